What follows belongs to an exercise in optimizing a design on an open flow for small area; a production flow would make more cautious choices. RTL that was checked went through simulation tests only; none was proved equivalent to the original. The runs stand in the order in which they began. Some may have run side by side, so a run need not build on the results above it, and the first need not be the original design. Some runs may be left out. An edit can pass the tests and still lose a function that they never use. Only the layout flow was run in runs 2 and 5 to 7; the RTL was not checked for function there.

==> design/flow/design.v <==
module gomoku(
    input        clk,
    input        rst,
    input        Btn0,
    output [3:0] VGA_R,     output [3:0] VGA_G,  output [3:0] VGA_B,
    output       VGA_HS,    output       VGA_VS,
    output [3:0] KeyPadRow, input  [3:0] KeyPadCol,
    output [7:0] Dot_row,
    output [7:0] Dot1_col,
    output [7:0] Dot2_col,
    output [6:0] HEX0,      output [6:0] HEX1
);
    wire enVGA, enPad, enDot, enSevenSegment;
    wire        key_valid_raw;
    wire [3:0]  key_code_raw;
    wire        key_valid;
    wire [3:0]  key_code;
    wire        place_en;
    wire [1:0]  place_result;
    wire [3:0] cursor_row;
    wire [3:0] cursor_col;
    wire [1:0]   current_player;
    wire [1:0]   cell_data;
    wire [511:0] board_snapshot;
    wire win_flag;
    wire game_over;
    wire [1:0] winner;
    wire [6:0] turn_sec;
    wire timeout_pulse;
    wire turn_reset_pulse;
    wire [3:0] last_row;
    wire [3:0] last_col;
    wire [1:0] last_player;
    freqDiv u_freqDiv(
        .clk(clk),
        .rst(rst),
        .en_vga(enVGA),
        .en_keypad(enPad),
        .en_dot(enDot),
        .en_7seg(enSevenSegment)
    );
    checkPad u_checkPad(
        .clk(clk),
        .en_scan(enPad),
        .rst(rst),
        .keypadRow(KeyPadRow),
        .keypadCol(KeyPadCol),
        .key_valid(key_valid_raw),
        .key_code(key_code_raw)
    );
    keypad_onepress_cdc #(
        .RELEASE_TH(3'd6)
    ) u_key_onepress (
        .en_scan(enPad),
        .clk(clk),
        .rst(rst),
        .raw_valid(key_valid_raw),
        .raw_code(key_code_raw),
        .key_valid(key_valid),
        .key_code(key_code)
    );
    game_fsm u_game_fsm(
        .clk(clk),
        .rst(rst),
        .key_valid(key_valid),
        .key_code(key_code),
        .btn0(Btn0),
        .current_cell_data(cell_data),
        .win_in(win_flag),
        .timeout_pulse(timeout_pulse),
        .place_en(place_en),
        .place_result(place_result),
        .game_over(game_over),
        .winner(winner),
        .turn_reset(turn_reset_pulse),
        .cursor_row(cursor_row),
        .cursor_col(cursor_col),
        .current_player(current_player),
        .last_row(last_row),
        .last_col(last_col),
        .last_player(last_player)
    );
    turn_timer u_turn_timer (
        .clk(clk),
        .rst(rst),
        .enable(~game_over),
        .reset_pulse(turn_reset_pulse),
        .sec_left(turn_sec),
        .timeout_pulse(timeout_pulse)
    );
    wire [3:0] sec_tens;
    wire [3:0] sec_ones;
    assign sec_tens = turn_sec / 7'd10;
    assign sec_ones = turn_sec % 7'd10;
    sevenseg_digit u_7seg0(.digit(sec_ones), .seg(HEX0));
    sevenseg_digit u_7seg1(.digit(sec_tens), .seg(HEX1));
    board_mem u_board_mem(
        .clk(clk),
        .rst(rst),
        .write_en(place_en),
        .row(cursor_row),
        .col(cursor_col),
        .player(current_player),
        .cell_data(cell_data),
        .board(board_snapshot)
    );
    win_checker u_win(
        .board(board_snapshot),
        .last_x(last_row),
        .last_y(last_col),
        .player(last_player),
        .win(win_flag)
    );
    vga_display u_vga(
        .clk(clk),
        .en_vga(enVGA),
        .rst(rst),
        .board(board_snapshot),
        .cursor_row(cursor_row),
        .cursor_col(cursor_col),
        .current_player(current_player),
        .VGA_R(VGA_R),
        .VGA_G(VGA_G),
        .VGA_B(VGA_B),
        .VGA_HS(VGA_HS),
        .VGA_VS(VGA_VS)
    );
    reg [2:0] row_index;
    always @(posedge clk or negedge rst) begin
        if (!rst) row_index <= 3'd0;
        else if (enDot) row_index <= row_index + 3'd1;
    end
    assign Dot_row = ~(8'b00000001 << row_index);
    dotmatrix_check u_dot1(
        .place_result(place_result),
        .row_index(row_index),
        .dot_col(Dot1_col)
    );
    dotmatrix_winner u_dot2(
        .game_over(game_over),
        .winner(winner),
        .row_index(row_index),
        .dot_col(Dot2_col)
    );
endmodule
module checkPad(
    input             clk,
    input             en_scan,
    input             rst,
    output reg [3:0]  keypadRow,
    input      [3:0]  keypadCol,
    output reg        key_valid,
    output reg [3:0]  key_code
);
    reg [1:0] row_index;
    always @(posedge clk or negedge rst) begin
        if (!rst) begin
            row_index <= 2'd0;
            keypadRow <= 4'b1110;
            key_valid <= 1'b0;
            key_code  <= 4'd0;
        end else if (en_scan) begin
            if (keypadCol != 4'b1111) begin
                key_valid <= 1'b1;
                case (keypadRow)
                    4'b1110: begin
                        if (!keypadCol[3]) key_code <= 4'h0;
                        else if (!keypadCol[2]) key_code <= 4'h1;
                        else if (!keypadCol[1]) key_code <= 4'h4;
                        else if (!keypadCol[0]) key_code <= 4'h7;
                    end
                    4'b1101: begin
                        if (!keypadCol[3]) key_code <= 4'hA;
                        else if (!keypadCol[2]) key_code <= 4'h2;
                        else if (!keypadCol[1]) key_code <= 4'h5;
                        else if (!keypadCol[0]) key_code <= 4'h8;
                    end
                    4'b1011: begin
                        if (!keypadCol[3]) key_code <= 4'hB;
                        else if (!keypadCol[2]) key_code <= 4'h3;
                        else if (!keypadCol[1]) key_code <= 4'h6;
                        else if (!keypadCol[0]) key_code <= 4'h9;
                    end
                    4'b0111: begin
                        if (!keypadCol[3]) key_code <= 4'hF;
                        else if (!keypadCol[2]) key_code <= 4'hE;
                        else if (!keypadCol[1]) key_code <= 4'hD;
                        else if (!keypadCol[0]) key_code <= 4'hC;
                    end
                endcase
            end else begin
                key_valid <= 1'b0;
            end
            row_index <= row_index + 2'd1;
            case (row_index + 2'd1)
                2'd0: keypadRow <= 4'b1110;
                2'd1: keypadRow <= 4'b1101;
                2'd2: keypadRow <= 4'b1011;
                2'd3: keypadRow <= 4'b0111;
            endcase
        end
    end
endmodule
module freqDiv(
    input  clk,
    input  rst,
    output en_vga,
    output en_keypad,
    output en_dot,
    output en_7seg
);
    reg [31:0] cnt_vga, cnt_keypad, cnt_dot, cnt_7seg;
    reg clk_vga, clk_keypad, clk_dot, clk_7seg;
    localparam VGA_EXP      = 32'd0;
    localparam KEYPAD_EXP   = 32'd1;
    localparam DOT_EXP      = 32'd3;
    localparam SEVENSEG_EXP = 32'd24;
    assign en_vga    = (cnt_vga    >= VGA_EXP)      & ~clk_vga;
    assign en_keypad = (cnt_keypad >= KEYPAD_EXP)   & ~clk_keypad;
    assign en_dot    = (cnt_dot    >= DOT_EXP)      & ~clk_dot;
    assign en_7seg   = (cnt_7seg   >= SEVENSEG_EXP) & ~clk_7seg;
    always @(posedge clk or negedge rst) begin
        if (!rst) begin
            cnt_vga    <= 32'd0;
            cnt_keypad <= 32'd0;
            cnt_dot    <= 32'd0;
            cnt_7seg   <= 32'd0;
            clk_vga    <= 1'b0;
            clk_keypad <= 1'b0;
            clk_dot    <= 1'b0;
            clk_7seg   <= 1'b0;
        end else begin
            if (cnt_vga >= VGA_EXP) begin
                cnt_vga <= 32'd0;
                clk_vga <= ~clk_vga;
            end else cnt_vga <= cnt_vga + 32'd1;
            if (cnt_keypad >= KEYPAD_EXP) begin
                cnt_keypad <= 32'd0;
                clk_keypad <= ~clk_keypad;
            end else cnt_keypad <= cnt_keypad + 32'd1;
            if (cnt_dot >= DOT_EXP) begin
                cnt_dot <= 32'd0;
                clk_dot <= ~clk_dot;
            end else cnt_dot <= cnt_dot + 32'd1;
            if (cnt_7seg >= SEVENSEG_EXP) begin
                cnt_7seg <= 32'd0;
                clk_7seg <= ~clk_7seg;
            end else cnt_7seg <= cnt_7seg + 32'd1;
        end
    end
endmodule
module game_fsm(
    input        clk,
    input        rst,
    input        key_valid,
    input  [3:0] key_code,
    input        btn0,
    input  [1:0] current_cell_data,
    input        win_in,
    input        timeout_pulse,
    output reg        place_en,
    output reg [1:0]  place_result,
    output reg        game_over,
    output reg [1:0]  winner,
    output reg        turn_reset,
    output reg [3:0]  cursor_row,
    output reg [3:0]  cursor_col,
    output reg [1:0]  current_player,
    output reg [3:0]  last_row,
    output reg [3:0]  last_col,
    output reg [1:0]  last_player
);
    localparam P1 = 2'b01;
    localparam P2 = 2'b10;
    reg key_valid_prev;
    reg btn0_prev;
    wire key_valid_pos_edge = key_valid & ~key_valid_prev;
    wire btn0_press_edge = (~btn0) & btn0_prev;
    reg pending_win_check;
    wire confirm_pulse = btn0_press_edge | (key_valid_pos_edge && (key_code == 4'h5));
    always @(posedge clk or negedge rst) begin
        if (!rst) begin
            current_player    <= P1;
            place_en          <= 1'b0;
            place_result      <= 2'b00;
            game_over         <= 1'b0;
            winner            <= 2'b00;
            turn_reset        <= 1'b0;
            cursor_row        <= 4'd0;
            cursor_col        <= 4'd0;
            last_row          <= 4'd0;
            last_col          <= 4'd0;
            last_player       <= 2'b00;
            key_valid_prev    <= 1'b0;
            btn0_prev         <= 1'b1;
            pending_win_check <= 1'b0;
        end else begin
            place_en   <= 1'b0;
            turn_reset <= 1'b0;
            key_valid_prev <= key_valid;
            btn0_prev      <= btn0;
            if (pending_win_check) begin
                pending_win_check <= 1'b0;
                if (win_in) begin
                    game_over <= 1'b1;
                    winner    <= current_player;
                end else begin
                    current_player <= (current_player == P1) ? P2 : P1;
                    turn_reset     <= 1'b1;
                end
            end
            if (!game_over) begin
                if (!pending_win_check && timeout_pulse) begin
                    current_player <= (current_player == P1) ? P2 : P1;
                    place_result   <= 2'b00;
                    turn_reset     <= 1'b1;
                end
                if (!pending_win_check && key_valid_pos_edge) begin
                    if (key_code == 4'h6) begin
                        if (cursor_row != 4'd0)  cursor_row <= cursor_row - 4'd1;
                        place_result <= 2'b00;
                    end else if (key_code == 4'h4) begin
                        if (cursor_row != 4'd15) cursor_row <= cursor_row + 4'd1;
                        place_result <= 2'b00;
                    end else if (key_code == 4'h2) begin
                        if (cursor_col != 4'd0)  cursor_col <= cursor_col - 4'd1;
                        place_result <= 2'b00;
                    end else if (key_code == 4'h8) begin
                        if (cursor_col != 4'd15) cursor_col <= cursor_col + 4'd1;
                        place_result <= 2'b00;
                    end
                end
                if (!pending_win_check && confirm_pulse) begin
                    if (current_cell_data == 2'b00) begin
                        place_en     <= 1'b1;
                        place_result <= 2'b01;
                        last_row     <= cursor_row;
                        last_col     <= cursor_col;
                        last_player  <= current_player;
                        pending_win_check <= 1'b1;
                    end else begin
                        place_result <= 2'b10;
                    end
                end
            end
        end
    end
endmodule
module board_mem(
    input   clk,
    input   rst,
    input   write_en,
    input  [3:0] row,
    input  [3:0] col,
    input  [1:0] player,
    output [1:0] cell_data,
    output reg [511:0] board
);
    wire [7:0] idx = {row, col};
    assign cell_data = board[2*idx +: 2];
    always @(posedge clk or negedge rst) begin
        if (!rst) begin
            board <= 512'd0;
        end else begin
            if (write_en) begin
                if (board[2*idx +: 2] == 2'b00)
                    board[2*idx +: 2] <= player;
            end
        end
    end
endmodule
module win_checker(
    input  [511:0] board,
    input  [3:0] last_x,
    input  [3:0] last_y,
    input  [1:0] player,
    output reg   win
);
    integer count;
    function integer in_range;
        input integer x;
        input integer y;
        begin
            in_range = (x >= 0 && x < 16 && y >= 0 && y < 16);
        end
    endfunction
    function [1:0] cell_at;
        input integer x;
        input integer y;
        begin
            cell_at = board[2*(16*(x & 15) + (y & 15)) +: 2];
        end
    endfunction
    task automatic count_dir;
        input integer dx;
        input integer dy;
        integer k;
        integer cx;
        integer cy;
        integer stop;
        begin
            count = 1;
            stop = 0;
            for (k = 1; k < 5; k = k + 1) begin
                if (!stop) begin
                    cx = last_x + dx * k;
                    cy = last_y + dy * k;
                    if (in_range(cx, cy) && cell_at(cx, cy) == player)
                        count = count + 1;
                    else
                        stop = 1;
                end
            end
            stop = 0;
            for (k = 1; k < 5; k = k + 1) begin
                if (!stop) begin
                    cx = last_x - dx * k;
                    cy = last_y - dy * k;
                    if (in_range(cx, cy) && cell_at(cx, cy) == player)
                        count = count + 1;
                    else
                        stop = 1;
                end
            end
        end
    endtask
    always @(*) begin
        win = 1'b0;
        count = 0;
        if (player != 2'b00) begin
            count_dir(1, 0);
            if (count >= 5) win = 1'b1;
            if (!win) begin
                count_dir(0, 1);
                if (count >= 5) win = 1'b1;
            end
            if (!win) begin
                count_dir(1, 1);
                if (count >= 5) win = 1'b1;
            end
            if (!win) begin
                count_dir(1, -1);
                if (count >= 5) win = 1'b1;
            end
        end
    end
endmodule
module vga_display(
    input  clk,
    input  en_vga,
    input  rst,
    input  [511:0] board,
    input  [3:0] cursor_row,
    input  [3:0] cursor_col,
    input  [1:0] current_player,
    output reg [3:0] VGA_R,
    output reg [3:0] VGA_G,
    output reg [3:0] VGA_B,
    output reg       VGA_HS,
    output reg       VGA_VS
);
    localparam H_VISIBLE = 640;
    localparam H_FRONT   = 16;
    localparam H_SYNC    = 96;
    localparam H_BACK    = 48;
    localparam H_TOTAL   = H_VISIBLE + H_FRONT + H_SYNC + H_BACK;
    localparam V_VISIBLE = 480;
    localparam V_FRONT   = 10;
    localparam V_SYNC    = 2;
    localparam V_BACK    = 33;
    localparam V_TOTAL   = V_VISIBLE + V_FRONT + V_SYNC + V_BACK;
    reg [9:0] h_cnt;
    reg [9:0] v_cnt;
    wire visible = (h_cnt < H_VISIBLE) && (v_cnt < V_VISIBLE);
    localparam integer GRID_N     = 16;
    localparam integer CELL_SIZE  = 28;
    localparam integer BOARD_SIZE = GRID_N * CELL_SIZE;
    localparam integer X0 = (H_VISIBLE - BOARD_SIZE) / 2;
    localparam integer Y0 = (V_VISIBLE - BOARD_SIZE) / 2;
    localparam [3:0] BG_R = 4'hD, BG_G = 4'h9, BG_B = 4'h4;
    localparam [3:0] GRID_R = 4'h0, GRID_G = 4'h6, GRID_B = 4'h0;
    localparam integer STONE_SIZE = 20;
    localparam integer STONE_HALF = STONE_SIZE / 2;
    localparam integer CUR_THICK   = 2;
    localparam integer CROSS_LEN   = 6;
    localparam integer CROSS_THICK = 1;
    wire [3:0] CUR_R = (current_player == 2'b01) ? 4'h0 :
                       (current_player == 2'b10) ? 4'hF : 4'hF;
    wire [3:0] CUR_G = (current_player == 2'b01) ? 4'h0 :
                       (current_player == 2'b10) ? 4'hF : 4'h0;
    wire [3:0] CUR_B = (current_player == 2'b01) ? 4'h0 :
                       (current_player == 2'b10) ? 4'hF : 4'h0;
    wire in_board = (h_cnt >= X0) && (h_cnt < (X0 + BOARD_SIZE)) &&
                    (v_cnt >= Y0) && (v_cnt < (Y0 + BOARD_SIZE));
    wire [9:0] rel_x = h_cnt - X0;
    wire [9:0] rel_y = v_cnt - Y0;
    wire [3:0] cell_c = rel_x / CELL_SIZE;
    wire [3:0] cell_r = rel_y / CELL_SIZE;
    wire [5:0] in_x = rel_x % CELL_SIZE;
    wire [5:0] in_y = rel_y % CELL_SIZE;
    wire grid_pixel = (in_x == 0) || (in_y == 0) || (in_x == (CELL_SIZE-1)) || (in_y == (CELL_SIZE-1));
    wire [1:0] cell_value = board[2*{cell_r, cell_c} +: 2];
    wire cell_has_stone = (cell_value != 2'b00);
    localparam integer CX = CELL_SIZE / 2;
    localparam integer CY = CELL_SIZE / 2;
    wire in_stone_square =
        (in_x >= (CX - STONE_HALF)) && (in_x < (CX + STONE_HALF)) &&
        (in_y >= (CY - STONE_HALF)) && (in_y < (CY + STONE_HALF));
    wire is_cursor_cell = (cell_r == cursor_row) && (cell_c == cursor_col);
    wire cursor_outline_pixel =
        (in_x < CUR_THICK) || (in_y < CUR_THICK) ||
        (in_x >= (CELL_SIZE - CUR_THICK)) || (in_y >= (CELL_SIZE - CUR_THICK));
    wire cursor_cross_pixel =
        ((in_x >= (CX - CROSS_THICK)) && (in_x <= (CX + CROSS_THICK)) &&
         (in_y >= (CY - CROSS_LEN))   && (in_y <= (CY + CROSS_LEN))) ||
        ((in_y >= (CY - CROSS_THICK)) && (in_y <= (CY + CROSS_THICK)) &&
         (in_x >= (CX - CROSS_LEN))   && (in_x <= (CX + CROSS_LEN)));
    always @(posedge clk or negedge rst) begin
        if (!rst) begin
            h_cnt  <= 10'd0;
            v_cnt  <= 10'd0;
            VGA_HS <= 1'b1;
            VGA_VS <= 1'b1;
        end else if (en_vga) begin
            if (h_cnt == H_TOTAL-1) begin
                h_cnt <= 10'd0;
                if (v_cnt == V_TOTAL-1) v_cnt <= 10'd0;
                else v_cnt <= v_cnt + 10'd1;
            end else begin
                h_cnt <= h_cnt + 10'd1;
            end
            VGA_HS <= ~((h_cnt >= (H_VISIBLE + H_FRONT)) && (h_cnt < (H_VISIBLE + H_FRONT + H_SYNC)));
            VGA_VS <= ~((v_cnt >= (V_VISIBLE + V_FRONT)) && (v_cnt < (V_VISIBLE + V_FRONT + V_SYNC)));
        end
    end
    always @(*) begin
        VGA_R = 4'h0;
        VGA_G = 4'h0;
        VGA_B = 4'h0;
        if (visible) begin
            VGA_R = BG_R;
            VGA_G = BG_G;
            VGA_B = BG_B;
            if (in_board) begin
                if (grid_pixel) begin
                    VGA_R = GRID_R;
                    VGA_G = GRID_G;
                    VGA_B = GRID_B;
                end
                if (cell_has_stone && in_stone_square) begin
                    if (cell_value == 2'b01) begin
                        VGA_R = 4'h0;
                        VGA_G = 4'h0;
                        VGA_B = 4'h0;
                    end else begin
                        VGA_R = 4'hF;
                        VGA_G = 4'hF;
                        VGA_B = 4'hF;
                    end
                end
                if (is_cursor_cell && (cursor_outline_pixel || cursor_cross_pixel)) begin
                    VGA_R = CUR_R;
                    VGA_G = CUR_G;
                    VGA_B = CUR_B;
                end
            end
        end
    end
endmodule
module dotmatrix_check(
    input  [1:0] place_result,
    input  [2:0] row_index,
    output reg [7:0] dot_col
);
    reg [7:0] pattern;
    always @(*) begin
        pattern = 8'b00000000;
        if (place_result == 2'b01) begin
            case (row_index)
                3'd7: pattern = 8'b11111111;
                3'd6: pattern = 8'b11100111;
                3'd5: pattern = 8'b11011011;
                3'd4: pattern = 8'b10111101;
                3'd3: pattern = 8'b10111101;
                3'd2: pattern = 8'b11011011;
                3'd1: pattern = 8'b11100111;
                3'd0: pattern = 8'b11111111;
            endcase
        end else if (place_result == 2'b10) begin
            case (row_index)
                3'd7: pattern = 8'b11111111;
                3'd6: pattern = 8'b10111101;
                3'd5: pattern = 8'b11011011;
                3'd4: pattern = 8'b11100111;
                3'd3: pattern = 8'b11100111;
                3'd2: pattern = 8'b11011011;
                3'd1: pattern = 8'b10111101;
                3'd0: pattern = 8'b11111111;
            endcase
        end
        dot_col = ~pattern;
    end
endmodule
module dotmatrix_winner(
    input        game_over,
    input  [1:0] winner,
    input  [2:0] row_index,
    output reg [7:0] dot_col
);
    reg [7:0] pattern;
    always @(*) begin
        pattern = 8'b00000000;
        if (game_over) begin
            if (winner == 2'b01) begin
                case (row_index)
                    3'd7: pattern = 8'b11110011;
                    3'd6: pattern = 8'b11100011;
                    3'd5: pattern = 8'b11000011;
                    3'd4: pattern = 8'b11110011;
                    3'd3: pattern = 8'b11110011;
                    3'd2: pattern = 8'b11110011;
                    3'd1: pattern = 8'b11000001;
                    3'd0: pattern = 8'b11111111;
                endcase
            end else if (winner == 2'b10) begin
                case (row_index)
                    3'd7: pattern = 8'b11100011;
                    3'd6: pattern = 8'b11001101;
                    3'd5: pattern = 8'b11111001;
                    3'd4: pattern = 8'b11110011;
                    3'd3: pattern = 8'b11100111;
                    3'd2: pattern = 8'b11001111;
                    3'd1: pattern = 8'b11000001;
                    3'd0: pattern = 8'b11111111;
                endcase
            end
        end
        dot_col = ~pattern;
    end
endmodule
module sevenseg_digit(
    input  [3:0] digit,
    output reg [6:0] seg
);
    always @(*) begin
        case (digit)
            4'd0: seg = 7'b1000000;
            4'd1: seg = 7'b1111001;
            4'd2: seg = 7'b0100100;
            4'd3: seg = 7'b0110000;
            4'd4: seg = 7'b0011001;
            4'd5: seg = 7'b0010010;
            4'd6: seg = 7'b0000010;
            4'd7: seg = 7'b1111000;
            4'd8: seg = 7'b0000000;
            4'd9: seg = 7'b0010000;
            default: seg = 7'b1111111;
        endcase
    end
endmodule
module turn_timer(
    input        clk,
    input        rst,
    input        enable,
    input        reset_pulse,
    output reg [6:0] sec_left,
    output reg       timeout_pulse
);
    localparam integer secClock = 500;
    localparam [6:0] seconds = 7'd99;
    reg [31:0] count;
    always @(posedge clk or negedge rst) begin
        if (!rst) begin
            count <= 32'd0;
            sec_left <= seconds;
            timeout_pulse <= 1'b0;
        end else begin
            timeout_pulse <= 1'b0;
            if (reset_pulse) begin
                count <= 32'd0;
                sec_left <= seconds;
            end else if (enable) begin
                if (count == (secClock - 1)) begin
                    count <= 32'd0;
                    if (sec_left != 7'd0) begin
                        sec_left <= sec_left - 7'd1;
                        if (sec_left == 7'd1) begin
                            timeout_pulse <= 1'b1;
                        end
                    end
                end else begin
                    count <= count + 32'd1;
                end
            end
        end
    end
endmodule
module keypad_onepress_cdc #(
    parameter [2:0] RELEASE_TH = 3'd6
)(
    input        en_scan,
    input        clk,
    input        rst,
    input        raw_valid,
    input  [3:0] raw_code,
    output       key_valid,
    output [3:0] key_code
);
    reg        held;
    reg [2:0]  miss_cnt;
    reg [3:0]  code_latched;
    reg        evt_tgl;
    always @(posedge clk or negedge rst) begin
        if (!rst) begin
            held         <= 1'b0;
            miss_cnt     <= 3'd0;
            code_latched <= 4'd0;
            evt_tgl      <= 1'b0;
        end else if (en_scan) begin
            if (!held) begin
                if (raw_valid) begin
                    held         <= 1'b1;
                    miss_cnt     <= 3'd0;
                    code_latched <= raw_code;
                    evt_tgl      <= ~evt_tgl;
                end
            end else begin
                if (raw_valid) begin
                    miss_cnt <= 3'd0;
                end else begin
                    if (miss_cnt < RELEASE_TH)
                        miss_cnt <= miss_cnt + 3'd1;
                end
                if (miss_cnt >= RELEASE_TH) begin
                    held     <= 1'b0;
                    miss_cnt <= 3'd0;
                end
            end
        end
    end
    reg [2:0] tgl_sync;
    always @(posedge clk or negedge rst) begin
        if (!rst) tgl_sync <= 3'b000;
        else      tgl_sync <= {tgl_sync[1:0], evt_tgl};
    end
    wire evt_pulse_raw = tgl_sync[2] ^ tgl_sync[1];
    reg [3:0] code_sync1, code_sync2;
    always @(posedge clk or negedge rst) begin
        if (!rst) begin
            code_sync1 <= 4'd0;
            code_sync2 <= 4'd0;
        end else begin
            code_sync1 <= code_latched;
            code_sync2 <= code_sync1;
        end
    end
    reg [3:0] key_code_reg;
    reg       key_valid_reg;
    always @(posedge clk or negedge rst) begin
        if (!rst) begin
            key_code_reg  <= 4'd0;
            key_valid_reg <= 1'b0;
        end else begin
            key_valid_reg <= evt_pulse_raw;
            if (evt_pulse_raw) begin
                key_code_reg <= code_sync2;
            end
        end
    end
    assign key_valid = key_valid_reg;
    assign key_code  = key_code_reg;
endmodule
==> design/flow/run.sh <==
#!/bin/bash
# synth_recipe.tcl (not shown) runs the flow's synth.tcl, then flattens the netlist and writes it again
# the make line also repeats each setting of config.mk as NAME=value (left out here)
make -C /OpenROAD-flow-scripts/flow DESIGN_CONFIG=/design/flow/config.mk WORK_HOME=/design/flow/orfs CLKGATE_MAP_FILE= SYNTH_SCRIPT=/design/flow/synth_recipe.tcl finish
==> design/flow/config.mk <==
export PLATFORM = sky130hd
export DESIGN_NAME = gomoku
export DESIGN_NICKNAME = gomoku
export VERILOG_FILES = /design/flow/design.v
export SDC_FILE = /design/flow/constraint.sdc
export NUM_CORES = 8
export LEC_CHECK = 0
export CAP_MARGIN = 20
export CORE_MARGIN = 2
export CORE_UTILIZATION = 30
export SLEW_MARGIN = 20
==> design/flow/constraint.sdc <==
create_clock -name core_clock -period 12.0 [get_ports {clk}]
set_input_delay 2.4000 -clock core_clock [delete_from_list [all_inputs] [get_ports {clk}]]
set_output_delay 2.4000 -clock core_clock [all_outputs]
set_load 0.01 [all_outputs]
==> impl_metrics.csv, run 1 <==
group,metric,value,unit
status,status,"no timing/DRC/antenna violations",
sta,post-route-period-util,98.3,%
routing,wl_per_cell,43.3,µm
setup_path,arrival,9.39,ns
global_route,grt.busiest_layer,"met2",
routing,vias_per_cell,6.90,
placement,hpwlAfterDp,355,mm
sta,post-route-min-period,11.79,ns
floorplan,dieArea,258000,µm²
routing,ant_nets,0,
cts,cts_made_buffers,85,
cells_and_area,largest_reg_flops,512,
floorplan,start_util,30.2,%
cts,clk_latency,0.82,ns
setup_path,worstSetupPathType,"flop to primary output",
global_route,gr-usage-all-layers,35.1,%
sta,slew_headroom,8.41,%
global_route,gr-usage-met2,49.3,%
hold_path,hold_path_end,"u_key_onepress.tgl_sync[1]",
cts,cts.sinks,709,
setup_path,crit_path_start_kind,"flop",
floorplan,die_x,508,µm
global_route,antenna_found_initial,56,
hold_path,min_from,"u_key_onepress.tgl_sync[0]",
setup_path,cp_top_family,"compound AO/OA/AOI/OAI gates",
cells_and_area,regMostFlops,"u_board_mem.board",
cts,cts_root_buffer,"clkbuf_16",
setup_path,cp-end-kind,"primary output",
sta,worst_pin_slew,1.37,ns
cts,cts_tree,"done",
global_route,grt_pass1_vias,69200,
setup_path,cp_max_fo,23,
synth,ys_types,116,
synth,syn-cell-area,76100,µm²
synth,yosysWarnings,12,
global_route,grt_pass1_wl,621,mm
cells_and_area,multi_input_area,55200,µm²
synth,synth-edff-count,0,
synth,synthArstFlopShare,100,%
synth,netlist_instances,7408,
cts,htree_levels,3,
placement,globalplace.congestion,1.13,
setup_path,timing.rr.end,"u_game_fsm.winner[0]",
routing,vias,73800,
synth,yosys_most_used_dff,"dfrtp_1",
floorplan,die_y,508,µm
sta,rsz0062_at_grt,"false",
cells_and_area,n_fill_cell,25400,
setup_path,crit_chain,"ha_1, or4_1, nand2_1, ha_1, o21a_1, nor3_1, mux2i_1, a21oi_1, a2111oi_1, o31ai_2, buf_4, nor2_4, buf_4, mux2_2, o221ai_1, a31oi_1, o31ai_1, o31ai_1, buf_4, o2111a_1, a311oi_1, clkdlybuf4s50_1",
sta,finalSetupViolations,0,
floorplan,io-pin-count,63,
setup_path,r2r-start,"u_game_fsm.last_col[2]",
synth,syn_avg_cell_area,10.3,µm²
floorplan,rows,184,
cells_and_area,area_growth,10.4,%
global_route,use_met3,14.8,%
cts,cts_buffer_depth,3,
floorplan,core_area,252000,µm²
setup_path,r2r_setup_slack,1.50,ns
cts,cts_setup_buffers,0,
setup_path,crit_top_cell,"buf_4",
sta,max_freq,84.8,MHz
setup_path,critPathMaxStageDelay,0.72,ns
cts,path_clk_slew,0.06,ns
sta,fin_skew,0.0859,ns
sta,tns,0,ns
setup_path,r2r_cells,28,
sta,hold_viol_final,0,
routing,routed_wl,464,mm
routing,drt-pass1-iter-count,9,
hold_path,hold_depth,0,
routing,dr.first_iter.drc_count,12200,
routing,drc_errors,0,
cells_and_area,seqCellArea,17800,µm²
placement,portBuffers,62,
synth,ys_ff_latch,709,
sta,drv_slew,0,
hold_path,min_path_type,"flop to flop",
global_route,use_met1,42.6,%
global_route,grt_max_degree,167,
setup_path,critical_path_buf_inv_count,4,
cells_and_area,finalNetCount,7358,
flow_run,cap_violations,0,
cells_and_area,drive_above_1_share,28.1,%
synth,ys_seq_area_share,23.3,%
setup_path,cpMaxStageDelayCell,"a2111oi_1",
setup_path,crit_required,9.60,ns
global_route,overflow,0,
per-layer routing:
metal	share of wire [%]	wire, µm
met1	37	170000
met4	9.2	42900
met3	14	62600
met2	40	188000
met5	0.082	381
per-stage QoR:
stage,setup WS (ns),cells,util [%],instance area [µm²],hold WS [ns]
global placement,1.25,10500,32.0,80700,0.336
CTS,0.331,10700,33.3,83800,0.352
global route,0.0127,10700,33.3,83900,0.355
detailed placement,1.17,10500,32.1,80700,0.338
finish,0.207,10700,33.3,84000,0.349
floorplan,2.16,7466,-,76300,0.331
Yosys cell counts, types with 23 or more instances:
library cell  instances  share of area [%]
ha_1                 97                1.6
a21o_1               23               0.23
nand3_1             252                1.7
mux2i_1             603                7.9
nor4_1               61               0.50
o2111ai_1            25               0.29
buf_6                39               0.58
nor2b_1              40               0.33
buf_2                89               0.59
a2111oi_0            23               0.26
a22o_1               31               0.36
o211ai_1             53               0.52
a211oi_1             99               0.98
mux2_2              677                 10
o22ai_1             127                1.0
nand4_1              79               0.65
o31ai_1              27               0.27
or3_1                24               0.20
clkbuf_1            367                1.8
a21oi_1             257                1.7
o21ai_0             184                1.2
buf_4                38               0.37
and2_1               47               0.39
buf_1                89               0.44
a22oi_1             106                1.0
a311oi_1             24               0.28
a31oi_1              40               0.33
a221oi_1             37               0.43
xnor2_1             118                1.4
mux4_2              802                 24
xor2_1               39               0.45
and3_1               41               0.34
nor3_1              239                1.6
inv_1                96               0.47
nand2_1             648                3.2
nand2b_1             34               0.28
dfrtp_1             698                 23
nor2_1              657                3.2
worst max path at each step:
stage,endpoint,slack [ns],startpoint,cells past startpoint
global placement,VGA_B[2],1.25,u_vga.h_cnt[5],22
finish,VGA_G[0],0.21,u_vga.h_cnt[5],22
global route,VGA_G[0],0.01,u_vga.h_cnt[5],22
CTS,VGA_G[0],0.33,u_vga.h_cnt[5],22
floorplan,u_game_fsm.winner[0],2.16,u_game_fsm.last_col[0],42
detailed placement,VGA_G[0],1.17,u_vga.h_cnt[5],22
placed cells by master, fill, tap and decap left out, types with 85 or more instances in the layout:
| cell | netlist | layout |
|---|---|---|
| nand2_1 | 648 | 645 |
| inv_1 | 96 | 94 |
| xnor2_1 | 118 | 113 |
| o21ai_0 | 184 | 184 |
| o22ai_1 | 127 | 127 |
| buf_4 | 38 | 254 |
| a211oi_1 | 99 | 99 |
| a22oi_1 | 106 | 106 |
| dfrtp_1 | 698 | 687 |
| mux4_2 | 802 | 802 |
| nand3_1 | 252 | 252 |
| nor2_1 | 657 | 641 |
| clkbuf_16 | 0 | 85 |
| nor3_1 | 239 | 238 |
| mux2_2 | 677 | 677 |
| a21oi_1 | 257 | 257 |
| mux2i_1 | 603 | 601 |
| ha_1 | 97 | 91 |
logic make-up (layout without fill, tap and decap cells):
logic type	Yosys count	count (layout)	synth area share, %
mux	2112	2112	42.4
flops	709	709	23.3
simple gates	2257	2257	13.8
other cells	1	89	0.00493
fa+ha+maj	101	101	1.67
buf+inv	761	615	4.98
xor+xnor	164	164	1.97
compound gates	1303	1303	11.8
worst reg2reg max path, delay by kind of cell, from the launching register on:
family                     cells  cell delay (ns)
AOI/OAI and AO/OA             10             3.88
buffers and inverters          4             1.48
DFF                            1             0.73
adders and majority gates      3             0.84
and+or+nand+nor                6             2.44
xor gates and xnor gates       3             0.57
muxes                          2             0.44
cell type report:
class                           count  area share (%)
Antenna cell                       30          0.0894
Clock buffer                      106            2.78
Multi-Input combinational cell   5996            65.7
Tap cell                         3348            4.99
Inverter                          109           0.495
Sequential cell                   709            21.2
Clock inverter                     49           0.900
Timing Repair Buffer              351            3.85
repair_timing:
action | 4_1_cts | 5_1_grt
hold buffers | 0 | 0
endpoints found under the setup margin | 0 | 6
resized for setup | 0 | 2
hold endpoints to repair | 0 | 0
Power of run 1 is not shown: the default activity estimate is doubtful for this run.
==> run 2, diff against run 1 <==
==> design/flow/design.v (replaced) <==
module gomoku(
    input        clk,
    input        rst,
    input        Btn0,
    output [3:0] VGA_R,     output [3:0] VGA_G,  output [3:0] VGA_B,
    output       VGA_HS,    output       VGA_VS,
    output [3:0] KeyPadRow, input  [3:0] KeyPadCol,
    output [7:0] Dot_row,
    output [7:0] Dot1_col,
    output [7:0] Dot2_col,
    output [6:0] HEX0,      output [6:0] HEX1
);
    reg [5:0] ph;
    always @(posedge clk or negedge rst) begin
        if (!rst) ph <= 6'd2;
        else      ph <= ph + 6'd1;
    end
    wire       en_vga = ~ph[0];
    wire       tick   = ph[1] & ph[0];
    wire [1:0] krow   = ph[3:2];
    wire [2:0] drow   = ph[5:3] + {2'b00, ph[2] & ph[1]};
    assign KeyPadRow = ~(4'b0001 << krow);
    assign Dot_row   = ~(8'b00000001 << drow);
    wire key_any = (KeyPadCol != 4'b1111);
    reg [3:0] key_now;
    always @(*) begin
        key_now = 4'h0;
        case (krow)
            2'd0: key_now = !KeyPadCol[3] ? 4'h0 : !KeyPadCol[2] ? 4'h1 : !KeyPadCol[1] ? 4'h4 : 4'h7;
            2'd1: key_now = !KeyPadCol[3] ? 4'hA : !KeyPadCol[2] ? 4'h2 : !KeyPadCol[1] ? 4'h5 : 4'h8;
            2'd2: key_now = !KeyPadCol[3] ? 4'hB : !KeyPadCol[2] ? 4'h3 : !KeyPadCol[1] ? 4'h6 : 4'h9;
            2'd3: key_now = !KeyPadCol[3] ? 4'hF : !KeyPadCol[2] ? 4'hE : !KeyPadCol[1] ? 4'hD : 4'hC;
        endcase
    end
    reg [2:0] kst;           
    reg [3:0] key_code;
    reg       ev1, ev2;
    always @(posedge clk or negedge rst) begin
        if (!rst) begin
            kst      <= 3'd0;
            key_code <= 4'd0;
            ev1      <= 1'b0;
            ev2      <= 1'b0;
        end else if (tick) begin
            ev1 <= 1'b0;
            ev2 <= ev1;
            if (kst == 3'd0) begin
                if (key_any) begin
                    kst      <= 3'd1;
                    key_code <= key_now;
                    ev1      <= 1'b1;
                end
            end else if (kst == 3'd7) begin
                kst <= 3'd0;
            end else begin
                kst <= key_any ? 3'd1 : kst + 3'd1;
            end
        end
    end
    wire key_valid = tick & ev2;
    reg       cp;            
    reg [1:0] place_result;
    reg       game_over;
    reg       turn_reset;
    reg       pending;       
    reg       btn0_prev;
    reg [3:0] cur_r, cur_c;
    reg       win_reg;
    wire      occ_cur;       
    wire      win_now;
    wire      timeout_pulse;
    wire confirm = (~Btn0 & btn0_prev) | (key_valid && key_code == 4'h5);
    always @(posedge clk or negedge rst) begin
        if (!rst) begin
            cp           <= 1'b0;
            place_result <= 2'b00;
            game_over    <= 1'b0;
            turn_reset   <= 1'b0;
            pending      <= 1'b0;
            btn0_prev    <= 1'b1;
            cur_r        <= 4'd0;
            cur_c        <= 4'd0;
            win_reg      <= 1'b0;
        end else begin
            turn_reset <= 1'b0;
            btn0_prev  <= Btn0;
            win_reg    <= win_now;
            if (pending) begin
                pending <= 1'b0;
                if (win_reg) game_over <= 1'b1;
                else begin
                    cp         <= ~cp;
                    turn_reset <= 1'b1;
                end
            end
            if (!game_over && !pending) begin
                if (timeout_pulse) begin
                    cp           <= ~cp;
                    place_result <= 2'b00;
                    turn_reset   <= 1'b1;
                end
                if (key_valid) begin
                    if (key_code == 4'h6) begin
                        if (cur_r != 4'd0)  cur_r <= cur_r - 4'd1;
                        place_result <= 2'b00;
                    end else if (key_code == 4'h4) begin
                        if (cur_r != 4'd15) cur_r <= cur_r + 4'd1;
                        place_result <= 2'b00;
                    end else if (key_code == 4'h2) begin
                        if (cur_c != 4'd0)  cur_c <= cur_c - 4'd1;
                        place_result <= 2'b00;
                    end else if (key_code == 4'h8) begin
                        if (cur_c != 4'd15) cur_c <= cur_c + 4'd1;
                        place_result <= 2'b00;
                    end
                end
                if (confirm) begin
                    if (!occ_cur) begin
                        pending      <= 1'b1;
                        place_result <= 2'b01;
                    end else begin
                        place_result <= 2'b10;
                    end
                end
            end
        end
    end
    reg [8:0] tcnt;
    reg [3:0] sec_t, sec_o;
    reg       tout;
    always @(posedge clk or negedge rst) begin
        if (!rst) begin
            tcnt  <= 9'd0;
            sec_t <= 4'd9;
            sec_o <= 4'd9;
            tout  <= 1'b0;
        end else begin
            tout <= 1'b0;
            if (turn_reset) begin
                tcnt  <= 9'd0;
                sec_t <= 4'd9;
                sec_o <= 4'd9;
            end else if (!game_over) begin
                if (tcnt == 9'd499) begin
                    tcnt <= 9'd0;
                    if (sec_t != 4'd0 || sec_o != 4'd0) begin
                        if (sec_o == 4'd0) begin
                            sec_o <= 4'd9;
                            sec_t <= sec_t - 4'd1;
                        end else begin
                            sec_o <= sec_o - 4'd1;
                        end
                        if (sec_t == 4'd0 && sec_o == 4'd1) tout <= 1'b1;
                    end
                end else begin
                    tcnt <= tcnt + 9'd1;
                end
            end
        end
    end
    assign timeout_pulse = tout;
    function [6:0] seg7;
        input [3:0] d;
        case (d)
            4'd0: seg7 = 7'b1000000;
            4'd1: seg7 = 7'b1111001;
            4'd2: seg7 = 7'b0100100;
            4'd3: seg7 = 7'b0110000;
            4'd4: seg7 = 7'b0011001;
            4'd5: seg7 = 7'b0010010;
            4'd6: seg7 = 7'b0000010;
            4'd7: seg7 = 7'b1111000;
            4'd8: seg7 = 7'b0000000;
            4'd9: seg7 = 7'b0010000;
            default: seg7 = 7'b1111111;
        endcase
    endfunction
    assign HEX0 = seg7(sec_o);
    assign HEX1 = seg7(sec_t);
    reg [255:0] b1, b2;
    wire [15:0] rsel = 16'd1 << cur_r;
    wire [15:0] csel = 16'd1 << cur_c;
    wire wen = pending & ~occ_cur;
    integer i, j;
    reg [255:0] cellsel;
    always @(*) begin
        for (i = 0; i < 16; i = i + 1)
            for (j = 0; j < 16; j = j + 1)
                cellsel[16*i+j] = rsel[i] & csel[j];
    end
    always @(posedge clk or negedge rst) begin
        if (!rst) begin
            b1 <= 256'd0;
            b2 <= 256'd0;
        end else begin
            b1 <= b1 | ({256{wen & ~cp}} & cellsel);
            b2 <= b2 | ({256{wen &  cp}} & cellsel);
        end
    end
    reg [15:0] r1, r2;
    always @(*) begin
        r1 = 16'd0; r2 = 16'd0;
        for (i = 0; i < 16; i = i + 1) begin
            r1 = r1 | ({16{rsel[i]}} & b1[16*i +: 16]);
            r2 = r2 | ({16{rsel[i]}} & b2[16*i +: 16]);
        end
    end
    assign occ_cur = |((r1 | r2) & csel);
    wire [255:0] mine = cp ? b2 : b1;
    wire [15:0] lh = (cp ? r2 : r1) | csel;
    reg  [15:0] lv, ld, la;
    wire [4:0]  dd = {1'b0, cur_c} - {1'b0, cur_r} + 5'd15;   
    wire [4:0]  ss = {1'b0, cur_c} + {1'b0, cur_r};            
    wire [30:0] dsel = 31'd1 << dd;
    wire [30:0] ssel = 31'd1 << ss;
    always @(*) begin
        for (i = 0; i < 16; i = i + 1) begin
            lv[i] = rsel[i];
            ld[i] = rsel[i];
            la[i] = rsel[i];
            for (j = 0; j < 16; j = j + 1) begin
                lv[i] = lv[i] | (csel[j] & mine[16*i+j]);
                ld[i] = ld[i] | (dsel[j - i + 15] & mine[16*i+j]);
                la[i] = la[i] | (ssel[i + j] & mine[16*i+j]);
            end
        end
    end
    function run5;
        input [15:0] l;
        input [15:0] p;    
        integer s;
        begin
            run5 = 1'b0;
            for (s = 0; s < 12; s = s + 1)
                if ((&l[s +: 5]) && (|p[s +: 5])) run5 = 1'b1;
        end
    endfunction
    assign win_now = run5(lh, csel) | run5(lv, rsel) | run5(ld, rsel) | run5(la, rsel);
    reg [4:0] hc, hx, vc, vy;
    wire h_last = (hc == 5'd25) && (hx == 5'd3);      
    always @(posedge clk or negedge rst) begin
        if (!rst) begin
            hc <= 5'd25; hx <= 5'd4;
            vc <= 5'd18; vy <= 5'd5;
        end else if (en_vga) begin
            if (hc == 5'd28 && hx == 5'd15) begin
                hc <= 5'd0; hx <= 5'd0;
            end else if (hx == 5'd27) begin
                hc <= hc + 5'd1; hx <= 5'd0;
            end else begin
                hx <= hx + 5'd1;
            end
            if (h_last) begin
                if (vc == 5'd18 && vy == 5'd20) begin
                    vc <= 5'd0; vy <= 5'd0;
                end else if (vy == 5'd27) begin
                    vc <= vc + 5'd1; vy <= 5'd0;
                end else begin
                    vy <= vy + 5'd1;
                end
            end
        end
    end
    wire h0 = (hc == 5'd25) && (hx == 5'd4);           
    wire hs_on = ({hc, hx} >= {5'd20, 5'd1}) && ({hc, hx} <= {5'd23, 5'd12});
    assign VGA_HS = ~hs_on;
    wire vs_on = h0 ? ((vc == 5'd16 && vy == 5'd27) || (vc == 5'd17 && vy == 5'd0))
                    : (vc == 5'd16 && (vy == 5'd26 || vy == 5'd27));
    assign VGA_VS = ~vs_on;
    wire vis_x = (hc >= 5'd26) || (hc == 5'd25 && hx >= 5'd4) || (hc < 5'd19) || (hc == 5'd19 && hx < 5'd12);
    wire vis_y = (vc == 5'd18 && vy >= 5'd5) || (vc < 5'd16) || (vc == 5'd16 && vy < 5'd16);
    wire visible  = vis_x & vis_y;
    wire in_board = ~hc[4] & ~vc[4];
    wire [15:0] vrsel = 16'd1 << vc[3:0];
    wire [15:0] vcsel = 16'd1 << hc[3:0];
    reg  [15:0] vr1, vr2;
    always @(*) begin
        vr1 = 16'd0; vr2 = 16'd0;
        for (i = 0; i < 16; i = i + 1) begin
            vr1 = vr1 | ({16{vrsel[i]}} & b1[16*i +: 16]);
            vr2 = vr2 | ({16{vrsel[i]}} & b2[16*i +: 16]);
        end
    end
    wire v_p1 = |(vr1 & vcsel);
    wire v_p2 = |(vr2 & vcsel);
    wire grid_pixel = (hx == 5'd0) || (vy == 5'd0) || (hx == 5'd27) || (vy == 5'd27);
    wire in_stone   = (hx >= 5'd4) && (hx < 5'd24) && (vy >= 5'd4) && (vy < 5'd24);
    wire is_cursor  = (vc[3:0] == cur_r) && (hc[3:0] == cur_c);
    wire cur_outline = (hx < 5'd2) || (vy < 5'd2) || (hx >= 5'd26) || (vy >= 5'd26);
    wire cur_cross  = ((hx >= 5'd13) && (hx <= 5'd15) && (vy >= 5'd8) && (vy <= 5'd20)) ||
                      ((vy >= 5'd13) && (vy <= 5'd15) && (hx >= 5'd8) && (hx <= 5'd20));
    reg [3:0] r_o, g_o, b_o;
    always @(*) begin
        r_o = 4'h0; g_o = 4'h0; b_o = 4'h0;
        if (visible) begin
            r_o = 4'hD; g_o = 4'h9; b_o = 4'h4;
            if (in_board) begin
                if (grid_pixel) begin
                    r_o = 4'h0; g_o = 4'h6; b_o = 4'h0;
                end
                if ((v_p1 | v_p2) && in_stone) begin
                    if (v_p1) begin
                        r_o = 4'h0; g_o = 4'h0; b_o = 4'h0;
                    end else begin
                        r_o = 4'hF; g_o = 4'hF; b_o = 4'hF;
                    end
                end
                if (is_cursor && (cur_outline || cur_cross)) begin
                    r_o = {4{cp}}; g_o = {4{cp}}; b_o = {4{cp}};
                end
            end
        end
    end
    assign VGA_R = r_o;
    assign VGA_G = g_o;
    assign VGA_B = b_o;
    reg [7:0] pat1, pat2;
    always @(*) begin
        pat1 = 8'b00000000;
        if (place_result == 2'b01) begin
            case (drow)
                3'd7: pat1 = 8'b11111111;
                3'd6: pat1 = 8'b11100111;
                3'd5: pat1 = 8'b11011011;
                3'd4: pat1 = 8'b10111101;
                3'd3: pat1 = 8'b10111101;
                3'd2: pat1 = 8'b11011011;
                3'd1: pat1 = 8'b11100111;
                3'd0: pat1 = 8'b11111111;
            endcase
        end else if (place_result == 2'b10) begin
            case (drow)
                3'd7: pat1 = 8'b11111111;
                3'd6: pat1 = 8'b10111101;
                3'd5: pat1 = 8'b11011011;
                3'd4: pat1 = 8'b11100111;
                3'd3: pat1 = 8'b11100111;
                3'd2: pat1 = 8'b11011011;
                3'd1: pat1 = 8'b10111101;
                3'd0: pat1 = 8'b11111111;
            endcase
        end
        pat2 = 8'b00000000;
        if (game_over) begin
            if (!cp) begin
                case (drow)
                    3'd7: pat2 = 8'b11110011;
                    3'd6: pat2 = 8'b11100011;
                    3'd5: pat2 = 8'b11000011;
                    3'd4: pat2 = 8'b11110011;
                    3'd3: pat2 = 8'b11110011;
                    3'd2: pat2 = 8'b11110011;
                    3'd1: pat2 = 8'b11000001;
                    3'd0: pat2 = 8'b11111111;
                endcase
            end else begin
                case (drow)
                    3'd7: pat2 = 8'b11100011;
                    3'd6: pat2 = 8'b11001101;
                    3'd5: pat2 = 8'b11111001;
                    3'd4: pat2 = 8'b11110011;
                    3'd3: pat2 = 8'b11100111;
                    3'd2: pat2 = 8'b11001111;
                    3'd1: pat2 = 8'b11000001;
                    3'd0: pat2 = 8'b11111111;
                endcase
            end
        end
    end
    assign Dot1_col = ~pat1;
    assign Dot2_col = ~pat2;
endmodule
--- a/design/flow/config.mk
+++ b/design/flow/config.mk
@@ -5,6 +5,7 @@
 export SDC_FILE = /design/flow/constraint.sdc
 export NUM_CORES = 8
 export LEC_CHECK = 0
+export ABC_AREA = 1
 export CAP_MARGIN = 20
 export CORE_MARGIN = 2
 export CORE_UTILIZATION = 30
==> run 2 against run 1 <==
  * Still clean
  * Area after synthesis shrank 40%
  * Register-to-register slack gained 3.0 ns
  * Hold slack gained 0.12 ns
  * Via count shrank 21%
  * Cell count shrank 12%
  * Highest routed layer unchanged
  * Maximum frequency grew 33%
==> impl_metrics.csv, run 2 <==
group,metric,value,unit
routing,vias_per_cell,6.23,
synth,synth.most_common_cell,"nand2_1",
routing,wl_met2,140,mm
cells_and_area,final_cell_mix,"nand2_1 (2,240), nor2_1 (989), nand4_1 (851), inv_1 (812), dfrtp_1 (565)",
flow_run,cap_violations,0,
setup_path,timing.rr.end,"b1[128]",
sta,finalSetupViolations,0,
sta,worst_pin_slew,1.33,ns
setup_path,arrival,6.44,ns
synth,syn_avg_cell_area,6.16,µm²
synth,synthSimpleGateAreaFrac,43.2,%
routing,top_layer,"met5",
setup_path,cp_max_fo,11,
hold_path,min_path_type,"flop to flop",
routing,drt-pass1-iter-count,7,
floorplan,io-pin-count,63,
routing,routed_wl,353,mm
synth,synthArstFlopShare,100,%
floorplan,rows,142,
routing,wl_per_cell,37.6,µm
global_route,grt_pass1_vias,53300,
synth,synth_xor_area_share,0.538,%
placement,globalplace.congestion,1.12,
floorplan,die_y,394,µm
setup_path,r2r_cells,17,
routing,ant_nets,0,
cts,cts_setup_buffers,0,
synth,synth_common_cells,"nand2_1 (2,264), nor2_1 (1,023), nand4_1 (851)",
cells_and_area,drive_above_1_share,7.37,%
global_route,overflow,0,
placement,hpwlAfterDp,256,mm
cts,ctsResizeCount,0,
floorplan,start_util,30.3,%
setup_path,worstSetupPathType,"flop to primary output",
cells_and_area,area_growth,13.9,%
sta,max_freq,113,MHz
synth,yosys_most_used_dff,"dfrtp_1",
sta,slew_headroom,10.9,%
cells_and_area,layout.cells.most_common,"nand2_1",
global_route,antenna_found_initial,51,
synth,syn-cell-area,45500,µm²
floorplan,die_x,394,µm
routing,drt-met1-wl,129,mm
routing,drc_errors,0,
cts,path_clk_slew,0.06,ns
global_route,gr-usage-all-layers,44.0,%
synth,synth_compound_area_share,10.5,%
routing,dr.first_iter.drc_count,9323,
setup_path,cp-end-kind,"primary output",
hold_path,hold_depth,2,
placement,numPlacedInstances,9239,
sta,post-route-min-period,8.84,ns
global_route,grt_max_degree,187,
setup_path,crit_required,9.60,ns
setup_path,r2r_setup_slack,4.45,ns
cts,clk_latency,0.76,ns
sta,fin_skew,0.0478,ns
cts,cts_buffer_depth,3,
sta,tns,0,ns
routing,wl_met3,45.4,mm
cts,cts_made_buffers,77,
synth,ys_seq_area_share,32.0,%
sta,rsz0062_at_grt,"false",
synth,synth.area.mux_share,0,%
cells_and_area,finalNetCount,7376,
sta,drv_slew,0,
hold_path,min_from,"ev2",
cts,postCtsHoldBufs,0,
sta,hold_viol_final,0,
synth,ys_ff_latch,581,
cts,cts.sinks,581,
synth,netlist_instances,7394,
routing,vias,58600,
synth,yosysTopAreaCell,"dfrtp_1",
status,status,"no timing/DRC/antenna violations",
setup_path,crit_path_start_kind,"flop",
synth,synth_top_family_by_area,"simple AND/OR/NAND/NOR gates",
hold_path,hold_path_end,"ev2",
synth,yosysWarnings,1,
synth,synth.area.top_cells,"dfrtp_1 (31%), nand2_1 (19%), nand4_1 (12%), nor2_1 (8.4%), inv_1 (6.7%)",
floorplan,dieArea,155000,µm²
cts,cts_tree,"done",
synth,synth-edff-count,0,
setup_path,r2r-start,"cur_r[0]",
synth,synth_fa_ha_area_share,1.82,%
synth,ys_types,46,
synth,synth.top_cell.area_share,31.2,%
placement,portBuffers,62,
cts,htree_levels,3,
sta,post-route-period-util,73.7,%
cells_and_area,top_regs,"b1: 256 flops, b2: 256 flops, tcnt: 9 flops",
global_route,grt_pass1_wl,468,mm
cells_and_area,fin_cells,9407,
floorplan,core_area,150000,µm²
cts,cts_root_buffer,"clkbuf_16",
run 2: cell count changes after synthesis, sizes merged, moves of 131 or more:
cell / delta
mux2i: -603
dfrtp: -131
o22ai: +168
o21ai: +274
nor2: +368
nand4: +771
nor3: -193
mux2: -694
inv: +721
a21oi: -221
mux4: -815
nand2: +1622
run 2: worst max-delay path by stage:
stage          start  endpoint  slack [ns]
2_1_floorplan  vc[2]  VGA_B[1]        6.82
3_3_place_gp   vc[1]  VGA_B[2]        3.94
3_5_place_dp   vc[1]  VGA_R[0]        4.28
4_1_cts        vc[1]  VGA_R[0]        3.48
5_1_grt        vc[1]  VGA_R[0]        3.19
6_report       vc[1]  VGA_R[0]        3.16
run 2: logic make-up (layout without fill, tap and decap cells):
| group | after synthesis | in the layout |
|---|---|---|
| buffers and inverters | 1346 | 1319 |
| adder cells (fa/ha/maj) | 64 | 64 |
| flip-flops | 581 | 581 |
| AO/OA/AOI/OAI | 852 | 852 |
| XOR/XNOR | 28 | 28 |
| AND/OR/NAND/NOR | 4523 | 4523 |
| other | 0 | 24 |
run 2: through the flow:
step | area, µm² | utilization [%] | hold slack [ns] | worst slack [ns]
6_report | 51900 | 34.5 | 0.470 | 3.16
5_1_grt | 51800 | 34.5 | 0.512 | 3.19
4_1_cts | 51800 | 34.4 | 0.474 | 3.48
3_5_place_dp | 49000 | 32.6 | 0.459 | 4.28
3_3_place_gp | 48900 | 32.6 | 0.456 | 3.94
2_1_floorplan | 45500 | - | 0.439 | 6.82
run 2: critical path, cell delays in order, from the launching register on:
cell and delay [ns]:
dfstp_2 0.58, inv_1 0.11, ha_1 0.27, inv_1 0.10, nor2_2 0.04, buf_4 0.23
inv_1 0.58, buf_4 0.35, o22ai_1 0.10, nor2_1 0.10, nand2_1 0.08, o21ai_0 0.91
nand4_1 0.29, nor2_1 0.51, nand3_1 0.15, nand3_1 0.21, nand2_1 0.11, inv_1 0.13
nand2_1 0.07, nand2_1 0.06, nand2_1 0.13, clkdlybuf4s50_1 0.54
run 2: final cells by class:
class                      count  area [µm²]
antenna                       24        60.1
clock buffer                 106        2220
clock inverter                35         554
fill                       16600       98400
inverter                     832        3130
multi-input combinational   5467       25900
sequential                   581       14600
tap                         2016        2520
timing repair buffer         346        2890
run 2: metal layers:
metal,track usage (%),vias up
li1,-,24300
met1,53.0,28200
met2,61.3,4770
met3,15.9,1361
met4,38.6,28
met5,0,-
Power of run 2 is not shown: the default activity estimate is doubtful for this run.
==> run 3, diff against run 2 <==
--- a/design/flow/design.v
+++ b/design/flow/design.v
@@ -59,20 +59,29 @@
     end
     wire key_valid = tick & ev2;
     reg       cp;            
+    reg       lp;            
     reg [1:0] place_result;
     reg       game_over;
     reg       turn_reset;
     reg       pending;       
     reg       btn0_prev;
     reg [3:0] cur_r, cur_c;
-    reg       win_reg;
-    wire      occ_cur;       
-    wire      win_now;
+    reg       occ_reg;       
+    reg       win1, win2;    
     wire      timeout_pulse;
-    wire confirm = (~Btn0 & btn0_prev) | (key_valid && key_code == 4'h5);
+    wire      occ_t_now;     
+    wire confirm  = (~Btn0 & btn0_prev) | (key_valid && key_code == 4'h5);
+    wire key_up    = (key_code == 4'h6);
+    wire key_down  = (key_code == 4'h4);
+    wire key_left  = (key_code == 4'h2);
+    wire key_right = (key_code == 4'h8);
+    wire do_move  = key_valid && !game_over && !pending &&
+                    ((key_up && cur_r != 4'd0) || (key_down && cur_r != 4'd15) ||
+                     (key_left && cur_c != 4'd0) || (key_right && cur_c != 4'd15));
     always @(posedge clk or negedge rst) begin
         if (!rst) begin
             cp           <= 1'b0;
+            lp           <= 1'b0;
             place_result <= 2'b00;
             game_over    <= 1'b0;
             turn_reset   <= 1'b0;
@@ -80,19 +89,21 @@
             btn0_prev    <= 1'b1;
             cur_r        <= 4'd0;
             cur_c        <= 4'd0;
-            win_reg      <= 1'b0;
+            occ_reg      <= 1'b0;
         end else begin
             turn_reset <= 1'b0;
             btn0_prev  <= Btn0;
-            win_reg    <= win_now;
+            lp         <= cp;
             if (pending) begin
                 pending <= 1'b0;
-                if (win_reg) game_over <= 1'b1;
+                occ_reg <= 1'b1;
+                if (lp ? win2 : win1) game_over <= 1'b1;
                 else begin
                     cp         <= ~cp;
                     turn_reset <= 1'b1;
                 end
             end
+            if (do_move) occ_reg <= occ_t_now;
             if (!game_over && !pending) begin
                 if (timeout_pulse) begin
                     cp           <= ~cp;
@@ -100,22 +111,22 @@
                     turn_reset   <= 1'b1;
                 end
                 if (key_valid) begin
-                    if (key_code == 4'h6) begin
+                    if (key_up) begin
                         if (cur_r != 4'd0)  cur_r <= cur_r - 4'd1;
                         place_result <= 2'b00;
-                    end else if (key_code == 4'h4) begin
+                    end else if (key_down) begin
                         if (cur_r != 4'd15) cur_r <= cur_r + 4'd1;
                         place_result <= 2'b00;
-                    end else if (key_code == 4'h2) begin
+                    end else if (key_left) begin
                         if (cur_c != 4'd0)  cur_c <= cur_c - 4'd1;
                         place_result <= 2'b00;
-                    end else if (key_code == 4'h8) begin
+                    end else if (key_right) begin
                         if (cur_c != 4'd15) cur_c <= cur_c + 4'd1;
                         place_result <= 2'b00;
                     end
                 end
                 if (confirm) begin
-                    if (!occ_cur) begin
+                    if (!occ_reg) begin
                         pending      <= 1'b1;
                         place_result <= 2'b01;
                     end else begin
@@ -177,10 +188,10 @@
     endfunction
     assign HEX0 = seg7(sec_o);
     assign HEX1 = seg7(sec_t);
-    reg [255:0] b1, b2;
+    reg [255:0] occ, bp2;
     wire [15:0] rsel = 16'd1 << cur_r;
     wire [15:0] csel = 16'd1 << cur_c;
-    wire wen = pending & ~occ_cur;
+    wire wen = pending & ~occ_reg;
     integer i, j;
     reg [255:0] cellsel;
     always @(*) begin
@@ -190,52 +201,142 @@
     end
     always @(posedge clk or negedge rst) begin
         if (!rst) begin
-            b1 <= 256'd0;
-            b2 <= 256'd0;
+            occ <= 256'd0;
+            bp2 <= 256'd0;
         end else begin
-            b1 <= b1 | ({256{wen & ~cp}} & cellsel);
-            b2 <= b2 | ({256{wen &  cp}} & cellsel);
+            occ <= occ | ({256{wen}} & cellsel);
+            bp2 <= bp2 | ({256{wen & cp}} & cellsel);
         end
     end
-    reg [15:0] r1, r2;
+    wire trig_key = tick && (kst == 3'd0) && key_any;
+    wire [1:0] mv_now = (key_now == 4'h6) ? 2'd0 : (key_now == 4'h4) ? 2'd1 :
+                        (key_now == 4'h2) ? 2'd2 : 2'd3;
+    wire mv_ok = ((key_now == 4'h6) && cur_r != 4'd0) || ((key_now == 4'h4) && cur_r != 4'd15) ||
+                 ((key_now == 4'h2) && cur_c != 4'd0) || ((key_now == 4'h8) && cur_c != 4'd15);
+    wire trig = trig_key & mv_ok;
+    reg [3:0] ust;           
+    reg [1:0] mv;
+    wire [3:0] s  = trig ? 4'd0 : ust;
+    wire busy = trig | ((ust != 4'd0) && (ust != 4'd9));
+    wire [1:0] m  = trig ? mv_now : mv;
+    wire [3:0] tr = (m == 2'd0) ? cur_r - 4'd1 : (m == 2'd1) ? cur_r + 4'd1 : cur_r;
+    wire [3:0] tc = (m == 2'd2) ? cur_c - 4'd1 : (m == 2'd3) ? cur_c + 4'd1 : cur_c;
+    reg signed [4:0] k;
     always @(*) begin
-        r1 = 16'd0; r2 = 16'd0;
-        for (i = 0; i < 16; i = i + 1) begin
-            r1 = r1 | ({16{rsel[i]}} & b1[16*i +: 16]);
-            r2 = r2 | ({16{rsel[i]}} & b2[16*i +: 16]);
-        end
+        case (s)
+            4'd0: k = -5'sd4;
+            4'd1: k =  5'sd4;
+            4'd2: k = -5'sd3;
+            4'd3: k =  5'sd3;
+            4'd4: k = -5'sd2;
+            4'd5: k =  5'sd2;
+            4'd6: k = (m == 2'd1) ?  5'sd1 : -5'sd1;
+            4'd7: k = (m[1]) ?  5'sd1 : 5'sd0;
+            default: k = (m == 2'd1) ? -5'sd1 : (m == 2'd0) ? 5'sd1 : 5'sd0;
+        endcase
     end
-    assign occ_cur = |((r1 | r2) & csel);
-    wire [255:0] mine = cp ? b2 : b1;
-    wire [15:0] lh = (cp ? r2 : r1) | csel;
-    reg  [15:0] lv, ld, la;
-    wire [4:0]  dd = {1'b0, cur_c} - {1'b0, cur_r} + 5'd15;   
-    wire [4:0]  ss = {1'b0, cur_c} + {1'b0, cur_r};            
-    wire [30:0] dsel = 31'd1 << dd;
-    wire [30:0] ssel = 31'd1 << ss;
+    wire [4:0] ra  = {1'b0, tr} + k;
+    wire [4:0] cd  = {1'b0, tc} + k;
+    wire [4:0] ca  = {1'b0, tc} - k;
+    wire row_ok = ~ra[4];
+    wire [3:0] pa = busy ? ra[3:0] : vc[3:0];
+    wire [15:0] pasel = 16'd1 << pa;
+    reg  [15:0] po, pq;
     always @(*) begin
+        po = 16'd0; pq = 16'd0;
         for (i = 0; i < 16; i = i + 1) begin
-            lv[i] = rsel[i];
-            ld[i] = rsel[i];
-            la[i] = rsel[i];
-            for (j = 0; j < 16; j = j + 1) begin
-                lv[i] = lv[i] | (csel[j] & mine[16*i+j]);
-                ld[i] = ld[i] | (dsel[j - i + 15] & mine[16*i+j]);
-                la[i] = la[i] | (ssel[i + j] & mine[16*i+j]);
-            end
+            po = po | ({16{pasel[i]}} & occ[16*i +: 16]);
+            pq = pq | ({16{pasel[i]}} & bp2[16*i +: 16]);
         end
     end
+    wire [2:0] co, cq;
+    assign co[0] = row_ok & po[tc];
+    assign cq[0] = row_ok & pq[tc];
+    assign co[1] = row_ok & ~cd[4] & po[cd[3:0]];
+    assign cq[1] = row_ok & ~cd[4] & pq[cd[3:0]];
+    assign co[2] = row_ok & ~ca[4] & po[ca[3:0]];
+    assign cq[2] = row_ok & ~ca[4] & pq[ca[3:0]];
+    wire [5:0] cpk = {cq, co & ~cq};       
+    reg [11:0] runb, runf;       
+    reg acc1, acc2;
+    reg win_d1, win_d2;      
+    reg [1:0] nb, nf;
+    reg x1, x2;
+    integer e;
     function run5;
         input [15:0] l;
         input [15:0] p;    
-        integer s;
+        integer q;
         begin
             run5 = 1'b0;
-            for (s = 0; s < 12; s = s + 1)
-                if ((&l[s +: 5]) && (|p[s +: 5])) run5 = 1'b1;
+            for (q = 0; q < 12; q = q + 1)
+                if ((&l[q +: 5]) && (|p[q +: 5])) run5 = 1'b1;
         end
     endfunction
-    assign win_now = run5(lh, csel) | run5(lv, rsel) | run5(ld, rsel) | run5(la, rsel);
+    wire [15:0] tcsel = 16'd1 << tc;
+    wire h1 = run5((po & ~pq) | tcsel, tcsel);
+    wire h2 = run5(pq | tcsel, tcsel);
+    wire is_h = (k == 5'sd0);
+    assign occ_t_now = ((s == 4'd8) && is_h) ? po[tc] : occ_t;
+    reg occ_t;
+    wire first_n  = (s == 4'd6);
+    wire second_n = (s == 4'd8 && !is_h) || (s == 4'd7 && m[1]);
+    wire side_f   = (k > 5'sd0);           
+    always @(*) begin
+        win_d1 = 1'b0; win_d2 = 1'b0;
+        for (e = 0; e < 6; e = e + 1) begin
+            if (second_n) begin
+                if (cpk[e] ? runf[2*e+1] : runb[2*e+1]) begin
+                    if (e < 3) win_d1 = 1'b1; else win_d2 = 1'b1;
+                end
+            end
+        end
+    end
+    always @(posedge clk or negedge rst) begin
+        if (!rst) begin
+            ust   <= 4'd0;
+            mv    <= 2'd0;
+            acc1  <= 1'b0;
+            acc2  <= 1'b0;
+            win1  <= 1'b0;
+            win2  <= 1'b0;
+            occ_t <= 1'b0;
+            runb <= 12'd0;
+            runf <= 12'd0;
+        end else begin
+            if (trig) begin
+                ust  <= 4'd1;
+                mv   <= mv_now;
+                acc1 <= 1'b0;
+                acc2 <= 1'b0;
+            end else if (ust == 4'd9) begin
+                ust  <= 4'd0;
+                win1 <= acc1;
+                win2 <= acc2;
+            end else if (ust != 4'd0) begin
+                ust <= ust + 4'd1;
+            end
+            if (busy) begin
+                if (is_h) begin
+                    occ_t <= po[tc];
+                    if (h1) acc1 <= 1'b1;
+                    if (h2) acc2 <= 1'b1;
+                end
+                if (win_d1) acc1 <= 1'b1;
+                if (win_d2) acc2 <= 1'b1;
+                for (e = 0; e < 6; e = e + 1) begin
+                    if (s < 4'd6) begin
+                        if (s[0]) runf[2*e +: 2] <= (cpk[e] ? ((s == 4'd1) ? 2'd1 : runf[2*e +: 2] + 2'd1) : 2'd0);
+                        else      runb[2*e +: 2] <= (cpk[e] ? ((s == 4'd0) ? 2'd1 : runb[2*e +: 2] + 2'd1) : 2'd0);
+                    end else if (first_n) begin
+                        runb[2*e+1] <= cpk[e] && ((side_f ? runf[2*e +: 2] : runb[2*e +: 2]) == 2'd3);
+                        runf[2*e+1] <= cpk[e] ? ({1'b0, runf[2*e +: 2]} + {1'b0, runb[2*e +: 2]} >= 3'd2)
+                                             : ((side_f ? runb[2*e +: 2] : runf[2*e +: 2]) == 2'd3);
+                    end
+                end
+            end
+        end
+    end
     reg [4:0] hc, hx, vc, vy;
     wire h_last = (hc == 5'd25) && (hx == 5'd3);      
     always @(posedge clk or negedge rst) begin
@@ -271,18 +372,20 @@
     wire vis_y = (vc == 5'd18 && vy >= 5'd5) || (vc < 5'd16) || (vc == 5'd16 && vy < 5'd16);
     wire visible  = vis_x & vis_y;
     wire in_board = ~hc[4] & ~vc[4];
-    wire [15:0] vrsel = 16'd1 << vc[3:0];
-    wire [15:0] vcsel = 16'd1 << hc[3:0];
-    reg  [15:0] vr1, vr2;
-    always @(*) begin
-        vr1 = 16'd0; vr2 = 16'd0;
-        for (i = 0; i < 16; i = i + 1) begin
-            vr1 = vr1 | ({16{vrsel[i]}} & b1[16*i +: 16]);
-            vr2 = vr2 | ({16{vrsel[i]}} & b2[16*i +: 16]);
+    reg [15:0] vr_o, vr_q;
+    wire load_row = ~busy & ((hc >= 5'd26) || (hc == 5'd25 && hx >= 5'd4));
+    wire vw = wen & (cur_r == vc[3:0]);
+    always @(posedge clk or negedge rst) begin
+        if (!rst) begin
+            vr_o <= 16'd0;
+            vr_q <= 16'd0;
+        end else begin
+            vr_o <= (load_row ? po : vr_o) | ({16{vw}} & csel);
+            vr_q <= (load_row ? pq : vr_q) | ({16{vw & cp}} & csel);
         end
     end
-    wire v_p1 = |(vr1 & vcsel);
-    wire v_p2 = |(vr2 & vcsel);
+    wire v_occ = vr_o[hc[3:0]];
+    wire v_p2  = vr_q[hc[3:0]];
     wire grid_pixel = (hx == 5'd0) || (vy == 5'd0) || (hx == 5'd27) || (vy == 5'd27);
     wire in_stone   = (hx >= 5'd4) && (hx < 5'd24) && (vy >= 5'd4) && (vy < 5'd24);
     wire is_cursor  = (vc[3:0] == cur_r) && (hc[3:0] == cur_c);
@@ -298,12 +401,8 @@
                 if (grid_pixel) begin
                     r_o = 4'h0; g_o = 4'h6; b_o = 4'h0;
                 end
-                if ((v_p1 | v_p2) && in_stone) begin
-                    if (v_p1) begin
-                        r_o = 4'h0; g_o = 4'h0; b_o = 4'h0;
-                    end else begin
-                        r_o = 4'hF; g_o = 4'hF; b_o = 4'hF;
-                    end
+                if (v_occ && in_stone) begin
+                    r_o = {4{v_p2}}; g_o = {4{v_p2}}; b_o = {4{v_p2}};
                 end
                 if (is_cursor && (cur_outline || cur_cross)) begin
                     r_o = {4{cp}}; g_o = {4{cp}}; b_o = {4{cp}};
--- a/design/flow/config.mk
+++ b/design/flow/config.mk
@@ -5,7 +5,7 @@
 export SDC_FILE = /design/flow/constraint.sdc
 export NUM_CORES = 8
 export LEC_CHECK = 0
-export ABC_AREA = 1
+export ABC_AREA = 0
 export CAP_MARGIN = 20
 export CORE_MARGIN = 2
 export CORE_UTILIZATION = 30
==> run 3 against run 2 <==
  * Critical path depth rose by 3
  * Utilization fell by 0.068 points
  * Hold slack got worse by 0.0034 ns
  * Synthesized cell count fell by 54%
  * Non-clock buffer count fell by 179
  * Clock-buffer cell count fell by 4
==> impl_metrics.csv, run 3 <==
group,metric,value,unit
status,status,"no timing/DRC/antenna violations",
synth,ys_ff_latch,649,
sta,worst_pin_slew,1.22,ns
routing,routed_wl,129,mm
routing,dr.first_iter.drc_count,3348,
sta,drv_slew,0,
synth,synth.area.top_cells,"dfrtp_1 (47%), o21bai_1 (11%), nand2_1 (3.2%), o21ai_0 (2.9%), ha_1 (2.8%)",
setup_path,crit_start,"KeyPadCol[3]",
hold_path,min_from,"bp2[78]",
placement,globalplace.congestion,0.995,
sta,fin_skew,0.0340,ns
floorplan,die_y,340,µm
placement,hpwlAfterDp,86.3,mm
routing,vias_per_cell,5.86,
setup_path,crit_path_start_kind,"input pin",
global_route,overflow,0,
cts,cts_tree,"done",
setup_path,r2r-start,"ph[0]",
synth,ys_types,109,
global_route,antenna_found_initial,0,
synth,syn_avg_cell_area,10.0,µm²
cts,cts_made_buffers,72,
cells_and_area,largest_reg_flops,257,
placement,portBuffers,62,
cts,postCtsHoldBufs,0,
global_route,gr-usage-all-layers,22.0,%
cells_and_area,antenna_cells,0,
floorplan,start_util,30.1,%
cells_and_area,area_growth,14.3,%
synth,netlist_instances,3369,
global_route,grt_max_degree,180,
sta,post-route-min-period,10.45,ns
global_route,grt_pass1_wl,192,mm
cts,cts_setup_buffers,0,
synth,synthArstFlopShare,100,%
synth,synth.most_common_cell,"dfrtp_1",
cts,clk_latency,0.66,ns
cells_and_area,finalNetCount,3436,
sta,rsz0062_at_grt,"false",
synth,yosys_most_used_dff,"dfrtp_1",
cts,cts_root_buffer,"clkbuf_16",
flow_run,cap_violations,0,
setup_path,worstSetupPathType,"input pin to flop",
sta,post-route-period-util,87.1,%
floorplan,io-pin-count,63,
setup_path,cp_max_fo,13,
sta,finalSetupViolations,0,
cells_and_area,n_fill_cell,11200,
sta,slew_headroom,17.4,%
setup_path,arrival,10.98,ns
synth,synth-edff-count,0,
routing,drt-pass1-iter-count,10,
hold_path,min_path_type,"flop to flop",
synth,ys_seq_area_share,48.1,%
cts,path_clk_slew,0.06,ns
sta,hold_viol_final,0,
synth,yosysWarnings,1,
routing,ant_nets,0,
setup_path,crit_required,12.53,ns
synth,synth.top_cell.area_share,47.0,%
cells_and_area,final_cell_mix,"dfrtp_1 (635), o21bai_1 (510), nand2_1 (285), o21ai_0 (196), nor2_1 (183)",
routing,vias,28800,
floorplan,dieArea,115000,µm²
floorplan,die_x,340,µm
sta,tns,0,ns
sta,max_freq,95.7,MHz
cts,htree_levels,3,
synth,yosysTopAreaCell,"dfrtp_1",
cts,ctsResizeCount,0,
setup_path,cp-end-kind,"flop",
cts,cts_buffer_depth,3,
cells_and_area,drive_above_1_share,9.96,%
routing,wl_per_cell,26.3,µm
global_route,grt_pass1_vias,28000,
routing,drc_errors,0,
floorplan,core_area,112000,µm²
synth,syn-cell-area,33800,µm²
floorplan,rows,123,
cts,cts.sinks,649,
synth,synth_common_cells,"dfrtp_1 (635), o21bai_1 (510), nand2_1 (288)",
cells_and_area,layout.cells.most_common,"dfrtp_1",
==> run 3: cell count changes after synthesis, moves of 31 or more <==
cell | before | now
a21oi_1 | 36 | 143
a22o_1 | 0 | 31
buf_1 | 86 | 2
clkbuf_1 | 319 | 207
dfrtp_1 | 567 | 635
inv_1 | 813 | 66
mux2i_1 | 0 | 75
nand2_1 | 2264 | 288
nand3_1 | 305 | 88
nand4_1 | 851 | 33
nor2_1 | 1023 | 183
o21ai_0 | 455 | 196
o21bai_1 | 5 | 510
o22ai_1 | 295 | 49
==> run 3: cells by family after synthesis <==
kind of cell | count (synthesis) | synth area share [%]
buf+inv | 332 | 4.16
flops | 649 | 48.1
compound gates | 1303 | 27.5
mux | 106 | 3.58
fa+ha+maj | 84 | 3.31
simple gates | 846 | 12.1
xor+xnor | 49 | 1.27
==> run 3: layer usage <==
| metal | part of all wire, % | vias to the layer above | track usage (%) | wire length, µm |
|---|---|---|---|---|
| met1 | 42 | 14600 | 30.0 | 54600 |
| met3 | 9.4 | 347 | 5.54 | 12100 |
| met4 | 5.0 | 0 | 9.94 | 6470 |
| met2 | 43 | 1479 | 32.6 | 55800 |
| li1 | - | 12400 | - | - |
| met5 | 0 | - | 0.408 | 0 |
==> run 3: per-stage QoR <==
stage	worst slack (ns)	utilization, %	instance area [µm²]	hold slack [ns]	cells
CTS	1.88	34.4	38600	0.467	4902
global placement	1.36	32.2	36100	0.447	4768
floorplan	3.46	-	33800	0.427	3369
detailed placement	1.23	32.2	36100	0.452	4769
global route	1.26	34.4	38600	0.477	4904
finish	1.55	34.4	38600	0.467	4904
==> run 3: path summary, 6_finish.rpt <==
kind / to / slack [ns] / cells after the start
max: acc1 / 1.55 / 24
min: bp2[78] / 0.47 / 2
max reg2reg: acc1 / 2.78 / 24
min reg2reg: bp2[78] / 0.47 / 2
max in group asynchronous: bp2[219] / 7.80 / 3
min in group asynchronous: sec_o[2] / 1.80 / 1
==> run 3: area by class of cell <==
class	count	area (µm²)	share of cell area, %
repair buffers	167	1470	3.79
inverters	67	251	0.651
clock buffers	102	2100	5.43
multi-input cells	2388	16300	42.2
flip-flops and latches	649	16300	42.1
well taps	1500	1880	4.86
clock inverters	31	408	1.06
==> run 3: worst max-delay path: stages <==
cell and delay, ns:
clkdlybuf4s50_1 0.66, and4bb_2 0.32, and3_1 0.46, nor4b_1 0.12
nand3b_1 0.43, and2_1 0.34, o21ai_0 0.16, a21oi_1 0.09
a211o_1 0.36, inv_1 0.20, fa_1 0.68, a22o_1 0.34
or3_1 0.65, o21ai_2 0.54, nor2_1 0.26, a2111oi_1 1.10
nand2_1 0.31, mux4_2 0.53, nand2b_1 0.09, a41oi_1 0.11
o2111a_2 0.27, mux2i_1 0.16, a31oi_1 0.10, a211o_1 0.27
Power of run 3 is not shown: the default activity estimate is doubtful for this run.
==> run 4, diff against run 3 <==
--- a/design/flow/config.mk
+++ b/design/flow/config.mk
@@ -8,5 +8,5 @@
 export ABC_AREA = 0
 export CAP_MARGIN = 20
 export CORE_MARGIN = 2
-export CORE_UTILIZATION = 30
+export CORE_UTILIZATION = 60
 export SLEW_MARGIN = 20
==> run 4 against run 3 <==
  * Via count up 2.8%
  * Sequential share of layout area up 1.2 points
  * Area after synthesis unchanged
  * Hold slack about the same
  * Cell count down 16%
  * Clock-buffer cell count down 7
  * Final area down 2.8%
  * Critical path depth up 1
  * Sequential cell count unchanged
  * Global-route usage up 21 points
  * Worst setup slack worse by 0.0017 ns
  * Largest cell class unchanged
==> impl_metrics.csv, run 4 <==
group,metric,value,unit
status,status,"no timing/DRC/antenna violations",
floorplan,rows,87,
setup_path,crit_required,12.50,ns
setup_path,cp_max_fo,19,
setup_path,cp_top_family,"compound AO/OA/AOI/OAI gates",
global_route,grt_pass1_vias,28500,
synth,synth.area.top_cells,"dfrtp_1 (47%), o21bai_1 (11%), nand2_1 (3.2%), o21ai_0 (2.9%), ha_1 (2.8%)",
cts,cts.sinks,649,
sta,post-route-min-period,10.46,ns
placement,numPlacedInstances,4010,
placement,portBuffers,62,
cts,cts_setup_buffers,0,
synth,netlist_instances,3369,
cts,ctsResizeCount,0,
global_route,grt_max_degree,112,
sta,drv_slew,0,
sta,hold_viol_final,0,
cts,postCtsHoldBufs,0,
cells_and_area,largest_reg_flops,257,
sta,worst_pin_slew,1.19,ns
floorplan,die_x,241,µm
sta,post-route-period-util,87.1,%
sta,tns,0,ns
cells_and_area,antenna_cells,0,
synth,syn_avg_cell_area,10.0,µm²
synth,syn-cell-area,33800,µm²
routing,dr.first_iter.drc_count,3871,
routing,ant_nets,0,
setup_path,critPathMaxStageDelay,0.97,ns
sta,max_freq,95.6,MHz
setup_path,crit_top_cell,"a211o_1",
cts,path_clk_slew,0.06,ns
synth,ys_seq_area_share,48.1,%
placement,globalplace.congestion,0.974,
floorplan,start_util,60.3,%
cts,cts_buffer_depth,3,
synth,synth.top_cell.area_share,47.0,%
setup_path,cpMaxStageDelayCell,"o21a_1",
cells_and_area,n_fill_cell,4267,
global_route,antenna_found_initial,6,
cts,clk_latency,0.65,ns
cts,cts_tree,"done",
hold_path,min_path_type,"flop to flop",
setup_path,critical_path_buf_inv_count,3,
global_route,overflow,0,
sta,slew_headroom,20.1,%
routing,vias_per_cell,7.14,
synth,yosys_most_used_dff,"dfrtp_1",
routing,routed_wl,124,mm
cells_and_area,finalNetCount,3419,
routing,wl_per_cell,29.9,µm
global_route,gr-usage-all-layers,42.7,%
sta,fin_skew,0.0377,ns
floorplan,io-pin-count,63,
cells_and_area,final_cell_mix,"dfrtp_1 (635), o21bai_1 (510), nand2_1 (288), o21ai_0 (195), nor2_1 (183)",
setup_path,cp-end-kind,"flop",
global_route,grt_pass1_wl,183,mm
synth,yosysWarnings,1,
floorplan,core_area,56100,µm²
placement,hpwlAfterDp,82.6,mm
setup_path,worstSetupPathType,"input pin to flop",
cells_and_area,drive_above_1_share,9.60,%
cells_and_area,fin_cells,4140,
synth,ys_types,109,
routing,vias,29600,
synth,yosysTopAreaCell,"dfrtp_1",
cts,cts_root_buffer,"clkbuf_16",
cts,htree_levels,3,
synth,synth.most_common_cell,"dfrtp_1",
floorplan,die_y,241,µm
cells_and_area,area_growth,11.1,%
flow_run,cap_violations,0,
routing,drt-pass1-iter-count,8,
sta,finalSetupViolations,0,
cts,cts_made_buffers,69,
routing,drc_errors,0,
cells_and_area,layout.cells.most_common,"dfrtp_1",
setup_path,crit_path_start_kind,"input pin",
sta,rsz0062_at_grt,"false",
synth,synth_common_cells,"dfrtp_1 (635), o21bai_1 (510), nand2_1 (288)",
synth,synthArstFlopShare,100,%
synth,ys_ff_latch,649,
synth,synth-edff-count,0,
floorplan,dieArea,58300,µm²
setup_path,arrival,10.96,ns
[run 4: logic make-up after synthesis]
kind of cell | synth area share (%)
XOR/XNOR | 1.27
buffers and inverters | 4.16
AND/OR/NAND/NOR | 12.1
adder cells (fa/ha/maj) | 3.31
flip-flops | 48.1
multiplexers | 3.58
AO/OA/AOI/OAI | 27.5
[run 4: worst register-to-register path: cells and delay by family (launching register included)]
kind                     cells  cell delay, ns
AND/OR/NAND/NOR              6            2.28
adder cells (fa/ha/maj)      2            1.17
AO/OA/AOI/OAI               14            4.43
multiplexers                 1            0.18
buffers and inverters        3            0.64
flip-flops                   1            0.32
[run 4: metal layers]
metal,track usage (%),up-vias,routed length [µm]
met4,28.3,8,9590
met2,62.9,2057,53000
met5,0,-,123
li1,-,12300,-
met1,55.1,14700,46100
met3,12.1,498,15000
[run 4: stage by stage]
| step | hold slack [ns] | instance area [µm²] | setup WS [ns] | utilization, % |
|---|---|---|---|---|
| 2_1_floorplan | 0.427 | 33800 | 3.46 | - |
| 3_5_place_dp | 0.453 | 35000 | 1.15 | 62.5 |
| 5_1_grt | 0.479 | 37600 | 1.10 | 67.0 |
| 3_3_place_gp | 0.444 | 35000 | 1.32 | 62.5 |
| 6_report | 0.467 | 37600 | 1.54 | 67.0 |
| 4_1_cts | 0.471 | 37500 | 1.77 | 66.9 |
[run 4: layout make-up]
type                    instances  area (µm²)  area share, %
repair buffers                153        1310           3.50
well taps                     756         946           2.52
inverters                      67         251          0.669
clock inverters                32         469           1.25
clock buffers                  95        2020           5.37
flip-flops and latches        649       16300           43.3
multi-input cells            2388       16300           43.4
[run 4: worst paths after layout]
path | depth (start not counted) | to | slack [ns] | start
setup / recovery | 25 | acc1 | 1.54 | KeyPadCol[3]
hold / removal | 1 | bp2[13] | 0.47 | bp2[13]
setup reg to reg | 26 | acc1 | 2.88 | ph[0]
hold reg to reg | 1 | bp2[13] | 0.47 | bp2[13]
max in group asynchronous | 3 | occ[95] | 7.83 | rst
min in group asynchronous | 1 | ph[4] | 1.84 | rst
Power of run 4 is not shown: the default activity estimate is doubtful for this run.
==> run 5, diff against run 4 <==
--- a/design/flow/design.v
+++ b/design/flow/design.v
@@ -188,24 +188,25 @@
     endfunction
     assign HEX0 = seg7(sec_o);
     assign HEX1 = seg7(sec_t);
-    reg [255:0] occ, bp2;
+    reg  [255:0] occ, bp2;
+    wire [255:0] occ_d, bp2_d;
     wire [15:0] rsel = 16'd1 << cur_r;
     wire [15:0] csel = 16'd1 << cur_c;
     wire wen = pending & ~occ_reg;
-    integer i, j;
-    reg [255:0] cellsel;
-    always @(*) begin
-        for (i = 0; i < 16; i = i + 1)
-            for (j = 0; j < 16; j = j + 1)
-                cellsel[16*i+j] = rsel[i] & csel[j];
-    end
+    genvar gi, gj;
+    generate
+        for (gi = 0; gi < 16; gi = gi + 1) begin : g_wr
+            gk_setrow u_o (.rw(wen & rsel[gi]),      .c(csel), .q(occ[16*gi +: 16]), .d(occ_d[16*gi +: 16]));
+            gk_setrow u_p (.rw(wen & cp & rsel[gi]), .c(csel), .q(bp2[16*gi +: 16]), .d(bp2_d[16*gi +: 16]));
+        end
+    endgenerate
     always @(posedge clk or negedge rst) begin
         if (!rst) begin
             occ <= 256'd0;
             bp2 <= 256'd0;
         end else begin
-            occ <= occ | ({256{wen}} & cellsel);
-            bp2 <= bp2 | ({256{wen & cp}} & cellsel);
+            occ <= occ_d;
+            bp2 <= bp2_d;
         end
     end
     wire trig_key = tick && (kst == 3'd0) && key_any;
@@ -241,14 +242,18 @@
     wire row_ok = ~ra[4];
     wire [3:0] pa = busy ? ra[3:0] : vc[3:0];
     wire [15:0] pasel = 16'd1 << pa;
-    reg  [15:0] po, pq;
-    always @(*) begin
-        po = 16'd0; pq = 16'd0;
-        for (i = 0; i < 16; i = i + 1) begin
-            po = po | ({16{pasel[i]}} & occ[16*i +: 16]);
-            pq = pq | ({16{pasel[i]}} & bp2[16*i +: 16]);
+    wire [15:0] po, pq;
+    generate
+        for (gj = 0; gj < 16; gj = gj + 1) begin : g_port
+            wire [15:0] col_o, col_q;
+            for (gi = 0; gi < 16; gi = gi + 1) begin : g_b
+                assign col_o[gi] = occ[16*gi + gj];
+                assign col_q[gi] = bp2[16*gi + gj];
+            end
+            gk_sel16 u_o (.s(pasel), .d(col_o), .o(po[gj]));
+            gk_sel16 u_q (.s(pasel), .d(col_q), .o(pq[gj]));
         end
-    end
+    endgenerate
     wire [2:0] co, cq;
     assign co[0] = row_ok & po[tc];
     assign cq[0] = row_ok & pq[tc];
@@ -257,11 +262,10 @@
     assign co[2] = row_ok & ~ca[4] & po[ca[3:0]];
     assign cq[2] = row_ok & ~ca[4] & pq[ca[3:0]];
     wire [5:0] cpk = {cq, co & ~cq};       
-    reg [11:0] runb, runf;       
+    reg [11:0] runb, runf;   
     reg acc1, acc2;
+    reg occ_t;
     reg win_d1, win_d2;      
-    reg [1:0] nb, nf;
-    reg x1, x2;
     integer e;
     function run5;
         input [15:0] l;
@@ -278,7 +282,6 @@
     wire h2 = run5(pq | tcsel, tcsel);
     wire is_h = (k == 5'sd0);
     assign occ_t_now = ((s == 4'd8) && is_h) ? po[tc] : occ_t;
-    reg occ_t;
     wire first_n  = (s == 4'd6);
     wire second_n = (s == 4'd8 && !is_h) || (s == 4'd7 && m[1]);
     wire side_f   = (k > 5'sd0);           
@@ -301,8 +304,8 @@
             win1  <= 1'b0;
             win2  <= 1'b0;
             occ_t <= 1'b0;
-            runb <= 12'd0;
-            runf <= 12'd0;
+            runb  <= 12'd0;
+            runf  <= 12'd0;
         end else begin
             if (trig) begin
                 ust  <= 4'd1;
@@ -339,12 +342,13 @@
     end
     reg [4:0] hc, hx, vc, vy;
     wire h_last = (hc == 5'd25) && (hx == 5'd3);      
+    wire h_wrap = (hc == 5'd28) && (hx == 5'd15);     
     always @(posedge clk or negedge rst) begin
         if (!rst) begin
             hc <= 5'd25; hx <= 5'd4;
             vc <= 5'd18; vy <= 5'd5;
         end else if (en_vga) begin
-            if (hc == 5'd28 && hx == 5'd15) begin
+            if (h_wrap) begin
                 hc <= 5'd0; hx <= 5'd0;
             end else if (hx == 5'd27) begin
                 hc <= hc + 5'd1; hx <= 5'd0;
@@ -368,27 +372,36 @@
     wire vs_on = h0 ? ((vc == 5'd16 && vy == 5'd27) || (vc == 5'd17 && vy == 5'd0))
                     : (vc == 5'd16 && (vy == 5'd26 || vy == 5'd27));
     assign VGA_VS = ~vs_on;
-    wire vis_x = (hc >= 5'd26) || (hc == 5'd25 && hx >= 5'd4) || (hc < 5'd19) || (hc == 5'd19 && hx < 5'd12);
+    wire left_border = (hc >= 5'd26) || (hc == 5'd25 && hx >= 5'd4);    
+    wire vis_x = left_border || (hc < 5'd19) || (hc == 5'd19 && hx < 5'd12);
     wire vis_y = (vc == 5'd18 && vy >= 5'd5) || (vc < 5'd16) || (vc == 5'd16 && vy < 5'd16);
     wire visible  = vis_x & vis_y;
     wire in_board = ~hc[4] & ~vc[4];
-    reg [15:0] vr_o, vr_q;
-    wire load_row = ~busy & ((hc >= 5'd26) || (hc == 5'd25 && hx >= 5'd4));
-    wire vw = wen & (cur_r == vc[3:0]);
+    reg [1:0] vcur, vnxt;    
+    wire [3:0] nc = hc[4] ? 4'd0 : hc[3:0] + 4'd1;
+    wire nxt_ok = ~busy & ((~hc[4] & (hc[3:0] != 4'd15)) | left_border);
+    wire [15:0] ncsel = 16'd1 << nc;
+    wire pn_o, pn_q;
+    gk_sel16 u_vn_o (.s(ncsel), .d(po), .o(pn_o));
+    gk_sel16 u_vn_q (.s(ncsel), .d(pq), .o(pn_q));
+    wire wr_nxt = wen & (cur_r == vc[3:0]) & (cur_c == nc);
+    wire is_cursor = (vc[3:0] == cur_r) && (hc[3:0] == cur_c);
+    wire wr_cur = wen & is_cursor;
+    wire enter = en_vga & (h_wrap | (hx == 5'd27));
+    wire [1:0] vnxt_d = (nxt_ok ? {pn_q, pn_o} : vnxt) | {wr_nxt & cp, wr_nxt};
     always @(posedge clk or negedge rst) begin
         if (!rst) begin
-            vr_o <= 16'd0;
-            vr_q <= 16'd0;
+            vcur <= 2'b00;
+            vnxt <= 2'b00;
         end else begin
-            vr_o <= (load_row ? po : vr_o) | ({16{vw}} & csel);
-            vr_q <= (load_row ? pq : vr_q) | ({16{vw & cp}} & csel);
+            vnxt <= vnxt_d;
+            vcur <= enter ? vnxt_d : (vcur | {wr_cur & cp, wr_cur});
         end
     end
-    wire v_occ = vr_o[hc[3:0]];
-    wire v_p2  = vr_q[hc[3:0]];
+    wire v_occ = vcur[0];
+    wire v_p2  = vcur[1];
     wire grid_pixel = (hx == 5'd0) || (vy == 5'd0) || (hx == 5'd27) || (vy == 5'd27);
     wire in_stone   = (hx >= 5'd4) && (hx < 5'd24) && (vy >= 5'd4) && (vy < 5'd24);
-    wire is_cursor  = (vc[3:0] == cur_r) && (hc[3:0] == cur_c);
     wire cur_outline = (hx < 5'd2) || (vy < 5'd2) || (hx >= 5'd26) || (vy >= 5'd26);
     wire cur_cross  = ((hx >= 5'd13) && (hx <= 5'd15) && (vy >= 5'd8) && (vy <= 5'd20)) ||
                       ((vy >= 5'd13) && (vy <= 5'd15) && (hx >= 5'd8) && (hx <= 5'd20));
@@ -469,3 +482,41 @@
     assign Dot1_col = ~pat1;
     assign Dot2_col = ~pat2;
 endmodule
+module gk_setrow(
+    input         rw,
+    input  [15:0] c,
+    input  [15:0] q,
+    output [15:0] d
+);
+    genvar i;
+    generate
+        for (i = 0; i < 16; i = i + 1) begin : g
+            gk_ao21 u (.a(rw), .b(c[i]), .c(q[i]), .y(d[i]));
+        end
+    endgenerate
+endmodule
+module gk_ao21(
+    input  a,
+    input  b,
+    input  c,
+    output y
+);
+    assign y = (a & b) | c;
+endmodule
+module gk_sel16(
+    input  [15:0] s,
+    input  [15:0] d,
+    output        o
+);
+    wire a, b;
+    gk_sel8 u0 (.s(s[7:0]),  .d(d[7:0]),  .o(a));
+    gk_sel8 u1 (.s(s[15:8]), .d(d[15:8]), .o(b));
+    assign o = a | b;
+endmodule
+module gk_sel8(
+    input  [7:0] s,
+    input  [7:0] d,
+    output       o
+);
+    assign o = |(s & d);
+endmodule
--- a/design/flow/config.mk
+++ b/design/flow/config.mk
@@ -8,5 +8,8 @@
 export ABC_AREA = 0
 export CAP_MARGIN = 20
 export CORE_MARGIN = 2
-export CORE_UTILIZATION = 60
+export CORE_UTILIZATION = 65
+export CTS_BUF_LIST = sky130_fd_sc_hd__clkbuf_4
 export SLEW_MARGIN = 20
+export SYNTH_HIERARCHICAL = 1
+export SYNTH_MINIMUM_KEEP_SIZE = 0
==> run 5 against run 4 <==
  * Die area is 14% lower
  * Cell count shrank 6.9%
  * Register-to-register slack worse by 0.50 ns
  * Routed wire length shrank 21%
  * Hold slack worse by 0.012 ns
  * Area after synthesis shrank 7.4%
  * Global-route usage decreased by 3.1 points
  * Sequential share of layout area rose by 1.4 points
  * Maximum frequency is essentially flat
  * Clock-buffer cell count grew 128
  * Critical path type unchanged
  * Critical endpoint unchanged
==> impl_metrics.csv, run 5 <==
group,metric,value,unit
cts,path_clk_slew,0.05,ns
cts,cts_buffer_depth,3,
cts,cts_tree,"done",
floorplan,io-pin-count,63,
setup_path,cp-end-kind,"flop",
setup_path,critPathMaxStageDelay,0.64,ns
setup_path,crit_top_cell,"buf_4",
cells_and_area,layout.cells.most_common,"dfrtp_1",
cts,ctsResizeCount,0,
cells_and_area,area_growth,11.1,%
synth,synth_common_cells,"dfrtp_1 (607), a21o_1 (533), a22oi_1 (282)",
synth,synth.area.mux_share,2.95,%
placement,globalplace.congestion,0.970,
routing,vias_per_cell,6.96,
sta,rsz0062_at_grt,"false",
sta,fin_skew,0.0771,ns
cts,cts_made_buffers,157,
flow_run,cap_violations,0,
synth,ys_ff_latch,621,
setup_path,cpMaxStageDelayCell,"o31ai_1",
hold_path,min_path_type,"flop to flop",
floorplan,core_area,47600,µm²
synth,synth_xor_area_share,1.58,%
cells_and_area,largest_reg_flops,257,
sta,drv_slew,0,
cells_and_area,n_fill_cell,3423,
routing,vias,26900,
synth,yosys_most_used_dff,"dfrtp_1",
synth,ys_seq_area_share,49.7,%
floorplan,die_x,223,µm
synth,synth-edff-count,0,
synth,synth_fa_ha_area_share,3.61,%
cts,postCtsHoldBufs,0,
setup_path,worstSetupPathType,"input pin to flop",
synth,yosysTopAreaCell,"dfrtp_1",
synth,yosysWarnings,7,
floorplan,rows,80,
synth,netlist_instances,2955,
cts,cts_root_buffer,"clkbuf_4",
floorplan,die_y,223,µm
routing,routed_wl,97.2,mm
synth,syn_avg_cell_area,10.6,µm²
routing,dr.first_iter.drc_count,3154,
sta,slew_headroom,22.3,%
synth,synth.top_cell.area_share,48.5,%
setup_path,cp_max_fo,40,
status,status,"no timing/DRC/antenna violations",
global_route,antenna_found_initial,4,
synth,synthSimpleGateAreaFrac,11.8,%
routing,wl_per_cell,25.2,µm
synth,syn-cell-area,31300,µm²
routing,drc_errors,0,
synth,synth_top_family_by_area,"compound AO/OA/AOI/OAI gates",
setup_path,crit_path_start_kind,"input pin",
placement,portBuffers,62,
cts,clk_latency,1.01,ns
synth,synthArstFlopShare,100,%
sta,post-route-period-util,87.1,%
setup_path,crit_required,12.84,ns
placement,place_ws,0.838,ns
global_route,grt_max_degree,185,
global_route,grt_pass1_wl,151,mm
synth,ys_types,96,
cells_and_area,finalNetCount,3221,
setup_path,critical_path_buf_inv_count,6,
routing,ant_nets,0,
synth,synth.area.top_cells,"dfrtp_1 (49%), a21o_1 (13%), a22oi_1 (6.8%), ha_1 (3.0%), nand2_1 (2.1%)",
sta,tns,0,ns
synth,synth.most_common_cell,"dfrtp_1",
sta,worst_pin_slew,1.16,ns
cts,htree_levels,4,
sta,setup_ws,1.55,ns
synth,synth_compound_area_share,27.9,%
floorplan,dieArea,49900,µm²
setup_path,arrival,11.29,ns
global_route,gr-usage-all-layers,39.6,%
sta,hold_viol_final,0,
floorplan,start_util,65.7,%
setup_path,cp_top_family,"simple AND/OR/NAND/NOR gates",
sta,max_freq,95.7,MHz
global_route,overflow,0,
cts,cts.sinks,621,
sta,finalSetupViolations,0,
placement,hpwlAfterDp,64.3,mm
cts,cts_setup_buffers,0,
cells_and_area,final_cell_mix,"dfrtp_1 (607), a21o_1 (533), a22oi_1 (282), clkbuf_4 (223), nand2_1 (175)",
global_route,grt_pass1_vias,26400,
routing,drt-pass1-iter-count,6,
sta,post-route-min-period,10.45,ns
cells_and_area,drive_above_1_share,12.9,%
[run 5: path summary, 6_finish.rpt]
| path | slack (ns) | endpoint | from | depth (start not counted) |
|---|---|---|---|---|
| max | 1.55 | acc1 | KeyPadCol[3] | 32 |
| max reg2reg | 2.38 | acc1 | cur_c[1] | 34 |
| min reg2reg | 0.45 | bp2[108] | bp2[108] | 1 |
| max in group asynchronous | 8.38 | bp2[102] | rst | 3 |
| min | 0.45 | bp2[108] | bp2[108] | 1 |
| min in group asynchronous | 1.42 | bp2[190] | rst | 1 |
[run 5: cell families (layout without fill, tap and decap cells)]
kind of cell	after synthesis	after routing
buf+inv	183	465
xor+xnor	54	54
mux	74	74
simple gates	730	730
fa+ha+maj	85	85
compound gates	1208	1208
other cells	0	4
flops	621	621
[run 5: Yosys stat by module, one instance, submodules excluded, a selection]
module / cell area, µm² / copies in the design / flops+latches
gk_ao21: 7.51 / 512 / 0
gk_sel16: 6.26 / 34 / 0
gk_sel8: 36.3 / 68 / 0
gomoku: 24800 / 1 / 621
[run 5: per-stage QoR]
step	cell area [µm²]	utilization [%]	std cells	hold slack (ns)
2_1_floorplan	31300	-	2955	0.390
3_3_place_gp	32800	68.8	3584	0.437
3_5_place_dp	32800	68.8	3584	0.444
4_1_cts	34700	72.9	3851	0.457
5_1_grt	34800	73.0	3856	0.466
6_report	34800	73.0	3856	0.455
[run 5: metal layers]
layer | track usage (%) | part of all wire, % | vias to the layer above | wire length, µm
met1 | 53.0 | 40 | 13400 | 38900
met5 | 0 | 0.010 | - | 10
li1 | - | - | 11600 | -
met3 | 11.2 | 10 | 304 | 9690
met4 | 19.0 | 4.6 | 2 | 4460
met2 | 59.9 | 45 | 1560 | 44100
[run 5: layout make-up]
class                           instances  area, µm²  area share, %
Sequential cell                       621      15600           44.7
Inverter                               73        274          0.788
Timing Repair Buffer                  125       1150           3.30
Clock buffer                          223       1670           4.81
Tap cell                              615        769           2.21
Multi-Input combinational cell       2151      15100           43.3
Antenna cell                            4       10.0         0.0288
Clock inverter                         44        295          0.849
Power of run 5 is not shown: the default activity estimate is doubtful for this run.
==> run 6, diff against run 5 <==
--- a/design/flow/design.v
+++ b/design/flow/design.v
@@ -70,14 +70,14 @@
     reg       win1, win2;    
     wire      timeout_pulse;
     wire      occ_t_now;     
+    reg [3:0] ust;           
+    wire [3:0] tr, tc;       
     wire confirm  = (~Btn0 & btn0_prev) | (key_valid && key_code == 4'h5);
     wire key_up    = (key_code == 4'h6);
     wire key_down  = (key_code == 4'h4);
     wire key_left  = (key_code == 4'h2);
     wire key_right = (key_code == 4'h8);
-    wire do_move  = key_valid && !game_over && !pending &&
-                    ((key_up && cur_r != 4'd0) || (key_down && cur_r != 4'd15) ||
-                     (key_left && cur_c != 4'd0) || (key_right && cur_c != 4'd15));
+    wire do_move  = key_valid && !game_over && !pending && (ust == 4'd8);
     always @(posedge clk or negedge rst) begin
         if (!rst) begin
             cp           <= 1'b0;
@@ -110,20 +110,11 @@
                     place_result <= 2'b00;
                     turn_reset   <= 1'b1;
                 end
-                if (key_valid) begin
-                    if (key_up) begin
-                        if (cur_r != 4'd0)  cur_r <= cur_r - 4'd1;
-                        place_result <= 2'b00;
-                    end else if (key_down) begin
-                        if (cur_r != 4'd15) cur_r <= cur_r + 4'd1;
-                        place_result <= 2'b00;
-                    end else if (key_left) begin
-                        if (cur_c != 4'd0)  cur_c <= cur_c - 4'd1;
-                        place_result <= 2'b00;
-                    end else if (key_right) begin
-                        if (cur_c != 4'd15) cur_c <= cur_c + 4'd1;
-                        place_result <= 2'b00;
-                    end
+                if (key_valid && (key_up || key_down || key_left || key_right))
+                    place_result <= 2'b00;
+                if (do_move) begin
+                    cur_r <= tr;
+                    cur_c <= tc;
                 end
                 if (confirm) begin
                     if (!occ_reg) begin
@@ -215,13 +206,12 @@
     wire mv_ok = ((key_now == 4'h6) && cur_r != 4'd0) || ((key_now == 4'h4) && cur_r != 4'd15) ||
                  ((key_now == 4'h2) && cur_c != 4'd0) || ((key_now == 4'h8) && cur_c != 4'd15);
     wire trig = trig_key & mv_ok;
-    reg [3:0] ust;           
     reg [1:0] mv;
     wire [3:0] s  = trig ? 4'd0 : ust;
     wire busy = trig | ((ust != 4'd0) && (ust != 4'd9));
     wire [1:0] m  = trig ? mv_now : mv;
-    wire [3:0] tr = (m == 2'd0) ? cur_r - 4'd1 : (m == 2'd1) ? cur_r + 4'd1 : cur_r;
-    wire [3:0] tc = (m == 2'd2) ? cur_c - 4'd1 : (m == 2'd3) ? cur_c + 4'd1 : cur_c;
+    assign tr = (m == 2'd0) ? cur_r - 4'd1 : (m == 2'd1) ? cur_r + 4'd1 : cur_r;
+    assign tc = (m == 2'd2) ? cur_c - 4'd1 : (m == 2'd3) ? cur_c + 4'd1 : cur_c;
     reg signed [4:0] k;
     always @(*) begin
         case (s)
@@ -254,34 +244,35 @@
             gk_sel16 u_q (.s(pasel), .d(col_q), .o(pq[gj]));
         end
     endgenerate
-    wire [2:0] co, cq;
-    assign co[0] = row_ok & po[tc];
-    assign cq[0] = row_ok & pq[tc];
-    assign co[1] = row_ok & ~cd[4] & po[cd[3:0]];
-    assign cq[1] = row_ok & ~cd[4] & pq[cd[3:0]];
-    assign co[2] = row_ok & ~ca[4] & po[ca[3:0]];
-    assign cq[2] = row_ok & ~ca[4] & pq[ca[3:0]];
+    wire [2:0] co, cq, cor, cqr;
+    gk_mux16 u_pv_o (.a(tc),      .d(po), .o(cor[0]));
+    gk_mux16 u_pv_q (.a(tc),      .d(pq), .o(cqr[0]));
+    gk_mux16 u_pd_o (.a(cd[3:0]), .d(po), .o(cor[1]));
+    gk_mux16 u_pd_q (.a(cd[3:0]), .d(pq), .o(cqr[1]));
+    gk_mux16 u_pa_o (.a(ca[3:0]), .d(po), .o(cor[2]));
+    gk_mux16 u_pa_q (.a(ca[3:0]), .d(pq), .o(cqr[2]));
+    wire [2:0] pk_ok = {row_ok & ~ca[4], row_ok & ~cd[4], row_ok};
+    assign co = cor & pk_ok;
+    assign cq = cqr & pk_ok;
     wire [5:0] cpk = {cq, co & ~cq};       
     reg [11:0] runb, runf;   
     reg acc1, acc2;
     reg occ_t;
     reg win_d1, win_d2;      
     integer e;
-    function run5;
-        input [15:0] l;
-        input [15:0] p;    
-        integer q;
-        begin
-            run5 = 1'b0;
-            for (q = 0; q < 12; q = q + 1)
-                if ((&l[q +: 5]) && (|p[q +: 5])) run5 = 1'b1;
+    wire [11:0] hwin;
+    genvar gq;
+    generate
+        for (gq = 0; gq < 12; gq = gq + 1) begin : g_hw
+            assign hwin[gq] = (tc >= gq) && (tc <= gq + 4);
         end
-    endfunction
+    endgenerate
     wire [15:0] tcsel = 16'd1 << tc;
-    wire h1 = run5((po & ~pq) | tcsel, tcsel);
-    wire h2 = run5(pq | tcsel, tcsel);
+    wire h1, h2;
+    gk_run5 u_h1 (.m((po & ~pq) | tcsel), .w(hwin), .y(h1));
+    gk_run5 u_h2 (.m(pq | tcsel),         .w(hwin), .y(h2));
     wire is_h = (k == 5'sd0);
-    assign occ_t_now = ((s == 4'd8) && is_h) ? po[tc] : occ_t;
+    assign occ_t_now = ((s == 4'd8) && is_h) ? cor[0] : occ_t;
     wire first_n  = (s == 4'd6);
     wire second_n = (s == 4'd8 && !is_h) || (s == 4'd7 && m[1]);
     wire side_f   = (k > 5'sd0);           
@@ -321,7 +312,7 @@
             end
             if (busy) begin
                 if (is_h) begin
-                    occ_t <= po[tc];
+                    occ_t <= cor[0];
                     if (h1) acc1 <= 1'b1;
                     if (h2) acc2 <= 1'b1;
                 end
@@ -520,3 +511,20 @@
 );
     assign o = |(s & d);
 endmodule
+module gk_mux16(
+    input  [3:0]  a,
+    input  [15:0] d,
+    output        o
+);
+    assign o = d[a];
+endmodule
+module gk_run5(
+    input  [15:0] m,
+    input  [11:0] w,
+    output        y
+);
+    wire [14:0] p2 = m[14:0] & m[15:1];
+    wire [12:0] p4 = p2[12:0] & p2[14:2];
+    wire [11:0] p5 = p4[11:0] & m[15:4];
+    assign y = |(p5 & w);
+endmodule
--- a/design/flow/config.mk
+++ b/design/flow/config.mk
@@ -8,8 +8,10 @@
 export ABC_AREA = 0
 export CAP_MARGIN = 20
 export CORE_MARGIN = 2
-export CORE_UTILIZATION = 65
-export CTS_BUF_LIST = sky130_fd_sc_hd__clkbuf_4
+export CORE_UTILIZATION = 70
+export CTS_BUF_LIST = sky130_fd_sc_hd__clkbuf_16
+export CTS_CLUSTER_DIAMETER = 80
+export CTS_CLUSTER_SIZE = 25
 export SLEW_MARGIN = 20
 export SYNTH_HIERARCHICAL = 1
 export SYNTH_MINIMUM_KEEP_SIZE = 0
==> run 6 against run 5 <==
  * Maximum frequency grew 5.6%
  * Sequential share of layout area is 2.3 points higher
  * Synthesized cell count fell by 5.8%
==> impl_metrics.csv, run 6 <==
group,metric,value,unit
status,status,"no timing/DRC/antenna violations",
synth,synth.most_common_cell,"dfrtp_1",
floorplan,die_x,213,µm
synth,synth.top_cell.area_share,49.5,%
sta,post-route-min-period,9.90,ns
cts,cts.sinks,621,
cells_and_area,n_fill_cell,2848,
setup_path,cp-end-kind,"flop",
setup_path,timing.rr.end,"acc2",
cells_and_area,layout.cells.most_common,"dfrtp_1",
routing,vias,25100,
synth,synth_common_cells,"dfrtp_1 (607), a21o_1 (530), a22oi_1 (281)",
synth,synth_xor_area_share,1.20,%
cells_and_area,final_cell_mix,"dfrtp_1 (607), a21o_1 (530), a22oi_1 (281), nand2_1 (145), nor2_1 (140)",
routing,routed_wl,91.5,mm
cts,clk_latency,0.67,ns
cells_and_area,multi_input_area,14500,µm²
cts,cts_setup_buffers,0,
cts,cts_root_buffer,"clkbuf_16",
cts,cts_tree,"done",
synth,ys_types,89,
setup_path,crit_start,"KeyPadCol[3]",
synth,synth.area.top_cells,"dfrtp_1 (50%), a21o_1 (13%), a22oi_1 (6.9%), ha_1 (3.1%), mux4_1 (2.1%)",
synth,yosysWarnings,7,
synth,synth_fa_ha_area_share,3.69,%
routing,ant_nets,0,
placement,portBuffers,62,
synth,ys_seq_area_share,50.7,%
synth,synth.area.mux_share,4.62,%
synth,synthSimpleGateAreaFrac,10.7,%
global_route,antenna_found_initial,0,
setup_path,r2r_setup_slack,3.62,ns
sta,tns,0,ns
global_route,grt_max_degree,190,
cells_and_area,area_growth,7.79,%
routing,vias_per_cell,7.27,
cts,ctsResizeCount,0,
cts,htree_levels,1,
setup_path,cpMaxStageDelayCell,"clkdlybuf4s50_1",
routing,drc_errors,0,
cells_and_area,largest_reg_flops,257,
cells_and_area,antenna_cells,0,
sta,rsz0062_at_grt,"false",
setup_path,crit_path_start_kind,"input pin",
placement,postPlaceCellArea,32100,µm²
sta,drv_slew,0,
setup_path,crit_chain,"clkdlybuf4s50_1, a311o_1, and3_1, mux2i_4, o21ai_1, a211oi_1, ha_1, inv_1, fa_1, nor3_1, a31oi_1, nor2_2, buf_4, a22oi_1, nand4_1, or2_1, mux4_1, mux2i_1, mux2i_1, and3_1, mux2i_1, mux2i_1, nand3_1, o2bb2ai_1",
routing,drt-pass1-iter-count,7,
routing,wl_per_cell,26.5,µm
cells_and_area,fin_area,33000,µm²
routing,dr.first_iter.drc_count,3389,
floorplan,dieArea,45500,µm²
setup_path,crit_required,12.50,ns
cells_and_area,drive_above_1_share,6.39,%
synth,synthArstFlopShare,100,%
sta,holdWs,0.462,ns
sta,fin_skew,0.0545,ns
synth,yosys_most_used_dff,"dfrtp_1",
setup_path,worstSetupPathType,"input pin to flop",
cts,cts_buffer_depth,3,
floorplan,rows,76,
setup_path,r2r_cells,25,
synth,syn_avg_cell_area,11.0,µm²
sta,finalSetupViolations,0,
cts,path_clk_slew,0.10,ns
sta,worst_pin_slew,1.13,ns
sta,post-route-period-util,82.5,%
global_route,gr-usage-all-layers,40.7,%
synth,synth_compound_area_share,26.7,%
hold_path,min_path_type,"flop to flop",
global_route,grt_pass1_vias,24700,
sta,slew_headroom,24.3,%
global_route,grt_pass1_wl,142,mm
sta,max_freq,101,MHz
cells_and_area,finalNetCount,2944,
cts,cts_made_buffers,31,
setup_path,critPathMaxStageDelay,0.74,ns
sta,hold_viol_final,0,
setup_path,crit_path_end,"acc2",
cts,postCtsHoldBufs,0,
placement,hpwlAfterDp,60.4,mm
synth,syn-cell-area,30700,µm²
hold_path,min_from,"occ[183]",
synth,synth-edff-count,0,
cells_and_area,seqCellArea,15600,µm²
setup_path,cp_max_fo,32,
synth,ys_ff_latch,621,
setup_path,arrival,10.39,ns
floorplan,die_y,213,µm
flow_run,cap_violations,0,
global_route,overflow,0,
synth,synth_top_family_by_area,"compound AO/OA/AOI/OAI gates",
setup_path,r2r-start,"cur_c[0]",
floorplan,start_util,71.0,%
placement,globalplace.congestion,1.02,
synth,netlist_instances,2785,
floorplan,io-pin-count,63,
setup_path,crit_top_cell,"mux2i_1",
synth,yosysTopAreaCell,"dfrtp_1",
floorplan,core_area,43200,µm²
[run 6: how the worst min path moves through the flow]
stage / endpoint / slack (ns) / cells past startpoint
finish: occ[183] / 0.46 / 1
floorplan: lp / 0.41 / 0
CTS: occ[39] / 0.46 / 1
global placement: occ[5] / 0.44 / 1
global route: bp2[109] / 0.47 / 1
detailed placement: occ[64] / 0.44 / 1
[run 6: final cells by class]
cell class                 count  share of cell area [%]
clock buffer                  31                    2.35
inverter                      82                   0.931
tap                          585                    2.21
clock inverter                15                   0.432
sequential                   621                    47.1
timing repair buffer         115                    3.18
multi-input combinational   2001                    43.8
[run 6: Yosys stat by module, one instance, submodules excluded, excerpt]
module	flops+latches	cell area (µm²)	cells inside
gomoku	621	23100	1821
gk_mux16	0	135	7
gk_run5	0	115	18
gk_sel8	0	36.3	5
gk_ao21	0	7.51	1
gk_sel16	0	6.26	1
[run 6: routing by layer]
metal	wire [µm]	vias up	part of all wire, %	track usage [%]
li1	-	10600	-	-
met1	35400	12600	39	56.4
met2	42000	1547	46	62.6
met3	8680	308	9.5	6.55
met4	5390	0	5.9	21.7
met5	0	-	0	0
[run 6: critical path: cells and delay by family]
kind / cells / cell delay [ns]
AOI/OAI and AO/OA: 6 / 2.20
adders and majority gates: 2 / 0.85
buffers and inverters: 3 / 1.12
muxes: 6 / 2.15
and+or+nand+nor: 7 / 1.64
[run 6: kinds of logic (layout without fill, tap and decap cells)]
logic type	Yosys count	after routing
multiplexers	94	94
XOR/XNOR	41	41
AO/OA/AOI/OAI	1129	1129
adder cells (fa/ha/maj)	85	85
AND/OR/NAND/NOR	652	652
buffers and inverters	163	243
flip-flops	621	621
[run 6: per-stage QoR]
step | std cells | setup slack, ns | utilization (%)
after global placement | 3404 | 1.92 | 74.4
after CTS | 3450 | 2.37 | 76.5
after global routing | 3450 | 1.77 | 76.6
after detailed placement | 3404 | 1.73 | 74.4
final | 3450 | 2.10 | 76.6
after floorplan | 2785 | 3.47 | -
Power of run 6 is not shown: the default activity estimate is doubtful for this run.
==> run 7, diff against run 6 <==
--- a/design/flow/config.mk
+++ b/design/flow/config.mk
@@ -10,8 +10,8 @@
 export CORE_MARGIN = 2
 export CORE_UTILIZATION = 70
 export CTS_BUF_LIST = sky130_fd_sc_hd__clkbuf_16
-export CTS_CLUSTER_DIAMETER = 80
-export CTS_CLUSTER_SIZE = 25
+export CTS_CLUSTER_DIAMETER = 60
+export CTS_CLUSTER_SIZE = 35
 export SLEW_MARGIN = 20
 export SYNTH_HIERARCHICAL = 1
 export SYNTH_MINIMUM_KEEP_SIZE = 0
==> run 7 against run 6 <==
  * Cell count increased by 0.64%
  * Sequential cell count unchanged
  * Clock-buffer cell count increased by 7
  * Final area increased by 1.7%
  * Clock skew increased by 0.00078 ns
  * Area after synthesis unchanged
  * First-iteration DRC count increased by 5.0%
  * Routed wire length increased by 1.9%
  * Hold slack improved by 0.0012 ns
  * Critical path depth increased by 2
  * Synthesized cell count unchanged
  * Register-to-register slack improved by 0.02 ns
  * Critical path type unchanged
  * Largest cell class unchanged
==> impl_metrics.csv, run 7 <==
group,metric,value,unit
floorplan,rows,76,
cts,cts.sinks,621,
sta,post-route-period-util,82.7,%
global_route,grt_max_degree,190,
synth,ys_seq_area_share,50.7,%
floorplan,dieArea,45500,µm²
synth,yosysWarnings,7,
sta,finalSetupViolations,0,
routing,ant_nets,0,
synth,syn-cell-area,30700,µm²
routing,drt-pass1-iter-count,6,
cells_and_area,antenna_cells,0,
sta,rsz0062_at_grt,"false",
floorplan,start_util,71.0,%
cells_and_area,final_cell_mix,"dfrtp_1 (607), a21o_1 (530), a22oi_1 (281), nand2_1 (145), nor2_1 (140)",
sta,slew_headroom,28.2,%
synth,synthArstFlopShare,100,%
cells_and_area,largest_reg_flops,257,
routing,vias_per_cell,7.27,
routing,vias,25300,
synth,ys_types,89,
global_route,grt_pass1_vias,25300,
cts,htree_levels,2,
flow_run,cap_violations,0,
floorplan,die_x,213,µm
cts,path_clk_slew,0.09,ns
synth,synth.top_cell.area_share,49.5,%
floorplan,core_area,43200,µm²
status,status,"no timing/DRC/antenna violations",
synth,synth_common_cells,"dfrtp_1 (607), a21o_1 (530), a22oi_1 (281)",
global_route,use_met3,6.49,%
synth,synth.most_common_cell,"dfrtp_1",
cts,postCtsHoldBufs,0,
cts,cts_setup_buffers,0,
sta,tns,0,ns
global_route,gr-usage-met2,64.6,%
placement,globalplace.congestion,1.02,
sta,worst_pin_slew,1.08,ns
setup_path,arrival,10.36,ns
setup_path,cpMaxStageDelayCell,"clkdlybuf4s50_1",
setup_path,critical_path_buf_inv_count,4,
synth,netlist_instances,2785,
global_route,grt_pass1_wl,145,mm
floorplan,io-pin-count,63,
synth,synth-edff-count,0,
sta,hold_viol_final,0,
cts,cts_buffer_depth,3,
setup_path,crit_required,12.44,ns
floorplan,die_y,213,µm
hold_path,min_path_type,"flop to flop",
setup_path,cp_top_family,"compound AO/OA/AOI/OAI gates",
placement,hpwlAfterDp,60.4,mm
setup_path,worstSetupPathType,"input pin to flop",
synth,yosys_most_used_dff,"dfrtp_1",
synth,ys_ff_latch,621,
cts,cts_tree,"done",
placement,portBuffers,62,
cts,clk_latency,0.63,ns
setup_path,cp_max_fo,32,
cells_and_area,layout.cells.most_common,"dfrtp_1",
cts,cts_root_buffer,"clkbuf_16",
routing,drc_errors,0,
global_route,use_met1,56.7,%
sta,post-route-min-period,9.92,ns
sta,drv_slew,0,
setup_path,cp-end-kind,"flop",
synth,yosysTopAreaCell,"dfrtp_1",
global_route,overflow,0,
global_route,grt.busiest_layer,"met2",
global_route,antenna_found_initial,0,
sta,max_freq,101,MHz
routing,routed_wl,93.3,mm
setup_path,crit_path_start_kind,"input pin",
setup_path,critPathMaxStageDelay,0.75,ns
cells_and_area,drive_above_1_share,7.27,%
routing,wl_per_cell,26.9,µm
cts,cts_made_buffers,37,
cells_and_area,finalNetCount,2951,
routing,dr.first_iter.drc_count,3560,
cts,ctsResizeCount,0,
synth,syn_avg_cell_area,11.0,µm²
cells_and_area,area_growth,9.60,%
sta,fin_skew,0.0553,ns
synth,synth.area.top_cells,"dfrtp_1 (50%), a21o_1 (13%), a22oi_1 (6.9%), ha_1 (3.1%), mux4_1 (2.1%)",
setup_path,crit_top_cell,"mux2i_1",
global_route,gr-usage-all-layers,41.8,%
run 7: modules after synthesis (local to each module, per instance), excerpt:
module | times used | area (µm²) | cells inside | flip-flops and latches
gomoku | 1 | 23100 | 1821 | 621
gk_mux16 | 6 | 135 | 7 | 0
gk_run5 | 2 | 115 | 18 | 0
gk_sel8 | 68 | 36.3 | 5 | 0
gk_ao21 | 512 | 7.51 | 1 | 0
gk_sel16 | 34 | 6.26 | 1 | 0
run 7: cell type report:
class	count	area, µm²
sequential	621	15600
multi-input combinational	2001	14500
fill	2711	9570
timing repair buffer	116	1080
clock buffer	38	951
tap	585	732
clock inverter	29	497
inverter	82	308
run 7: cell families (layout without fill, tap and decap cells):
logic type | Yosys count | after routing | synth area share [%]
AOI/OAI and AO/OA | 1129 | 1129 | 26.7
xor gates and xnor gates | 41 | 41 | 1.20
adders and majority gates | 85 | 85 | 3.69
buffers and inverters | 163 | 265 | 2.30
DFF | 621 | 621 | 50.7
muxes | 94 | 94 | 4.62
and+or+nand+nor | 652 | 652 | 10.7
run 7: metrics by stage:
| step | util [%] | instance area [µm²] | std cells | hold WS, ns | setup WS, ns |
|---|---|---|---|---|---|
| after floorplan | - | 30700 | 2785 | 0.410 | 3.47 |
| after global placement | 74.4 | 32100 | 3404 | 0.437 | 1.92 |
| after detailed placement | 74.4 | 32100 | 3404 | 0.444 | 1.73 |
| after CTS | 77.8 | 33600 | 3471 | 0.464 | 2.30 |
| after global routing | 77.8 | 33600 | 3472 | 0.474 | 1.72 |
| final | 77.8 | 33600 | 3472 | 0.464 | 2.08 |
run 7: path summary, 6_finish.rpt:
kind | start | end | slack [ns] | cells past startpoint
max in group asynchronous | rst | occ[89] | 7.91 | 3
min in group asynchronous | rst | hx[4] | 1.83 | 1
max reg2reg | cur_c[0] | acc1 | 3.64 | 27
min | bp2[156] | bp2[156] | 0.46 | 1
max | KeyPadCol[3] | acc1 | 2.08 | 26
min reg2reg | bp2[156] | bp2[156] | 0.46 | 1
run 7: layer usage:
layer | share of wire, % | vias up
met5 | 0 | -
met4 | 6.3 | 0
met3 | 8.9 | 348
met2 | 46 | 1546
met1 | 39 | 12700
li1 | - | 10600
Power of run 7 is not shown: the default activity estimate is doubtful for this run.
==> run 8, diff against run 7 <==
--- a/design/flow/design.v
+++ b/design/flow/design.v
@@ -130,6 +130,7 @@
     reg [8:0] tcnt;
     reg [3:0] sec_t, sec_o;
     reg       tout;
+    wire      tend = (tcnt == 9'h021);
     always @(posedge clk or negedge rst) begin
         if (!rst) begin
             tcnt  <= 9'd0;
@@ -143,7 +144,7 @@
                 sec_t <= 4'd9;
                 sec_o <= 4'd9;
             end else if (!game_over) begin
-                if (tcnt == 9'd499) begin
+                if (tend) begin
                     tcnt <= 9'd0;
                     if (sec_t != 4'd0 || sec_o != 4'd0) begin
                         if (sec_o == 4'd0) begin
@@ -155,7 +156,7 @@
                         if (sec_t == 4'd0 && sec_o == 4'd1) tout <= 1'b1;
                     end
                 end else begin
-                    tcnt <= tcnt + 9'd1;
+                    tcnt <= {tcnt[7:0], ~(tcnt[8] ^ tcnt[4])};
                 end
             end
         end
@@ -163,19 +164,15 @@
     assign timeout_pulse = tout;
     function [6:0] seg7;
         input [3:0] d;
-        case (d)
-            4'd0: seg7 = 7'b1000000;
-            4'd1: seg7 = 7'b1111001;
-            4'd2: seg7 = 7'b0100100;
-            4'd3: seg7 = 7'b0110000;
-            4'd4: seg7 = 7'b0011001;
-            4'd5: seg7 = 7'b0010010;
-            4'd6: seg7 = 7'b0000010;
-            4'd7: seg7 = 7'b1111000;
-            4'd8: seg7 = 7'b0000000;
-            4'd9: seg7 = 7'b0010000;
-            default: seg7 = 7'b1111111;
-        endcase
+        begin
+        seg7[0] = ~((d[3]) | (d[2] & d[0]) | (~d[2] & ~d[0]) | (d[1]));
+        seg7[1] = ~((~d[1] & ~d[0]) | (~d[2]) | (d[1] & d[0]));
+        seg7[2] = (~d[2] & d[1] & ~d[0]);
+        seg7[3] = (d[2] & ~d[1] & ~d[0]) | (~d[3] & ~d[2] & ~d[1] & d[0]) | (d[2] & d[1] & d[0]);
+        seg7[4] = (d[2] & ~d[1]) | (d[0]);
+        seg7[5] = (~d[2] & d[1]) | (~d[3] & ~d[2] & d[0]) | (d[1] & d[0]);
+        seg7[6] = (~d[3] & ~d[2] & ~d[1]) | (d[2] & d[1] & d[0]);
+        end
     endfunction
     assign HEX0 = seg7(sec_o);
     assign HEX1 = seg7(sec_t);
@@ -255,10 +252,9 @@
     assign co = cor & pk_ok;
     assign cq = cqr & pk_ok;
     wire [5:0] cpk = {cq, co & ~cq};       
-    reg [11:0] runb, runf;   
+    reg [11:0] rx, ry;
     reg acc1, acc2;
     reg occ_t;
-    reg win_d1, win_d2;      
     integer e;
     wire [11:0] hwin;
     genvar gq;
@@ -274,16 +270,27 @@
     wire is_h = (k == 5'sd0);
     assign occ_t_now = ((s == 4'd8) && is_h) ? cor[0] : occ_t;
     wire first_n  = (s == 4'd6);
+    wire s_first  = (s[3:1] == 3'd0);      
     wire second_n = (s == 4'd8 && !is_h) || (s == 4'd7 && m[1]);
-    wire side_f   = (k > 5'sd0);           
+    wire side_f   = (m == 2'd1);           
+    reg [11:0] rx_d, ry_d;
+    reg [5:0]  fin;                        
+    reg [1:0]  rs, ro;
+    reg        x1, x2;
     always @(*) begin
-        win_d1 = 1'b0; win_d2 = 1'b0;
         for (e = 0; e < 6; e = e + 1) begin
-            if (second_n) begin
-                if (cpk[e] ? runf[2*e+1] : runb[2*e+1]) begin
-                    if (e < 3) win_d1 = 1'b1; else win_d2 = 1'b1;
-                end
+            rs = side_f ? ry[2*e +: 2] : rx[2*e +: 2];
+            ro = side_f ? rx[2*e +: 2] : ry[2*e +: 2];
+            x1 = cpk[e] & (rs == 2'd3);
+            x2 = cpk[e] ? ({1'b0, rs} + {1'b0, ro} >= 3'd2) : (ro == 2'd3);
+            if (first_n) begin
+                rx_d[2*e +: 2] = {x2, x1};
+                ry_d[2*e +: 2] = {x2, x1};
+            end else begin
+                rx_d[2*e +: 2] = ry[2*e +: 2];
+                ry_d[2*e +: 2] = {cpk[e] & ~s_first & (rx[2*e+1] ^ rx[2*e]), cpk[e] & (s_first | ~rx[2*e])};
             end
+            fin[e] = second_n & (cpk[e] ? rx[2*e+1] : rx[2*e]);
         end
     end
     always @(posedge clk or negedge rst) begin
@@ -295,9 +302,11 @@
             win1  <= 1'b0;
             win2  <= 1'b0;
             occ_t <= 1'b0;
-            runb  <= 12'd0;
-            runf  <= 12'd0;
+            rx    <= 12'd0;
+            ry    <= 12'd0;
         end else begin
+            rx <= rx_d;
+            ry <= ry_d;
             if (trig) begin
                 ust  <= 4'd1;
                 mv   <= mv_now;
@@ -316,18 +325,8 @@
                     if (h1) acc1 <= 1'b1;
                     if (h2) acc2 <= 1'b1;
                 end
-                if (win_d1) acc1 <= 1'b1;
-                if (win_d2) acc2 <= 1'b1;
-                for (e = 0; e < 6; e = e + 1) begin
-                    if (s < 4'd6) begin
-                        if (s[0]) runf[2*e +: 2] <= (cpk[e] ? ((s == 4'd1) ? 2'd1 : runf[2*e +: 2] + 2'd1) : 2'd0);
-                        else      runb[2*e +: 2] <= (cpk[e] ? ((s == 4'd0) ? 2'd1 : runb[2*e +: 2] + 2'd1) : 2'd0);
-                    end else if (first_n) begin
-                        runb[2*e+1] <= cpk[e] && ((side_f ? runf[2*e +: 2] : runb[2*e +: 2]) == 2'd3);
-                        runf[2*e+1] <= cpk[e] ? ({1'b0, runf[2*e +: 2]} + {1'b0, runb[2*e +: 2]} >= 3'd2)
-                                             : ((side_f ? runb[2*e +: 2] : runf[2*e +: 2]) == 2'd3);
-                    end
-                end
+                if (|fin[2:0]) acc1 <= 1'b1;
+                if (|fin[5:3]) acc2 <= 1'b1;
             end
         end
     end
@@ -418,30 +417,14 @@
     assign VGA_G = g_o;
     assign VGA_B = b_o;
     reg [7:0] pat1, pat2;
+    reg [1:0] dcq;
+    integer i;
+    wire [1:0] rp = drow[1:0] ^ {2{drow[2]}};
     always @(*) begin
-        pat1 = 8'b00000000;
-        if (place_result == 2'b01) begin
-            case (drow)
-                3'd7: pat1 = 8'b11111111;
-                3'd6: pat1 = 8'b11100111;
-                3'd5: pat1 = 8'b11011011;
-                3'd4: pat1 = 8'b10111101;
-                3'd3: pat1 = 8'b10111101;
-                3'd2: pat1 = 8'b11011011;
-                3'd1: pat1 = 8'b11100111;
-                3'd0: pat1 = 8'b11111111;
-            endcase
-        end else if (place_result == 2'b10) begin
-            case (drow)
-                3'd7: pat1 = 8'b11111111;
-                3'd6: pat1 = 8'b10111101;
-                3'd5: pat1 = 8'b11011011;
-                3'd4: pat1 = 8'b11100111;
-                3'd3: pat1 = 8'b11100111;
-                3'd2: pat1 = 8'b11011011;
-                3'd1: pat1 = 8'b10111101;
-                3'd0: pat1 = 8'b11111111;
-            endcase
+        for (i = 0; i < 8; i = i + 1) begin
+            dcq = (i < 4) ? i : 7 - i;
+            pat1[i] = (place_result[0] & ({1'b0, rp} + {1'b0, dcq} != 3'd4)) |
+                      (place_result[1] & ((rp != dcq) || (dcq == 2'd0)));
         end
         pat2 = 8'b00000000;
         if (game_over) begin
--- a/design/flow/config.mk
+++ b/design/flow/config.mk
@@ -10,8 +10,8 @@
 export CORE_MARGIN = 2
 export CORE_UTILIZATION = 70
 export CTS_BUF_LIST = sky130_fd_sc_hd__clkbuf_16
-export CTS_CLUSTER_DIAMETER = 60
-export CTS_CLUSTER_SIZE = 35
+export CTS_CLUSTER_DIAMETER = 80
+export CTS_CLUSTER_SIZE = 25
 export SLEW_MARGIN = 20
 export SYNTH_HIERARCHICAL = 1
 export SYNTH_MINIMUM_KEEP_SIZE = 0
==> run 8 against run 7 <==
  * Still clean
  * Clock-buffer cell count shrank 7
  * Routed wire length decreased by 3.6%
  * Die area down 2.3%
  * Utilization is 0.94 points lower
  * Clock skew is 0.024 ns lower
  * Global-route usage fell by 0.91 points
  * Worst setup slack worse by 0.71 ns
  * Hold slack got worse by 0.0014 ns
  * Register-to-register slack got worse by 0.86 ns
  * Maximum frequency fell by 6.7%
  * First-iteration DRC count decreased by 21%
  * Sequential share of layout area grew 1.8 points
  * Highest routed layer is now met5
==> impl_metrics.csv, run 8 <==
group,metric,value,unit
hold_path,min_path_type,"flop to flop",
floorplan,dieArea,44400,µm²
cells_and_area,layout.cells.most_common,"dfrtp_1",
global_route,grt_max_degree,221,
sta,max_freq,94.0,MHz
cts,htree_levels,1,
setup_path,worstSetupPathType,"input pin to flop",
synth,netlist_instances,2653,
synth,synth.top_cell.area_share,50.7,%
sta,finalSetupViolations,0,
synth,ys_types,101,
setup_path,critical_path_buf_inv_count,4,
routing,routed_wl,89.9,mm
floorplan,die_y,211,µm
synth,yosysTopAreaCell,"dfrtp_1",
cts,cts_made_buffers,31,
routing,dr.first_iter.drc_count,2817,
sta,hold_viol_final,0,
synth,ys_ff_latch,621,
routing,drc_errors,0,
sta,tns,0,ns
sta,post-route-min-period,10.63,ns
floorplan,io-pin-count,63,
setup_path,crit_required,12.53,ns
synth,synth.area.top_cells,"dfrtp_1 (51%), a21o_1 (13%), a22oi_1 (6.9%), ha_1 (2.7%), mux4_1 (2.1%)",
placement,hpwlAfterDp,59.2,mm
routing,wl_per_cell,27.4,µm
floorplan,rows,75,
global_route,antenna_found_initial,2,
routing,drt-pass1-iter-count,6,
synth,yosys_most_used_dff,"dfrtp_1",
synth,synth_common_cells,"dfrtp_1 (607), a21o_1 (526), a22oi_1 (277)",
cells_and_area,final_cell_mix,"dfrtp_1 (607), a21o_1 (526), a22oi_1 (277), nor2_1 (121), nand2_1 (115)",
cts,cts_buffer_depth,3,
floorplan,start_util,71.2,%
floorplan,die_x,211,µm
setup_path,crit_path_start_kind,"input pin",
placement,portBuffers,62,
cells_and_area,finalNetCount,2808,
sta,drv_slew,0,
cts,ctsResizeCount,0,
cells_and_area,area_growth,7.99,%
global_route,grt_pass1_vias,24200,
sta,fin_skew,0.0316,ns
synth,synth.most_common_cell,"dfrtp_1",
synth,syn-cell-area,29900,µm²
cts,cts.sinks,621,
cts,path_clk_slew,0.09,ns
global_route,grt_pass1_wl,140,mm
setup_path,critPathMaxStageDelay,0.68,ns
cells_and_area,drive_above_1_share,6.79,%
setup_path,cpMaxStageDelayCell,"clkdlybuf4s50_1",
cts,postCtsHoldBufs,0,
setup_path,r2r_setup_slack,2.78,ns
cts,cts_setup_buffers,0,
setup_path,cp_top_family,"compound AO/OA/AOI/OAI gates",
floorplan,core_area,42000,µm²
sta,post-route-period-util,88.6,%
routing,vias_per_cell,7.37,
synth,synthArstFlopShare,100,%
sta,slew_headroom,22.3,%
flow_run,cap_violations,0,
setup_path,cp-end-kind,"flop",
routing,vias,24200,
sta,worst_pin_slew,1.16,ns
synth,yosysWarnings,7,
status,status,"no timing/DRC/antenna violations",
synth,ys_seq_area_share,52.0,%
sta,rsz0062_at_grt,"false",
cells_and_area,largest_reg_flops,257,
global_route,gr-usage-all-layers,40.9,%
synth,syn_avg_cell_area,11.3,µm²
setup_path,cp_max_fo,18,
cts,cts_tree,"done",
routing,ant_nets,0,
setup_path,arrival,11.17,ns
cts,clk_latency,0.64,ns
global_route,overflow,0,
placement,globalplace.congestion,1.09,
synth,synth-edff-count,0,
cts,cts_root_buffer,"clkbuf_16",
run 8: kinds of logic after synthesis:
kind of cell / after synthesis / synth area share, %
and+or+nand+nor: 594 / 10.4
muxes: 72 / 3.74
xor gates and xnor gates: 49 / 1.46
adders and majority gates: 74 / 3.32
buffers and inverters: 153 / 2.22
DFF: 621 / 52.0
AOI/OAI and AO/OA: 1090 / 26.9
run 8: final timing paths:
kind / start / endpoint / cells past startpoint
worst min-delay path: occ[225] / occ[225] / 1
worst max register to register: cur_c[1] / acc1 / 29
min in group asynchronous: rst / sec_t[2] / 1
worst min register to register: occ[225] / occ[225] / 1
max in group asynchronous: rst / occ[94] / 3
worst max-delay path: KeyPadCol[3] / acc1 / 29
run 8: routing by layer:
metal	vias to the layer above	routed length [µm]	global-route usage, %
met4	4	4800	19.5
met5	-	29	0
met2	1548	41700	64.5
met1	12100	33500	53.9
li1	10200	-	-
met3	318	9790	10.1
run 8: per-stage QoR:
step,cell area (µm²),setup WS [ns],util [%],cells,hold WS (ns)
after floorplan,29900,3.31,-,2653,0.390
after global placement,31400,1.25,74.6,3231,0.437
after detailed placement,31400,1.08,74.6,3231,0.444
after CTS,32300,1.68,76.8,3278,0.463
after global routing,32300,0.909,76.9,3280,0.473
final,32300,1.37,76.9,3281,0.462
run 8: cell type report:
class | count | area, µm²
fill | 2741 | 9710
sequential | 621 | 15600
clock inverter | 16 | 131
tap | 539 | 674
timing repair buffer | 120 | 1110
multi-input combinational | 1879 | 13800
inverter | 74 | 278
clock buffer | 31 | 776
antenna | 1 | 2.50
run 8: per-module statistics from Yosys (local to each module, per instance), excerpt:
module    times used  cells inside  flip-flops and latches  area (µm²)
gk_ao21          512             1                       0        7.51
gk_mux16           6             7                       0         135
gk_run5            2            18                       0         115
gk_sel16          34             1                       0        6.26
gk_sel8           68             5                       0        36.3
gomoku             1          1689                     621       22400
run 8: worst register-to-register path: cells and delay by family (launching register included):
family / cells / cell delay, ns
mux: 3 / 1.08
buf+inv: 3 / 0.68
flops: 1 / 0.52
compound gates: 9 / 2.92
fa+ha+maj: 2 / 0.74
simple gates: 11 / 2.99
xor+xnor: 1 / 0.18
Power of run 8 is not shown: the default activity estimate is doubtful for this run.
==> run 9, diff against run 8 <==
--- a/design/flow/config.mk
+++ b/design/flow/config.mk
@@ -12,6 +12,7 @@
 export CTS_BUF_LIST = sky130_fd_sc_hd__clkbuf_16
 export CTS_CLUSTER_DIAMETER = 80
 export CTS_CLUSTER_SIZE = 25
+export GPL_TIMING_DRIVEN = 0
 export SLEW_MARGIN = 20
 export SYNTH_HIERARCHICAL = 1
 export SYNTH_MINIMUM_KEEP_SIZE = 0
==> run 9 against run 8 <==
  * Critical path type unchanged
  * Maximum frequency increased by 3.1%
  * Non-clock buffer count rose by 58
  * Clock-buffer cell count unchanged
  * Sequential share of layout area shrank 1.2 points
  * Area after synthesis did not move
  * Routed wire length shrank 5.3%
  * Clock skew about the same
  * Final area rose by 2.5%
  * Critical path depth fell by 2
==> impl_metrics.csv, run 9 <==
group,metric,value,unit
status,status,"no timing/DRC/antenna violations",
cts,postCtsHoldBufs,0,
routing,vias,24000,
routing,drt-pass1-iter-count,6,
global_route,gr-usage-all-layers,38.4,%
synth,synth_xor_area_share,1.46,%
sta,post-route-period-util,86.0,%
routing,vias_per_cell,7.18,
flow_run,cap_violations,0,
floorplan,io-pin-count,63,
setup_path,cp_top_family,"simple AND/OR/NAND/NOR gates",
setup_path,crit_path_start_kind,"input pin",
cells_and_area,largest_reg_flops,257,
setup_path,arrival,10.82,ns
setup_path,crit_required,12.51,ns
setup_path,cp-end-kind,"flop",
synth,synth.most_common_cell,"dfrtp_1",
cts,cts_made_buffers,30,
synth,synth_common_cells,"dfrtp_1 (607), a21o_1 (526), a22oi_1 (277)",
cts,htree_levels,1,
cells_and_area,finalNetCount,2865,
synth,synth_fa_ha_area_share,3.32,%
cells_and_area,final_cell_mix,"dfrtp_1 (607), a21o_1 (526), a22oi_1 (277), nand2_1 (115), nor2_1 (105)",
synth,ys_types,101,
synth,synth.area.top_cells,"dfrtp_1 (51%), a21o_1 (13%), a22oi_1 (6.9%), ha_1 (2.7%), mux4_1 (2.1%)",
hold_path,min_path_type,"flop to flop",
cells_and_area,layout.cells.most_common,"dfrtp_1",
synth,syn-cell-area,29900,µm²
synth,synth-edff-count,0,
setup_path,critical_path_buf_inv_count,4,
floorplan,dieArea,44400,µm²
synth,synth.top_cell.area_share,50.7,%
cells_and_area,area_growth,10.6,%
cts,ctsResizeCount,0,
global_route,grt_pass1_vias,24100,
cts,cts_root_buffer,"clkbuf_16",
sta,max_freq,97.0,MHz
synth,yosys_most_used_dff,"dfrtp_1",
placement,globalplace.congestion,0.976,
global_route,gr-usage-met2,62.8,%
sta,holdWs,0.445,ns
sta,slew_headroom,24.4,%
cts,clk_latency,0.62,ns
global_route,use_met3,8.74,%
setup_path,cp_max_fo,19,
sta,drv_slew,0,
sta,finalSetupViolations,0,
sta,worst_pin_slew,1.12,ns
global_route,use_met1,49.6,%
floorplan,start_util,71.2,%
setup_path,worstSetupPathType,"input pin to flop",
global_route,grt_max_degree,111,
synth,yosysWarnings,7,
sta,rsz0062_at_grt,"false",
placement,portBuffers,61,
synth,synthSimpleGateAreaFrac,10.4,%
synth,syn_avg_cell_area,11.3,µm²
synth,ys_seq_area_share,52.0,%
synth,yosysTopAreaCell,"dfrtp_1",
floorplan,core_area,42000,µm²
sta,fin_skew,0.0311,ns
synth,synth_top_family_by_area,"compound AO/OA/AOI/OAI gates",
cts,cts.sinks,621,
cts,cts_setup_buffers,0,
routing,drc_errors,0,
cells_and_area,antenna_cells,0,
synth,netlist_instances,2653,
placement,numPlacedInstances,3291,
global_route,antenna_found_initial,2,
cells_and_area,n_fill_cell,2618,
synth,synth_compound_area_share,26.9,%
synth,synth.area.mux_share,3.74,%
cells_and_area,drive_above_1_share,7.78,%
floorplan,rows,75,
setup_path,cpMaxStageDelayCell,"a221oi_2",
global_route,grt_pass1_wl,132,mm
global_route,overflow,0,
synth,synthArstFlopShare,100,%
cells_and_area,finish.utilization,78.8,%
cts,cts_buffer_depth,3,
sta,tns,0,ns
sta,post-route-min-period,10.31,ns
routing,dr.first_iter.drc_count,2668,
cts,cts_tree,"done",
placement,hpwlAfterDp,57.1,mm
floorplan,die_y,211,µm
sta,hold_viol_final,0,
setup_path,critPathMaxStageDelay,0.70,ns
global_route,grt.busiest_layer,"met2",
floorplan,die_x,211,µm
synth,ys_ff_latch,621,
routing,wl_per_cell,25.5,µm
cells_and_area,fin_cells,3340,
cts,path_clk_slew,0.10,ns
routing,routed_wl,85.1,mm
routing,ant_nets,0,
run 9: changes by cell type in the layout (fill, tap and decap cells not counted), sizes merged:
cell,before,now
buf,59,71
inv,86,87
diode,1,0
clkbuf,31,78
clkdlybuf4s50,61,60
clkinvlp,0,1
run 9: logic make-up (layout without fill, tap and decap cells):
| logic type | after synthesis | in the layout |
|---|---|---|
| adder cells (fa/ha/maj) | 74 | 74 |
| AND/OR/NAND/NOR | 594 | 594 |
| AO/OA/AOI/OAI | 1090 | 1090 |
| flip-flops | 621 | 621 |
| buffers and inverters | 153 | 301 |
| XOR/XNOR | 49 | 49 |
| multiplexers | 72 | 72 |
run 9: cell type report:
class / instances / area, µm² / area share (%)
multi-input cells: 1879 / 14000 / 42.2
repair buffers: 99 / 1370 / 4.14
well taps: 539 / 674 / 2.04
flip-flops and latches: 621 / 15600 / 47.0
plain buffers: 79 / 385 / 1.16
inverters: 74 / 278 / 0.839
clock inverters: 18 / 108 / 0.325
clock buffers: 31 / 776 / 2.34
run 9: layer usage:
metal	part of all wire [%]	vias to the layer above
met3	9.8	295
met5	0.049	-
met2	47	1279
li1	-	10300
met4	4.6	2
met1	38	12100
run 9: stage by stage:
| step | cell area, µm² | setup slack, ns |
|---|---|---|
| after CTS | 33100 | 1.79 |
| after detailed placement | 32200 | 1.20 |
| final | 33100 | 1.69 |
| after floorplan | 29900 | 3.31 |
| after global routing | 33100 | 1.29 |
| after global placement | 31200 | -17.14 |
run 9: modules after synthesis (local to each module, per instance), excerpt:
module	cell area [µm²]	flip-flops and latches	copies in the design
gk_ao21	7.51	0	512
gk_mux16	135	0	6
gk_run5	115	0	2
gk_sel16	6.26	0	34
gk_sel8	36.3	0	68
gomoku	22400	621	1
run 9: final timing paths:
path / start / to / slack [ns] / cells past startpoint
min: cp / lp / 0.44 / 0
max reg2reg: cur_c[1] / acc1 / 2.92 / 28
max: KeyPadCol[3] / acc1 / 1.69 / 27
max in group asynchronous: rst / occ[95] / 8.54 / 4
min in group asynchronous: rst / sec_t[1] / 1.68 / 1
min reg2reg: cp / lp / 0.44 / 0
Power of run 9 is not shown: the default activity estimate is doubtful for this run.
==> run 10, diff against run 9 <==
--- a/design/flow/design.v
+++ b/design/flow/design.v
@@ -32,23 +32,26 @@
             2'd3: key_now = !KeyPadCol[3] ? 4'hF : !KeyPadCol[2] ? 4'hE : !KeyPadCol[1] ? 4'hD : 4'hC;
         endcase
     end
+    wire [2:0] kc_now = (key_now == 4'h6) ? 3'd0 : (key_now == 4'h4) ? 3'd1 :
+                        (key_now == 4'h2) ? 3'd2 : (key_now == 4'h8) ? 3'd3 :
+                        (key_now == 4'h5) ? 3'd4 : 3'd5;
     reg [2:0] kst;           
-    reg [3:0] key_code;
+    reg [2:0] kc;
     reg       ev1, ev2;
     always @(posedge clk or negedge rst) begin
         if (!rst) begin
-            kst      <= 3'd0;
-            key_code <= 4'd0;
-            ev1      <= 1'b0;
-            ev2      <= 1'b0;
+            kst <= 3'd0;
+            kc  <= 3'd0;
+            ev1 <= 1'b0;
+            ev2 <= 1'b0;
         end else if (tick) begin
             ev1 <= 1'b0;
             ev2 <= ev1;
             if (kst == 3'd0) begin
                 if (key_any) begin
-                    kst      <= 3'd1;
-                    key_code <= key_now;
-                    ev1      <= 1'b1;
+                    kst <= 3'd1;
+                    kc  <= kc_now;
+                    ev1 <= 1'b1;
                 end
             end else if (kst == 3'd7) begin
                 kst <= 3'd0;
@@ -72,11 +75,8 @@
     wire      occ_t_now;     
     reg [3:0] ust;           
     wire [3:0] tr, tc;       
-    wire confirm  = (~Btn0 & btn0_prev) | (key_valid && key_code == 4'h5);
-    wire key_up    = (key_code == 4'h6);
-    wire key_down  = (key_code == 4'h4);
-    wire key_left  = (key_code == 4'h2);
-    wire key_right = (key_code == 4'h8);
+    wire confirm  = (~Btn0 & btn0_prev) | (key_valid && kc == 3'd4);
+    wire key_dir   = ~kc[2];
     wire do_move  = key_valid && !game_over && !pending && (ust == 4'd8);
     always @(posedge clk or negedge rst) begin
         if (!rst) begin
@@ -110,7 +110,7 @@
                     place_result <= 2'b00;
                     turn_reset   <= 1'b1;
                 end
-                if (key_valid && (key_up || key_down || key_left || key_right))
+                if (key_valid && key_dir)
                     place_result <= 2'b00;
                 if (do_move) begin
                     cur_r <= tr;
@@ -198,15 +198,14 @@
         end
     end
     wire trig_key = tick && (kst == 3'd0) && key_any;
-    wire [1:0] mv_now = (key_now == 4'h6) ? 2'd0 : (key_now == 4'h4) ? 2'd1 :
-                        (key_now == 4'h2) ? 2'd2 : 2'd3;
-    wire mv_ok = ((key_now == 4'h6) && cur_r != 4'd0) || ((key_now == 4'h4) && cur_r != 4'd15) ||
-                 ((key_now == 4'h2) && cur_c != 4'd0) || ((key_now == 4'h8) && cur_c != 4'd15);
+    wire [1:0] mv_now = kc_now[1:0];
+    wire mv_ok = ~kc_now[2] &&
+                 ((kc_now[1:0] == 2'd0) ? (cur_r != 4'd0) : (kc_now[1:0] == 2'd1) ? (cur_r != 4'd15) :
+                  (kc_now[1:0] == 2'd2) ? (cur_c != 4'd0) : (cur_c != 4'd15));
     wire trig = trig_key & mv_ok;
-    reg [1:0] mv;
     wire [3:0] s  = trig ? 4'd0 : ust;
     wire busy = trig | ((ust != 4'd0) && (ust != 4'd9));
-    wire [1:0] m  = trig ? mv_now : mv;
+    wire [1:0] m  = trig ? mv_now : kc[1:0];
     assign tr = (m == 2'd0) ? cur_r - 4'd1 : (m == 2'd1) ? cur_r + 4'd1 : cur_r;
     assign tc = (m == 2'd2) ? cur_c - 4'd1 : (m == 2'd3) ? cur_c + 4'd1 : cur_c;
     reg signed [4:0] k;
@@ -282,7 +281,7 @@
             rs = side_f ? ry[2*e +: 2] : rx[2*e +: 2];
             ro = side_f ? rx[2*e +: 2] : ry[2*e +: 2];
             x1 = cpk[e] & (rs == 2'd3);
-            x2 = cpk[e] ? ({1'b0, rs} + {1'b0, ro} >= 3'd2) : (ro == 2'd3);
+            x2 = cpk[e] ? (rs[1] | ro[1] | (rs[0] & ro[0])) : (ro == 2'd3);
             if (first_n) begin
                 rx_d[2*e +: 2] = {x2, x1};
                 ry_d[2*e +: 2] = {x2, x1};
@@ -296,7 +295,6 @@
     always @(posedge clk or negedge rst) begin
         if (!rst) begin
             ust   <= 4'd0;
-            mv    <= 2'd0;
             acc1  <= 1'b0;
             acc2  <= 1'b0;
             win1  <= 1'b0;
@@ -309,7 +307,6 @@
             ry <= ry_d;
             if (trig) begin
                 ust  <= 4'd1;
-                mv   <= mv_now;
                 acc1 <= 1'b0;
                 acc2 <= 1'b0;
             end else if (ust == 4'd9) begin
@@ -370,7 +367,8 @@
     reg [1:0] vcur, vnxt;    
     wire [3:0] nc = hc[4] ? 4'd0 : hc[3:0] + 4'd1;
     wire nxt_ok = ~busy & ((~hc[4] & (hc[3:0] != 4'd15)) | left_border);
-    wire [15:0] ncsel = 16'd1 << nc;
+    wire [15:0] hcsel = 16'd1 << hc[3:0];
+    wire [15:0] ncsel = hc[4] ? 16'd1 : {hcsel[14:0], 1'b0};
     wire pn_o, pn_q;
     gk_sel16 u_vn_o (.s(ncsel), .d(po), .o(pn_o));
     gk_sel16 u_vn_q (.s(ncsel), .d(pq), .o(pn_q));
==> design/flow/flow/run.sh (new file) <==
#!/bin/bash
# Layout flow: the standard ORFS flow (same config.mk, same steps and
# synthesis script) with three changes:
#   - ABC maps the logic with flow/abc.script (area oriented, no buffering)
#   - the port buffers are sky130_fd_sc_hd__buf_1
#   - clock tree synthesis inserts no dummy loads
# Each tool's full output is kept under orfs/logs; make's own output in make.log.
set -euo pipefail
W=$(pwd)
cat > "$W/flow_synth.tcl" <<EOS
proc abc {args} {
  set i [lsearch \$args -script]
  if {\$i >= 0} { lset args [expr {\$i + 1}] $W/flow/abc.script }
  yosys abc {*}\$args
}
source $W/synth_recipe.tcl
EOS
make -C "$FLOW_HOME" DESIGN_CONFIG="$W/config.mk" WORK_HOME="$W/orfs" CLKGATE_MAP_FILE= \
    SYNTH_SCRIPT="$W/flow_synth.tcl" \
    BUFFER_PORTS_ARGS="-buffer_cell sky130_fd_sc_hd__buf_1" \
    CTS_ARGS="-sink_clustering_enable -repair_clock_nets -sink_clustering_size 25 -sink_clustering_max_diameter 80 -buf_list sky130_fd_sc_hd__clkbuf_16 -dont_use_dummy_load" \
    finish > "$W/make.log" 2>&1
R="$W/orfs/results/$FLOW_PLATFORM/gomoku/base"
: # left out here: write the final layout as DEF
==> design/flow/flow/abc.script (new file) <==
&get -n
&st
&dch
&nf
&put
==> design/flow/standard.sh (new file) <==
#!/bin/bash
# synth_recipe.tcl (not shown) runs the flow's synth.tcl, then flattens the netlist and writes it again
# the make line also repeats each setting of config.mk as NAME=value (left out here)
make -C /OpenROAD-flow-scripts/flow DESIGN_CONFIG=/design/flow/config.mk WORK_HOME=/design/flow/orfs CLKGATE_MAP_FILE= SYNTH_SCRIPT=/design/flow/synth_recipe.tcl "${@:-finish}"
--- a/design/flow/config.mk
+++ b/design/flow/config.mk
@@ -9,10 +9,6 @@
 export CAP_MARGIN = 20
 export CORE_MARGIN = 2
 export CORE_UTILIZATION = 70
-export CTS_BUF_LIST = sky130_fd_sc_hd__clkbuf_16
-export CTS_CLUSTER_DIAMETER = 80
-export CTS_CLUSTER_SIZE = 25
-export GPL_TIMING_DRIVEN = 0
 export SLEW_MARGIN = 20
 export SYNTH_HIERARCHICAL = 1
 export SYNTH_MINIMUM_KEEP_SIZE = 0
removed: design/flow/run.sh
==> run 10 against run 9 <==
  * Cell count shrank 2.2%
  * Critical path type unchanged
  * Still clean
  * Global-route usage is 5.1 points higher
  * Final area fell by 6.0%
==> impl_metrics.csv, run 10 <==
group,metric,value,unit
placement,hpwlAfterDp,63.0,mm
hold_path,hold_depth,1,
setup_path,r2r-start,"ph[2]",
placement,portBuffers,62,
global_route,grt_pass1_vias,23400,
synth,synthArstFlopShare,100,%
global_route,gr-usage-met2,69.9,%
global_route,use_met1,56.0,%
cts,htree_levels,1,
status,status,"no timing/DRC/antenna violations",
cells_and_area,fin_cells,3267,
cells_and_area,drive_above_1_share,6.88,%
setup_path,r2r_setup_slack,2.56,ns
routing,ant_nets,0,
cells_and_area,seqCellArea,15500,µm²
cells_and_area,n_fill_cell,2564,
synth,syn_avg_cell_area,11.2,µm²
hold_path,min_path_type,"flop to flop",
cts,path_clk_slew,0.08,ns
cts,cts_buffer_depth,3,
synth,syn-cell-area,28800,µm²
synth,synth.area.top_cells,"dfrtp_1 (53%), a21o_1 (14%), a22oi_1 (3.8%), ha_1 (2.9%), a22o_1 (2.2%)",
floorplan,dieArea,42800,µm²
flow_run,cap_violations,0,
routing,wl_per_cell,28.2,µm
cells_and_area,area_growth,8.19,%
synth,synth.top_cell.area_share,52.5,%
sta,worst_pin_slew,1.12,ns
cts,clk_latency,0.64,ns
floorplan,core_area,40700,µm²
global_route,antenna_found_initial,6,
global_route,grt_max_degree,170,
sta,finalSetupViolations,0,
sta,max_freq,92.9,MHz
routing,vias,23900,
cts,cts_root_buffer,"clkbuf_16",
sta,slew_headroom,24.7,%
synth,ys_types,64,
setup_path,crit_path_start_kind,"input pin",
global_route,use_met3,8.82,%
global_route,gr-usage-all-layers,43.5,%
synth,ys_ff_latch,618,
synth,yosys_most_used_dff,"dfrtp_1",
sta,rsz0062_at_grt,"false",
hold_path,hold_path_end,"occ[16]",
setup_path,cpMaxStageDelayCell,"or4_1",
setup_path,crit_required,12.48,ns
placement,numPlacedInstances,3235,
routing,dr.first_iter.drc_count,2960,
setup_path,r2r_cells,25,
cts,cts_tree,"done",
cts,ctsResizeCount,0,
setup_path,cp_top_family,"simple AND/OR/NAND/NOR gates",
routing,drt-pass1-iter-count,6,
setup_path,critPathMaxStageDelay,0.82,ns
synth,yosysTopAreaCell,"dfrtp_1",
cts,cts_setup_buffers,0,
sta,tns,0,ns
placement,globalplace.congestion,1.01,
placement,place_ws,1.05,ns
sta,fin_skew,0.0644,ns
synth,ys_seq_area_share,53.8,%
sta,hold_viol_final,0,
routing,routed_wl,92.1,mm
synth,synth_common_cells,"dfrtp_1 (604), a21o_1 (521), nor2_1 (168)",
hold_path,min_from,"occ[16]",
routing,vias_per_cell,7.30,
cells_and_area,largest_reg_flops,257,
setup_path,timing.rr.end,"ry[1]",
cells_and_area,final_cell_mix,"dfrtp_1 (604), a21o_1 (521), nand2_1 (165), a22oi_1 (146), nor2_1 (145)",
floorplan,start_util,70.7,%
global_route,grt.busiest_layer,"met2",
synth,synth.most_common_cell,"dfrtp_1",
setup_path,cp-end-kind,"flop",
cts,cts.sinks,618,
cts,cts_made_buffers,31,
setup_path,critical_path_buf_inv_count,3,
cells_and_area,finalNetCount,2813,
cells_and_area,multi_input_area,13000,µm²
cells_and_area,layout.cells.most_common,"dfrtp_1",
global_route,overflow,0,
floorplan,die_x,207,µm
sta,setup_ws,1.23,ns
setup_path,worstSetupPathType,"input pin to flop",
synth,yosysWarnings,7,
synth,synth-edff-count,0,
floorplan,rows,74,
setup_path,arrival,11.25,ns
floorplan,io-pin-count,63,
routing,drc_errors,0,
sta,post-route-min-period,10.77,ns
setup_path,cp_max_fo,17,
sta,drv_slew,0,
floorplan,die_y,207,µm
cts,postCtsHoldBufs,0,
synth,netlist_instances,2572,
global_route,grt_pass1_wl,139,mm
sta,post-route-period-util,89.7,%
## run 10: worst max path at each step
| stage | from | end | slack, ns | cells past startpoint |
|---|---|---|---|---|
| floorplan | KeyPadCol[2] | ry[1] | 2.10 | 26 |
| global route | KeyPadCol[3] | ry[1] | 0.77 | 27 |
| detailed placement | KeyPadCol[3] | ry[1] | 1.05 | 29 |
| global placement | KeyPadCol[3] | ry[1] | 1.18 | 29 |
| CTS | KeyPadCol[3] | ry[1] | 1.63 | 29 |
| finish | KeyPadCol[3] | ry[1] | 1.23 | 26 |
## run 10: cell type report
type	count	share of cell area [%]
Multi-Input combinational cell	1863	41.8
Sequential cell	618	49.7
Antenna cell	1	0.00804
Timing Repair Buffer	146	2.89
Inverter	76	0.916
Tap cell	532	2.14
Clock buffer	31	2.49
## run 10: per-stage QoR
stage / hold WS (ns) / util, % / cell area (µm²)
6_report: 0.459 / 76.4 / 31100
2_1_floorplan: 0.428 / - / 28800
5_1_grt: 0.474 / 76.4 / 31100
3_3_place_gp: 0.437 / 74.5 / 30300
3_5_place_dp: 0.444 / 74.5 / 30300
4_1_cts: 0.458 / 76.4 / 31100
## run 10: kinds of logic after synthesis
kind of cell / count (synthesis) / share of synthesized area (%)
muxes: 47 / 2.72
adders and majority gates: 70 / 3.12
DFF: 618 / 53.8
AOI/OAI and AO/OA: 1055 / 27.0
and+or+nand+nor: 643 / 10.5
buffers and inverters: 91 / 1.38
xor gates and xnor gates: 48 / 1.46
## run 10: layer usage
metal  share of wire (%)  up-vias
met5               0.059        -
met2                  46     1495
met3                  10      382
li1                    -     9988
met1                  37    12000
met4                 6.8        8
## run 10: worst reg2reg max path, stage by stage, from the launching register on
cell	delay, ns
dfrtp_1	0.62
nor4bb_1	0.71
a31oi_1	0.14
a22oi_1	0.23
a211oi_1	0.11
or4_1	0.82
mux2_1	0.49
a21oi_1	0.31
nor3_1	0.11
nor2_1	0.39
clkinv_1	0.30
fa_1	0.55
o21ai_0	0.37
nand3_1	0.22
nor2_2	0.74
buf_4	0.32
a221oi_1	0.13
nand3_1	0.16
or2_0	0.42
mux4_2	0.33
nor2_1	0.04
o32ai_1	0.71
nand3b_1	0.36
a2111oi_0	0.45
a211o_1	0.19
o41ai_1	0.08
## run 10: modules after synthesis, one instance, submodules excluded, excerpt
module / copies in the design / cells inside / area [µm²] / flip-flops and latches
gk_sel8: 68 / 5 / 37.5 / 0
gk_run5: 2 / 20 / 121 / 0
gk_sel16: 34 / 1 / 6.26 / 0
gomoku: 1 / 1586 / 21200 / 618
gk_mux16: 6 / 10 / 119 / 0
gk_ao21: 512 / 1 / 7.51 / 0
Power of run 10 is not shown: the default activity estimate is doubtful for this run.
==> run 11, diff against run 10 <==
==> design/flow/run.sh (new file) <==
#!/bin/bash
# synth_recipe.tcl (not shown) runs the flow's synth.tcl, then flattens the netlist and writes it again
# the make line also repeats each setting of config.mk as NAME=value (left out here)
make -C /OpenROAD-flow-scripts/flow DESIGN_CONFIG=/design/flow/config.mk WORK_HOME=/design/flow/orfs CLKGATE_MAP_FILE= SYNTH_SCRIPT=/design/flow/synth_recipe.tcl finish
--- a/design/flow/config.mk
+++ b/design/flow/config.mk
@@ -9,6 +9,9 @@
 export CAP_MARGIN = 20
 export CORE_MARGIN = 2
 export CORE_UTILIZATION = 70
+export CTS_BUF_LIST = sky130_fd_sc_hd__clkbuf_16
+export CTS_CLUSTER_DIAMETER = 80
+export CTS_CLUSTER_SIZE = 25
 export SLEW_MARGIN = 20
 export SYNTH_HIERARCHICAL = 1
 export SYNTH_MINIMUM_KEEP_SIZE = 0
removed: design/flow/flow/run.sh
removed: design/flow/flow/abc.script
removed: design/flow/standard.sh
==> run 11 against run 10 <==
  * Non-clock buffer count down 29
  * Critical path depth stayed put
  * Sequential cell count did not move
  * Register-to-register slack improved by 0.43 ns
  * Die area increased by 3.3%
  * Clock skew is 0.030 ns lower
  * Area after synthesis up 3.4%
==> impl_metrics.csv, run 11 <==
group,metric,value,unit
routing,vias_per_cell,7.40,
synth,synth-edff-count,0,
sta,max_freq,95.2,MHz
synth,yosys_most_used_dff,"dfrtp_1",
cts,ctsResizeCount,0,
cells_and_area,drive_above_1_share,7.45,%
setup_path,worstSetupPathType,"input pin to flop",
placement,hpwlAfterDp,60.1,mm
cts,cts_made_buffers,31,
floorplan,start_util,70.9,%
global_route,grt_pass1_wl,139,mm
cts,clk_latency,0.65,ns
cts,htree_levels,1,
synth,yosysTopAreaCell,"dfrtp_1",
cells_and_area,layout.cells.most_common,"dfrtp_1",
global_route,overflow,0,
synth,netlist_instances,2632,
routing,drc_errors,0,
routing,vias,24100,
setup_path,cp_max_fo,17,
synth,synth_common_cells,"dfrtp_1 (604), a21o_1 (534), a22oi_1 (277)",
floorplan,rows,75,
floorplan,die_y,210,µm
sta,drv_slew,0,
setup_path,crit_required,12.59,ns
sta,hold_viol_final,0,
cts,cts_root_buffer,"clkbuf_16",
cells_and_area,n_fill_cell,2713,
routing,wl_per_cell,27.4,µm
sta,post-route-period-util,87.6,%
setup_path,arrival,11.09,ns
cts,cts_buffer_depth,3,
synth,syn-cell-area,29800,µm²
global_route,antenna_found_initial,1,
routing,routed_wl,89.0,mm
sta,finalSetupViolations,0,
sta,worst_pin_slew,1.14,ns
synth,synth.most_common_cell,"dfrtp_1",
sta,tns,0,ns
status,status,"no timing/DRC/antenna violations",
placement,portBuffers,62,
routing,drt-pass1-iter-count,7,
synth,ys_seq_area_share,52.0,%
flow_run,cap_violations,0,
cells_and_area,finish.utilization,76.5,%
cells_and_area,final_cell_mix,"dfrtp_1 (604), a21o_1 (534), a22oi_1 (277), nand2_1 (115), nor2_1 (98)",
synth,synth.top_cell.area_share,50.8,%
synth,ys_ff_latch,618,
setup_path,cp-end-kind,"flop",
cells_and_area,largest_reg_flops,257,
sta,post-route-min-period,10.51,ns
sta,rsz0062_at_grt,"false",
hold_path,min_path_type,"flop to flop",
synth,synthArstFlopShare,100,%
cts,cts_setup_buffers,0,
cells_and_area,finalNetCount,2777,
cts,path_clk_slew,0.10,ns
floorplan,dieArea,44200,µm²
cts,postCtsHoldBufs,0,
global_route,grt_pass1_vias,24000,
sta,fin_skew,0.0344,ns
routing,dr.first_iter.drc_count,2902,
floorplan,io-pin-count,63,
synth,synth.area.top_cells,"dfrtp_1 (51%), a21o_1 (13%), a22oi_1 (7.0%), ha_1 (2.8%), mux4_1 (2.1%)",
cts,cts.sinks,618,
synth,ys_types,82,
sta,slew_headroom,23.5,%
cells_and_area,area_growth,7.88,%
placement,globalplace.congestion,1.02,
floorplan,die_x,210,µm
routing,ant_nets,0,
synth,syn_avg_cell_area,11.3,µm²
floorplan,core_area,41900,µm²
synth,yosysWarnings,7,
setup_path,crit_path_start_kind,"input pin",
global_route,grt_max_degree,112,
global_route,gr-usage-all-layers,40.7,%
cts,cts_tree,"done",
-- run 11: modules after synthesis (local to each module, per instance), a selection --
module | area, µm² | cells inside | flops+latches
gomoku | 22200 | 1668 | 618
gk_run5 | 115 | 18 | 0
gk_sel16 | 6.26 | 1 | 0
gk_mux16 | 135 | 7 | 0
gk_sel8 | 36.3 | 5 | 0
gk_ao21 | 7.51 | 1 | 0
-- run 11: path summary, 6_finish.rpt --
check | slack [ns] | cells after the start | start | endpoint
worst max-delay path | 1.49 | 26 | KeyPadCol[3] | ry[3]
worst min-delay path | 0.46 | 1 | occ[98] | occ[98]
worst max register to register | 2.99 | 24 | cur_c[0] | ry[3]
worst min register to register | 0.46 | 1 | occ[98] | occ[98]
max in group asynchronous | 7.80 | 3 | rst | bp2[138]
min in group asynchronous | 1.77 | 1 | rst | vy[4]
-- run 11: cells by family after synthesis --
| kind of cell | share of synthesized area (%) |
|---|---|
| AOI/OAI and AO/OA | 26.5 |
| buffers and inverters | 2.33 |
| adders and majority gates | 3.02 |
| DFF | 52.0 |
| muxes | 4.42 |
| xor gates and xnor gates | 1.47 |
| and+or+nand+nor | 10.3 |
-- run 11: layout make-up --
| cell class | instances | area, µm² | share of cell area [%] |
|---|---|---|---|
| sequential | 618 | 15500 | 48.2 |
| multi-input combinational | 1856 | 13700 | 42.7 |
| antenna | 1 | 2.50 | 0.00780 |
| tap | 539 | 674 | 2.10 |
| clock buffer | 31 | 776 | 2.42 |
| inverter | 76 | 288 | 0.897 |
| timing repair buffer | 117 | 1050 | 3.26 |
| clock inverter | 13 | 139 | 0.433 |
-- run 11: critical path: stages --
cell and delay (ns):
clkdlybuf4s50_1 0.67, nand4_1 0.30, nand4b_2 0.27, nand4bb_4 0.46, o31ai_1 0.67, nand2_1 0.25, xor2_1 0.20, a21oi_1 0.26
ha_1 0.28, a21o_1 0.17, a21oi_1 0.24, xor2_1 0.21, nor3_1 0.07, a31oi_1 0.52, nor2_2 0.38, buf_4 0.32
a22oi_1 0.21, nand4_1 0.21, or2_1 0.38, mux4_1 0.53, mux2i_1 0.17, mux2i_1 0.26, o311ai_0 0.90, o21ai_0 0.27
a31oi_1 0.27, a31o_2 0.16
-- run 11: metrics by stage --
stage | instance area [µm²] | std cells | hold slack, ns | setup slack, ns
global placement | 31100 | 3206 | 0.437 | 1.46
global route | 32100 | 3250 | 0.468 | 1.09
detailed placement | 31200 | 3206 | 0.444 | 1.30
finish | 32100 | 3251 | 0.464 | 1.49
CTS | 32100 | 3250 | 0.465 | 1.84
floorplan | 29800 | 2632 | 0.428 | 3.65
-- run 11: routing by layer --
metal / vias to the layer above / track usage (%) / part of all wire (%)
met4: 2 / 20.0 / 5.3
li1: 10100 / - / -
met1: 12100 / 54.0 / 38
met3: 332 / 10.1 / 11
met5: - / 0 / 0.012
met2: 1531 / 63.5 / 46
Power of run 11 is not shown: the default activity estimate is doubtful for this run.
==> run 12, diff against run 11 <==
==> design/flow/flow/run.sh (new file) <==
#!/bin/bash
# Layout flow: the standard ORFS flow (same config.mk, same steps and
# synthesis script) with three changes:
#   - ABC maps the logic with flow/abc.script (area oriented, no buffering)
#   - the port buffers are sky130_fd_sc_hd__buf_1
#   - clock tree synthesis inserts no dummy loads
# Each tool's full output is kept under orfs/logs; make's own output in make.log.
set -euo pipefail
W=$(pwd)
cat > "$W/flow_synth.tcl" <<EOS
proc abc {args} {
  set i [lsearch \$args -script]
  if {\$i >= 0} { lset args [expr {\$i + 1}] $W/flow/abc.script }
  yosys abc {*}\$args
}
source $W/synth_recipe.tcl
EOS
make -C "$FLOW_HOME" DESIGN_CONFIG="$W/config.mk" WORK_HOME="$W/orfs" CLKGATE_MAP_FILE= \
    SYNTH_SCRIPT="$W/flow_synth.tcl" \
    BUFFER_PORTS_ARGS="-buffer_cell sky130_fd_sc_hd__buf_1" \
    CTS_ARGS="-sink_clustering_enable -repair_clock_nets -sink_clustering_size 15 -sink_clustering_max_diameter 60 -buf_list sky130_fd_sc_hd__clkbuf_8 -dont_use_dummy_load" \
    finish > "$W/make.log" 2>&1
R="$W/orfs/results/$FLOW_PLATFORM/gomoku/base"
: # left out here: write the final layout as DEF
==> design/flow/flow/abc.script (new file) <==
&get -n
&st
&dch
&nf
&put
==> design/flow/standard.sh (new file) <==
#!/bin/bash
# synth_recipe.tcl (not shown) runs the flow's synth.tcl, then flattens the netlist and writes it again
# the make line also repeats each setting of config.mk as NAME=value (left out here)
make -C /OpenROAD-flow-scripts/flow DESIGN_CONFIG=/design/flow/config.mk WORK_HOME=/design/flow/orfs CLKGATE_MAP_FILE= SYNTH_SCRIPT=/design/flow/synth_recipe.tcl "${@:-finish}"
--- a/design/flow/config.mk
+++ b/design/flow/config.mk
@@ -9,9 +9,6 @@
 export CAP_MARGIN = 20
 export CORE_MARGIN = 2
 export CORE_UTILIZATION = 70
-export CTS_BUF_LIST = sky130_fd_sc_hd__clkbuf_16
-export CTS_CLUSTER_DIAMETER = 80
-export CTS_CLUSTER_SIZE = 25
 export SLEW_MARGIN = 20
 export SYNTH_HIERARCHICAL = 1
 export SYNTH_MINIMUM_KEEP_SIZE = 0
removed: design/flow/run.sh
==> run 12 against run 11 <==
  * Clock skew up 0.074 ns
  * Worst setup slack lost 0.21 ns
  * Sequential cell count is the same
  * Die area is 3.2% lower
  * Via count down 1.1%
  * Critical path depth is 1 higher
  * Critical path type unchanged
  * Critical endpoint is now ry[1]
  * Largest cell class unchanged
==> impl_metrics.csv, run 12 <==
group,metric,value,unit
cells_and_area,layout.cells.most_common,"dfrtp_1",
floorplan,dieArea,42800,µm²
routing,routed_wl,91.7,mm
global_route,grt_pass1_wl,138,mm
sta,tns,0,ns
synth,ys_seq_area_share,53.8,%
flow_run,cap_violations,0,
routing,drt-pass1-iter-count,5,
cts,path_clk_slew,0.09,ns
hold_path,min_path_type,"flop to flop",
floorplan,io-pin-count,63,
cells_and_area,finalNetCount,2832,
synth,synth.most_common_cell,"dfrtp_1",
floorplan,start_util,70.7,%
synth,yosysTopAreaCell,"dfrtp_1",
setup_path,crit_path_start_kind,"input pin",
synth,synth.area.top_cells,"dfrtp_1 (53%), a21o_1 (14%), a22oi_1 (3.8%), ha_1 (2.9%), a22o_1 (2.2%)",
floorplan,die_x,207,µm
placement,portBuffers,62,
setup_path,crit_path_end,"ry[1]",
sta,max_freq,93.3,MHz
cts,cts_root_buffer,"clkbuf_8",
setup_path,cp_max_fo,17,
routing,drc_errors,0,
sta,finalSetupViolations,0,
sta,fin_skew,0.108,ns
cts,cts_tree,"done",
sta,setup_ws,1.28,ns
sta,drv_slew,0,
placement,postPlaceCellArea,30300,µm²
setup_path,r2r_setup_slack,2.61,ns
synth,synth.top_cell.area_share,52.5,%
cells_and_area,drive_above_1_share,7.52,%
cts,cts_setup_buffers,0,
cells_and_area,finish.utilization,76.2,%
placement,globalplace.congestion,1.01,
cells_and_area,final_cell_mix,"dfrtp_1 (604), a21o_1 (521), nand2_1 (165), a22oi_1 (146), nor2_1 (145)",
floorplan,die_y,207,µm
cts,cts.sinks,618,
synth,synth-edff-count,0,
cts,cts_buffer_depth,3,
global_route,grt_max_degree,170,
setup_path,crit_start,"KeyPadCol[3]",
global_route,grt_pass1_vias,23600,
setup_path,worstSetupPathType,"input pin to flop",
sta,post-route-period-util,89.4,%
synth,syn_avg_cell_area,11.2,µm²
synth,yosys_most_used_dff,"dfrtp_1",
setup_path,timing.rr.end,"ry[1]",
synth,synthArstFlopShare,100,%
global_route,overflow,0,
setup_path,crit_required,12.45,ns
placement,hpwlAfterDp,63.0,mm
cells_and_area,fin_area,31100,µm²
routing,vias,23800,
synth,synth_common_cells,"dfrtp_1 (604), a21o_1 (521), nor2_1 (168)",
cells_and_area,area_growth,7.89,%
cells_and_area,n_fill_cell,2599,
setup_path,r2r_cells,26,
global_route,antenna_found_initial,4,
cts,clk_latency,0.69,ns
cts,postCtsHoldBufs,0,
sta,worst_pin_slew,1.06,ns
floorplan,rows,74,
cts,ctsResizeCount,0,
synth,netlist_instances,2572,
floorplan,core_area,40700,µm²
synth,yosysWarnings,7,
synth,ys_types,64,
cts,cts_made_buffers,50,
sta,post-route-min-period,10.72,ns
setup_path,arrival,11.18,ns
cts,htree_levels,2,
placement,place_ws,1.05,ns
sta,rsz0062_at_grt,"false",
cells_and_area,largest_reg_flops,257,
synth,syn-cell-area,28800,µm²
routing,wl_per_cell,27.9,µm
sta,hold_viol_final,0,
routing,dr.first_iter.drc_count,2696,
global_route,gr-usage-all-layers,43.7,%
hold_path,min_from,"occ[52]",
sta,slew_headroom,27.6,%
synth,ys_ff_latch,618,
routing,vias_per_cell,7.24,
routing,ant_nets,0,
status,status,"no timing/DRC/antenna violations",
setup_path,r2r-start,"ph[2]",
setup_path,cp-end-kind,"flop",
==> run 12: changes by cell type in the layout (fill, tap and decap cells not counted), sizes merged, moves of 63 or more <==
cell,change
nand3,+71
buf,+89
inv,-85
a221oi,+63
a22oi,-131
nand4,-70
clkinv,+73
==> run 12: how the worst min path moves through the flow <==
stage	endpoint	depth (start not counted)
4_1_cts	occ[161]	1
3_5_place_dp	bp2[34]	1
3_3_place_gp	occ[43]	1
5_1_grt	bp2[23]	1
6_report	occ[52]	1
2_1_floorplan	bp2[160]	1
==> run 12: modules after synthesis, one instance, submodules excluded, excerpt <==
module	cell area, µm²	copies in the design
gomoku	21200	1
gk_sel16	6.26	34
gk_sel8	37.5	68
gk_run5	121	2
gk_mux16	119	6
gk_ao21	7.51	512
==> run 12: kinds of logic (layout without fill, tap and decap cells) <==
kind of cell               Yosys count  count (layout)  synth area share [%]
AOI/OAI and AO/OA                 1055            1055                  27.0
and+or+nand+nor                    643             643                  10.5
DFF                                618             618                  53.8
buffers and inverters               91             272                  1.38
adders and majority gates           70              70                  3.12
xor gates and xnor gates            48              48                  1.46
muxes                               47              47                  2.72
other                                0               1                     0
==> run 12: final cells by class <==
type / instances / area (µm²) / area share, %
tap: 532 / 666 / 2.14
timing repair buffer: 146 / 900 / 2.90
clock buffer: 50 / 688 / 2.22
multi-input combinational: 1863 / 13000 / 42.0
sequential: 618 / 15500 / 49.9
inverter: 76 / 285 / 0.919
antenna: 1 / 2.50 / 0.00806
==> run 12: metal layers <==
| layer | part of all wire [%] | wire, µm | track usage [%] |
|---|---|---|---|
| met3 | 10 | 9240 | 9.00 |
| met5 | 0.028 | 26 | 0 |
| met2 | 47 | 42700 | 69.2 |
| met1 | 36 | 33400 | 56.3 |
| met4 | 6.9 | 6290 | 25.9 |
==> run 12: per-stage QoR <==
stage | hold slack [ns] | instances
detailed placement | 0.444 | 3235
global route | 0.475 | 3285
global placement | 0.437 | 3235
finish | 0.462 | 3286
floorplan | 0.428 | 2572
CTS | 0.459 | 3285
==> run 12: critical path, stage by stage <==
cell	delay, ns
buf_1	0.26
nor4bb_1	0.63
a31oi_1	0.14
a22oi_1	0.24
a211oi_1	0.11
or4_1	0.82
mux2_1	0.49
a21oi_1	0.31
nor3_1	0.11
nor2_1	0.40
clkinv_1	0.30
fa_1	0.51
xor2_1	0.19
o21ai_0	0.35
nand3_1	0.21
nor2_2	0.72
buf_4	0.31
a221oi_1	0.10
nand3_1	0.15
or2_0	0.34
mux4_2	0.31
nor2_1	0.04
o32ai_1	0.69
nand3b_1	0.36
a2111oi_0	0.41
a211o_1	0.19
o41ai_1	0.08
Power of run 12 is not shown: the default activity estimate is doubtful for this run.
==> run 13, diff against run 12 <==
--- a/design/flow/flow/run.sh
+++ b/design/flow/flow/run.sh
@@ -18,7 +18,7 @@
 make -C "$FLOW_HOME" DESIGN_CONFIG="$W/config.mk" WORK_HOME="$W/orfs" CLKGATE_MAP_FILE= \
     SYNTH_SCRIPT="$W/flow_synth.tcl" \
     BUFFER_PORTS_ARGS="-buffer_cell sky130_fd_sc_hd__buf_1" \
-    CTS_ARGS="-sink_clustering_enable -repair_clock_nets -sink_clustering_size 15 -sink_clustering_max_diameter 60 -buf_list sky130_fd_sc_hd__clkbuf_8 -dont_use_dummy_load" \
+    CTS_ARGS="-sink_clustering_enable -repair_clock_nets -sink_clustering_size 25 -sink_clustering_max_diameter 80 -buf_list sky130_fd_sc_hd__clkbuf_16 -dont_use_dummy_load" \
     finish > "$W/make.log" 2>&1
 R="$W/orfs/results/$FLOW_PLATFORM/gomoku/base"
 : # left out here: write the final layout as DEF
--- a/design/flow/config.mk
+++ b/design/flow/config.mk
@@ -6,9 +6,9 @@
 export NUM_CORES = 8
 export LEC_CHECK = 0
 export ABC_AREA = 0
-export CAP_MARGIN = 20
+export CAP_MARGIN = 5
 export CORE_MARGIN = 2
 export CORE_UTILIZATION = 70
-export SLEW_MARGIN = 20
+export SLEW_MARGIN = 5
 export SYNTH_HIERARCHICAL = 1
 export SYNTH_MINIMUM_KEEP_SIZE = 0
==> run 13 against run 12 <==
  * Critical path type unchanged
  * Non-clock buffer count unchanged
  * Final area grew 0.18%
  * Sequential share of layout area is 0.090 points lower
  * Routed wire length is 0.43% higher
  * Worst setup slack improved by 0.13 ns
  * Cell count down 0.55%
  * Utilization increased by 0.14 points
  * Sequential cell count unchanged
  * Synthesized cell count unchanged
  * Largest cell class unchanged
==> impl_metrics.csv, run 13 <==
group,metric,value,unit
cts,clk_latency,0.64,ns
routing,drc_errors,0,
placement,hpwlAfterDp,63.0,mm
cts,htree_levels,1,
floorplan,core_area,40700,µm²
synth,syn_avg_cell_area,11.2,µm²
setup_path,worstSetupPathType,"input pin to flop",
floorplan,die_y,207,µm
routing,drt-pass1-iter-count,7,
global_route,grt_pass1_wl,139,mm
global_route,grt_max_degree,170,
setup_path,cp-end-kind,"flop",
routing,dr.first_iter.drc_count,2843,
cts,cts_setup_buffers,0,
synth,ys_types,64,
placement,globalplace.congestion,1.01,
sta,hold_viol_final,0,
cts,path_clk_slew,0.09,ns
cells_and_area,largest_reg_flops,257,
synth,synth.most_common_cell,"dfrtp_1",
sta,slew_headroom,12.2,%
synth,ys_seq_area_share,53.8,%
setup_path,crit_required,12.47,ns
sta,post-route-min-period,10.59,ns
hold_path,min_path_type,"flop to flop",
cells_and_area,drive_above_1_share,6.77,%
floorplan,rows,74,
synth,yosysTopAreaCell,"dfrtp_1",
sta,rsz0062_at_grt,"false",
sta,holdWs,0.460,ns
global_route,overflow,0,
setup_path,crit_start,"KeyPadCol[3]",
global_route,gr-usage-all-layers,43.6,%
status,status,"no timing/DRC/antenna violations",
cells_and_area,finalNetCount,2813,
floorplan,start_util,70.7,%
routing,routed_wl,92.1,mm
global_route,grt_pass1_vias,23700,
cts,cts.sinks,618,
synth,ys_ff_latch,618,
cts,cts_made_buffers,31,
cts,ctsResizeCount,0,
routing,vias_per_cell,7.29,
synth,netlist_instances,2572,
cells_and_area,layout.cells.most_common,"dfrtp_1",
floorplan,die_x,207,µm
setup_path,cp_max_fo,17,
setup_path,r2r-start,"ph[2]",
synth,synthArstFlopShare,100,%
synth,yosysWarnings,7,
cells_and_area,fin_area,31100,µm²
cells_and_area,area_growth,8.09,%
synth,synth.area.top_cells,"dfrtp_1 (53%), a21o_1 (14%), a22oi_1 (3.8%), ha_1 (2.9%), a22o_1 (2.2%)",
sta,post-route-period-util,88.2,%
cells_and_area,n_fill_cell,2575,
routing,ant_nets,0,
sta,max_freq,94.4,MHz
sta,fin_skew,0.0606,ns
setup_path,arrival,11.06,ns
hold_path,min_from,"occ[16]",
routing,vias,23800,
floorplan,dieArea,42800,µm²
sta,drv_slew,0,
synth,synth-edff-count,0,
global_route,antenna_found_initial,4,
cts,cts_tree,"done",
cts,postCtsHoldBufs,0,
placement,portBuffers,62,
routing,wl_per_cell,28.2,µm
placement,place_ws,1.07,ns
synth,syn-cell-area,28800,µm²
setup_path,crit_path_start_kind,"input pin",
synth,yosys_most_used_dff,"dfrtp_1",
cells_and_area,final_cell_mix,"dfrtp_1 (604), a21o_1 (521), nand2_1 (165), nor2_1 (148), a22oi_1 (146)",
cts,cts_buffer_depth,3,
sta,setup_ws,1.41,ns
synth,synth.top_cell.area_share,52.5,%
floorplan,io-pin-count,63,
sta,tns,0,ns
cts,cts_root_buffer,"clkbuf_16",
synth,synth_common_cells,"dfrtp_1 (604), a21o_1 (521), nor2_1 (168)",
placement,postPlaceCellArea,30300,µm²
sta,worst_pin_slew,1.31,ns
flow_run,cap_violations,0,
sta,finalSetupViolations,0,
run 13: worst paths after layout:
| path | to | slack (ns) | cells after the start |
|---|---|---|---|
| worst max-delay path | ry[1] | 1.41 | 27 |
| worst min-delay path | occ[16] | 0.46 | 1 |
| worst max register to register | ry[1] | 2.72 | 26 |
| worst min register to register | occ[16] | 0.46 | 1 |
| max in group asynchronous | occ[92] | 7.67 | 3 |
| min in group asynchronous | hx[3] | 1.91 | 1 |
run 13: modules after synthesis (local to each module, per instance), excerpt:
module,area (µm²),copies in the design,flops+latches,cells inside
gk_run5,121,2,0,20
gk_mux16,119,6,0,10
gk_sel16,6.26,34,0,1
gk_ao21,7.51,512,0,1
gk_sel8,37.5,68,0,5
gomoku,21200,1,618,1586
run 13: critical path, cell delays in order:
cell and delay, ns:
buf_1 0.26, nor4bb_1 0.67, a31oi_1 0.14, a22oi_1 0.23, a211oi_1 0.10, or4_1 0.81
mux2_1 0.49, a21oi_1 0.33, nor3_1 0.11, nor2_1 0.37, clkinv_1 0.29, fa_1 0.50
xor2_1 0.19, o21ai_0 0.34, nand3_1 0.21, nor2_2 0.74, buf_4 0.31, a221oi_1 0.11
nand3_1 0.14, or2_0 0.33, mux4_2 0.31, nor2_1 0.04, o32ai_1 0.68, nand3b_1 0.33
a2111oi_0 0.36, a211o_1 0.18, o41ai_1 0.07
run 13: per-stage QoR:
step | std cells | utilization (%)
after floorplan | 2572 | -
after global placement | 3235 | 74.5
after detailed placement | 3235 | 74.5
after CTS | 3266 | 76.4
after global routing | 3267 | 76.4
final | 3268 | 76.4
run 13: kinds of logic (layout without fill, tap and decap cells):
kind of cell,after synthesis,count (layout),share of synthesized area (%)
xor+xnor,48,48,1.46
flops,618,618,53.8
compound gates,1055,1055,27.0
simple gates,643,643,10.5
buf+inv,91,253,1.38
other cells,0,2,0
mux,47,47,2.72
fa+ha+maj,70,70,3.12
run 13: area by class of cell:
cell class,instances,area (µm²),share of cell area (%)
inverter,76,285,0.917
timing repair buffer,146,892,2.87
antenna,2,5.00,0.0161
sequential,618,15500,49.8
tap,532,666,2.14
clock buffer,31,776,2.49
multi-input combinational,1863,13000,41.8
run 13: routing by layer:
layer | part of all wire, % | wire (µm) | track usage (%) | up-vias
li1 | - | - | - | 10000
met1 | 36 | 33500 | 55.0 | 11900
met2 | 47 | 42900 | 69.3 | 1506
met3 | 10 | 9350 | 10.5 | 386
met4 | 6.9 | 6350 | 25.8 | 0
met5 | 0 | 0 | 0.346 | -
Power of run 13 is not shown: the default activity estimate is doubtful for this run.
==> run 14, diff against run 13 <==
--- a/design/flow/flow/run.sh
+++ b/design/flow/flow/run.sh
@@ -18,7 +18,7 @@
 make -C "$FLOW_HOME" DESIGN_CONFIG="$W/config.mk" WORK_HOME="$W/orfs" CLKGATE_MAP_FILE= \
     SYNTH_SCRIPT="$W/flow_synth.tcl" \
     BUFFER_PORTS_ARGS="-buffer_cell sky130_fd_sc_hd__buf_1" \
-    CTS_ARGS="-sink_clustering_enable -repair_clock_nets -sink_clustering_size 25 -sink_clustering_max_diameter 80 -buf_list sky130_fd_sc_hd__clkbuf_16 -dont_use_dummy_load" \
+    CTS_ARGS="-sink_clustering_enable -repair_clock_nets -sink_clustering_size 15 -sink_clustering_max_diameter 60 -buf_list sky130_fd_sc_hd__clkbuf_8 -dont_use_dummy_load" \
     finish > "$W/make.log" 2>&1
 R="$W/orfs/results/$FLOW_PLATFORM/gomoku/base"
 : # left out here: write the final layout as DEF
==> run 14 against run 13 <==
  * Still clean
  * First-iteration DRC count decreased by 8.7%
  * Clock skew increased by 0.077 ns
  * Synthesized cell count unchanged
  * Critical path depth decreased by 1
  * Area after synthesis unchanged
==> impl_metrics.csv, run 14 <==
group,metric,value,unit
status,status,"no timing/DRC/antenna violations",
sta,post-route-period-util,89.3,%
setup_path,worstSetupPathDepth,26,
sta,post-route-min-period,10.72,ns
floorplan,die_x,207,µm
setup_path,cp-end-kind,"flop",
cts,cts.sinks,618,
cells_and_area,finish.utilization,76.1,%
hold_path,min_path_type,"flop to flop",
routing,drt-pass1-iter-count,5,
placement,hpwlAfterDp,63.0,mm
setup_path,r2r_cells,25,
cells_and_area,drive_above_1_share,7.41,%
setup_path,crit_required,12.43,ns
synth,synth_common_cells,"dfrtp_1 (604), a21o_1 (521), nor2_1 (168)",
synth,netlist_instances,2572,
synth,yosys_most_used_dff,"dfrtp_1",
cells_and_area,antenna_cells,0,
cells_and_area,layout.cells.most_common,"dfrtp_1",
routing,vias,23800,
setup_path,arrival,11.15,ns
routing,ant_nets,0,
synth,synthArstFlopShare,100,%
synth,ys_seq_area_share,53.8,%
routing,wl_per_cell,27.8,µm
synth,syn-cell-area,28800,µm²
flow_run,cap_violations,0,
setup_path,critical_path_buf_inv_count,3,
sta,setup_ws,1.28,ns
floorplan,rows,74,
setup_path,r2r_setup_slack,2.62,ns
synth,synth.most_common_cell,"dfrtp_1",
floorplan,start_util,70.7,%
routing,routed_wl,91.4,mm
sta,fin_skew,0.138,ns
placement,portBuffers,62,
cts,cts_setup_buffers,0,
routing,vias_per_cell,7.24,
cells_and_area,final_cell_mix,"dfrtp_1 (604), a21o_1 (521), nand2_1 (165), nor2_1 (148), a22oi_1 (146)",
placement,globalplace.congestion,1.01,
setup_path,cp_top_family,"simple AND/OR/NAND/NOR gates",
global_route,grt_max_degree,170,
synth,synth-edff-count,0,
sta,max_freq,93.3,MHz
cts,path_clk_slew,0.07,ns
global_route,overflow,0,
synth,synth.top_cell.area_share,52.5,%
cts,ctsResizeCount,0,
cts,cts_made_buffers,50,
synth,synth.area.top_cells,"dfrtp_1 (53%), a21o_1 (14%), a22oi_1 (3.8%), ha_1 (2.9%), a22o_1 (2.2%)",
sta,worst_pin_slew,1.31,ns
cts,htree_levels,2,
cts,cts_buffer_depth,3,
cts,cts_root_buffer,"clkbuf_8",
placement,place_ws,1.07,ns
cells_and_area,largest_reg_flops,257,
cells_and_area,finalNetCount,2832,
global_route,grt_pass1_wl,138,mm
floorplan,io-pin-count,63,
setup_path,crit_path_start_kind,"input pin",
cells_and_area,area_growth,7.76,%
floorplan,core_area,40700,µm²
setup_path,critPathMaxStageDelay,0.81,ns
sta,tns,0,ns
routing,dr.first_iter.drc_count,2595,
synth,ys_types,64,
sta,finalSetupViolations,0,
setup_path,cpMaxStageDelayCell,"or4_1",
setup_path,cp_max_fo,17,
synth,yosysWarnings,7,
sta,rsz0062_at_grt,"false",
cts,postCtsHoldBufs,0,
global_route,grt_pass1_vias,23600,
floorplan,die_y,207,µm
sta,slew_headroom,12.4,%
routing,drc_errors,0,
global_route,antenna_found_initial,4,
synth,yosysTopAreaCell,"dfrtp_1",
global_route,gr-usage-all-layers,43.5,%
cts,cts_tree,"done",
setup_path,worstSetupPathType,"input pin to flop",
sta,hold_viol_final,0,
hold_path,hold_depth,1,
synth,syn_avg_cell_area,11.2,µm²
cts,clk_latency,0.70,ns
floorplan,dieArea,42800,µm²
sta,drv_slew,0,
synth,ys_ff_latch,618,
-- run 14: cell types whose count changed in the layout (fill, tap and decap cells not counted), sizes merged --
cell	delta
clkbuf	+19
diode	-2
-- run 14: area by class of cell --
class / instances / area [µm²]
clock buffers: 50 / 688
well taps: 532 / 666
flip-flops and latches: 618 / 15500
multi-input cells: 1863 / 13000
fillers: 2605 / 9720
repair buffers: 146 / 892
inverters: 76 / 285
-- run 14: through the flow --
step                      area, µm²  cells  hold slack, ns
after floorplan               28800   2572           0.428
after global placement        30300   3235           0.437
after detailed placement      30300   3235           0.444
after CTS                     31000   3285           0.459
after global routing          31000   3285           0.474
final                         31000   3285           0.461
-- run 14: layer usage --
layer  wire (µm)  up-vias  part of all wire [%]  GRT usage (%)
met3        9390      362                    10           9.97
met5          39        -                 0.043              0
li1            -    10000                     -              -
met2       42400     1508                    46           68.5
met1       33000    11900                    36           55.0
met4        6540        6                   7.2           27.4
-- run 14: per-module statistics from Yosys, one instance, submodules excluded, a selection --
module    times used  cells  flops+latches
gk_ao21          512      1              0
gomoku             1   1586            618
gk_sel8           68      5              0
gk_mux16           6     10              0
gk_run5            2     20              0
gk_sel16          34      1              0
-- run 14: cells by family after synthesis --
group	synth area share, %
compound gates	27.0
simple gates	10.5
flops	53.8
fa+ha+maj	3.12
buf+inv	1.38
xor+xnor	1.46
mux	2.72
-- run 14: path summary, 6_finish.rpt --
kind                                    from      end
worst max-delay path            KeyPadCol[3]    ry[1]
worst min-delay path                 occ[76]  occ[76]
worst max register to register         ph[2]    ry[1]
worst min register to register       occ[76]  occ[76]
max in group asynchronous                rst  occ[92]
min in group asynchronous                rst    vy[4]
Power of run 14 is not shown: the default activity estimate is doubtful for this run.
==> run 15, diff against run 14 <==
--- a/design/flow/flow/run.sh
+++ b/design/flow/flow/run.sh
@@ -18,7 +18,7 @@
 make -C "$FLOW_HOME" DESIGN_CONFIG="$W/config.mk" WORK_HOME="$W/orfs" CLKGATE_MAP_FILE= \
     SYNTH_SCRIPT="$W/flow_synth.tcl" \
     BUFFER_PORTS_ARGS="-buffer_cell sky130_fd_sc_hd__buf_1" \
-    CTS_ARGS="-sink_clustering_enable -repair_clock_nets -sink_clustering_size 15 -sink_clustering_max_diameter 60 -buf_list sky130_fd_sc_hd__clkbuf_8 -dont_use_dummy_load" \
+    CTS_ARGS="-sink_clustering_enable -repair_clock_nets -sink_clustering_size 10 -sink_clustering_max_diameter 50 -buf_list sky130_fd_sc_hd__clkbuf_4 -dont_use_dummy_load" \
     finish > "$W/make.log" 2>&1
 R="$W/orfs/results/$FLOW_PLATFORM/gomoku/base"
 : # left out here: write the final layout as DEF
--- a/design/flow/config.mk
+++ b/design/flow/config.mk
@@ -6,9 +6,9 @@
 export NUM_CORES = 8
 export LEC_CHECK = 0
 export ABC_AREA = 0
-export CAP_MARGIN = 5
+export CAP_MARGIN = 20
 export CORE_MARGIN = 2
 export CORE_UTILIZATION = 70
-export SLEW_MARGIN = 5
+export SLEW_MARGIN = 20
 export SYNTH_HIERARCHICAL = 1
 export SYNTH_MINIMUM_KEEP_SIZE = 0
==> run 15 against run 14 <==
  * Cell count grew 0.91%
  * Non-clock buffer count unchanged
  * Largest cell class unchanged
  * Critical endpoint unchanged
  * Utilization down 0.19 points
  * Area after synthesis did not move
  * First-iteration DRC count up 8.7%
  * Hold slack got worse by 0.0021 ns
  * Die area is the same
  * Sequential cell count is the same
==> impl_metrics.csv, run 15 <==
group,metric,value,unit
routing,routed_wl,92.1,mm
synth,netlist_instances,2572,
cells_and_area,seqCellArea,15500,µm²
floorplan,die_y,207,µm
sta,worst_pin_slew,1.03,ns
cells_and_area,largest_reg_flops,257,
cells_and_area,final_cell_mix,"dfrtp_1 (604), a21o_1 (521), nand2_1 (165), a22oi_1 (146), nor2_1 (145)",
cells_and_area,finalNetCount,2857,
cts,cts.sinks,618,
synth,syn_avg_cell_area,11.2,µm²
cts,postCtsHoldBufs,0,
routing,drc_errors,0,
synth,yosysWarnings,7,
synth,ys_seq_area_share,53.8,%
setup_path,r2r-start,"ph[2]",
hold_path,hold_path_end,"occ[76]",
floorplan,dieArea,42800,µm²
global_route,grt_max_degree,170,
sta,hold_viol_final,0,
cts,ctsResizeCount,0,
global_route,gr-usage-met2,68.5,%
placement,hpwlAfterDp,63.0,mm
cells_and_area,n_fill_cell,2608,
cts,cts_tree,"done",
setup_path,cp-end-kind,"flop",
global_route,grt_pass1_wl,139,mm
routing,vias_per_cell,7.25,
synth,synthArstFlopShare,100,%
sta,finalSetupViolations,0,
placement,portBuffers,62,
cells_and_area,drive_above_1_share,8.35,%
sta,tns,0,ns
synth,synth.area.top_cells,"dfrtp_1 (53%), a21o_1 (14%), a22oi_1 (3.8%), ha_1 (2.9%), a22o_1 (2.2%)",
synth,synth.most_common_cell,"dfrtp_1",
cells_and_area,layout.cells.most_common,"dfrtp_1",
floorplan,start_util,70.7,%
hold_path,min_from,"occ[76]",
cts,clk_latency,0.87,ns
setup_path,arrival,11.21,ns
hold_path,min_path_type,"flop to flop",
cts,htree_levels,3,
cts,cts_root_buffer,"clkbuf_4",
status,status,"no timing/DRC/antenna violations",
cells_and_area,area_growth,7.49,%
synth,synth_common_cells,"dfrtp_1 (604), a21o_1 (521), nor2_1 (168)",
sta,post-route-min-period,10.54,ns
setup_path,r2r_cells,27,
synth,ys_ff_latch,618,
setup_path,timing.rr.end,"ry[1]",
setup_path,r2r_setup_slack,2.61,ns
floorplan,die_x,207,µm
cells_and_area,multi_input_area,13000,µm²
floorplan,core_area,40700,µm²
setup_path,crit_top_cell,"nor2_1",
synth,synth-edff-count,0,
placement,postPlaceCellArea,30300,µm²
sta,post-route-period-util,87.8,%
routing,ant_nets,0,
setup_path,worstSetupPathType,"input pin to flop",
synth,ys_types,64,
routing,dr.first_iter.drc_count,2820,
setup_path,crit_path_start_kind,"input pin",
sta,fin_skew,0.0713,ns
synth,yosys_most_used_dff,"dfrtp_1",
global_route,use_met1,55.1,%
synth,synth.top_cell.area_share,52.5,%
floorplan,io-pin-count,63,
global_route,grt_pass1_vias,23800,
sta,rsz0062_at_grt,"false",
cts,cts_made_buffers,75,
placement,globalplace.congestion,1.01,
floorplan,rows,74,
global_route,antenna_found_initial,7,
global_route,grt.busiest_layer,"met2",
global_route,overflow,0,
routing,drt-pass1-iter-count,6,
routing,wl_per_cell,27.8,µm
global_route,use_met3,11.9,%
routing,vias,24000,
setup_path,critPathMaxStageDelay,0.82,ns
global_route,gr-usage-all-layers,43.9,%
setup_path,cpMaxStageDelayCell,"or4_1",
sta,slew_headroom,29.6,%
cts,cts_setup_buffers,0,
synth,yosysTopAreaCell,"dfrtp_1",
setup_path,crit_required,12.66,ns
cts,path_clk_slew,0.10,ns
sta,max_freq,94.9,MHz
synth,syn-cell-area,28800,µm²
hold_path,hold_depth,1,
setup_path,cp_max_fo,17,
flow_run,cap_violations,0,
cts,cts_buffer_depth,3,
sta,drv_slew,0,
cells_and_area,fin_area,30900,µm²
-- run 15: changes by cell type in the layout (fill, tap and decap cells not counted) --
cell / delta
buf_4: -2
a21boi_1: +1
nor2_2: +3
nor2_1: -3
nor3_2: -3
buf_6: +2
clkbuf_8: -50
nor3_4: +3
diode_2: +5
a21boi_0: -1
clkbuf_4: +75
-- run 15: final cells by class --
cell class | count | area share, %
antenna | 5 | 0.0404
clock buffer | 75 | 1.82
inverter | 76 | 0.922
multi-input combinational | 1863 | 42.1
sequential | 618 | 50.0
tap | 532 | 2.15
timing repair buffer | 146 | 2.91
-- run 15: through the flow --
stage | std cells | setup WS (ns) | util [%] | hold slack, ns
after floorplan | 2572 | 2.10 | - | 0.428
after global placement | 3235 | 1.18 | 74.5 | 0.437
after detailed placement | 3235 | 1.05 | 74.5 | 0.444
after CTS | 3310 | 1.87 | 75.9 | 0.460
after global routing | 3313 | 1.02 | 75.9 | 0.476
final | 3315 | 1.46 | 75.9 | 0.459
-- run 15: how the worst max path moves through the flow --
stage / startpoint / endpoint / slack, ns / depth (start not counted)
floorplan: KeyPadCol[2] / ry[1] / 2.10 / 26
global placement: KeyPadCol[3] / ry[1] / 1.18 / 29
detailed placement: KeyPadCol[3] / ry[1] / 1.05 / 29
CTS: KeyPadCol[3] / ry[1] / 1.87 / 29
global route: KeyPadCol[3] / ry[1] / 1.02 / 27
finish: KeyPadCol[3] / ry[1] / 1.46 / 28
-- run 15: kinds of logic (layout without fill, tap and decap cells) --
family          count (synthesis)  after routing  synth area share, %
fa+ha+maj                      70             70                 3.12
compound gates               1055           1055                 27.0
mux                            47             47                 2.72
other cells                     0              5                    0
buf+inv                        91            297                 1.38
simple gates                  643            643                 10.5
flops                         618            618                 53.8
xor+xnor                       48             48                 1.46
-- run 15: modules after synthesis (local to each module, per instance), excerpt --
module | cells inside | times used | flops+latches
gomoku | 1586 | 1 | 618
gk_run5 | 20 | 2 | 0
gk_mux16 | 10 | 6 | 0
gk_sel8 | 5 | 68 | 0
gk_ao21 | 1 | 512 | 0
gk_sel16 | 1 | 34 | 0
-- run 15: critical path, delay by kind of cell --
family / cells / cell delay, ns
xor gates and xnor gates: 1 / 0.19
adders and majority gates: 1 / 0.51
and+or+nand+nor: 10 / 3.69
buffers and inverters: 3 / 0.83
AOI/OAI and AO/OA: 11 / 2.75
muxes: 2 / 0.82
-- run 15: metal layers --
metal / vias up / wire [µm] / part of all wire, %
li1: 10100 / - / -
met1: 12000 / 33500 / 36
met2: 1531 / 42400 / 46
met3: 376 / 9670 / 11
met4: 6 / 6400 / 7.0
met5: - / 46 / 0.050
Power of run 15 is not shown: the default activity estimate is doubtful for this run.
==> run 16, diff against run 15 <==
--- a/design/flow/design.v
+++ b/design/flow/design.v
@@ -21,6 +21,40 @@
     wire [2:0] drow   = ph[5:3] + {2'b00, ph[2] & ph[1]};
     assign KeyPadRow = ~(4'b0001 << krow);
     assign Dot_row   = ~(8'b00000001 << drow);
+    function ge5;                
+        input [4:0] x;
+        input [4:0] c;
+        integer b;
+        begin
+            ge5 = 1'b1;
+            for (b = 0; b < 5; b = b + 1)
+                ge5 = c[b] ? (x[b] & ge5) : (x[b] | ge5);
+        end
+    endfunction
+    function ge10;               
+        input [9:0] x;
+        input [9:0] c;
+        integer b;
+        begin
+            ge10 = 1'b1;
+            for (b = 0; b < 10; b = b + 1)
+                ge10 = c[b] ? (x[b] & ge10) : (x[b] | ge10);
+        end
+    endfunction
+    function [3:0] step4;
+        input [3:0] x;
+        input       en;
+        input       dn;
+        integer b;
+        reg t;
+        begin
+            t = en;
+            for (b = 0; b < 4; b = b + 1) begin
+                step4[b] = x[b] ^ t;
+                t = t & (x[b] ^ dn);
+            end
+        end
+    endfunction
     wire key_any = (KeyPadCol != 4'b1111);
     reg [3:0] key_now;
     always @(*) begin
@@ -73,6 +107,7 @@
     reg       win1, win2;    
     wire      timeout_pulse;
     wire      occ_t_now;     
+    reg [4:0] hc, hx, vc, vy;    
     reg [3:0] ust;           
     wire [3:0] tr, tc;       
     wire confirm  = (~Btn0 & btn0_prev) | (key_valid && kc == 3'd4);
@@ -206,8 +241,8 @@
     wire [3:0] s  = trig ? 4'd0 : ust;
     wire busy = trig | ((ust != 4'd0) && (ust != 4'd9));
     wire [1:0] m  = trig ? mv_now : kc[1:0];
-    assign tr = (m == 2'd0) ? cur_r - 4'd1 : (m == 2'd1) ? cur_r + 4'd1 : cur_r;
-    assign tc = (m == 2'd2) ? cur_c - 4'd1 : (m == 2'd3) ? cur_c + 4'd1 : cur_c;
+    assign tr = step4(cur_r, ~m[1], ~m[0]);
+    assign tc = step4(cur_c, m[1], ~m[0]);
     reg signed [4:0] k;
     always @(*) begin
         case (s)
@@ -241,8 +276,10 @@
         end
     endgenerate
     wire [2:0] co, cq, cor, cqr;
-    gk_mux16 u_pv_o (.a(tc),      .d(po), .o(cor[0]));
-    gk_mux16 u_pv_q (.a(tc),      .d(pq), .o(cqr[0]));
+    wire [3:0] nc = hc[4] ? 4'd0 : hc[3:0] + 4'd1;
+    wire [3:0] va = busy ? tc : nc;
+    gk_mux16 u_pv_o (.a(va),      .d(po), .o(cor[0]));
+    gk_mux16 u_pv_q (.a(va),      .d(pq), .o(cqr[0]));
     gk_mux16 u_pd_o (.a(cd[3:0]), .d(po), .o(cor[1]));
     gk_mux16 u_pd_q (.a(cd[3:0]), .d(pq), .o(cqr[1]));
     gk_mux16 u_pa_o (.a(ca[3:0]), .d(po), .o(cor[2]));
@@ -259,7 +296,7 @@
     genvar gq;
     generate
         for (gq = 0; gq < 12; gq = gq + 1) begin : g_hw
-            assign hwin[gq] = (tc >= gq) && (tc <= gq + 4);
+            assign hwin[gq] = ge5({1'b0, tc}, gq) & ~ge5({1'b0, tc}, gq + 5);
         end
     endgenerate
     wire [15:0] tcsel = 16'd1 << tc;
@@ -327,7 +364,6 @@
             end
         end
     end
-    reg [4:0] hc, hx, vc, vy;
     wire h_last = (hc == 5'd25) && (hx == 5'd3);      
     wire h_wrap = (hc == 5'd28) && (hx == 5'd15);     
     always @(posedge clk or negedge rst) begin
@@ -354,24 +390,20 @@
         end
     end
     wire h0 = (hc == 5'd25) && (hx == 5'd4);           
-    wire hs_on = ({hc, hx} >= {5'd20, 5'd1}) && ({hc, hx} <= {5'd23, 5'd12});
+    wire hs_on = ge10({hc, hx}, {5'd20, 5'd1}) & ~ge10({hc, hx}, {5'd23, 5'd13});
     assign VGA_HS = ~hs_on;
     wire vs_on = h0 ? ((vc == 5'd16 && vy == 5'd27) || (vc == 5'd17 && vy == 5'd0))
                     : (vc == 5'd16 && (vy == 5'd26 || vy == 5'd27));
     assign VGA_VS = ~vs_on;
-    wire left_border = (hc >= 5'd26) || (hc == 5'd25 && hx >= 5'd4);    
-    wire vis_x = left_border || (hc < 5'd19) || (hc == 5'd19 && hx < 5'd12);
-    wire vis_y = (vc == 5'd18 && vy >= 5'd5) || (vc < 5'd16) || (vc == 5'd16 && vy < 5'd16);
+    wire left_border = ge10({hc, hx}, {5'd25, 5'd4});                  
+    wire vis_x = left_border | ~ge10({hc, hx}, {5'd19, 5'd12});
+    wire vis_y = ge10({vc, vy}, {5'd18, 5'd5}) | ~ge10({vc, vy}, {5'd16, 5'd16});
     wire visible  = vis_x & vis_y;
     wire in_board = ~hc[4] & ~vc[4];
     reg [1:0] vcur, vnxt;    
-    wire [3:0] nc = hc[4] ? 4'd0 : hc[3:0] + 4'd1;
     wire nxt_ok = ~busy & ((~hc[4] & (hc[3:0] != 4'd15)) | left_border);
-    wire [15:0] hcsel = 16'd1 << hc[3:0];
-    wire [15:0] ncsel = hc[4] ? 16'd1 : {hcsel[14:0], 1'b0};
-    wire pn_o, pn_q;
-    gk_sel16 u_vn_o (.s(ncsel), .d(po), .o(pn_o));
-    gk_sel16 u_vn_q (.s(ncsel), .d(pq), .o(pn_q));
+    wire pn_o = cor[0];
+    wire pn_q = cqr[0];
     wire wr_nxt = wen & (cur_r == vc[3:0]) & (cur_c == nc);
     wire is_cursor = (vc[3:0] == cur_r) && (hc[3:0] == cur_c);
     wire wr_cur = wen & is_cursor;
@@ -389,10 +421,10 @@
     wire v_occ = vcur[0];
     wire v_p2  = vcur[1];
     wire grid_pixel = (hx == 5'd0) || (vy == 5'd0) || (hx == 5'd27) || (vy == 5'd27);
-    wire in_stone   = (hx >= 5'd4) && (hx < 5'd24) && (vy >= 5'd4) && (vy < 5'd24);
-    wire cur_outline = (hx < 5'd2) || (vy < 5'd2) || (hx >= 5'd26) || (vy >= 5'd26);
-    wire cur_cross  = ((hx >= 5'd13) && (hx <= 5'd15) && (vy >= 5'd8) && (vy <= 5'd20)) ||
-                      ((vy >= 5'd13) && (vy <= 5'd15) && (hx >= 5'd8) && (hx <= 5'd20));
+    wire in_stone   = ge5(hx, 5'd4) & ~ge5(hx, 5'd24) & ge5(vy, 5'd4) & ~ge5(vy, 5'd24);
+    wire cur_outline = ~ge5(hx, 5'd2) | ~ge5(vy, 5'd2) | ge5(hx, 5'd26) | ge5(vy, 5'd26);
+    wire cur_cross  = (ge5(hx, 5'd13) & ~ge5(hx, 5'd16) & ge5(vy, 5'd8) & ~ge5(vy, 5'd21)) |
+                      (ge5(vy, 5'd13) & ~ge5(vy, 5'd16) & ge5(hx, 5'd8) & ~ge5(hx, 5'd21));
     reg [3:0] r_o, g_o, b_o;
     always @(*) begin
         r_o = 4'h0; g_o = 4'h0; b_o = 4'h0;
--- a/design/flow/flow/run.sh
+++ b/design/flow/flow/run.sh
@@ -18,7 +18,7 @@
 make -C "$FLOW_HOME" DESIGN_CONFIG="$W/config.mk" WORK_HOME="$W/orfs" CLKGATE_MAP_FILE= \
     SYNTH_SCRIPT="$W/flow_synth.tcl" \
     BUFFER_PORTS_ARGS="-buffer_cell sky130_fd_sc_hd__buf_1" \
-    CTS_ARGS="-sink_clustering_enable -repair_clock_nets -sink_clustering_size 10 -sink_clustering_max_diameter 50 -buf_list sky130_fd_sc_hd__clkbuf_4 -dont_use_dummy_load" \
+    CTS_ARGS="-sink_clustering_enable -repair_clock_nets -sink_clustering_size 20 -sink_clustering_max_diameter 60 -buf_list {sky130_fd_sc_hd__clkbuf_8 sky130_fd_sc_hd__clkbuf_16} -dont_use_dummy_load" \
     finish > "$W/make.log" 2>&1
 R="$W/orfs/results/$FLOW_PLATFORM/gomoku/base"
 : # left out here: write the final layout as DEF
==> design/flow/flow/abc.script (replaced) <==
strash
dc2
dch -f
amap
&get -n
&st
&dch -f
&nf -p -R 1000
&put
==> design/flow/config.mk (replaced) <==
export PLATFORM = sky130hd
export DESIGN_NAME = gomoku
export DESIGN_NICKNAME = gomoku
export VERILOG_FILES = /design/flow/design.v
export SDC_FILE = /design/flow/constraint.sdc
export NUM_CORES = 8
export LEC_CHECK = 0
export ABC_AREA = 0
export CAP_MARGIN = 5
export CORE_MARGIN = 2
export CORE_UTILIZATION = 70
export SLEW_MARGIN = 5
==> run 16 against run 15 <==
  * Still clean
  * Clock skew fell by 0.020 ns
  * First-iteration DRC count rose by 20%
  * Die area is 3.1% lower
  * Global-route usage is 0.62 points lower
  * Via count fell by 3.0%
==> impl_metrics.csv, run 16 <==
group,metric,value,unit
floorplan,die_x,204,µm
cells_and_area,n_fill_cell,2603,
hold_path,min_path_type,"flop to flop",
cts,path_clk_slew,0.08,ns
cells_and_area,seqCellArea,15500,µm²
placement,globalplace.congestion,1.02,
cts,cts_made_buffers,42,
routing,vias_per_cell,7.38,
floorplan,io-pin-count,63,
cells_and_area,finalNetCount,2693,
setup_path,timing.rr.end,"ry[3]",
synth,syn_avg_cell_area,11.2,µm²
placement,portBuffers,62,
cts,cts_root_buffer,"clkbuf_16",
synth,ys_ff_latch,618,
setup_path,crit_required,12.46,ns
routing,vias,23300,
cts,cts.sinks,618,
setup_path,critPathMaxStageDelay,0.89,ns
synth,synth.most_common_cell,"dfrtp_1",
cells_and_area,antenna_cells,0,
sta,fin_skew,0.0513,ns
synth,synthArstFlopShare,100,%
cts,cts_buffer_depth,3,
floorplan,dieArea,41400,µm²
synth,synth.top_cell.area_share,54.2,%
cts,htree_levels,2,
routing,drt-pass1-iter-count,8,
cells_and_area,fin_area,30300,µm²
synth,synth.area.top_cells,"dfrtp_1 (54%), o21bai_1 (8.7%), a21o_1 (5.8%), a22oi_1 (3.0%), nand2_1 (2.8%)",
sta,hold_viol_final,0,
cells_and_area,area_growth,8.77,%
setup_path,crit_path_start_kind,"input pin",
floorplan,core_area,39500,µm²
routing,ant_nets,0,
flow_run,cap_violations,0,
routing,routed_wl,87.7,mm
sta,max_freq,88.7,MHz
setup_path,r2r-start,"ph[2]",
cells_and_area,drive_above_1_share,5.35,%
floorplan,start_util,70.4,%
global_route,gr-usage-all-layers,43.2,%
sta,slew_headroom,8.21,%
setup_path,worstSetupPathType,"input pin to flop",
synth,synth_common_cells,"dfrtp_1 (604), o21bai_1 (324), a21o_1 (214)",
setup_path,cp-end-kind,"flop",
routing,drc_errors,0,
global_route,grt_pass1_vias,22900,
hold_path,hold_path_end,"occ[145]",
hold_path,min_from,"occ[145]",
setup_path,cp_top_family,"simple AND/OR/NAND/NOR gates",
global_route,overflow,0,
routing,dr.first_iter.drc_count,3388,
placement,postPlaceCellArea,29200,µm²
cts,ctsResizeCount,0,
cts,postCtsHoldBufs,0,
setup_path,r2r_setup_slack,2.26,ns
placement,hpwlAfterDp,55.3,mm
global_route,antenna_found_initial,1,
hold_path,hold_depth,1,
cells_and_area,layout.cells.most_common,"dfrtp_1",
placement,numPlacedInstances,3120,
setup_path,crit_top_cell,"nand2_1",
status,status,"no timing/DRC/antenna violations",
global_route,grt_pass1_wl,136,mm
global_route,grt_max_degree,175,
sta,tns,0,ns
synth,ys_types,65,
synth,synth-edff-count,0,
setup_path,cpMaxStageDelayCell,"mux2i_2",
cells_and_area,multi_input_area,12200,µm²
floorplan,rows,73,
floorplan,die_y,204,µm
synth,netlist_instances,2490,
sta,worst_pin_slew,1.37,ns
synth,syn-cell-area,27900,µm²
sta,finalSetupViolations,0,
setup_path,cp_max_fo,23,
cells_and_area,largest_reg_flops,257,
synth,yosysTopAreaCell,"dfrtp_1",
cts,clk_latency,0.61,ns
setup_path,critical_path_buf_inv_count,3,
sta,post-route-min-period,11.27,ns
cells_and_area,final_cell_mix,"dfrtp_1 (604), o21bai_1 (324), a21o_1 (214), nand2_1 (206), nor2_1 (157)",
sta,post-route-period-util,93.9,%
cts,cts_setup_buffers,0,
routing,wl_per_cell,27.7,µm
setup_path,arrival,11.73,ns
synth,ys_seq_area_share,55.6,%
sta,drv_slew,0,
synth,yosys_most_used_dff,"dfrtp_1",
setup_path,r2r_cells,33,
sta,rsz0062_at_grt,"false",
cells_and_area,fin_cells,3162,
synth,yosysWarnings,1,
cts,cts_tree,"done",
==> run 16: cell types whose count changed after synthesis, sizes merged, moves of 23 or more <==
cell    previous run  this run
nand2            165       206
a221oi            70        15
nand3            119        62
a22oi            146       111
o21bai             1       324
clkinv            76        52
a21o             521       214
a22o              72        26
a222oi             1        68
or2               39        13
nand4             13        50
ha                67        44
==> run 16: logic make-up after synthesis <==
kind of cell / synth area share (%)
flip-flops: 55.6
AND/OR/NAND/NOR: 10.8
multiplexers: 1.56
adder cells (fa/ha/maj): 2.19
buffers and inverters: 1.10
AO/OA/AOI/OAI: 27.1
XOR/XNOR: 1.60
==> run 16: worst max path at each step <==
stage | from | endpoint | slack (ns) | cells after the start
global route | KeyPadCol[2] | ry[5] | 0.16 | 34
finish | KeyPadCol[2] | ry[3] | 0.73 | 32
global placement | KeyPadCol[2] | ry[5] | 0.74 | 34
floorplan | KeyPadCol[2] | ry[3] | 1.55 | 30
detailed placement | KeyPadCol[2] | ry[3] | 0.44 | 34
CTS | KeyPadCol[2] | ry[3] | 1.00 | 34
==> run 16: metrics by stage <==
stage / util [%] / worst slack [ns] / hold WS (ns)
3_5_place_dp: 73.9 / 0.442 / 0.443
4_1_cts: 76.6 / 1.00 / 0.460
5_1_grt: 76.6 / 0.160 / 0.466
2_1_floorplan: - / 1.55 / 0.427
6_report: 76.6 / 0.730 / 0.458
3_3_place_gp: 73.9 / 0.741 / 0.436
==> run 16: worst register-to-register path, delay by kind of cell, from the launching register on <==
kind / cells / cell delay, ns
AOI/OAI and AO/OA: 11 / 3.09
and+or+nand+nor: 13 / 2.82
muxes: 4 / 1.97
buffers and inverters: 3 / 0.71
DFF: 1 / 0.56
adders and majority gates: 1 / 0.34
xor gates and xnor gates: 1 / 0.18
==> run 16: metal layers <==
| layer | vias up | share of wire (%) | global-route usage, % |
|---|---|---|---|
| met2 | 1663 | 45 | 65.6 |
| met4 | 2 | 5.5 | 22.4 |
| li1 | 9695 | - | - |
| met5 | - | 0.019 | 0 |
| met1 | 11600 | 37 | 58.1 |
| met3 | 395 | 12 | 11.4 |
==> run 16: layout make-up <==
type | instances | area share, %
inverters | 52 | 0.644
clock buffers | 42 | 3.47
multi-input cells | 1805 | 40.3
repair buffers | 120 | 2.30
well taps | 525 | 2.17
flip-flops and latches | 618 | 51.1
Power of run 16 is not shown: the default activity estimate is doubtful for this run.
==> run 17, diff against run 16 <==
--- a/design/flow/flow/run.sh
+++ b/design/flow/flow/run.sh
@@ -18,7 +18,7 @@
 make -C "$FLOW_HOME" DESIGN_CONFIG="$W/config.mk" WORK_HOME="$W/orfs" CLKGATE_MAP_FILE= \
     SYNTH_SCRIPT="$W/flow_synth.tcl" \
     BUFFER_PORTS_ARGS="-buffer_cell sky130_fd_sc_hd__buf_1" \
-    CTS_ARGS="-sink_clustering_enable -repair_clock_nets -sink_clustering_size 20 -sink_clustering_max_diameter 60 -buf_list {sky130_fd_sc_hd__clkbuf_8 sky130_fd_sc_hd__clkbuf_16} -dont_use_dummy_load" \
+    CTS_ARGS="-sink_clustering_enable -repair_clock_nets -sink_clustering_size 12 -sink_clustering_max_diameter 45 -buf_list sky130_fd_sc_hd__clkbuf_8 -dont_use_dummy_load" \
     finish > "$W/make.log" 2>&1
 R="$W/orfs/results/$FLOW_PLATFORM/gomoku/base"
 : # left out here: write the final layout as DEF
==> run 17 against run 16 <==
  * Final area decreased by 0.33%
  * Area after synthesis unchanged
  * Hold slack got worse by 0.0015 ns
  * Critical path depth increased by 2
  * Sequential share of layout area grew 0.17 points
  * Maximum frequency grew 0.30%
  * Clock skew rose by 0.054 ns
  * Non-clock buffer count unchanged
  * Sequential cell count unchanged
  * Critical path type unchanged
  * Critical endpoint is now ry[5]
==> impl_metrics.csv, run 17 <==
group,metric,value,unit
status,status,"no timing/DRC/antenna violations",
cts,cts_setup_buffers,0,
hold_path,min_path_type,"flop to flop",
synth,ys_seq_area_share,55.6,%
setup_path,crit_path_start_kind,"input pin",
floorplan,die_x,204,µm
setup_path,worstSetupPathType,"input pin to flop",
routing,ant_nets,0,
routing,vias_per_cell,7.34,
cts,cts_root_buffer,"clkbuf_8",
synth,synth-edff-count,0,
routing,drt-pass1-iter-count,9,
floorplan,die_y,204,µm
synth,yosysWarnings,1,
sta,fin_skew,0.106,ns
cts,postCtsHoldBufs,0,
cts,htree_levels,3,
sta,max_freq,89.0,MHz
routing,dr.first_iter.drc_count,3278,
placement,globalplace.congestion,1.02,
synth,syn-cell-area,27900,µm²
placement,hpwlAfterDp,55.3,mm
routing,drc_errors,0,
synth,ys_types,65,
sta,drv_slew,0,
routing,routed_wl,88.2,mm
floorplan,start_util,70.4,%
setup_path,critPathMaxStageDelay,0.89,ns
setup_path,cp-end-kind,"flop",
cells_and_area,largest_reg_flops,257,
synth,synth_top_family_by_area,"compound AO/OA/AOI/OAI gates",
global_route,antenna_found_initial,1,
cells_and_area,n_fill_cell,2630,
cts,cts_tree,"done",
global_route,grt_max_degree,175,
floorplan,dieArea,41400,µm²
synth,synth_common_cells,"dfrtp_1 (604), o21bai_1 (324), a21o_1 (214)",
synth,synth_fa_ha_area_share,2.19,%
cts,ctsResizeCount,0,
synth,synth_compound_area_share,27.1,%
placement,portBuffers,62,
flow_run,cap_violations,0,
synth,synth.area.mux_share,1.56,%
sta,tns,0,ns
global_route,grt_pass1_vias,23000,
synth,synth.area.top_cells,"dfrtp_1 (54%), o21bai_1 (8.7%), a21o_1 (5.8%), a22oi_1 (3.0%), nand2_1 (2.8%)",
sta,finalSetupViolations,0,
cells_and_area,area_growth,8.40,%
synth,synth_xor_area_share,1.60,%
setup_path,arrival,11.74,ns
floorplan,rows,73,
floorplan,core_area,39500,µm²
synth,synth.top_cell.area_share,54.2,%
global_route,gr-usage-all-layers,43.5,%
sta,post-route-min-period,11.24,ns
cells_and_area,finalNetCount,2720,
global_route,overflow,0,
sta,slew_headroom,5.91,%
synth,yosysTopAreaCell,"dfrtp_1",
cts,cts_buffer_depth,3,
synth,ys_ff_latch,618,
cells_and_area,final_cell_mix,"dfrtp_1 (604), o21bai_1 (324), a21o_1 (214), nand2_1 (206), nor2_1 (157)",
sta,rsz0062_at_grt,"false",
cells_and_area,antenna_cells,0,
cts,cts.sinks,618,
routing,wl_per_cell,27.7,µm
cells_and_area,multi_input_area,12200,µm²
cells_and_area,drive_above_1_share,6.31,%
sta,post-route-period-util,93.6,%
floorplan,io-pin-count,63,
cells_and_area,seqCellArea,15500,µm²
cells_and_area,layout.cells.most_common,"dfrtp_1",
sta,hold_viol_final,0,
synth,yosys_most_used_dff,"dfrtp_1",
cts,clk_latency,0.69,ns
synth,syn_avg_cell_area,11.2,µm²
synth,netlist_instances,2490,
setup_path,cp_max_fo,23,
cts,path_clk_slew,0.07,ns
setup_path,crit_required,12.51,ns
routing,vias,23400,
synth,synthArstFlopShare,100,%
setup_path,crit_top_cell,"nand2_1",
synth,synthSimpleGateAreaFrac,10.8,%
global_route,grt_pass1_wl,136,mm
synth,synth.most_common_cell,"dfrtp_1",
cts,cts_made_buffers,69,
sta,worst_pin_slew,1.41,ns
setup_path,cpMaxStageDelayCell,"mux2i_2",
## run 17: changes by cell type in the layout (fill, tap and decap cells not counted)
cell | previous run | this run
clkbuf_16 | 42 | 0
clkbuf_8 | 0 | 69
## run 17: worst max-delay path, delay by kind of cell
family | cells | cell delay (ns)
compound gates | 12 | 3.39
simple gates | 11 | 2.48
mux | 5 | 2.17
buf+inv | 3 | 0.67
fa+ha+maj | 1 | 0.34
xor+xnor | 2 | 0.26
## run 17: metal layers
metal / vias up / part of all wire (%) / wire length, µm / global-route usage, %
met2: 1684 / 45 / 39600 / 65.0
met5: - / 0 / 0 / 0.476
met3: 398 / 12 / 10900 / 12.4
met1: 11600 / 37 / 33000 / 58.8
li1: 9745 / - / - / -
met4: 0 / 5.4 / 4790 / 22.2
## run 17: cells by family after synthesis
group / Yosys count
and+or+nand+nor: 648
AOI/OAI and AO/OA: 1022
buffers and inverters: 67
adders and majority gates: 47
DFF: 618
muxes: 37
xor gates and xnor gates: 51
## run 17: worst paths after layout
| kind | startpoint | endpoint | slack [ns] | cells past startpoint |
|---|---|---|---|---|
| worst max-delay path | KeyPadCol[2] | ry[5] | 0.76 | 34 |
| max in group asynchronous | rst | occ[194] | 7.74 | 3 |
| min in group asynchronous | rst | sec_t[1] | 1.80 | 1 |
| worst max register to register | ph[2] | ry[5] | 2.24 | 35 |
| worst min-delay path | occ[188] | occ[188] | 0.46 | 1 |
| worst min register to register | occ[188] | occ[188] | 0.46 | 1 |
## run 17: cell type report
cell class / count / share of cell area, %
clock buffers: 69 / 3.14
well taps: 525 / 2.17
repair buffers: 120 / 2.31
inverters: 52 / 0.646
multi-input cells: 1805 / 40.5
flip-flops and latches: 618 / 51.3
## run 17: metrics by stage
stage / area (µm²) / cells / utilization [%] / hold slack (ns) / worst slack [ns]
floorplan: 27900 / 2490 / - / 0.427 / 1.55
global placement: 29200 / 3120 / 73.9 / 0.436 / 0.741
detailed placement: 29200 / 3120 / 73.9 / 0.443 / 0.442
CTS: 30200 / 3189 / 76.3 / 0.458 / 0.978
global route: 30200 / 3189 / 76.4 / 0.465 / 0.0732
finish: 30200 / 3189 / 76.4 / 0.456 / 0.764
Power of run 17 is not shown: the default activity estimate is doubtful for this run.
==> run 18, diff against run 17 <==
--- a/design/flow/flow/run.sh
+++ b/design/flow/flow/run.sh
@@ -18,7 +18,7 @@
 make -C "$FLOW_HOME" DESIGN_CONFIG="$W/config.mk" WORK_HOME="$W/orfs" CLKGATE_MAP_FILE= \
     SYNTH_SCRIPT="$W/flow_synth.tcl" \
     BUFFER_PORTS_ARGS="-buffer_cell sky130_fd_sc_hd__buf_1" \
-    CTS_ARGS="-sink_clustering_enable -repair_clock_nets -sink_clustering_size 12 -sink_clustering_max_diameter 45 -buf_list sky130_fd_sc_hd__clkbuf_8 -dont_use_dummy_load" \
+    CTS_ARGS="-sink_clustering_enable -repair_clock_nets -sink_clustering_size 8 -sink_clustering_max_diameter 40 -buf_list sky130_fd_sc_hd__clkbuf_4 -dont_use_dummy_load" \
     finish > "$W/make.log" 2>&1
 R="$W/orfs/results/$FLOW_PLATFORM/gomoku/base"
 : # left out here: write the final layout as DEF
==> run 18 against run 17 <==
  * Utilization is 0.62 points lower
  * Routed wire length is 0.29% lower
  * Non-clock buffer count unchanged
  * Highest routed layer unchanged
  * Critical path type unchanged
==> impl_metrics.csv, run 18 <==
group,metric,value,unit
global_route,overflow,0,
cells_and_area,layout.cells.most_common,"dfrtp_1",
cells_and_area,fin_cells,3215,
routing,vias,23600,
setup_path,worstSetupPathType,"input pin to flop",
placement,numPlacedInstances,3120,
setup_path,r2r_cells,33,
synth,netlist_instances,2490,
synth,syn-cell-area,27900,µm²
synth,synth_compound_area_share,27.1,%
floorplan,rows,73,
cells_and_area,largest_reg_flops,257,
setup_path,crit_required,12.72,ns
routing,wl_met2,39.2,mm
routing,drt-pass1-iter-count,9,
setup_path,critPathMaxStageDelay,0.89,ns
synth,yosysTopAreaCell,"dfrtp_1",
cts,cts.sinks,618,
synth,yosysWarnings,1,
sta,post-route-period-util,91.3,%
cts,postCtsHoldBufs,0,
floorplan,core_area,39500,µm²
global_route,gr-usage-all-layers,43.5,%
synth,synth.area.top_cells,"dfrtp_1 (54%), o21bai_1 (8.7%), a21o_1 (5.8%), a22oi_1 (3.0%), nand2_1 (2.8%)",
synth,synthArstFlopShare,100,%
cells_and_area,n_fill_cell,2685,
routing,drt-met1-wl,33.0,mm
setup_path,cp_max_fo,23,
hold_path,hold_depth,1,
setup_path,cpMaxStageDelayCell,"mux2i_2",
hold_path,min_from,"occ[179]",
routing,top_layer,"met4",
routing,ant_nets,0,
placement,portBuffers,62,
synth,ys_seq_area_share,55.6,%
synth,synthSimpleGateAreaFrac,10.8,%
synth,synth.area.mux_share,1.56,%
cts,cts_made_buffers,93,
cells_and_area,drive_above_1_share,7.14,%
sta,slew_headroom,6.73,%
global_route,antenna_found_initial,2,
cells_and_area,area_growth,7.52,%
hold_path,hold_path_end,"occ[179]",
sta,rsz0062_at_grt,"false",
synth,synth_fa_ha_area_share,2.19,%
setup_path,r2r-start,"ph[2]",
status,status,"no timing/DRC/antenna violations",
floorplan,die_y,204,µm
cts,cts_buffer_depth,3,
setup_path,arrival,11.68,ns
sta,fin_skew,0.0839,ns
setup_path,timing.rr.end,"ry[3]",
synth,synth_top_family_by_area,"compound AO/OA/AOI/OAI gates",
synth,synth_xor_area_share,1.60,%
global_route,grt_max_degree,175,
flow_run,cap_violations,0,
synth,ys_types,65,
synth,ys_ff_latch,618,
setup_path,cp-end-kind,"flop",
routing,routed_wl,88.0,mm
setup_path,crit_path_start_kind,"input pin",
sta,max_freq,91.3,MHz
cts,cts_setup_buffers,0,
cts,cts_root_buffer,"clkbuf_4",
cts,htree_levels,3,
cts,clk_latency,0.86,ns
cts,path_clk_slew,0.08,ns
global_route,grt_pass1_vias,23300,
routing,drc_errors,0,
cells_and_area,finalNetCount,2744,
routing,wl_per_cell,27.4,µm
sta,worst_pin_slew,1.40,ns
cells_and_area,final_cell_mix,"dfrtp_1 (604), o21bai_1 (324), a21o_1 (214), nand2_1 (206), nor2_1 (157)",
hold_path,min_path_type,"flop to flop",
floorplan,start_util,70.4,%
sta,finalSetupViolations,0,
setup_path,critical_path_buf_inv_count,3,
sta,post-route-min-period,10.96,ns
sta,hold_viol_final,0,
floorplan,dieArea,41400,µm²
cts,cts_tree,"done",
placement,hpwlAfterDp,55.3,mm
cts,ctsResizeCount,0,
floorplan,die_x,204,µm
synth,yosys_most_used_dff,"dfrtp_1",
routing,wl_met3,11.1,mm
cells_and_area,multi_input_area,12200,µm²
sta,tns,0,ns
sta,drv_slew,0,
routing,dr.first_iter.drc_count,3350,
setup_path,r2r_setup_slack,2.29,ns
routing,vias_per_cell,7.33,
global_route,grt_pass1_wl,136,mm
setup_path,crit_top_cell,"nand2_1",
setup_path,cp_top_family,"compound AO/OA/AOI/OAI gates",
synth,synth.top_cell.area_share,54.2,%
cells_and_area,seqCellArea,15500,µm²
synth,synth.most_common_cell,"dfrtp_1",
synth,synth_common_cells,"dfrtp_1 (604), o21bai_1 (324), a21o_1 (214)",
synth,synth-edff-count,0,
floorplan,io-pin-count,63,
synth,syn_avg_cell_area,11.2,µm²
placement,globalplace.congestion,1.02,
==> run 18: cell counts after synthesis <==
No cell type changed its count.
==> run 18: layer usage <==
metal / track usage (%) / up-vias
met1: 58.3 / 11600
li1: - / 9827
met3: 13.1 / 412
met2: 64.7 / 1722
met4: 23.2 / 0
met5: 0 / -
==> run 18: area by class of cell <==
cell class	instances	area share (%)
diodes	2	0.0167
well taps	525	2.19
repair buffers	120	2.33
inverters	52	0.652
clock buffers	93	2.33
multi-input cells	1805	40.8
flip-flops and latches	618	51.7
==> run 18: worst max-delay path by stage <==
stage / from / to / slack (ns) / cells after the start
after floorplan: KeyPadCol[2] / ry[3] / 1.55 / 30
after global placement: KeyPadCol[2] / ry[5] / 0.74 / 34
after detailed placement: KeyPadCol[2] / ry[3] / 0.44 / 34
after CTS: KeyPadCol[2] / ry[3] / 1.30 / 34
after global routing: KeyPadCol[2] / ry[5] / 0.44 / 34
final: KeyPadCol[2] / ry[3] / 1.04 / 32
==> run 18: stage by stage <==
stage | utilization (%) | area (µm²) | hold slack (ns) | setup WS (ns)
floorplan | - | 27900 | 0.427 | 1.55
global placement | 73.9 | 29200 | 0.436 | 0.741
detailed placement | 73.9 | 29200 | 0.443 | 0.442
CTS | 75.7 | 29900 | 0.459 | 1.30
global route | 75.7 | 30000 | 0.470 | 0.444
finish | 75.7 | 30000 | 0.458 | 1.04
==> run 18: cell families after synthesis <==
logic type	Yosys count
AOI/OAI and AO/OA	1022
buffers and inverters	67
muxes	37
adders and majority gates	47
and+or+nand+nor	648
xor gates and xnor gates	51
DFF	618
==> run 18: worst register-to-register path, delay by kind of cell (launching register included) <==
family          cells  cell delay [ns]
flops               1             0.58
compound gates     11             3.58
buf+inv             3             0.54
xor+xnor            1             0.17
mux                 4             1.83
simple gates       13             2.55
fa+ha+maj           1             0.34
Power of run 18 is not shown: the default activity estimate is doubtful for this run.
==> run 19, diff against run 18 <==
==> design/flow/flow/abc.script (replaced) <==
strash
dc2
dch -f
amap
&get -n
&st
&syn3
&dch -f
&nf -p -R 1000 -C 32 -F 8
&put
==> run 19 against run 18 <==
  * Synthesized cell count decreased by 2.0%
  * Area after synthesis decreased by 0.81%
  * Maximum frequency increased by 1.8%
  * Hold slack improved by 0.0020 ns
  * Worst setup slack improved by 0.20 ns
  * Utilization increased by 0.90 points
  * Routed wire length decreased by 2.7%
  * Non-clock buffer count increased by 9
  * First-iteration DRC count decreased by 8.6%
==> impl_metrics.csv, run 19 <==
group,metric,value,unit
setup_path,crit_path_start_kind,"input pin",
sta,hold_viol_final,0,
synth,synth-edff-count,0,
sta,fin_skew,0.120,ns
cells_and_area,n_fill_cell,2592,
setup_path,r2r_setup_slack,1.95,ns
routing,drt-pass1-iter-count,10,
cells_and_area,layout.cells.most_common,"dfrtp_1",
floorplan,die_x,203,µm
routing,dr.first_iter.drc_count,3061,
cells_and_area,multi_input_area,12000,µm²
cts,cts_made_buffers,93,
global_route,gr-usage-all-layers,42.5,%
global_route,grt_pass1_wl,133,mm
hold_path,min_from,"occ[13]",
floorplan,die_y,203,µm
synth,netlist_instances,2439,
cts,ctsResizeCount,0,
setup_path,r2r-start,"ph[1]",
synth,synth.most_common_cell,"dfrtp_1",
cts,htree_levels,3,
synth,syn_avg_cell_area,11.3,µm²
status,status,"no timing/DRC/antenna violations",
placement,hpwlAfterDp,54.7,mm
sta,drv_slew,0,
cells_and_area,seqCellArea,15500,µm²
global_route,grt_max_degree,175,
setup_path,crit_top_cell,"o21ai_0",
flow_run,cap_violations,0,
setup_path,worstSetupPathType,"input pin to flop",
routing,vias,23000,
synth,syn-cell-area,27600,µm²
sta,max_freq,92.9,MHz
hold_path,min_path_type,"flop to flop",
hold_path,hold_depth,1,
setup_path,cp-end-kind,"flop",
cells_and_area,drive_above_1_share,7.75,%
synth,synth_common_cells,"dfrtp_1 (604), o21bai_1 (274), a21o_1 (249)",
routing,vias_per_cell,7.26,
cts,path_clk_slew,0.09,ns
routing,ant_nets,0,
cells_and_area,finalNetCount,2702,
placement,portBuffers,62,
setup_path,cpMaxStageDelayCell,"o21ai_0",
floorplan,io-pin-count,63,
synth,ys_ff_latch,618,
synth,ys_types,63,
cts,cts_tree,"done",
cts,cts_root_buffer,"clkbuf_4",
synth,yosysTopAreaCell,"dfrtp_1",
floorplan,start_util,71.2,%
global_route,grt_pass1_vias,23000,
cts,clk_latency,0.88,ns
setup_path,cp_top_family,"simple AND/OR/NAND/NOR gates",
sta,rsz0062_at_grt,"false",
global_route,antenna_found_initial,2,
synth,yosysWarnings,1,
setup_path,cp_max_fo,12,
floorplan,core_area,38800,µm²
synth,synth.area.top_cells,"dfrtp_1 (55%), o21bai_1 (7.4%), a21o_1 (6.8%), a222oi_1 (3.5%), nand2_1 (3.2%)",
sta,post-route-period-util,89.7,%
setup_path,crit_required,12.71,ns
setup_path,r2r_cells,30,
setup_path,arrival,11.47,ns
synth,synth.top_cell.area_share,54.7,%
cts,cts_buffer_depth,3,
sta,finalSetupViolations,0,
setup_path,critical_path_buf_inv_count,5,
sta,post-route-min-period,10.76,ns
synth,synthArstFlopShare,100,%
setup_path,critPathMaxStageDelay,0.68,ns
placement,globalplace.congestion,0.952,
cts,postCtsHoldBufs,0,
synth,ys_seq_area_share,56.0,%
cells_and_area,largest_reg_flops,257,
routing,drc_errors,0,
sta,worst_pin_slew,1.23,ns
floorplan,rows,72,
routing,wl_per_cell,27.0,µm
sta,tns,0,ns
hold_path,hold_path_end,"occ[13]",
global_route,overflow,0,
synth,yosys_most_used_dff,"dfrtp_1",
setup_path,timing.rr.end,"ry[5]",
cells_and_area,final_cell_mix,"dfrtp_1 (604), o21bai_1 (274), a21o_1 (249), nand2_1 (236), nor2_1 (154)",
sta,slew_headroom,17.4,%
routing,routed_wl,85.6,mm
cells_and_area,area_growth,7.68,%
floorplan,dieArea,41100,µm²
cts,cts.sinks,618,
cts,cts_setup_buffers,0,
[run 19: logic make-up (layout without fill, tap and decap cells)]
logic type,after synthesis,after routing,synth area share (%)
AO/OA/AOI/OAI,962,962,25.9
AND/OR/NAND/NOR,643,643,10.6
flip-flops,618,618,56.0
buffers and inverters,62,269,1.05
XOR/XNOR,54,54,1.71
multiplexers,53,53,2.49
adder cells (fa/ha/maj),47,47,2.21
other,0,7,0
[run 19: worst max-delay path by stage]
stage	start	end	slack [ns]	cells past startpoint
floorplan	KeyPadCol[2]	acc2	2.09	24
global placement	KeyPadCol[2]	ry[5]	1.15	32
detailed placement	KeyPadCol[2]	ry[5]	0.65	32
CTS	KeyPadCol[2]	ry[5]	1.49	31
global route	KeyPadCol[2]	ry[5]	0.61	31
finish	KeyPadCol[2]	ry[5]	1.24	31
[run 19: worst reg2reg max path: cells and delay by family, from the launching register on]
| family | cells | cell delay [ns] |
|---|---|---|
| and+or+nand+nor | 11 | 3.36 |
| AOI/OAI and AO/OA | 9 | 2.77 |
| muxes | 3 | 1.61 |
| buffers and inverters | 4 | 0.77 |
| adders and majority gates | 2 | 0.75 |
| DFF | 1 | 0.55 |
| xor gates and xnor gates | 1 | 0.15 |
[run 19: through the flow]
step           hold WS (ns)  area [µm²]  util [%]  cells  setup WS, ns
2_1_floorplan         0.427       27600         -   2439          2.09
3_3_place_gp          0.436       29000      74.8   3071          1.15
3_5_place_dp          0.443       29000      74.8   3071         0.648
4_1_cts               0.458       29700      76.6   3164          1.49
5_1_grt               0.471       29800      76.6   3170         0.608
6_report              0.460       29800      76.6   3171          1.24
[run 19: cell type report]
type	instances	area share, %
repair buffers	129	2.57
diodes	7	0.0589
flip-flops and latches	618	52.0
well taps	518	2.18
inverters	47	0.593
clock buffers	93	2.35
multi-input cells	1759	40.2
[run 19: per-layer routing]
layer	global-route usage, %	up-vias	share of wire (%)
li1	-	9640	-
met1	57.0	11400	38
met2	64.0	1640	45
met3	11.9	375	12
met4	22.4	0	5.7
met5	0	-	0
Power of run 19 is not shown: the default activity estimate is doubtful for this run.
==> run 20, diff against run 19 <==
--- a/design/flow/config.mk
+++ b/design/flow/config.mk
@@ -8,5 +8,5 @@
 export ABC_AREA = 0
 export CAP_MARGIN = 5
 export CORE_MARGIN = 2
-export CORE_UTILIZATION = 70
+export CORE_UTILIZATION = 60
 export SLEW_MARGIN = 5
==> run 20 against run 19 <==
  * Maximum frequency up 1.5%
  * Clock skew grew 0.016 ns
  * Still clean on timing, DRC and antenna
  * Worst setup slack better by 0.16 ns
  * Largest cell class unchanged
  * Via count down 2.1%
  * Clock-buffer cell count increased by 5
  * Register-to-register slack improved by 0.26 ns
  * Cell count up 2.4%
  * Area after synthesis did not move
==> impl_metrics.csv, run 20 <==
group,metric,value,unit
status,status,"no timing/DRC/antenna violations",
synth,synth.top_cell.area_share,54.7,%
sta,finalSetupViolations,0,
sta,rsz0062_at_grt,"false",
setup_path,crit_required,12.74,ns
routing,drt-pass1-iter-count,6,
synth,synth_xor_area_share,1.71,%
cells_and_area,drive_above_1_share,7.83,%
floorplan,die_y,219,µm
synth,yosysWarnings,1,
sta,drv_slew,0,
routing,vias_per_cell,6.94,
sta,worst_pin_slew,1.25,ns
setup_path,critPathMaxStageDelay,0.71,ns
cells_and_area,n_fill_cell,3576,
cts,clk_latency,0.92,ns
cts,htree_levels,3,
floorplan,core_area,45400,µm²
cells_and_area,finish.utilization,65.8,%
synth,synth_fa_ha_area_share,2.21,%
cells_and_area,area_growth,8.10,%
sta,tns,0,ns
global_route,antenna_found_initial,3,
floorplan,dieArea,47800,µm²
cells_and_area,layout.cells.most_common,"dfrtp_1",
setup_path,arrival,11.34,ns
placement,portBuffers,62,
cells_and_area,largest_reg_flops,257,
cts,cts_tree,"done",
synth,synth-edff-count,0,
setup_path,cpMaxStageDelayCell,"a211oi_1",
routing,ant_nets,0,
cts,ctsResizeCount,0,
setup_path,r2r_setup_slack,2.21,ns
placement,hpwlAfterDp,56.4,mm
cts,cts_made_buffers,98,
routing,wl_per_cell,27.0,µm
floorplan,io-pin-count,63,
hold_path,hold_depth,1,
setup_path,cp_max_fo,15,
cts,cts_root_buffer,"clkbuf_4",
routing,vias,22500,
synth,synth.area.mux_share,2.49,%
cts,cts.sinks,618,
sta,post-route-period-util,88.3,%
global_route,overflow,0,
setup_path,worstSetupPathType,"input pin to flop",
global_route,grt_pass1_wl,135,mm
sta,post-route-min-period,10.60,ns
synth,netlist_instances,2439,
sta,fin_skew,0.135,ns
synth,ys_types,63,
global_route,grt_max_degree,177,
floorplan,die_x,219,µm
synth,synth_top_family_by_area,"compound AO/OA/AOI/OAI gates",
synth,synth_compound_area_share,25.9,%
cells_and_area,seqCellArea,15500,µm²
synth,ys_seq_area_share,56.0,%
routing,routed_wl,87.6,mm
routing,drc_errors,0,
synth,synth_common_cells,"dfrtp_1 (604), o21bai_1 (274), a21o_1 (249)",
floorplan,start_util,60.9,%
cts,path_clk_slew,0.09,ns
synth,yosys_most_used_dff,"dfrtp_1",
hold_path,min_path_type,"flop to flop",
sta,slew_headroom,16.1,%
synth,synth.most_common_cell,"dfrtp_1",
placement,globalplace.congestion,0.930,
synth,yosysTopAreaCell,"dfrtp_1",
setup_path,crit_path_start_kind,"input pin",
sta,holdWs,0.455,ns
global_route,gr-usage-all-layers,37.5,%
cts,postCtsHoldBufs,0,
routing,dr.first_iter.drc_count,2842,
cts,cts_buffer_depth,3,
cells_and_area,multi_input_area,12000,µm²
setup_path,crit_top_cell,"o21ai_0",
global_route,grt_pass1_vias,22100,
cells_and_area,final_cell_mix,"dfrtp_1 (604), o21bai_1 (274), a21o_1 (249), nand2_1 (236), nor2_1 (152)",
setup_path,cp-end-kind,"flop",
hold_path,hold_path_end,"win2",
cells_and_area,finalNetCount,2700,
placement,numPlacedInstances,3146,
setup_path,r2r-start,"ph[1]",
sta,hold_viol_final,0,
synth,syn-cell-area,27600,µm²
floorplan,rows,78,
setup_path,r2r_cells,31,
synth,syn_avg_cell_area,11.3,µm²
sta,max_freq,94.3,MHz
synth,synthArstFlopShare,100,%
flow_run,cap_violations,0,
synth,synthSimpleGateAreaFrac,10.6,%
setup_path,timing.rr.end,"ry[5]",
cts,cts_setup_buffers,0,
cells_and_area,fin_cells,3248,
synth,ys_ff_latch,618,
hold_path,min_from,"acc2",
synth,synth.area.top_cells,"dfrtp_1 (55%), o21bai_1 (7.4%), a21o_1 (6.8%), a222oi_1 (3.5%), nand2_1 (3.2%)",
run 20: layer usage:
layer	wire length, µm	GRT usage, %	vias to the layer above
met2	40000	57.2	1303
li1	-	-	9636
met5	0	0	-
met4	3560	15.6	0
met1	35500	52.3	11400
met3	8520	8.39	235
run 20: cells by family after synthesis:
| group | after synthesis |
|---|---|
| AO/OA/AOI/OAI | 962 |
| XOR/XNOR | 54 |
| adder cells (fa/ha/maj) | 47 |
| buffers and inverters | 62 |
| flip-flops | 618 |
| multiplexers | 53 |
| AND/OR/NAND/NOR | 643 |
run 20: per-stage QoR:
stage | cell area [µm²] | setup slack [ns]
detailed placement | 29100 | 0.674
floorplan | 27600 | 2.09
finish | 29900 | 1.40
global placement | 29100 | 0.926
global route | 29900 | 0.803
CTS | 29900 | 1.62
run 20: critical path: cells and delay by family:
kind | cells | cell delay (ns)
adder cells (fa/ha/maj) | 1 | 0.33
multiplexers | 2 | 0.98
XOR/XNOR | 1 | 0.17
buffers and inverters | 4 | 0.59
AO/OA/AOI/OAI | 12 | 3.50
AND/OR/NAND/NOR | 12 | 3.34
run 20: how the worst max path moves through the flow:
stage / from / end / slack, ns / depth (start not counted)
after detailed placement: KeyPadCol[2] / ry[5] / 0.67 / 32
final: KeyPadCol[2] / ry[5] / 1.40 / 32
after floorplan: KeyPadCol[2] / acc2 / 2.09 / 24
after global placement: KeyPadCol[2] / ry[5] / 0.93 / 32
after global routing: KeyPadCol[2] / ry[5] / 0.80 / 32
after CTS: KeyPadCol[2] / ry[5] / 1.62 / 32
run 20: area by class of cell:
class                   count  share of cell area, %
inverters                  47                  0.591
well taps                 600                   2.51
clock buffers              98                   2.46
repair buffers            122                   2.42
flip-flops and latches    618                   51.8
multi-input cells        1759                   40.2
diodes                      4                 0.0335
Power of run 20 is not shown: the default activity estimate is doubtful for this run.
==> run 21, diff against run 20 <==
--- a/design/flow/design.v
+++ b/design/flow/design.v
@@ -276,7 +276,7 @@
         end
     endgenerate
     wire [2:0] co, cq, cor, cqr;
-    wire [3:0] nc = hc[4] ? 4'd0 : hc[3:0] + 4'd1;
+    wire [3:0] nc;           
     wire [3:0] va = busy ? tc : nc;
     gk_mux16 u_pv_o (.a(va),      .d(po), .o(cor[0]));
     gk_mux16 u_pv_q (.a(va),      .d(pq), .o(cqr[0]));
@@ -400,28 +400,21 @@
     wire vis_y = ge10({vc, vy}, {5'd18, 5'd5}) | ~ge10({vc, vy}, {5'd16, 5'd16});
     wire visible  = vis_x & vis_y;
     wire in_board = ~hc[4] & ~vc[4];
-    reg [1:0] vcur, vnxt;    
-    wire nxt_ok = ~busy & ((~hc[4] & (hc[3:0] != 4'd15)) | left_border);
-    wire pn_o = cor[0];
-    wire pn_q = cqr[0];
-    wire wr_nxt = wen & (cur_r == vc[3:0]) & (cur_c == nc);
-    wire is_cursor = (vc[3:0] == cur_r) && (hc[3:0] == cur_c);
-    wire wr_cur = wen & is_cursor;
-    wire enter = en_vga & (h_wrap | (hx == 5'd27));
-    wire [1:0] vnxt_d = (nxt_ok ? {pn_q, pn_o} : vnxt) | {wr_nxt & cp, wr_nxt};
+    reg [1:0] vcell;         
+    wire in_sq_x  = ge5(hx, 5'd4) & ~ge5(hx, 5'd24);
+    wire vtail    = ge5(hx, 5'd24);                    
+    assign nc     = hc[4] ? 4'd0 : hc[3:0] + {3'd0, vtail};
+    wire vref     = ~busy & (hc[4] | ~in_sq_x);
+    wire vw       = wen & (cur_r == vc[3:0]) & (cur_c == nc);
     always @(posedge clk or negedge rst) begin
-        if (!rst) begin
-            vcur <= 2'b00;
-            vnxt <= 2'b00;
-        end else begin
-            vnxt <= vnxt_d;
-            vcur <= enter ? vnxt_d : (vcur | {wr_cur & cp, wr_cur});
-        end
+        if (!rst) vcell <= 2'b00;
+        else      vcell <= (vref ? {cqr[0], cor[0]} : vcell) | {vw & cp, vw};
     end
-    wire v_occ = vcur[0];
-    wire v_p2  = vcur[1];
+    wire v_occ = vcell[0];
+    wire v_p2  = vcell[1];
+    wire is_cursor = (vc[3:0] == cur_r) && (hc[3:0] == cur_c);
     wire grid_pixel = (hx == 5'd0) || (vy == 5'd0) || (hx == 5'd27) || (vy == 5'd27);
-    wire in_stone   = ge5(hx, 5'd4) & ~ge5(hx, 5'd24) & ge5(vy, 5'd4) & ~ge5(vy, 5'd24);
+    wire in_stone   = in_sq_x & ge5(vy, 5'd4) & ~ge5(vy, 5'd24);
     wire cur_outline = ~ge5(hx, 5'd2) | ~ge5(vy, 5'd2) | ge5(hx, 5'd26) | ge5(vy, 5'd26);
     wire cur_cross  = (ge5(hx, 5'd13) & ~ge5(hx, 5'd16) & ge5(vy, 5'd8) & ~ge5(vy, 5'd21)) |
                       (ge5(vy, 5'd13) & ~ge5(vy, 5'd16) & ge5(hx, 5'd8) & ~ge5(hx, 5'd21));
==> design/flow/flow/abc.script (replaced) <==
strash
dc2
dch -f
amap
&get -n
&st
&deepsyn -T 60
&dch -f
&nf -p -R 1000 -C 32 -F 8
&put
--- a/design/flow/config.mk
+++ b/design/flow/config.mk
@@ -8,5 +8,5 @@
 export ABC_AREA = 0
 export CAP_MARGIN = 5
 export CORE_MARGIN = 2
-export CORE_UTILIZATION = 60
+export CORE_UTILIZATION = 70
 export SLEW_MARGIN = 5
==> run 21 against run 20 <==
  * Register-to-register slack better by 0.05 ns
  * Final area fell by 1.3%
  * Utilization increased by 10 points
  * Cell count decreased by 3.2%
  * Sequential cell count is 2 lower
  * Critical path type unchanged
==> impl_metrics.csv, run 21 <==
group,metric,value,unit
cts,ctsResizeCount,0,
routing,vias,22900,
synth,syn-cell-area,27400,µm²
synth,yosysWarnings,1,
sta,post-route-period-util,88.0,%
cells_and_area,area_growth,7.75,%
sta,worst_pin_slew,1.33,ns
synth,synth.area.top_cells,"dfrtp_1 (55%), o21bai_1 (8.4%), a21o_1 (5.9%), a222oi_1 (3.6%), nand2_1 (3.2%)",
routing,vias_per_cell,7.29,
routing,dr.first_iter.drc_count,3027,
synth,synth.top_cell.area_share,55.1,%
status,status,"no timing/DRC/antenna violations",
floorplan,die_y,202,µm
sta,tns,0,ns
cells_and_area,n_fill_cell,2600,
cells_and_area,multi_input_area,11800,µm²
global_route,antenna_found_initial,1,
synth,ys_types,61,
hold_path,min_path_type,"flop to flop",
floorplan,io-pin-count,63,
cts,cts_setup_buffers,0,
routing,routed_wl,85.4,mm
cts,htree_levels,3,
synth,yosys_most_used_dff,"dfrtp_1",
sta,max_freq,94.7,MHz
global_route,grt_max_degree,180,
sta,post-route-min-period,10.56,ns
setup_path,critPathMaxStageDelay,0.85,ns
cells_and_area,largest_reg_flops,257,
synth,synth-edff-count,0,
routing,drc_errors,0,
floorplan,start_util,70.8,%
routing,ant_nets,0,
sta,drv_slew,0,
synth,netlist_instances,2417,
routing,wl_per_cell,27.2,µm
cells_and_area,seqCellArea,15400,µm²
sta,finalSetupViolations,0,
cts,cts_root_buffer,"clkbuf_4",
cts,clk_latency,0.88,ns
routing,drt-pass1-iter-count,12,
setup_path,crit_path_start_kind,"input pin",
cts,cts.sinks,616,
cts,cts_buffer_depth,3,
cells_and_area,drive_above_1_share,7.58,%
global_route,grt_pass1_vias,23200,
placement,hpwlAfterDp,55.3,mm
placement,globalplace.congestion,0.978,
floorplan,core_area,38600,µm²
global_route,gr-usage-all-layers,42.8,%
cells_and_area,fin_area,29500,µm²
synth,synth.most_common_cell,"dfrtp_1",
cells_and_area,layout.cells.most_common,"dfrtp_1",
synth,syn_avg_cell_area,11.3,µm²
flow_run,cap_violations,0,
setup_path,cp_max_fo,17,
floorplan,die_x,202,µm
setup_path,worstSetupPathType,"input pin to flop",
setup_path,cpMaxStageDelayCell,"a31oi_1",
synth,ys_ff_latch,616,
placement,postPlaceCellArea,28800,µm²
floorplan,dieArea,40700,µm²
placement,portBuffers,62,
sta,slew_headroom,10.8,%
setup_path,crit_top_cell,"nor2_1",
cts,path_clk_slew,0.08,ns
sta,fin_skew,0.102,ns
cts,cts_made_buffers,93,
setup_path,crit_required,12.67,ns
synth,ys_seq_area_share,56.4,%
global_route,grt_pass1_wl,133,mm
floorplan,rows,72,
sta,rsz0062_at_grt,"false",
setup_path,cp-end-kind,"flop",
synth,yosysTopAreaCell,"dfrtp_1",
setup_path,arrival,11.23,ns
cells_and_area,final_cell_mix,"dfrtp_1 (602), o21bai_1 (307), nand2_1 (231), a21o_1 (216), nor2_1 (146)",
cells_and_area,finalNetCount,2683,
global_route,overflow,0,
synth,synthArstFlopShare,100,%
synth,synth_common_cells,"dfrtp_1 (602), o21bai_1 (307), nand2_1 (231)",
cts,postCtsHoldBufs,0,
cts,cts_tree,"done",
sta,hold_viol_final,0,
[run 21: area by class of cell]
type / instances / area share (%)
flip-flops and latches: 616 / 52.3
multi-input cells: 1743 / 39.9
repair buffers: 130 / 2.62
clock buffers: 93 / 2.37
well taps: 518 / 2.20
inverters: 43 / 0.548
diodes: 1 / 0.00849
[run 21: worst paths after layout]
path / start / slack [ns] / endpoint / cells past startpoint
min in group asynchronous: rst / 1.44 / sec_o[1] / 1
min: occ[145] / 0.46 / occ[145] / 1
max in group asynchronous: rst / 8.40 / bp2[174] / 3
max reg2reg: ph[0] / 2.26 / acc1 / 28
min reg2reg: occ[145] / 0.46 / occ[145] / 1
max: KeyPadCol[2] / 1.44 / acc1 / 30
[run 21: cells by family (layout without fill, tap and decap cells)]
family,Yosys count,in the layout,synth area share [%]
adder cells (fa/ha/maj),49,49,2.32
other,0,1,0
buffers and inverters,58,266,1.00
flip-flops,616,616,56.4
AO/OA/AOI/OAI,965,965,26.4
XOR/XNOR,50,50,1.60
multiplexers,30,30,1.21
AND/OR/NAND/NOR,649,649,11.0
[run 21: per-stage QoR]
stage               worst slack (ns)  util (%)  hold slack, ns  std cells
global route                   0.901      76.3           0.472       3144
global placement                1.23      74.5           0.437       3050
detailed placement             0.877      74.5           0.443       3050
CTS                             1.71      76.3           0.459       3143
finish                          1.44      76.3           0.460       3144
floorplan                       2.73         -           0.427       2417
[run 21: critical path: cells and delay by family]
kind,cells,cell delay (ns)
XOR/XNOR,1,0.20
AO/OA/AOI/OAI,10,3.52
buffers and inverters,4,1.01
AND/OR/NAND/NOR,11,2.81
adder cells (fa/ha/maj),1,0.44
multiplexers,3,0.81
[run 21: metal layers]
metal	global-route usage [%]	vias up	routed length, µm
met5	0	-	0
li1	-	9591	-
met1	56.5	11500	31900
met3	11.9	343	9950
met2	65.1	1543	38900
met4	23.1	0	4620
Power of run 21 is not shown: the default activity estimate is doubtful for this run.
==> run 22, diff against run 21 <==
--- a/design/flow/design.v
+++ b/design/flow/design.v
@@ -96,7 +96,6 @@
     end
     wire key_valid = tick & ev2;
     reg       cp;            
-    reg       lp;            
     reg [1:0] place_result;
     reg       game_over;
     reg       turn_reset;
@@ -108,15 +107,14 @@
     wire      timeout_pulse;
     wire      occ_t_now;     
     reg [4:0] hc, hx, vc, vy;    
-    reg [3:0] ust;           
+    reg       urun;          
     wire [3:0] tr, tc;       
     wire confirm  = (~Btn0 & btn0_prev) | (key_valid && kc == 3'd4);
     wire key_dir   = ~kc[2];
-    wire do_move  = key_valid && !game_over && !pending && (ust == 4'd8);
+    wire do_move  = key_valid && !game_over && !pending && urun;
     always @(posedge clk or negedge rst) begin
         if (!rst) begin
             cp           <= 1'b0;
-            lp           <= 1'b0;
             place_result <= 2'b00;
             game_over    <= 1'b0;
             turn_reset   <= 1'b0;
@@ -128,11 +126,10 @@
         end else begin
             turn_reset <= 1'b0;
             btn0_prev  <= Btn0;
-            lp         <= cp;
             if (pending) begin
                 pending <= 1'b0;
                 occ_reg <= 1'b1;
-                if (lp ? win2 : win1) game_over <= 1'b1;
+                if ((cp ^ turn_reset) ? win2 : win1) game_over <= 1'b1;
                 else begin
                     cp         <= ~cp;
                     turn_reset <= 1'b1;
@@ -238,8 +235,9 @@
                  ((kc_now[1:0] == 2'd0) ? (cur_r != 4'd0) : (kc_now[1:0] == 2'd1) ? (cur_r != 4'd15) :
                   (kc_now[1:0] == 2'd2) ? (cur_c != 4'd0) : (cur_c != 4'd15));
     wire trig = trig_key & mv_ok;
-    wire [3:0] s  = trig ? 4'd0 : ust;
-    wire busy = trig | ((ust != 4'd0) && (ust != 4'd9));
+    wire [3:0] s  = trig ? 4'd0 : ({1'b0, ev2, ph[1:0]} + 4'd1);
+    wire busy = trig | (urun & (ev1 | ev2));
+    wire uswap = urun & ~ev1 & ~ev2;
     wire [1:0] m  = trig ? mv_now : kc[1:0];
     assign tr = step4(cur_r, ~m[1], ~m[0]);
     assign tc = step4(cur_c, m[1], ~m[0]);
@@ -331,7 +329,7 @@
     end
     always @(posedge clk or negedge rst) begin
         if (!rst) begin
-            ust   <= 4'd0;
+            urun  <= 1'b0;
             acc1  <= 1'b0;
             acc2  <= 1'b0;
             win1  <= 1'b0;
@@ -343,15 +341,13 @@
             rx <= rx_d;
             ry <= ry_d;
             if (trig) begin
-                ust  <= 4'd1;
+                urun <= 1'b1;
                 acc1 <= 1'b0;
                 acc2 <= 1'b0;
-            end else if (ust == 4'd9) begin
-                ust  <= 4'd0;
+            end else if (uswap) begin
+                urun <= 1'b0;
                 win1 <= acc1;
                 win2 <= acc2;
-            end else if (ust != 4'd0) begin
-                ust <= ust + 4'd1;
             end
             if (busy) begin
                 if (is_h) begin
==> run 22 against run 21 <==
  * Via count is 1.0% lower
  * Still clean on timing, DRC and antenna
  * Utilization is 0.24 points lower
  * Clock-buffer cell count stayed put
==> impl_metrics.csv, run 22 <==
group,metric,value,unit
synth,ys_seq_area_share,56.3,%
routing,routed_wl,84.4,mm
routing,wl_per_cell,26.8,µm
synth,synth_top_family_by_area,"compound AO/OA/AOI/OAI gates",
synth,synth_common_cells,"dfrtp_1 (598), o21bai_1 (288), a21o_1 (232)",
setup_path,r2r_cells,32,
sta,post-route-min-period,10.76,ns
cts,clk_latency,0.86,ns
global_route,grt_pass1_vias,23000,
routing,ant_nets,0,
setup_path,crit_required,12.69,ns
cts,cts.sinks,612,
setup_path,worstSetupPathType,"input pin to flop",
setup_path,arrival,11.45,ns
sta,finalSetupViolations,0,
global_route,overflow,0,
synth,yosysTopAreaCell,"dfrtp_1",
setup_path,cpMaxStageDelayCell,"a2111oi_0",
cts,ctsResizeCount,0,
floorplan,core_area,38600,µm²
setup_path,r2r-start,"ph[0]",
sta,tns,0,ns
sta,post-route-period-util,89.7,%
sta,setup_ws,1.24,ns
cells_and_area,final_cell_mix,"dfrtp_1 (598), o21bai_1 (288), a21o_1 (232), nand2_1 (215), nor2_1 (143)",
cells_and_area,layout.cells.most_common,"dfrtp_1",
setup_path,crit_path_start_kind,"input pin",
sta,fin_skew,0.136,ns
routing,vias_per_cell,7.21,
setup_path,timing.rr.end,"acc1",
synth,ys_ff_latch,612,
synth,synth.area.mux_share,1.03,%
routing,dr.first_iter.drc_count,3211,
cells_and_area,area_growth,7.58,%
floorplan,rows,72,
synth,synth_compound_area_share,27.4,%
cts,cts_buffer_depth,3,
synth,yosysWarnings,1,
flow_run,cap_violations,0,
global_route,grt_pass1_wl,132,mm
sta,worst_pin_slew,1.24,ns
setup_path,cp_max_fo,19,
placement,globalplace.congestion,0.972,
synth,synth_fa_ha_area_share,2.42,%
synth,synth.most_common_cell,"dfrtp_1",
placement,hpwlAfterDp,55.0,mm
floorplan,die_y,201,µm
synth,syn-cell-area,27300,µm²
setup_path,r2r_setup_slack,1.90,ns
setup_path,critPathMaxStageDelay,0.81,ns
cells_and_area,largest_reg_flops,257,
synth,synth_xor_area_share,1.61,%
sta,holdWs,0.435,ns
cells_and_area,n_fill_cell,2619,
sta,drv_slew,0,
floorplan,die_x,201,µm
global_route,antenna_found_initial,4,
hold_path,hold_depth,1,
cts,htree_levels,3,
cts,cts_setup_buffers,0,
sta,max_freq,92.9,MHz
placement,place_ws,0.702,ns
synth,yosys_most_used_dff,"dfrtp_1",
hold_path,min_path_type,"flop to flop",
placement,portBuffers,62,
cts,postCtsHoldBufs,0,
cts,cts_tree,"done",
routing,drc_errors,0,
synth,netlist_instances,2426,
synth,synthSimpleGateAreaFrac,10.2,%
synth,synthArstFlopShare,100,%
placement,numPlacedInstances,3052,
setup_path,cp-end-kind,"flop",
synth,ys_types,58,
synth,synth-edff-count,0,
global_route,grt_max_degree,185,
sta,hold_viol_final,0,
floorplan,io-pin-count,63,
sta,slew_headroom,17.5,%
hold_path,min_from,"ry[5]",
floorplan,dieArea,40500,µm²
global_route,gr-usage-all-layers,42.5,%
synth,syn_avg_cell_area,11.2,µm²
cts,cts_made_buffers,93,
cells_and_area,fin_cells,3148,
synth,synth.area.top_cells,"dfrtp_1 (55%), o21bai_1 (7.9%), a21o_1 (6.4%), a22oi_1 (3.3%), nand2_1 (3.0%)",
status,status,"no timing/DRC/antenna violations",
cts,cts_root_buffer,"clkbuf_4",
sta,rsz0062_at_grt,"false",
cells_and_area,finalNetCount,2687,
synth,synth.top_cell.area_share,54.9,%
cts,path_clk_slew,0.09,ns
routing,drt-pass1-iter-count,25,
routing,vias,22700,
cells_and_area,drive_above_1_share,7.12,%
hold_path,hold_path_end,"rx[5]",
floorplan,start_util,70.7,%
run 22: changes by cell type after synthesis, moves of 7 or more:
cell and change:
a222oi_1 -40, a21o_1 +16, a22oi_1 +61, o21ai_0 +11, nand4_1 -15, o21bai_1 -19, or3_1 -9, nand3_1 +17
nor2_1 -7, and4_1 -8, nand2_1 -16
run 22: critical path: cells and delay by family:
kind	cells	cell delay, ns
compound gates	12	3.82
xor+xnor	1	0.19
fa+ha+maj	1	0.28
buf+inv	2	0.34
mux	2	0.82
simple gates	15	3.57
run 22: cells by family (layout without fill, tap and decap cells):
| kind of cell | after synthesis | after routing |
|---|---|---|
| AOI/OAI and AO/OA | 1014 | 1014 |
| DFF | 612 | 612 |
| and+or+nand+nor | 611 | 611 |
| buffers and inverters | 61 | 262 |
| adders and majority gates | 51 | 51 |
| xor gates and xnor gates | 50 | 50 |
| muxes | 27 | 27 |
| other | 0 | 3 |
run 22: worst max path at each step:
stage	start	to	slack [ns]	depth (start not counted)
after floorplan	KeyPadCol[2]	acc2	2.48	33
after global placement	KeyPadCol[2]	acc2	1.19	36
after detailed placement	KeyPadCol[2]	acc1	0.70	33
after CTS	KeyPadCol[2]	acc1	1.46	33
after global routing	KeyPadCol[2]	acc1	0.46	33
final	KeyPadCol[2]	acc1	1.24	33
run 22: routing by layer:
| layer | wire length, µm | vias to the layer above | track usage [%] |
|---|---|---|---|
| met2 | 38200 | 1542 | 65.4 |
| met3 | 10500 | 387 | 13.2 |
| met1 | 30700 | 11200 | 54.9 |
| met4 | 5000 | 4 | 22.3 |
| li1 | - | 9581 | - |
| met5 | 23 | - | 0 |
run 22: area by class of cell:
cell class	instances	area [µm²]	share of cell area [%]
multi-input combinational	1753	11700	40.0
inverter	46	173	0.589
antenna	3	7.51	0.0256
timing repair buffer	123	732	2.50
clock buffer	93	698	2.38
sequential	612	15300	52.3
tap	518	648	2.21
run 22: through the flow:
stage	area (µm²)	utilization (%)
global route	29300	76.0
floorplan	27300	-
CTS	29300	76.0
global placement	28600	74.2
finish	29300	76.0
detailed placement	28600	74.2
Power of run 22 is not shown: the default activity estimate is doubtful for this run.
==> run 23, diff against run 22 <==
--- a/design/flow/flow/run.sh
+++ b/design/flow/flow/run.sh
@@ -18,7 +18,7 @@
 make -C "$FLOW_HOME" DESIGN_CONFIG="$W/config.mk" WORK_HOME="$W/orfs" CLKGATE_MAP_FILE= \
     SYNTH_SCRIPT="$W/flow_synth.tcl" \
     BUFFER_PORTS_ARGS="-buffer_cell sky130_fd_sc_hd__buf_1" \
-    CTS_ARGS="-sink_clustering_enable -repair_clock_nets -sink_clustering_size 8 -sink_clustering_max_diameter 40 -buf_list sky130_fd_sc_hd__clkbuf_4 -dont_use_dummy_load" \
+    CTS_ARGS="-sink_clustering_enable -repair_clock_nets -sink_clustering_size 10 -sink_clustering_max_diameter 30 -buf_list sky130_fd_sc_hd__clkbuf_4 -dont_use_dummy_load" \
     finish > "$W/make.log" 2>&1
 R="$W/orfs/results/$FLOW_PLATFORM/gomoku/base"
 : # left out here: write the final layout as DEF
==> run 23 against run 22 <==
  * Still clean
  * Final area grew 0.46%
  * First-iteration DRC count grew 5.0%
  * Clock skew grew 0.014 ns
  * Cell count grew 0.70%
  * Critical endpoint unchanged
==> impl_metrics.csv, run 23 <==
group,metric,value,unit
synth,synth.top_cell.area_share,54.9,%
routing,vias_per_cell,7.20,
hold_path,min_path_type,"flop to flop",
cells_and_area,finish.utilization,76.4,%
global_route,grt_max_degree,185,
cts,postCtsHoldBufs,0,
synth,synth.most_common_cell,"dfrtp_1",
synth,ys_types,58,
synth,syn_avg_cell_area,11.2,µm²
status,status,"no timing/DRC/antenna violations",
sta,post-route-period-util,91.4,%
floorplan,die_x,201,µm
floorplan,io-pin-count,63,
cells_and_area,largest_reg_flops,257,
cts,cts_buffer_depth,3,
flow_run,cap_violations,0,
cts,clk_latency,0.95,ns
routing,ant_nets,0,
setup_path,critPathMaxStageDelay,0.87,ns
cells_and_area,area_growth,8.08,%
setup_path,arrival,11.69,ns
synth,ys_ff_latch,612,
sta,hold_viol_final,0,
setup_path,r2r_cells,32,
setup_path,crit_start,"KeyPadCol[2]",
cts,ctsResizeCount,0,
hold_path,hold_depth,1,
global_route,use_met3,13.8,%
sta,max_freq,91.1,MHz
placement,hpwlAfterDp,55.0,mm
cts,cts.sinks,612,
routing,routed_wl,84.7,mm
synth,ys_seq_area_share,56.3,%
sta,fin_skew,0.150,ns
sta,post-route-min-period,10.97,ns
cells_and_area,fin_cells,3170,
synth,synthArstFlopShare,100,%
routing,wl_per_cell,26.7,µm
global_route,use_met1,54.7,%
cts,htree_levels,3,
routing,drc_errors,0,
cells_and_area,n_fill_cell,2632,
global_route,grt_pass1_vias,23000,
global_route,antenna_found_initial,2,
cts,cts_made_buffers,109,
floorplan,start_util,70.7,%
global_route,gr-usage-met2,65.5,%
setup_path,cp_max_fo,19,
setup_path,cp-end-kind,"flop",
floorplan,core_area,38600,µm²
floorplan,rows,72,
global_route,grt_pass1_wl,132,mm
hold_path,min_from,"occ[56]",
sta,finalSetupViolations,0,
synth,synth-edff-count,0,
setup_path,r2r-start,"ph[0]",
setup_path,cpMaxStageDelayCell,"a2111oi_0",
cells_and_area,final_cell_mix,"dfrtp_1 (598), o21bai_1 (288), a21o_1 (232), nand2_1 (215), nor2_1 (143)",
synth,syn-cell-area,27300,µm²
synth,yosysTopAreaCell,"dfrtp_1",
synth,yosys_most_used_dff,"dfrtp_1",
synth,netlist_instances,2426,
setup_path,worstSetupPathType,"input pin to flop",
cts,cts_tree,"done",
placement,globalplace.congestion,0.972,
cts,path_clk_slew,0.05,ns
cts,cts_setup_buffers,0,
sta,worst_pin_slew,1.26,ns
synth,synth_common_cells,"dfrtp_1 (598), o21bai_1 (288), a21o_1 (232)",
sta,tns,0,ns
floorplan,dieArea,40500,µm²
sta,rsz0062_at_grt,"false",
setup_path,crit_required,12.72,ns
placement,portBuffers,62,
routing,dr.first_iter.drc_count,3371,
cells_and_area,drive_above_1_share,7.68,%
synth,yosysWarnings,1,
global_route,overflow,0,
global_route,gr-usage-all-layers,42.6,%
sta,drv_slew,0,
routing,drt-pass1-iter-count,9,
routing,vias,22800,
sta,slew_headroom,15.8,%
cts,cts_root_buffer,"clkbuf_4",
synth,synth.area.top_cells,"dfrtp_1 (55%), o21bai_1 (7.9%), a21o_1 (6.4%), a22oi_1 (3.3%), nand2_1 (3.0%)",
global_route,grt.busiest_layer,"met2",
cells_and_area,layout.cells.most_common,"dfrtp_1",
setup_path,crit_path_start_kind,"input pin",
cells_and_area,finalNetCount,2703,
floorplan,die_y,201,µm
placement,numPlacedInstances,3052,
run 23: cell counts after synthesis:
Identical to the previous run, type by type.
run 23: layout make-up:
cell class,count,area [µm²],area share (%)
Timing Repair Buffer,123,732,2.49
Multi-Input combinational cell,1753,11700,39.8
Sequential cell,612,15300,52.1
Inverter,46,173,0.586
Clock buffer,109,818,2.78
Antenna cell,9,22.5,0.0765
Tap cell,518,648,2.20
run 23: logic make-up (layout without fill, tap and decap cells):
kind of cell | count (synthesis) | in the layout | synth area share, %
flip-flops | 612 | 612 | 56.3
AND/OR/NAND/NOR | 611 | 611 | 10.2
AO/OA/AOI/OAI | 1014 | 1014 | 27.4
buffers and inverters | 61 | 278 | 1.05
XOR/XNOR | 50 | 50 | 1.61
adder cells (fa/ha/maj) | 51 | 51 | 2.42
other | 0 | 9 | 0
multiplexers | 27 | 27 | 1.03
run 23: final timing paths:
check / endpoint / slack [ns]
max in group asynchronous: occ[137] / 8.42
min: occ[56] / 0.46
max: acc1 / 1.03
max reg2reg: acc1 / 1.61
min in group asynchronous: sec_t[2] / 1.64
min reg2reg: occ[56] / 0.46
run 23: metrics by stage:
step / instance area [µm²] / hold slack [ns] / setup slack, ns
6_report: 29500 / 0.458 / 1.03
5_1_grt: 29500 / 0.467 / 0.228
4_1_cts: 29400 / 0.457 / 1.38
3_5_place_dp: 28600 / 0.444 / 0.702
3_3_place_gp: 28600 / 0.433 / 1.19
2_1_floorplan: 27300 / 0.424 / 2.48
run 23: per-layer routing:
| metal | routed length [µm] | part of all wire (%) |
|---|---|---|
| met1 | 30800 | 36 |
| met2 | 38300 | 45 |
| met3 | 10600 | 13 |
| met4 | 4910 | 5.8 |
| met5 | 0 | 0 |
run 23: critical path: cells and delay by family:
family                     cells  cell delay, ns
buffers and inverters          2            0.34
AOI/OAI and AO/OA             12            3.93
xor gates and xnor gates       1            0.18
and+or+nand+nor               15            3.73
adders and majority gates      1            0.28
muxes                          2            0.83
Power of run 23 is not shown: the default activity estimate is doubtful for this run.
==> run 24, diff against run 23 <==
--- a/design/flow/flow/run.sh
+++ b/design/flow/flow/run.sh
@@ -18,7 +18,7 @@
 make -C "$FLOW_HOME" DESIGN_CONFIG="$W/config.mk" WORK_HOME="$W/orfs" CLKGATE_MAP_FILE= \
     SYNTH_SCRIPT="$W/flow_synth.tcl" \
     BUFFER_PORTS_ARGS="-buffer_cell sky130_fd_sc_hd__buf_1" \
-    CTS_ARGS="-sink_clustering_enable -repair_clock_nets -sink_clustering_size 10 -sink_clustering_max_diameter 30 -buf_list sky130_fd_sc_hd__clkbuf_4 -dont_use_dummy_load" \
+    CTS_ARGS="-sink_clustering_enable -repair_clock_nets -sink_clustering_size 9 -sink_clustering_max_diameter 40 -buf_list sky130_fd_sc_hd__clkbuf_4 -dont_use_dummy_load" \
     finish > "$W/make.log" 2>&1
 R="$W/orfs/results/$FLOW_PLATFORM/gomoku/base"
 : # left out here: write the final layout as DEF
==> run 24 against run 23 <==
  * Clock-buffer cell count is 21 lower
  * Register-to-register slack improved by 0.14 ns
  * Critical path depth is 3 higher
  * Synthesized cell count is the same
==> impl_metrics.csv, run 24 <==
group,metric,value,unit
setup_path,cp-end-kind,"flop",
routing,drt-pass1-iter-count,18,
cts,cts_root_buffer,"clkbuf_4",
synth,synth_top_family_by_area,"compound AO/OA/AOI/OAI gates",
global_route,grt_pass1_wl,131,mm
floorplan,io-pin-count,63,
synth,synth_common_cells,"dfrtp_1 (598), o21bai_1 (288), a21o_1 (232)",
hold_path,hold_depth,1,
sta,max_freq,91.7,MHz
cts,postCtsHoldBufs,0,
routing,drc_errors,0,
sta,drv_slew,0,
setup_path,cp_max_fo,25,
cts,htree_levels,3,
sta,tns,0,ns
cells_and_area,area_growth,7.44,%
sta,post-route-min-period,10.90,ns
setup_path,arrival,11.56,ns
synth,ys_seq_area_share,56.3,%
setup_path,crit_path_start_kind,"input pin",
synth,synth.area.top_cells,"dfrtp_1 (55%), o21bai_1 (7.9%), a21o_1 (6.4%), a22oi_1 (3.3%), nand2_1 (3.0%)",
floorplan,die_x,201,µm
setup_path,cpMaxStageDelayCell,"a211oi_1",
cts,cts_buffer_depth,3,
routing,ant_nets,0,
routing,dr.first_iter.drc_count,3275,
cells_and_area,largest_reg_flops,257,
cts,cts_setup_buffers,0,
synth,ys_ff_latch,612,
synth,synthArstFlopShare,100,%
routing,wl_per_cell,26.9,µm
cells_and_area,drive_above_1_share,6.94,%
routing,vias,22700,
setup_path,r2r_setup_slack,1.75,ns
routing,vias_per_cell,7.22,
setup_path,r2r_cells,35,
cts,clk_latency,0.89,ns
synth,yosys_most_used_dff,"dfrtp_1",
setup_path,timing.rr.end,"acc2",
setup_path,worstSetupPathType,"input pin to flop",
cts,path_clk_slew,0.09,ns
cells_and_area,final_cell_mix,"dfrtp_1 (598), o21bai_1 (288), a21o_1 (232), nand2_1 (215), nor2_1 (143)",
placement,place_ws,0.702,ns
setup_path,crit_required,12.66,ns
synth,synth.top_cell.area_share,54.9,%
sta,fin_skew,0.170,ns
sta,hold_viol_final,0,
cts,cts_tree,"done",
routing,routed_wl,84.4,mm
cts,cts_made_buffers,88,
cells_and_area,finalNetCount,2682,
synth,netlist_instances,2426,
sta,slew_headroom,20.3,%
synth,synth_fa_ha_area_share,2.42,%
status,status,"no timing/DRC/antenna violations",
flow_run,cap_violations,0,
sta,setup_ws,1.10,ns
synth,synth-edff-count,0,
cells_and_area,fin_cells,3142,
sta,worst_pin_slew,1.19,ns
setup_path,critPathMaxStageDelay,0.84,ns
hold_path,min_path_type,"flop to flop",
placement,hpwlAfterDp,55.0,mm
global_route,antenna_found_initial,2,
floorplan,dieArea,40500,µm²
sta,finalSetupViolations,0,
synth,synth_xor_area_share,1.61,%
synth,synth_compound_area_share,27.4,%
global_route,grt_max_degree,185,
floorplan,core_area,38600,µm²
placement,globalplace.congestion,0.972,
synth,syn_avg_cell_area,11.2,µm²
floorplan,die_y,201,µm
cells_and_area,fin_area,29300,µm²
synth,ys_types,58,
placement,postPlaceCellArea,28600,µm²
cells_and_area,n_fill_cell,2629,
setup_path,crit_top_cell,"nand2_1",
global_route,overflow,0,
synth,yosysTopAreaCell,"dfrtp_1",
setup_path,r2r-start,"ph[0]",
cts,ctsResizeCount,0,
floorplan,start_util,70.7,%
synth,yosysWarnings,1,
synth,synthSimpleGateAreaFrac,10.2,%
synth,syn-cell-area,27300,µm²
synth,synth.most_common_cell,"dfrtp_1",
global_route,grt_pass1_vias,22800,
global_route,gr-usage-all-layers,42.4,%
sta,rsz0062_at_grt,"false",
floorplan,rows,72,
setup_path,crit_path_end,"acc2",
placement,numPlacedInstances,3052,
cells_and_area,layout.cells.most_common,"dfrtp_1",
cts,cts.sinks,612,
setup_path,crit_start,"KeyPadCol[2]",
placement,portBuffers,62,
synth,synth.area.mux_share,1.03,%
sta,post-route-period-util,90.8,%
## run 24: cell counts after synthesis
Identical to the previous run, type by type.
## run 24: worst max-delay path: cells and delay by family
family | cells | cell delay (ns)
and+or+nand+nor | 16 | 3.61
adders and majority gates | 1 | 0.28
buffers and inverters | 3 | 0.68
muxes | 2 | 0.99
AOI/OAI and AO/OA | 13 | 3.38
xor gates and xnor gates | 1 | 0.17
## run 24: per-stage QoR
step / utilization [%] / hold slack (ns)
after floorplan: - / 0.424
after global placement: 74.2 / 0.433
after detailed placement: 74.2 / 0.444
after CTS: 75.9 / 0.435
after global routing: 75.9 / 0.462
final: 75.9 / 0.441
## run 24: cells by family (layout without fill, tap and decap cells)
| logic type | Yosys count | after routing |
|---|---|---|
| buffers and inverters | 61 | 257 |
| AO/OA/AOI/OAI | 1014 | 1014 |
| flip-flops | 612 | 612 |
| other | 0 | 2 |
| AND/OR/NAND/NOR | 611 | 611 |
| XOR/XNOR | 50 | 50 |
| adder cells (fa/ha/maj) | 51 | 51 |
| multiplexers | 27 | 27 |
## run 24: how the worst min path moves through the flow
stage / end / slack (ns) / from
6_report: rx[5] / 0.44 / ry[5]
5_1_grt: rx[5] / 0.46 / ry[5]
3_5_place_dp: occ[220] / 0.44 / occ[220]
4_1_cts: rx[5] / 0.43 / ry[5]
2_1_floorplan: occ[164] / 0.42 / occ[164]
3_3_place_gp: occ[236] / 0.43 / occ[236]
## run 24: area by class of cell
class	instances	area [µm²]	area share (%)
multi-input combinational	1753	11700	40.1
tap	518	648	2.21
antenna	2	5.00	0.0171
sequential	612	15300	52.4
inverter	46	173	0.590
clock buffer	88	661	2.26
timing repair buffer	123	732	2.50
## run 24: metal layers
layer  global-route usage (%)  routed length, µm
met3                     13.2              10300
met1                     55.1              31100
met5                        0                 12
met4                     21.7               4660
met2                     65.2              38400
Power of run 24 is not shown: the default activity estimate is doubtful for this run.
==> run 25, diff against run 24 <==
--- a/design/flow/flow/run.sh
+++ b/design/flow/flow/run.sh
@@ -18,7 +18,7 @@
 make -C "$FLOW_HOME" DESIGN_CONFIG="$W/config.mk" WORK_HOME="$W/orfs" CLKGATE_MAP_FILE= \
     SYNTH_SCRIPT="$W/flow_synth.tcl" \
     BUFFER_PORTS_ARGS="-buffer_cell sky130_fd_sc_hd__buf_1" \
-    CTS_ARGS="-sink_clustering_enable -repair_clock_nets -sink_clustering_size 9 -sink_clustering_max_diameter 40 -buf_list sky130_fd_sc_hd__clkbuf_4 -dont_use_dummy_load" \
+    CTS_ARGS="-sink_clustering_enable -repair_clock_nets -sink_clustering_size 8 -sink_clustering_max_diameter 40 -buf_list sky130_fd_sc_hd__clkbuf_4 -dont_use_dummy_load" \
     finish > "$W/make.log" 2>&1
 R="$W/orfs/results/$FLOW_PLATFORM/gomoku/base"
 : # left out here: write the final layout as DEF
--- a/design/flow/config.mk
+++ b/design/flow/config.mk
@@ -9,4 +9,5 @@
 export CAP_MARGIN = 5
 export CORE_MARGIN = 2
 export CORE_UTILIZATION = 70
+export PLACE_DENSITY = 0.75
 export SLEW_MARGIN = 5
==> run 25 against run 24 <==
  * Clock-buffer cell count up 5
  * Utilization grew 0.10 points
  * First-iteration DRC count decreased by 2.0%
  * Sequential cell count unchanged
  * Synthesized cell count unchanged
  * Register-to-register slack better by 0.15 ns
  * Clock skew down 0.034 ns
  * Final area is 0.14% higher
  * Sequential share of layout area down 0.072 points
  * Die area unchanged
  * Area after synthesis did not move
==> impl_metrics.csv, run 25 <==
group,metric,value,unit
routing,vias,22700,
floorplan,start_util,70.7,%
synth,synth-edff-count,0,
sta,finalSetupViolations,0,
setup_path,cp-end-kind,"flop",
hold_path,min_from,"ry[5]",
floorplan,core_area,38600,µm²
sta,tns,0,ns
sta,hold_viol_final,0,
cts,postCtsHoldBufs,0,
cells_and_area,fin_cells,3148,
placement,globalplace.congestion,0.972,
synth,syn-cell-area,27300,µm²
setup_path,cpMaxStageDelayCell,"a2111oi_0",
synth,synthArstFlopShare,100,%
sta,post-route-period-util,89.7,%
status,status,"no timing/DRC/antenna violations",
floorplan,dieArea,40500,µm²
routing,drc_errors,0,
routing,drt-pass1-iter-count,25,
synth,yosys_most_used_dff,"dfrtp_1",
synth,yosysWarnings,1,
cells_and_area,finish.utilization,76.0,%
cells_and_area,finalNetCount,2687,
setup_path,crit_path_start_kind,"input pin",
setup_path,arrival,11.45,ns
cells_and_area,largest_reg_flops,257,
sta,drv_slew,0,
synth,synth.area.top_cells,"dfrtp_1 (55%), o21bai_1 (7.9%), a21o_1 (6.4%), a22oi_1 (3.3%), nand2_1 (3.0%)",
setup_path,crit_required,12.69,ns
global_route,overflow,0,
cts,cts_tree,"done",
setup_path,cp_max_fo,19,
routing,ant_nets,0,
global_route,antenna_found_initial,4,
setup_path,critical_path_buf_inv_count,2,
synth,synth_common_cells,"dfrtp_1 (598), o21bai_1 (288), a21o_1 (232)",
cells_and_area,layout.cells.most_common,"dfrtp_1",
cts,cts_root_buffer,"clkbuf_4",
synth,ys_seq_area_share,56.3,%
sta,fin_skew,0.136,ns
sta,slew_headroom,17.5,%
cts,clk_latency,0.86,ns
setup_path,cp_top_family,"compound AO/OA/AOI/OAI gates",
routing,routed_wl,84.4,mm
placement,numPlacedInstances,3052,
placement,hpwlAfterDp,55.0,mm
routing,wl_per_cell,26.8,µm
synth,ys_types,58,
flow_run,cap_violations,0,
cts,path_clk_slew,0.09,ns
routing,dr.first_iter.drc_count,3211,
cts,cts.sinks,612,
setup_path,critPathMaxStageDelay,0.81,ns
synth,netlist_instances,2426,
global_route,gr-usage-all-layers,42.5,%
synth,yosysTopAreaCell,"dfrtp_1",
global_route,grt_pass1_vias,23000,
setup_path,r2r-start,"ph[0]",
hold_path,min_path_type,"flop to flop",
cts,htree_levels,3,
routing,vias_per_cell,7.21,
cells_and_area,final_cell_mix,"dfrtp_1 (598), o21bai_1 (288), a21o_1 (232), nand2_1 (215), nor2_1 (143)",
floorplan,rows,72,
synth,syn_avg_cell_area,11.2,µm²
floorplan,io-pin-count,63,
cts,cts_buffer_depth,3,
floorplan,die_y,201,µm
cts,cts_setup_buffers,0,
cts,cts_made_buffers,93,
synth,synth.most_common_cell,"dfrtp_1",
global_route,grt_pass1_wl,132,mm
setup_path,worstSetupPathType,"input pin to flop",
sta,max_freq,92.9,MHz
global_route,grt_max_degree,185,
cells_and_area,drive_above_1_share,7.12,%
cts,ctsResizeCount,0,
sta,worst_pin_slew,1.24,ns
sta,rsz0062_at_grt,"false",
placement,portBuffers,62,
synth,synth.top_cell.area_share,54.9,%
sta,holdWs,0.435,ns
cells_and_area,area_growth,7.58,%
synth,ys_ff_latch,612,
setup_path,crit_start,"KeyPadCol[2]",
sta,post-route-min-period,10.76,ns
floorplan,die_x,201,µm
run 25: changes by cell type in the layout (fill, tap and decap cells not counted), sizes merged:
cell,before,now
clkbuf,89,94
diode,2,3
run 25: final timing paths:
check	slack, ns	cells after the start	endpoint
setup / recovery	1.24	33	acc1
hold / removal	0.43	1	rx[5]
setup reg to reg	1.90	32	acc1
hold reg to reg	0.43	1	rx[5]
max in group asynchronous	8.34	3	occ[121]
min in group asynchronous	1.68	1	bp2[112]
run 25: kinds of logic (layout without fill, tap and decap cells):
logic type	Yosys count	count (layout)	synth area share (%)
AOI/OAI and AO/OA	1014	1014	27.4
DFF	612	612	56.3
and+or+nand+nor	611	611	10.2
buffers and inverters	61	262	1.05
adders and majority gates	51	51	2.42
xor gates and xnor gates	50	50	1.61
muxes	27	27	1.03
other	0	3	0
run 25: cell type report:
cell class | count | area, µm²
fillers | 2619 | 9240
flip-flops and latches | 612 | 15300
multi-input cells | 1753 | 11700
well taps | 518 | 648
inverters | 46 | 173
repair buffers | 123 | 732
clock buffers | 93 | 698
diodes | 3 | 7.51
run 25: metrics by stage:
stage	setup slack (ns)	instance area (µm²)
2_1_floorplan	2.48	27300
3_3_place_gp	1.19	28600
3_5_place_dp	0.702	28600
4_1_cts	1.46	29300
5_1_grt	0.459	29300
6_report	1.24	29300
run 25: per-layer routing:
layer  wire (µm)  share of wire, %  vias up  track usage, %
met5          23             0.027        -               0
met4        5000               5.9        4            22.3
met3       10500                12      387            13.2
met2       38200                45     1542            65.4
met1       30700                36    11200            54.9
li1            -                 -     9581               -
Power of run 25 is not shown: the default activity estimate is doubtful for this run.
==> run 26, diff against run 25 <==
--- a/design/flow/config.mk
+++ b/design/flow/config.mk
@@ -9,5 +9,5 @@
 export CAP_MARGIN = 5
 export CORE_MARGIN = 2
 export CORE_UTILIZATION = 70
-export PLACE_DENSITY = 0.75
+export PLACE_DENSITY = 0.85
 export SLEW_MARGIN = 5
==> run 26 against run 25 <==
  * Still clean on timing, DRC and antenna
  * Sequential share of layout area fell by 0.065 points
  * Area after synthesis did not move
  * Final area rose by 0.12%
  * Die area did not move
  * Via count barely moved
  * Utilization rose by 0.094 points
  * Cell count rose by 0.16%
  * Routed wire length rose by 0.62%
  * Clock skew fell by 0.064 ns
  * Sequential cell count did not move
  * Maximum frequency barely moved
  * Largest cell class unchanged
  * Highest routed layer is now met4
==> impl_metrics.csv, run 26 <==
group,metric,value,unit
status,status,"no timing/DRC/antenna violations",
setup_path,arrival,11.47,ns
cts,cts_made_buffers,94,
synth,ys_ff_latch,612,
synth,netlist_instances,2426,
floorplan,io-pin-count,63,
synth,synth_compound_area_share,27.4,%
synth,synth_common_cells,"dfrtp_1 (598), o21bai_1 (288), a21o_1 (232)",
synth,synth.area.top_cells,"dfrtp_1 (55%), o21bai_1 (7.9%), a21o_1 (6.4%), a22oi_1 (3.3%), nand2_1 (3.0%)",
cells_and_area,largest_reg_flops,257,
routing,vias,22700,
setup_path,worstSetupPathType,"input pin to flop",
routing,dr.first_iter.drc_count,2870,
routing,routed_wl,84.9,mm
global_route,overflow,0,
setup_path,cp_max_fo,18,
global_route,grt_pass1_wl,132,mm
setup_path,critical_path_buf_inv_count,3,
placement,portBuffers,62,
cells_and_area,layout.cells.most_common,"dfrtp_1",
sta,setup_ws,1.24,ns
setup_path,cp-end-kind,"flop",
cts,path_clk_slew,0.08,ns
cts,cts.sinks,612,
synth,synthSimpleGateAreaFrac,10.2,%
floorplan,die_x,201,µm
global_route,grt_pass1_vias,22900,
sta,drv_slew,0,
placement,place_ws,0.612,ns
cts,clk_latency,0.84,ns
synth,synth.most_common_cell,"dfrtp_1",
placement,globalplace.congestion,0.984,
sta,finalSetupViolations,0,
sta,worst_pin_slew,1.32,ns
routing,drt-pass1-iter-count,9,
cells_and_area,fin_cells,3153,
setup_path,crit_top_cell,"nor2_1",
synth,ys_types,58,
sta,post-route-period-util,89.7,%
cts,cts_root_buffer,"clkbuf_4",
synth,syn-cell-area,27300,µm²
cts,ctsResizeCount,0,
sta,fin_skew,0.0712,ns
cts,postCtsHoldBufs,0,
flow_run,cap_violations,0,
cts,cts_buffer_depth,3,
routing,wl_per_cell,26.9,µm
synth,synth.top_cell.area_share,54.9,%
setup_path,crit_path_start_kind,"input pin",
routing,vias_per_cell,7.20,
setup_path,r2r-start,"ph[0]",
cells_and_area,finalNetCount,2693,
sta,hold_viol_final,0,
placement,numPlacedInstances,3057,
synth,ys_seq_area_share,56.3,%
floorplan,rows,72,
synth,synth.area.mux_share,1.03,%
synth,yosysWarnings,1,
synth,synthArstFlopShare,100,%
sta,slew_headroom,11.9,%
synth,synth_top_family_by_area,"compound AO/OA/AOI/OAI gates",
cts,htree_levels,3,
cells_and_area,area_growth,7.72,%
setup_path,crit_start,"KeyPadCol[2]",
synth,yosys_most_used_dff,"dfrtp_1",
setup_path,r2r_setup_slack,1.85,ns
cells_and_area,drive_above_1_share,7.33,%
synth,synth-edff-count,0,
setup_path,crit_required,12.71,ns
floorplan,die_y,201,µm
sta,post-route-min-period,10.76,ns
hold_path,min_path_type,"flop to flop",
synth,synth_fa_ha_area_share,2.42,%
floorplan,core_area,38600,µm²
setup_path,cpMaxStageDelayCell,"a2111oi_0",
floorplan,start_util,70.7,%
cells_and_area,final_cell_mix,"dfrtp_1 (598), o21bai_1 (288), a21o_1 (232), nand2_1 (215), nor2_1 (143)",
placement,hpwlAfterDp,54.9,mm
setup_path,critPathMaxStageDelay,1.01,ns
synth,yosysTopAreaCell,"dfrtp_1",
sta,rsz0062_at_grt,"false",
placement,postPlaceCellArea,28600,µm²
global_route,grt_max_degree,181,
synth,syn_avg_cell_area,11.2,µm²
global_route,gr-usage-all-layers,42.6,%
cts,cts_setup_buffers,0,
hold_path,min_from,"occ[81]",
routing,ant_nets,0,
synth,synth_xor_area_share,1.61,%
global_route,antenna_found_initial,1,
cells_and_area,fin_area,29400,µm²
sta,tns,0,ns
sta,max_freq,92.9,MHz
cts,cts_tree,"done",
routing,drc_errors,0,
setup_path,cp_top_family,"compound AO/OA/AOI/OAI gates",
floorplan,dieArea,40500,µm²
-- run 26: path summary, 6_finish.rpt --
check | end | cells past startpoint
hold / removal | occ[81] | 1
setup / recovery | acc1 | 31
min in group asynchronous | sec_o[2] | 1
hold reg to reg | occ[81] | 1
setup reg to reg | acc1 | 30
max in group asynchronous | bp2[133] | 3
-- run 26: per-layer routing --
layer  vias to the layer above  track usage (%)  wire length (µm)
li1                       9612                -                 -
met1                     11300             55.3             31800
met2                      1504             64.4             38400
met3                       325             13.2              9940
met4                         0             24.2              4730
met5                         -                0                 0
-- run 26: area by class of cell --
type                    count  area [µm²]
diodes                      2        5.00
multi-input cells        1753       11700
fillers                  2692        9200
well taps                 518         648
repair buffers            128         757
inverters                  46         173
clock buffers              94         706
flip-flops and latches    612       15300
-- run 26: metrics by stage --
step | utilization, % | hold slack (ns)
finish | 76.1 | 0.462
floorplan | - | 0.424
CTS | 76.1 | 0.460
detailed placement | 74.3 | 0.444
global placement | 74.3 | 0.436
global route | 76.1 | 0.469
-- run 26: cell families (layout without fill, tap and decap cells) --
family                     count (synthesis)  count (layout)
adders and majority gates                 51              51
DFF                                      612             612
and+or+nand+nor                          611             611
AOI/OAI and AO/OA                       1014            1014
xor gates and xnor gates                  50              50
other                                      0               2
muxes                                     27              27
buffers and inverters                     61             268
Power of run 26 is not shown: the default activity estimate is doubtful for this run.
==> run 27, diff against run 26 <==
--- a/design/flow/flow/run.sh
+++ b/design/flow/flow/run.sh
@@ -1,7 +1,8 @@
 #!/bin/bash
 # Layout flow: the standard ORFS flow (same config.mk, same steps and
-# synthesis script) with three changes:
+# synthesis script) with four changes:
 #   - ABC maps the logic with flow/abc.script (area oriented, no buffering)
+#   - adders are left to ABC (no separate half/full adder mapping)
 #   - the port buffers are sky130_fd_sc_hd__buf_1
 #   - clock tree synthesis inserts no dummy loads
 # Each tool's full output is kept under orfs/logs; make's own output in make.log.
@@ -16,7 +17,7 @@
 source $W/synth_recipe.tcl
 EOS
 make -C "$FLOW_HOME" DESIGN_CONFIG="$W/config.mk" WORK_HOME="$W/orfs" CLKGATE_MAP_FILE= \
-    SYNTH_SCRIPT="$W/flow_synth.tcl" \
+    SYNTH_SCRIPT="$W/flow_synth.tcl" ADDER_MAP_FILE= \
     BUFFER_PORTS_ARGS="-buffer_cell sky130_fd_sc_hd__buf_1" \
     CTS_ARGS="-sink_clustering_enable -repair_clock_nets -sink_clustering_size 8 -sink_clustering_max_diameter 40 -buf_list sky130_fd_sc_hd__clkbuf_4 -dont_use_dummy_load" \
     finish > "$W/make.log" 2>&1
--- a/design/flow/config.mk
+++ b/design/flow/config.mk
@@ -9,5 +9,4 @@
 export CAP_MARGIN = 5
 export CORE_MARGIN = 2
 export CORE_UTILIZATION = 70
-export PLACE_DENSITY = 0.85
 export SLEW_MARGIN = 5
==> run 27 against run 26 <==
  * Still clean
  * Clock-buffer cell count decreased by 3
  * Clock skew increased by 0.060 ns
  * Sequential cell count unchanged
  * Hold slack improved by 0.0019 ns
  * Routed wire length increased by 1.4%
  * Critical path type unchanged
==> impl_metrics.csv, run 27 <==
group,metric,value,unit
setup_path,cpMaxStageDelayCell,"nor2_4",
sta,post-route-min-period,10.40,ns
global_route,overflow,0,
synth,synth-edff-count,0,
sta,slew_headroom,8.16,%
cells_and_area,largest_reg_flops,257,
synth,synth.top_cell.area_share,56.1,%
cells_and_area,drive_above_1_share,7.06,%
placement,hpwlAfterDp,54.6,mm
sta,drv_slew,0,
cts,ctsResizeCount,0,
setup_path,arrival,11.09,ns
synth,yosysWarnings,1,
setup_path,crit_required,12.69,ns
setup_path,critPathMaxStageDelay,1.16,ns
routing,wl_per_cell,28.1,µm
routing,drt-pass1-iter-count,10,
cts,cts.sinks,612,
placement,globalplace.congestion,0.994,
floorplan,die_y,199,µm
synth,ys_ff_latch,612,
setup_path,cp_top_family,"simple AND/OR/NAND/NOR gates",
cells_and_area,finalNetCount,2560,
hold_path,min_path_type,"flop to flop",
synth,netlist_instances,2358,
floorplan,rows,71,
routing,drc_errors,0,
global_route,grt_pass1_vias,22400,
floorplan,die_x,199,µm
routing,vias,22700,
placement,portBuffers,62,
routing,dr.first_iter.drc_count,3149,
cts,htree_levels,3,
cts,cts_buffer_depth,3,
sta,fin_skew,0.131,ns
sta,max_freq,96.2,MHz
cts,cts_tree,"done",
floorplan,dieArea,39700,µm²
cells_and_area,layout.cells.most_common,"dfrtp_1",
setup_path,crit_top_cell,"nand2_1",
setup_path,crit_path_start_kind,"input pin",
cts,clk_latency,0.87,ns
cells_and_area,area_growth,7.60,%
cts,path_clk_slew,0.09,ns
global_route,grt_max_degree,185,
sta,post-route-period-util,86.7,%
cells_and_area,final_cell_mix,"dfrtp_1 (598), o21bai_1 (306), a21o_1 (217), a22oi_1 (214), nor2_1 (164)",
routing,vias_per_cell,7.41,
setup_path,worstSetupPathType,"input pin to flop",
routing,ant_nets,0,
synth,yosys_most_used_dff,"dfrtp_1",
synth,synth.area.top_cells,"dfrtp_1 (56%), o21bai_1 (8.6%), a21o_1 (6.1%), a22oi_1 (6.0%), nor2_1 (2.5%)",
synth,synth.most_common_cell,"dfrtp_1",
flow_run,cap_violations,0,
sta,worst_pin_slew,1.37,ns
synth,yosysTopAreaCell,"dfrtp_1",
setup_path,cp_max_fo,32,
synth,synth_common_cells,"dfrtp_1 (598), o21bai_1 (306), a21o_1 (217)",
setup_path,critical_path_buf_inv_count,1,
setup_path,cp-end-kind,"flop",
cts,postCtsHoldBufs,0,
cts,cts_setup_buffers,0,
cts,cts_root_buffer,"clkbuf_4",
floorplan,start_util,71.0,%
synth,syn-cell-area,26700,µm²
global_route,antenna_found_initial,2,
synth,synthArstFlopShare,100,%
sta,hold_viol_final,0,
synth,syn_avg_cell_area,11.3,µm²
sta,tns,0,ns
global_route,grt_pass1_wl,131,mm
floorplan,io-pin-count,63,
synth,ys_types,61,
cts,cts_made_buffers,91,
synth,ys_seq_area_share,57.5,%
global_route,gr-usage-all-layers,44.4,%
floorplan,core_area,37600,µm²
sta,rsz0062_at_grt,"false",
status,status,"no timing/DRC/antenna violations",
routing,routed_wl,86.1,mm
sta,finalSetupViolations,0,
[run 27: layout make-up]
cell class / instances / area [µm²]
repair buffers: 117 / 674
fillers: 2490 / 8870
well taps: 511 / 639
inverters: 18 / 67.6
clock buffers: 91 / 683
flip-flops and latches: 612 / 15300
multi-input cells: 1713 / 11300
diodes: 4 / 10.0
[run 27: final timing paths]
check | start | endpoint | slack (ns) | depth (start not counted)
setup / recovery | KeyPadCol[2] | acc2 | 1.60 | 30
hold / removal | occ[54] | occ[54] | 0.46 | 1
setup reg to reg | ph[1] | acc2 | 2.26 | 29
hold reg to reg | occ[54] | occ[54] | 0.46 | 1
max in group asynchronous | rst | bp2[33] | 7.90 | 3
min in group asynchronous | rst | hx[4] | 1.64 | 1
[run 27: layer usage]
metal	up-vias	part of all wire [%]	GRT usage, %
met5	-	0	0
met4	0	6.4	24.5
met3	435	13	14.3
met2	1676	44	65.7
met1	11300	37	58.5
li1	9351	-	-
[run 27: cell families after synthesis]
| logic type | synth area share [%] |
|---|---|
| buffers and inverters | 0.675 |
| AOI/OAI and AO/OA | 27.7 |
| and+or+nand+nor | 11.1 |
| muxes | 1.21 |
| adders and majority gates | 0.0750 |
| DFF | 57.5 |
| xor gates and xnor gates | 1.84 |
[run 27: metrics by stage]
stage / hold WS [ns] / util, % / setup slack [ns] / std cells / cell area (µm²)
6_report: 0.464 / 76.4 / 1.60 / 3066 / 28700
5_1_grt: 0.473 / 76.4 / 1.02 / 3066 / 28700
4_1_cts: 0.462 / 76.4 / 1.87 / 3062 / 28700
3_5_place_dp: 0.444 / 74.6 / 1.06 / 2971 / 28000
3_3_place_gp: 0.437 / 74.6 / 1.43 / 2971 / 28000
2_1_floorplan: 0.427 / - / 2.67 / 2358 / 26700
Power of run 27 is not shown: the default activity estimate is doubtful for this run.
==> run 28, diff against run 27 <==
--- a/design/flow/design.v
+++ b/design/flow/design.v
@@ -13,7 +13,7 @@
     reg [5:0] ph;
     always @(posedge clk or negedge rst) begin
         if (!rst) ph <= 6'd2;
-        else      ph <= ph + 6'd1;
+        else      ph <= inc6(ph);
     end
     wire       en_vga = ~ph[0];
     wire       tick   = ph[1] & ph[0];
@@ -21,6 +21,30 @@
     wire [2:0] drow   = ph[5:3] + {2'b00, ph[2] & ph[1]};
     assign KeyPadRow = ~(4'b0001 << krow);
     assign Dot_row   = ~(8'b00000001 << drow);
+    function [5:0] inc6;
+        input [5:0] x;
+        integer b;
+        reg t;
+        begin
+            t = 1'b1;
+            for (b = 0; b < 6; b = b + 1) begin
+                inc6[b] = x[b] ^ t;
+                t = t & x[b];
+            end
+        end
+    endfunction
+    function [3:0] dec4;
+        input [3:0] x;
+        integer b;
+        reg t;
+        begin
+            t = 1'b1;
+            for (b = 0; b < 4; b = b + 1) begin
+                dec4[b] = x[b] ^ t;
+                t = t & ~x[b];
+            end
+        end
+    endfunction
     function ge5;                
         input [4:0] x;
         input [4:0] c;
@@ -90,7 +114,7 @@
             end else if (kst == 3'd7) begin
                 kst <= 3'd0;
             end else begin
-                kst <= key_any ? 3'd1 : kst + 3'd1;
+                kst <= key_any ? 3'd1 : inc6({3'd0, kst}) ;
             end
         end
     end
@@ -181,9 +205,9 @@
                     if (sec_t != 4'd0 || sec_o != 4'd0) begin
                         if (sec_o == 4'd0) begin
                             sec_o <= 4'd9;
-                            sec_t <= sec_t - 4'd1;
+                            sec_t <= dec4(sec_t);
                         end else begin
-                            sec_o <= sec_o - 4'd1;
+                            sec_o <= dec4(sec_o);
                         end
                         if (sec_t == 4'd0 && sec_o == 4'd1) tout <= 1'b1;
                     end
@@ -370,17 +394,17 @@
             if (h_wrap) begin
                 hc <= 5'd0; hx <= 5'd0;
             end else if (hx == 5'd27) begin
-                hc <= hc + 5'd1; hx <= 5'd0;
+                hc <= inc6({1'b0, hc}); hx <= 5'd0;
             end else begin
-                hx <= hx + 5'd1;
+                hx <= inc6({1'b0, hx});
             end
             if (h_last) begin
                 if (vc == 5'd18 && vy == 5'd20) begin
                     vc <= 5'd0; vy <= 5'd0;
                 end else if (vy == 5'd27) begin
-                    vc <= vc + 5'd1; vy <= 5'd0;
+                    vc <= inc6({1'b0, vc}); vy <= 5'd0;
                 end else begin
-                    vy <= vy + 5'd1;
+                    vy <= inc6({1'b0, vy});
                 end
             end
         end
@@ -399,7 +423,7 @@
     reg [1:0] vcell;         
     wire in_sq_x  = ge5(hx, 5'd4) & ~ge5(hx, 5'd24);
     wire vtail    = ge5(hx, 5'd24);                    
-    assign nc     = hc[4] ? 4'd0 : hc[3:0] + {3'd0, vtail};
+    assign nc     = hc[4] ? 4'd0 : (vtail ? inc6({2'b0, hc[3:0]}) : hc[3:0]);
     wire vref     = ~busy & (hc[4] | ~in_sq_x);
     wire vw       = wen & (cur_r == vc[3:0]) & (cur_c == nc);
     always @(posedge clk or negedge rst) begin
--- a/design/flow/config.mk
+++ b/design/flow/config.mk
@@ -6,7 +6,7 @@
 export NUM_CORES = 8
 export LEC_CHECK = 0
 export ABC_AREA = 0
-export CAP_MARGIN = 5
+export CAP_MARGIN = 0
 export CORE_MARGIN = 2
 export CORE_UTILIZATION = 70
-export SLEW_MARGIN = 5
+export SLEW_MARGIN = 0
==> run 28 against run 27 <==
  * Cell count shrank 1.1%
  * Synthesized cell count fell by 1.5%
  * Still clean
  * Die area shrank 0.32%
  * Highest routed layer unchanged
  * Clock skew down 0.0056 ns
  * Critical endpoint is now acc1
==> impl_metrics.csv, run 28 <==
group,metric,value,unit
routing,routed_wl,86.8,mm
sta,fin_skew,0.126,ns
synth,syn_avg_cell_area,11.5,µm²
routing,dr.first_iter.drc_count,2974,
synth,synthSimpleGateAreaFrac,10.7,%
setup_path,r2r-start,"ph[1]",
sta,post-route-period-util,86.9,%
sta,hold_viol_final,0,
setup_path,r2r_setup_slack,2.41,ns
hold_path,hold_depth,1,
sta,slew_headroom,13.6,%
floorplan,die_x,199,µm
synth,syn-cell-area,26600,µm²
setup_path,cp_max_fo,20,
setup_path,crit_required,12.68,ns
cts,clk_latency,0.89,ns
synth,synth.most_common_cell,"dfrtp_1",
cells_and_area,layout.cells.most_common,"dfrtp_1",
cells_and_area,fin_area,28700,µm²
synth,ys_types,61,
synth,synth_common_cells,"dfrtp_1 (598), o21bai_1 (273), a21o_1 (249)",
cts,cts_buffer_depth,3,
cells_and_area,drive_above_1_share,7.35,%
global_route,grt_pass1_vias,22500,
placement,postPlaceCellArea,28000,µm²
synth,synth.area.mux_share,1.40,%
routing,wl_per_cell,28.6,µm
status,status,"no timing/DRC/antenna violations",
cts,ctsResizeCount,0,
cells_and_area,n_fill_cell,2509,
synth,synth_fa_ha_area_share,0.0376,%
floorplan,dieArea,39600,µm²
synth,yosys_most_used_dff,"dfrtp_1",
floorplan,rows,71,
synth,synth.top_cell.area_share,56.3,%
placement,hpwlAfterDp,54.9,mm
cts,cts_tree,"done",
cts,htree_levels,3,
cells_and_area,fin_cells,3031,
global_route,gr-usage-all-layers,45.1,%
sta,max_freq,95.8,MHz
floorplan,die_y,199,µm
floorplan,core_area,37600,µm²
sta,drv_slew,0,
global_route,grt_max_degree,203,
global_route,antenna_found_initial,2,
setup_path,timing.rr.end,"acc1",
routing,drt-pass1-iter-count,8,
setup_path,cp-end-kind,"flop",
routing,vias,22400,
placement,globalplace.congestion,1.00,
setup_path,crit_path_start_kind,"input pin",
synth,netlist_instances,2322,
cells_and_area,area_growth,7.78,%
synth,synth_compound_area_share,27.7,%
synth,yosysWarnings,1,
sta,post-route-min-period,10.43,ns
synth,yosysTopAreaCell,"dfrtp_1",
setup_path,worstSetupPathType,"input pin to flop",
cells_and_area,final_cell_mix,"dfrtp_1 (598), o21bai_1 (273), a21o_1 (249), nand2_1 (173), nor2_1 (147)",
synth,synth.area.top_cells,"dfrtp_1 (56%), o21bai_1 (7.7%), a21o_1 (7.0%), a22oi_1 (4.0%), a222oi_1 (2.6%)",
hold_path,min_path_type,"flop to flop",
sta,worst_pin_slew,1.29,ns
cts,postCtsHoldBufs,0,
cts,cts_setup_buffers,0,
cells_and_area,finalNetCount,2526,
cells_and_area,largest_reg_flops,257,
hold_path,min_from,"occ[68]",
cts,cts_made_buffers,92,
floorplan,start_util,70.8,%
placement,numPlacedInstances,2936,
floorplan,io-pin-count,63,
sta,tns,0,ns
cts,cts.sinks,612,
cts,path_clk_slew,0.09,ns
sta,holdWs,0.459,ns
setup_path,crit_top_cell,"nor2_1",
setup_path,arrival,11.12,ns
routing,ant_nets,0,
cts,cts_root_buffer,"clkbuf_4",
synth,synth_xor_area_share,1.78,%
synth,ys_ff_latch,612,
routing,vias_per_cell,7.40,
synth,ys_seq_area_share,57.7,%
synth,synth_top_family_by_area,"compound AO/OA/AOI/OAI gates",
flow_run,cap_violations,0,
global_route,grt_pass1_wl,132,mm
setup_path,cpMaxStageDelayCell,"nor3b_1",
sta,rsz0062_at_grt,"false",
setup_path,crit_path_end,"acc1",
sta,finalSetupViolations,0,
synth,synthArstFlopShare,100,%
placement,portBuffers,62,
routing,drc_errors,0,
setup_path,critPathMaxStageDelay,0.70,ns
synth,synth-edff-count,0,
global_route,overflow,0,
setup_path,crit_start,"KeyPadCol[2]",
setup_path,r2r_cells,29,
run 28: cell types whose count changed after synthesis, moves of 13 or more:
cell | before | now
a21o_1 | 217 | 249
a221oi_1 | 1 | 14
a222oi_1 | 29 | 68
a22oi_1 | 214 | 141
nand2_1 | 150 | 173
nand4_1 | 73 | 57
nor2_1 | 180 | 163
o21bai_1 | 306 | 273
run 28: cell type report:
type	count	area [µm²]	share of cell area [%]
inverter	21	78.8	0.275
clock buffer	92	691	2.41
sequential	612	15300	53.5
multi-input combinational	1674	11200	39.1
tap	511	639	2.23
timing repair buffer	118	694	2.42
antenna	3	7.51	0.0262
run 28: metal layers:
layer	GRT usage, %	up-vias	part of all wire (%)
li1	-	9266	-
met1	57.8	11000	36
met2	67.8	1705	44
met3	14.6	428	13
met4	26.4	0	6.3
met5	0	-	0
run 28: cells by family after synthesis:
logic type      count (synthesis)
simple gates                  600
buf+inv                        36
xor+xnor                       54
compound gates                985
flops                         612
mux                            34
fa+ha+maj                       1
run 28: worst min-delay path by stage:
stage	endpoint	slack (ns)
global placement	occ[211]	0.44
global route	occ[177]	0.47
floorplan	occ[154]	0.43
detailed placement	occ[3]	0.44
finish	occ[68]	0.46
CTS	occ[251]	0.46
run 28: metrics by stage:
stage / util [%] / worst slack, ns
final: 76.3 / 1.57
after global placement: 74.4 / 1.47
after global routing: 76.3 / 1.01
after detailed placement: 74.4 / 1.15
after CTS: 76.3 / 1.90
after floorplan: - / 2.46
run 28: worst max-delay path: cells and delay by family:
kind	cells	cell delay, ns
adder cells (fa/ha/maj)	1	0.46
XOR/XNOR	1	0.17
multiplexers	3	1.17
AO/OA/AOI/OAI	10	2.50
buffers and inverters	3	0.67
AND/OR/NAND/NOR	12	3.72
Power of run 28 is not shown: the default activity estimate is doubtful for this run.
==> run 29, diff against run 28 <==
--- a/design/flow/config.mk
+++ b/design/flow/config.mk
@@ -6,7 +6,8 @@
 export NUM_CORES = 8
 export LEC_CHECK = 0
 export ABC_AREA = 0
-export CAP_MARGIN = 0
+export CAP_MARGIN = 5
 export CORE_MARGIN = 2
 export CORE_UTILIZATION = 70
-export SLEW_MARGIN = 0
+export GPL_TIMING_DRIVEN = 0
+export SLEW_MARGIN = 5
==> run 29 against run 28 <==
  * Largest cell class unchanged
  * Utilization is 1.8 points higher
  * Maximum frequency decreased by 8.8%
  * Clock skew fell by 0.030 ns
  * Critical path type unchanged
  * Highest routed layer unchanged
  * Critical endpoint is now acc2
  * Non-clock buffer count rose by 11
  * Still clean
  * Sequential share of layout area decreased by 1.2 points
  * First-iteration DRC count increased by 2.7%
==> impl_metrics.csv, run 29 <==
group,metric,value,unit
synth,synth-edff-count,0,
placement,hpwlAfterDp,56.9,mm
routing,drt-pass1-iter-count,14,
routing,dr.first_iter.drc_count,3053,
sta,max_freq,87.4,MHz
sta,fin_skew,0.0956,ns
setup_path,crit_top_cell,"nor2_1",
hold_path,hold_depth,1,
sta,post-route-min-period,11.44,ns
sta,worst_pin_slew,1.27,ns
synth,yosys_most_used_dff,"dfrtp_1",
cells_and_area,layout.cells.most_common,"dfrtp_1",
routing,vias_per_cell,7.44,
setup_path,arrival,12.13,ns
sta,rsz0062_at_grt,"false",
sta,tns,0,ns
status,status,"no timing/DRC/antenna violations",
floorplan,io-pin-count,63,
setup_path,cp_max_fo,17,
global_route,gr-usage-met2,67.5,%
sta,finalSetupViolations,0,
synth,ys_seq_area_share,57.7,%
global_route,grt.busiest_layer,"met2",
global_route,grt_pass1_wl,133,mm
cells_and_area,finalNetCount,2536,
cts,cts.sinks,612,
floorplan,die_y,199,µm
routing,vias,22600,
hold_path,hold_path_end,"occ[39]",
synth,ys_types,61,
cts,cts_root_buffer,"clkbuf_4",
synth,synthArstFlopShare,100,%
synth,synth.area.top_cells,"dfrtp_1 (56%), o21bai_1 (7.7%), a21o_1 (7.0%), a22oi_1 (4.0%), a222oi_1 (2.6%)",
setup_path,worstSetupPathType,"input pin to flop",
setup_path,timing.rr.end,"acc2",
synth,synth_common_cells,"dfrtp_1 (598), o21bai_1 (273), a21o_1 (249)",
global_route,antenna_found_initial,2,
floorplan,dieArea,39600,µm²
cells_and_area,drive_above_1_share,8.51,%
setup_path,crit_required,12.69,ns
setup_path,crit_path_start_kind,"input pin",
routing,drc_errors,0,
sta,slew_headroom,14.9,%
cts,path_clk_slew,0.09,ns
cts,postCtsHoldBufs,0,
synth,yosysTopAreaCell,"dfrtp_1",
setup_path,cpMaxStageDelayCell,"nor3_1",
global_route,grt_pass1_vias,22300,
setup_path,critPathMaxStageDelay,0.89,ns
cells_and_area,finish.utilization,78.0,%
sta,drv_slew,0,
synth,syn-cell-area,26600,µm²
cells_and_area,area_growth,10.3,%
synth,yosysWarnings,1,
cts,htree_levels,3,
cts,clk_latency,0.89,ns
cells_and_area,largest_reg_flops,257,
setup_path,cp-end-kind,"flop",
sta,hold_viol_final,0,
routing,ant_nets,0,
routing,wl_per_cell,29.1,µm
synth,synth.most_common_cell,"dfrtp_1",
floorplan,core_area,37600,µm²
floorplan,start_util,70.8,%
global_route,overflow,0,
placement,globalplace.congestion,0.963,
hold_path,min_from,"occ[39]",
setup_path,r2r_cells,26,
cells_and_area,n_fill_cell,2401,
sta,post-route-period-util,95.4,%
cts,cts_made_buffers,91,
setup_path,r2r_setup_slack,0.80,ns
flow_run,cap_violations,0,
synth,netlist_instances,2322,
cts,cts_buffer_depth,3,
synth,ys_ff_latch,612,
cells_and_area,final_cell_mix,"dfrtp_1 (598), o21bai_1 (273), a21o_1 (249), nand2_1 (173), a22oi_1 (141)",
synth,syn_avg_cell_area,11.5,µm²
setup_path,r2r-start,"cur_c[0]",
floorplan,die_x,199,µm
placement,portBuffers,62,
placement,place_ws,-0.133,ns
global_route,gr-usage-all-layers,45.8,%
sta,setup_ws,0.556,ns
hold_path,min_path_type,"flop to flop",
global_route,use_met1,60.5,%
floorplan,rows,71,
routing,routed_wl,88.6,mm
global_route,grt_max_degree,44,
cts,cts_tree,"done",
global_route,use_met3,14.8,%
synth,synth.top_cell.area_share,56.3,%
cts,cts_setup_buffers,0,
[run 29: worst max path at each step]
stage / start / endpoint / slack [ns] / depth (start not counted)
floorplan: KeyPadCol[1] / acc2 / 2.46 / 28
global placement: rst / occ[57] / -20.89 / 1
detailed placement: KeyPadCol[2] / acc2 / -0.13 / 29
CTS: KeyPadCol[2] / acc2 / 0.69 / 29
global route: KeyPadCol[2] / acc2 / 0.28 / 28
finish: KeyPadCol[2] / acc2 / 0.56 / 29
[run 29: per-stage QoR]
step / cell area [µm²] / hold WS [ns] / cells
floorplan: 26600 / 0.427 / 2322
global placement: 27500 / 0.436 / 2895
detailed placement: 28600 / 0.444 / 2947
CTS: 29300 / 0.463 / 3038
global route: 29300 / 0.474 / 3041
finish: 29300 / 0.460 / 3041
[run 29: metal layers]
layer / share of wire, % / wire (µm)
met2: 44 / 38900
met4: 6.3 / 5620
met5: 0 / 0
met1: 36 / 32200
met3: 14 / 12000
[run 29: critical path: cells and delay by family]
kind                       cells  cell delay [ns]
buffers and inverters          2             0.42
xor gates and xnor gates       1             0.36
muxes                          2             0.80
AOI/OAI and AO/OA              9             2.09
and+or+nand+nor               14             5.58
adders and majority gates      1             0.45
[run 29: timing repair]
item	4_1_cts	5_1_grt
endpoints found under the hold margin	0	0
resized for setup	0	1
endpoints found under the setup margin	0	1
[run 29: final cells by class]
| type | count | area [µm²] | share of cell area (%) |
|---|---|---|---|
| Tap cell | 511 | 639 | 2.18 |
| Sequential cell | 612 | 15300 | 52.3 |
| Inverter | 21 | 78.8 | 0.269 |
| Clock buffer | 91 | 683 | 2.33 |
| Buffer | 15 | 113 | 0.384 |
| Multi-Input combinational cell | 1674 | 11300 | 38.5 |
| Timing Repair Buffer | 114 | 1170 | 4.00 |
| Antenna cell | 3 | 7.51 | 0.0256 |
[run 29: cell families (layout without fill, tap and decap cells)]
family,Yosys count,count (layout),synth area share [%]
adders and majority gates,1,1,0.0376
and+or+nand+nor,600,600,10.7
other,0,3,0
xor gates and xnor gates,54,54,1.78
DFF,612,612,57.7
AOI/OAI and AO/OA,985,985,27.7
muxes,34,34,1.40
buffers and inverters,36,241,0.720
Power of run 29 is not shown: the default activity estimate is doubtful for this run.
==> run 30, diff against run 29 <==
--- a/design/flow/config.mk
+++ b/design/flow/config.mk
@@ -9,5 +9,4 @@
 export CAP_MARGIN = 5
 export CORE_MARGIN = 2
 export CORE_UTILIZATION = 70
-export GPL_TIMING_DRIVEN = 0
 export SLEW_MARGIN = 5
==> run 30 against run 29 <==
  * Still clean on timing, DRC and antenna
  * First-iteration DRC count fell by 2.6%
  * Clock-buffer cell count increased by 1
  * Clock skew is 0.030 ns higher
  * Sequential cell count stayed put
  * Final area fell by 2.2%
  * Critical path type unchanged
  * Critical endpoint is now acc1
  * Highest routed layer unchanged
==> impl_metrics.csv, run 30 <==
group,metric,value,unit
cells_and_area,finalNetCount,2526,
cells_and_area,n_fill_cell,2509,
global_route,antenna_found_initial,2,
floorplan,die_x,199,µm
cells_and_area,final_cell_mix,"dfrtp_1 (598), o21bai_1 (273), a21o_1 (249), nand2_1 (173), nor2_1 (147)",
routing,dr.first_iter.drc_count,2974,
synth,synth.top_cell.area_share,56.3,%
synth,synthArstFlopShare,100,%
cts,postCtsHoldBufs,0,
placement,hpwlAfterDp,54.9,mm
cts,cts_root_buffer,"clkbuf_4",
cells_and_area,multi_input_area,11200,µm²
synth,syn_avg_cell_area,11.5,µm²
sta,finalSetupViolations,0,
setup_path,cp_max_fo,20,
synth,yosysWarnings,1,
setup_path,crit_path_start_kind,"input pin",
sta,fin_skew,0.126,ns
synth,synth.most_common_cell,"dfrtp_1",
setup_path,cpMaxStageDelayCell,"nor3b_1",
sta,rsz0062_at_grt,"false",
placement,portBuffers,62,
routing,routed_wl,86.8,mm
routing,top_layer,"met4",
setup_path,cp-end-kind,"flop",
status,status,"no timing/DRC/antenna violations",
sta,slew_headroom,13.6,%
hold_path,min_path_type,"flop to flop",
global_route,overflow,0,
flow_run,cap_violations,0,
global_route,grt_max_degree,203,
floorplan,rows,71,
floorplan,dieArea,39600,µm²
synth,syn-cell-area,26600,µm²
sta,max_freq,95.8,MHz
cells_and_area,layout.cells.most_common,"dfrtp_1",
synth,yosysTopAreaCell,"dfrtp_1",
floorplan,core_area,37600,µm²
setup_path,r2r_setup_slack,2.41,ns
cts,cts_made_buffers,92,
synth,ys_seq_area_share,57.7,%
cts,path_clk_slew,0.09,ns
sta,worst_pin_slew,1.29,ns
sta,post-route-min-period,10.43,ns
global_route,gr-usage-all-layers,45.1,%
routing,drt-met1-wl,31.4,mm
cts,cts.sinks,612,
cts,clk_latency,0.89,ns
floorplan,start_util,70.8,%
sta,tns,0,ns
routing,vias,22400,
sta,hold_viol_final,0,
placement,globalplace.congestion,1.00,
synth,synth.area.top_cells,"dfrtp_1 (56%), o21bai_1 (7.7%), a21o_1 (7.0%), a22oi_1 (4.0%), a222oi_1 (2.6%)",
setup_path,crit_top_cell,"nor2_1",
cts,cts_buffer_depth,3,
sta,post-route-period-util,86.9,%
setup_path,arrival,11.12,ns
cells_and_area,largest_reg_flops,257,
routing,wl_met2,38.6,mm
sta,drv_slew,0,
setup_path,critPathMaxStageDelay,0.70,ns
synth,ys_types,61,
synth,yosys_most_used_dff,"dfrtp_1",
synth,synth-edff-count,0,
cells_and_area,drive_above_1_share,7.35,%
setup_path,worstSetupPathType,"input pin to flop",
routing,wl_met3,11.3,mm
routing,vias_per_cell,7.40,
cts,ctsResizeCount,0,
cts,cts_tree,"done",
global_route,grt_pass1_vias,22500,
synth,netlist_instances,2322,
routing,wl_per_cell,28.6,µm
cts,cts_setup_buffers,0,
routing,drt-pass1-iter-count,8,
cells_and_area,seqCellArea,15300,µm²
routing,drc_errors,0,
global_route,grt_pass1_wl,132,mm
cts,htree_levels,3,
setup_path,crit_required,12.68,ns
cells_and_area,area_growth,7.78,%
synth,ys_ff_latch,612,
floorplan,die_y,199,µm
synth,synth_common_cells,"dfrtp_1 (598), o21bai_1 (273), a21o_1 (249)",
routing,ant_nets,0,
floorplan,io-pin-count,63,
## run 30: cell counts after synthesis
Identical to the previous run, type by type.
## run 30: final timing paths
path | from | cells after the start | endpoint
worst max-delay path | KeyPadCol[2] | 30 | acc1
worst min-delay path | occ[68] | 1 | occ[68]
worst max register to register | ph[1] | 29 | acc1
worst min register to register | occ[68] | 1 | occ[68]
max in group asynchronous | rst | 2 | occ[135]
min in group asynchronous | rst | 1 | bp2[237]
## run 30: cell families after synthesis
| kind of cell | synth area share [%] |
|---|---|
| AND/OR/NAND/NOR | 10.7 |
| flip-flops | 57.7 |
| adder cells (fa/ha/maj) | 0.0376 |
| multiplexers | 1.40 |
| buffers and inverters | 0.720 |
| XOR/XNOR | 1.78 |
| AO/OA/AOI/OAI | 27.7 |
## run 30: metal layers
layer  up-vias  global-route usage, %
met4         0                   26.4
met5         -                      0
met2      1705                   67.8
li1       9266                      -
met1     11000                   57.8
met3       428                   14.6
## run 30: final cells by class
cell class	instances	share of cell area [%]
flip-flops and latches	612	53.5
multi-input cells	1674	39.1
repair buffers	118	2.42
clock buffers	92	2.41
well taps	511	2.23
inverters	21	0.275
diodes	3	0.0262
## run 30: critical path: cells and delay by family
family / cells / cell delay (ns)
compound gates: 10 / 2.50
fa+ha+maj: 1 / 0.46
simple gates: 12 / 3.72
xor+xnor: 1 / 0.17
buf+inv: 3 / 0.67
mux: 3 / 1.17
## run 30: through the flow
| step | cell area, µm² | worst slack [ns] | instances | hold WS (ns) | utilization, % |
|---|---|---|---|---|---|
| detailed placement | 28000 | 1.15 | 2936 | 0.443 | 74.4 |
| global route | 28700 | 1.01 | 3031 | 0.468 | 76.3 |
| global placement | 28000 | 1.47 | 2936 | 0.436 | 74.4 |
| CTS | 28700 | 1.90 | 3028 | 0.460 | 76.3 |
| floorplan | 26600 | 2.46 | 2322 | 0.427 | - |
| finish | 28700 | 1.57 | 3031 | 0.459 | 76.3 |
Power of run 30 is not shown: the default activity estimate is doubtful for this run.
==> run 31, diff against run 30 <==
--- a/design/flow/flow/run.sh
+++ b/design/flow/flow/run.sh
@@ -19,7 +19,7 @@
 make -C "$FLOW_HOME" DESIGN_CONFIG="$W/config.mk" WORK_HOME="$W/orfs" CLKGATE_MAP_FILE= \
     SYNTH_SCRIPT="$W/flow_synth.tcl" ADDER_MAP_FILE= \
     BUFFER_PORTS_ARGS="-buffer_cell sky130_fd_sc_hd__buf_1" \
-    CTS_ARGS="-sink_clustering_enable -repair_clock_nets -sink_clustering_size 8 -sink_clustering_max_diameter 40 -buf_list sky130_fd_sc_hd__clkbuf_4 -dont_use_dummy_load" \
+    CTS_ARGS="-sink_clustering_enable -repair_clock_nets -sink_clustering_size 8 -sink_clustering_max_diameter 50 -buf_list sky130_fd_sc_hd__clkbuf_4 -dont_use_dummy_load" \
     finish > "$W/make.log" 2>&1
 R="$W/orfs/results/$FLOW_PLATFORM/gomoku/base"
 : # left out here: write the final layout as DEF
==> run 31 against run 30 <==
  * Still clean
  * Highest routed layer unchanged
  * Routed wire length rose by 0.30%
  * Utilization fell by 0.053 points
  * Synthesized cell count did not move
  * First-iteration DRC count rose by 2.2%
  * Cell count barely moved
  * Critical endpoint is now acc2
  * Clock-buffer cell count fell by 3
  * Global-route usage rose by 0.18 points
  * Area after synthesis did not move
  * Register-to-register slack improved by 0.05 ns
  * Sequential cell count did not move
  * Worst setup slack improved by 0.072 ns
  * Critical path type unchanged
==> impl_metrics.csv, run 31 <==
group,metric,value,unit
synth,synth.top_cell.area_share,56.3,%
hold_path,min_from,"occ[249]",
cells_and_area,seqCellArea,15300,µm²
cts,cts_setup_buffers,0,
floorplan,die_y,199,µm
sta,hold_viol_final,0,
routing,routed_wl,87.0,mm
synth,yosys_most_used_dff,"dfrtp_1",
setup_path,r2r_setup_slack,2.46,ns
cts,postCtsHoldBufs,0,
setup_path,cp-end-kind,"flop",
setup_path,cp_max_fo,32,
sta,rsz0062_at_grt,"false",
synth,synth.area.top_cells,"dfrtp_1 (56%), o21bai_1 (7.7%), a21o_1 (7.0%), a22oi_1 (4.0%), a222oi_1 (2.6%)",
setup_path,r2r_cells,27,
synth,ys_seq_area_share,57.7,%
cts,ctsResizeCount,0,
cells_and_area,n_fill_cell,2471,
global_route,grt_pass1_vias,22500,
global_route,overflow,0,
sta,worst_pin_slew,1.40,ns
flow_run,cap_violations,0,
sta,drv_slew,0,
synth,yosysTopAreaCell,"dfrtp_1",
hold_path,hold_path_end,"occ[249]",
routing,vias_per_cell,7.41,
synth,synth.most_common_cell,"dfrtp_1",
setup_path,arrival,10.99,ns
setup_path,r2r-start,"ph[1]",
floorplan,io-pin-count,63,
setup_path,crit_required,12.63,ns
floorplan,core_area,37600,µm²
placement,hpwlAfterDp,54.9,mm
routing,dr.first_iter.drc_count,3039,
global_route,grt_max_degree,203,
global_route,gr-usage-all-layers,45.2,%
routing,drt-met1-wl,31.4,mm
global_route,grt_pass1_wl,133,mm
routing,ant_nets,0,
cts,cts_made_buffers,89,
synth,synth_common_cells,"dfrtp_1 (598), o21bai_1 (273), a21o_1 (249)",
setup_path,worstSetupPathType,"input pin to flop",
cells_and_area,layout.cells.most_common,"dfrtp_1",
routing,wl_per_cell,28.7,µm
cts,path_clk_slew,0.08,ns
cells_and_area,area_growth,7.70,%
floorplan,rows,71,
synth,netlist_instances,2322,
setup_path,timing.rr.end,"acc2",
routing,drt-pass1-iter-count,7,
synth,syn_avg_cell_area,11.5,µm²
synth,syn-cell-area,26600,µm²
cts,cts_buffer_depth,3,
synth,synth-edff-count,0,
cts,cts.sinks,612,
placement,globalplace.congestion,1.00,
cts,htree_levels,3,
sta,max_freq,96.5,MHz
sta,fin_skew,0.131,ns
synth,yosysWarnings,1,
routing,top_layer,"met4",
cts,clk_latency,0.89,ns
cells_and_area,multi_input_area,11200,µm²
cells_and_area,drive_above_1_share,7.24,%
cells_and_area,final_cell_mix,"dfrtp_1 (598), o21bai_1 (273), a21o_1 (249), nand2_1 (173), nor2_1 (147)",
cts,cts_root_buffer,"clkbuf_4",
setup_path,crit_path_start_kind,"input pin",
cells_and_area,finalNetCount,2523,
synth,ys_ff_latch,612,
synth,synthArstFlopShare,100,%
sta,tns,0,ns
cts,cts_tree,"done",
routing,drc_errors,0,
hold_path,hold_depth,1,
status,status,"no timing/DRC/antenna violations",
floorplan,start_util,70.8,%
sta,post-route-min-period,10.36,ns
routing,vias,22500,
floorplan,dieArea,39600,µm²
sta,post-route-period-util,86.3,%
sta,slew_headroom,6.32,%
global_route,antenna_found_initial,2,
hold_path,min_path_type,"flop to flop",
sta,finalSetupViolations,0,
routing,wl_met2,38.6,mm
cells_and_area,largest_reg_flops,257,
routing,wl_met3,11.4,mm
placement,portBuffers,62,
floorplan,die_x,199,µm
sta,holdWs,0.462,ns
synth,ys_types,61,
## run 31: worst max-delay path: stages
cell and delay (ns):
buf_1 0.17, nand2b_1 0.14, nor2_1 0.13, o21ai_0 0.13
a221oi_1 0.31, a311oi_1 0.08, nor2_1 0.37, mux2i_1 0.59
or2_0 0.55, nor2_1 0.29, a211oi_1 0.65, nor2_1 0.25
maj3_1 0.46, xnor2_1 0.17, mux2i_1 0.20, nand2_1 0.28
nor2_4 1.11, a222oi_1 0.32, nand4_1 0.20, nor2_1 0.12
o21ai_0 0.34, o22ai_1 0.14, o41ai_1 0.55, nand2b_1 0.30
mux2i_1 0.22, o221ai_1 0.12, a221oi_1 0.24, o221ai_1 0.14
## run 31: through the flow
step	instances	area, µm²	setup slack [ns]	util [%]
6_report	3029	28600	1.64	76.2
5_1_grt	3027	28600	1.03	76.2
4_1_cts	3025	28600	1.92	76.2
3_5_place_dp	2936	28000	1.15	74.4
3_3_place_gp	2936	28000	1.47	74.4
2_1_floorplan	2322	26600	2.46	-
## run 31: kinds of logic (layout without fill, tap and decap cells)
logic type | count (synthesis) | in the layout | share of synthesized area (%)
AO/OA/AOI/OAI | 985 | 985 | 27.7
XOR/XNOR | 54 | 54 | 1.78
adder cells (fa/ha/maj) | 1 | 1 | 0.0376
buffers and inverters | 36 | 228 | 0.720
flip-flops | 612 | 612 | 57.7
multiplexers | 34 | 34 | 1.40
other | 0 | 4 | 0
AND/OR/NAND/NOR | 600 | 600 | 10.7
## run 31: worst max path at each step
stage | to | from | cells after the start
detailed placement | acc1 | KeyPadCol[1] | 30
finish | acc2 | KeyPadCol[2] | 28
CTS | acc1 | KeyPadCol[1] | 30
floorplan | acc2 | KeyPadCol[1] | 28
global placement | acc1 | KeyPadCol[1] | 30
global route | acc1 | KeyPadCol[2] | 30
## run 31: layout make-up
cell class / instances / area share, %
antenna: 4 / 0.0349
clock buffer: 89 / 2.33
inverter: 21 / 0.275
multi-input combinational: 1674 / 39.2
sequential: 612 / 53.5
tap: 511 / 2.23
timing repair buffer: 118 / 2.42
## run 31: metal layers
layer | vias up | global-route usage [%]
li1 | 9270 | -
met1 | 11000 | 58.1
met2 | 1708 | 68.0
met3 | 442 | 14.7
met4 | 0 | 26.3
met5 | - | 0.511
Power of run 31 is not shown: the default activity estimate is doubtful for this run.
==> run 32, diff against run 31 <==
--- a/design/flow/flow/run.sh
+++ b/design/flow/flow/run.sh
@@ -19,7 +19,7 @@
 make -C "$FLOW_HOME" DESIGN_CONFIG="$W/config.mk" WORK_HOME="$W/orfs" CLKGATE_MAP_FILE= \
     SYNTH_SCRIPT="$W/flow_synth.tcl" ADDER_MAP_FILE= \
     BUFFER_PORTS_ARGS="-buffer_cell sky130_fd_sc_hd__buf_1" \
-    CTS_ARGS="-sink_clustering_enable -repair_clock_nets -sink_clustering_size 8 -sink_clustering_max_diameter 50 -buf_list sky130_fd_sc_hd__clkbuf_4 -dont_use_dummy_load" \
+    CTS_ARGS="-sink_clustering_enable -repair_clock_nets -sink_clustering_size 8 -sink_clustering_max_diameter 40 -buf_list {sky130_fd_sc_hd__clkbuf_2 sky130_fd_sc_hd__clkbuf_4} -dont_use_dummy_load" \
     finish > "$W/make.log" 2>&1
 R="$W/orfs/results/$FLOW_PLATFORM/gomoku/base"
 : # left out here: write the final layout as DEF
==> run 32 against run 31 <==
  * Critical path depth grew 2
  * First-iteration DRC count shrank 2.1%
  * Hold slack lost 0.0032 ns
  * Highest routed layer unchanged
==> impl_metrics.csv, run 32 <==
group,metric,value,unit
cells_and_area,largest_reg_flops,257,
hold_path,min_path_type,"flop to flop",
routing,vias,22400,
cts,ctsResizeCount,0,
cts,htree_levels,3,
routing,vias_per_cell,7.40,
synth,syn-cell-area,26600,µm²
routing,drt-pass1-iter-count,8,
routing,ant_nets,0,
setup_path,critPathMaxStageDelay,0.70,ns
cells_and_area,finalNetCount,2526,
sta,worst_pin_slew,1.29,ns
placement,hpwlAfterDp,54.9,mm
global_route,grt_pass1_wl,132,mm
floorplan,rows,71,
global_route,grt_pass1_vias,22500,
setup_path,worstSetupPathType,"input pin to flop",
global_route,grt_max_degree,203,
sta,holdWs,0.459,ns
sta,post-route-min-period,10.43,ns
sta,finalSetupViolations,0,
synth,yosysWarnings,1,
routing,dr.first_iter.drc_count,2974,
floorplan,start_util,70.8,%
synth,yosys_most_used_dff,"dfrtp_1",
synth,ys_ff_latch,612,
setup_path,cpMaxStageDelayCell,"nor3b_1",
setup_path,r2r_cells,29,
floorplan,die_x,199,µm
sta,hold_viol_final,0,
cells_and_area,area_growth,7.78,%
routing,routed_wl,86.8,mm
cts,postCtsHoldBufs,0,
synth,ys_seq_area_share,57.7,%
sta,slew_headroom,13.6,%
sta,fin_skew,0.126,ns
cts,cts.sinks,612,
setup_path,timing.rr.end,"acc1",
synth,yosysTopAreaCell,"dfrtp_1",
synth,synth.area.top_cells,"dfrtp_1 (56%), o21bai_1 (7.7%), a21o_1 (7.0%), a22oi_1 (4.0%), a222oi_1 (2.6%)",
cts,cts_made_buffers,92,
cells_and_area,final_cell_mix,"dfrtp_1 (598), o21bai_1 (273), a21o_1 (249), nand2_1 (173), nor2_1 (147)",
placement,portBuffers,62,
synth,synth_common_cells,"dfrtp_1 (598), o21bai_1 (273), a21o_1 (249)",
synth,netlist_instances,2322,
setup_path,crit_path_end,"acc1",
cts,cts_tree,"done",
synth,synth.most_common_cell,"dfrtp_1",
global_route,gr-usage-all-layers,45.1,%
cts,path_clk_slew,0.09,ns
global_route,antenna_found_initial,2,
setup_path,crit_start,"KeyPadCol[2]",
placement,globalplace.congestion,1.00,
cts,cts_root_buffer,"clkbuf_4",
setup_path,r2r-start,"ph[1]",
setup_path,crit_path_start_kind,"input pin",
floorplan,dieArea,39600,µm²
setup_path,arrival,11.12,ns
synth,syn_avg_cell_area,11.5,µm²
cts,clk_latency,0.89,ns
setup_path,crit_top_cell,"nor2_1",
setup_path,cp-end-kind,"flop",
synth,ys_types,61,
sta,post-route-period-util,86.9,%
sta,tns,0,ns
synth,synth-edff-count,0,
routing,wl_per_cell,28.6,µm
setup_path,r2r_setup_slack,2.41,ns
routing,drc_errors,0,
sta,rsz0062_at_grt,"false",
sta,max_freq,95.8,MHz
synth,synth.top_cell.area_share,56.3,%
setup_path,crit_required,12.68,ns
setup_path,cp_max_fo,20,
synth,synthArstFlopShare,100,%
status,status,"no timing/DRC/antenna violations",
floorplan,die_y,199,µm
cells_and_area,drive_above_1_share,7.35,%
flow_run,cap_violations,0,
cells_and_area,layout.cells.most_common,"dfrtp_1",
cts,cts_setup_buffers,0,
sta,drv_slew,0,
global_route,overflow,0,
floorplan,core_area,37600,µm²
floorplan,io-pin-count,63,
cts,cts_buffer_depth,3,
==> run 32: cell counts after synthesis <==
No cell type changed its count.
==> run 32: worst min-delay path by stage <==
| stage | from | depth (start not counted) | endpoint | slack, ns |
|---|---|---|---|---|
| 2_1_floorplan | occ[154] | 1 | occ[154] | 0.43 |
| 4_1_cts | occ[251] | 1 | occ[251] | 0.46 |
| 3_3_place_gp | occ[211] | 1 | occ[211] | 0.44 |
| 5_1_grt | occ[177] | 1 | occ[177] | 0.47 |
| 3_5_place_dp | occ[3] | 1 | occ[3] | 0.44 |
| 6_report | occ[68] | 1 | occ[68] | 0.46 |
==> run 32: worst max-delay path: cells and delay by family <==
kind / cells / cell delay, ns
compound gates: 10 / 2.50
buf+inv: 3 / 0.67
simple gates: 12 / 3.72
fa+ha+maj: 1 / 0.46
mux: 3 / 1.17
xor+xnor: 1 / 0.17
==> run 32: routing by layer <==
layer / track usage, % / wire (µm) / vias to the layer above
met3: 14.6 / 11300 / 428
met2: 67.8 / 38600 / 1705
met4: 26.4 / 5470 / 0
li1: - / - / 9266
met5: 0 / 0 / -
met1: 57.8 / 31400 / 11000
==> run 32: final cells by class <==
type / count / area (µm²)
clock buffer: 92 / 691
inverter: 21 / 78.8
fill: 2509 / 8920
sequential: 612 / 15300
tap: 511 / 639
multi-input combinational: 1674 / 11200
timing repair buffer: 118 / 694
antenna: 3 / 7.51
==> run 32: logic make-up after synthesis <==
family / count (synthesis) / synth area share [%]
fa+ha+maj: 1 / 0.0376
buf+inv: 36 / 0.720
simple gates: 600 / 10.7
flops: 612 / 57.7
mux: 34 / 1.40
xor+xnor: 54 / 1.78
compound gates: 985 / 27.7
==> run 32: stage by stage <==
stage	util [%]	worst slack, ns	std cells	instance area (µm²)
finish	76.3	1.57	3031	28700
detailed placement	74.4	1.15	2936	28000
floorplan	-	2.46	2322	26600
global placement	74.4	1.47	2936	28000
global route	76.3	1.01	3031	28700
CTS	76.3	1.90	3028	28700
Power of run 32 is not shown: the default activity estimate is doubtful for this run.

-- what the ideal ports hide --
Ports are ideal in the flow. The routed layouts listed here were re-timed in OpenROAD.
Step 1 assumes that a clkbuf_16 drives the clock port and a buf_2 every other input.
Step 2 adds t to the input delays and takes it off the output delays; t is the mean of the earliest and latest rising clock arrival at the registers after step 1. Input paths then give back, and output paths get back, about the clock's delay inside the block.
Slacks: ideal / step 1 / step 2; pairs: ideal / step 1.
run	t (ns)	setup slack, ns	hold slack, ns	worst setup path at the end	worst register clock-pin slew, ns
run 1	0.873	0.207 / 0.110 / 0.983	0.349 / 0.349 / 0.349	register to output	0.08 / 0.08
run 2	0.816	3.159 / 3.074 / 3.890	0.470 / 0.470 / 0.470	register to output	0.07 / 0.07
run 3	0.714	1.546 / 1.588 / 0.874	0.467 / 0.467 / 0.467	input to register	0.07 / 0.07
run 4	0.694	1.545 / 1.565 / 0.872	0.467 / 0.467 / 0.467	input to register	0.07 / 0.07
run 5	1.030	1.550 / 1.558 / 0.527	0.455 / 0.455 / 0.455	input to register	0.07 / 0.07
run 6	0.704	2.104 / 2.116 / 1.413	0.462 / 0.462 / 0.462	input to register	0.10 / 0.10
run 7	0.662	2.080 / 2.095 / 1.433	0.464 / 0.464 / 0.464	input to register	0.12 / 0.12
run 8	0.682	1.367 / 1.397 / 0.714	0.462 / 0.462 / 0.462	input to register	0.10 / 0.10
run 9	0.667	1.686 / 1.718 / 1.051	0.445 / 0.445 / 0.445	input to register	0.11 / 0.11
run 10	0.676	1.230 / 1.267 / 0.591	0.459 / 0.459 / 0.459	input to register	0.10 / 0.10
run 11	0.695	1.491 / 1.520 / 0.825	0.464 / 0.464 / 0.464	input to register	0.10 / 0.10
run 12	0.691	1.277 / 1.306 / 0.615	0.462 / 0.462 / 0.462	input to register	0.10 / 0.10
run 13	0.669	1.411 / 1.449 / 0.780	0.460 / 0.460 / 0.460	input to register	0.10 / 0.10
run 14	0.692	1.279 / 1.314 / 0.622	0.461 / 0.461 / 0.461	input to register	0.10 / 0.10
run 15	0.881	1.460 / 1.493 / 0.611	0.459 / 0.459 / 0.459	input to register	0.12 / 0.12
run 16	0.644	0.730 / 0.766 / 0.122	0.458 / 0.458 / 0.458	input to register	0.08 / 0.08
run 17	0.695	0.764 / 0.795 / 0.100	0.456 / 0.456 / 0.456	input to register	0.08 / 0.08
run 18	0.870	1.041 / 1.071 / 0.201	0.458 / 0.458 / 0.458	input to register	0.10 / 0.10
run 19	0.884	1.237 / 1.274 / 0.390	0.460 / 0.460 / 0.460	input to register	0.10 / 0.10
run 20	0.883	1.399 / 1.430 / 0.547	0.455 / 0.455 / 0.455	input to register	0.10 / 0.10
run 21	0.882	1.445 / 1.480 / 0.598	0.460 / 0.460 / 0.460	input to register	0.10 / 0.10
run 22	0.848	1.238 / 1.273 / 0.425	0.435 / 0.435 / 0.435	input to register	0.09 / 0.09
run 23	0.933	1.027 / 1.063 / 0.130	0.458 / 0.458 / 0.458	input to register	0.11 / 0.11
run 24	0.860	1.098 / 1.132 / 0.272	0.441 / 0.441 / 0.441	input to register	0.11 / 0.11
run 25	0.848	1.238 / 1.273 / 0.425	0.435 / 0.435 / 0.435	input to register	0.09 / 0.09
run 26	0.857	1.240 / 1.270 / 0.413	0.462 / 0.462 / 0.462	input to register	0.09 / 0.09
run 27	0.862	1.600 / 1.630 / 0.769	0.464 / 0.464 / 0.464	input to register	0.10 / 0.10
run 28	0.869	1.567 / 1.587 / 0.718	0.459 / 0.459 / 0.459	input to register	0.10 / 0.10
run 29	0.887	0.556 / 0.592 / -0.295	0.460 / 0.460 / 0.460	input to register	0.10 / 0.10
run 30	0.869	1.567 / 1.587 / 0.718	0.459 / 0.459 / 0.459	input to register	0.10 / 0.10
run 31	0.866	1.639 / 1.660 / 0.794	0.462 / 0.462 / 0.462	input to register	0.10 / 0.10
run 32	0.869	1.567 / 1.587 / 0.718	0.459 / 0.459 / 0.459	input to register	0.10 / 0.10
Met with ideal ports but missed after step 2: setup timing in run 29. The setup slack of run 5, which loses most, moves by +0.008 ns with the drivers and by -1.023 ns with both steps.
